This is an optimization exercise on Yosys and OpenROAD, whose aim is small area, not a production implementation.
In this exercise RTL edits were held to simulation tests only and were not proved equivalent to the original.
Order is by start time. A run may have started before the one above it ended, and the first run may already hold edits.
Some runs may be left out. An edit can pass the tests and still lose a function that they never use.

<file path="flow/design.v">
module axi_interconnect
      #(parameter W_CID  = 4            
                , W_ID   = 4            
                , W_ADDR = 32           
                , W_LEN  = 8            
                , W_DATA = 32           
                , W_STRB = (W_DATA/8)   
                , W_SID  = (W_CID+W_ID) 
       )
(
       input   wire                      AXI_RSTn
     , input   wire                      AXI_CLK
     , input   wire  [3*(W_ID-1+1)-1:0] M_AXI_AWID
     , input   wire  [3*(W_ADDR-1+1)-1:0] M_AXI_AWADDR
     , input   wire  [3*(W_LEN-1+1)-1:0] M_AXI_AWLEN
     , input   wire  [3*(2+1)-1:0] M_AXI_AWSIZE
     , input   wire  [3*(1+1)-1:0] M_AXI_AWBURST
     , input   wire  [3*(0+1)-1:0] M_AXI_AWVALID
     , output   wire  [3*(0+1)-1:0] M_AXI_AWREADY
     , input   wire  [3*(W_ID-1+1)-1:0] M_AXI_WID
     , input   wire  [3*(W_DATA-1+1)-1:0] M_AXI_WDATA
     , input   wire  [3*(W_STRB-1+1)-1:0] M_AXI_WSTRB
     , input   wire  [3*(0+1)-1:0] M_AXI_WLAST
     , input   wire  [3*(0+1)-1:0] M_AXI_WVALID
     , output   wire  [3*(0+1)-1:0] M_AXI_WREADY
     , output   wire  [3*(W_ID-1+1)-1:0] M_AXI_BID
     , output   wire  [3*(1+1)-1:0] M_AXI_BRESP
     , output   wire  [3*(0+1)-1:0] M_AXI_BVALID
     , input   wire  [3*(0+1)-1:0] M_AXI_BREADY
     , input   wire  [3*(W_ID-1+1)-1:0] M_AXI_ARID
     , input   wire  [3*(W_ADDR-1+1)-1:0] M_AXI_ARADDR
     , input   wire  [3*(W_LEN-1+1)-1:0] M_AXI_ARLEN
     , input   wire  [3*(2+1)-1:0] M_AXI_ARSIZE
     , input   wire  [3*(1+1)-1:0] M_AXI_ARBURST
     , input   wire  [3*(0+1)-1:0] M_AXI_ARVALID
     , output   wire  [3*(0+1)-1:0] M_AXI_ARREADY
     , output   wire  [3*(W_ID-1+1)-1:0] M_AXI_RID
     , output   wire  [3*(W_DATA-1+1)-1:0] M_AXI_RDATA
     , output   wire  [3*(1+1)-1:0] M_AXI_RRESP
     , output   wire  [3*(0+1)-1:0] M_AXI_RLAST
     , output   wire  [3*(0+1)-1:0] M_AXI_RVALID
     , input   wire  [3*(0+1)-1:0] M_AXI_RREADY
     , output   wire  [3*(W_SID-1+1)-1:0] S_AXI_AWID
     , output   wire  [3*(W_ADDR-1+1)-1:0] S_AXI_AWADDR
     , output   wire  [3*(W_LEN-1+1)-1:0] S_AXI_AWLEN
     , output   wire  [3*(2+1)-1:0] S_AXI_AWSIZE
     , output   wire  [3*(1+1)-1:0] S_AXI_AWBURST
     , output   wire  [3*(0+1)-1:0] S_AXI_AWVALID
     , input   wire  [3*(0+1)-1:0] S_AXI_AWREADY
     , output   wire  [3*(W_SID-1+1)-1:0] S_AXI_WID
     , output   wire  [3*(W_DATA-1+1)-1:0] S_AXI_WDATA
     , output   wire  [3*(W_STRB-1+1)-1:0] S_AXI_WSTRB
     , output   wire  [3*(0+1)-1:0] S_AXI_WLAST
     , output   wire  [3*(0+1)-1:0] S_AXI_WVALID
     , input   wire  [3*(0+1)-1:0] S_AXI_WREADY
     , input   wire  [3*(W_SID-1+1)-1:0] S_AXI_BID
     , input   wire  [3*(1+1)-1:0] S_AXI_BRESP
     , input   wire  [3*(0+1)-1:0] S_AXI_BVALID
     , output   wire  [3*(0+1)-1:0] S_AXI_BREADY
     , output   wire  [3*(W_SID-1+1)-1:0] S_AXI_ARID
     , output   wire  [3*(W_ADDR-1+1)-1:0] S_AXI_ARADDR
     , output   wire  [3*(W_LEN-1+1)-1:0] S_AXI_ARLEN
     , output   wire  [3*(2+1)-1:0] S_AXI_ARSIZE
     , output   wire  [3*(1+1)-1:0] S_AXI_ARBURST
     , output   wire  [3*(0+1)-1:0] S_AXI_ARVALID
     , input   wire  [3*(0+1)-1:0] S_AXI_ARREADY
     , input   wire  [3*(W_SID-1+1)-1:0] S_AXI_RID
     , input   wire  [3*(W_DATA-1+1)-1:0] S_AXI_RDATA
     , input   wire  [3*(1+1)-1:0] S_AXI_RRESP
     , input   wire  [3*(0+1)-1:0] S_AXI_RLAST
     , input   wire  [3*(0+1)-1:0] S_AXI_RVALID
     , output   wire  [3*(0+1)-1:0] S_AXI_RREADY
     , input  wire                     pwrite 
     , input  wire                     psel 
     , input  wire                     penable 
     , input  wire    [W_ADDR-1:0]     paddr 
     , input  wire    [W_DATA-1:0]     pwdata 
     , output reg     [W_DATA-1:0]     prdata
);
wire [W_ID-1:0]           M_AXI_AWID_a [0:2];
assign M_AXI_AWID_a[0] = M_AXI_AWID[0*(W_ID-1+1) +: (W_ID-1+1)];
assign M_AXI_AWID_a[1] = M_AXI_AWID[1*(W_ID-1+1) +: (W_ID-1+1)];
assign M_AXI_AWID_a[2] = M_AXI_AWID[2*(W_ID-1+1) +: (W_ID-1+1)];
wire [W_ADDR-1:0]         M_AXI_AWADDR_a [0:2];
assign M_AXI_AWADDR_a[0] = M_AXI_AWADDR[0*(W_ADDR-1+1) +: (W_ADDR-1+1)];
assign M_AXI_AWADDR_a[1] = M_AXI_AWADDR[1*(W_ADDR-1+1) +: (W_ADDR-1+1)];
assign M_AXI_AWADDR_a[2] = M_AXI_AWADDR[2*(W_ADDR-1+1) +: (W_ADDR-1+1)];
wire [W_LEN-1:0]          M_AXI_AWLEN_a [0:2];
assign M_AXI_AWLEN_a[0] = M_AXI_AWLEN[0*(W_LEN-1+1) +: (W_LEN-1+1)];
assign M_AXI_AWLEN_a[1] = M_AXI_AWLEN[1*(W_LEN-1+1) +: (W_LEN-1+1)];
assign M_AXI_AWLEN_a[2] = M_AXI_AWLEN[2*(W_LEN-1+1) +: (W_LEN-1+1)];
wire [2:0]                M_AXI_AWSIZE_a [0:2];
assign M_AXI_AWSIZE_a[0] = M_AXI_AWSIZE[0*(2+1) +: (2+1)];
assign M_AXI_AWSIZE_a[1] = M_AXI_AWSIZE[1*(2+1) +: (2+1)];
assign M_AXI_AWSIZE_a[2] = M_AXI_AWSIZE[2*(2+1) +: (2+1)];
wire [1:0]                M_AXI_AWBURST_a [0:2];
assign M_AXI_AWBURST_a[0] = M_AXI_AWBURST[0*(1+1) +: (1+1)];
assign M_AXI_AWBURST_a[1] = M_AXI_AWBURST[1*(1+1) +: (1+1)];
assign M_AXI_AWBURST_a[2] = M_AXI_AWBURST[2*(1+1) +: (1+1)];
wire                      M_AXI_AWVALID_a [0:2];
assign M_AXI_AWVALID_a[0] = M_AXI_AWVALID[0*(0+1) +: (0+1)];
assign M_AXI_AWVALID_a[1] = M_AXI_AWVALID[1*(0+1) +: (0+1)];
assign M_AXI_AWVALID_a[2] = M_AXI_AWVALID[2*(0+1) +: (0+1)];
wire                      M_AXI_AWREADY_a [0:2];
assign M_AXI_AWREADY[0*(0+1) +: (0+1)] = M_AXI_AWREADY_a[0];
assign M_AXI_AWREADY[1*(0+1) +: (0+1)] = M_AXI_AWREADY_a[1];
assign M_AXI_AWREADY[2*(0+1) +: (0+1)] = M_AXI_AWREADY_a[2];
wire [W_ID-1:0]           M_AXI_WID_a [0:2];
assign M_AXI_WID_a[0] = M_AXI_WID[0*(W_ID-1+1) +: (W_ID-1+1)];
assign M_AXI_WID_a[1] = M_AXI_WID[1*(W_ID-1+1) +: (W_ID-1+1)];
assign M_AXI_WID_a[2] = M_AXI_WID[2*(W_ID-1+1) +: (W_ID-1+1)];
wire [W_DATA-1:0]         M_AXI_WDATA_a [0:2];
assign M_AXI_WDATA_a[0] = M_AXI_WDATA[0*(W_DATA-1+1) +: (W_DATA-1+1)];
assign M_AXI_WDATA_a[1] = M_AXI_WDATA[1*(W_DATA-1+1) +: (W_DATA-1+1)];
assign M_AXI_WDATA_a[2] = M_AXI_WDATA[2*(W_DATA-1+1) +: (W_DATA-1+1)];
wire [W_STRB-1:0]         M_AXI_WSTRB_a [0:2];
assign M_AXI_WSTRB_a[0] = M_AXI_WSTRB[0*(W_STRB-1+1) +: (W_STRB-1+1)];
assign M_AXI_WSTRB_a[1] = M_AXI_WSTRB[1*(W_STRB-1+1) +: (W_STRB-1+1)];
assign M_AXI_WSTRB_a[2] = M_AXI_WSTRB[2*(W_STRB-1+1) +: (W_STRB-1+1)];
wire                      M_AXI_WLAST_a [0:2];
assign M_AXI_WLAST_a[0] = M_AXI_WLAST[0*(0+1) +: (0+1)];
assign M_AXI_WLAST_a[1] = M_AXI_WLAST[1*(0+1) +: (0+1)];
assign M_AXI_WLAST_a[2] = M_AXI_WLAST[2*(0+1) +: (0+1)];
wire                      M_AXI_WVALID_a [0:2];
assign M_AXI_WVALID_a[0] = M_AXI_WVALID[0*(0+1) +: (0+1)];
assign M_AXI_WVALID_a[1] = M_AXI_WVALID[1*(0+1) +: (0+1)];
assign M_AXI_WVALID_a[2] = M_AXI_WVALID[2*(0+1) +: (0+1)];
wire                      M_AXI_WREADY_a [0:2];
assign M_AXI_WREADY[0*(0+1) +: (0+1)] = M_AXI_WREADY_a[0];
assign M_AXI_WREADY[1*(0+1) +: (0+1)] = M_AXI_WREADY_a[1];
assign M_AXI_WREADY[2*(0+1) +: (0+1)] = M_AXI_WREADY_a[2];
wire [W_ID-1:0]           M_AXI_BID_a [0:2];
assign M_AXI_BID[0*(W_ID-1+1) +: (W_ID-1+1)] = M_AXI_BID_a[0];
assign M_AXI_BID[1*(W_ID-1+1) +: (W_ID-1+1)] = M_AXI_BID_a[1];
assign M_AXI_BID[2*(W_ID-1+1) +: (W_ID-1+1)] = M_AXI_BID_a[2];
wire [1:0]                M_AXI_BRESP_a [0:2];
assign M_AXI_BRESP[0*(1+1) +: (1+1)] = M_AXI_BRESP_a[0];
assign M_AXI_BRESP[1*(1+1) +: (1+1)] = M_AXI_BRESP_a[1];
assign M_AXI_BRESP[2*(1+1) +: (1+1)] = M_AXI_BRESP_a[2];
wire                      M_AXI_BVALID_a [0:2];
assign M_AXI_BVALID[0*(0+1) +: (0+1)] = M_AXI_BVALID_a[0];
assign M_AXI_BVALID[1*(0+1) +: (0+1)] = M_AXI_BVALID_a[1];
assign M_AXI_BVALID[2*(0+1) +: (0+1)] = M_AXI_BVALID_a[2];
wire                      M_AXI_BREADY_a [0:2];
assign M_AXI_BREADY_a[0] = M_AXI_BREADY[0*(0+1) +: (0+1)];
assign M_AXI_BREADY_a[1] = M_AXI_BREADY[1*(0+1) +: (0+1)];
assign M_AXI_BREADY_a[2] = M_AXI_BREADY[2*(0+1) +: (0+1)];
wire [W_ID-1:0]           M_AXI_ARID_a [0:2];
assign M_AXI_ARID_a[0] = M_AXI_ARID[0*(W_ID-1+1) +: (W_ID-1+1)];
assign M_AXI_ARID_a[1] = M_AXI_ARID[1*(W_ID-1+1) +: (W_ID-1+1)];
assign M_AXI_ARID_a[2] = M_AXI_ARID[2*(W_ID-1+1) +: (W_ID-1+1)];
wire [W_ADDR-1:0]         M_AXI_ARADDR_a [0:2];
assign M_AXI_ARADDR_a[0] = M_AXI_ARADDR[0*(W_ADDR-1+1) +: (W_ADDR-1+1)];
assign M_AXI_ARADDR_a[1] = M_AXI_ARADDR[1*(W_ADDR-1+1) +: (W_ADDR-1+1)];
assign M_AXI_ARADDR_a[2] = M_AXI_ARADDR[2*(W_ADDR-1+1) +: (W_ADDR-1+1)];
wire [W_LEN-1:0]          M_AXI_ARLEN_a [0:2];
assign M_AXI_ARLEN_a[0] = M_AXI_ARLEN[0*(W_LEN-1+1) +: (W_LEN-1+1)];
assign M_AXI_ARLEN_a[1] = M_AXI_ARLEN[1*(W_LEN-1+1) +: (W_LEN-1+1)];
assign M_AXI_ARLEN_a[2] = M_AXI_ARLEN[2*(W_LEN-1+1) +: (W_LEN-1+1)];
wire [2:0]                M_AXI_ARSIZE_a [0:2];
assign M_AXI_ARSIZE_a[0] = M_AXI_ARSIZE[0*(2+1) +: (2+1)];
assign M_AXI_ARSIZE_a[1] = M_AXI_ARSIZE[1*(2+1) +: (2+1)];
assign M_AXI_ARSIZE_a[2] = M_AXI_ARSIZE[2*(2+1) +: (2+1)];
wire [1:0]                M_AXI_ARBURST_a [0:2];
assign M_AXI_ARBURST_a[0] = M_AXI_ARBURST[0*(1+1) +: (1+1)];
assign M_AXI_ARBURST_a[1] = M_AXI_ARBURST[1*(1+1) +: (1+1)];
assign M_AXI_ARBURST_a[2] = M_AXI_ARBURST[2*(1+1) +: (1+1)];
wire                      M_AXI_ARVALID_a [0:2];
assign M_AXI_ARVALID_a[0] = M_AXI_ARVALID[0*(0+1) +: (0+1)];
assign M_AXI_ARVALID_a[1] = M_AXI_ARVALID[1*(0+1) +: (0+1)];
assign M_AXI_ARVALID_a[2] = M_AXI_ARVALID[2*(0+1) +: (0+1)];
wire                      M_AXI_ARREADY_a [0:2];
assign M_AXI_ARREADY[0*(0+1) +: (0+1)] = M_AXI_ARREADY_a[0];
assign M_AXI_ARREADY[1*(0+1) +: (0+1)] = M_AXI_ARREADY_a[1];
assign M_AXI_ARREADY[2*(0+1) +: (0+1)] = M_AXI_ARREADY_a[2];
wire [W_ID-1:0]           M_AXI_RID_a [0:2];
assign M_AXI_RID[0*(W_ID-1+1) +: (W_ID-1+1)] = M_AXI_RID_a[0];
assign M_AXI_RID[1*(W_ID-1+1) +: (W_ID-1+1)] = M_AXI_RID_a[1];
assign M_AXI_RID[2*(W_ID-1+1) +: (W_ID-1+1)] = M_AXI_RID_a[2];
wire [W_DATA-1:0]         M_AXI_RDATA_a [0:2];
assign M_AXI_RDATA[0*(W_DATA-1+1) +: (W_DATA-1+1)] = M_AXI_RDATA_a[0];
assign M_AXI_RDATA[1*(W_DATA-1+1) +: (W_DATA-1+1)] = M_AXI_RDATA_a[1];
assign M_AXI_RDATA[2*(W_DATA-1+1) +: (W_DATA-1+1)] = M_AXI_RDATA_a[2];
wire [1:0]                M_AXI_RRESP_a [0:2];
assign M_AXI_RRESP[0*(1+1) +: (1+1)] = M_AXI_RRESP_a[0];
assign M_AXI_RRESP[1*(1+1) +: (1+1)] = M_AXI_RRESP_a[1];
assign M_AXI_RRESP[2*(1+1) +: (1+1)] = M_AXI_RRESP_a[2];
wire                      M_AXI_RLAST_a [0:2];
assign M_AXI_RLAST[0*(0+1) +: (0+1)] = M_AXI_RLAST_a[0];
assign M_AXI_RLAST[1*(0+1) +: (0+1)] = M_AXI_RLAST_a[1];
assign M_AXI_RLAST[2*(0+1) +: (0+1)] = M_AXI_RLAST_a[2];
wire                      M_AXI_RVALID_a [0:2];
assign M_AXI_RVALID[0*(0+1) +: (0+1)] = M_AXI_RVALID_a[0];
assign M_AXI_RVALID[1*(0+1) +: (0+1)] = M_AXI_RVALID_a[1];
assign M_AXI_RVALID[2*(0+1) +: (0+1)] = M_AXI_RVALID_a[2];
wire                      M_AXI_RREADY_a [0:2];
assign M_AXI_RREADY_a[0] = M_AXI_RREADY[0*(0+1) +: (0+1)];
assign M_AXI_RREADY_a[1] = M_AXI_RREADY[1*(0+1) +: (0+1)];
assign M_AXI_RREADY_a[2] = M_AXI_RREADY[2*(0+1) +: (0+1)];
wire [W_SID-1:0]          S_AXI_AWID_a [0:2];
assign S_AXI_AWID[0*(W_SID-1+1) +: (W_SID-1+1)] = S_AXI_AWID_a[0];
assign S_AXI_AWID[1*(W_SID-1+1) +: (W_SID-1+1)] = S_AXI_AWID_a[1];
assign S_AXI_AWID[2*(W_SID-1+1) +: (W_SID-1+1)] = S_AXI_AWID_a[2];
wire [W_ADDR-1:0]         S_AXI_AWADDR_a [0:2];
assign S_AXI_AWADDR[0*(W_ADDR-1+1) +: (W_ADDR-1+1)] = S_AXI_AWADDR_a[0];
assign S_AXI_AWADDR[1*(W_ADDR-1+1) +: (W_ADDR-1+1)] = S_AXI_AWADDR_a[1];
assign S_AXI_AWADDR[2*(W_ADDR-1+1) +: (W_ADDR-1+1)] = S_AXI_AWADDR_a[2];
wire [W_LEN-1:0]          S_AXI_AWLEN_a [0:2];
assign S_AXI_AWLEN[0*(W_LEN-1+1) +: (W_LEN-1+1)] = S_AXI_AWLEN_a[0];
assign S_AXI_AWLEN[1*(W_LEN-1+1) +: (W_LEN-1+1)] = S_AXI_AWLEN_a[1];
assign S_AXI_AWLEN[2*(W_LEN-1+1) +: (W_LEN-1+1)] = S_AXI_AWLEN_a[2];
wire [2:0]                S_AXI_AWSIZE_a [0:2];
assign S_AXI_AWSIZE[0*(2+1) +: (2+1)] = S_AXI_AWSIZE_a[0];
assign S_AXI_AWSIZE[1*(2+1) +: (2+1)] = S_AXI_AWSIZE_a[1];
assign S_AXI_AWSIZE[2*(2+1) +: (2+1)] = S_AXI_AWSIZE_a[2];
wire [1:0]                S_AXI_AWBURST_a [0:2];
assign S_AXI_AWBURST[0*(1+1) +: (1+1)] = S_AXI_AWBURST_a[0];
assign S_AXI_AWBURST[1*(1+1) +: (1+1)] = S_AXI_AWBURST_a[1];
assign S_AXI_AWBURST[2*(1+1) +: (1+1)] = S_AXI_AWBURST_a[2];
wire                      S_AXI_AWVALID_a [0:2];
assign S_AXI_AWVALID[0*(0+1) +: (0+1)] = S_AXI_AWVALID_a[0];
assign S_AXI_AWVALID[1*(0+1) +: (0+1)] = S_AXI_AWVALID_a[1];
assign S_AXI_AWVALID[2*(0+1) +: (0+1)] = S_AXI_AWVALID_a[2];
wire                      S_AXI_AWREADY_a [0:2];
assign S_AXI_AWREADY_a[0] = S_AXI_AWREADY[0*(0+1) +: (0+1)];
assign S_AXI_AWREADY_a[1] = S_AXI_AWREADY[1*(0+1) +: (0+1)];
assign S_AXI_AWREADY_a[2] = S_AXI_AWREADY[2*(0+1) +: (0+1)];
wire [W_SID-1:0]          S_AXI_WID_a [0:2];
assign S_AXI_WID[0*(W_SID-1+1) +: (W_SID-1+1)] = S_AXI_WID_a[0];
assign S_AXI_WID[1*(W_SID-1+1) +: (W_SID-1+1)] = S_AXI_WID_a[1];
assign S_AXI_WID[2*(W_SID-1+1) +: (W_SID-1+1)] = S_AXI_WID_a[2];
wire [W_DATA-1:0]         S_AXI_WDATA_a [0:2];
assign S_AXI_WDATA[0*(W_DATA-1+1) +: (W_DATA-1+1)] = S_AXI_WDATA_a[0];
assign S_AXI_WDATA[1*(W_DATA-1+1) +: (W_DATA-1+1)] = S_AXI_WDATA_a[1];
assign S_AXI_WDATA[2*(W_DATA-1+1) +: (W_DATA-1+1)] = S_AXI_WDATA_a[2];
wire [W_STRB-1:0]         S_AXI_WSTRB_a [0:2];
assign S_AXI_WSTRB[0*(W_STRB-1+1) +: (W_STRB-1+1)] = S_AXI_WSTRB_a[0];
assign S_AXI_WSTRB[1*(W_STRB-1+1) +: (W_STRB-1+1)] = S_AXI_WSTRB_a[1];
assign S_AXI_WSTRB[2*(W_STRB-1+1) +: (W_STRB-1+1)] = S_AXI_WSTRB_a[2];
wire                      S_AXI_WLAST_a [0:2];
assign S_AXI_WLAST[0*(0+1) +: (0+1)] = S_AXI_WLAST_a[0];
assign S_AXI_WLAST[1*(0+1) +: (0+1)] = S_AXI_WLAST_a[1];
assign S_AXI_WLAST[2*(0+1) +: (0+1)] = S_AXI_WLAST_a[2];
wire                      S_AXI_WVALID_a [0:2];
assign S_AXI_WVALID[0*(0+1) +: (0+1)] = S_AXI_WVALID_a[0];
assign S_AXI_WVALID[1*(0+1) +: (0+1)] = S_AXI_WVALID_a[1];
assign S_AXI_WVALID[2*(0+1) +: (0+1)] = S_AXI_WVALID_a[2];
wire                      S_AXI_WREADY_a [0:2];
assign S_AXI_WREADY_a[0] = S_AXI_WREADY[0*(0+1) +: (0+1)];
assign S_AXI_WREADY_a[1] = S_AXI_WREADY[1*(0+1) +: (0+1)];
assign S_AXI_WREADY_a[2] = S_AXI_WREADY[2*(0+1) +: (0+1)];
wire [W_SID-1:0]          S_AXI_BID_a [0:2];
assign S_AXI_BID_a[0] = S_AXI_BID[0*(W_SID-1+1) +: (W_SID-1+1)];
assign S_AXI_BID_a[1] = S_AXI_BID[1*(W_SID-1+1) +: (W_SID-1+1)];
assign S_AXI_BID_a[2] = S_AXI_BID[2*(W_SID-1+1) +: (W_SID-1+1)];
wire [1:0]                S_AXI_BRESP_a [0:2];
assign S_AXI_BRESP_a[0] = S_AXI_BRESP[0*(1+1) +: (1+1)];
assign S_AXI_BRESP_a[1] = S_AXI_BRESP[1*(1+1) +: (1+1)];
assign S_AXI_BRESP_a[2] = S_AXI_BRESP[2*(1+1) +: (1+1)];
wire                      S_AXI_BVALID_a [0:2];
assign S_AXI_BVALID_a[0] = S_AXI_BVALID[0*(0+1) +: (0+1)];
assign S_AXI_BVALID_a[1] = S_AXI_BVALID[1*(0+1) +: (0+1)];
assign S_AXI_BVALID_a[2] = S_AXI_BVALID[2*(0+1) +: (0+1)];
wire                      S_AXI_BREADY_a [0:2];
assign S_AXI_BREADY[0*(0+1) +: (0+1)] = S_AXI_BREADY_a[0];
assign S_AXI_BREADY[1*(0+1) +: (0+1)] = S_AXI_BREADY_a[1];
assign S_AXI_BREADY[2*(0+1) +: (0+1)] = S_AXI_BREADY_a[2];
wire [W_SID-1:0]          S_AXI_ARID_a [0:2];
assign S_AXI_ARID[0*(W_SID-1+1) +: (W_SID-1+1)] = S_AXI_ARID_a[0];
assign S_AXI_ARID[1*(W_SID-1+1) +: (W_SID-1+1)] = S_AXI_ARID_a[1];
assign S_AXI_ARID[2*(W_SID-1+1) +: (W_SID-1+1)] = S_AXI_ARID_a[2];
wire [W_ADDR-1:0]         S_AXI_ARADDR_a [0:2];
assign S_AXI_ARADDR[0*(W_ADDR-1+1) +: (W_ADDR-1+1)] = S_AXI_ARADDR_a[0];
assign S_AXI_ARADDR[1*(W_ADDR-1+1) +: (W_ADDR-1+1)] = S_AXI_ARADDR_a[1];
assign S_AXI_ARADDR[2*(W_ADDR-1+1) +: (W_ADDR-1+1)] = S_AXI_ARADDR_a[2];
wire [W_LEN-1:0]          S_AXI_ARLEN_a [0:2];
assign S_AXI_ARLEN[0*(W_LEN-1+1) +: (W_LEN-1+1)] = S_AXI_ARLEN_a[0];
assign S_AXI_ARLEN[1*(W_LEN-1+1) +: (W_LEN-1+1)] = S_AXI_ARLEN_a[1];
assign S_AXI_ARLEN[2*(W_LEN-1+1) +: (W_LEN-1+1)] = S_AXI_ARLEN_a[2];
wire [2:0]                S_AXI_ARSIZE_a [0:2];
assign S_AXI_ARSIZE[0*(2+1) +: (2+1)] = S_AXI_ARSIZE_a[0];
assign S_AXI_ARSIZE[1*(2+1) +: (2+1)] = S_AXI_ARSIZE_a[1];
assign S_AXI_ARSIZE[2*(2+1) +: (2+1)] = S_AXI_ARSIZE_a[2];
wire [1:0]                S_AXI_ARBURST_a [0:2];
assign S_AXI_ARBURST[0*(1+1) +: (1+1)] = S_AXI_ARBURST_a[0];
assign S_AXI_ARBURST[1*(1+1) +: (1+1)] = S_AXI_ARBURST_a[1];
assign S_AXI_ARBURST[2*(1+1) +: (1+1)] = S_AXI_ARBURST_a[2];
wire                      S_AXI_ARVALID_a [0:2];
assign S_AXI_ARVALID[0*(0+1) +: (0+1)] = S_AXI_ARVALID_a[0];
assign S_AXI_ARVALID[1*(0+1) +: (0+1)] = S_AXI_ARVALID_a[1];
assign S_AXI_ARVALID[2*(0+1) +: (0+1)] = S_AXI_ARVALID_a[2];
wire                      S_AXI_ARREADY_a [0:2];
assign S_AXI_ARREADY_a[0] = S_AXI_ARREADY[0*(0+1) +: (0+1)];
assign S_AXI_ARREADY_a[1] = S_AXI_ARREADY[1*(0+1) +: (0+1)];
assign S_AXI_ARREADY_a[2] = S_AXI_ARREADY[2*(0+1) +: (0+1)];
wire [W_SID-1:0]          S_AXI_RID_a [0:2];
assign S_AXI_RID_a[0] = S_AXI_RID[0*(W_SID-1+1) +: (W_SID-1+1)];
assign S_AXI_RID_a[1] = S_AXI_RID[1*(W_SID-1+1) +: (W_SID-1+1)];
assign S_AXI_RID_a[2] = S_AXI_RID[2*(W_SID-1+1) +: (W_SID-1+1)];
wire [W_DATA-1:0]         S_AXI_RDATA_a [0:2];
assign S_AXI_RDATA_a[0] = S_AXI_RDATA[0*(W_DATA-1+1) +: (W_DATA-1+1)];
assign S_AXI_RDATA_a[1] = S_AXI_RDATA[1*(W_DATA-1+1) +: (W_DATA-1+1)];
assign S_AXI_RDATA_a[2] = S_AXI_RDATA[2*(W_DATA-1+1) +: (W_DATA-1+1)];
wire [1:0]                S_AXI_RRESP_a [0:2];
assign S_AXI_RRESP_a[0] = S_AXI_RRESP[0*(1+1) +: (1+1)];
assign S_AXI_RRESP_a[1] = S_AXI_RRESP[1*(1+1) +: (1+1)];
assign S_AXI_RRESP_a[2] = S_AXI_RRESP[2*(1+1) +: (1+1)];
wire                      S_AXI_RLAST_a [0:2];
assign S_AXI_RLAST_a[0] = S_AXI_RLAST[0*(0+1) +: (0+1)];
assign S_AXI_RLAST_a[1] = S_AXI_RLAST[1*(0+1) +: (0+1)];
assign S_AXI_RLAST_a[2] = S_AXI_RLAST[2*(0+1) +: (0+1)];
wire                      S_AXI_RVALID_a [0:2];
assign S_AXI_RVALID_a[0] = S_AXI_RVALID[0*(0+1) +: (0+1)];
assign S_AXI_RVALID_a[1] = S_AXI_RVALID[1*(0+1) +: (0+1)];
assign S_AXI_RVALID_a[2] = S_AXI_RVALID[2*(0+1) +: (0+1)];
wire                      S_AXI_RREADY_a [0:2];
assign S_AXI_RREADY[0*(0+1) +: (0+1)] = S_AXI_RREADY_a[0];
assign S_AXI_RREADY[1*(0+1) +: (0+1)] = S_AXI_RREADY_a[1];
assign S_AXI_RREADY[2*(0+1) +: (0+1)] = S_AXI_RREADY_a[2];
wire [W_ID-1:0]       M_AWID    [0:2] ;
wire [W_ADDR-1:0]     M_AWADDR  [0:2] ;
wire [W_LEN-1:0]      M_AWLEN   [0:2] ;
wire [2:0]            M_AWSIZE  [0:2] ;
wire [1:0]            M_AWBURST [0:2] ;
wire                  M_AWVALID [0:2] ;
wire                  M_AWREADY [0:2] ;
wire [W_ID-1:0]       M_WID     [0:2] ;
wire [W_DATA-1:0]     M_WDATA   [0:2] ;
wire [W_STRB-1:0]     M_WSTRB   [0:2] ;
wire                  M_WLAST   [0:2] ;
wire                  M_WVALID  [0:2] ;
wire                  M_WREADY  [0:2] ;
wire [W_ID-1:0]       M_BID     [0:2] ;
wire [1:0]            M_BRESP   [0:2] ;
wire                  M_BVALID  [0:2] ;
wire                  M_BREADY  [0:2] ;
wire [W_ID-1:0]       M_ARID    [0:2] ;
wire [W_ADDR-1:0]     M_ARADDR  [0:2] ;
wire [W_LEN-1:0]      M_ARLEN   [0:2] ;
wire [2:0]            M_ARSIZE  [0:2] ;
wire [1:0]            M_ARBURST [0:2] ;
wire                  M_ARVALID [0:2] ;
wire                  M_ARREADY [0:2] ;
wire [W_SID-1:0]      M_RSID    [0:2] ;
wire [W_DATA-1:0]     M_RDATA   [0:2] ;
wire [1:0]            M_RRESP   [0:2] ;
wire                  M_RLAST   [0:2] ;
wire                  M_RVALID  [0:2] ;
wire                  M_RREADY  [0:2] ;
wire [W_SID-1:0]      S_AWID    [0:2] ;
wire [W_ADDR-1:0]     S_AWADDR  [0:2] ;
wire [W_LEN-1:0]      S_AWLEN   [0:2] ;
wire [2:0]            S_AWSIZE  [0:2] ;
wire [1:0]            S_AWBURST [0:2] ;
wire                  S_AWVALID [0:2] ;
wire                  S_AWREADY [0:2] ;
wire [W_SID-1:0]      S_WID     [0:2] ;
wire [W_DATA-1:0]     S_WDATA   [0:2] ;
wire [W_STRB-1:0]     S_WSTRB   [0:2] ;
wire                  S_WLAST   [0:2] ;
wire                  S_WVALID  [0:2] ;
wire                  S_WREADY  [0:2] ;
wire [W_SID-1:0]      S_BID     [0:2] ;
wire [1:0]            S_BRESP   [0:2] ;
wire                  S_BVALID  [0:2] ;
wire                  S_BREADY  [0:2] ;
wire [W_SID-1:0]      S_ARID    [0:2] ;
wire [W_ADDR-1:0]     S_ARADDR  [0:2] ;
wire [W_LEN-1:0]      S_ARLEN   [0:2] ;
wire [2:0]            S_ARSIZE  [0:2] ;
wire [1:0]            S_ARBURST [0:2] ;
wire                  S_ARVALID [0:2] ;
wire                  S_ARREADY [0:2] ;
wire [W_SID-1:0]      S_RID     [0:2] ;
wire [W_DATA-1:0]     S_RDATA   [0:2] ;
wire [1:0]            S_RRESP   [0:2] ;
wire                  S_RLAST   [0:2] ;
wire                  S_RVALID  [0:2] ;
wire                  S_RREADY  [0:2] ;
wire      [W_ID-1:0]       c4k_arid    [0:2];
wire      [W_ADDR-1:0]     c4k_araddr  [0:2];
wire      [W_LEN-1:0]      c4k_arlen   [0:2];
wire      [2:0]            c4k_arsize  [0:2];
wire      [1:0]            c4k_arburst [0:2];
wire                       c4k_arvalid [0:2];
wire                       c4k_arready [0:2];
wire      [W_ID-1:0]       c4k_awid    [0:2];
wire      [W_ADDR-1:0]     c4k_awaddr  [0:2];
wire      [W_LEN-1:0]      c4k_awlen   [0:2];
wire      [2:0]            c4k_awsize  [0:2];
wire      [1:0]            c4k_awburst [0:2];
wire                       c4k_awvalid [0:2];
wire                       c4k_awready [0:2];
wire [2:0] s_push_srid_rdy    ;
wire [7:0] ar_sid_buffer [0:3];
wire [31:0] ar_sid_buffer_flat;
assign ar_sid_buffer[0] = ar_sid_buffer_flat[7:0];
assign ar_sid_buffer[1] = ar_sid_buffer_flat[15:8];
assign ar_sid_buffer[2] = ar_sid_buffer_flat[23:16];
assign ar_sid_buffer[3] = ar_sid_buffer_flat[31:24];
wire [2:0] r_order_grant      ;
wire       m0_rsid_clr_rdy    ;
wire       m1_rsid_clr_rdy    ;
wire       m2_rsid_clr_rdy    ;
wire [2:0] S_ARREADY_in       ;
wire [2:0] M_RREADY_in        ;
wire [2:0] fifo_ar_sx_vld     ;
wire [2:0] fifo_r_mx_vld      ;
wire [2:0] s_push_swid_rdy    ;
wire [7:0] aw_sid_buffer [0:3];
wire [31:0] aw_sid_buffer_flat;
assign aw_sid_buffer[0] = aw_sid_buffer_flat[7:0];
assign aw_sid_buffer[1] = aw_sid_buffer_flat[15:8];
assign aw_sid_buffer[2] = aw_sid_buffer_flat[23:16];
assign aw_sid_buffer[3] = aw_sid_buffer_flat[31:24];
wire [2:0] w_order_grant      ;
wire       s0_wsid_clr_rdy    ;
wire       s1_wsid_clr_rdy    ;
wire       s2_wsid_clr_rdy    ;
wire [2:0] S_AWREADY_in       ;
wire [2:0] S_WREADY_in        ;
wire [2:0] fifo_aw_sx_vld     ;
wire [2:0] fifo_w_sx_vld      ;
assign S_ARREADY_in[0] = S_ARREADY[0] & s_push_srid_rdy[0];
assign S_ARREADY_in[1] = S_ARREADY[1] & s_push_srid_rdy[1];
assign S_ARREADY_in[2] = S_ARREADY[2] & s_push_srid_rdy[2];
assign fifo_ar_sx_vld[0] = S_ARVALID[0] & s_push_srid_rdy[0];
assign fifo_ar_sx_vld[1] = S_ARVALID[1] & s_push_srid_rdy[1];
assign fifo_ar_sx_vld[2] = S_ARVALID[2] & s_push_srid_rdy[2];
assign M_RREADY_in[0] = M_RREADY[0] & m0_rsid_clr_rdy;
assign M_RREADY_in[1] = M_RREADY[1] & m1_rsid_clr_rdy;
assign M_RREADY_in[2] = M_RREADY[2] & m2_rsid_clr_rdy;
assign fifo_r_mx_vld[0]  = M_RVALID[0] & m0_rsid_clr_rdy;
assign fifo_r_mx_vld[1]  = M_RVALID[1] & m1_rsid_clr_rdy;
assign fifo_r_mx_vld[2]  = M_RVALID[2] & m2_rsid_clr_rdy;
assign S_AWREADY_in[0] = S_AWREADY[0] & s_push_swid_rdy[0];
assign S_AWREADY_in[1] = S_AWREADY[1] & s_push_swid_rdy[1];
assign S_AWREADY_in[2] = S_AWREADY[2] & s_push_swid_rdy[2];
assign fifo_aw_sx_vld[0] = S_AWVALID[0] & s_push_swid_rdy[0];
assign fifo_aw_sx_vld[1] = S_AWVALID[1] & s_push_swid_rdy[1];
assign fifo_aw_sx_vld[2] = S_AWVALID[2] & s_push_swid_rdy[2];
assign S_WREADY_in[0] = S_WREADY[0] & s0_wsid_clr_rdy;
assign S_WREADY_in[1] = S_WREADY[1] & s1_wsid_clr_rdy;
assign S_WREADY_in[2] = S_WREADY[2] & s2_wsid_clr_rdy;
assign fifo_w_sx_vld[0]  = S_WVALID[0] & s0_wsid_clr_rdy;
assign fifo_w_sx_vld[1]  = S_WVALID[1] & s1_wsid_clr_rdy;
assign fifo_w_sx_vld[2]  = S_WVALID[2] & s2_wsid_clr_rdy;
wire [2:0] aw_decode_err;
wire [2:0] ar_decode_err;
wire       arbiter_type ;
wire       slaver0_en;
wire       slaver1_en;
wire       slaver2_en;
genvar i;
generate
    for (i = 0; i < 3; i++) begin:mx_cross_4k_if
        cross_4k_if #()
        mx_cross_4k_if(
            .clk                       (AXI_CLK         ),
            .rst_n                     (AXI_RSTn        ),
            .m_axi_arid                (M_AXI_ARID_a   [i]),
            .m_axi_araddr              (M_AXI_ARADDR_a [i]),
            .m_axi_arlen               (M_AXI_ARLEN_a  [i]),
            .m_axi_arsize              (M_AXI_ARSIZE_a [i]),
            .m_axi_arburst             (M_AXI_ARBURST_a[i]),
            .m_axi_arvalid             (M_AXI_ARVALID_a[i]),
            .m_axi_arready             (M_AXI_ARREADY_a[i]),
            .m_axi_awid                (M_AXI_AWID_a   [i]),
            .m_axi_awaddr              (M_AXI_AWADDR_a [i]),
            .m_axi_awlen               (M_AXI_AWLEN_a  [i]),
            .m_axi_awsize              (M_AXI_AWSIZE_a [i]),
            .m_axi_awburst             (M_AXI_AWBURST_a[i]),
            .m_axi_awvalid             (M_AXI_AWVALID_a[i]),
            .m_axi_awready             (M_AXI_AWREADY_a[i]),
            .s_axi_arid                (c4k_arid   [i]  ),
            .s_axi_araddr              (c4k_araddr [i]  ),
            .s_axi_arlen               (c4k_arlen  [i]  ),
            .s_axi_arsize              (c4k_arsize [i]  ),
            .s_axi_arburst             (c4k_arburst[i]  ),
            .s_axi_arvalid             (c4k_arvalid[i]  ),
            .s_axi_arready             (c4k_arready[i]  ),
            .s_axi_awid                (c4k_awid   [i]  ),
            .s_axi_awaddr              (c4k_awaddr [i]  ),
            .s_axi_awlen               (c4k_awlen  [i]  ),
            .s_axi_awsize              (c4k_awsize [i]  ),
            .s_axi_awburst             (c4k_awburst[i]  ),
            .s_axi_awvalid             (c4k_awvalid[i]  ),
            .s_axi_awready             (c4k_awready[i]  )
        );
    end
endgenerate
generate
    for (i = 0; i < 3; i = i + 1) begin:fifo_ar_mx
        axi_fifo_sync #(.FDW(4+32+8+3+2), .FAW(2))  
        u_fifo_ar_mx(
              .rstn     (AXI_RSTn)
            , .clr      (1'b0   )
            , .clk      (AXI_CLK   )
            , .wr_rdy   (c4k_arready[i])
            , .wr_vld   (c4k_arvalid[i])
            , .wr_din   ({c4k_arid[i], c4k_araddr[i], c4k_arlen[i], c4k_arsize[i], c4k_arburst[i]})
            , .rd_rdy   (M_ARREADY[i])
            , .rd_vld   (M_ARVALID[i])
            , .rd_dout  ({M_ARID[i], M_ARADDR[i], M_ARLEN[i], M_ARSIZE[i], M_ARBURST[i]})
        );
    end
endgenerate
generate
    for (i = 0; i < 3; i = i + 1) begin:fifo_ar_sx
        axi_fifo_sync #(.FDW(8+32+8+3+2), .FAW(2))
        u_fifo_ar_sx(
              .rstn     (AXI_RSTn)
            , .clr      (1'b0   )
            , .clk      (AXI_CLK   )
            , .wr_rdy   (S_ARREADY[i])
            , .wr_vld   (fifo_ar_sx_vld[i])
            , .wr_din   ({S_ARID[i], S_ARADDR[i], S_ARLEN[i], S_ARSIZE[i], S_ARBURST[i]})
            , .rd_rdy   (S_AXI_ARREADY_a[i])
            , .rd_vld   (S_AXI_ARVALID_a[i])
            , .rd_dout  ({S_AXI_ARID_a[i], S_AXI_ARADDR_a[i], S_AXI_ARLEN_a[i], S_AXI_ARSIZE_a[i], S_AXI_ARBURST_a[i]})
        );
    end
endgenerate
generate
    for (i = 0; i < 3; i = i + 1) begin:fifo_r_sx
        axi_fifo_sync #(.FDW(8+32+2+1), .FAW(2))
        u_fifo_r_sx(
              .rstn     (AXI_RSTn)
            , .clr      (1'b0   )
            , .clk      (AXI_CLK   )
            , .wr_rdy   (S_AXI_RREADY_a[i])
            , .wr_vld   (S_AXI_RVALID_a[i])
            , .wr_din   ({S_AXI_RID_a[i], S_AXI_RDATA_a[i], S_AXI_RRESP_a[i], S_AXI_RLAST_a[i]})
            , .rd_rdy   (S_RREADY[i])
            , .rd_vld   (S_RVALID[i])
            , .rd_dout  ({S_RID[i], S_RDATA[i], S_RRESP[i], S_RLAST[i]})
        );
    end
endgenerate
generate
    for (i = 0; i < 3; i = i + 1) begin:fifo_r_mx
        axi_fifo_sync #(.FDW(4+32+2+1), .FAW(2))
        u_fifo_r_mx(
            .rstn     (AXI_RSTn)
          , .clr      (1'b0   )
          , .clk      (AXI_CLK   )
          , .wr_rdy   (M_RREADY[i])
          , .wr_vld   (fifo_r_mx_vld[i])
          , .wr_din   ({M_RSID[i][3:0], M_RDATA[i], M_RRESP[i], M_RLAST[i]})
          , .rd_rdy   (M_AXI_RREADY_a[i])
          , .rd_vld   (M_AXI_RVALID_a[i])
          , .rd_dout  ({M_AXI_RID_a[i], M_AXI_RDATA_a[i], M_AXI_RRESP_a[i], M_AXI_RLAST_a[i]})
      );
    end
endgenerate
generate
    for (i = 0; i < 3; i = i + 1) begin:fifo_aw_mx
        axi_fifo_sync #(.FDW(4+32+8+3+2), .FAW(2))
        u_fifo_aw_mx(
              .rstn     (AXI_RSTn)
            , .clr      (1'b0   )
            , .clk      (AXI_CLK   )
            , .wr_rdy   (c4k_awready[i])
            , .wr_vld   (c4k_awvalid[i])
            , .wr_din   ({c4k_awid[i], c4k_awaddr[i], c4k_awlen[i], c4k_awsize[i], c4k_awburst[i]})
            , .rd_rdy   (M_AWREADY[i])
            , .rd_vld   (M_AWVALID[i])
            , .rd_dout  ({M_AWID[i], M_AWADDR[i], M_AWLEN[i], M_AWSIZE[i], M_AWBURST[i]})
        );
    end
endgenerate
generate
    for (i = 0; i < 3; i = i + 1) begin:fifo_aw_sx
        axi_fifo_sync #(.FDW(8+32+8+3+2), .FAW(2))
        u_fifo_aw_sx(
              .rstn     (AXI_RSTn)
            , .clr      (1'b0   )
            , .clk      (AXI_CLK   )
            , .wr_rdy   (S_AWREADY[i])
            , .wr_vld   (fifo_aw_sx_vld[i] )
            , .wr_din   ({S_AWID[i], S_AWADDR[i], S_AWLEN[i], S_AWSIZE[i], S_AWBURST[i]})
            , .rd_rdy   (S_AXI_AWREADY_a[i])
            , .rd_vld   (S_AXI_AWVALID_a[i])
            , .rd_dout  ({S_AXI_AWID_a[i], S_AXI_AWADDR_a[i], S_AXI_AWLEN_a[i], S_AXI_AWSIZE_a[i], S_AXI_AWBURST_a[i]})
        );
    end
endgenerate
generate
    for (i = 0; i < 3; i = i + 1) begin:fifo_w_mx
        axi_fifo_sync #(.FDW(4+32+4+1), .FAW(2))
        u_fifo_w_mx(
              .rstn     (AXI_RSTn)
            , .clr      (1'b0   )
            , .clk      (AXI_CLK   )
            , .wr_rdy   (M_AXI_WREADY_a[i])
            , .wr_vld   (M_AXI_WVALID_a[i])
            , .wr_din   ({M_AXI_WID_a[i], M_AXI_WDATA_a[i], M_AXI_WSTRB_a[i], M_AXI_WLAST_a[i]})
            , .rd_rdy   (M_WREADY[i])
            , .rd_vld   (M_WVALID[i])
            , .rd_dout  ({M_WID[i], M_WDATA[i], M_WSTRB[i], M_WLAST[i]})
        );
    end
endgenerate
generate
    for (i = 0; i < 3; i = i + 1) begin:fifo_w_sx
        axi_fifo_sync #(.FDW(8+32+4+1), .FAW(2))
        u_fifo_w_sx(
              .rstn     (AXI_RSTn)
            , .clr      (1'b0   )
            , .clk      (AXI_CLK   )
            , .wr_rdy   (S_WREADY[i])
            , .wr_vld   (fifo_w_sx_vld[i] )
            , .wr_din   ({S_WID[i], S_WDATA[i], S_WSTRB[i], S_WLAST[i]})
            , .rd_rdy   (S_AXI_WREADY_a[i])
            , .rd_vld   (S_AXI_WVALID_a[i])
            , .rd_dout  ({S_AXI_WID_a[i], S_AXI_WDATA_a[i], S_AXI_WSTRB_a[i], S_AXI_WLAST_a[i]})
        );
    end
endgenerate
generate
    for (i = 0; i < 3; i = i + 1) begin:fifo_b_sx
        axi_fifo_sync #(.FDW(8+2), .FAW(2))
        u_fifo_b_sx(
              .rstn     (AXI_RSTn)
            , .clr      (1'b0   )
            , .clk      (AXI_CLK   )
            , .wr_rdy   (S_AXI_BREADY_a[i])
            , .wr_vld   (S_AXI_BVALID_a[i])
            , .wr_din   ({S_AXI_BID_a[i], S_AXI_BRESP_a[i]})
            , .rd_rdy   (S_BREADY[i])
            , .rd_vld   (S_BVALID[i])
            , .rd_dout  ({S_BID[i], S_BRESP[i]})
        );
    end
endgenerate
generate
    for (i = 0; i < 3; i = i + 1) begin:fifo_b_mx
        axi_fifo_sync #(.FDW(4+2), .FAW(2))
        u_fifo_b_mx(
              .rstn     (AXI_RSTn)
            , .clr      (1'b0   )
            , .clk      (AXI_CLK   )
            , .wr_rdy   (M_BREADY[i])
            , .wr_vld   (M_BVALID[i])
            , .wr_din   ({M_BID[i], M_BRESP[i]})
            , .rd_rdy   (M_AXI_BREADY_a[i])
            , .rd_vld   (M_AXI_BVALID_a[i])
            , .rd_dout  ({M_AXI_BID_a[i], M_AXI_BRESP_a[i]})
        );
    end
endgenerate
axi_crossbar #(
)
    u_axi_crossbar(
      .AXI_RSTn                           (AXI_RSTn                    )
    , .AXI_CLK                            (AXI_CLK                     )
    , .M0_MID                             (2'b01                       )
    , .M0_AWID                            (M_AWID    [0]               )
    , .M0_AWADDR                          (M_AWADDR  [0]               )
    , .M0_AWLEN                           (M_AWLEN   [0]               )
    , .M0_AWSIZE                          (M_AWSIZE  [0]               )
    , .M0_AWBURST                         (M_AWBURST [0]               )
    , .M0_AWVALID                         (M_AWVALID [0]               )
    , .M0_AWREADY                         (M_AWREADY [0]               )
    , .M0_WID                             (M_WID     [0]               )
    , .M0_WDATA                           (M_WDATA   [0]               )
    , .M0_WSTRB                           (M_WSTRB   [0]               )
    , .M0_WLAST                           (M_WLAST   [0]               )
    , .M0_WVALID                          (M_WVALID  [0]               )
    , .M0_WREADY                          (M_WREADY  [0]               )
    , .M0_BID                             (M_BID     [0]               )
    , .M0_BRESP                           (M_BRESP   [0]               )
    , .M0_BVALID                          (M_BVALID  [0]               )
    , .M0_BREADY                          (M_BREADY  [0]               )
    , .M0_ARID                            (M_ARID    [0]               )
    , .M0_ARADDR                          (M_ARADDR  [0]               )
    , .M0_ARLEN                           (M_ARLEN   [0]               )
    , .M0_ARSIZE                          (M_ARSIZE  [0]               )
    , .M0_ARBURST                         (M_ARBURST [0]               )
    , .M0_ARVALID                         (M_ARVALID [0]               )
    , .M0_ARREADY                         (M_ARREADY [0]               )
    , .M0_RSID                            (M_RSID    [0]               )
    , .M0_RDATA                           (M_RDATA   [0]               )
    , .M0_RRESP                           (M_RRESP   [0]               )
    , .M0_RLAST                           (M_RLAST   [0]               )
    , .M0_RVALID                          (M_RVALID  [0]               )
    , .M0_RREADY                          (M_RREADY_in[0]              )
    , .M1_MID                             (2'b10                       )
    , .M1_AWID                            (M_AWID    [1]               )
    , .M1_AWADDR                          (M_AWADDR  [1]               )
    , .M1_AWLEN                           (M_AWLEN   [1]               )
    , .M1_AWSIZE                          (M_AWSIZE  [1]               )
    , .M1_AWBURST                         (M_AWBURST [1]               )
    , .M1_AWVALID                         (M_AWVALID [1]               )
    , .M1_AWREADY                         (M_AWREADY [1]               )
    , .M1_WID                             (M_WID     [1]               )
    , .M1_WDATA                           (M_WDATA   [1]               )
    , .M1_WSTRB                           (M_WSTRB   [1]               )
    , .M1_WLAST                           (M_WLAST   [1]               )
    , .M1_WVALID                          (M_WVALID  [1]               )
    , .M1_WREADY                          (M_WREADY  [1]               )
    , .M1_BID                             (M_BID     [1]               )
    , .M1_BRESP                           (M_BRESP   [1]               )
    , .M1_BVALID                          (M_BVALID  [1]               )
    , .M1_BREADY                          (M_BREADY  [1]               )
    , .M1_ARID                            (M_ARID    [1]               )
    , .M1_ARADDR                          (M_ARADDR  [1]               )
    , .M1_ARLEN                           (M_ARLEN   [1]               )
    , .M1_ARSIZE                          (M_ARSIZE  [1]               )
    , .M1_ARBURST                         (M_ARBURST [1]               )
    , .M1_ARVALID                         (M_ARVALID [1]               )
    , .M1_ARREADY                         (M_ARREADY [1]               )
    , .M1_RSID                            (M_RSID    [1]               )
    , .M1_RDATA                           (M_RDATA   [1]               )
    , .M1_RRESP                           (M_RRESP   [1]               )
    , .M1_RLAST                           (M_RLAST   [1]               )
    , .M1_RVALID                          (M_RVALID  [1]               )
    , .M1_RREADY                          (M_RREADY_in[1]              )
    , .M2_MID                             (2'b11                       )
    , .M2_AWID                            (M_AWID    [2]               )
    , .M2_AWADDR                          (M_AWADDR  [2]               )
    , .M2_AWLEN                           (M_AWLEN   [2]               )
    , .M2_AWSIZE                          (M_AWSIZE  [2]               )
    , .M2_AWBURST                         (M_AWBURST [2]               )
    , .M2_AWVALID                         (M_AWVALID [2]               )
    , .M2_AWREADY                         (M_AWREADY [2]               )
    , .M2_WID                             (M_WID     [2]               )
    , .M2_WDATA                           (M_WDATA   [2]               )
    , .M2_WSTRB                           (M_WSTRB   [2]               )
    , .M2_WLAST                           (M_WLAST   [2]               )
    , .M2_WVALID                          (M_WVALID  [2]               )
    , .M2_WREADY                          (M_WREADY  [2]               )
    , .M2_BID                             (M_BID     [2]               )
    , .M2_BRESP                           (M_BRESP   [2]               )
    , .M2_BVALID                          (M_BVALID  [2]               )
    , .M2_BREADY                          (M_BREADY  [2]               )
    , .M2_ARID                            (M_ARID    [2]               )
    , .M2_ARADDR                          (M_ARADDR  [2]               )
    , .M2_ARLEN                           (M_ARLEN   [2]               )
    , .M2_ARSIZE                          (M_ARSIZE  [2]               )
    , .M2_ARBURST                         (M_ARBURST [2]               )
    , .M2_ARVALID                         (M_ARVALID [2]               )
    , .M2_ARREADY                         (M_ARREADY [2]               )
    , .M2_RSID                            (M_RSID    [2]               )
    , .M2_RDATA                           (M_RDATA   [2]               )
    , .M2_RRESP                           (M_RRESP   [2]               )
    , .M2_RLAST                           (M_RLAST   [2]               )
    , .M2_RVALID                          (M_RVALID  [2]               )
    , .M2_RREADY                          (M_RREADY_in[2]              )
    , .S0_AWID                            (S_AWID    [0]               )
    , .S0_AWADDR                          (S_AWADDR  [0]               )
    , .S0_AWLEN                           (S_AWLEN   [0]               )
    , .S0_AWSIZE                          (S_AWSIZE  [0]               )
    , .S0_AWBURST                         (S_AWBURST [0]               )
    , .S0_AWVALID                         (S_AWVALID [0]               )
    , .S0_AWREADY                         (S_AWREADY_in[0]             )
    , .S0_WID                             (S_WID     [0]               )
    , .S0_WDATA                           (S_WDATA   [0]               )
    , .S0_WSTRB                           (S_WSTRB   [0]               )
    , .S0_WLAST                           (S_WLAST   [0]               )
    , .S0_WVALID                          (S_WVALID  [0]               )
    , .S0_WREADY                          (S_WREADY_in[0]              )
    , .S0_BID                             (S_BID     [0]               )
    , .S0_BRESP                           (S_BRESP   [0]               )
    , .S0_BVALID                          (S_BVALID  [0]               )
    , .S0_BREADY                          (S_BREADY  [0]               )
    , .S0_ARID                            (S_ARID    [0]               )
    , .S0_ARADDR                          (S_ARADDR  [0]               )
    , .S0_ARLEN                           (S_ARLEN   [0]               )
    , .S0_ARSIZE                          (S_ARSIZE  [0]               )
    , .S0_ARBURST                         (S_ARBURST [0]               )
    , .S0_ARVALID                         (S_ARVALID [0]               )
    , .S0_ARREADY                         (S_ARREADY_in[0]             )
    , .S0_RID                             (S_RID     [0]               )
    , .S0_RDATA                           (S_RDATA   [0]               )
    , .S0_RRESP                           (S_RRESP   [0]               )
    , .S0_RLAST                           (S_RLAST   [0]               )
    , .S0_RVALID                          (S_RVALID  [0]               )
    , .S0_RREADY                          (S_RREADY  [0]               )
    , .S1_AWID                            (S_AWID    [1]               )
    , .S1_AWADDR                          (S_AWADDR  [1]               )
    , .S1_AWLEN                           (S_AWLEN   [1]               )
    , .S1_AWSIZE                          (S_AWSIZE  [1]               )
    , .S1_AWBURST                         (S_AWBURST [1]               )
    , .S1_AWVALID                         (S_AWVALID [1]               )
    , .S1_AWREADY                         (S_AWREADY_in[1]             )
    , .S1_WID                             (S_WID     [1]               )
    , .S1_WDATA                           (S_WDATA   [1]               )
    , .S1_WSTRB                           (S_WSTRB   [1]               )
    , .S1_WLAST                           (S_WLAST   [1]               )
    , .S1_WVALID                          (S_WVALID  [1]               )
    , .S1_WREADY                          (S_WREADY_in[1]              )
    , .S1_BID                             (S_BID     [1]               )
    , .S1_BRESP                           (S_BRESP   [1]               )
    , .S1_BVALID                          (S_BVALID  [1]               )
    , .S1_BREADY                          (S_BREADY  [1]               )
    , .S1_ARID                            (S_ARID    [1]               )
    , .S1_ARADDR                          (S_ARADDR  [1]               )
    , .S1_ARLEN                           (S_ARLEN   [1]               )
    , .S1_ARSIZE                          (S_ARSIZE  [1]               )
    , .S1_ARBURST                         (S_ARBURST [1]               )
    , .S1_ARVALID                         (S_ARVALID [1]               )
    , .S1_ARREADY                         (S_ARREADY_in[1]             )
    , .S1_RID                             (S_RID     [1]               )
    , .S1_RDATA                           (S_RDATA   [1]               )
    , .S1_RRESP                           (S_RRESP   [1]               )
    , .S1_RLAST                           (S_RLAST   [1]               )
    , .S1_RVALID                          (S_RVALID  [1]               )
    , .S1_RREADY                          (S_RREADY  [1]               )
    , .S2_AWID                            (S_AWID    [2]               )
    , .S2_AWADDR                          (S_AWADDR  [2]               )
    , .S2_AWLEN                           (S_AWLEN   [2]               )
    , .S2_AWSIZE                          (S_AWSIZE  [2]               )
    , .S2_AWBURST                         (S_AWBURST [2]               )
    , .S2_AWVALID                         (S_AWVALID [2]               )
    , .S2_AWREADY                         (S_AWREADY_in[2]             )
    , .S2_WID                             (S_WID     [2]               )
    , .S2_WDATA                           (S_WDATA   [2]               )
    , .S2_WSTRB                           (S_WSTRB   [2]               )
    , .S2_WLAST                           (S_WLAST   [2]               )
    , .S2_WVALID                          (S_WVALID  [2]               )
    , .S2_WREADY                          (S_WREADY_in[2]              )
    , .S2_BID                             (S_BID     [2]               )
    , .S2_BRESP                           (S_BRESP   [2]               )
    , .S2_BVALID                          (S_BVALID  [2]               )
    , .S2_BREADY                          (S_BREADY  [2]               )
    , .S2_ARID                            (S_ARID    [2]               )
    , .S2_ARADDR                          (S_ARADDR  [2]               )
    , .S2_ARLEN                           (S_ARLEN   [2]               )
    , .S2_ARSIZE                          (S_ARSIZE  [2]               )
    , .S2_ARBURST                         (S_ARBURST [2]               )
    , .S2_ARVALID                         (S_ARVALID [2]               )
    , .S2_ARREADY                         (S_ARREADY_in[2]             )
    , .S2_RID                             (S_RID     [2]               )
    , .S2_RDATA                           (S_RDATA   [2]               )
    , .S2_RRESP                           (S_RRESP   [2]               )
    , .S2_RLAST                           (S_RLAST   [2]               )
    , .S2_RVALID                          (S_RVALID  [2]               )
    , .S2_RREADY                          (S_RREADY  [2]               )
    , .r_order_grant                      (r_order_grant               )  
    , .w_order_grant                      (w_order_grant               )
    , .arbiter_type                       (arbiter_type                )
    , .aw_decode_err                      (aw_decode_err               )
    , .ar_decode_err                      (ar_decode_err               )
    , .slaver0_en                         (slaver0_en                  )
    , .slaver1_en                         (slaver1_en                  )
    , .slaver2_en                         (slaver2_en                  )
);
sid_buffer u_ar_sid_buffer(
.clk             (AXI_CLK           ),      
.rstn            (AXI_RSTn          ),      
.s0_axid         (S_ARID    [0]     ),      
.s0_axid_vld     (S_ARVALID [0]     ),      
.s0_fifo_rdy     (S_ARREADY [0]     ),      
.s0_push_rdy     (s_push_srid_rdy[0]),      
.s1_axid         (S_ARID    [1]     ),      
.s1_axid_vld     (S_ARVALID [1]     ),      
.s1_fifo_rdy     (S_ARREADY [1]     ),      
.s1_push_rdy     (s_push_srid_rdy[1]),      
.s2_axid         (S_ARID    [2]     ),      
.s2_axid_vld     (S_ARVALID [2]     ),      
.s2_fifo_rdy     (S_ARREADY [2]     ),      
.s2_push_rdy     (s_push_srid_rdy[2]),      
.last_0          (M_RLAST [0]       ),      
.sid_0           (M_RSID  [0]       ),      
.sid_0_vld       (M_RVALID[0]       ),      
.sid_0_clr_rdy   (m0_rsid_clr_rdy   ),      
.last_1          (M_RLAST [1]       ),      
.sid_1           (M_RSID  [1]       ),      
.sid_1_vld       (M_RVALID[1]       ),      
.sid_1_clr_rdy   (m1_rsid_clr_rdy   ),      
.last_2          (M_RLAST [2]       ),      
.sid_2           (M_RSID  [2]       ),      
.sid_2_vld       (M_RVALID[2]       ),      
.sid_2_clr_rdy   (m2_rsid_clr_rdy   ),      
.sid_buffer_flat (ar_sid_buffer_flat     )       
);
reorder ar_reorder(
.clk            (AXI_CLK       ),     
.rstn           (AXI_RSTn      ),     
.sid_0          (S_RID[0]      ),     
.sid_0_vld      (S_RVALID[0]   ),     
.sid_1          (S_RID[1]      ),     
.sid_1_vld      (S_RVALID[1]   ),     
.sid_2          (S_RID[2]      ),     
.sid_2_vld      (S_RVALID[2]   ),     
.rob_buffer_flat(ar_sid_buffer_flat ),     
.order_grant    (r_order_grant   )      
);
sid_buffer u_aw_sid_buffer(
.clk           (AXI_CLK      ),      
.rstn          (AXI_RSTn     ),      
.s0_axid         (S_AWID    [0]     ),      
.s0_axid_vld     (S_AWVALID [0]     ),      
.s0_fifo_rdy     (S_AWREADY [0]     ),      
.s0_push_rdy     (s_push_swid_rdy[0]),      
.s1_axid         (S_AWID    [1]     ),      
.s1_axid_vld     (S_AWVALID [1]     ),      
.s1_fifo_rdy     (S_AWREADY [1]     ),      
.s1_push_rdy     (s_push_swid_rdy[1]),      
.s2_axid         (S_AWID    [2]     ),      
.s2_axid_vld     (S_AWVALID [2]     ),      
.s2_fifo_rdy     (S_AWREADY [2]     ),      
.s2_push_rdy     (s_push_swid_rdy[2]),      
.last_0          (S_WLAST [0]       ),      
.sid_0           (S_WID  [0]        ),      
.sid_0_vld       (S_WVALID[0]       ),      
.sid_0_clr_rdy   (s0_wsid_clr_rdy   ),      
.last_1          (S_WLAST [1]       ),      
.sid_1           (S_WID  [1]        ),      
.sid_1_vld       (S_WVALID[1]       ),      
.sid_1_clr_rdy   (s1_wsid_clr_rdy   ),      
.last_2          (S_WLAST [2]       ),      
.sid_2           (S_WID  [2]        ),      
.sid_2_vld       (S_WVALID[2]       ),      
.sid_2_clr_rdy   (s2_wsid_clr_rdy   ),      
.sid_buffer_flat (aw_sid_buffer_flat     )       
);
reorder aw_reorder(
.clk         (AXI_CLK  ),     
.rstn        (AXI_RSTn ),     
.sid_0       ({M_WID[0][3:2], 2'b01, M_WID[0]}),     
.sid_0_vld   (M_WVALID[0]                     ),     
.sid_1       ({M_WID[1][3:2], 2'b10, M_WID[1]}),     
.sid_1_vld   (M_WVALID[1]                     ),     
.sid_2       ({M_WID[2][3:2], 2'b11, M_WID[2]}),     
.sid_2_vld   (M_WVALID[2]                     ),     
.rob_buffer_flat(aw_sid_buffer_flat                   ),     
.order_grant (w_order_grant                   )      
);
wire [31:0] aw_count, ar_count;
assign aw_count = |aw_sid_buffer[0] + |aw_sid_buffer[1] + |aw_sid_buffer[2] + |aw_sid_buffer[3];
assign ar_count = |ar_sid_buffer[0] + |ar_sid_buffer[1] + |ar_sid_buffer[2] + |ar_sid_buffer[3];
apb_regs_cfg u_apb_cfg(
      .clk                  (AXI_CLK )
    , .rst_n                (AXI_RSTn)
    , .pwrite               (pwrite  )
    , .psel                 (psel    )
    , .penable              (penable )
    , .paddr                (paddr   )
    , .pwdata               (pwdata  )
    , .prdata               (prdata  )
    , .aw_decode_err_reg    (|aw_decode_err  )
    , .ar_decode_err_reg    (|ar_decode_err  )
    , .aw_sid_buffer3       (aw_sid_buffer[3])
    , .aw_sid_buffer2       (aw_sid_buffer[2])
    , .aw_sid_buffer1       (aw_sid_buffer[1])
    , .aw_sid_buffer0       (aw_sid_buffer[0])
    , .ar_sid_buffer3       (ar_sid_buffer[3])
    , .ar_sid_buffer2       (ar_sid_buffer[2])
    , .ar_sid_buffer1       (ar_sid_buffer[1])
    , .ar_sid_buffer0       (ar_sid_buffer[0])
    , .aw_transation_count  (aw_count        )
    , .ar_transation_count  (ar_count        )
    , .arbiter_type         (arbiter_type    )
    , .slaver2_en           (slaver2_en      )
    , .slaver1_en           (slaver1_en      )
    , .slaver0_en           (slaver0_en      )
);
endmodule
module axi_crossbar
      #(parameter W_CID      = 4                
                , W_ID       = 4                
                , W_ADDR     = 32               
                , W_DATA     = 32               
                , W_STRB     = (W_DATA/8)       
                , W_SID      = (W_CID+W_ID)     
                , ADDR_BASE0 = 32'h00001000 , ADDR_LENGTH0 = 12  
                , ADDR_BASE1 = 32'h00002000 , ADDR_LENGTH1 = 12
                , ADDR_BASE2 = 32'h00003000 , ADDR_LENGTH2 = 12
                , NUM_MASTER = 3
                , NUM_SLAVE  = 3
       )
(
       input   wire                      AXI_RSTn
     , input   wire                      AXI_CLK
     , input   wire  [2-1:0]             M0_MID    
     , input   wire  [W_ID-1:0]          M0_AWID
     , input   wire  [W_ADDR-1:0]        M0_AWADDR
     , input   wire  [7:0]               M0_AWLEN
     , input   wire  [2:0]               M0_AWSIZE
     , input   wire  [1:0]               M0_AWBURST
     , input   wire                      M0_AWVALID
     , output  wire                      M0_AWREADY
     , input   wire  [W_ID-1:0]          M0_WID
     , input   wire  [W_DATA-1:0]        M0_WDATA
     , input   wire  [W_STRB-1:0]        M0_WSTRB
     , input   wire                      M0_WLAST
     , input   wire                      M0_WVALID
     , output  wire                      M0_WREADY
     , output  wire  [W_ID-1:0]          M0_BID
     , output  wire  [1:0]               M0_BRESP
     , output  wire                      M0_BVALID
     , input   wire                      M0_BREADY
     , input   wire  [W_ID-1:0]          M0_ARID
     , input   wire  [W_ADDR-1:0]        M0_ARADDR
     , input   wire  [7:0]               M0_ARLEN
     , input   wire  [2:0]               M0_ARSIZE
     , input   wire  [1:0]               M0_ARBURST
     , input   wire                      M0_ARVALID
     , output  wire                      M0_ARREADY
     , output  wire  [W_SID-1:0]         M0_RSID
     , output  wire  [W_DATA-1:0]        M0_RDATA
     , output  wire  [1:0]               M0_RRESP
     , output  wire                      M0_RLAST
     , output  wire                      M0_RVALID
     , input   wire                      M0_RREADY
     , input   wire  [2-1:0]             M1_MID    
     , input   wire  [W_ID-1:0]          M1_AWID
     , input   wire  [W_ADDR-1:0]        M1_AWADDR
     , input   wire  [7:0]               M1_AWLEN
     , input   wire  [2:0]               M1_AWSIZE
     , input   wire  [1:0]               M1_AWBURST
     , input   wire                      M1_AWVALID
     , output  wire                      M1_AWREADY
     , input   wire  [W_ID-1:0]          M1_WID
     , input   wire  [W_DATA-1:0]        M1_WDATA
     , input   wire  [W_STRB-1:0]        M1_WSTRB
     , input   wire                      M1_WLAST
     , input   wire                      M1_WVALID
     , output  wire                      M1_WREADY
     , output  wire  [W_ID-1:0]          M1_BID
     , output  wire  [1:0]               M1_BRESP
     , output  wire                      M1_BVALID
     , input   wire                      M1_BREADY
     , input   wire  [W_ID-1:0]          M1_ARID
     , input   wire  [W_ADDR-1:0]        M1_ARADDR
     , input   wire  [7:0]               M1_ARLEN
     , input   wire  [2:0]               M1_ARSIZE
     , input   wire  [1:0]               M1_ARBURST
     , input   wire                      M1_ARVALID
     , output  wire                      M1_ARREADY
     , output  wire  [W_SID-1:0]         M1_RSID
     , output  wire  [W_DATA-1:0]        M1_RDATA
     , output  wire  [1:0]               M1_RRESP
     , output  wire                      M1_RLAST
     , output  wire                      M1_RVALID
     , input   wire                      M1_RREADY
     , input   wire  [2-1:0]             M2_MID    
     , input   wire  [W_ID-1:0]          M2_AWID
     , input   wire  [W_ADDR-1:0]        M2_AWADDR
     , input   wire  [7:0]               M2_AWLEN
     , input   wire  [2:0]               M2_AWSIZE
     , input   wire  [1:0]               M2_AWBURST
     , input   wire                      M2_AWVALID
     , output  wire                      M2_AWREADY
     , input   wire  [W_ID-1:0]          M2_WID
     , input   wire  [W_DATA-1:0]        M2_WDATA
     , input   wire  [W_STRB-1:0]        M2_WSTRB
     , input   wire                      M2_WLAST
     , input   wire                      M2_WVALID
     , output  wire                      M2_WREADY
     , output  wire  [W_ID-1:0]          M2_BID
     , output  wire  [1:0]               M2_BRESP
     , output  wire                      M2_BVALID
     , input   wire                      M2_BREADY
     , input   wire  [W_ID-1:0]          M2_ARID
     , input   wire  [W_ADDR-1:0]        M2_ARADDR
     , input   wire  [7:0]               M2_ARLEN
     , input   wire  [2:0]               M2_ARSIZE
     , input   wire  [1:0]               M2_ARBURST
     , input   wire                      M2_ARVALID
     , output  wire                      M2_ARREADY
     , output  wire  [W_SID-1:0]         M2_RSID
     , output  wire  [W_DATA-1:0]        M2_RDATA
     , output  wire  [1:0]               M2_RRESP
     , output  wire                      M2_RLAST
     , output  wire                      M2_RVALID
     , input   wire                      M2_RREADY
     , output  wire   [W_SID-1:0]        S0_AWID
     , output  wire   [W_ADDR-1:0]       S0_AWADDR
     , output  wire   [7:0]              S0_AWLEN
     , output  wire   [2:0]              S0_AWSIZE
     , output  wire   [1:0]              S0_AWBURST
     , output  wire                      S0_AWVALID
     , input   wire                      S0_AWREADY
     , output  wire   [W_SID-1:0]        S0_WID
     , output  wire   [W_DATA-1:0]       S0_WDATA
     , output  wire   [W_STRB-1:0]       S0_WSTRB
     , output  wire                      S0_WLAST
     , output  wire                      S0_WVALID
     , input   wire                      S0_WREADY
     , input   wire   [W_SID-1:0]        S0_BID
     , input   wire   [1:0]              S0_BRESP
     , input   wire                      S0_BVALID
     , output  wire                      S0_BREADY
     , output  wire   [W_SID-1:0]        S0_ARID
     , output  wire   [W_ADDR-1:0]       S0_ARADDR
     , output  wire   [7:0]              S0_ARLEN
     , output  wire   [2:0]              S0_ARSIZE
     , output  wire   [1:0]              S0_ARBURST
     , output  wire                      S0_ARVALID
     , input   wire                      S0_ARREADY
     , input   wire   [W_SID-1:0]        S0_RID
     , input   wire   [W_DATA-1:0]       S0_RDATA
     , input   wire   [1:0]              S0_RRESP
     , input   wire                      S0_RLAST
     , input   wire                      S0_RVALID
     , output  wire                      S0_RREADY
     , output  wire   [W_SID-1:0]        S1_AWID
     , output  wire   [W_ADDR-1:0]       S1_AWADDR
     , output  wire   [7:0]              S1_AWLEN
     , output  wire   [2:0]              S1_AWSIZE
     , output  wire   [1:0]              S1_AWBURST
     , output  wire                      S1_AWVALID
     , input   wire                      S1_AWREADY
     , output  wire   [W_SID-1:0]        S1_WID
     , output  wire   [W_DATA-1:0]       S1_WDATA
     , output  wire   [W_STRB-1:0]       S1_WSTRB
     , output  wire                      S1_WLAST
     , output  wire                      S1_WVALID
     , input   wire                      S1_WREADY
     , input   wire   [W_SID-1:0]        S1_BID
     , input   wire   [1:0]              S1_BRESP
     , input   wire                      S1_BVALID
     , output  wire                      S1_BREADY
     , output  wire   [W_SID-1:0]        S1_ARID
     , output  wire   [W_ADDR-1:0]       S1_ARADDR
     , output  wire   [7:0]              S1_ARLEN
     , output  wire   [2:0]              S1_ARSIZE
     , output  wire   [1:0]              S1_ARBURST
     , output  wire                      S1_ARVALID
     , input   wire                      S1_ARREADY
     , input   wire   [W_SID-1:0]        S1_RID
     , input   wire   [W_DATA-1:0]       S1_RDATA
     , input   wire   [1:0]              S1_RRESP
     , input   wire                      S1_RLAST
     , input   wire                      S1_RVALID
     , output  wire                      S1_RREADY
     , output  wire   [W_SID-1:0]        S2_AWID
     , output  wire   [W_ADDR-1:0]       S2_AWADDR
     , output  wire   [7:0]              S2_AWLEN
     , output  wire   [2:0]              S2_AWSIZE
     , output  wire   [1:0]              S2_AWBURST
     , output  wire                      S2_AWVALID
     , input   wire                      S2_AWREADY
     , output  wire   [W_SID-1:0]        S2_WID
     , output  wire   [W_DATA-1:0]       S2_WDATA
     , output  wire   [W_STRB-1:0]       S2_WSTRB
     , output  wire                      S2_WLAST
     , output  wire                      S2_WVALID
     , input   wire                      S2_WREADY
     , input   wire   [W_SID-1:0]        S2_BID
     , input   wire   [1:0]              S2_BRESP
     , input   wire                      S2_BVALID
     , output  wire                      S2_BREADY
     , output  wire   [W_SID-1:0]        S2_ARID
     , output  wire   [W_ADDR-1:0]       S2_ARADDR
     , output  wire   [7:0]              S2_ARLEN
     , output  wire   [2:0]              S2_ARSIZE
     , output  wire   [1:0]              S2_ARBURST
     , output  wire                      S2_ARVALID
     , input   wire                      S2_ARREADY
     , input   wire   [W_SID-1:0]        S2_RID
     , input   wire   [W_DATA-1:0]       S2_RDATA
     , input   wire   [1:0]              S2_RRESP
     , input   wire                      S2_RLAST
     , input   wire                      S2_RVALID
     , output  wire                      S2_RREADY
     , input   wire  [2:0]               r_order_grant
     , input   wire  [2:0]               w_order_grant
     , input   wire  [0:0]               arbiter_type
     , output  wire  [2:0]               aw_decode_err
     , output  wire  [2:0]               ar_decode_err
     , input   wire                      slaver0_en
     , input   wire                      slaver1_en
     , input   wire                      slaver2_en
);
    wire  [W_SID-1:0]         SD_AWID     ;
    wire  [W_ADDR-1:0]        SD_AWADDR   ;
    wire  [7:0]               SD_AWLEN    ;
    wire  [2:0]               SD_AWSIZE   ;
    wire  [1:0]               SD_AWBURST  ;
    wire                      SD_AWVALID  ;
    wire                      SD_AWREADY  ;
    wire  [W_SID-1:0]         SD_WID      ;
    wire  [W_DATA-1:0]        SD_WDATA    ;
    wire  [W_STRB-1:0]        SD_WSTRB    ;
    wire                      SD_WLAST    ;
    wire                      SD_WVALID   ;
    wire                      SD_WREADY   ;
    wire  [W_SID-1:0]         SD_BID      ;
    wire  [1:0]               SD_BRESP    ;
    wire                      SD_BVALID   ;
    wire                      SD_BREADY   ;
    wire  [W_SID-1:0]         SD_ARID     ;
    wire  [W_ADDR-1:0]        SD_ARADDR   ;
    wire  [7:0]               SD_ARLEN    ;
    wire  [2:0]               SD_ARSIZE   ;
    wire  [1:0]               SD_ARBURST  ;
    wire                      SD_ARVALID  ;
    wire                      SD_ARREADY  ;
    wire  [W_SID-1:0]         SD_RID      ;
    wire  [W_DATA-1:0]        SD_RDATA    ;
    wire  [1:0]               SD_RRESP    ;
    wire                      SD_RLAST    ;
    wire                      SD_RVALID   ;
    wire                      SD_RREADY   ;
    wire M0_AWREADY_S0, M0_AWREADY_S1, M0_AWREADY_S2, M0_AWREADY_SD  ;
    wire M0_WREADY_S0 , M0_WREADY_S1 , M0_WREADY_S2 , M0_WREADY_SD   ;
    wire M0_ARREADY_S0, M0_ARREADY_S1, M0_ARREADY_S2, M0_ARREADY_SD  ;
    wire M1_AWREADY_S0, M1_AWREADY_S1, M1_AWREADY_S2, M1_AWREADY_SD  ;
    wire M1_WREADY_S0 , M1_WREADY_S1 , M1_WREADY_S2 , M1_WREADY_SD   ;
    wire M1_ARREADY_S0, M1_ARREADY_S1, M1_ARREADY_S2, M1_ARREADY_SD  ;
    wire M2_AWREADY_S0, M2_AWREADY_S1, M2_AWREADY_S2, M2_AWREADY_SD  ;
    wire M2_WREADY_S0 , M2_WREADY_S1 , M2_WREADY_S2 , M2_WREADY_SD   ;
    wire M2_ARREADY_S0, M2_ARREADY_S1, M2_ARREADY_S2, M2_ARREADY_SD  ;
    assign M0_AWREADY = M0_AWREADY_S0 | M0_AWREADY_S1 | M0_AWREADY_S2 | M0_AWREADY_SD  ;
    assign M0_WREADY  = M0_WREADY_S0  | M0_WREADY_S1  | M0_WREADY_S2  | M0_WREADY_SD   ;
    assign M0_ARREADY = M0_ARREADY_S0 | M0_ARREADY_S1 | M0_ARREADY_S2 | M0_ARREADY_SD  ;
    assign M1_AWREADY = M1_AWREADY_S0 | M1_AWREADY_S1 | M1_AWREADY_S2 | M1_AWREADY_SD  ;
    assign M1_WREADY  = M1_WREADY_S0  | M1_WREADY_S1  | M1_WREADY_S2  | M1_WREADY_SD   ;
    assign M1_ARREADY = M1_ARREADY_S0 | M1_ARREADY_S1 | M1_ARREADY_S2 | M1_ARREADY_SD  ;
    assign M2_AWREADY = M2_AWREADY_S0 | M2_AWREADY_S1 | M2_AWREADY_S2 | M2_AWREADY_SD  ;
    assign M2_WREADY  = M2_WREADY_S0  | M2_WREADY_S1  | M2_WREADY_S2  | M2_WREADY_SD   ;
    assign M2_ARREADY = M2_ARREADY_S0 | M2_ARREADY_S1 | M2_ARREADY_S2 | M2_ARREADY_SD  ;
    wire S0_BREADY_M0, S0_BREADY_M1, S0_BREADY_M2;
    wire S0_RREADY_M0, S0_RREADY_M1, S0_RREADY_M2;
    wire S1_BREADY_M0, S1_BREADY_M1, S1_BREADY_M2;
    wire S1_RREADY_M0, S1_RREADY_M1, S1_RREADY_M2;
    wire S2_BREADY_M0, S2_BREADY_M1, S2_BREADY_M2;
    wire S2_RREADY_M0, S2_RREADY_M1, S2_RREADY_M2;
    wire SD_BREADY_M0, SD_BREADY_M1, SD_BREADY_M2;
    wire SD_RREADY_M0, SD_RREADY_M1, SD_RREADY_M2;
    assign S0_BREADY = S0_BREADY_M0 | S0_BREADY_M1 | S0_BREADY_M2;
    assign S0_RREADY = S0_RREADY_M0 | S0_RREADY_M1 | S0_RREADY_M2;
    assign S1_BREADY = S1_BREADY_M0 | S1_BREADY_M1 | S1_BREADY_M2;
    assign S1_RREADY = S1_RREADY_M0 | S1_RREADY_M1 | S1_RREADY_M2;
    assign S2_BREADY = S2_BREADY_M0 | S2_BREADY_M1 | S2_BREADY_M2;
    assign S2_RREADY = S2_RREADY_M0 | S2_RREADY_M1 | S2_RREADY_M2;
    assign SD_BREADY = SD_BREADY_M0 | SD_BREADY_M1 | SD_BREADY_M2;
    assign SD_RREADY = SD_RREADY_M0 | SD_RREADY_M1 | SD_RREADY_M2;
    wire [NUM_MASTER-1:0] AWSELECT_OUT [0:NUM_SLAVE-1];
    wire [NUM_MASTER-1:0] ARSELECT_OUT [0:NUM_SLAVE-1];
    wire [NUM_MASTER-1:0] AWSELECT;  
    wire [NUM_MASTER-1:0] ARSELECT;  
    assign AWSELECT[0] = AWSELECT_OUT[0][0] | AWSELECT_OUT[1][0] | AWSELECT_OUT[2][0];
    assign AWSELECT[1] = AWSELECT_OUT[0][1] | AWSELECT_OUT[1][1] | AWSELECT_OUT[2][1];
    assign AWSELECT[2] = AWSELECT_OUT[0][2] | AWSELECT_OUT[1][2] | AWSELECT_OUT[2][2];
    assign ARSELECT[0] = ARSELECT_OUT[0][0] | ARSELECT_OUT[1][0] | ARSELECT_OUT[2][0];
    assign ARSELECT[1] = ARSELECT_OUT[0][1] | ARSELECT_OUT[1][1] | ARSELECT_OUT[2][1];
    assign ARSELECT[2] = ARSELECT_OUT[0][2] | ARSELECT_OUT[1][2] | ARSELECT_OUT[2][2];
     axi_m2s_m3 #(.SLAVE_ID      (1           )
                  ,.ADDR_BASE     (ADDR_BASE0  )
                  ,.ADDR_LENGTH   (ADDR_LENGTH0)
                  ,.W_CID         (W_CID       )
                  ,.W_ID          (W_ID        )
                  ,.W_ADDR        (W_ADDR      )
                  ,.W_DATA        (W_DATA      )
                  ,.W_STRB        (W_STRB      )
                  ,.W_SID         (W_SID       )
                  ,.SLAVE_DEFAULT (1'b0        )
                 )
     u_axi_m2s_s0 (
                                .AXI_RSTn             (AXI_RSTn     )
                              , .AXI_CLK              (AXI_CLK      )
                              , .M0_MID               (M0_MID       )
                              , .M0_AWID              (M0_AWID      )
                              , .M0_AWADDR            (M0_AWADDR    )
                              , .M0_AWLEN             (M0_AWLEN     )
                              , .M0_AWSIZE            (M0_AWSIZE    )
                              , .M0_AWBURST           (M0_AWBURST   )
                              , .M0_AWVALID           (M0_AWVALID   )
                              , .M0_AWREADY           (M0_AWREADY_S0)  
                              , .M0_WID               (M0_WID       )
                              , .M0_WDATA             (M0_WDATA     )
                              , .M0_WSTRB             (M0_WSTRB     )
                              , .M0_WLAST             (M0_WLAST     )
                              , .M0_WVALID            (M0_WVALID    )
                              , .M0_WREADY            (M0_WREADY_S0 )
                              , .M0_ARID              (M0_ARID      )
                              , .M0_ARADDR            (M0_ARADDR    )
                              , .M0_ARLEN             (M0_ARLEN     )
                              , .M0_ARSIZE            (M0_ARSIZE    )
                              , .M0_ARBURST           (M0_ARBURST   )
                              , .M0_ARVALID           (M0_ARVALID   )
                              , .M0_ARREADY           (M0_ARREADY_S0)
                              , .M1_MID               (M1_MID       )
                              , .M1_AWID              (M1_AWID      )
                              , .M1_AWADDR            (M1_AWADDR    )
                              , .M1_AWLEN             (M1_AWLEN     )
                              , .M1_AWSIZE            (M1_AWSIZE    )
                              , .M1_AWBURST           (M1_AWBURST   )
                              , .M1_AWVALID           (M1_AWVALID   )
                              , .M1_AWREADY           (M1_AWREADY_S0)
                              , .M1_WID               (M1_WID       )
                              , .M1_WDATA             (M1_WDATA     )
                              , .M1_WSTRB             (M1_WSTRB     )
                              , .M1_WLAST             (M1_WLAST     )
                              , .M1_WVALID            (M1_WVALID    )
                              , .M1_WREADY            (M1_WREADY_S0 )
                              , .M1_ARID              (M1_ARID      )
                              , .M1_ARADDR            (M1_ARADDR    )
                              , .M1_ARLEN             (M1_ARLEN     )
                              , .M1_ARSIZE            (M1_ARSIZE    )
                              , .M1_ARBURST           (M1_ARBURST   )
                              , .M1_ARVALID           (M1_ARVALID   )
                              , .M1_ARREADY           (M1_ARREADY_S0)
                              , .M2_MID               (M2_MID       )
                              , .M2_AWID              (M2_AWID      )
                              , .M2_AWADDR            (M2_AWADDR    )
                              , .M2_AWLEN             (M2_AWLEN     )
                              , .M2_AWSIZE            (M2_AWSIZE    )
                              , .M2_AWBURST           (M2_AWBURST   )
                              , .M2_AWVALID           (M2_AWVALID   )
                              , .M2_AWREADY           (M2_AWREADY_S0)
                              , .M2_WID               (M2_WID       )
                              , .M2_WDATA             (M2_WDATA     )
                              , .M2_WSTRB             (M2_WSTRB     )
                              , .M2_WLAST             (M2_WLAST     )
                              , .M2_WVALID            (M2_WVALID    )
                              , .M2_WREADY            (M2_WREADY_S0 )
                              , .M2_ARID              (M2_ARID      )
                              , .M2_ARADDR            (M2_ARADDR    )
                              , .M2_ARLEN             (M2_ARLEN     )
                              , .M2_ARSIZE            (M2_ARSIZE    )
                              , .M2_ARBURST           (M2_ARBURST   )
                              , .M2_ARVALID           (M2_ARVALID   )
                              , .M2_ARREADY           (M2_ARREADY_S0)
                              , .w_order_grant        (w_order_grant)
                              , .arbiter_type         (arbiter_type )
                              , .channel_en           (slaver0_en   )
         , .S_AWID               (S0_AWID      )
         , .S_AWADDR             (S0_AWADDR    )
         , .S_AWLEN              (S0_AWLEN     )
         , .S_AWSIZE             (S0_AWSIZE    )
         , .S_AWBURST            (S0_AWBURST   )
         , .S_AWVALID            (S0_AWVALID   )
         , .S_AWREADY            (S0_AWREADY   )
         , .S_WID                (S0_WID       )
         , .S_WDATA              (S0_WDATA     )
         , .S_WSTRB              (S0_WSTRB     )
         , .S_WLAST              (S0_WLAST     )
         , .S_WVALID             (S0_WVALID    )
         , .S_WREADY             (S0_WREADY    )
         , .S_ARID               (S0_ARID      )
         , .S_ARADDR             (S0_ARADDR    )
         , .S_ARLEN              (S0_ARLEN     )
         , .S_ARSIZE             (S0_ARSIZE    )
         , .S_ARBURST            (S0_ARBURST   )
         , .S_ARVALID            (S0_ARVALID   )
         , .S_ARREADY            (S0_ARREADY   )
         , .AWSELECT_OUT         (AWSELECT_OUT[0])
         , .ARSELECT_OUT         (ARSELECT_OUT[0])
         , .AWSELECT_IN          (AWSELECT_OUT[0]) 
         , .ARSELECT_IN          (ARSELECT_OUT[0]) 
     );
     axi_m2s_m3 #(.SLAVE_ID      (2           )
                  ,.ADDR_BASE     (ADDR_BASE1  )
                  ,.ADDR_LENGTH   (ADDR_LENGTH1)
                  ,.W_CID         (W_CID       )
                  ,.W_ID          (W_ID        )
                  ,.W_ADDR        (W_ADDR      )
                  ,.W_DATA        (W_DATA      )
                  ,.W_STRB        (W_STRB      )
                  ,.W_SID         (W_SID       )
                  ,.SLAVE_DEFAULT (1'b0        )
                 )
     u_axi_m2s_s1 (
                                .AXI_RSTn             (AXI_RSTn     )
                              , .AXI_CLK              (AXI_CLK      )
                              , .M0_MID               (M0_MID       )
                              , .M0_AWID              (M0_AWID      )
                              , .M0_AWADDR            (M0_AWADDR    )
                              , .M0_AWLEN             (M0_AWLEN     )
                              , .M0_AWSIZE            (M0_AWSIZE    )
                              , .M0_AWBURST           (M0_AWBURST   )
                              , .M0_AWVALID           (M0_AWVALID   )
                              , .M0_AWREADY           (M0_AWREADY_S1)
                              , .M0_WID               (M0_WID       )
                              , .M0_WDATA             (M0_WDATA     )
                              , .M0_WSTRB             (M0_WSTRB     )
                              , .M0_WLAST             (M0_WLAST     )
                              , .M0_WVALID            (M0_WVALID    )
                              , .M0_WREADY            (M0_WREADY_S1 )
                              , .M0_ARID              (M0_ARID      )
                              , .M0_ARADDR            (M0_ARADDR    )
                              , .M0_ARLEN             (M0_ARLEN     )
                              , .M0_ARSIZE            (M0_ARSIZE    )
                              , .M0_ARBURST           (M0_ARBURST   )
                              , .M0_ARVALID           (M0_ARVALID   )
                              , .M0_ARREADY           (M0_ARREADY_S1)
                              , .M1_MID               (M1_MID       )
                              , .M1_AWID              (M1_AWID      )
                              , .M1_AWADDR            (M1_AWADDR    )
                              , .M1_AWLEN             (M1_AWLEN     )
                              , .M1_AWSIZE            (M1_AWSIZE    )
                              , .M1_AWBURST           (M1_AWBURST   )
                              , .M1_AWVALID           (M1_AWVALID   )
                              , .M1_AWREADY           (M1_AWREADY_S1)
                              , .M1_WID               (M1_WID       )
                              , .M1_WDATA             (M1_WDATA     )
                              , .M1_WSTRB             (M1_WSTRB     )
                              , .M1_WLAST             (M1_WLAST     )
                              , .M1_WVALID            (M1_WVALID    )
                              , .M1_WREADY            (M1_WREADY_S1 )
                              , .M1_ARID              (M1_ARID      )
                              , .M1_ARADDR            (M1_ARADDR    )
                              , .M1_ARLEN             (M1_ARLEN     )
                              , .M1_ARSIZE            (M1_ARSIZE    )
                              , .M1_ARBURST           (M1_ARBURST   )
                              , .M1_ARVALID           (M1_ARVALID   )
                              , .M1_ARREADY           (M1_ARREADY_S1)
                              , .M2_MID               (M2_MID       )
                              , .M2_AWID              (M2_AWID      )
                              , .M2_AWADDR            (M2_AWADDR    )
                              , .M2_AWLEN             (M2_AWLEN     )
                              , .M2_AWSIZE            (M2_AWSIZE    )
                              , .M2_AWBURST           (M2_AWBURST   )
                              , .M2_AWVALID           (M2_AWVALID   )
                              , .M2_AWREADY           (M2_AWREADY_S1)
                              , .M2_WID               (M2_WID       )
                              , .M2_WDATA             (M2_WDATA     )
                              , .M2_WSTRB             (M2_WSTRB     )
                              , .M2_WLAST             (M2_WLAST     )
                              , .M2_WVALID            (M2_WVALID    )
                              , .M2_WREADY            (M2_WREADY_S1 )
                              , .M2_ARID              (M2_ARID      )
                              , .M2_ARADDR            (M2_ARADDR    )
                              , .M2_ARLEN             (M2_ARLEN     )
                              , .M2_ARSIZE            (M2_ARSIZE    )
                              , .M2_ARBURST           (M2_ARBURST   )
                              , .M2_ARVALID           (M2_ARVALID   )
                              , .M2_ARREADY           (M2_ARREADY_S1)
                              , .w_order_grant        (w_order_grant)
                              , .arbiter_type         (arbiter_type )
                              , .channel_en           (slaver1_en   )
         , .S_AWID               (S1_AWID      )
         , .S_AWADDR             (S1_AWADDR    )
         , .S_AWLEN              (S1_AWLEN     )
         , .S_AWSIZE             (S1_AWSIZE    )
         , .S_AWBURST            (S1_AWBURST   )
         , .S_AWVALID            (S1_AWVALID   )
         , .S_AWREADY            (S1_AWREADY   )
         , .S_WID                (S1_WID       )
         , .S_WDATA              (S1_WDATA     )
         , .S_WSTRB              (S1_WSTRB     )
         , .S_WLAST              (S1_WLAST     )
         , .S_WVALID             (S1_WVALID    )
         , .S_WREADY             (S1_WREADY    )
         , .S_ARID               (S1_ARID      )
         , .S_ARADDR             (S1_ARADDR    )
         , .S_ARLEN              (S1_ARLEN     )
         , .S_ARSIZE             (S1_ARSIZE    )
         , .S_ARBURST            (S1_ARBURST   )
         , .S_ARVALID            (S1_ARVALID   )
         , .S_ARREADY            (S1_ARREADY   )
         , .AWSELECT_OUT         (AWSELECT_OUT[1])
         , .ARSELECT_OUT         (ARSELECT_OUT[1])
         , .AWSELECT_IN          (AWSELECT_OUT[1]) 
         , .ARSELECT_IN          (ARSELECT_OUT[1]) 
     );
     axi_m2s_m3 #(.SLAVE_ID      (3           )
                  ,.ADDR_BASE     (ADDR_BASE2  )
                  ,.ADDR_LENGTH   (ADDR_LENGTH2)
                  ,.W_CID         (W_CID       )
                  ,.W_ID          (W_ID        )
                  ,.W_ADDR        (W_ADDR      )
                  ,.W_DATA        (W_DATA      )
                  ,.W_STRB        (W_STRB      )
                  ,.W_SID         (W_SID       )
                  ,.SLAVE_DEFAULT (1'b0        )
                 )
     u_axi_m2s_s2 (
                                .AXI_RSTn             (AXI_RSTn     )
                              , .AXI_CLK              (AXI_CLK      )
                              , .M0_MID               (M0_MID       )
                              , .M0_AWID              (M0_AWID      )
                              , .M0_AWADDR            (M0_AWADDR    )
                              , .M0_AWLEN             (M0_AWLEN     )
                              , .M0_AWSIZE            (M0_AWSIZE    )
                              , .M0_AWBURST           (M0_AWBURST   )
                              , .M0_AWVALID           (M0_AWVALID   )
                              , .M0_AWREADY           (M0_AWREADY_S2)
                              , .M0_WID               (M0_WID       )
                              , .M0_WDATA             (M0_WDATA     )
                              , .M0_WSTRB             (M0_WSTRB     )
                              , .M0_WLAST             (M0_WLAST     )
                              , .M0_WVALID            (M0_WVALID    )
                              , .M0_WREADY            (M0_WREADY_S2 )
                              , .M0_ARID              (M0_ARID      )
                              , .M0_ARADDR            (M0_ARADDR    )
                              , .M0_ARLEN             (M0_ARLEN     )
                              , .M0_ARSIZE            (M0_ARSIZE    )
                              , .M0_ARBURST           (M0_ARBURST   )
                              , .M0_ARVALID           (M0_ARVALID   )
                              , .M0_ARREADY           (M0_ARREADY_S2)
                              , .M1_MID               (M1_MID       )
                              , .M1_AWID              (M1_AWID      )
                              , .M1_AWADDR            (M1_AWADDR    )
                              , .M1_AWLEN             (M1_AWLEN     )
                              , .M1_AWSIZE            (M1_AWSIZE    )
                              , .M1_AWBURST           (M1_AWBURST   )
                              , .M1_AWVALID           (M1_AWVALID   )
                              , .M1_AWREADY           (M1_AWREADY_S2)
                              , .M1_WID               (M1_WID       )
                              , .M1_WDATA             (M1_WDATA     )
                              , .M1_WSTRB             (M1_WSTRB     )
                              , .M1_WLAST             (M1_WLAST     )
                              , .M1_WVALID            (M1_WVALID    )
                              , .M1_WREADY            (M1_WREADY_S2 )
                              , .M1_ARID              (M1_ARID      )
                              , .M1_ARADDR            (M1_ARADDR    )
                              , .M1_ARLEN             (M1_ARLEN     )
                              , .M1_ARSIZE            (M1_ARSIZE    )
                              , .M1_ARBURST           (M1_ARBURST   )
                              , .M1_ARVALID           (M1_ARVALID   )
                              , .M1_ARREADY           (M1_ARREADY_S2)
                              , .M2_MID               (M2_MID       )
                              , .M2_AWID              (M2_AWID      )
                              , .M2_AWADDR            (M2_AWADDR    )
                              , .M2_AWLEN             (M2_AWLEN     )
                              , .M2_AWSIZE            (M2_AWSIZE    )
                              , .M2_AWBURST           (M2_AWBURST   )
                              , .M2_AWVALID           (M2_AWVALID   )
                              , .M2_AWREADY           (M2_AWREADY_S2)
                              , .M2_WID               (M2_WID       )
                              , .M2_WDATA             (M2_WDATA     )
                              , .M2_WSTRB             (M2_WSTRB     )
                              , .M2_WLAST             (M2_WLAST     )
                              , .M2_WVALID            (M2_WVALID    )
                              , .M2_WREADY            (M2_WREADY_S2 )
                              , .M2_ARID              (M2_ARID      )
                              , .M2_ARADDR            (M2_ARADDR    )
                              , .M2_ARLEN             (M2_ARLEN     )
                              , .M2_ARSIZE            (M2_ARSIZE    )
                              , .M2_ARBURST           (M2_ARBURST   )
                              , .M2_ARVALID           (M2_ARVALID   )
                              , .M2_ARREADY           (M2_ARREADY_S2)
                              , .w_order_grant        (w_order_grant)
                              , .arbiter_type         (arbiter_type )
                              , .channel_en           (slaver2_en   )
         , .S_AWID               (S2_AWID      )
         , .S_AWADDR             (S2_AWADDR    )
         , .S_AWLEN              (S2_AWLEN     )
         , .S_AWSIZE             (S2_AWSIZE    )
         , .S_AWBURST            (S2_AWBURST   )
         , .S_AWVALID            (S2_AWVALID   )
         , .S_AWREADY            (S2_AWREADY   )
         , .S_WID                (S2_WID       )
         , .S_WDATA              (S2_WDATA     )
         , .S_WSTRB              (S2_WSTRB     )
         , .S_WLAST              (S2_WLAST     )
         , .S_WVALID             (S2_WVALID    )
         , .S_WREADY             (S2_WREADY    )
         , .S_ARID               (S2_ARID      )
         , .S_ARADDR             (S2_ARADDR    )
         , .S_ARLEN              (S2_ARLEN     )
         , .S_ARSIZE             (S2_ARSIZE    )
         , .S_ARBURST            (S2_ARBURST   )
         , .S_ARVALID            (S2_ARVALID   )
         , .S_ARREADY            (S2_ARREADY   )
         , .AWSELECT_OUT         (AWSELECT_OUT[2])
         , .ARSELECT_OUT         (ARSELECT_OUT[2])
         , .AWSELECT_IN          (AWSELECT_OUT[2]) 
         , .ARSELECT_IN          (ARSELECT_OUT[2]) 
     );
     axi_m2s_m3 #(.SLAVE_ID      (0           )
                  ,.ADDR_BASE     (            )
                  ,.ADDR_LENGTH   (ADDR_LENGTH1)
                  ,.W_CID         (W_CID       )
                  ,.W_ID          (W_ID        )
                  ,.W_ADDR        (W_ADDR      )
                  ,.W_DATA        (W_DATA      )
                  ,.W_STRB        (W_STRB      )
                  ,.W_SID         (W_SID       )
                  ,.SLAVE_DEFAULT (1'b1        )
                 )
     u_axi_m2s_sd (
                                .AXI_RSTn             (AXI_RSTn     )
                              , .AXI_CLK              (AXI_CLK      )
                              , .M0_MID               (M0_MID       )
                              , .M0_AWID              (M0_AWID      )
                              , .M0_AWADDR            (M0_AWADDR    )
                              , .M0_AWLEN             (M0_AWLEN     )
                              , .M0_AWSIZE            (M0_AWSIZE    )
                              , .M0_AWBURST           (M0_AWBURST   )
                              , .M0_AWVALID           (M0_AWVALID   )
                              , .M0_AWREADY           (M0_AWREADY_SD)
                              , .M0_WID               (M0_WID       )
                              , .M0_WDATA             (M0_WDATA     )
                              , .M0_WSTRB             (M0_WSTRB     )
                              , .M0_WLAST             (M0_WLAST     )
                              , .M0_WVALID            (M0_WVALID    )
                              , .M0_WREADY            (M0_WREADY_SD )
                              , .M0_ARID              (M0_ARID      )
                              , .M0_ARADDR            (M0_ARADDR    )
                              , .M0_ARLEN             (M0_ARLEN     )
                              , .M0_ARSIZE            (M0_ARSIZE    )
                              , .M0_ARBURST           (M0_ARBURST   )
                              , .M0_ARVALID           (M0_ARVALID   )
                              , .M0_ARREADY           (M0_ARREADY_SD)
                              , .M1_MID               (M1_MID       )
                              , .M1_AWID              (M1_AWID      )
                              , .M1_AWADDR            (M1_AWADDR    )
                              , .M1_AWLEN             (M1_AWLEN     )
                              , .M1_AWSIZE            (M1_AWSIZE    )
                              , .M1_AWBURST           (M1_AWBURST   )
                              , .M1_AWVALID           (M1_AWVALID   )
                              , .M1_AWREADY           (M1_AWREADY_SD)
                              , .M1_WID               (M1_WID       )
                              , .M1_WDATA             (M1_WDATA     )
                              , .M1_WSTRB             (M1_WSTRB     )
                              , .M1_WLAST             (M1_WLAST     )
                              , .M1_WVALID            (M1_WVALID    )
                              , .M1_WREADY            (M1_WREADY_SD )
                              , .M1_ARID              (M1_ARID      )
                              , .M1_ARADDR            (M1_ARADDR    )
                              , .M1_ARLEN             (M1_ARLEN     )
                              , .M1_ARSIZE            (M1_ARSIZE    )
                              , .M1_ARBURST           (M1_ARBURST   )
                              , .M1_ARVALID           (M1_ARVALID   )
                              , .M1_ARREADY           (M1_ARREADY_SD)
                              , .M2_MID               (M2_MID       )
                              , .M2_AWID              (M2_AWID      )
                              , .M2_AWADDR            (M2_AWADDR    )
                              , .M2_AWLEN             (M2_AWLEN     )
                              , .M2_AWSIZE            (M2_AWSIZE    )
                              , .M2_AWBURST           (M2_AWBURST   )
                              , .M2_AWVALID           (M2_AWVALID   )
                              , .M2_AWREADY           (M2_AWREADY_SD)
                              , .M2_WID               (M2_WID       )
                              , .M2_WDATA             (M2_WDATA     )
                              , .M2_WSTRB             (M2_WSTRB     )
                              , .M2_WLAST             (M2_WLAST     )
                              , .M2_WVALID            (M2_WVALID    )
                              , .M2_WREADY            (M2_WREADY_SD )
                              , .M2_ARID              (M2_ARID      )
                              , .M2_ARADDR            (M2_ARADDR    )
                              , .M2_ARLEN             (M2_ARLEN     )
                              , .M2_ARSIZE            (M2_ARSIZE    )
                              , .M2_ARBURST           (M2_ARBURST   )
                              , .M2_ARVALID           (M2_ARVALID   )
                              , .M2_ARREADY           (M2_ARREADY_SD)
                              , .w_order_grant        (w_order_grant)
                              , .arbiter_type         (arbiter_type)
                              , .channel_en           (1'b1)
         , .S_AWID               (SD_AWID      )
         , .S_AWADDR             (SD_AWADDR    )
         , .S_AWLEN              (SD_AWLEN     )
         , .S_AWSIZE             (SD_AWSIZE    )
         , .S_AWBURST            (SD_AWBURST   )
         , .S_AWVALID            (SD_AWVALID   )
         , .S_AWREADY            (SD_AWREADY   )
         , .S_WID                (SD_WID       )
         , .S_WDATA              (SD_WDATA     )
         , .S_WSTRB              (SD_WSTRB     )
         , .S_WLAST              (SD_WLAST     )
         , .S_WVALID             (SD_WVALID    )
         , .S_WREADY             (SD_WREADY    )
         , .S_ARID               (SD_ARID      )
         , .S_ARADDR             (SD_ARADDR    )
         , .S_ARLEN              (SD_ARLEN     )
         , .S_ARSIZE             (SD_ARSIZE    )
         , .S_ARBURST            (SD_ARBURST   )
         , .S_ARVALID            (SD_ARVALID   )
         , .S_ARREADY            (SD_ARREADY   )
         , .AWSELECT_OUT         (aw_decode_err)
         , .ARSELECT_OUT         (ar_decode_err)
         , .AWSELECT_IN          (AWSELECT     )
         , .ARSELECT_IN          (ARSELECT     )
     );
    axi_default_slave #(  .W_CID  (W_CID  )
                        , .W_ID   (W_ID   )
                        , .W_ADDR (W_ADDR )
                        , .W_DATA (W_DATA )
    ) 
    u_axi_default_slave (
      .AXI_RSTn (AXI_RSTn   )  
    , .AXI_CLK  (AXI_CLK    )  
    , .AWID     (SD_AWID    )  
    , .AWADDR   (SD_AWADDR  )  
    , .AWLEN    (SD_AWLEN   )  
    , .AWSIZE   (SD_AWSIZE  )  
    , .AWBURST  (SD_AWBURST )  
    , .AWVALID  (SD_AWVALID )  
    , .AWREADY  (SD_AWREADY )  
    , .WID      (SD_WID     )  
    , .WDATA    (SD_WDATA   )  
    , .WSTRB    (SD_WSTRB   )  
    , .WLAST    (SD_WLAST   )  
    , .WVALID   (SD_WVALID  )  
    , .WREADY   (SD_WREADY  )  
    , .BID      (SD_BID     )  
    , .BRESP    (SD_BRESP   )  
    , .BVALID   (SD_BVALID  )  
    , .BREADY   (SD_BREADY  )  
    , .ARID     (SD_ARID    )  
    , .ARADDR   (SD_ARADDR  )  
    , .ARLEN    (SD_ARLEN   )  
    , .ARSIZE   (SD_ARSIZE  )  
    , .ARBURST  (SD_ARBURST )  
    , .ARVALID  (SD_ARVALID )  
    , .ARREADY  (SD_ARREADY )  
    , .RID      (SD_RID     )  
    , .RDATA    (SD_RDATA   )  
    , .RRESP    (SD_RRESP   )  
    , .RLAST    (SD_RLAST   )  
    , .RVALID   (SD_RVALID  )  
    , .RREADY   (SD_RREADY  )  
    );
     axi_s2m_s3 #( .MASTER_ID (1       )
                  , .W_CID     (W_CID   )
                  , .W_ID      (W_ID    )
                  , .W_ADDR    (W_ADDR  )
                  , .W_DATA    (W_DATA  )
                  , .W_STRB    (W_STRB  )
                  , .W_SID     (W_SID   )
                 )
     u_axi_stom_m0 (
           .AXI_RSTn             (AXI_RSTn    )
         , .AXI_CLK              (AXI_CLK     )
         , .M_MID                (M0_MID      )
         , .M_BID                (M0_BID      )
         , .M_BRESP              (M0_BRESP    )
         , .M_BVALID             (M0_BVALID   )
         , .M_BREADY             (M0_BREADY   )
         , .M_RSID               (M0_RSID     )
         , .M_RDATA              (M0_RDATA    )
         , .M_RRESP              (M0_RRESP    )
         , .M_RLAST              (M0_RLAST    )
         , .M_RVALID             (M0_RVALID   )
         , .M_RREADY             (M0_RREADY   )
                           , .S0_BID               (S0_BID      )
                           , .S0_BRESP             (S0_BRESP    )
                           , .S0_BVALID            (S0_BVALID   )
                           , .S0_BREADY            (S0_BREADY_M0)
                           , .S0_RID               (S0_RID      )
                           , .S0_RDATA             (S0_RDATA    )
                           , .S0_RRESP             (S0_RRESP    )
                           , .S0_RLAST             (S0_RLAST    )
                           , .S0_RVALID            (S0_RVALID   )
                           , .S0_RREADY            (S0_RREADY_M0)
                           , .S1_BID               (S1_BID      )
                           , .S1_BRESP             (S1_BRESP    )
                           , .S1_BVALID            (S1_BVALID   )
                           , .S1_BREADY            (S1_BREADY_M0)
                           , .S1_RID               (S1_RID      )
                           , .S1_RDATA             (S1_RDATA    )
                           , .S1_RRESP             (S1_RRESP    )
                           , .S1_RLAST             (S1_RLAST    )
                           , .S1_RVALID            (S1_RVALID   )
                           , .S1_RREADY            (S1_RREADY_M0)
                           , .S2_BID               (S2_BID      )
                           , .S2_BRESP             (S2_BRESP    )
                           , .S2_BVALID            (S2_BVALID   )
                           , .S2_BREADY            (S2_BREADY_M0)
                           , .S2_RID               (S2_RID      )
                           , .S2_RDATA             (S2_RDATA    )
                           , .S2_RRESP             (S2_RRESP    )
                           , .S2_RLAST             (S2_RLAST    )
                           , .S2_RVALID            (S2_RVALID   )
                           , .S2_RREADY            (S2_RREADY_M0)
                           , .SD_BID               (SD_BID      )
                           , .SD_BRESP             (SD_BRESP    )
                           , .SD_BVALID            (SD_BVALID   )
                           , .SD_BREADY            (SD_BREADY_M0)
                           , .SD_RID               (SD_RID      )
                           , .SD_RDATA             (SD_RDATA    )
                           , .SD_RRESP             (SD_RRESP    )
                           , .SD_RLAST             (SD_RLAST    )
                           , .SD_RVALID            (SD_RVALID   )
                           , .SD_RREADY            (SD_RREADY_M0)
                           , .r_order_grant        (r_order_grant)  
                           , .arbiter_type         (arbiter_type)
     );
     axi_s2m_s3 #( .MASTER_ID   (2       )
                  , .W_CID       (W_CID   )
                  , .W_ID        (W_ID    )
                  , .W_ADDR      (W_ADDR  )
                  , .W_DATA      (W_DATA  )
                  , .W_STRB      (W_STRB  )
                  , .W_SID       (W_SID   )
                 )
     u_axi_stom_m1 (
           .AXI_RSTn             (AXI_RSTn    )
         , .AXI_CLK              (AXI_CLK     )
         , .M_MID                (M1_MID      )
         , .M_BID                (M1_BID      )
         , .M_BRESP              (M1_BRESP    )
         , .M_BVALID             (M1_BVALID   )
         , .M_BREADY             (M1_BREADY   )
         , .M_RSID               (M1_RSID     )
         , .M_RDATA              (M1_RDATA    )
         , .M_RRESP              (M1_RRESP    )
         , .M_RLAST              (M1_RLAST    )
         , .M_RVALID             (M1_RVALID   )
         , .M_RREADY             (M1_RREADY   )
                           , .S0_BID               (S0_BID      )
                           , .S0_BRESP             (S0_BRESP    )
                           , .S0_BVALID            (S0_BVALID   )
                           , .S0_BREADY            (S0_BREADY_M1)
                           , .S0_RID               (S0_RID      )
                           , .S0_RDATA             (S0_RDATA    )
                           , .S0_RRESP             (S0_RRESP    )
                           , .S0_RLAST             (S0_RLAST    )
                           , .S0_RVALID            (S0_RVALID   )
                           , .S0_RREADY            (S0_RREADY_M1)
                           , .S1_BID               (S1_BID      )
                           , .S1_BRESP             (S1_BRESP    )
                           , .S1_BVALID            (S1_BVALID   )
                           , .S1_BREADY            (S1_BREADY_M1)
                           , .S1_RID               (S1_RID      )
                           , .S1_RDATA             (S1_RDATA    )
                           , .S1_RRESP             (S1_RRESP    )
                           , .S1_RLAST             (S1_RLAST    )
                           , .S1_RVALID            (S1_RVALID   )
                           , .S1_RREADY            (S1_RREADY_M1)
                           , .S2_BID               (S2_BID      )
                           , .S2_BRESP             (S2_BRESP    )
                           , .S2_BVALID            (S2_BVALID   )
                           , .S2_BREADY            (S2_BREADY_M1)
                           , .S2_RID               (S2_RID      )
                           , .S2_RDATA             (S2_RDATA    )
                           , .S2_RRESP             (S2_RRESP    )
                           , .S2_RLAST             (S2_RLAST    )
                           , .S2_RVALID            (S2_RVALID   )
                           , .S2_RREADY            (S2_RREADY_M1)
                           , .SD_BID               (SD_BID      )
                           , .SD_BRESP             (SD_BRESP    )
                           , .SD_BVALID            (SD_BVALID   )
                           , .SD_BREADY            (SD_BREADY_M1)
                           , .SD_RID               (SD_RID      )
                           , .SD_RDATA             (SD_RDATA    )
                           , .SD_RRESP             (SD_RRESP    )
                           , .SD_RLAST             (SD_RLAST    )
                           , .SD_RVALID            (SD_RVALID   )
                           , .SD_RREADY            (SD_RREADY_M1)
                           , .r_order_grant        (r_order_grant)  
                           , .arbiter_type         (arbiter_type)
     );
     axi_s2m_s3 #( .MASTER_ID (3       )
                  , .W_CID     (W_CID   )
                  , .W_ID      (W_ID    )
                  , .W_ADDR    (W_ADDR  )
                  , .W_DATA    (W_DATA  )
                  , .W_STRB    (W_STRB  )
                  , .W_SID     (W_SID   )
                 )
     u_axi_stom_m2 (
           .AXI_RSTn             (AXI_RSTn    )
         , .AXI_CLK              (AXI_CLK     )
         , .M_MID                (M2_MID      )
         , .M_BID                (M2_BID      )
         , .M_BRESP              (M2_BRESP    )
         , .M_BVALID             (M2_BVALID   )
         , .M_BREADY             (M2_BREADY   )
         , .M_RSID               (M2_RSID     )
         , .M_RDATA              (M2_RDATA    )
         , .M_RRESP              (M2_RRESP    )
         , .M_RLAST              (M2_RLAST    )
         , .M_RVALID             (M2_RVALID   )
         , .M_RREADY             (M2_RREADY   )
                           , .S0_BID               (S0_BID      )
                           , .S0_BRESP             (S0_BRESP    )
                           , .S0_BVALID            (S0_BVALID   )
                           , .S0_BREADY            (S0_BREADY_M2)
                           , .S0_RID               (S0_RID      )
                           , .S0_RDATA             (S0_RDATA    )
                           , .S0_RRESP             (S0_RRESP    )
                           , .S0_RLAST             (S0_RLAST    )
                           , .S0_RVALID            (S0_RVALID   )
                           , .S0_RREADY            (S0_RREADY_M2)
                           , .S1_BID               (S1_BID      )
                           , .S1_BRESP             (S1_BRESP    )
                           , .S1_BVALID            (S1_BVALID   )
                           , .S1_BREADY            (S1_BREADY_M2)
                           , .S1_RID               (S1_RID      )
                           , .S1_RDATA             (S1_RDATA    )
                           , .S1_RRESP             (S1_RRESP    )
                           , .S1_RLAST             (S1_RLAST    )
                           , .S1_RVALID            (S1_RVALID   )
                           , .S1_RREADY            (S1_RREADY_M2)
                           , .S2_BID               (S2_BID      )
                           , .S2_BRESP             (S2_BRESP    )
                           , .S2_BVALID            (S2_BVALID   )
                           , .S2_BREADY            (S2_BREADY_M2)
                           , .S2_RID               (S2_RID      )
                           , .S2_RDATA             (S2_RDATA    )
                           , .S2_RRESP             (S2_RRESP    )
                           , .S2_RLAST             (S2_RLAST    )
                           , .S2_RVALID            (S2_RVALID   )
                           , .S2_RREADY            (S2_RREADY_M2)
                           , .SD_BID               (SD_BID      )
                           , .SD_BRESP             (SD_BRESP    )
                           , .SD_BVALID            (SD_BVALID   )
                           , .SD_BREADY            (SD_BREADY_M2)
                           , .SD_RID               (SD_RID      )
                           , .SD_RDATA             (SD_RDATA    )
                           , .SD_RRESP             (SD_RRESP    )
                           , .SD_RLAST             (SD_RLAST    )
                           , .SD_RVALID            (SD_RVALID   )
                           , .SD_RREADY            (SD_RREADY_M2)
                           , .r_order_grant        (r_order_grant)  
                           , .arbiter_type         (arbiter_type)
     );
endmodule
module axi_m2s_m3
#(parameter SLAVE_ID      = 0              
          , ADDR_BASE     = 32'h0
          , ADDR_LENGTH   = 12             
          , W_CID         = 4              
          , W_ID          = 4              
          , W_ADDR        = 32             
          , W_DATA        = 32             
          , W_STRB        = (W_DATA/8)     
          , W_SID         = W_CID+W_ID     
          , NUM_MASTER    = 3
          , SLAVE_DEFAULT = 1'b0   
 )
(
       input   wire                      AXI_RSTn
     , input   wire                      AXI_CLK
     , input   wire  [2-1:0]             M0_MID
     , input   wire  [W_ID-1:0]          M0_AWID
     , input   wire  [W_ADDR-1:0]        M0_AWADDR
     , input   wire  [7:0]               M0_AWLEN
     , input   wire  [2:0]               M0_AWSIZE
     , input   wire  [1:0]               M0_AWBURST
     , input   wire                      M0_AWVALID
     , output  wire                      M0_AWREADY
     , input   wire  [W_ID-1:0]          M0_WID
     , input   wire  [W_DATA-1:0]        M0_WDATA
     , input   wire  [W_STRB-1:0]        M0_WSTRB
     , input   wire                      M0_WLAST
     , input   wire                      M0_WVALID
     , output  wire                      M0_WREADY
     , input   wire  [W_ID-1:0]          M0_ARID
     , input   wire  [W_ADDR-1:0]        M0_ARADDR
     , input   wire  [7:0]               M0_ARLEN
     , input   wire  [2:0]               M0_ARSIZE
     , input   wire  [1:0]               M0_ARBURST
     , input   wire                      M0_ARVALID
     , output  wire                      M0_ARREADY
     , input   wire  [2-1:0]             M1_MID
     , input   wire  [W_ID-1:0]          M1_AWID
     , input   wire  [W_ADDR-1:0]        M1_AWADDR
     , input   wire  [7:0]               M1_AWLEN
     , input   wire  [2:0]               M1_AWSIZE
     , input   wire  [1:0]               M1_AWBURST
     , input   wire                      M1_AWVALID
     , output  wire                      M1_AWREADY
     , input   wire  [W_ID-1:0]          M1_WID
     , input   wire  [W_DATA-1:0]        M1_WDATA
     , input   wire  [W_STRB-1:0]        M1_WSTRB
     , input   wire                      M1_WLAST
     , input   wire                      M1_WVALID
     , output  wire                      M1_WREADY
     , input   wire  [W_ID-1:0]          M1_ARID
     , input   wire  [W_ADDR-1:0]        M1_ARADDR
     , input   wire  [7:0]               M1_ARLEN
     , input   wire  [2:0]               M1_ARSIZE
     , input   wire  [1:0]               M1_ARBURST
     , input   wire                      M1_ARVALID
     , output  wire                      M1_ARREADY
     , input   wire  [2-1:0]             M2_MID
     , input   wire  [W_ID-1:0]          M2_AWID
     , input   wire  [W_ADDR-1:0]        M2_AWADDR
     , input   wire  [7:0]               M2_AWLEN
     , input   wire  [2:0]               M2_AWSIZE
     , input   wire  [1:0]               M2_AWBURST
     , input   wire                      M2_AWVALID
     , output  wire                      M2_AWREADY
     , input   wire  [W_ID-1:0]          M2_WID
     , input   wire  [W_DATA-1:0]        M2_WDATA
     , input   wire  [W_STRB-1:0]        M2_WSTRB
     , input   wire                      M2_WLAST
     , input   wire                      M2_WVALID
     , output  wire                      M2_WREADY
     , input   wire  [W_ID-1:0]          M2_ARID
     , input   wire  [W_ADDR-1:0]        M2_ARADDR
     , input   wire  [7:0]               M2_ARLEN
     , input   wire  [2:0]               M2_ARSIZE
     , input   wire  [1:0]               M2_ARBURST
     , input   wire                      M2_ARVALID
     , output  wire                      M2_ARREADY
     , output  reg    [W_SID-1:0]        S_AWID
     , output  reg    [W_ADDR-1:0]       S_AWADDR
     , output  reg    [7:0]              S_AWLEN
     , output  reg    [2:0]              S_AWSIZE
     , output  reg    [1:0]              S_AWBURST
     , output  reg                       S_AWVALID
     , input   wire                      S_AWREADY
     , output  reg    [W_SID-1:0]        S_WID
     , output  reg    [W_DATA-1:0]       S_WDATA
     , output  reg    [W_STRB-1:0]       S_WSTRB
     , output  reg                       S_WLAST
     , output  reg                       S_WVALID
     , input   wire                      S_WREADY
     , output  reg    [W_SID-1:0]        S_ARID
     , output  reg    [W_ADDR-1:0]       S_ARADDR
     , output  reg    [7:0]              S_ARLEN
     , output  reg    [2:0]              S_ARSIZE
     , output  reg    [1:0]              S_ARBURST
     , output  reg                       S_ARVALID
     , input   wire                      S_ARREADY
     , output  wire  [NUM_MASTER-1:0]    AWSELECT_OUT
     , output  wire  [NUM_MASTER-1:0]    ARSELECT_OUT
     , input   wire  [NUM_MASTER-1:0]    AWSELECT_IN
     , input   wire  [NUM_MASTER-1:0]    ARSELECT_IN
     , input   wire  [2:0]               w_order_grant
     , input   wire                      arbiter_type
     , input   wire                      channel_en
);
reg  [NUM_MASTER-1:0] AWSELECT  ;
reg  [NUM_MASTER-1:0] ARSELECT  ;
reg  [NUM_MASTER-1:0] WSELECT   ;
wire [2:0]            WSELECT_in;
wire [NUM_MASTER-1:0] AWGRANT, WGRANT, ARGRANT;
assign  AWSELECT_OUT = AWSELECT;
assign  ARSELECT_OUT = ARSELECT;
always@(*) begin
 if (SLAVE_DEFAULT=='h0) begin
     AWSELECT[0] = channel_en & (M0_AWADDR[W_ADDR-1:ADDR_LENGTH] == ADDR_BASE[W_ADDR-1:ADDR_LENGTH]);
     AWSELECT[1] = channel_en & (M1_AWADDR[W_ADDR-1:ADDR_LENGTH] == ADDR_BASE[W_ADDR-1:ADDR_LENGTH]);
     AWSELECT[2] = channel_en & (M2_AWADDR[W_ADDR-1:ADDR_LENGTH] == ADDR_BASE[W_ADDR-1:ADDR_LENGTH]);
     ARSELECT[0] = channel_en & (M0_ARADDR[W_ADDR-1:ADDR_LENGTH] == ADDR_BASE[W_ADDR-1:ADDR_LENGTH]);
     ARSELECT[1] = channel_en & (M1_ARADDR[W_ADDR-1:ADDR_LENGTH] == ADDR_BASE[W_ADDR-1:ADDR_LENGTH]);
     ARSELECT[2] = channel_en & (M2_ARADDR[W_ADDR-1:ADDR_LENGTH] == ADDR_BASE[W_ADDR-1:ADDR_LENGTH]);
 end else begin
     AWSELECT = ~AWSELECT_IN & {M2_AWVALID,M1_AWVALID,M0_AWVALID};
     ARSELECT = ~ARSELECT_IN & {M2_ARVALID,M1_ARVALID,M0_ARVALID};
 end
 begin
     WSELECT[0]  = channel_en & (M0_WID[3:2] == ADDR_BASE[ADDR_LENGTH+1:ADDR_LENGTH]); 
     WSELECT[1]  = channel_en & (M1_WID[3:2] == ADDR_BASE[ADDR_LENGTH+1:ADDR_LENGTH]); 
     WSELECT[2]  = channel_en & (M2_WID[3:2] == ADDR_BASE[ADDR_LENGTH+1:ADDR_LENGTH]); 
 end
end
assign WSELECT_in = WSELECT & w_order_grant;
wire [NUM_MASTER-1:0] AWVALID_ALL = {M2_AWVALID  , M1_AWVALID  , M0_AWVALID  };
wire [NUM_MASTER-1:0] AWREADY_ALL = {M2_AWREADY  , M1_AWREADY  , M0_AWREADY  };
wire [NUM_MASTER-1:0] ARVALID_ALL = {M2_ARVALID  , M1_ARVALID  , M0_ARVALID  };
wire [NUM_MASTER-1:0] ARREADY_ALL = {M2_ARREADY  , M1_ARREADY  , M0_ARREADY  };
wire [NUM_MASTER-1:0] WVALID_ALL  = {M2_WVALID   , M1_WVALID   , M0_WVALID   };
wire [NUM_MASTER-1:0] WREADY_ALL  = {M2_WREADY   , M1_WREADY   , M0_WREADY   };
wire [NUM_MASTER-1:0] WLAST_ALL   = {M2_WLAST    , M1_WLAST    , M0_WLAST    };
axi_arbiter_m2s_m3 #( .W_CID (W_CID)
                     , .W_ID (W_ID )
                   )
u_axi_arbiter_m2s_m3 (
    .AXI_RSTn (AXI_RSTn          )  
  , .AXI_CLK  (AXI_CLK           )  
  , .AXI_CLKEN(channel_en        )  
  , .AWSELECT (AWSELECT          )  
  , .AWVALID  (AWVALID_ALL       )  
  , .AWREADY  (AWREADY_ALL       )  
  , .AWGRANT  (AWGRANT           )  
  , .WSELECT  (WSELECT_in        )
  , .WVALID   (WVALID_ALL        )  
  , .WREADY   (WREADY_ALL        )  
  , .WLAST    (WLAST_ALL         )  
  , .WGRANT   (WGRANT            )  
  , .ARSELECT (ARSELECT          )  
  , .ARVALID  (ARVALID_ALL       )  
  , .ARREADY  (ARREADY_ALL       )  
  , .ARGRANT  (ARGRANT           )  
  , .arbiter_type (arbiter_type  )  
);
localparam NUM_AW_WIDTH = W_SID + W_ADDR + 8 + 3 + 2 + 1;   
localparam NUM_W_WIDTH = W_SID + W_DATA + W_STRB + 1 + 1; 
localparam NUM_AR_WIDTH = W_SID + W_ADDR + 8 + 3 + 2 + 1;   
wire [NUM_AW_WIDTH-1:0] bus_aw [0:NUM_MASTER-1];
wire [NUM_W_WIDTH-1 :0] bus_w  [0:NUM_MASTER-1];
wire [NUM_AR_WIDTH-1:0] bus_ar [0:NUM_MASTER-1];
assign M0_AWREADY = AWGRANT[0] & S_AWREADY;
assign M1_AWREADY = AWGRANT[1] & S_AWREADY;
assign M2_AWREADY = AWGRANT[2] & S_AWREADY;
assign M0_WREADY  = WGRANT [0] & S_WREADY;
assign M1_WREADY  = WGRANT [1] & S_WREADY;
assign M2_WREADY  = WGRANT [2] & S_WREADY;
assign M0_ARREADY = ARGRANT[0] & S_ARREADY;
assign M1_ARREADY = ARGRANT[1] & S_ARREADY;
assign M2_ARREADY = ARGRANT[2] & S_ARREADY;
assign bus_aw[0] = {ADDR_BASE[13:12], M0_MID, M0_AWID, M0_AWADDR, M0_AWLEN, M0_AWSIZE, M0_AWBURST, M0_AWVALID};
assign bus_aw[1] = {ADDR_BASE[13:12], M1_MID, M1_AWID, M1_AWADDR, M1_AWLEN, M1_AWSIZE, M1_AWBURST, M1_AWVALID};
assign bus_aw[2] = {ADDR_BASE[13:12], M2_MID, M2_AWID, M2_AWADDR, M2_AWLEN, M2_AWSIZE, M2_AWBURST, M2_AWVALID};
assign bus_w[0]  = {ADDR_BASE[13:12], M0_MID, M0_WID, M0_WDATA, M0_WSTRB, M0_WLAST, M0_WVALID};
assign bus_w[1]  = {ADDR_BASE[13:12], M1_MID, M1_WID, M1_WDATA, M1_WSTRB, M1_WLAST, M1_WVALID};
assign bus_w[2]  = {ADDR_BASE[13:12], M2_MID, M2_WID, M2_WDATA, M2_WSTRB, M2_WLAST, M2_WVALID};
assign bus_ar[0] = {ADDR_BASE[13:12], M0_MID, M0_ARID, M0_ARADDR, M0_ARLEN, M0_ARSIZE, M0_ARBURST, M0_ARVALID};
assign bus_ar[1] = {ADDR_BASE[13:12], M1_MID, M1_ARID, M1_ARADDR, M1_ARLEN, M1_ARSIZE, M1_ARBURST, M1_ARVALID};
assign bus_ar[2] = {ADDR_BASE[13:12], M2_MID, M2_ARID, M2_ARADDR, M2_ARLEN, M2_ARSIZE, M2_ARBURST, M2_ARVALID};
always @ ( AWGRANT, bus_aw[0], bus_aw[1], bus_aw[2] ) begin
     case (AWGRANT)
         3'h1:   {S_AWID, S_AWADDR, S_AWLEN, S_AWSIZE, S_AWBURST, S_AWVALID} = bus_aw[0];
         3'h2:   {S_AWID, S_AWADDR, S_AWLEN, S_AWSIZE, S_AWBURST, S_AWVALID} = bus_aw[1];
         3'h4:   {S_AWID, S_AWADDR, S_AWLEN, S_AWSIZE, S_AWBURST, S_AWVALID} = bus_aw[2];
         default:{S_AWID, S_AWADDR, S_AWLEN, S_AWSIZE, S_AWBURST, S_AWVALID} = 'h0;
     endcase
end
always @ ( WGRANT, bus_w[0], bus_w[1], bus_w[2] ) begin
     case (WGRANT)
         3'h1:   {S_WID, S_WDATA, S_WSTRB, S_WLAST, S_WVALID} = bus_w[0];
         3'h2:   {S_WID, S_WDATA, S_WSTRB, S_WLAST, S_WVALID} = bus_w[1];
         3'h4:   {S_WID, S_WDATA, S_WSTRB, S_WLAST, S_WVALID} = bus_w[2];
         default:{S_WID, S_WDATA, S_WSTRB, S_WLAST, S_WVALID} = 'h0;
     endcase
end
always @ ( ARGRANT, bus_ar[0], bus_ar[1], bus_ar[2] ) begin
     case (ARGRANT)
         3'h1:   {S_ARID, S_ARADDR, S_ARLEN, S_ARSIZE, S_ARBURST, S_ARVALID} = bus_ar[0];
         3'h2:   {S_ARID, S_ARADDR, S_ARLEN, S_ARSIZE, S_ARBURST, S_ARVALID} = bus_ar[1];
         3'h4:   {S_ARID, S_ARADDR, S_ARLEN, S_ARSIZE, S_ARBURST, S_ARVALID} = bus_ar[2];
         default:{S_ARID, S_ARADDR, S_ARLEN, S_ARSIZE, S_ARBURST, S_ARVALID} = 'h0;
     endcase
end
endmodule
module axi_s2m_s3
#(parameter MASTER_ID   = 0             
          , W_CID       = 4             
          , W_ID        = 4             
          , W_ADDR      = 32            
          , W_DATA      = 32            
          , W_STRB      = (W_DATA/8)    
          , W_SID       = W_CID+W_ID    
 )
(
      input   wire                      AXI_RSTn
    , input   wire                      AXI_CLK
    , input   wire  [2-1:0]             M_MID
    , output  reg   [W_ID-1:0]          M_BID
    , output  reg   [ 1:0]              M_BRESP
    , output  reg                       M_BVALID
    , input   wire                      M_BREADY
    , output  reg   [W_SID-1:0]         M_RSID
    , output  reg   [W_DATA-1:0]        M_RDATA
    , output  reg   [ 1:0]              M_RRESP
    , output  reg                       M_RLAST
    , output  reg                       M_RVALID
    , input   wire                      M_RREADY
    , input   wire   [W_SID-1:0]        S0_BID
    , input   wire   [ 1:0]             S0_BRESP
    , input   wire                      S0_BVALID
    , output  wire                      S0_BREADY
    , input   wire   [W_SID-1:0]        S0_RID
    , input   wire   [W_DATA-1:0]       S0_RDATA
    , input   wire   [ 1:0]             S0_RRESP
    , input   wire                      S0_RLAST
    , input   wire                      S0_RVALID
    , output  wire                      S0_RREADY
    , input   wire   [W_SID-1:0]        S1_BID
    , input   wire   [ 1:0]             S1_BRESP
    , input   wire                      S1_BVALID
    , output  wire                      S1_BREADY
    , input   wire   [W_SID-1:0]        S1_RID
    , input   wire   [W_DATA-1:0]       S1_RDATA
    , input   wire   [ 1:0]             S1_RRESP
    , input   wire                      S1_RLAST
    , input   wire                      S1_RVALID
    , output  wire                      S1_RREADY
    , input   wire   [W_SID-1:0]        S2_BID
    , input   wire   [ 1:0]             S2_BRESP
    , input   wire                      S2_BVALID
    , output  wire                      S2_BREADY
    , input   wire   [W_SID-1:0]        S2_RID
    , input   wire   [W_DATA-1:0]       S2_RDATA
    , input   wire   [ 1:0]             S2_RRESP
    , input   wire                      S2_RLAST
    , input   wire                      S2_RVALID
    , output  wire                      S2_RREADY
    , input   wire   [W_SID-1:0]        SD_BID
    , input   wire   [ 1:0]             SD_BRESP
    , input   wire                      SD_BVALID
    , output  wire                      SD_BREADY
    , input   wire   [W_SID-1:0]        SD_RID
    , input   wire   [W_DATA-1:0]       SD_RDATA
    , input   wire   [ 1:0]             SD_RRESP
    , input   wire                      SD_RLAST
    , input   wire                      SD_RVALID
    , output  wire                      SD_RREADY
    , input wire [2:0]                  r_order_grant
    , input wire                        arbiter_type
);
localparam NUM=3;
wire [NUM:0] BSELECT, RSELECT;
wire [NUM:0] RSELECT_in;
wire [NUM:0] BGRANT, RGRANT;
assign BSELECT[0] = (S0_BID[W_ID+1:W_ID] == M_MID);
assign BSELECT[1] = (S1_BID[W_ID+1:W_ID] == M_MID);
assign BSELECT[2] = (S2_BID[W_ID+1:W_ID] == M_MID);
assign BSELECT[3] = (SD_BID[W_ID+1:W_ID] == M_MID);
assign RSELECT[0] = (S0_RID[W_ID+1:W_ID] == M_MID); 
assign RSELECT[1] = (S1_RID[W_ID+1:W_ID] == M_MID);
assign RSELECT[2] = (S2_RID[W_ID+1:W_ID] == M_MID);
assign RSELECT[3] = (SD_RID[W_ID+1:W_ID] == M_MID);
assign RSELECT_in = RSELECT & {1'b1,r_order_grant};
axi_arbiter_s2m_s3 #(.NUM(NUM))
u_axi_arbiter_s2m_s3 (
    .AXI_RSTn     (AXI_RSTn    )
  , .AXI_CLK      (AXI_CLK     )
  , .BSELECT      (BSELECT)
  , .BVALID       ({SD_BVALID,S2_BVALID,S1_BVALID,S0_BVALID})
  , .BREADY       ({SD_BREADY,S2_BREADY,S1_BREADY,S0_BREADY})
  , .BGRANT       (BGRANT      )
  , .RSELECT      (RSELECT_in  )
  , .RVALID       ({SD_RVALID,S2_RVALID,S1_RVALID,S0_RVALID})
  , .RREADY       ({SD_RREADY,S2_RREADY,S1_RREADY,S0_RREADY})
  , .RLAST        ({SD_RLAST,S2_RLAST,S1_RLAST,S0_RLAST})
  , .RGRANT       (RGRANT      )
  , .arbiter_type (arbiter_type)
);
localparam NUM_B_WIDTH = W_ID+2+1 ;  
localparam NUM_R_WIDTH = W_SID+W_DATA+2+1+1;  
wire [NUM_B_WIDTH-1:0] bus_b [0:NUM];
wire [NUM_R_WIDTH-1:0] bus_r [0:NUM];
assign bus_b[0] = {  S0_BID[W_ID-1:0], S0_BRESP, S0_BVALID};
assign bus_b[1] = {  S1_BID[W_ID-1:0], S1_BRESP, S1_BVALID};
assign bus_b[2] = {  S2_BID[W_ID-1:0], S2_BRESP, S2_BVALID};
assign bus_b[NUM] = {SD_BID[W_ID-1:0], SD_BRESP, SD_BVALID};
assign bus_r[0] = {  S0_RID, S0_RDATA, S0_RRESP, S0_RLAST, S0_RVALID};
assign bus_r[1] = {  S1_RID, S1_RDATA, S1_RRESP, S1_RLAST, S1_RVALID};
assign bus_r[2] = {  S2_RID, S2_RDATA, S2_RRESP, S2_RLAST, S2_RVALID};
assign bus_r[NUM] = {SD_RID, SD_RDATA, SD_RRESP, SD_RLAST, SD_RVALID};
always @ ( BGRANT, bus_b[0], bus_b[1], bus_b[2], bus_b[NUM] ) begin
    case (BGRANT)
        4'h1:   {M_BID[W_ID-1:0], M_BRESP, M_BVALID } = bus_b[0];
        4'h2:   {M_BID[W_ID-1:0], M_BRESP, M_BVALID } = bus_b[1];
        4'h4:   {M_BID[W_ID-1:0], M_BRESP, M_BVALID } = bus_b[2];
        4'h8:   {M_BID[W_ID-1:0], M_BRESP, M_BVALID } = bus_b[NUM];
        default:{M_BID[W_ID-1:0], M_BRESP, M_BVALID } = 'h0;
    endcase
end
always @ ( RGRANT, bus_r[0], bus_r[1], bus_r[2], bus_r[NUM] ) begin
    case (RGRANT)
        4'h1:   {M_RSID, M_RDATA, M_RRESP, M_RLAST, M_RVALID} = bus_r[0];
        4'h2:   {M_RSID, M_RDATA, M_RRESP, M_RLAST, M_RVALID} = bus_r[1];
        4'h4:   {M_RSID, M_RDATA, M_RRESP, M_RLAST, M_RVALID} = bus_r[2];
        4'h8:   {M_RSID, M_RDATA, M_RRESP, M_RLAST, M_RVALID} = bus_r[NUM];
        default:{M_RSID, M_RDATA, M_RRESP, M_RLAST, M_RVALID} = 'h0;
    endcase
end
assign S0_BREADY = BGRANT[0]   & M_BREADY;
assign S1_BREADY = BGRANT[1]   & M_BREADY;
assign S2_BREADY = BGRANT[2]   & M_BREADY;
assign SD_BREADY = BGRANT[NUM] & M_BREADY;
assign S0_RREADY = RGRANT[0]   & M_RREADY;
assign S1_RREADY = RGRANT[1]   & M_RREADY;
assign S2_RREADY = RGRANT[2]   & M_RREADY;
assign SD_RREADY = RGRANT[NUM] & M_RREADY;
endmodule
module axi_default_slave
     #(parameter W_CID  = 4         
               , W_ID   = 4         
               , W_ADDR = 32        
               , W_DATA = 32        
               , W_STRB = W_DATA/8  
               , W_SID  = W_CID+W_ID
      )
(
       input  wire                  AXI_RSTn
     , input  wire                  AXI_CLK
     , input  wire [W_SID-1:0]      AWID
     , input  wire [W_ADDR-1:0]     AWADDR
     , input  wire [ 7:0]           AWLEN
     , input  wire [ 2:0]           AWSIZE
     , input  wire [ 1:0]           AWBURST
     , input  wire                  AWVALID
     , output reg                   AWREADY
     , input  wire [W_SID-1:0]      WID
     , input  wire [W_DATA-1:0]     WDATA
     , input  wire [W_STRB-1:0]     WSTRB
     , input  wire                  WLAST
     , input  wire                  WVALID
     , output reg                   WREADY
     , output reg  [W_SID-1:0]      BID
     , output wire [ 1:0]           BRESP
     , output reg                   BVALID
     , input  wire                  BREADY
     , input  wire [W_SID-1:0]      ARID
     , input  wire [W_ADDR-1:0]     ARADDR
     , input  wire [ 7:0]           ARLEN
     , input  wire [ 2:0]           ARSIZE
     , input  wire [ 1:0]           ARBURST
     , input  wire                  ARVALID
     , output reg                   ARREADY
     , output reg  [W_SID-1:0]      RID
     , output wire [W_DATA-1:0]     RDATA
     , output wire [ 1:0]           RRESP
     , output reg                   RLAST
     , output reg                   RVALID
     , input  wire                  RREADY
);
     assign BRESP = 2'b11;  
     reg [W_SID-1:0] awid_reg;
     reg [8:0] countW, awlen_reg;
     localparam STW_IDLE   = 'h0,
                STW_RUN    = 'h1,
                STW_WAIT   = 'h2,
                STW_RSP    = 'h3;
     reg [1:0] stateW;
     always @ (posedge AXI_CLK) begin
         if (!AXI_RSTn) begin
             AWREADY   <= 1'b0;
             WREADY    <= 1'b0;
             BID       <=  'h0;
             BVALID    <= 1'b0;
             countW    <=  'h0;
             awlen_reg <=  'h0;
             awid_reg  <=  'h0;
             stateW    <= STW_IDLE;
         end else begin
             case (stateW)
             STW_IDLE: begin
                 if (AWVALID==1'b1) begin
                     AWREADY <= 1'b1;
                     stateW  <= STW_RUN;
                 end
                 end  
             STW_RUN: begin
                 if ((AWVALID==1'b1)&&(AWREADY==1'b1)) begin
                      AWREADY   <= 1'b0;
                      WREADY    <= 1'b1;
                      awlen_reg <= {1'b0,AWLEN};
                      awid_reg  <= AWID;
                      stateW    <= STW_WAIT;
                 end else begin
                 end
                 end  
             STW_WAIT: begin
                 if (WVALID==1'b1) begin
                     if ((countW>=awlen_reg)||(WLAST==1'b1)) begin
                         BID    <= awid_reg;
                         BVALID <= 1'b1;
                         WREADY <= 1'b0;
                         countW <= 'h0;
                         stateW <= STW_RSP;
                     end else begin
                         countW <= countW + 1;
                     end
                 end
                 end  
             STW_RSP: begin
                 if (BREADY==1'b1) begin
                     BVALID  <= 1'b0;
                     if (AWVALID==1'b1) begin
                         AWREADY <= 1'b1;
                         stateW  <= STW_RUN;
                     end else begin
                         stateW  <= STW_IDLE;
                     end
                 end
                 end  
             endcase
         end
     end
     assign RRESP = 2'b11;  
     assign RDATA = ~'h0;
     reg [W_SID-1:0] arid_reg;
     reg [8:0] countR, arlen_reg;
     localparam STR_IDLE   = 'h0,
                STR_RUN    = 'h1,
                STR_WAIT   = 'h2,
                STR_END    = 'h3;
     reg [1:0] stateR;
     always @ (posedge AXI_CLK) begin
         if (!AXI_RSTn) begin
             ARREADY   <= 1'b0;
             RID       <=  'h0;
             RLAST     <= 1'b0;
             RVALID    <= 1'b0;
             arid_reg  <=  'h0;
             arlen_reg <=  'h0;
             countR    <=  'h0;
             stateR    <= STR_IDLE;
         end else begin
             case (stateR)
             STR_IDLE: begin
                 if (ARVALID==1'b1) begin
                      ARREADY   <= 1'b1;
                      stateR    <= STR_RUN;
                 end
                 end  
             STR_RUN: begin
                 if ((ARVALID==1'b1)&&(ARREADY==1'b1)) begin
                      ARREADY   <= 1'b0;
                      arlen_reg <= ARLEN+1;
                      arid_reg  <= ARID;
                      RID       <= ARID;
                      RVALID    <= 1'b1;
                      RLAST     <= (ARLEN=='h0) ? 1'b1 : 1'b0;
                      countR    <=  'h2;
                      stateR    <= STR_WAIT;
                 end
                 end  
             STR_WAIT: begin
                 if (RREADY==1'b1) begin
                     if (countR>=(arlen_reg+1)) begin
                         RVALID  <= 1'b0;
                         RLAST   <= 1'b0;
                         countR  <= 'h0;
                         stateR  <= STR_END;
                     end else begin
                         if (countR==arlen_reg) RLAST  <= 1'b1;
                         countR <= countR + 1;
                     end
                 end
                 end  
             STR_END: begin
                 if (ARVALID==1'b1) begin
                      ARREADY   <= 1'b1;
                      stateR    <= STR_RUN;
                 end else begin
                      stateR    <= STR_IDLE;
                 end
                 end  
             endcase
         end
     end
endmodule
module axi_fifo_sync
     #(parameter FDW =32,  
                 FAW =5    
                 )
(
       input   wire           rstn
     , input   wire           clr 
     , input   wire           clk
     , output  wire           wr_rdy
     , input   wire           wr_vld
     , input   wire [FDW-1:0] wr_din
     , input   wire           rd_rdy
     , output  wire           rd_vld
     , output  wire [FDW-1:0] rd_dout
);
   localparam FDT = 1 << FAW;
   wire           full     ;
   wire           empty    ;
   reg  [FAW:0]   item_cnt ;
   reg  [FAW:0]   fifo_head;  
   reg  [FAW:0]   fifo_tail;  
   reg  [FAW:0]   next_tail;
   reg  [FAW:0]   next_head;
   always @(posedge clk) begin
      if (!rstn) begin
          fifo_tail <= 0;
          next_tail <= 1;
      end else if (clr) begin
          fifo_tail <= 0;
          next_tail <= 1;
      end else begin
          if (!full && wr_vld) begin
              fifo_tail <= next_tail;
              next_tail <= next_tail + 1;
          end 
      end
   end
   always @(posedge clk) begin
      if (!rstn) begin
          fifo_head <= 0;
          next_head <= 1;
      end else if (clr) begin
          fifo_head <= 0;
          next_head <= 1;
      end else begin
          if (!empty && rd_rdy) begin
              fifo_head <= next_head;
              next_head <= next_head + 1;
          end
      end
   end
   always @(posedge clk) begin
      if (!rstn) begin
         item_cnt <= 0;
      end else if (clr) begin
         item_cnt <= 0;
      end else begin
         if (wr_vld && !full && (!rd_rdy || (rd_rdy && empty))) begin
             item_cnt <= item_cnt + 1;
         end else
         if (rd_rdy && !empty && (!wr_vld || (wr_vld && full))) begin
             item_cnt <= item_cnt - 1;
         end
      end
   end
   assign rd_vld = ~empty;
   assign wr_rdy = ~full;
   assign empty  = (fifo_head == fifo_tail);
   assign full   = (item_cnt >= FDT);
   reg [FDW-1:0] Mem [0:FDT-1];
   assign rd_dout  = Mem[fifo_head[FAW-1:0]];
   always @(posedge clk) begin
       if (!full && wr_vld) begin
           Mem[fifo_tail[FAW-1:0]] <= wr_din;
       end
   end
endmodule
module axi_arbiter_m2s_m3
#(parameter W_CID = 4
          , W_ID  = 4
          , W_SID = (W_CID+W_ID)
          , NUM   = 3
          )
(
      input  wire                  AXI_RSTn
    , input  wire                  AXI_CLK
    , input  wire                  AXI_CLKEN  
    , input  wire  [NUM-1:0]       AWSELECT
    , input  wire  [NUM-1:0]       AWVALID
    , input  wire  [NUM-1:0]       AWREADY
    , output wire  [NUM-1:0]       AWGRANT
    , input  wire  [NUM-1:0]       WSELECT
    , input  wire  [NUM-1:0]       WVALID
    , input  wire  [NUM-1:0]       WREADY
    , input  wire  [NUM-1:0]       WLAST
    , output wire  [NUM-1:0]       WGRANT
    , input  wire  [NUM-1:0]       ARSELECT
    , input  wire  [NUM-1:0]       ARVALID
    , input  wire  [NUM-1:0]       ARREADY
    , output wire  [NUM-1:0]       ARGRANT
    ,input   wire                  arbiter_type
);
localparam STAR_RUN = 'h0, STAR_WAIT = 'h1;
reg  [NUM-1:0] argrant_reg;
reg  [1:0]     stateAR;
always @(posedge AXI_CLK) if (AXI_CLKEN) begin
    if (!AXI_RSTn) begin
        argrant_reg <= 'h0;
        stateAR     <= STAR_RUN;
    end else begin
        case (stateAR)
            STAR_RUN: begin
                if (|ARGRANT) begin
                   if (~|(ARGRANT & ARREADY)) begin  
                       argrant_reg <= ARGRANT;
                       stateAR     <= STAR_WAIT;
                   end
                end
            end  
            STAR_WAIT: begin  
                if (|(ARGRANT & ARVALID & ARREADY)) begin
                    stateAR <= STAR_RUN;
                end
            end  
        endcase
    end
end
wire [2:0] ARREQ;
wire [2:0] ar_sel;
assign ARREQ = ARSELECT & ARVALID;
rr_fixed_arbiter u_arbiter_ar(
.clk          (AXI_CLK      ),
.clk_en       (AXI_CLKEN    ),
.rst_n        (AXI_RSTn     ),
.arbiter_type (arbiter_type ),
.req          ({1'b0, ARREQ}),
.sel          (ar_sel       ) 
);
assign ARGRANT = (stateAR == STAR_RUN) ? ar_sel : argrant_reg;
localparam STAW_RUN = 'h0, STAW_WAIT = 'h1;
reg [NUM-1:0] awgrant_reg;
reg [1:0]     stateAW;
always @(posedge AXI_CLK) if (AXI_CLKEN) begin
    if (!AXI_RSTn) begin
        awgrant_reg <=  'h0;
        stateAW     <= STAW_RUN;
    end else begin
    case (stateAW)
        STAW_RUN: begin
            if (|AWGRANT) begin
                if (~|(AWGRANT & AWREADY)) begin
                    awgrant_reg <= AWGRANT;
                    stateAW     <= STAW_WAIT;
                end
            end
        end  
        STAW_WAIT: begin
            if (|(AWGRANT & AWVALID & AWREADY)) begin
                stateAW     <= STAW_RUN;
            end
        end  
    endcase
    end
end
wire [2:0] AWREQ;
wire [2:0] aw_sel;
assign AWREQ = AWSELECT & AWVALID;
rr_fixed_arbiter u_arbiter_aw(
.clk          (AXI_CLK      ),
.clk_en       (AXI_CLKEN    ),
.rst_n        (AXI_RSTn     ),
.arbiter_type (arbiter_type ),
.req          ({1'b0, AWREQ}),
.sel          (aw_sel       ) 
);
assign AWGRANT = ((stateAW == STAW_RUN)) ? aw_sel : awgrant_reg;
localparam STW_RUN = 'h0, STW_WAIT = 'h1;
reg [NUM:0] wgrant_reg;
reg         stateW;
always @(posedge AXI_CLK) if (AXI_CLKEN) begin
    if (!AXI_RSTn) begin
        wgrant_reg  <= 'h0;
        stateW      <= STW_RUN;
    end else begin
        case (stateW)
        STW_RUN: begin
             if (|WGRANT) begin
                if (~|(WGRANT & WREADY )) begin
                    wgrant_reg <= WGRANT;
                    stateW     <= STW_WAIT;
                end
             end
             end  
        STW_WAIT: begin
             if (|(WGRANT & WVALID & WREADY )) begin
                 stateW     <= STW_RUN;
             end
             end  
        endcase
    end
end
wire [2:0] WREQ;
wire [2:0] w_sel;
assign WREQ = WSELECT & WVALID;
rr_fixed_arbiter u_arbiter_w(
.clk          (AXI_CLK      ),
.clk_en       (AXI_CLKEN    ),
.rst_n        (AXI_RSTn     ),
.arbiter_type (arbiter_type ),
.req          ({1'b0, WREQ} ),
.sel          (w_sel        ) 
);
assign WGRANT = (stateW==STW_RUN) ? w_sel : wgrant_reg;
endmodule
module axi_arbiter_s2m_s3
#(parameter NUM=3)
(
  input  wire           AXI_RSTn
, input  wire           AXI_CLK
, input  wire  [NUM:0]  BSELECT
, input  wire  [NUM:0]  BVALID
, input  wire  [NUM:0]  BREADY
, output wire  [NUM:0]  BGRANT
, input  wire  [NUM:0]  RSELECT
, input  wire  [NUM:0]  RVALID
, input  wire  [NUM:0]  RREADY
, input  wire  [NUM:0]  RLAST
, output wire  [NUM:0]  RGRANT
, input wire            arbiter_type
);
localparam  STR_RUN = 'h0, STR_WAIT= 'h1;
reg [NUM:0] rgrant_reg;
reg         stateR;
always @ (posedge AXI_CLK) begin
      if (!AXI_RSTn) begin
          rgrant_reg  <= 'h0;
          stateR      <= STR_RUN;
      end else begin
          case (stateR)
          STR_RUN: begin
               if (|RGRANT) begin
                  if (~|(RGRANT & RREADY )) begin
                      rgrant_reg <= RGRANT;
                      stateR     <= STR_WAIT;
                  end
               end
               end  
          STR_WAIT: begin
               if (|(RGRANT & RVALID & RREADY )) begin
                   stateR     <= STR_RUN;
               end
               end  
          endcase
      end
end
wire [3:0] RREQ;
wire [3:0] r_sel;
assign RREQ = RSELECT & RVALID;
rr_fixed_arbiter u_arbiter_r(
.clk          (AXI_CLK      ),
.clk_en       (1'b1         ),
.rst_n        (AXI_RSTn     ),
.arbiter_type (arbiter_type ),
.req          (RREQ         ),
.sel          (r_sel       ) 
);
assign RGRANT = (stateR==STR_RUN) ? r_sel : rgrant_reg;
localparam  STB_RUN = 'h0, STB_WAIT = 'h1;
reg [NUM:0] bgrant_reg;
reg         stateB;
always @ (posedge AXI_CLK) begin
      if (!AXI_RSTn) begin
          bgrant_reg  <= 'h0;
          stateB      <= STB_RUN;
      end else begin
          case (stateB)
          STB_RUN: begin
               if (|BGRANT) begin
                  if (~|(BGRANT&BREADY)) begin
                      bgrant_reg <= BGRANT;
                      stateB     <= STB_WAIT;
                  end
               end
               end  
          STB_WAIT: begin
               if (|(BGRANT&BVALID&BREADY)) begin
                   stateB     <= STB_RUN;
               end
               end  
          endcase
      end
end
wire [3:0] BREQ;
wire [3:0] b_sel;
assign BREQ = BSELECT & BVALID;
rr_fixed_arbiter u_arbiter_b(
.clk          (AXI_CLK      ),
.clk_en       (1'b1         ),
.rst_n        (AXI_RSTn     ),
.arbiter_type (arbiter_type ),
.req          (BREQ         ),
.sel          (b_sel       ) 
);
assign BGRANT = (stateB==STB_RUN) ? b_sel : bgrant_reg;
endmodule
module rr_fixed_arbiter (
    input        clk         ,
    input        clk_en      ,  
    input        rst_n       ,
    input        arbiter_type,  
    input  [3:0] req         ,
    output [3:0] sel     
);
wire          rr_vld       ;     
reg [3:0]    last_winner   ;     
reg [3:0]    curr_winner   ;     
assign rr_vld = req[0] | req[1] | req[2] | req[3];    
always @ (posedge clk) if (clk_en) begin 
    if (!rst_n) 
        last_winner <= 4'b0; 
    else if (rr_vld == 1'b1)  
        last_winner <= curr_winner;            
end 
always @ (*) begin 
    if (last_winner == 4'b0001) begin       
        if(req[1] == 1'b1)
            curr_winner = 4'b0010;           
        else if(req[2] == 1'b1)
            curr_winner = 4'b0100;
        else if(req[3] == 1'b1)
                curr_winner = 4'b1000;        
        else if(req[0] == 1'b1)
            curr_winner = 4'b0001; 
        else  
            curr_winner = 4'b0000;    
    end 
    else if(last_winner == 4'b0010)begin 
        if(req[2] == 1'b1)
            curr_winner = 4'b0100;
        else if(req[3] == 1'b1)
            curr_winner = 4'b1000;        
        else if(req[0] == 1'b1)
            curr_winner = 4'b0001; 
        else if(req[1] == 1'b1)
            curr_winner = 4'b0010;    
        else  
            curr_winner = 4'b0000;    
    end  
    else if(last_winner == 4'b0100)begin 
        if(req[3] == 1'b1)
            curr_winner = 4'b1000; 
        else if(req[0] == 1'b1)
            curr_winner = 4'b0001; 
        else if(req[1] == 1'b1)
            curr_winner = 4'b0010;    
        else if(req[2] == 1'b1)
            curr_winner = 4'b0100; 
        else  
            curr_winner = 4'b0000;    
    end
    else begin 
        if(req[0] == 1'b1)
            curr_winner = 4'b0001; 
        else if(req[1] == 1'b1)
            curr_winner = 4'b0010;    
        else if(req[2] == 1'b1)
            curr_winner = 4'b0100; 
        else if(req[3] == 1'b1)
            curr_winner = 4'b1000; 
        else  
            curr_winner = 4'b0000;    
    end     
end 
parameter NUM = 4;
function [NUM-1:0] priority_sel;
     input    [NUM-1:0] request;
     begin
          casex (request)
          4'bxxx1: priority_sel = 4'h1;
          4'bxx10: priority_sel = 4'h2;
          4'bx100: priority_sel = 4'h4;
          4'b1000: priority_sel = 4'h8;
          default: priority_sel = 4'h0;
          endcase
     end
endfunction
assign sel = arbiter_type ? priority_sel(req) : curr_winner;
endmodule
module sid_buffer(
    input            clk          ,
    input            rstn         ,
    input [7:0]      s0_axid      ,
    input            s0_axid_vld  ,
    input            s0_fifo_rdy  ,
    output           s0_push_rdy  ,
    input [7:0]      s1_axid      ,
    input            s1_axid_vld  ,
    input            s1_fifo_rdy  ,
    output           s1_push_rdy  ,
    input [7:0]      s2_axid      ,
    input            s2_axid_vld  ,
    input            s2_fifo_rdy  ,
    output           s2_push_rdy  ,
    input            last_0       ,      
    input [7:0]      sid_0        ,
    input            sid_0_vld    ,
    output           sid_0_clr_rdy,
    input            last_1       ,      
    input [7:0]      sid_1        ,
    input            sid_1_vld    ,
    output           sid_1_clr_rdy,
    input            last_2       ,      
    input [7:0]      sid_2        ,
    input            sid_2_vld    ,
    output           sid_2_clr_rdy,
    output [31:0]    sid_buffer_flat
);
reg [7:0] sid_buf [0:3];
assign sid_buffer_flat = {sid_buf[3], sid_buf[2], sid_buf[1], sid_buf[0]};
parameter NUM = 3;
reg  [2:0] push_select;
wire [2:0] push_grant;
wire       full;
wire [2:0] clr_select;
wire [2:0] clr_grant;
wire [3:0] clr_idx;
wire       clr_rdy;
always @(*) begin
    if (!rstn) begin
        push_select = 'd0;
    end else begin
        push_select[0] = s0_axid_vld & s0_fifo_rdy;
        push_select[1] = s1_axid_vld & s1_fifo_rdy;
        push_select[2] = s2_axid_vld & s2_fifo_rdy;
    end
end
assign push_grant = priority_sel(push_select);
assign clr_rdy = (~|clr_grant) && (~full);
assign s0_push_rdy = ~(push_select[0] ^ push_grant[0]) && clr_rdy;
assign s1_push_rdy = ~(push_select[1] ^ push_grant[1]) && clr_rdy;
assign s2_push_rdy = ~(push_select[2] ^ push_grant[2]) && clr_rdy;
always @(posedge clk ) begin
    if(!rstn) begin
        sid_buf[0] <= 1'b0;
        sid_buf[1] <= 1'b0;
        sid_buf[2] <= 1'b0;
        sid_buf[3] <= 1'b0;
    end 
    else if(push_grant[0] && s0_push_rdy) begin
        if (sid_buf[0] == 1'b0) begin
            sid_buf[0] <= s0_axid;
        end 
        else if (sid_buf[1] == 1'b0) begin
            sid_buf[1] <= s0_axid;
        end
        else if (sid_buf[2] == 1'b0) begin
            sid_buf[2] <= s0_axid;
        end
        else if (sid_buf[3] == 1'b0) begin
            sid_buf[3] <= s0_axid;
        end
    end
    else if(push_grant[1] && s1_push_rdy) begin
        if (sid_buf[0] == 1'b0) begin
            sid_buf[0] <= s1_axid;
        end 
        else if (sid_buf[1] == 1'b0) begin
            sid_buf[1] <= s1_axid;
        end
        else if (sid_buf[2] == 1'b0) begin
            sid_buf[2] <= s1_axid;
        end
        else if (sid_buf[3] == 1'b0) begin
            sid_buf[3] <= s1_axid;
        end
    end
    else if(push_grant[2] && s2_push_rdy) begin
        if (sid_buf[0] == 1'b0) begin
            sid_buf[0] <= s2_axid;
        end 
        else if (sid_buf[1] == 1'b0) begin
            sid_buf[1] <= s2_axid;
        end
        else if (sid_buf[2] == 1'b0) begin
            sid_buf[2] <= s2_axid;
        end
        else if (sid_buf[3] == 1'b0) begin
            sid_buf[3] <= s2_axid;
        end
    end
    if (rstn) begin
        if (clr_idx[0]) begin
            sid_buf[0] <= sid_buf[1];
            sid_buf[1] <= sid_buf[2];
            sid_buf[2] <= sid_buf[3];
            sid_buf[3] <= 1'b0;
        end 
        else if (clr_idx[1]) begin
            sid_buf[1] <= sid_buf[2];
            sid_buf[2] <= sid_buf[3];
            sid_buf[3] <= 1'b0;
        end
        else if(clr_idx[2]) begin
            sid_buf[2] <= sid_buf[3];
            sid_buf[3] <= 1'b0;
        end
        else if (clr_idx[3]) begin
            sid_buf[3] <= 1'b0;
        end
    end
end
assign full = (sid_buf[3] == 1'b0) ? 0 : 1;
assign clr_select[0] = last_0 & sid_0_vld;
assign clr_select[1] = last_1 & sid_1_vld;
assign clr_select[2] = last_2 & sid_2_vld;
assign clr_grant = priority_sel(clr_select);
assign sid_0_clr_rdy = ~(clr_select[0] ^ clr_grant[0]);
assign sid_1_clr_rdy = ~(clr_select[1] ^ clr_grant[1]);
assign sid_2_clr_rdy = ~(clr_select[2] ^ clr_grant[2]);
genvar i;
generate
    for (i = 0; i < 4; i=i+1) begin : idx_loop
        assign clr_idx[i] = (clr_grant[0] && (sid_0 == sid_buf[i])) ? 1'b1 :
                            (clr_grant[1] && (sid_1 == sid_buf[i])) ? 1'b1 :
                            (clr_grant[2] && (sid_2 == sid_buf[i])) ? 1'b1 : 1'b0;
    end
endgenerate
function [NUM-1:0] priority_sel;
    input    [NUM-1:0] request;
    begin
        casex (request)
            3'bxx1: priority_sel = 3'h1;
            3'bx10: priority_sel = 3'h2;
            3'b100: priority_sel = 3'h4;
            default:priority_sel = 3'h0;
        endcase
    end
endfunction
endmodule
module reorder (
    input            clk        ,
    input            rstn       ,
    input [7:0]      sid_0      ,
    input            sid_0_vld  ,
    input [7:0]      sid_1      ,
    input            sid_1_vld  ,
    input [7:0]      sid_2      ,
    input            sid_2_vld  ,
    input wire [31:0] rob_buffer_flat ,
    output reg [2:0] order_grant   
);
wire [7:0] rob_buffer [0:3];
assign rob_buffer[0] = rob_buffer_flat[7:0];
assign rob_buffer[1] = rob_buffer_flat[15:8];
assign rob_buffer[2] = rob_buffer_flat[23:16];
assign rob_buffer[3] = rob_buffer_flat[31:24];
wire [3:0] s0_rid_low, s0_rid_high;
wire [3:0] s1_rid_low, s1_rid_high;
wire [3:0] s2_rid_low, s2_rid_high;
assign s0_rid_low[0] = (sid_0_vld && sid_0[3:0]==rob_buffer[0][3:0]) ? 1'b1 : 1'b0;
assign s0_rid_low[1] = (sid_0_vld && sid_0[3:0]==rob_buffer[1][3:0]) ? 1'b1 : 1'b0;
assign s0_rid_low[2] = (sid_0_vld && sid_0[3:0]==rob_buffer[2][3:0]) ? 1'b1 : 1'b0;
assign s0_rid_low[3] = (sid_0_vld && sid_0[3:0]==rob_buffer[3][3:0]) ? 1'b1 : 1'b0;
assign s1_rid_low[0] = (sid_1_vld && sid_1[3:0]==rob_buffer[0][3:0]) ? 1'b1 : 1'b0;
assign s1_rid_low[1] = (sid_1_vld && sid_1[3:0]==rob_buffer[1][3:0]) ? 1'b1 : 1'b0;
assign s1_rid_low[2] = (sid_1_vld && sid_1[3:0]==rob_buffer[2][3:0]) ? 1'b1 : 1'b0;
assign s1_rid_low[3] = (sid_1_vld && sid_1[3:0]==rob_buffer[3][3:0]) ? 1'b1 : 1'b0;
assign s2_rid_low[0] = (sid_2_vld && sid_2[3:0]==rob_buffer[0][3:0]) ? 1'b1 : 1'b0;
assign s2_rid_low[1] = (sid_2_vld && sid_2[3:0]==rob_buffer[1][3:0]) ? 1'b1 : 1'b0;
assign s2_rid_low[2] = (sid_2_vld && sid_2[3:0]==rob_buffer[2][3:0]) ? 1'b1 : 1'b0;
assign s2_rid_low[3] = (sid_2_vld && sid_2[3:0]==rob_buffer[3][3:0]) ? 1'b1 : 1'b0;
assign s0_rid_high[0] = (sid_0_vld && sid_0[7:4]==rob_buffer[0][7:4]) ? 1'b1 : 1'b0;
assign s0_rid_high[1] = (sid_0_vld && sid_0[7:4]==rob_buffer[1][7:4]) ? 1'b1 : 1'b0;
assign s0_rid_high[2] = (sid_0_vld && sid_0[7:4]==rob_buffer[2][7:4]) ? 1'b1 : 1'b0;
assign s0_rid_high[3] = (sid_0_vld && sid_0[7:4]==rob_buffer[3][7:4]) ? 1'b1 : 1'b0;
assign s1_rid_high[0] = (sid_1_vld && sid_1[7:4]==rob_buffer[0][7:4]) ? 1'b1 : 1'b0;
assign s1_rid_high[1] = (sid_1_vld && sid_1[7:4]==rob_buffer[1][7:4]) ? 1'b1 : 1'b0;
assign s1_rid_high[2] = (sid_1_vld && sid_1[7:4]==rob_buffer[2][7:4]) ? 1'b1 : 1'b0;
assign s1_rid_high[3] = (sid_1_vld && sid_1[7:4]==rob_buffer[3][7:4]) ? 1'b1 : 1'b0;
assign s2_rid_high[0] = (sid_2_vld && sid_2[7:4]==rob_buffer[0][7:4]) ? 1'b1 : 1'b0;
assign s2_rid_high[1] = (sid_2_vld && sid_2[7:4]==rob_buffer[1][7:4]) ? 1'b1 : 1'b0;
assign s2_rid_high[2] = (sid_2_vld && sid_2[7:4]==rob_buffer[2][7:4]) ? 1'b1 : 1'b0;
assign s2_rid_high[3] = (sid_2_vld && sid_2[7:4]==rob_buffer[3][7:4]) ? 1'b1 : 1'b0;
always @(posedge clk) begin
    if(!rstn) begin
        order_grant[0] <= 'd0;
    end
    else begin
        if(s0_rid_high[0]==1'b1 && s0_rid_low[0]==1'b1)
            order_grant[0] <= 1'b1;
        else if(s0_rid_high[1:0]==2'b10 && s0_rid_low[1:0]==2'b10)
            order_grant[0] <= 1'b1;
        else if(s0_rid_high[2:0]==3'b100 && s0_rid_low[2:0]==3'b100)
            order_grant[0] <= 1'b1;
        else if(s0_rid_high[3:0]==4'b1000 && s0_rid_low[3:0]==4'b1000)
            order_grant[0] <= 1'b1;
        else
            order_grant[0] <= 1'b0;
    end
end  
always @(posedge clk) begin
    if(!rstn) begin
        order_grant[1] <= 'd0;
    end
    else begin
        if(s1_rid_high[0]==1'b1 && s1_rid_low[0]==1'b1)
            order_grant[1] <= 1'b1;
        else if(s1_rid_high[1:0]==2'b10 && s1_rid_low[1:0]==2'b10)
            order_grant[1] <= 1'b1;
        else if(s1_rid_high[2:0]==3'b100 && s1_rid_low[2:0]==3'b100)
            order_grant[1] <= 1'b1;
        else if(s1_rid_high[3:0]==4'b1000 && s1_rid_low[3:0]==4'b1000)
            order_grant[1] <= 1'b1;
        else
            order_grant[1] <= 1'b0;
    end
end  
always @(posedge clk) begin
    if(!rstn) begin
        order_grant[2] <= 'd0;
    end
    else begin
        if(s2_rid_high[0]==1'b1 && s2_rid_low[0]==1'b1)
            order_grant[2] <= 1'b1;
        else if(s2_rid_high[1:0]==2'b10 && s2_rid_low[1:0]==2'b10)
            order_grant[2] <= 1'b1;
        else if(s2_rid_high[2:0]==3'b100 && s2_rid_low[2:0]==3'b100)
            order_grant[2] <= 1'b1;
        else if(s2_rid_high[3:0]==4'b1000 && s2_rid_low[3:0]==4'b1000)
            order_grant[2] <= 1'b1;
        else
            order_grant[2] <= 1'b0;
    end
end  
endmodule
module cross_4k_if #(
      parameter W_ID   = 4            
              , W_CID  = 4
              , W_ADDR = 32           
              , W_LEN  = 8
              , W_DATA = 32           
              , W_STRB = (W_DATA/8)   
              , W_SID  = (W_CID+W_ID) 
) (
      input                          clk        
    , input                          rst_n      
    , input  wire    [W_ID-1 :0]     m_axi_arid    
    , input  wire    [W_ADDR-1:0]    m_axi_araddr  
    , input  wire    [W_LEN-1 :0]    m_axi_arlen   
    , input  wire    [2 :0]          m_axi_arsize  
    , input  wire    [1 :0]          m_axi_arburst 
    , input  wire                    m_axi_arvalid 
    , output reg                     m_axi_arready 
    , input  wire    [W_ID-1 :0]     m_axi_awid    
    , input  wire    [W_ADDR-1:0]    m_axi_awaddr  
    , input  wire    [W_LEN-1 :0]    m_axi_awlen   
    , input  wire    [2 :0]          m_axi_awsize  
    , input  wire    [1 :0]          m_axi_awburst 
    , input  wire                    m_axi_awvalid 
    , output reg                     m_axi_awready 
    , output  reg    [W_ID-1:0]      s_axi_arid    
    , output  reg    [W_ADDR-1:0]    s_axi_araddr  
    , output  reg    [W_LEN-1:0]     s_axi_arlen   
    , output  reg    [2:0]           s_axi_arsize  
    , output  reg    [1:0]           s_axi_arburst 
    , output  reg                    s_axi_arvalid 
    , input   wire                   s_axi_arready
    , output  reg    [W_ID-1:0]      s_axi_awid    
    , output  reg    [W_ADDR-1:0]    s_axi_awaddr  
    , output  reg    [W_LEN-1:0]     s_axi_awlen   
    , output  reg    [2:0]           s_axi_awsize  
    , output  reg    [1:0]           s_axi_awburst 
    , output  reg                    s_axi_awvalid 
    , input   wire                   s_axi_awready
);
wire [W_ADDR-1 : 0]    m_araddr_end  ;
wire [W_ADDR-1 : 0]    m_awaddr_end  ;
assign m_araddr_end = m_axi_araddr + (m_axi_arlen << 2);  
assign m_awaddr_end = m_axi_awaddr + (m_axi_awlen << 2);
assign ar_cross4k_flag = m_axi_araddr[12] ^ m_araddr_end[12];
assign aw_cross4k_flag = m_axi_awaddr[12] ^ m_awaddr_end[12];
reg [W_ID-1:0]      trans_arid    ; 
reg [2:0]           trans_arsize  ; 
reg [1:0]           trans_arburst ; 
reg [W_ADDR-1:0]    trans1_araddr ; 
reg [W_LEN-1:0]     trans1_arlen  ; 
reg [W_ADDR-1:0]    trans2_araddr ; 
reg [W_LEN-1:0]     trans2_arlen  ; 
reg                 trans_arvalid ; 
reg [W_ID-1:0]      trans_awid    ; 
reg [2:0]           trans_awsize  ; 
reg [1:0]           trans_awburst ; 
reg [W_ADDR-1:0]    trans1_awaddr ; 
reg [W_LEN-1:0]     trans1_awlen  ; 
reg [W_ADDR-1:0]    trans2_awaddr ; 
reg [W_LEN-1:0]     trans2_awlen  ; 
reg                 trans_awvalid ; 
reg                 aw_trans_stall;
always @(*) begin
    begin  
        trans_arid    = m_axi_arid   ;
        trans_arsize  = m_axi_arsize ;
        trans_arburst = m_axi_arburst;
        trans1_araddr = m_axi_araddr ;
        trans1_arlen  = ({m_axi_araddr[29:12], 12'hfff} - m_axi_araddr + 1'b1) >> 2;
        trans2_araddr = {m_axi_araddr[29:12] + 1'b1, 12'h0};
        trans2_arlen  = (m_araddr_end - {m_axi_araddr[29:12] + 1'b1, 12'h0} + 1'b1) >> 2;
        trans_arvalid = m_axi_arvalid;
    end
    begin  
        trans_awid    = m_axi_awid   ;
        trans_awsize  = m_axi_awsize ;
        trans_awburst = m_axi_awburst;
        trans1_awaddr = m_axi_awaddr ;
        trans1_awlen  = ({m_axi_awaddr[29:12], 12'hfff} - m_axi_awaddr + 1'b1) >> 2;
        trans2_awaddr = {m_axi_awaddr[29:12] + 1'b1, 12'h0};
        trans2_awlen  = (m_awaddr_end - {m_axi_awaddr[29:12] + 1'b1, 12'h0} + 1'b1) >> 2;
        trans_awvalid = m_axi_awvalid;
    end
end
reg [2:0] ST_AR_C4K, ST_AW_C4K;
parameter IDLE   = 3'h0,
          TRANS1 = 3'h1,
          TRANS2 = 3'h2;
always @(posedge clk) begin
    if (!rst_n) begin
        ST_AR_C4K <= 0;
    end else begin
        case (ST_AR_C4K)
            IDLE: begin 
                if (ar_cross4k_flag) begin
                    ST_AR_C4K  <= TRANS1;
                end
            end
            TRANS1: begin
                if (s_axi_arready) begin
                    ST_AR_C4K  <= TRANS2;
                end
            end
            TRANS2: if (s_axi_arready) begin
                ST_AR_C4K  <= IDLE;
            end
        endcase
    end
end
always @(*) begin
    if (ST_AR_C4K==TRANS1) begin
        s_axi_arid    = trans_arid   ;
        s_axi_araddr  = trans1_araddr ;
        s_axi_arlen   = trans1_arlen  ;
        s_axi_arsize  = trans_arsize ;
        s_axi_arburst = trans_arburst;
        s_axi_arvalid = trans_arvalid;
        m_axi_arready = 0;
    end
    else if (ST_AR_C4K==TRANS2) begin
        s_axi_arid    = trans_arid   ;
        s_axi_araddr  = trans2_araddr ;
        s_axi_arlen   = trans2_arlen  ;
        s_axi_arsize  = trans_arsize ;
        s_axi_arburst = trans_arburst;
        s_axi_arvalid = trans_arvalid;
        m_axi_arready = 1;
    end
    else begin  
        if(!ar_cross4k_flag && s_axi_arready) begin
            s_axi_arid    = m_axi_arid   ;
            s_axi_araddr  = m_axi_araddr ;
            s_axi_arlen   = m_axi_arlen  ;
            s_axi_arsize  = m_axi_arsize ;
            s_axi_arburst = m_axi_arburst;
            s_axi_arvalid = m_axi_arvalid;
            m_axi_arready = 1;
        end
        else begin
            s_axi_arid    = 0;
            s_axi_araddr  = 0;
            s_axi_arlen   = 0;
            s_axi_arsize  = 0;
            s_axi_arburst = 0;
            s_axi_arvalid = 0;
            m_axi_arready = 0;
        end
    end
end
always @(posedge clk) begin
    if (!rst_n) begin
        ST_AW_C4K <= 0;
    end else begin
        case (ST_AW_C4K)
            IDLE: begin 
                if (aw_cross4k_flag) begin
                    ST_AW_C4K  <= TRANS1;
                end
            end
            TRANS1: begin
                if (s_axi_awready) begin
                    ST_AW_C4K  <= TRANS2;
                end
            end
            TRANS2: if (s_axi_awready) begin
                ST_AW_C4K  <= IDLE;
            end
        endcase
    end
end
always @(*) begin
    if (ST_AW_C4K == TRANS1) begin
        s_axi_awid    = trans_awid   ;
        s_axi_awaddr  = trans1_awaddr ;
        s_axi_awlen   = trans1_awlen  ;
        s_axi_awsize  = trans_awsize ;
        s_axi_awburst = trans_awburst;
        s_axi_awvalid = trans_awvalid;
        m_axi_awready = 0;
    end
    else if (ST_AW_C4K == TRANS2) begin
        s_axi_awid    = {(trans_awid[3:2] + 2'b1), trans_awid[1:0]};
        s_axi_awaddr  = trans2_awaddr ;
        s_axi_awlen   = trans2_awlen  ;
        s_axi_awsize  = trans_awsize ;
        s_axi_awburst = trans_awburst;
        s_axi_awvalid = trans_awvalid;
        m_axi_awready = 1;
    end
    else begin  
        if(!aw_cross4k_flag && s_axi_awready) begin
            s_axi_awid    = m_axi_awid   ;
            s_axi_awaddr  = m_axi_awaddr ;
            s_axi_awlen   = m_axi_awlen  ;
            s_axi_awsize  = m_axi_awsize ;
            s_axi_awburst = m_axi_awburst;
            s_axi_awvalid = m_axi_awvalid;
            m_axi_awready = 1;
        end
        else begin
            s_axi_awid    = 0;
            s_axi_awaddr  = 0;
            s_axi_awlen   = 0;
            s_axi_awsize  = 0;
            s_axi_awburst = 0;
            s_axi_awvalid = 0;
            m_axi_awready = 0;
        end
    end
end
endmodule
module apb_regs_cfg (
                 clk
                ,rst_n
                ,pwrite
                ,psel
                ,penable
                ,paddr
                ,pwdata
                ,prdata
                ,aw_decode_err_reg
                ,ar_decode_err_reg
                ,aw_sid_buffer3
                ,aw_sid_buffer2
                ,aw_sid_buffer1
                ,aw_sid_buffer0
                ,ar_sid_buffer3
                ,ar_sid_buffer2
                ,ar_sid_buffer1
                ,ar_sid_buffer0
                ,aw_transation_count
                ,ar_transation_count
                ,arbiter_type
                ,slaver2_en
                ,slaver1_en
                ,slaver0_en
                );
input           clk;
input           rst_n;
input           pwrite;
input           psel;
input           penable;
input  [31:0]   paddr;
input  [31:0]   pwdata;
output [31:0]   prdata;
input           aw_decode_err_reg;
input           ar_decode_err_reg;
input  [7:0]    aw_sid_buffer3;
input  [7:0]    aw_sid_buffer2;
input  [7:0]    aw_sid_buffer1;
input  [7:0]    aw_sid_buffer0;
input  [7:0]    ar_sid_buffer3;
input  [7:0]    ar_sid_buffer2;
input  [7:0]    ar_sid_buffer1;
input  [7:0]    ar_sid_buffer0;
input  [31:0]   aw_transation_count;
input  [31:0]   ar_transation_count;
output          arbiter_type;
output          slaver2_en;
output          slaver1_en;
output          slaver0_en;
wire            clk;
wire            rst_n;
wire            pwrite;
wire            psel;
wire            penable;
wire [31:0]     paddr;
wire [31:0]     pwdata;
reg  [31:0]     prdata;
wire            aw_decode_err_reg;
wire            ar_decode_err_reg;
wire [7:0]      aw_sid_buffer3;
wire [7:0]      aw_sid_buffer2;
wire [7:0]      aw_sid_buffer1;
wire [7:0]      aw_sid_buffer0;
wire [7:0]      ar_sid_buffer3;
wire [7:0]      ar_sid_buffer2;
wire [7:0]      ar_sid_buffer1;
wire [7:0]      ar_sid_buffer0;
wire [31:0]     aw_transation_count;
wire [31:0]     ar_transation_count;
reg             arbiter_type;
reg             slaver2_en;
reg             slaver1_en;
reg             slaver0_en;
wire [31:0]     DECODE_ERR_REG;
wire [31:0]     AW_SID_BUFFER;
wire [31:0]     AR_SID_BUFFER;
wire [31:0]     AW_TRANSATION_COUNT;
wire [31:0]     AR_TRANSATION_COUNT;
wire [31:0]     ARBITER_TYPE;
wire [31:0]     SLAVER_EN;
wire            decode_err_reg_wr;
wire            decode_err_reg_rd;
wire            aw_sid_buffer_wr;
wire            aw_sid_buffer_rd;
wire            ar_sid_buffer_wr;
wire            ar_sid_buffer_rd;
wire            aw_transation_count_wr;
wire            aw_transation_count_rd;
wire            ar_transation_count_wr;
wire            ar_transation_count_rd;
wire            arbiter_type_wr;
wire            arbiter_type_rd;
wire            slaver_en_wr;
wire            slaver_en_rd;
wire            reg_wr;
wire            reg_rd;
wire            apb_wr_en;
wire            apb_rd_en;
assign reg_wr = psel & pwrite & penable;
assign reg_rd = psel & (~pwrite) & (~penable);
assign decode_err_reg_wr = (paddr == 32'h50000000 + 8'h00) & reg_wr;
assign decode_err_reg_rd = (paddr == 32'h50000000 + 8'h00) & reg_rd;
assign aw_sid_buffer_wr = (paddr == 32'h50000000 + 8'h04) & reg_wr;
assign aw_sid_buffer_rd = (paddr == 32'h50000000 + 8'h04) & reg_rd;
assign ar_sid_buffer_wr = (paddr == 32'h50000000 + 8'h08) & reg_wr;
assign ar_sid_buffer_rd = (paddr == 32'h50000000 + 8'h08) & reg_rd;
assign aw_transation_count_wr = (paddr == 32'h50000000 + 8'h0c) & reg_wr;
assign aw_transation_count_rd = (paddr == 32'h50000000 + 8'h0c) & reg_rd;
assign ar_transation_count_wr = (paddr == 32'h50000000 + 8'h10) & reg_wr;
assign ar_transation_count_rd = (paddr == 32'h50000000 + 8'h10) & reg_rd;
assign arbiter_type_wr = (paddr == 32'h50000000 + 8'h14) & reg_wr;
assign arbiter_type_rd = (paddr == 32'h50000000 + 8'h14) & reg_rd;
assign slaver_en_wr = (paddr == 32'h50000000 + 8'h18) & reg_wr;
assign slaver_en_rd = (paddr == 32'h50000000 + 8'h18) & reg_rd;
assign apb_wr_en = decode_err_reg_wr | aw_sid_buffer_wr | ar_sid_buffer_wr | aw_transation_count_wr | ar_transation_count_wr | arbiter_type_wr | slaver_en_wr;
assign apb_rd_en = decode_err_reg_rd | aw_sid_buffer_rd | ar_sid_buffer_rd | aw_transation_count_rd | ar_transation_count_rd | arbiter_type_rd | slaver_en_rd;
assign DECODE_ERR_REG[31:2] = 30'b0;
assign DECODE_ERR_REG[1] = aw_decode_err_reg;
assign DECODE_ERR_REG[0] = ar_decode_err_reg;
assign AW_SID_BUFFER[31:24] = aw_sid_buffer3;
assign AW_SID_BUFFER[23:16] = aw_sid_buffer2;
assign AW_SID_BUFFER[15:8] = aw_sid_buffer1;
assign AW_SID_BUFFER[7:0] = aw_sid_buffer0;
assign AR_SID_BUFFER[31:24] = ar_sid_buffer3;
assign AR_SID_BUFFER[23:16] = ar_sid_buffer2;
assign AR_SID_BUFFER[15:8] = ar_sid_buffer1;
assign AR_SID_BUFFER[7:0] = ar_sid_buffer0;
assign AW_TRANSATION_COUNT[31:0] = aw_transation_count;
assign AR_TRANSATION_COUNT[31:0] = ar_transation_count;
assign ARBITER_TYPE[31:1] = 31'b0;
assign ARBITER_TYPE[0] = 1'b0;
assign SLAVER_EN[31:3] = 29'b0;
assign SLAVER_EN[2] = 1'b1;
assign SLAVER_EN[1] = 1'b1;
assign SLAVER_EN[0] = 1'b1;
always@(posedge clk) begin
    if(!rst_n) begin
        arbiter_type <= 1'b0;
    end
    else if(arbiter_type_wr) begin
        arbiter_type <= pwdata[0];
    end
end
always@(posedge clk) begin
    if(!rst_n) begin
        slaver2_en <= 1'b1;
    end
    else if(slaver_en_wr) begin
        slaver2_en <= pwdata[2];
    end
end
always@(posedge clk) begin
    if(!rst_n) begin
        slaver1_en <= 1'b1;
    end
    else if(slaver_en_wr) begin
        slaver1_en <= pwdata[1];
    end
end
always@(posedge clk) begin
    if(!rst_n) begin
        slaver0_en <= 1'b1;
    end
    else if(slaver_en_wr) begin
        slaver0_en <= pwdata[0];
    end
end
always@(posedge clk) begin
    if(!rst_n) begin
        prdata <= 32'b0;
    end
    else if (apb_rd_en) begin
        case(paddr)
        32'h50000000 + 8'h00 : prdata <= DECODE_ERR_REG;
        32'h50000000 + 8'h04 : prdata <= AW_SID_BUFFER;
        32'h50000000 + 8'h08 : prdata <= AR_SID_BUFFER;
        32'h50000000 + 8'h0c : prdata <= AW_TRANSATION_COUNT;
        32'h50000000 + 8'h10 : prdata <= AR_TRANSATION_COUNT;
        32'h50000000 + 8'h14 : prdata <= ARBITER_TYPE;
        32'h50000000 + 8'h18 : prdata <= SLAVER_EN ;
        default:prdata <= 32'b0;
        endcase
    end
end
endmodule
</file>
<file path="flow/run.sh">
#!/bin/bash
# synth_recipe.tcl (not shown) runs the flow's synth.tcl, then flattens the netlist and writes it again
# the make line also repeats each setting of config.mk as NAME=value (left out here)
make -C /OpenROAD-flow-scripts/flow DESIGN_CONFIG=/design/flow/config.mk WORK_HOME=/design/flow/orfs CLKGATE_MAP_FILE= SYNTH_SCRIPT=/design/flow/synth_recipe.tcl finish
</file>
<file path="flow/config.mk">
export PLATFORM = sky130hd
export DESIGN_NAME = axi_interconnect
export DESIGN_NICKNAME = axi_interconnect
export VERILOG_FILES = /design/flow/design.v
export SDC_FILE = /design/flow/constraint.sdc
export NUM_CORES = 4
export LEC_CHECK = 0
export CAP_MARGIN = 20
export CORE_MARGIN = 2
export CORE_UTILIZATION = 40
export SLEW_MARGIN = 20
</file>
<file path="flow/constraint.sdc">
create_clock -name core_clock -period 10.0 [get_ports {AXI_CLK}]
set_input_delay 2.0000 -clock core_clock [delete_from_list [all_inputs] [get_ports {AXI_CLK}]]
set_output_delay 2.0000 -clock core_clock [all_outputs]
set_load 0.01 [all_outputs]
</file>
==> impl_metrics.tcl, run 1 <==
set metrics [dict create \
    slew_headroom 0.140 \
    yosysWarnings 31 \
    syn_avg_cell_area_um2 14.8 \
    firstDrtPassIters 9 \
    max_stage_delay_ns 0.83 \
    vias 150000 \
    die-area_mm2 0.595 \
    yosys-top-cells-count "edfxtp_1 (4659), nand2_1 (1488), mux4_2 (1146)" \
    numCtsBuffers 577 \
    yosysSeqAreaShare 0.659 \
    worstSetupPathType "flop to flop" \
    status "finished clean" \
    row_count 281 \
    clk_pin_slew_worst_paths_ns 0.06 \
    crit_chain "mux4_2, o31a_1, nand2_1, a2111oi_2, or2_1, nor4_4, buf_4, a221o_1, o21a_1, or2_1, a21oi_1, and2_1, nand2_1, nor2_4, buf_4" \
    path_buf_inv 2 \
    async_reset_ff_frac 0 \
    drc_errors 0 \
    drt_iter0_drc 18500 \
    seq_area_mm2 0.155 \
    nNetsFinal 18000 \
    cts-resized-gates 0 \
    grt_pass1_vias 141000 \
    hpwlAfterDp_um 535000 \
    antenna_found_initial 191 \
    track_usage 0.248 \
    netlist_area_mm2 0.236 \
    layout-drive-gt1-share 0.152 \
    fmax_mhz 121 \
    syn_to_final_growth_pct 17.4 \
    worstPathMaxFanout 41 \
    synth.top_cell.area_share 0.594 \
    cts_tree "done" \
    yosysUniqueCellTypes 124 \
    clock-sinks 5425 \
    ys.flop_type "edfxtp_1" \
    multi_input_area_mm2 0.0760 \
    end_kind "flop" \
    avgViaCountPerCell 5.90 \
    setup_viol 0 \
    htreeDepth 6 \
    grt_max_degree 140 \
    maxSlewViolCount 0 \
    tightestPinTransition_ns 1.28 \
    fp.dieH_um 771 \
    detail-route-antenna-nets 0 \
    start_kind "flop" \
    fillCellCount 50400 \
    synth_area_leaders "edfxtp_1 (59%), mux4_2 (11%), dfxtp_1 (6.5%), nand2_1 (2.4%), xnor2_1 (1.6%)" \
    hold_viol_final 0 \
    die_x_um 771 \
    synth.ff_latch_count 5425 \
    hp-class "flop to flop" \
    wirelength_um 764000 \
    synth-edff-count 4659 \
    clock-root-buffer "clkbuf_16" \
    period_needed_ns 8.24 \
    ios 1325 \
    finalSetupTns_ns 0 \
    cts_buffer_depth 4 \
    wire_per_inst_um 30.1 \
    netlist_instances 15900 \
    path_delay_family "simple AND/OR/NAND/NOR gates" \
    numPortBuffers 1283 \
    rsz0062_at_grt "false" \
    cap_violations 0 \
    yosysTopAreaCell "edfxtp_1" \
    cp_data_arrival_time_ns 8.97 \
    initial_core_util 0.402 \
    hold_buffers 0 \
    hold_start "fifo_aw_sx[0].u_fifo_aw_sx.next_head[2]$_SDFFE_PN0P_" \
    clock_latency_ns 1.10 \
    overflow 0 \
    core_mm2 0.586 \
    skew_ns 0.0899 \
    finalWeightedCongestion 0.929 \
    yosys.cell_count.top_type "edfxtp_1" \
    postCtsSetupBuffers 0 \
    grt_first_pass_wirelength_um 1070000 \
    cp_data_required_time_ns 10.74 \
    post-route-period-util 0.824 \
    cp_slowest_cell "dfxtp_2" \
]
## layer usage
metal / routed length [um] / share of wire / vias to the layer above / track usage
met4: 31800 / 0.042 / 114 / 0.0893
li1: - / - / 64200 / -
met3: 78900 / 0.10 / 1468 / 0.0615
met1: 304000 / 0.40 / 76200 / 0.339
met5: 714 / 0.00094 / - / 0.000483
met2: 348000 / 0.46 / 7670 / 0.386
## final cells by class
type | count | share of cell area
flip-flops and latches | 5425 | 0.562
multi-input cells | 9139 | 0.275
repair buffers | 1624 | 0.0560
clock buffers | 737 | 0.0556
well taps | 7782 | 0.0352
clock inverters | 303 | 0.0122
inverters | 293 | 0.00401
diodes | 73 | 0.000660
## path summary, 6_finish.rpt
check / end / slack, ns / cells after the start
min reg2reg: fifo_aw_sx[0].u_fifo_aw_sx.fifo_head[2]$_SDFFE_PN0P_ / 0.45 / 2
max reg2reg: fifo_r_mx[2].u_fifo_r_mx.Mem[1][1]$_DFFE_PP_ / 1.76 / 15
min: fifo_aw_sx[0].u_fifo_aw_sx.fifo_head[2]$_SDFFE_PN0P_ / 0.45 / 2
max: fifo_r_mx[2].u_fifo_r_mx.Mem[1][1]$_DFFE_PP_ / 1.76 / 15
## cells in the final DEF, fill, tap and decap left out, types with 190 or more instances in the layout
cell	n
a22oi_1	459
o21ai_0	700
inv_1	262
nand3_1	365
a21oi_1	640
nand2_1	1484
and3_1	190
clkdlybuf4s50_1	1282
edfxtp_1	4659
nor2_1	730
clkbuf_16	585
buf_4	329
mux4_2	1146
dfxtp_1	713
xnor2_1	439
ha_1	232
xor2_1	304
## per-stage QoR
step / hold slack (ns) / instances / setup slack [ns] / instance area, um2 / utilization
after global placement: 0.452 / 24300 / 1.96 / 258000 / 0.439
final: 0.448 / 25400 / 1.76 / 277000 / 0.472
after global routing: 0.480 / 25300 / 1.39 / 276000 / 0.472
after detailed placement: 0.454 / 24300 / 1.99 / 258000 / 0.439
after floorplan: 0.436 / 15900 / 0.965 / 236000 / -
after CTS: 0.446 / 25300 / 1.96 / 276000 / 0.471
## tightest hold or removal path: stages, from the launching register on
cell     delay (ns)
dfxtp_1        0.32
nand2_1        0.06
a21oi_1        0.05
## cell families after synthesis
| kind of cell | share of synthesized area |
|---|---|
| xor+xnor | 0.0276 |
| mux | 0.118 |
| buf+inv | 0.0222 |
| flops | 0.659 |
| simple gates | 0.0812 |
| other cells | 0.0000159 |
| compound gates | 0.0768 |
| fa+ha+maj | 0.0156 |
Power of run 1 is not shown: the default activity estimate is doubtful for this run.
==> run 2: changes to the inputs <==
--- a/flow/design.v
+++ b/flow/design.v
@@ -507,18 +507,21 @@
 endgenerate
 generate
     for (i = 0; i < 3; i = i + 1) begin:fifo_ar_sx
-        axi_fifo_sync #(.FDW(8+32+8+3+2), .FAW(2))
+        localparam [1:0] SC = i + 1;
+        wire [5:0] arid_lo;
+        axi_fifo_sync #(.FDW(6+32+8+3+2), .FAW(2))
         u_fifo_ar_sx(
               .rstn     (AXI_RSTn)
             , .clr      (1'b0   )
             , .clk      (AXI_CLK   )
             , .wr_rdy   (S_ARREADY[i])
             , .wr_vld   (fifo_ar_sx_vld[i])
-            , .wr_din   ({S_ARID[i], S_ARADDR[i], S_ARLEN[i], S_ARSIZE[i], S_ARBURST[i]})
+            , .wr_din   ({S_ARID[i][5:0], S_ARADDR[i], S_ARLEN[i], S_ARSIZE[i], S_ARBURST[i]})
             , .rd_rdy   (S_AXI_ARREADY_a[i])
             , .rd_vld   (S_AXI_ARVALID_a[i])
-            , .rd_dout  ({S_AXI_ARID_a[i], S_AXI_ARADDR_a[i], S_AXI_ARLEN_a[i], S_AXI_ARSIZE_a[i], S_AXI_ARBURST_a[i]})
+            , .rd_dout  ({arid_lo, S_AXI_ARADDR_a[i], S_AXI_ARLEN_a[i], S_AXI_ARSIZE_a[i], S_AXI_ARBURST_a[i]})
         );
+        assign S_AXI_ARID_a[i] = {SC, arid_lo};
     end
 endgenerate
 generate
@@ -571,18 +574,21 @@
 endgenerate
 generate
     for (i = 0; i < 3; i = i + 1) begin:fifo_aw_sx
-        axi_fifo_sync #(.FDW(8+32+8+3+2), .FAW(2))
+        localparam [1:0] SC = i + 1;
+        wire [5:0] awid_lo;
+        axi_fifo_sync #(.FDW(6+32+8+3+2), .FAW(2))
         u_fifo_aw_sx(
               .rstn     (AXI_RSTn)
             , .clr      (1'b0   )
             , .clk      (AXI_CLK   )
             , .wr_rdy   (S_AWREADY[i])
             , .wr_vld   (fifo_aw_sx_vld[i] )
-            , .wr_din   ({S_AWID[i], S_AWADDR[i], S_AWLEN[i], S_AWSIZE[i], S_AWBURST[i]})
+            , .wr_din   ({S_AWID[i][5:0], S_AWADDR[i], S_AWLEN[i], S_AWSIZE[i], S_AWBURST[i]})
             , .rd_rdy   (S_AXI_AWREADY_a[i])
             , .rd_vld   (S_AXI_AWVALID_a[i])
-            , .rd_dout  ({S_AXI_AWID_a[i], S_AXI_AWADDR_a[i], S_AXI_AWLEN_a[i], S_AXI_AWSIZE_a[i], S_AXI_AWBURST_a[i]})
+            , .rd_dout  ({awid_lo, S_AXI_AWADDR_a[i], S_AXI_AWLEN_a[i], S_AXI_AWSIZE_a[i], S_AXI_AWBURST_a[i]})
         );
+        assign S_AXI_AWID_a[i] = {SC, awid_lo};
     end
 endgenerate
 generate
@@ -603,34 +609,39 @@
 endgenerate
 generate
     for (i = 0; i < 3; i = i + 1) begin:fifo_w_sx
-        axi_fifo_sync #(.FDW(8+32+4+1), .FAW(2))
+        localparam [1:0] SC = i + 1;
+        wire [5:0] wid_lo;
+        axi_fifo_sync #(.FDW(6+32+4+1), .FAW(2))
         u_fifo_w_sx(
               .rstn     (AXI_RSTn)
             , .clr      (1'b0   )
             , .clk      (AXI_CLK   )
             , .wr_rdy   (S_WREADY[i])
             , .wr_vld   (fifo_w_sx_vld[i] )
-            , .wr_din   ({S_WID[i], S_WDATA[i], S_WSTRB[i], S_WLAST[i]})
+            , .wr_din   ({S_WID[i][5:0], S_WDATA[i], S_WSTRB[i], S_WLAST[i]})
             , .rd_rdy   (S_AXI_WREADY_a[i])
             , .rd_vld   (S_AXI_WVALID_a[i])
-            , .rd_dout  ({S_AXI_WID_a[i], S_AXI_WDATA_a[i], S_AXI_WSTRB_a[i], S_AXI_WLAST_a[i]})
+            , .rd_dout  ({wid_lo, S_AXI_WDATA_a[i], S_AXI_WSTRB_a[i], S_AXI_WLAST_a[i]})
         );
+        assign S_AXI_WID_a[i] = {SC, wid_lo};
     end
 endgenerate
 generate
     for (i = 0; i < 3; i = i + 1) begin:fifo_b_sx
-        axi_fifo_sync #(.FDW(8+2), .FAW(2))
+        wire [5:0] bid_lo;
+        axi_fifo_sync #(.FDW(6+2), .FAW(2))
         u_fifo_b_sx(
               .rstn     (AXI_RSTn)
             , .clr      (1'b0   )
             , .clk      (AXI_CLK   )
             , .wr_rdy   (S_AXI_BREADY_a[i])
             , .wr_vld   (S_AXI_BVALID_a[i])
-            , .wr_din   ({S_AXI_BID_a[i], S_AXI_BRESP_a[i]})
+            , .wr_din   ({S_AXI_BID_a[i][5:0], S_AXI_BRESP_a[i]})
             , .rd_rdy   (S_BREADY[i])
             , .rd_vld   (S_BVALID[i])
-            , .rd_dout  ({S_BID[i], S_BRESP[i]})
+            , .rd_dout  ({bid_lo, S_BRESP[i]})
         );
+        assign S_BID[i] = {2'b00, bid_lo};
     end
 endgenerate
 generate
@@ -2283,7 +2294,7 @@
 );
      assign BRESP = 2'b11;  
      reg [W_SID-1:0] awid_reg;
-     reg [8:0] countW, awlen_reg;
+     reg [7:0] remW;
      localparam STW_IDLE   = 'h0,
                 STW_RUN    = 'h1,
                 STW_WAIT   = 'h2,
@@ -2295,8 +2306,7 @@
              WREADY    <= 1'b0;
              BID       <=  'h0;
              BVALID    <= 1'b0;
-             countW    <=  'h0;
-             awlen_reg <=  'h0;
+             remW      <=  'h0;
              awid_reg  <=  'h0;
              stateW    <= STW_IDLE;
          end else begin
@@ -2306,30 +2316,28 @@
                      AWREADY <= 1'b1;
                      stateW  <= STW_RUN;
                  end
-                 end  
+                 end
              STW_RUN: begin
                  if ((AWVALID==1'b1)&&(AWREADY==1'b1)) begin
                       AWREADY   <= 1'b0;
                       WREADY    <= 1'b1;
-                      awlen_reg <= {1'b0,AWLEN};
+                      remW      <= AWLEN;
                       awid_reg  <= AWID;
                       stateW    <= STW_WAIT;
-                 end else begin
                  end
-                 end  
+                 end
              STW_WAIT: begin
                  if (WVALID==1'b1) begin
-                     if ((countW>=awlen_reg)||(WLAST==1'b1)) begin
+                     if ((remW==8'd0)||(WLAST==1'b1)) begin
                          BID    <= awid_reg;
                          BVALID <= 1'b1;
                          WREADY <= 1'b0;
-                         countW <= 'h0;
                          stateW <= STW_RSP;
                      end else begin
-                         countW <= countW + 1;
+                         remW <= remW - 1'b1;
                      end
                  end
-                 end  
+                 end
              STW_RSP: begin
                  if (BREADY==1'b1) begin
                      BVALID  <= 1'b0;
@@ -2340,14 +2348,13 @@
                          stateW  <= STW_IDLE;
                      end
                  end
-                 end  
+                 end
              endcase
          end
      end
      assign RRESP = 2'b11;  
      assign RDATA = ~'h0;
-     reg [W_SID-1:0] arid_reg;
-     reg [8:0] countR, arlen_reg;
+     reg [7:0] remR;
      localparam STR_IDLE   = 'h0,
                 STR_RUN    = 'h1,
                 STR_WAIT   = 'h2,
@@ -2359,9 +2366,7 @@
              RID       <=  'h0;
              RLAST     <= 1'b0;
              RVALID    <= 1'b0;
-             arid_reg  <=  'h0;
-             arlen_reg <=  'h0;
-             countR    <=  'h0;
+             remR      <=  'h0;
              stateR    <= STR_IDLE;
          end else begin
              case (stateR)
@@ -2370,32 +2375,29 @@
                       ARREADY   <= 1'b1;
                       stateR    <= STR_RUN;
                  end
-                 end  
+                 end
              STR_RUN: begin
                  if ((ARVALID==1'b1)&&(ARREADY==1'b1)) begin
                       ARREADY   <= 1'b0;
-                      arlen_reg <= ARLEN+1;
-                      arid_reg  <= ARID;
                       RID       <= ARID;
                       RVALID    <= 1'b1;
                       RLAST     <= (ARLEN=='h0) ? 1'b1 : 1'b0;
-                      countR    <=  'h2;
+                      remR      <= ARLEN;
                       stateR    <= STR_WAIT;
                  end
-                 end  
+                 end
              STR_WAIT: begin
                  if (RREADY==1'b1) begin
-                     if (countR>=(arlen_reg+1)) begin
+                     if (remR==8'd0) begin
                          RVALID  <= 1'b0;
                          RLAST   <= 1'b0;
-                         countR  <= 'h0;
                          stateR  <= STR_END;
                      end else begin
-                         if (countR==arlen_reg) RLAST  <= 1'b1;
-                         countR <= countR + 1;
+                         if (remR==8'd1) RLAST  <= 1'b1;
+                         remR <= remR - 1'b1;
                      end
                  end
-                 end  
+                 end
              STR_END: begin
                  if (ARVALID==1'b1) begin
                       ARREADY   <= 1'b1;
@@ -2403,7 +2405,7 @@
                  end else begin
                       stateR    <= STR_IDLE;
                  end
-                 end  
+                 end
              endcase
          end
      end
@@ -2414,7 +2416,7 @@
                  )
 (
        input   wire           rstn
-     , input   wire           clr 
+     , input   wire           clr
      , input   wire           clk
      , output  wire           wr_rdy
      , input   wire           wr_vld
@@ -2424,63 +2426,28 @@
      , output  wire [FDW-1:0] rd_dout
 );
    localparam FDT = 1 << FAW;
-   wire           full     ;
-   wire           empty    ;
-   reg  [FAW:0]   item_cnt ;
-   reg  [FAW:0]   fifo_head;  
-   reg  [FAW:0]   fifo_tail;  
-   reg  [FAW:0]   next_tail;
-   reg  [FAW:0]   next_head;
+   reg  [FAW:0]   fifo_head;
+   reg  [FAW:0]   fifo_tail;
+   wire empty = (fifo_head == fifo_tail);
+   wire full  = (fifo_head[FAW-1:0] == fifo_tail[FAW-1:0]) & (fifo_head[FAW] ^ fifo_tail[FAW]);
+   wire push  = wr_vld & ~full;
+   wire pop   = rd_rdy & ~empty;
    always @(posedge clk) begin
-      if (!rstn) begin
+      if (!rstn || clr) begin
           fifo_tail <= 0;
-          next_tail <= 1;
-      end else if (clr) begin
-          fifo_tail <= 0;
-          next_tail <= 1;
-      end else begin
-          if (!full && wr_vld) begin
-              fifo_tail <= next_tail;
-              next_tail <= next_tail + 1;
-          end 
-      end
-   end
-   always @(posedge clk) begin
-      if (!rstn) begin
           fifo_head <= 0;
-          next_head <= 1;
-      end else if (clr) begin
-          fifo_head <= 0;
-          next_head <= 1;
       end else begin
-          if (!empty && rd_rdy) begin
-              fifo_head <= next_head;
-              next_head <= next_head + 1;
-          end
-      end
-   end
-   always @(posedge clk) begin
-      if (!rstn) begin
-         item_cnt <= 0;
-      end else if (clr) begin
-         item_cnt <= 0;
-      end else begin
-         if (wr_vld && !full && (!rd_rdy || (rd_rdy && empty))) begin
-             item_cnt <= item_cnt + 1;
-         end else
-         if (rd_rdy && !empty && (!wr_vld || (wr_vld && full))) begin
-             item_cnt <= item_cnt - 1;
-         end
+          if (push) fifo_tail <= fifo_tail + 1'b1;
+          if (pop)  fifo_head <= fifo_head + 1'b1;
       end
    end
    assign rd_vld = ~empty;
    assign wr_rdy = ~full;
-   assign empty  = (fifo_head == fifo_tail);
-   assign full   = (item_cnt >= FDT);
    reg [FDW-1:0] Mem [0:FDT-1];
-   assign rd_dout  = Mem[fifo_head[FAW-1:0]];
+   wire [3:0] hsel = 4'b0001 << fifo_head[1:0];
+   assign rd_dout = ({FDW{hsel[0]}} & Mem[0]) | ({FDW{hsel[1]}} & Mem[1]) | ({FDW{hsel[2]}} & Mem[2]) | ({FDW{hsel[3]}} & Mem[3]);
    always @(posedge clk) begin
-       if (!full && wr_vld) begin
+       if (push) begin
            Mem[fifo_tail[FAW-1:0]] <= wr_din;
        end
    end
@@ -2512,7 +2479,7 @@
 );
 localparam STAR_RUN = 'h0, STAR_WAIT = 'h1;
 reg  [NUM-1:0] argrant_reg;
-reg  [1:0]     stateAR;
+reg            stateAR;
 always @(posedge AXI_CLK) if (AXI_CLKEN) begin
     if (!AXI_RSTn) begin
         argrant_reg <= 'h0;
@@ -2538,18 +2505,18 @@
 wire [2:0] ARREQ;
 wire [2:0] ar_sel;
 assign ARREQ = ARSELECT & ARVALID;
-rr_fixed_arbiter u_arbiter_ar(
+rr_fixed_arbiter #(.N(3)) u_arbiter_ar(
 .clk          (AXI_CLK      ),
 .clk_en       (AXI_CLKEN    ),
 .rst_n        (AXI_RSTn     ),
 .arbiter_type (arbiter_type ),
-.req          ({1'b0, ARREQ}),
+.req          (ARREQ        ),
 .sel          (ar_sel       ) 
 );
 assign ARGRANT = (stateAR == STAR_RUN) ? ar_sel : argrant_reg;
 localparam STAW_RUN = 'h0, STAW_WAIT = 'h1;
 reg [NUM-1:0] awgrant_reg;
-reg [1:0]     stateAW;
+reg           stateAW;
 always @(posedge AXI_CLK) if (AXI_CLKEN) begin
     if (!AXI_RSTn) begin
         awgrant_reg <=  'h0;
@@ -2575,17 +2542,17 @@
 wire [2:0] AWREQ;
 wire [2:0] aw_sel;
 assign AWREQ = AWSELECT & AWVALID;
-rr_fixed_arbiter u_arbiter_aw(
+rr_fixed_arbiter #(.N(3)) u_arbiter_aw(
 .clk          (AXI_CLK      ),
 .clk_en       (AXI_CLKEN    ),
 .rst_n        (AXI_RSTn     ),
 .arbiter_type (arbiter_type ),
-.req          ({1'b0, AWREQ}),
+.req          (AWREQ        ),
 .sel          (aw_sel       ) 
 );
 assign AWGRANT = ((stateAW == STAW_RUN)) ? aw_sel : awgrant_reg;
 localparam STW_RUN = 'h0, STW_WAIT = 'h1;
-reg [NUM:0] wgrant_reg;
+reg [NUM-1:0] wgrant_reg;
 reg         stateW;
 always @(posedge AXI_CLK) if (AXI_CLKEN) begin
     if (!AXI_RSTn) begin
@@ -2612,12 +2579,12 @@
 wire [2:0] WREQ;
 wire [2:0] w_sel;
 assign WREQ = WSELECT & WVALID;
-rr_fixed_arbiter u_arbiter_w(
+rr_fixed_arbiter #(.N(3)) u_arbiter_w(
 .clk          (AXI_CLK      ),
 .clk_en       (AXI_CLKEN    ),
 .rst_n        (AXI_RSTn     ),
 .arbiter_type (arbiter_type ),
-.req          ({1'b0, WREQ} ),
+.req          (WREQ         ),
 .sel          (w_sel        ) 
 );
 assign WGRANT = (stateW==STW_RUN) ? w_sel : wgrant_reg;
@@ -2713,88 +2680,51 @@
 );
 assign BGRANT = (stateB==STB_RUN) ? b_sel : bgrant_reg;
 endmodule
-module rr_fixed_arbiter (
-    input        clk         ,
-    input        clk_en      ,  
-    input        rst_n       ,
-    input        arbiter_type,  
-    input  [3:0] req         ,
-    output [3:0] sel     
-);
-wire          rr_vld       ;     
-reg [3:0]    last_winner   ;     
-reg [3:0]    curr_winner   ;     
-assign rr_vld = req[0] | req[1] | req[2] | req[3];    
-always @ (posedge clk) if (clk_en) begin 
-    if (!rst_n) 
-        last_winner <= 4'b0; 
-    else if (rr_vld == 1'b1)  
-        last_winner <= curr_winner;            
-end 
-always @ (*) begin 
-    if (last_winner == 4'b0001) begin       
-        if(req[1] == 1'b1)
-            curr_winner = 4'b0010;           
-        else if(req[2] == 1'b1)
-            curr_winner = 4'b0100;
-        else if(req[3] == 1'b1)
-                curr_winner = 4'b1000;        
-        else if(req[0] == 1'b1)
-            curr_winner = 4'b0001; 
-        else  
-            curr_winner = 4'b0000;    
-    end 
-    else if(last_winner == 4'b0010)begin 
-        if(req[2] == 1'b1)
-            curr_winner = 4'b0100;
-        else if(req[3] == 1'b1)
-            curr_winner = 4'b1000;        
-        else if(req[0] == 1'b1)
-            curr_winner = 4'b0001; 
-        else if(req[1] == 1'b1)
-            curr_winner = 4'b0010;    
-        else  
-            curr_winner = 4'b0000;    
-    end  
-    else if(last_winner == 4'b0100)begin 
-        if(req[3] == 1'b1)
-            curr_winner = 4'b1000; 
-        else if(req[0] == 1'b1)
-            curr_winner = 4'b0001; 
-        else if(req[1] == 1'b1)
-            curr_winner = 4'b0010;    
-        else if(req[2] == 1'b1)
-            curr_winner = 4'b0100; 
-        else  
-            curr_winner = 4'b0000;    
-    end
-    else begin 
-        if(req[0] == 1'b1)
-            curr_winner = 4'b0001; 
-        else if(req[1] == 1'b1)
-            curr_winner = 4'b0010;    
-        else if(req[2] == 1'b1)
-            curr_winner = 4'b0100; 
-        else if(req[3] == 1'b1)
-            curr_winner = 4'b1000; 
-        else  
-            curr_winner = 4'b0000;    
-    end     
-end 
-parameter NUM = 4;
-function [NUM-1:0] priority_sel;
-     input    [NUM-1:0] request;
-     begin
-          casex (request)
-          4'bxxx1: priority_sel = 4'h1;
-          4'bxx10: priority_sel = 4'h2;
-          4'bx100: priority_sel = 4'h4;
-          4'b1000: priority_sel = 4'h8;
-          default: priority_sel = 4'h0;
-          endcase
-     end
-endfunction
-assign sel = arbiter_type ? priority_sel(req) : curr_winner;
+module rr_fixed_arbiter #(parameter N = 4) (
+    input          clk         ,
+    input          clk_en      ,  
+    input          rst_n       ,
+    input          arbiter_type,  
+    input  [N-1:0] req         ,
+    output [N-1:0] sel
+);
+reg  [1:0]   lw;
+reg  [N-1:0] curr_winner;
+wire [N-1:0] fixed_winner = req & ~(req - 1'b1);
+wire rr_vld = |req;
+reg [1:0] lw_next;
+integer k;
+always @(*) begin
+    lw_next = 2'd0;
+    for (k = 0; k < N-1; k = k + 1)
+        if (curr_winner[k]) lw_next = k + 1;
+end
+always @(posedge clk) if (clk_en) begin
+    if (!rst_n)
+        lw <= 2'd0;
+    else if (rr_vld)
+        lw <= lw_next;
+end
+wire [2*N-1:0] req2 = {req, req};
+reg  [N-1:0]   rot, rot_sel;
+reg  [2*N-1:0] back2;
+always @(*) begin
+    case (lw)
+        2'd0:    rot = req;
+        2'd1:    rot = req2[1 +: N];
+        2'd2:    rot = req2[2 +: N];
+        default: rot = req2[3 +: N];
+    endcase
+    rot_sel = rot & ~(rot - 1'b1);
+    back2   = {rot_sel, rot_sel};
+    case (lw)
+        2'd0:    curr_winner = rot_sel;
+        2'd1:    curr_winner = back2[N-1 +: N];
+        2'd2:    curr_winner = back2[N-2 +: N];
+        default: curr_winner = back2[N-3 +: N];
+    endcase
+end
+assign sel = arbiter_type ? fixed_winner : curr_winner;
 endmodule
 module sid_buffer(
     input            clk          ,
@@ -2849,74 +2779,26 @@
 assign s0_push_rdy = ~(push_select[0] ^ push_grant[0]) && clr_rdy;
 assign s1_push_rdy = ~(push_select[1] ^ push_grant[1]) && clr_rdy;
 assign s2_push_rdy = ~(push_select[2] ^ push_grant[2]) && clr_rdy;
-always @(posedge clk ) begin
-    if(!rstn) begin
-        sid_buf[0] <= 1'b0;
-        sid_buf[1] <= 1'b0;
-        sid_buf[2] <= 1'b0;
-        sid_buf[3] <= 1'b0;
-    end 
-    else if(push_grant[0] && s0_push_rdy) begin
-        if (sid_buf[0] == 1'b0) begin
-            sid_buf[0] <= s0_axid;
-        end 
-        else if (sid_buf[1] == 1'b0) begin
-            sid_buf[1] <= s0_axid;
-        end
-        else if (sid_buf[2] == 1'b0) begin
-            sid_buf[2] <= s0_axid;
-        end
-        else if (sid_buf[3] == 1'b0) begin
-            sid_buf[3] <= s0_axid;
-        end
-    end
-    else if(push_grant[1] && s1_push_rdy) begin
-        if (sid_buf[0] == 1'b0) begin
-            sid_buf[0] <= s1_axid;
-        end 
-        else if (sid_buf[1] == 1'b0) begin
-            sid_buf[1] <= s1_axid;
-        end
-        else if (sid_buf[2] == 1'b0) begin
-            sid_buf[2] <= s1_axid;
-        end
-        else if (sid_buf[3] == 1'b0) begin
-            sid_buf[3] <= s1_axid;
-        end
-    end
-    else if(push_grant[2] && s2_push_rdy) begin
-        if (sid_buf[0] == 1'b0) begin
-            sid_buf[0] <= s2_axid;
-        end 
-        else if (sid_buf[1] == 1'b0) begin
-            sid_buf[1] <= s2_axid;
-        end
-        else if (sid_buf[2] == 1'b0) begin
-            sid_buf[2] <= s2_axid;
-        end
-        else if (sid_buf[3] == 1'b0) begin
-            sid_buf[3] <= s2_axid;
-        end
-    end
-    if (rstn) begin
-        if (clr_idx[0]) begin
-            sid_buf[0] <= sid_buf[1];
-            sid_buf[1] <= sid_buf[2];
-            sid_buf[2] <= sid_buf[3];
-            sid_buf[3] <= 1'b0;
-        end 
-        else if (clr_idx[1]) begin
-            sid_buf[1] <= sid_buf[2];
-            sid_buf[2] <= sid_buf[3];
-            sid_buf[3] <= 1'b0;
-        end
-        else if(clr_idx[2]) begin
-            sid_buf[2] <= sid_buf[3];
-            sid_buf[3] <= 1'b0;
-        end
-        else if (clr_idx[3]) begin
-            sid_buf[3] <= 1'b0;
-        end
+wire       push    = |push_select && clr_rdy;
+wire [7:0] push_id = push_select[0] ? s0_axid : push_select[1] ? s1_axid : s2_axid;
+wire [3:0] v;
+assign v[0] = |sid_buf[0];
+assign v[1] = |sid_buf[1];
+assign v[2] = |sid_buf[2];
+assign v[3] = |sid_buf[3];
+wire [3:0] wr_at = {v[0] & v[1] & v[2] & ~v[3], v[0] & v[1] & ~v[2], v[0] & ~v[1], ~v[0]};
+wire [3:0] shift = {|clr_idx[3:0], |clr_idx[2:0], |clr_idx[1:0], clr_idx[0]};
+always @(posedge clk) begin
+    if (!rstn) begin
+        sid_buf[0] <= 8'd0;
+        sid_buf[1] <= 8'd0;
+        sid_buf[2] <= 8'd0;
+        sid_buf[3] <= 8'd0;
+    end else begin
+        if (push & wr_at[0]) sid_buf[0] <= push_id; else if (shift[0]) sid_buf[0] <= sid_buf[1];
+        if (push & wr_at[1]) sid_buf[1] <= push_id; else if (shift[1]) sid_buf[1] <= sid_buf[2];
+        if (push & wr_at[2]) sid_buf[2] <= push_id; else if (shift[2]) sid_buf[2] <= sid_buf[3];
+        if (push & wr_at[3]) sid_buf[3] <= push_id; else if (shift[3]) sid_buf[3] <= 8'd0;
     end
 end
 assign full = (sid_buf[3] == 1'b0) ? 0 : 1;
@@ -2927,14 +2809,12 @@
 assign sid_0_clr_rdy = ~(clr_select[0] ^ clr_grant[0]);
 assign sid_1_clr_rdy = ~(clr_select[1] ^ clr_grant[1]);
 assign sid_2_clr_rdy = ~(clr_select[2] ^ clr_grant[2]);
-genvar i;
-generate
-    for (i = 0; i < 4; i=i+1) begin : idx_loop
-        assign clr_idx[i] = (clr_grant[0] && (sid_0 == sid_buf[i])) ? 1'b1 :
-                            (clr_grant[1] && (sid_1 == sid_buf[i])) ? 1'b1 :
-                            (clr_grant[2] && (sid_2 == sid_buf[i])) ? 1'b1 : 1'b0;
-    end
-endgenerate
+wire [7:0] clr_sid = ({8{clr_grant[0]}} & sid_0) | ({8{clr_grant[1]}} & sid_1) | ({8{clr_grant[2]}} & sid_2);
+wire       clr_any = |clr_grant;
+assign clr_idx[0] = clr_any && (clr_sid == sid_buf[0]);
+assign clr_idx[1] = clr_any && (clr_sid == sid_buf[1]);
+assign clr_idx[2] = clr_any && (clr_sid == sid_buf[2]);
+assign clr_idx[3] = clr_any && (clr_sid == sid_buf[3]);
 function [NUM-1:0] priority_sel;
     input    [NUM-1:0] request;
     begin
@@ -3083,176 +2963,65 @@
     , output  reg                    s_axi_awvalid 
     , input   wire                   s_axi_awready
 );
-wire [W_ADDR-1 : 0]    m_araddr_end  ;
-wire [W_ADDR-1 : 0]    m_awaddr_end  ;
-assign m_araddr_end = m_axi_araddr + (m_axi_arlen << 2);  
-assign m_awaddr_end = m_axi_awaddr + (m_axi_awlen << 2);
-assign ar_cross4k_flag = m_axi_araddr[12] ^ m_araddr_end[12];
-assign aw_cross4k_flag = m_axi_awaddr[12] ^ m_awaddr_end[12];
-reg [W_ID-1:0]      trans_arid    ; 
-reg [2:0]           trans_arsize  ; 
-reg [1:0]           trans_arburst ; 
-reg [W_ADDR-1:0]    trans1_araddr ; 
-reg [W_LEN-1:0]     trans1_arlen  ; 
-reg [W_ADDR-1:0]    trans2_araddr ; 
-reg [W_LEN-1:0]     trans2_arlen  ; 
-reg                 trans_arvalid ; 
-reg [W_ID-1:0]      trans_awid    ; 
-reg [2:0]           trans_awsize  ; 
-reg [1:0]           trans_awburst ; 
-reg [W_ADDR-1:0]    trans1_awaddr ; 
-reg [W_LEN-1:0]     trans1_awlen  ; 
-reg [W_ADDR-1:0]    trans2_awaddr ; 
-reg [W_LEN-1:0]     trans2_awlen  ; 
-reg                 trans_awvalid ; 
-reg                 aw_trans_stall;
-always @(*) begin
-    begin  
-        trans_arid    = m_axi_arid   ;
-        trans_arsize  = m_axi_arsize ;
-        trans_arburst = m_axi_arburst;
-        trans1_araddr = m_axi_araddr ;
-        trans1_arlen  = ({m_axi_araddr[29:12], 12'hfff} - m_axi_araddr + 1'b1) >> 2;
-        trans2_araddr = {m_axi_araddr[29:12] + 1'b1, 12'h0};
-        trans2_arlen  = (m_araddr_end - {m_axi_araddr[29:12] + 1'b1, 12'h0} + 1'b1) >> 2;
-        trans_arvalid = m_axi_arvalid;
-    end
-    begin  
-        trans_awid    = m_axi_awid   ;
-        trans_awsize  = m_axi_awsize ;
-        trans_awburst = m_axi_awburst;
-        trans1_awaddr = m_axi_awaddr ;
-        trans1_awlen  = ({m_axi_awaddr[29:12], 12'hfff} - m_axi_awaddr + 1'b1) >> 2;
-        trans2_awaddr = {m_axi_awaddr[29:12] + 1'b1, 12'h0};
-        trans2_awlen  = (m_awaddr_end - {m_axi_awaddr[29:12] + 1'b1, 12'h0} + 1'b1) >> 2;
-        trans_awvalid = m_axi_awvalid;
-    end
-end
-reg [2:0] ST_AR_C4K, ST_AW_C4K;
-parameter IDLE   = 3'h0,
-          TRANS1 = 3'h1,
-          TRANS2 = 3'h2;
+wire [10:0] ar_sum = {1'b0, m_axi_araddr[11:2]} + {3'b0, m_axi_arlen};
+wire [10:0] aw_sum = {1'b0, m_axi_awaddr[11:2]} + {3'b0, m_axi_awlen};
+wire ar_cross4k_flag = ar_sum[10];
+wire aw_cross4k_flag = aw_sum[10];
+wire [7:0]  trans1_arlen  = ~m_axi_araddr[9:2] + {7'd0, m_axi_araddr[1:0] == 2'b00};
+wire [7:0]  trans2_arlen  = ar_sum[7:0] + {7'd0, m_axi_araddr[1:0] == 2'b11};
+wire [17:0] ar_page2      = m_axi_araddr[29:12] + 1'b1;
+wire [7:0]  trans1_awlen  = ~m_axi_awaddr[9:2] + {7'd0, m_axi_awaddr[1:0] == 2'b00};
+wire [7:0]  trans2_awlen  = aw_sum[7:0] + {7'd0, m_axi_awaddr[1:0] == 2'b11};
+wire [17:0] aw_page2      = m_axi_awaddr[29:12] + 1'b1;
+reg [1:0] ST_AR_C4K, ST_AW_C4K;
+localparam IDLE   = 2'h0,
+           TRANS1 = 2'h1,
+           TRANS2 = 2'h2;
 always @(posedge clk) begin
     if (!rst_n) begin
-        ST_AR_C4K <= 0;
+        ST_AR_C4K <= IDLE;
     end else begin
         case (ST_AR_C4K)
-            IDLE: begin 
-                if (ar_cross4k_flag) begin
-                    ST_AR_C4K  <= TRANS1;
-                end
-            end
-            TRANS1: begin
-                if (s_axi_arready) begin
-                    ST_AR_C4K  <= TRANS2;
-                end
-            end
-            TRANS2: if (s_axi_arready) begin
-                ST_AR_C4K  <= IDLE;
-            end
+            IDLE:    if (ar_cross4k_flag) ST_AR_C4K <= TRANS1;
+            TRANS1:  if (s_axi_arready)   ST_AR_C4K <= TRANS2;
+            TRANS2:  if (s_axi_arready)   ST_AR_C4K <= IDLE;
+            default: ;
         endcase
     end
 end
-always @(*) begin
-    if (ST_AR_C4K==TRANS1) begin
-        s_axi_arid    = trans_arid   ;
-        s_axi_araddr  = trans1_araddr ;
-        s_axi_arlen   = trans1_arlen  ;
-        s_axi_arsize  = trans_arsize ;
-        s_axi_arburst = trans_arburst;
-        s_axi_arvalid = trans_arvalid;
-        m_axi_arready = 0;
-    end
-    else if (ST_AR_C4K==TRANS2) begin
-        s_axi_arid    = trans_arid   ;
-        s_axi_araddr  = trans2_araddr ;
-        s_axi_arlen   = trans2_arlen  ;
-        s_axi_arsize  = trans_arsize ;
-        s_axi_arburst = trans_arburst;
-        s_axi_arvalid = trans_arvalid;
-        m_axi_arready = 1;
-    end
-    else begin  
-        if(!ar_cross4k_flag && s_axi_arready) begin
-            s_axi_arid    = m_axi_arid   ;
-            s_axi_araddr  = m_axi_araddr ;
-            s_axi_arlen   = m_axi_arlen  ;
-            s_axi_arsize  = m_axi_arsize ;
-            s_axi_arburst = m_axi_arburst;
-            s_axi_arvalid = m_axi_arvalid;
-            m_axi_arready = 1;
-        end
-        else begin
-            s_axi_arid    = 0;
-            s_axi_araddr  = 0;
-            s_axi_arlen   = 0;
-            s_axi_arsize  = 0;
-            s_axi_arburst = 0;
-            s_axi_arvalid = 0;
-            m_axi_arready = 0;
-        end
-    end
-end
 always @(posedge clk) begin
     if (!rst_n) begin
-        ST_AW_C4K <= 0;
+        ST_AW_C4K <= IDLE;
     end else begin
         case (ST_AW_C4K)
-            IDLE: begin 
-                if (aw_cross4k_flag) begin
-                    ST_AW_C4K  <= TRANS1;
-                end
-            end
-            TRANS1: begin
-                if (s_axi_awready) begin
-                    ST_AW_C4K  <= TRANS2;
-                end
-            end
-            TRANS2: if (s_axi_awready) begin
-                ST_AW_C4K  <= IDLE;
-            end
+            IDLE:    if (aw_cross4k_flag) ST_AW_C4K <= TRANS1;
+            TRANS1:  if (s_axi_awready)   ST_AW_C4K <= TRANS2;
+            TRANS2:  if (s_axi_awready)   ST_AW_C4K <= IDLE;
+            default: ;
         endcase
     end
 end
+wire ar_t1 = (ST_AR_C4K == TRANS1);
+wire ar_t2 = (ST_AR_C4K == TRANS2);
+wire ar_id = (ST_AR_C4K == IDLE);
+wire aw_t1 = (ST_AW_C4K == TRANS1);
+wire aw_t2 = (ST_AW_C4K == TRANS2);
+wire aw_id = (ST_AW_C4K == IDLE);
 always @(*) begin
-    if (ST_AW_C4K == TRANS1) begin
-        s_axi_awid    = trans_awid   ;
-        s_axi_awaddr  = trans1_awaddr ;
-        s_axi_awlen   = trans1_awlen  ;
-        s_axi_awsize  = trans_awsize ;
-        s_axi_awburst = trans_awburst;
-        s_axi_awvalid = trans_awvalid;
-        m_axi_awready = 0;
-    end
-    else if (ST_AW_C4K == TRANS2) begin
-        s_axi_awid    = {(trans_awid[3:2] + 2'b1), trans_awid[1:0]};
-        s_axi_awaddr  = trans2_awaddr ;
-        s_axi_awlen   = trans2_awlen  ;
-        s_axi_awsize  = trans_awsize ;
-        s_axi_awburst = trans_awburst;
-        s_axi_awvalid = trans_awvalid;
-        m_axi_awready = 1;
-    end
-    else begin  
-        if(!aw_cross4k_flag && s_axi_awready) begin
-            s_axi_awid    = m_axi_awid   ;
-            s_axi_awaddr  = m_axi_awaddr ;
-            s_axi_awlen   = m_axi_awlen  ;
-            s_axi_awsize  = m_axi_awsize ;
-            s_axi_awburst = m_axi_awburst;
-            s_axi_awvalid = m_axi_awvalid;
-            m_axi_awready = 1;
-        end
-        else begin
-            s_axi_awid    = 0;
-            s_axi_awaddr  = 0;
-            s_axi_awlen   = 0;
-            s_axi_awsize  = 0;
-            s_axi_awburst = 0;
-            s_axi_awvalid = 0;
-            m_axi_awready = 0;
-        end
-    end
+    s_axi_arid    = m_axi_arid;
+    s_axi_araddr  = ar_t2 ? {2'b00, ar_page2, 12'h000} : m_axi_araddr;
+    s_axi_arlen   = ar_t1 ? trans1_arlen : ar_t2 ? trans2_arlen : m_axi_arlen;
+    s_axi_arsize  = m_axi_arsize;
+    s_axi_arburst = m_axi_arburst;
+    s_axi_arvalid = m_axi_arvalid & (ar_t1 | ar_t2 | (ar_id & ~ar_cross4k_flag & s_axi_arready));
+    m_axi_arready = ar_t2 | (ar_id & ~ar_cross4k_flag & s_axi_arready);
+    s_axi_awid    = aw_t2 ? {m_axi_awid[3:2] + 2'b1, m_axi_awid[1:0]} : m_axi_awid;
+    s_axi_awaddr  = aw_t2 ? {2'b00, aw_page2, 12'h000} : m_axi_awaddr;
+    s_axi_awlen   = aw_t1 ? trans1_awlen : aw_t2 ? trans2_awlen : m_axi_awlen;
+    s_axi_awsize  = m_axi_awsize;
+    s_axi_awburst = m_axi_awburst;
+    s_axi_awvalid = m_axi_awvalid & (aw_t1 | aw_t2 | (aw_id & ~aw_cross4k_flag & s_axi_awready));
+    m_axi_awready = aw_t2 | (aw_id & ~aw_cross4k_flag & s_axi_awready);
 end
 endmodule
 module apb_regs_cfg (
==> run 2 against run 1 <==
Compared with the run above: still clean on timing, DRC and antenna; sequential cell count decreased by 409; die area down 9.0%; via count shrank 1.6%; cell count fell by 3.9%; non-clock buffer count rose by 32; synthesized area decreased by 9.0%; synthesized cell count fell by 1.1%; critical path depth increased by 2; largest cell class unchanged.
==> impl_metrics.tcl, run 2 <==
set metrics [dict create \
    status "finished clean" \
    postCtsSetupBuffers 0 \
    vias 147000 \
    cap_violations 0 \
    layout-drive-gt1-share 0.0888 \
    path_delay_family "compound AO/OA/AOI/OAI gates" \
    path_buf_inv 3 \
    worstReg2RegEnd "fifo_aw_sx[2].u_fifo_aw_sx.Mem[2][5]$_DFFE_PP_" \
    worstSetupPathType "flop to flop" \
    synth.ff_latch_count 5016 \
    clock_latency_ns 1.07 \
    drc_errors 0 \
    avgViaCountPerCell 6.04 \
    grt_pass1_vias 136000 \
    wire_per_inst_um 30.7 \
    fp.dieH_um 736 \
    yosysTopAreaCell "edfxtp_1" \
    synth_area_leaders "edfxtp_1 (65%), a22oi_1 (7.0%), dfxtp_1 (3.8%), nand2_1 (2.7%), ha_1 (2.3%)" \
    fmax_mhz 124 \
    cp_data_required_time_ns 10.71 \
    ff2ff_path_depth 17 \
    die-area_mm2 0.542 \
    slew_headroom 0.179 \
    cts_buffer_depth 4 \
    netlist_instances 15700 \
    yosys-top-cells-count "edfxtp_1 (4614), a22oi_1 (1995), nand2_1 (1562)" \
    htreeDepth 6 \
    die_x_um 736 \
    cts-resized-gates 0 \
    numCtsBuffers 542 \
    hold_viol_final 0 \
    ys.flop_type "edfxtp_1" \
    final_common_cell "edfxtp_1" \
    worstPathMaxFanout 31 \
    cts_tree "done" \
    finalSetupTns_ns 0 \
    overflow 0 \
    hp-class "flop to flop" \
    synth.top_cell.area_share 0.647 \
    hpwlAfterDp_um 524000 \
    row_count 268 \
    max_stage_delay_ns 0.94 \
    skew_ns 0.0777 \
    clock-root-buffer "clkbuf_16" \
    syn_to_final_growth_pct 17.8 \
    clock-sinks 5016 \
    period_needed_ns 8.03 \
    core_mm2 0.533 \
    maxSlewViolCount 0 \
    syn_avg_cell_area_um2 13.7 \
    drt_iter0_drc 19000 \
    post-route-period-util 0.803 \
    track_usage 0.265 \
    ios 1325 \
    yosysUniqueCellTypes 135 \
    antenna_found_initial 212 \
    r2r_start "fifo_aw_mx[0].u_fifo_aw_mx.fifo_head[0]$_SDFFE_PN0P_" \
    yosysSeqAreaShare 0.684 \
    nNetsFinal 17900 \
    cp_data_arrival_time_ns 8.74 \
    most-common-layout-cells "edfxtp_1 (4614), a22oi_1 (1995), nand2_1 (1555), clkdlybuf4s50_1 (1270), nor2_1 (715)" \
    detail-route-antenna-nets 0 \
    rsz0062_at_grt "false" \
    setup_viol 0 \
    firstDrtPassIters 14 \
    synth-edff-count 4614 \
    grt_max_degree 85 \
    tightestPinTransition_ns 1.23 \
    netlist_area_mm2 0.214 \
    yosysWarnings 26 \
    hold_buffers 0 \
    yosys.cell_count.top_type "edfxtp_1" \
    wirelength_um 749000 \
    finalWeightedCongestion 0.922 \
    initial_core_util 0.402 \
    r2r_slack_ns 1.97 \
    end_kind "flop" \
    hold_path_depth 2 \
    clk_pin_slew_worst_paths_ns 0.06 \
    fillCellCount 46500 \
    cp_slowest_cell "nor4_1" \
    grt_first_pass_wirelength_um 1040000 \
    async_reset_ff_frac 0 \
    crit_chain "inv_1, ha_2, buf_4, a22o_1, a221oi_1, and2_1, nand3_1, nor4_1, nand2_1, a21oi_1, o31a_1, mux2i_1, o31a_1, a221oi_2, a211oi_2, and2_2, buf_4" \
    start_kind "flop" \
    numPortBuffers 1271 \
]
## run 2: kinds of logic after synthesis
logic type | count (synthesis) | share of synthesized area
flops | 5016 | 0.684
compound gates | 4656 | 0.159
fa+ha+maj | 394 | 0.0233
buf+inv | 1364 | 0.0254
xor+xnor | 618 | 0.0254
mux | 162 | 0.00779
other cells | 2 | 0.0000350
simple gates | 3482 | 0.0752
## run 2: layout make-up
class / count / area [um2] / share of cell area
Multi-Input combinational cell: 9330 / 63000 / 0.250
Sequential cell: 5016 / 147000 / 0.581
Antenna cell: 80 / 200 / 0.000793
Clock inverter: 275 / 2740 / 0.0108
Timing Repair Buffer: 1656 / 15600 / 0.0617
Clock buffer: 689 / 14400 / 0.0572
Tap cell: 7020 / 8780 / 0.0348
Inverter: 312 / 1180 / 0.00467
## run 2: layer usage
metal  part of all wire  vias to the layer above  global-route usage
li1                   -                    64000                   -
met1               0.39                    73800               0.351
met2               0.46                     7916               0.415
met3              0.096                     1443              0.0575
met4              0.053                       88               0.123
met5            0.00075                        -                   0
## run 2: metrics by stage
step	utilization	hold WS [ns]	area (um2)	setup slack, ns	std cells
after floorplan	-	0.437	214000	4.09	15700
after global placement	0.441	0.443	235000	1.97	23300
after detailed placement	0.441	0.452	235000	2.02	23300
after CTS	0.473	0.462	252000	2.00	24300
after global routing	0.474	0.483	252000	1.67	24300
final	0.474	0.468	253000	1.97	24400
## run 2: worst register-to-register path, cell delays in order (launching register included)
cell and delay (ns):
dfxtp_1 0.41, inv_1 0.13, ha_2 0.38, buf_4 0.35, a22o_1 0.30, a221oi_1 0.88
and2_1 0.26, nand3_1 0.18, nor4_1 0.95, nand2_1 0.26, a21oi_1 0.27, o31a_1 0.51
mux2i_1 0.35, o31a_1 0.59, a221oi_2 0.23, a211oi_2 0.49, and2_2 0.73, buf_4 0.46
## run 2: worst max-delay path by stage
| stage | start | end | slack (ns) | cells past startpoint |
|---|---|---|---|---|
| after detailed placement | M_AXI_AWADDR[2] | M_AXI_AWREADY[0] | 2.02 | 13 |
| final | fifo_aw_mx[0].u_fifo_aw_mx.fifo_head[0]$_SDFFE_PN0P_ | fifo_aw_sx[2].u_fifo_aw_sx.Mem[2][5]$_DFFE_PP_ | 1.97 | 17 |
| after global placement | M_AXI_AWADDR[66] | M_AXI_AWREADY[2] | 1.97 | 14 |
| after floorplan | M_AXI_ARADDR[2] | M_AXI_ARREADY[0] | 4.09 | 13 |
| after CTS | M_AXI_AWADDR[2] | M_AXI_AWREADY[0] | 2.00 | 13 |
| after global routing | fifo_r_sx[0].u_fifo_r_sx.fifo_head[0]$_SDFFE_PN0P_ | fifo_ar_sx[0].u_fifo_ar_sx.Mem[3][9]$_DFFE_PP_ | 1.67 | 16 |
Power of run 2 is not shown: the default activity estimate is doubtful for this run.
==> run 3: changes to the inputs <==
--- a/flow/design.v
+++ b/flow/design.v
@@ -940,8 +940,16 @@
 .order_grant (w_order_grant                   )      
 );
 wire [31:0] aw_count, ar_count;
-assign aw_count = |aw_sid_buffer[0] + |aw_sid_buffer[1] + |aw_sid_buffer[2] + |aw_sid_buffer[3];
-assign ar_count = |ar_sid_buffer[0] + |ar_sid_buffer[1] + |ar_sid_buffer[2] + |ar_sid_buffer[3];
+function [2:0] cnt4;
+    input [3:0] v;
+    begin
+        cnt4[0] = v[0] ^ v[1] ^ v[2] ^ v[3];
+        cnt4[1] = ((v[0] ^ v[1]) & (v[2] ^ v[3])) | ((v[0] & v[1]) ^ (v[2] & v[3]));
+        cnt4[2] = v[0] & v[1] & v[2] & v[3];
+    end
+endfunction
+assign aw_count = {29'd0, cnt4({|aw_sid_buffer[3], |aw_sid_buffer[2], |aw_sid_buffer[1], |aw_sid_buffer[0]})};
+assign ar_count = {29'd0, cnt4({|ar_sid_buffer[3], |ar_sid_buffer[2], |ar_sid_buffer[1], |ar_sid_buffer[0]})};
 apb_regs_cfg u_apb_cfg(
       .clk                  (AXI_CLK )
     , .rst_n                (AXI_RSTn)
@@ -2295,6 +2303,18 @@
      assign BRESP = 2'b11;  
      reg [W_SID-1:0] awid_reg;
      reg [7:0] remW;
+     function [7:0] dec8;
+         input [7:0] a;
+         integer k;
+         reg b;
+         begin
+             b = 1'b1;
+             for (k = 0; k < 8; k = k + 1) begin
+                 dec8[k] = a[k] ^ b;
+                 b = b & ~a[k];
+             end
+         end
+     endfunction
      localparam STW_IDLE   = 'h0,
                 STW_RUN    = 'h1,
                 STW_WAIT   = 'h2,
@@ -2334,7 +2354,7 @@
                          WREADY <= 1'b0;
                          stateW <= STW_RSP;
                      end else begin
-                         remW <= remW - 1'b1;
+                         remW <= dec8(remW);
                      end
                  end
                  end
@@ -2394,7 +2414,7 @@
                          stateR  <= STR_END;
                      end else begin
                          if (remR==8'd1) RLAST  <= 1'b1;
-                         remR <= remR - 1'b1;
+                         remR <= dec8(remR);
                      end
                  end
                  end
@@ -2412,7 +2432,7 @@
 endmodule
 module axi_fifo_sync
      #(parameter FDW =32,  
-                 FAW =5    
+                 FAW =2    
                  )
 (
        input   wire           rstn
@@ -2425,31 +2445,36 @@
      , output  wire           rd_vld
      , output  wire [FDW-1:0] rd_dout
 );
-   localparam FDT = 1 << FAW;
-   reg  [FAW:0]   fifo_head;
-   reg  [FAW:0]   fifo_tail;
-   wire empty = (fifo_head == fifo_tail);
-   wire full  = (fifo_head[FAW-1:0] == fifo_tail[FAW-1:0]) & (fifo_head[FAW] ^ fifo_tail[FAW]);
+   reg  [2:0]   fifo_head;
+   reg  [2:0]   fifo_tail;
+   wire same  = (fifo_head[1:0] == fifo_tail[1:0]);
+   wire empty = same & (fifo_head[2] == fifo_tail[2]);
+   wire full  = same & (fifo_head[2] != fifo_tail[2]);
    wire push  = wr_vld & ~full;
    wire pop   = rd_rdy & ~empty;
    always @(posedge clk) begin
       if (!rstn || clr) begin
-          fifo_tail <= 0;
-          fifo_head <= 0;
+          fifo_tail <= 3'd0;
+          fifo_head <= 3'd0;
       end else begin
-          if (push) fifo_tail <= fifo_tail + 1'b1;
-          if (pop)  fifo_head <= fifo_head + 1'b1;
+          if (push) fifo_tail <= {fifo_tail[2] ^ (fifo_tail[1] & fifo_tail[0]), fifo_tail[1] ^ fifo_tail[0], ~fifo_tail[0]};
+          if (pop)  fifo_head <= {fifo_head[2] ^ (fifo_head[1] & fifo_head[0]), fifo_head[1] ^ fifo_head[0], ~fifo_head[0]};
       end
    end
    assign rd_vld = ~empty;
    assign wr_rdy = ~full;
-   reg [FDW-1:0] Mem [0:FDT-1];
-   wire [3:0] hsel = 4'b0001 << fifo_head[1:0];
-   assign rd_dout = ({FDW{hsel[0]}} & Mem[0]) | ({FDW{hsel[1]}} & Mem[1]) | ({FDW{hsel[2]}} & Mem[2]) | ({FDW{hsel[3]}} & Mem[3]);
+   reg [FDW-1:0] Mem0, Mem1, Mem2, Mem3;
+   wire [3:0] hsel = {fifo_head[1] & fifo_head[0], fifo_head[1] & ~fifo_head[0],
+                      ~fifo_head[1] & fifo_head[0], ~fifo_head[1] & ~fifo_head[0]};
+   wire [3:0] tsel = {fifo_tail[1] & fifo_tail[0], fifo_tail[1] & ~fifo_tail[0],
+                      ~fifo_tail[1] & fifo_tail[0], ~fifo_tail[1] & ~fifo_tail[0]};
+   assign rd_dout = ({FDW{hsel[0]}} & Mem0) | ({FDW{hsel[1]}} & Mem1) |
+                    ({FDW{hsel[2]}} & Mem2) | ({FDW{hsel[3]}} & Mem3);
    always @(posedge clk) begin
-       if (push) begin
-           Mem[fifo_tail[FAW-1:0]] <= wr_din;
-       end
+       if (push & tsel[0]) Mem0 <= wr_din;
+       if (push & tsel[1]) Mem1 <= wr_din;
+       if (push & tsel[2]) Mem2 <= wr_din;
+       if (push & tsel[3]) Mem3 <= wr_din;
    end
 endmodule
 module axi_arbiter_m2s_m3
@@ -2688,43 +2713,29 @@
     input  [N-1:0] req         ,
     output [N-1:0] sel
 );
-reg  [1:0]   lw;
-reg  [N-1:0] curr_winner;
-wire [N-1:0] fixed_winner = req & ~(req - 1'b1);
-wire rr_vld = |req;
-reg [1:0] lw_next;
-integer k;
-always @(*) begin
-    lw_next = 2'd0;
-    for (k = 0; k < N-1; k = k + 1)
-        if (curr_winner[k]) lw_next = k + 1;
-end
+reg  [1:0] lw;
+wire [3:0] r = (N == 3) ? {1'b0, req[2:0]} : req;
+function [3:0] pick;
+    input [1:0] s;
+    input [3:0] q;
+    begin
+        case (s)
+            2'd0: pick = {q[3] & ~q[2] & ~q[1] & ~q[0], q[2] & ~q[1] & ~q[0], q[1] & ~q[0], q[0]};
+            2'd1: pick = {q[3] & ~q[2] & ~q[1], q[2] & ~q[1], q[1], q[0] & ~q[3] & ~q[2] & ~q[1]};
+            2'd2: pick = {q[3] & ~q[2], q[2], q[1] & ~q[0] & ~q[3] & ~q[2], q[0] & ~q[3] & ~q[2]};
+            default: pick = {q[3], q[2] & ~q[1] & ~q[0] & ~q[3], q[1] & ~q[0] & ~q[3], q[0] & ~q[3]};
+        endcase
+    end
+endfunction
+wire [3:0] rr_win = pick(lw, r);
+wire [3:0] win    = pick(arbiter_type ? 2'd0 : lw, r);
 always @(posedge clk) if (clk_en) begin
     if (!rst_n)
         lw <= 2'd0;
-    else if (rr_vld)
-        lw <= lw_next;
+    else if (|r)
+        lw <= {rr_win[1] | (rr_win[2] & (N == 4)), rr_win[0] | (rr_win[2] & (N == 4))} ;
 end
-wire [2*N-1:0] req2 = {req, req};
-reg  [N-1:0]   rot, rot_sel;
-reg  [2*N-1:0] back2;
-always @(*) begin
-    case (lw)
-        2'd0:    rot = req;
-        2'd1:    rot = req2[1 +: N];
-        2'd2:    rot = req2[2 +: N];
-        default: rot = req2[3 +: N];
-    endcase
-    rot_sel = rot & ~(rot - 1'b1);
-    back2   = {rot_sel, rot_sel};
-    case (lw)
-        2'd0:    curr_winner = rot_sel;
-        2'd1:    curr_winner = back2[N-1 +: N];
-        2'd2:    curr_winner = back2[N-2 +: N];
-        default: curr_winner = back2[N-3 +: N];
-    endcase
-end
-assign sel = arbiter_type ? fixed_winner : curr_winner;
+assign sel = win[N-1:0];
 endmodule
 module sid_buffer(
     input            clk          ,
@@ -2963,16 +2974,49 @@
     , output  reg                    s_axi_awvalid 
     , input   wire                   s_axi_awready
 );
-wire [10:0] ar_sum = {1'b0, m_axi_araddr[11:2]} + {3'b0, m_axi_arlen};
-wire [10:0] aw_sum = {1'b0, m_axi_awaddr[11:2]} + {3'b0, m_axi_awlen};
+function [10:0] add10_8;           
+    input [9:0] a;
+    input [7:0] b;
+    integer k;
+    reg c;
+    reg [9:0] bb;
+    begin
+        c = 1'b0;
+        bb = {2'b00, b};
+        for (k = 0; k < 10; k = k + 1) begin
+            add10_8[k] = a[k] ^ bb[k] ^ c;
+            c = (a[k] & bb[k]) | (c & (a[k] ^ bb[k]));
+        end
+        add10_8[10] = c;
+    end
+endfunction
+function [17:0] inc18;
+    input [17:0] a;
+    input        ci;
+    integer k;
+    reg c;
+    begin
+        c = ci;
+        for (k = 0; k < 18; k = k + 1) begin
+            inc18[k] = a[k] ^ c;
+            c = c & a[k];
+        end
+    end
+endfunction
+wire [10:0] ar_sum = add10_8(m_axi_araddr[11:2], m_axi_arlen);
+wire [10:0] aw_sum = add10_8(m_axi_awaddr[11:2], m_axi_awlen);
 wire ar_cross4k_flag = ar_sum[10];
 wire aw_cross4k_flag = aw_sum[10];
-wire [7:0]  trans1_arlen  = ~m_axi_araddr[9:2] + {7'd0, m_axi_araddr[1:0] == 2'b00};
-wire [7:0]  trans2_arlen  = ar_sum[7:0] + {7'd0, m_axi_araddr[1:0] == 2'b11};
-wire [17:0] ar_page2      = m_axi_araddr[29:12] + 1'b1;
-wire [7:0]  trans1_awlen  = ~m_axi_awaddr[9:2] + {7'd0, m_axi_awaddr[1:0] == 2'b00};
-wire [7:0]  trans2_awlen  = aw_sum[7:0] + {7'd0, m_axi_awaddr[1:0] == 2'b11};
-wire [17:0] aw_page2      = m_axi_awaddr[29:12] + 1'b1;
+wire [17:0] ar_t1l  = inc18({10'd0, ~m_axi_araddr[9:2]}, m_axi_araddr[1:0] == 2'b00);
+wire [17:0] ar_t2l  = inc18({10'd0, ar_sum[7:0]}, m_axi_araddr[1:0] == 2'b11);
+wire [17:0] aw_t1l  = inc18({10'd0, ~m_axi_awaddr[9:2]}, m_axi_awaddr[1:0] == 2'b00);
+wire [17:0] aw_t2l  = inc18({10'd0, aw_sum[7:0]}, m_axi_awaddr[1:0] == 2'b11);
+wire [7:0]  trans1_arlen = ar_t1l[7:0];
+wire [7:0]  trans2_arlen = ar_t2l[7:0];
+wire [7:0]  trans1_awlen = aw_t1l[7:0];
+wire [7:0]  trans2_awlen = aw_t2l[7:0];
+wire [17:0] ar_page2  = inc18(m_axi_araddr[29:12], 1'b1);
+wire [17:0] aw_page2  = inc18(m_axi_awaddr[29:12], 1'b1);
 reg [1:0] ST_AR_C4K, ST_AW_C4K;
 localparam IDLE   = 2'h0,
            TRANS1 = 2'h1,
@@ -3015,7 +3059,7 @@
     s_axi_arburst = m_axi_arburst;
     s_axi_arvalid = m_axi_arvalid & (ar_t1 | ar_t2 | (ar_id & ~ar_cross4k_flag & s_axi_arready));
     m_axi_arready = ar_t2 | (ar_id & ~ar_cross4k_flag & s_axi_arready);
-    s_axi_awid    = aw_t2 ? {m_axi_awid[3:2] + 2'b1, m_axi_awid[1:0]} : m_axi_awid;
+    s_axi_awid    = aw_t2 ? {m_axi_awid[3] ^ m_axi_awid[2], ~m_axi_awid[2], m_axi_awid[1:0]} : m_axi_awid;
     s_axi_awaddr  = aw_t2 ? {2'b00, aw_page2, 12'h000} : m_axi_awaddr;
     s_axi_awlen   = aw_t1 ? trans1_awlen : aw_t2 ? trans2_awlen : m_axi_awlen;
     s_axi_awsize  = m_axi_awsize;
--- a/flow/config.mk
+++ b/flow/config.mk
@@ -7,5 +7,5 @@
 export LEC_CHECK = 0
 export CAP_MARGIN = 20
 export CORE_MARGIN = 2
-export CORE_UTILIZATION = 40
+export CORE_UTILIZATION = 60
 export SLEW_MARGIN = 20
==> run 3 against run 2 <==
Compared with the run above: sequential cell count stayed put; synthesized area hardly changed; via count is 0.50% higher; sequential share of layout area is 0.92 points higher; utilization is 23 points higher; setup slack worse by 0.27 ns; count of clock-buffer cells in the layout is 63 lower; wire length is 6.4% lower; critical path depth is 1 higher; register-to-register slack worse by 0.27 ns; synthesized cell count is 0.68% lower; critical path type unchanged; highest routed layer unchanged.
==> impl_metrics.tcl, run 3 <==
set metrics [dict create \
    synth.top_cell.area_share 0.646 \
    drt_iter0_drc 22000 \
    die_x_um 602 \
    start_kind "flop" \
    initial_core_util 0.603 \
    final_common_cell "edfxtp_1" \
    slew_headroom 0.186 \
    clock-root-buffer "clkbuf_16" \
    rsz0062_at_grt "false" \
    numPortBuffers 1271 \
    clock-sinks 5016 \
    grt_max_degree 82 \
    most-common-layout-cells "edfxtp_1 (4614), a22oi_1 (2002), nand2_1 (1379), clkdlybuf4s50_1 (1270), nor2_1 (721)" \
    row_count 219 \
    fillCellCount 23600 \
    netlist_area_mm2 0.214 \
    cp_slowest_cell "and2_2" \
    max_stage_delay_ns 0.96 \
    hpwlAfterDp_um 485000 \
    cp_data_arrival_time_ns 8.99 \
    setup_viol 0 \
    grt_first_pass_wirelength_um 988000 \
    clk_pin_slew_worst_paths_ns 0.06 \
    fp.dieH_um 602 \
    worstPathMaxFanout 43 \
    worstSetupPathType "flop to flop" \
    netlist_instances 15600 \
    overflow 0 \
    nNetsFinal 17900 \
    vias 148000 \
    finalWeightedCongestion 0.958 \
    hold_viol_final 0 \
    yosysUniqueCellTypes 118 \
    yosysSeqAreaShare 0.684 \
    synth-edff-count 4614 \
    cts_buffer_depth 4 \
    ios 1325 \
    yosys-top-cells-count "edfxtp_1 (4614), a22oi_1 (2002), nand2_1 (1383)" \
    detail-route-antenna-nets 0 \
    avgViaCountPerCell 6.74 \
    finalSetupTns_ns 0 \
    end_kind "flop" \
    skew_ns 0.0895 \
    track_usage 0.375 \
    status "finished clean" \
    path_buf_inv 5 \
    numCtsBuffers 483 \
    yosysWarnings 26 \
    core_mm2 0.356 \
    syn_avg_cell_area_um2 13.8 \
    wire_per_inst_um 31.9 \
    yosys.cell_count.top_type "edfxtp_1" \
    hold_buffers 0 \
    antenna_found_initial 167 \
    post-route-period-util 0.830 \
    cp_common_cell "buf_4" \
    period_needed_ns 8.30 \
    cts-resized-gates 0 \
    wirelength_um 701000 \
    syn_to_final_growth_pct 15.9 \
    synth.ff_latch_count 5016 \
    cap_violations 0 \
    hp-class "flop to flop" \
    tightestPinTransition_ns 1.22 \
    firstDrtPassIters 11 \
    maxSlewViolCount 0 \
    synth_area_leaders "edfxtp_1 (65%), a22oi_1 (7.0%), dfxtp_1 (3.8%), ha_1 (3.1%), nand2_1 (2.4%)" \
    crit_chain "inv_1, ha_1, buf_4, a22o_1, or2_0, or3_4, o41ai_2, or2_0, nor4_2, a222oi_1, buf_4, nor2_2, buf_4, nor4_4, nand2_1, a21oi_1, and2_2, buf_4" \
    layout-drive-gt1-share 0.0873 \
    ys.flop_type "edfxtp_1" \
    cp_data_required_time_ns 10.69 \
    drc_errors 0 \
    path_delay_family "simple AND/OR/NAND/NOR gates" \
    postCtsSetupBuffers 0 \
    fmax_mhz 120 \
    yosysTopAreaCell "edfxtp_1" \
    async_reset_ff_frac 0 \
    htreeDepth 5 \
    cts_tree "done" \
    die-area_mm2 0.362 \
    clock_latency_ns 1.03 \
    grt_pass1_vias 141000 \
]
[run 3: logic make-up after synthesis]
| logic type | share of synthesized area |
|---|---|
| AO/OA/AOI/OAI | 0.154 |
| buffers and inverters | 0.0278 |
| XOR/XNOR | 0.0184 |
| flip-flops | 0.684 |
| other | 0.0000350 |
| adder cells (fa/ha/maj) | 0.0346 |
| AND/OR/NAND/NOR | 0.0678 |
| multiplexers | 0.0134 |
[run 3: stage by stage]
stage                     worst slack, ns  cell area, um2  hold WS, ns  cells   util
after floorplan                      3.09          214000        0.437  15600      -
after detailed placement             1.95          232000        0.474  20900  0.653
after CTS                            1.87          248000        0.485  21800  0.698
after global routing                 1.49          249000        0.492  21900  0.699
after global placement               1.91          232000        0.446  20900  0.652
final                                1.70          249000        0.490  21900  0.699
[run 3: path summary, 6_finish.rpt]
path | from | cells after the start | slack (ns) | endpoint
setup / recovery | fifo_r_sx[1].u_fifo_r_sx.fifo_head[0]$_SDFFE_PN0P_ | 18 | 1.70 | fifo_ar_sx[0].u_fifo_ar_sx.Mem0[13]$_DFFE_PP_
hold / removal | u_apb_cfg.prdata[16]$_SDFFE_PN0P_ | 2 | 0.49 | u_apb_cfg.prdata[16]$_SDFFE_PN0P_
setup reg to reg | fifo_r_sx[1].u_fifo_r_sx.fifo_head[0]$_SDFFE_PN0P_ | 18 | 1.70 | fifo_ar_sx[0].u_fifo_ar_sx.Mem0[13]$_DFFE_PP_
hold reg to reg | u_apb_cfg.prdata[16]$_SDFFE_PN0P_ | 2 | 0.49 | u_apb_cfg.prdata[16]$_SDFFE_PN0P_
[run 3: per-layer routing]
layer  global-route usage  up-vias  wire length [um]
met4                0.198       46             42000
li1                     -    63300                 -
met5                    0        -               300
met3               0.0953     1711             84000
met2                0.570     9872            318000
met1                0.502    73100            257000
[run 3: area by class of cell]
class | instances | area (um2) | area share
flip-flops and latches | 5016 | 147000 | 0.590
multi-input cells | 9078 | 62500 | 0.251
repair buffers | 1646 | 15600 | 0.0627
clock buffers | 626 | 12900 | 0.0518
well taps | 4751 | 5940 | 0.0239
clock inverters | 283 | 3190 | 0.0128
inverters | 434 | 1640 | 0.00658
diodes | 111 | 278 | 0.00112
[run 3: tightest hold or removal path: cells and delay by family, from the launching register on]
kind | cells | cell delay [ns]
flip-flops | 1 | 0.32
AND/OR/NAND/NOR | 1 | 0.07
AO/OA/AOI/OAI | 1 | 0.06
Power of run 3 is not shown: the default activity estimate is doubtful for this run.
==> run 4: changes to the inputs <==
--- a/flow/config.mk
+++ b/flow/config.mk
@@ -7,5 +7,6 @@
 export LEC_CHECK = 0
 export CAP_MARGIN = 20
 export CORE_MARGIN = 2
-export CORE_UTILIZATION = 60
+export CORE_UTILIZATION = 40
+export CTS_BUF_LIST = sky130_fd_sc_hd__clkbuf_4
 export SLEW_MARGIN = 20
==> run 4 against run 3 <==
Compared with the run above: die area grew 50%; cell count up 17%; still clean; register-to-register slack better by 0.18 ns; fmax rose by 1.8%; critical path depth fell by 3; wire length rose by 7.5%; synthesized area unchanged; largest cell class unchanged; synthesized cell count stayed put; via count rose by 2.2%; non-clock buffer count is 38 higher; global-route usage decreased by 11 points; sequential share of layout area decreased by 0.78 points.
==> impl_metrics.tcl, run 4 <==
set metrics [dict create \
    r2r_slack_ns 1.88 \
    syn_to_final_growth_pct 17.5 \
    clock-root-buffer "clkbuf_4" \
    track_usage 0.269 \
    holdWs_ns 0.467 \
    end_kind "output pin" \
    clock-sinks 5016 \
    grt_pass1_vias 143000 \
    r2r_start "fifo_r_sx[2].u_fifo_r_sx.fifo_head[0]$_SDFFE_PN0P_" \
    clk_pin_slew_worst_paths_ns 0.06 \
    synth.top_cell.area_share 0.646 \
    initial_core_util 0.402 \
    ios 1325 \
    cp-endpoint "M_AXI_AWREADY[0]" \
    fin_cells 25600 \
    clock_latency_ns 1.83 \
    synth-edff-count 4614 \
    firstDrtPassIters 7 \
    vias 151000 \
    start_kind "input pin" \
    worstReg2RegEnd "fifo_ar_sx[1].u_fifo_ar_sx.Mem1[18]$_DFFE_PP_" \
    netlist_instances 15600 \
    grt_first_pass_wirelength_um 1040000 \
    yosysUniqueCellTypes 118 \
    synth_area_leaders "edfxtp_1 (65%), a22oi_1 (7.0%), dfxtp_1 (3.8%), ha_1 (3.1%), nand2_1 (2.4%)" \
    yosys.cell_count.top_type "edfxtp_1" \
    htreeDepth 7 \
    detail-route-antenna-nets 0 \
    maxSlewViolCount 0 \
    cp_common_cell "fa_1" \
    grt_max_degree 77 \
    yosysSeqAreaShare 0.684 \
    finalSetupTns_ns 0 \
    layout-drive-gt1-share 0.157 \
    post-route-period-util 0.816 \
    nNetsFinal 18800 \
    core_mm2 0.533 \
    die-area_mm2 0.542 \
    numPortBuffers 1271 \
    fmax_mhz 123 \
    postCtsSetupBuffers 0 \
    wire_per_inst_um 29.5 \
    cts_buffer_depth 5 \
    hp-class "flop to flop" \
    cts-resized-gates 0 \
    status "finished clean" \
    finalWeightedCongestion 0.939 \
    crit_chain "clkdlybuf4s50_1, ha_1, inv_1, fa_1, fa_1, fa_1, fa_1, inv_1, fa_1, fa_1, inv_1, fa_1, o21ai_0, o21bai_1, clkdlybuf4s50_1" \
    overflow 0 \
    post-route-util 0.473 \
    drt_iter0_drc 18100 \
    slew_headroom 0.132 \
    skew_ns 0.191 \
    numCtsBuffers 1372 \
    ys.flop_type "edfxtp_1" \
    hold_buffers 0 \
    final_common_cell "edfxtp_1" \
    place_inst 23200 \
    tightestPinTransition_ns 1.29 \
    worstPathMaxFanout 3 \
    worstSetupPathType "input pin to output pin" \
    yosysTopAreaCell "edfxtp_1" \
    async_reset_ff_frac 0 \
    cts_tree "done" \
    syn_avg_cell_area_um2 13.8 \
    cp_data_arrival_time_ns 6.16 \
    hpwlAfterDp_um 525000 \
    period_needed_ns 8.16 \
    most-common-layout-cells "edfxtp_1 (4614), a22oi_1 (2002), clkbuf_4 (1974), nand2_1 (1377), clkdlybuf4s50_1 (1270)" \
    rsz0062_at_grt "false" \
    antenna_found_initial 187 \
    drc_errors 0 \
    max_stage_delay_ns 0.53 \
    setup_viol 0 \
    yosysWarnings 26 \
    wirelength_um 753000 \
    netlist_area_mm2 0.214 \
    fillCellCount 47200 \
    synth.ff_latch_count 5016 \
    cap_violations 0 \
    ff2ff_path_depth 17 \
    yosys-top-cells-count "edfxtp_1 (4614), a22oi_1 (2002), nand2_1 (1383)" \
    startpoint "M_AXI_AWLEN[0]" \
    cp_slowest_cell "clkdlybuf4s50_1" \
    hold_viol_final 0 \
    cp_data_required_time_ns 8.00 \
    die_x_um 736 \
    row_count 268 \
    avgViaCountPerCell 5.91 \
    fp.dieH_um 736 \
]
==> run 4: changes by cell type in the layout (fill, tap and decap cells not counted), sizes merged <==
cell	previous run	this run
clkbuf	632	1976
diode	111	105
clkinvlp	23	3
buf	369	403
bufinv	55	16
clkdlybuf4s18	1	0
clkinv	191	244
==> run 4: cells by family after synthesis <==
group           after synthesis  synth area share
compound gates             4584             0.154
mux                         272            0.0134
buf+inv                    1509            0.0278
simple gates               3186            0.0678
other cells                   2         0.0000350
fa+ha+maj                   567            0.0346
flops                      5016             0.684
xor+xnor                    451            0.0184
==> run 4: metal layers <==
metal,vias to the layer above,track usage,routed length [um]
met2,8773,0.396,332000
met3,1634,0.0853,83300
li1,65900,-,-
met5,-,0,538
met1,74900,0.365,306000
met4,86,0.118,31700
==> run 4: layout make-up <==
| class | count | area, um2 | share of cell area |
|---|---|---|---|
| repair buffers | 1684 | 15800 | 0.0628 |
| inverters | 434 | 1640 | 0.00650 |
| diodes | 105 | 263 | 0.00104 |
| multi-input cells | 9078 | 62600 | 0.248 |
| flip-flops and latches | 5016 | 147000 | 0.582 |
| clock buffers | 1965 | 14800 | 0.0586 |
| well taps | 7020 | 8780 | 0.0349 |
| clock inverters | 277 | 1520 | 0.00602 |
==> run 4: critical path: cells and delay by family <==
kind | cells | cell delay, ns
AOI/OAI and AO/OA | 2 | 0.52
adders and majority gates | 8 | 2.44
buffers and inverters | 5 | 1.20
==> run 4: worst min path at each step <==
stage / from / end / slack [ns] / cells after the start
final: flop / flop / 0.47 / 2
after floorplan: flop / flop / 0.44 / 2
after global placement: flop / flop / 0.45 / 2
after global routing: flop / flop / 0.48 / 2
after CTS: flop / flop / 0.46 / 2
after detailed placement: flop / flop / 0.45 / 2
==> run 4: metrics by stage <==
stage          worst slack [ns]  area, um2
3_3_place_gp               1.88     235000
3_5_place_dp               1.85     235000
5_1_grt                    1.47     252000
4_1_cts                    1.84     252000
2_1_floorplan              3.09     214000
6_report                   1.84     252000
Power of run 4 is not shown: the default activity estimate is doubtful for this run.
==> run 5: changes to the inputs <==
--- a/flow/design.v
+++ b/flow/design.v
@@ -2282,7 +2282,7 @@
      , input  wire                  WLAST
      , input  wire                  WVALID
      , output reg                   WREADY
-     , output reg  [W_SID-1:0]      BID
+     , output wire [W_SID-1:0]      BID
      , output wire [ 1:0]           BRESP
      , output reg                   BVALID
      , input  wire                  BREADY
@@ -2303,6 +2303,7 @@
      assign BRESP = 2'b11;  
      reg [W_SID-1:0] awid_reg;
      reg [7:0] remW;
+     assign BID = awid_reg;
      function [7:0] dec8;
          input [7:0] a;
          integer k;
@@ -2324,7 +2325,6 @@
          if (!AXI_RSTn) begin
              AWREADY   <= 1'b0;
              WREADY    <= 1'b0;
-             BID       <=  'h0;
              BVALID    <= 1'b0;
              remW      <=  'h0;
              awid_reg  <=  'h0;
@@ -2349,7 +2349,6 @@
              STW_WAIT: begin
                  if (WVALID==1'b1) begin
                      if ((remW==8'd0)||(WLAST==1'b1)) begin
-                         BID    <= awid_reg;
                          BVALID <= 1'b1;
                          WREADY <= 1'b0;
                          stateW <= STW_RSP;
@@ -2502,117 +2501,66 @@
     , output wire  [NUM-1:0]       ARGRANT
     ,input   wire                  arbiter_type
 );
-localparam STAR_RUN = 'h0, STAR_WAIT = 'h1;
-reg  [NUM-1:0] argrant_reg;
-reg            stateAR;
+reg  [NUM-1:0] ar_held;
+wire [2:0]     ar_sel;
+assign ARGRANT = (|ar_held) ? ar_held : ar_sel;
 always @(posedge AXI_CLK) if (AXI_CLKEN) begin
-    if (!AXI_RSTn) begin
-        argrant_reg <= 'h0;
-        stateAR     <= STAR_RUN;
+    if (!AXI_RSTn)
+        ar_held <= 'h0;
+    else if (~|ar_held) begin
+        if (|ARGRANT && ~|(ARGRANT & ARREADY)) ar_held <= ARGRANT;
     end else begin
-        case (stateAR)
-            STAR_RUN: begin
-                if (|ARGRANT) begin
-                   if (~|(ARGRANT & ARREADY)) begin  
-                       argrant_reg <= ARGRANT;
-                       stateAR     <= STAR_WAIT;
-                   end
-                end
-            end  
-            STAR_WAIT: begin  
-                if (|(ARGRANT & ARVALID & ARREADY)) begin
-                    stateAR <= STAR_RUN;
-                end
-            end  
-        endcase
+        if (|(ARGRANT & ARVALID & ARREADY)) ar_held <= 'h0;
     end
 end
-wire [2:0] ARREQ;
-wire [2:0] ar_sel;
-assign ARREQ = ARSELECT & ARVALID;
 rr_fixed_arbiter #(.N(3)) u_arbiter_ar(
 .clk          (AXI_CLK      ),
 .clk_en       (AXI_CLKEN    ),
 .rst_n        (AXI_RSTn     ),
 .arbiter_type (arbiter_type ),
-.req          (ARREQ        ),
-.sel          (ar_sel       ) 
+.req          (ARSELECT & ARVALID),
+.sel          (ar_sel       )
 );
-assign ARGRANT = (stateAR == STAR_RUN) ? ar_sel : argrant_reg;
-localparam STAW_RUN = 'h0, STAW_WAIT = 'h1;
-reg [NUM-1:0] awgrant_reg;
-reg           stateAW;
+reg  [NUM-1:0] aw_held;
+wire [2:0]     aw_sel;
+assign AWGRANT = (|aw_held) ? aw_held : aw_sel;
 always @(posedge AXI_CLK) if (AXI_CLKEN) begin
-    if (!AXI_RSTn) begin
-        awgrant_reg <=  'h0;
-        stateAW     <= STAW_RUN;
+    if (!AXI_RSTn)
+        aw_held <= 'h0;
+    else if (~|aw_held) begin
+        if (|AWGRANT && ~|(AWGRANT & AWREADY)) aw_held <= AWGRANT;
     end else begin
-    case (stateAW)
-        STAW_RUN: begin
-            if (|AWGRANT) begin
-                if (~|(AWGRANT & AWREADY)) begin
-                    awgrant_reg <= AWGRANT;
-                    stateAW     <= STAW_WAIT;
-                end
-            end
-        end  
-        STAW_WAIT: begin
-            if (|(AWGRANT & AWVALID & AWREADY)) begin
-                stateAW     <= STAW_RUN;
-            end
-        end  
-    endcase
+        if (|(AWGRANT & AWVALID & AWREADY)) aw_held <= 'h0;
     end
 end
-wire [2:0] AWREQ;
-wire [2:0] aw_sel;
-assign AWREQ = AWSELECT & AWVALID;
 rr_fixed_arbiter #(.N(3)) u_arbiter_aw(
 .clk          (AXI_CLK      ),
 .clk_en       (AXI_CLKEN    ),
 .rst_n        (AXI_RSTn     ),
 .arbiter_type (arbiter_type ),
-.req          (AWREQ        ),
-.sel          (aw_sel       ) 
+.req          (AWSELECT & AWVALID),
+.sel          (aw_sel       )
 );
-assign AWGRANT = ((stateAW == STAW_RUN)) ? aw_sel : awgrant_reg;
-localparam STW_RUN = 'h0, STW_WAIT = 'h1;
-reg [NUM-1:0] wgrant_reg;
-reg         stateW;
+reg  [NUM-1:0] w_held;
+wire [2:0]     w_sel;
+assign WGRANT = (|w_held) ? w_held : w_sel;
 always @(posedge AXI_CLK) if (AXI_CLKEN) begin
-    if (!AXI_RSTn) begin
-        wgrant_reg  <= 'h0;
-        stateW      <= STW_RUN;
+    if (!AXI_RSTn)
+        w_held <= 'h0;
+    else if (~|w_held) begin
+        if (|WGRANT && ~|(WGRANT & WREADY)) w_held <= WGRANT;
     end else begin
-        case (stateW)
-        STW_RUN: begin
-             if (|WGRANT) begin
-                if (~|(WGRANT & WREADY )) begin
-                    wgrant_reg <= WGRANT;
-                    stateW     <= STW_WAIT;
-                end
-             end
-             end  
-        STW_WAIT: begin
-             if (|(WGRANT & WVALID & WREADY )) begin
-                 stateW     <= STW_RUN;
-             end
-             end  
-        endcase
+        if (|(WGRANT & WVALID & WREADY)) w_held <= 'h0;
     end
 end
-wire [2:0] WREQ;
-wire [2:0] w_sel;
-assign WREQ = WSELECT & WVALID;
 rr_fixed_arbiter #(.N(3)) u_arbiter_w(
 .clk          (AXI_CLK      ),
 .clk_en       (AXI_CLKEN    ),
 .rst_n        (AXI_RSTn     ),
 .arbiter_type (arbiter_type ),
-.req          (WREQ         ),
-.sel          (w_sel        ) 
+.req          (WSELECT & WVALID),
+.sel          (w_sel        )
 );
-assign WGRANT = (stateW==STW_RUN) ? w_sel : wgrant_reg;
 endmodule
 module axi_arbiter_s2m_s3
 #(parameter NUM=3)
@@ -2630,80 +2578,46 @@
 , output wire  [NUM:0]  RGRANT
 , input wire            arbiter_type
 );
-localparam  STR_RUN = 'h0, STR_WAIT= 'h1;
-reg [NUM:0] rgrant_reg;
-reg         stateR;
-always @ (posedge AXI_CLK) begin
-      if (!AXI_RSTn) begin
-          rgrant_reg  <= 'h0;
-          stateR      <= STR_RUN;
-      end else begin
-          case (stateR)
-          STR_RUN: begin
-               if (|RGRANT) begin
-                  if (~|(RGRANT & RREADY )) begin
-                      rgrant_reg <= RGRANT;
-                      stateR     <= STR_WAIT;
-                  end
-               end
-               end  
-          STR_WAIT: begin
-               if (|(RGRANT & RVALID & RREADY )) begin
-                   stateR     <= STR_RUN;
-               end
-               end  
-          endcase
-      end
+reg  [NUM:0] r_held;
+wire [3:0]   r_sel;
+assign RGRANT = (|r_held) ? r_held : r_sel;
+always @(posedge AXI_CLK) begin
+    if (!AXI_RSTn)
+        r_held <= 'h0;
+    else if (~|r_held) begin
+        if (|RGRANT && ~|(RGRANT & RREADY)) r_held <= RGRANT;
+    end else begin
+        if (|(RGRANT & RVALID & RREADY)) r_held <= 'h0;
+    end
 end
-wire [3:0] RREQ;
-wire [3:0] r_sel;
-assign RREQ = RSELECT & RVALID;
 rr_fixed_arbiter u_arbiter_r(
 .clk          (AXI_CLK      ),
 .clk_en       (1'b1         ),
 .rst_n        (AXI_RSTn     ),
 .arbiter_type (arbiter_type ),
-.req          (RREQ         ),
-.sel          (r_sel       ) 
+.req          (RSELECT & RVALID),
+.sel          (r_sel        )
 );
-assign RGRANT = (stateR==STR_RUN) ? r_sel : rgrant_reg;
-localparam  STB_RUN = 'h0, STB_WAIT = 'h1;
-reg [NUM:0] bgrant_reg;
-reg         stateB;
-always @ (posedge AXI_CLK) begin
-      if (!AXI_RSTn) begin
-          bgrant_reg  <= 'h0;
-          stateB      <= STB_RUN;
-      end else begin
-          case (stateB)
-          STB_RUN: begin
-               if (|BGRANT) begin
-                  if (~|(BGRANT&BREADY)) begin
-                      bgrant_reg <= BGRANT;
-                      stateB     <= STB_WAIT;
-                  end
-               end
-               end  
-          STB_WAIT: begin
-               if (|(BGRANT&BVALID&BREADY)) begin
-                   stateB     <= STB_RUN;
-               end
-               end  
-          endcase
-      end
+reg  [NUM:0] b_held;
+wire [3:0]   b_sel;
+assign BGRANT = (|b_held) ? b_held : b_sel;
+always @(posedge AXI_CLK) begin
+    if (!AXI_RSTn)
+        b_held <= 'h0;
+    else if (~|b_held) begin
+        if (|BGRANT && ~|(BGRANT & BREADY)) b_held <= BGRANT;
+    end else begin
+        if (|(BGRANT & BVALID & BREADY)) b_held <= 'h0;
+    end
 end
-wire [3:0] BREQ;
-wire [3:0] b_sel;
-assign BREQ = BSELECT & BVALID;
 rr_fixed_arbiter u_arbiter_b(
 .clk          (AXI_CLK      ),
 .clk_en       (1'b1         ),
 .rst_n        (AXI_RSTn     ),
 .arbiter_type (arbiter_type ),
-.req          (BREQ         ),
-.sel          (b_sel       ) 
+.req          (BSELECT & BVALID),
+.sel          (b_sel        )
 );
-assign BGRANT = (stateB==STB_RUN) ? b_sel : bgrant_reg;
 endmodule
 module rr_fixed_arbiter #(parameter N = 4) (
     input          clk         ,
@@ -3007,20 +2921,22 @@
 wire [10:0] aw_sum = add10_8(m_axi_awaddr[11:2], m_axi_awlen);
 wire ar_cross4k_flag = ar_sum[10];
 wire aw_cross4k_flag = aw_sum[10];
-wire [17:0] ar_t1l  = inc18({10'd0, ~m_axi_araddr[9:2]}, m_axi_araddr[1:0] == 2'b00);
-wire [17:0] ar_t2l  = inc18({10'd0, ar_sum[7:0]}, m_axi_araddr[1:0] == 2'b11);
-wire [17:0] aw_t1l  = inc18({10'd0, ~m_axi_awaddr[9:2]}, m_axi_awaddr[1:0] == 2'b00);
-wire [17:0] aw_t2l  = inc18({10'd0, aw_sum[7:0]}, m_axi_awaddr[1:0] == 2'b11);
-wire [7:0]  trans1_arlen = ar_t1l[7:0];
-wire [7:0]  trans2_arlen = ar_t2l[7:0];
-wire [7:0]  trans1_awlen = aw_t1l[7:0];
-wire [7:0]  trans2_awlen = aw_t2l[7:0];
 wire [17:0] ar_page2  = inc18(m_axi_araddr[29:12], 1'b1);
 wire [17:0] aw_page2  = inc18(m_axi_awaddr[29:12], 1'b1);
 reg [1:0] ST_AR_C4K, ST_AW_C4K;
 localparam IDLE   = 2'h0,
            TRANS1 = 2'h1,
            TRANS2 = 2'h2;
+wire ar_t1 = (ST_AR_C4K == TRANS1);
+wire ar_t2 = (ST_AR_C4K == TRANS2);
+wire ar_id = (ST_AR_C4K == IDLE);
+wire aw_t1 = (ST_AW_C4K == TRANS1);
+wire aw_t2 = (ST_AW_C4K == TRANS2);
+wire aw_id = (ST_AW_C4K == IDLE);
+wire [17:0] ar_lenx = inc18({10'd0, ar_t1 ? ~m_axi_araddr[9:2] : ar_t2 ? ar_sum[7:0] : m_axi_arlen},
+                            ar_t1 ? (m_axi_araddr[1:0] == 2'b00) : ar_t2 & (m_axi_araddr[1:0] == 2'b11));
+wire [17:0] aw_lenx = inc18({10'd0, aw_t1 ? ~m_axi_awaddr[9:2] : aw_t2 ? aw_sum[7:0] : m_axi_awlen},
+                            aw_t1 ? (m_axi_awaddr[1:0] == 2'b00) : aw_t2 & (m_axi_awaddr[1:0] == 2'b11));
 always @(posedge clk) begin
     if (!rst_n) begin
         ST_AR_C4K <= IDLE;
@@ -3045,23 +2961,17 @@
         endcase
     end
 end
-wire ar_t1 = (ST_AR_C4K == TRANS1);
-wire ar_t2 = (ST_AR_C4K == TRANS2);
-wire ar_id = (ST_AR_C4K == IDLE);
-wire aw_t1 = (ST_AW_C4K == TRANS1);
-wire aw_t2 = (ST_AW_C4K == TRANS2);
-wire aw_id = (ST_AW_C4K == IDLE);
 always @(*) begin
     s_axi_arid    = m_axi_arid;
     s_axi_araddr  = ar_t2 ? {2'b00, ar_page2, 12'h000} : m_axi_araddr;
-    s_axi_arlen   = ar_t1 ? trans1_arlen : ar_t2 ? trans2_arlen : m_axi_arlen;
+    s_axi_arlen   = ar_lenx[7:0];
     s_axi_arsize  = m_axi_arsize;
     s_axi_arburst = m_axi_arburst;
     s_axi_arvalid = m_axi_arvalid & (ar_t1 | ar_t2 | (ar_id & ~ar_cross4k_flag & s_axi_arready));
     m_axi_arready = ar_t2 | (ar_id & ~ar_cross4k_flag & s_axi_arready);
     s_axi_awid    = aw_t2 ? {m_axi_awid[3] ^ m_axi_awid[2], ~m_axi_awid[2], m_axi_awid[1:0]} : m_axi_awid;
     s_axi_awaddr  = aw_t2 ? {2'b00, aw_page2, 12'h000} : m_axi_awaddr;
-    s_axi_awlen   = aw_t1 ? trans1_awlen : aw_t2 ? trans2_awlen : m_axi_awlen;
+    s_axi_awlen   = aw_lenx[7:0];
     s_axi_awsize  = m_axi_awsize;
     s_axi_awburst = m_axi_awburst;
     s_axi_awvalid = m_axi_awvalid & (aw_t1 | aw_t2 | (aw_id & ~aw_cross4k_flag & s_axi_awready));
==> flow/flow/run.sh (new file) <==
#!/bin/bash
set -euo pipefail
cd "$(dirname "$0")/.."
bash standard.sh \
  "BUFFER_PORTS_ARGS=-buffer_cell sky130_fd_sc_hd__buf_1" \
  "CTS_ARGS=-sink_clustering_enable -repair_clock_nets -dont_use_dummy_load -sink_clustering_size 25 -sink_clustering_max_diameter 100" \
  finish > make_finish.log 2>&1
==> flow/standard.sh (new file) <==
#!/bin/bash
# synth_recipe.tcl (not shown) runs the flow's synth.tcl, then flattens the netlist and writes it again
# the make line also repeats each setting of config.mk as NAME=value (left out here)
make -C /OpenROAD-flow-scripts/flow DESIGN_CONFIG=/design/flow/config.mk WORK_HOME=/design/flow/orfs CLKGATE_MAP_FILE= SYNTH_SCRIPT=/design/flow/synth_recipe.tcl "${@:-finish}"
--- a/flow/config.mk
+++ b/flow/config.mk
@@ -8,5 +8,6 @@
 export CAP_MARGIN = 20
 export CORE_MARGIN = 2
 export CORE_UTILIZATION = 40
-export CTS_BUF_LIST = sky130_fd_sc_hd__clkbuf_4
+export CTS_CLUSTER_DIAMETER = 100
+export CTS_CLUSTER_SIZE = 25
 export SLEW_MARGIN = 20
removed: flow/run.sh
==> run 5 against run 4 <==
Compared with the run above: utilization decreased by 3.5 points; hold slack got worse by 0.011 ns; via count decreased by 5.4%; fmax increased by 2.7%; clock skew decreased by 0.026 ns; sequential cell count decreased by 24; setup slack improved by 0.21 ns.
==> impl_metrics.tcl, run 5 <==
set metrics [dict create \
    status "finished clean" \
    netlist_area_mm2 0.213 \
    row_count 268 \
    r2r_slack_ns 2.06 \
    clk_pin_slew_worst_paths_ns 0.10 \
    hold_start "u_axi_crossbar.u_axi_default_slave.remR[3]$_SDFFE_PN0P_" \
    die-area_mm2 0.539 \
    slew_headroom 0.132 \
    yosysUniqueCellTypes 111 \
    crit_chain "inv_1, ha_1, buf_4, a22oi_1, o211ai_1, nor2_1, o311ai_0, nand2_1, mux2i_1, o211ai_1, nand2_2, a311oi_1, o311ai_0, nor4_1, nand4_1, nand3_1, o31ai_1" \
    wire_per_inst_um 31.3 \
    cts-resized-gates 0 \
    wirelength_um 735000 \
    avgViaCountPerCell 6.10 \
    worstSetupPathType "flop to flop" \
    ff2ff_path_depth 17 \
    most-common-layout-cells "edfxtp_1 (4605), a22oi_1 (1960), nand2_1 (1430), buf_1 (1270), nor2_1 (685)" \
    antenna_found_initial 190 \
    overflow 0 \
    final_common_cell "edfxtp_1" \
    start_kind "flop" \
    yosys.cell_count.top_type "edfxtp_1" \
    end_kind "flop" \
    yosysTopAreaCell "edfxtp_1" \
    die_x_um 734 \
    numCtsBuffers 237 \
    numPortBuffers 1271 \
    nNetsFinal 17600 \
    cap_violations 0 \
    route.met2.wl_um 330000 \
    clock_latency_ns 1.07 \
    drc_errors 0 \
    wl_met3_um 70800 \
    async_reset_ff_frac 0 \
    path_buf_inv 2 \
    detail-route-antenna-nets 0 \
    htreeDepth 4 \
    syn_to_final_growth_pct 9.10 \
    hp-class "flop to flop" \
    post-route-period-util 0.794 \
    skew_ns 0.165 \
    grt_pass1_vias 132000 \
    min_to "u_axi_crossbar.u_axi_default_slave.remR[3]$_SDFFE_PN0P_" \
    hpwlAfterDp_um 522000 \
    wl_met1_um 304000 \
    period_needed_ns 7.94 \
    ios 1325 \
    worstReg2RegEnd "u_ar_sid_buffer.sid_buf[3][4]$_SDFFE_PN0P_" \
    clock-sinks 4992 \
    finalWeightedCongestion 0.928 \
    syn_avg_cell_area_um2 13.8 \
    drt_iter0_drc 18900 \
    fmax_mhz 126 \
    synth_area_leaders "edfxtp_1 (65%), a22oi_1 (6.9%), dfxtp_1 (3.6%), ha_1 (2.8%), nand2_1 (2.5%)" \
    top_layer "met5" \
    maxSlewViolCount 0 \
    synth.top_cell.area_share 0.648 \
    clock-root-buffer "clkbuf_16" \
    hold_buffers 0 \
    tightestPinTransition_ns 1.29 \
    hold_viol_final 0 \
    yosysSeqAreaShare 0.684 \
    cts_buffer_depth 4 \
    max_stage_delay_ns 0.80 \
    setup_viol 0 \
    rsz0062_at_grt "false" \
    vias 143000 \
    firstDrtPassIters 7 \
    worstPathMaxFanout 43 \
    yosys-top-cells-count "edfxtp_1 (4605), a22oi_1 (1960), nand2_1 (1434)" \
    cp_slowest_cell "o211ai_1" \
    ys.flop_type "edfxtp_1" \
    cts_tree "done" \
    track_usage 0.260 \
    synth-edff-count 4605 \
    finalSetupTns_ns 0 \
    cp_data_arrival_time_ns 8.74 \
    layout-drive-gt1-share 0.0673 \
    hold_path_depth 2 \
    cp_data_required_time_ns 10.79 \
    netlist_instances 15500 \
    synth.ff_latch_count 4992 \
    yosysWarnings 26 \
    postCtsSetupBuffers 0 \
    initial_core_util 0.401 \
    path_delay_family "simple AND/OR/NAND/NOR gates" \
    r2r_start "fifo_r_sx[2].u_fifo_r_sx.fifo_head[0]$_SDFFE_PN0P_" \
    fp.dieH_um 734 \
    grt_first_pass_wirelength_um 1010000 \
    core_mm2 0.532 \
    grt_max_degree 121 \
]
[run 5: area by class of cell]
class	count	area, um2
diodes	77	193
clock buffers	237	5930
fillers	47800	299000
inverters	450	1700
multi-input cells	9004	62400
flip-flops and latches	4992	146000
well taps	7020	8780
repair buffers	1666	7840
[run 5: worst max-delay path by stage]
stage / from / to / slack, ns / depth (start not counted)
final: fifo_r_sx[2].u_fifo_r_sx.fifo_head[0]$_SDFFE_PN0P_ / u_ar_sid_buffer.sid_buf[3][4]$_SDFFE_PN0P_ / 2.06 / 17
after global routing: fifo_r_sx[2].u_fifo_r_sx.fifo_head[0]$_SDFFE_PN0P_ / u_ar_sid_buffer.sid_buf[3][2]$_SDFFE_PN0P_ / 1.70 / 17
after CTS: fifo_r_sx[1].u_fifo_r_sx.fifo_head[0]$_SDFFE_PN0P_ / fifo_ar_sx[2].u_fifo_ar_sx.Mem1[38]$_DFFE_PP_ / 2.36 / 17
after global placement: fifo_w_mx[2].u_fifo_w_mx.fifo_head[0]$_SDFFE_PN0P_ / fifo_aw_sx[0].u_fifo_aw_sx.Mem1[34]$_DFFE_PP_ / 2.43 / 18
after floorplan: M_AXI_ARADDR[34] / M_AXI_ARREADY[1] / 3.09 / 14
after detailed placement: fifo_w_mx[2].u_fifo_w_mx.fifo_head[0]$_SDFFE_PN0P_ / fifo_aw_sx[0].u_fifo_aw_sx.Mem1[34]$_DFFE_PP_ / 2.36 / 18
[run 5: through the flow]
stage	worst slack (ns)	hold WS, ns	instances	instance area [um2]	utilization
3_5_place_dp	2.36	0.447	23100	227000	0.426
5_1_grt	1.70	0.485	23400	233000	0.437
3_3_place_gp	2.43	0.442	23100	227000	0.426
6_report	2.06	0.455	23400	233000	0.438
4_1_cts	2.36	0.457	23400	233000	0.437
2_1_floorplan	3.09	0.432	15500	213000	-
[run 5: cells by family (layout without fill, tap and decap cells)]
family | after synthesis | after routing | share of synthesized area
flip-flops | 4992 | 4992 | 0.684
XOR/XNOR | 433 | 433 | 0.0178
buffers and inverters | 1505 | 2353 | 0.0277
AND/OR/NAND/NOR | 3198 | 3198 | 0.0686
AO/OA/AOI/OAI | 4591 | 4591 | 0.158
adder cells (fa/ha/maj) | 525 | 525 | 0.0323
other | 2 | 95 | 0.0000352
multiplexers | 239 | 239 | 0.0119
[run 5: per-layer routing]
layer,up-vias,global-route usage
li1,62300,-
met2,7481,0.400
met1,72100,0.367
met3,1119,0.0553
met5,-,0
met4,82,0.0888
[run 5: tightest hold or removal path: cells and delay by family, from the launching register on]
family,cells,cell delay (ns)
DFF,1,0.31
AOI/OAI and AO/OA,1,0.05
and+or+nand+nor,1,0.05
Power of run 5 is not shown: the default activity estimate is doubtful for this run.
==> run 6: changes to the inputs <==
==> flow/run.sh (new file) <==
#!/bin/bash
# synth_recipe.tcl (not shown) runs the flow's synth.tcl, then flattens the netlist and writes it again
# the make line also repeats each setting of config.mk as NAME=value (left out here)
make -C /OpenROAD-flow-scripts/flow DESIGN_CONFIG=/design/flow/config.mk WORK_HOME=/design/flow/orfs CLKGATE_MAP_FILE= SYNTH_SCRIPT=/design/flow/synth_recipe.tcl finish
removed: flow/flow/run.sh
removed: flow/standard.sh
==> run 6 against run 5 <==
Compared with the run above: still clean; die area did not move; synthesized area did not move; setup slack got worse by 0.23 ns; non-clock buffer count rose by 14; register-to-register slack improved by 0.12 ns; utilization rose by 1.8 points; count of clock-buffer cells in the layout rose by 139; final area rose by 4.0%; wire length rose by 0.12%; critical path type is now input pin to output pin.
==> impl_metrics.tcl, run 6 <==
set metrics [dict create \
    status "finished clean" \
    skew_ns 0.0920 \
    firstDrtPassIters 9 \
    synth.ff_latch_count 4992 \
    synth-edff-count 4605 \
    clock-sinks 4992 \
    wire_per_inst_um 31.1 \
    end_kind "output pin" \
    track_usage 0.261 \
    grt_max_degree 88 \
    overflow 0 \
    final_common_cell "edfxtp_1" \
    cts_buffer_depth 4 \
    worstSetupPathType "input pin to output pin" \
    initial_core_util 0.401 \
    tightestPinTransition_ns 1.30 \
    start_kind "input pin" \
    cap_violations 0 \
    yosysWarnings 26 \
    cts-resized-gates 0 \
    yosysSeqAreaShare 0.684 \
    cp_data_required_time_ns 8.00 \
    yosys-top-cells-count "edfxtp_1 (4605), a22oi_1 (1960), nand2_1 (1434)" \
    clock-root-buffer "clkbuf_16" \
    fp.dieH_um 734 \
    hold_viol_final 0 \
    wirelength_um 735000 \
    postCtsSetupBuffers 0 \
    nNetsFinal 17600 \
    antenna_found_initial 149 \
    crit_chain "clkdlybuf4s50_1, ha_1, inv_1, fa_1, fa_1, fa_1, fa_1, inv_1, fa_1, fa_1, inv_1, fa_1, o21ai_0, o21bai_1, clkdlybuf4s50_1" \
    fillCellCount 47000 \
    rsz0062_at_grt "false" \
    yosysTopAreaCell "edfxtp_1" \
    numCtsBuffers 239 \
    grt_first_pass_wirelength_um 1020000 \
    detail-route-antenna-nets 0 \
    core_mm2 0.532 \
    cp_data_arrival_time_ns 6.17 \
    netlist_instances 15500 \
    fmax_mhz 122 \
    cp_common_cell "fa_1" \
    numPortBuffers 1271 \
    die-area_mm2 0.539 \
    row_count 268 \
    vias 143000 \
    worstPathMaxFanout 3 \
    slew_headroom 0.136 \
    yosysUniqueCellTypes 111 \
    period_needed_ns 8.17 \
    clk_pin_slew_worst_paths_ns 0.10 \
    synth_area_leaders "edfxtp_1 (65%), a22oi_1 (6.9%), dfxtp_1 (3.6%), ha_1 (2.8%), nand2_1 (2.5%)" \
    clock_latency_ns 1.04 \
    drt_iter0_drc 18100 \
    netlist_area_mm2 0.213 \
    async_reset_ff_frac 0 \
    htreeDepth 4 \
    setup_viol 0 \
    finalWeightedCongestion 0.920 \
    drc_errors 0 \
    avgViaCountPerCell 6.07 \
    max_stage_delay_ns 0.54 \
    ys.flop_type "edfxtp_1" \
    finalSetupTns_ns 0 \
    syn_avg_cell_area_um2 13.8 \
    hold_buffers 0 \
    yosys.cell_count.top_type "edfxtp_1" \
    syn_to_final_growth_pct 13.5 \
    grt_pass1_vias 133000 \
    hp-class "flop to flop" \
    cp_slowest_cell "clkdlybuf4s50_1" \
    maxSlewViolCount 0 \
    post-route-period-util 0.817 \
    cts_tree "done" \
    layout-drive-gt1-share 0.0708 \
    synth.top_cell.area_share 0.648 \
    ios 1325 \
    hpwlAfterDp_um 522000 \
    die_x_um 734 \
    most-common-layout-cells "edfxtp_1 (4605), a22oi_1 (1960), nand2_1 (1429), clkdlybuf4s50_1 (1270), nor2_1 (685)" \
]
run 6: cell counts after synthesis:
Identical to the previous run, type by type.
run 6: cells by family (layout without fill, tap and decap cells):
family,Yosys count,after routing,synth area share
XOR/XNOR,433,433,0.0178
multiplexers,239,239,0.0119
adder cells (fa/ha/maj),525,525,0.0323
buffers and inverters,1505,2554,0.0277
AND/OR/NAND/NOR,3198,3198,0.0686
flip-flops,4992,4992,0.684
AO/OA/AOI/OAI,4591,4591,0.158
other,2,81,0.0000352
run 6: final timing paths:
| kind | slack (ns) | end | cells after the start | startpoint |
|---|---|---|---|---|
| worst min-delay path | 0.46 | u_axi_crossbar.u_axi_default_slave.remR[1]$_SDFFE_PN0P_ | 2 | u_axi_crossbar.u_axi_default_slave.remR[1]$_SDFFE_PN0P_ |
| worst max-delay path | 1.83 | M_AXI_AWREADY[2] | 15 | M_AXI_AWADDR[66] |
| worst max register to register | 2.18 | fifo_aw_sx[2].u_fifo_aw_sx.Mem2[41]$_DFFE_PP_ | 18 | fifo_aw_mx[2].u_fifo_aw_mx.fifo_head[0]$_SDFFE_PN0P_ |
| worst min register to register | 0.46 | u_axi_crossbar.u_axi_default_slave.remR[1]$_SDFFE_PN0P_ | 2 | u_axi_crossbar.u_axi_default_slave.remR[1]$_SDFFE_PN0P_ |
run 6: critical path, delay by kind of cell:
family | cells | cell delay, ns
compound gates | 2 | 0.49
buf+inv | 5 | 1.23
fa+ha+maj | 8 | 2.46
run 6: area by class of cell:
type                       count  area (um2)  area share
inverter                     450        1700     0.00701
multi-input combinational   9004       62400       0.258
tap                         7020        8780      0.0363
antenna                       63         158    0.000651
sequential                  4992      146000       0.603
clock buffer                 376        6560      0.0271
timing repair buffer        1680       15800      0.0653
clock inverter                48         739     0.00305
run 6: layer usage:
layer	vias up	wire length, um	track usage
met2	7277	332000	0.403
met3	1127	73600	0.0630
li1	62500	-	-
met5	-	424	0
met1	72500	301000	0.362
met4	64	28500	0.0894
run 6: per-stage QoR:
step	utilization	hold slack [ns]	cell area, um2	std cells	worst slack [ns]
3_3_place_gp	0.441	0.440	235000	23100	1.83
6_report	0.455	0.459	242000	23600	1.83
4_1_cts	0.455	0.461	242000	23600	1.82
3_5_place_dp	0.441	0.446	235000	23100	1.85
5_1_grt	0.455	0.484	242000	23600	1.65
2_1_floorplan	-	0.432	213000	15500	3.09
Power of run 6 is not shown: the default activity estimate is doubtful for this run.
==> run 7: changes to the inputs <==
==> flow/flow/run.sh (new file) <==
#!/bin/bash
set -euo pipefail
cd "$(dirname "$0")/.."
bash standard.sh \
  "BUFFER_PORTS_ARGS=-buffer_cell sky130_fd_sc_hd__buf_1" \
  "CTS_ARGS=-sink_clustering_enable -repair_clock_nets -dont_use_dummy_load -sink_clustering_size 25 -sink_clustering_max_diameter 100" \
  "RECOVER_POWER=100" \
  finish > make_finish.log 2>&1
==> flow/standard.sh (new file) <==
#!/bin/bash
# synth_recipe.tcl (not shown) runs the flow's synth.tcl, then flattens the netlist and writes it again
# the make line also repeats each setting of config.mk as NAME=value (left out here)
make -C /OpenROAD-flow-scripts/flow DESIGN_CONFIG=/design/flow/config.mk WORK_HOME=/design/flow/orfs CLKGATE_MAP_FILE= SYNTH_SCRIPT=/design/flow/synth_recipe.tcl "${@:-finish}"
removed: flow/run.sh
==> run 7 against run 6 <==
Compared with the run above: now fails the layout checks on capacitance limit, slew limit; largest cell class unchanged; critical path type is now flop to flop; wire length is essentially flat; non-clock buffer count is 14 lower; first-iteration DRC count increased by 6.3%; via count hardly changed; hold slack worse by 0.0040 ns; critical endpoint is now u_ar_sid_buffer.sid_buf[3][3]$_SDFFE_PN0P_; fmax is 8.3% lower; count of clock-buffer cells in the layout fell by 139; final area shrank 4.1%.
==> impl_metrics.tcl, run 7 <==
set metrics [dict create \
    max_stage_delay_ns 1.53 \
    hold_viol_final 0 \
    yosysUniqueCellTypes 111 \
    cp_common_cell "a221oi_1" \
    die-area_mm2 0.539 \
    nNetsFinal 17600 \
    hold_start "u_axi_crossbar.u_axi_default_slave.remR[3]$_SDFFE_PN0P_" \
    slew_headroom -1.94 \
    path_buf_inv 3 \
    most-common-layout-cells "edfxtp_1 (4605), a22oi_1 (1961), nand2_1 (1430), buf_1 (1208), nor2_1 (687)" \
    end_kind "flop" \
    setup_viol 0 \
    clock_latency_ns 1.07 \
    so_faults "capacitance limit, slew limit" \
    finalWeightedCongestion 0.928 \
    grt_pass1_vias 132000 \
    clk_pin_slew_worst_paths_ns 0.10 \
    synth.ff_latch_count 4992 \
    yosys-top-cells-count "edfxtp_1 (4605), a22oi_1 (1960), nand2_1 (1434)" \
    cts_tree "done" \
    layout-drive-gt1-share 0.0496 \
    netlist_instances 15500 \
    start_kind "flop" \
    skew_ns 0.170 \
    core_mm2 0.532 \
    worstPathMaxFanout 43 \
    final_common_cell "edfxtp_1" \
    synth_area_leaders "edfxtp_1 (65%), a22oi_1 (6.9%), dfxtp_1 (3.6%), ha_1 (2.8%), nand2_1 (2.5%)" \
    path_delay_family "simple AND/OR/NAND/NOR gates" \
    cts-resized-gates 0 \
    tightestPinTransition_ns 4.40 \
    cp_data_arrival_time_ns 9.71 \
    row_count 268 \
    status "failed layout checks" \
    clock-sinks 4992 \
    ios 1325 \
    yosysWarnings 26 \
    firstDrtPassIters 6 \
    worstReg2RegEnd "u_ar_sid_buffer.sid_buf[3][3]$_SDFFE_PN0P_" \
    track_usage 0.260 \
    antenna_found_initial 189 \
    cts_buffer_depth 4 \
    clock-root-buffer "clkbuf_16" \
    synth.top_cell.area_share 0.648 \
    postCtsSetupBuffers 0 \
    fp.dieH_um 734 \
    cap_violations 103 \
    vias 144000 \
    finalSetupTns_ns 0 \
    overflow 0 \
    numCtsBuffers 237 \
    async_reset_ff_frac 0 \
    die_x_um 734 \
    cp_num_cells 18 \
    yosysTopAreaCell "edfxtp_1" \
    hp-class "flop to flop" \
    fmax_mhz 112 \
    cp_data_required_time_ns 10.80 \
    wirelength_um 735000 \
    cp-endpoint "u_ar_sid_buffer.sid_buf[3][3]$_SDFFE_PN0P_" \
    ys.flop_type "edfxtp_1" \
    avgViaCountPerCell 6.12 \
    grt_first_pass_wirelength_um 1010000 \
    drt_iter0_drc 19300 \
    detail-route-antenna-nets 0 \
    drc_errors 0 \
    period_needed_ns 8.92 \
    rsz0062_at_grt "false" \
    post-route-period-util 0.892 \
    hpwlAfterDp_um 522000 \
    numPortBuffers 1271 \
    hold_path_depth 2 \
    yosys.cell_count.top_type "edfxtp_1" \
    crit_chain "inv_1, ha_1, buf_4, a22oi_1, o211ai_1, nor2_1, or4_1, nand2_1, nor4_4, clkbuf_1, a221oi_1, nor3_1, a311oi_1, a21oi_1, a221oi_1, nand4_1, nand3_1, o41ai_1" \
    syn_to_final_growth_pct 8.78 \
    ff2ff_path_depth 18 \
    maxSlewViolCount 4263 \
    synth-edff-count 4605 \
    r2r_slack_ns 1.08 \
    r2r_start "fifo_r_sx[2].u_fifo_r_sx.fifo_head[0]$_SDFFE_PN0P_" \
    yosysSeqAreaShare 0.684 \
    hold_buffers 0 \
    netlist_area_mm2 0.213 \
    startpoint "fifo_r_sx[2].u_fifo_r_sx.fifo_head[0]$_SDFFE_PN0P_" \
    worstSetupPathType "flop to flop" \
    initial_core_util 0.401 \
    grt_max_degree 121 \
    cp_slowest_cell "clkbuf_1" \
    wire_per_inst_um 31.3 \
    syn_avg_cell_area_um2 13.8 \
    min_to "u_axi_crossbar.u_axi_default_slave.remR[3]$_SDFFE_PN0P_" \
    htreeDepth 4 \
]
## run 7: per-stage QoR
| step | instances | setup WS, ns | area [um2] | hold WS [ns] | utilization |
|---|---|---|---|---|---|
| finish | 23500 | 1.08 | 232000 | 0.455 | 0.436 |
| global route | 23400 | 0.854 | 232000 | 0.485 | 0.436 |
| CTS | 23400 | 2.36 | 233000 | 0.457 | 0.437 |
| detailed placement | 23100 | 2.36 | 227000 | 0.447 | 0.426 |
| global placement | 23100 | 2.43 | 227000 | 0.442 | 0.426 |
| floorplan | 15500 | 3.09 | 213000 | 0.432 | - |
## run 7: how the worst min path moves through the flow
stage                                                                    endpoint  cells after the start  slack [ns]                                                     from
after floorplan           u_axi_crossbar.u_axi_default_slave.remR[1]$_SDFFE_PN0P_                      2        0.43  u_axi_crossbar.u_axi_default_slave.remR[1]$_SDFFE_PN0P_
after global placement    u_axi_crossbar.u_axi_default_slave.remR[3]$_SDFFE_PN0P_                      2        0.44  u_axi_crossbar.u_axi_default_slave.remR[3]$_SDFFE_PN0P_
after detailed placement  u_axi_crossbar.u_axi_default_slave.remR[3]$_SDFFE_PN0P_                      2        0.45  u_axi_crossbar.u_axi_default_slave.remR[3]$_SDFFE_PN0P_
after CTS                 u_axi_crossbar.u_axi_default_slave.remR[3]$_SDFFE_PN0P_                      2        0.46  u_axi_crossbar.u_axi_default_slave.remR[3]$_SDFFE_PN0P_
## run 7: kinds of logic (layout without fill, tap and decap cells)
logic type               count (synthesis)  in the layout  share of synthesized area
XOR/XNOR                               433            433                     0.0178
buffers and inverters                 1505           2353                     0.0277
other                                    2            104                  0.0000352
adder cells (fa/ha/maj)                525            525                     0.0323
AO/OA/AOI/OAI                         4591           4591                      0.158
multiplexers                           239            239                     0.0119
AND/OR/NAND/NOR                       3198           3198                     0.0686
flip-flops                            4992           4992                      0.684
## run 7: final cells by class
class,count,area (um2)
Fill cell,47900,300000
Sequential cell,4992,146000
Multi-Input combinational cell,9004,62100
Tap cell,7020,8780
Timing Repair Buffer,1666,7410
Clock buffer,237,5930
Inverter,450,1700
Antenna cell,86,215
## run 7: layer usage
| metal | wire length [um] | GRT usage | up-vias |
|---|---|---|---|
| met3 | 71700 | 0.0553 | 1183 |
| met4 | 29500 | 0.0888 | 82 |
| met5 | 543 | 0 | - |
| met1 | 303000 | 0.367 | 72300 |
| met2 | 330000 | 0.400 | 7689 |
| li1 | - | - | 62300 |
Power of run 7 is not shown: the default activity estimate is doubtful for this run.

[static timing again, ports no longer ideal]
No port has a modelled driver above. Below, the same layouts with a new extraction and two added sets of constraints. Step 1 sets driving cells, clkbuf_16 on the clock port and buf_2 on the other inputs (assumed; they add their load-dependent delay and slew). Step 2, shift: input delay + t, output delay - t, t = (earliest + latest rising clock arrival at the registers) / 2. This alone moves slack from input paths to output paths. Slacks: no drivers / after step 1 / after step 2; pairs: no drivers / after step 1.
| run | t, ns | setup WS [ns] | latest minus earliest clock arrival (ns) |
|---|---|---|---|
| run 1 | 1.204 | 1.763 / 1.763 / 1.763 | 0.102 / 0.102 |
| run 2 | 1.165 | 1.967 / 1.967 / 1.967 | 0.086 / 0.086 |
| run 3 | 1.123 | 1.699 / 1.699 / 1.699 | 0.090 / 0.091 |
| run 4 | 1.841 | 1.843 / 1.819 / 1.819 | 0.203 / 0.203 |
| run 5 | 1.107 | 2.055 / 2.055 / 2.055 | 0.170 / 0.170 |
| run 6 | 1.109 | 1.825 / 1.803 / 1.803 | 0.105 / 0.105 |
| run 7 | 1.108 | 1.084 / 1.084 / 0.934 | 0.170 / 0.170 |
For run 7, which loses most, drivers alone change the setup slack by 0.000 ns; drivers and shift together by -0.150 ns.
